This design comes from an exercise in tuning for small area and a short achievable clock period on the open sky130 flow, not from production work.
Where RTL was checked, it was by simulation tests only, not by an equivalence proof against the original.
Order is by start time. A run may have started before the one above it ended, and the first run may already hold edits.
The series may have gaps, and a smaller design here may also do less where the tests do not look.
Function not checked in runs 1 to 10, 15 to 17, 21, 22, 24, 25, 33, 34, 39, 40, 42, 44, 47, 50 and 51: the RTL went through the layout flow alone.
No activity file was given, so power comes from the tool's default toggle rates.

### run.sh
#!/bin/bash
# synth_recipe.tcl (not shown) runs the flow's synth.tcl, then flattens the netlist and writes it again
# the make line also repeats each setting of config.mk as NAME=value (left out here)
make -C /OpenROAD-flow-scripts/flow DESIGN_CONFIG=/design/flow/config.mk WORK_HOME=/design/flow/orfs CLKGATE_MAP_FILE= SYNTH_SCRIPT=/design/flow/synth_recipe.tcl finish
### config.mk
export PLATFORM = sky130hd
export DESIGN_NAME = radix3_fft
export DESIGN_NICKNAME = radix3_fft
export VERILOG_FILES = /design/flow/design.v
export SDC_FILE = /design/flow/constraint.sdc
export NUM_CORES = 8
export LEC_CHECK = 0
export CAP_MARGIN = 20
export CORE_MARGIN = 2
export CORE_UTILIZATION = 40
export SLEW_MARGIN = 20
### constraint.sdc
create_clock -name core_clock -period 5.0 [get_ports {clk}]
set_input_delay 1.0000 -clock core_clock [delete_from_list [all_inputs] [get_ports {clk}]]
set_output_delay 1.0000 -clock core_clock [all_outputs]
set_load 0.01 [all_outputs]
### design.v
`timescale 1ns / 1ps
module Complex_adder(
    input [31:0] a_re,
    input [31:0] b_re,
    input [31:0] a_img,
    input [31:0] b_img,
    input clk,
    output [31:0] c_re,
    output [31:0] c_img
    );
floating_1 	M1 (.a(a_re),.b(b_re),.clk(clk),.c(c_re));
floating_1	M2 (.a(a_img),.b(b_img),.clk(clk),.c(c_img));
endmodule
`timescale 1ns / 1ps
module add_1(
    input [23:0] AA,
    input [23:0] BA,
    input [7:0] BEA,
    input [7:0] AEA,
    input ASA,
    input BSA,
    output reg [23:0] Z,
    output reg [7:0] ZE,
    output reg ZS,
    output reg E
    );
always @(ASA,BSA,AA,BA,AEA,BEA) begin
ZE<=(AEA|BEA);
if (ASA==1 && BSA==1) begin
ZS<=ASA;
{E,Z}<=AA+BA;
end
else if (ASA==0 && BSA==1) begin
if(AA>=BA) begin
ZS<=0;
end
else begin
ZS<=1;
end
{E,Z}<=AA+(~BA)+24'b1;
end
else if (ASA==1 && BSA==0) begin
if(AA>=BA) begin
ZS<=1;
end
else begin
ZS<=0;
end
{E,Z}<=BA+(~AA)+24'b1;
end
else begin
ZS<=ASA;
{E,Z}<=AA+BA;
end
end
endmodule
`timescale 1ns / 1ps
module align_1(
    input [7:0] BE,
    input [7:0] AE,
	 output reg [7:0] d
    );
always @(AE,BE) begin
if (AE>BE) begin
d=AE-BE;
end
else if (AE<BE) begin
d=BE-AE;
end
else begin
d=8'b0;
end
end
endmodule
`timescale 1ns / 1ps
module align_2(
    input [23:0] A,
    input [23:0] B,
    input [7:0] AE,
    input [7:0] BE,
    input [7:0] D,
    output reg [23:0] A1,
    output reg [23:0] B1,
    output reg [7:0] AE1,
    output reg [7:0] BE1
    );
always @(A,B,AE,BE,D) begin
if (AE>BE) begin
B1<=B>>D;
BE1<=BE+D;
A1<=A;
AE1<=AE;
end
else if (AE<BE) begin
A1<=A>>D;
AE1<=AE+D;
B1<=B;
BE1<=BE;
end
else begin
A1<=A;
B1<=B;
BE1<=BE;
AE1<=AE;
end
end
endmodule
`timescale 1ns / 1ps
module buf0(
    input [23:0] A,
    input [23:0] B,
    input [7:0] AE,
    input [7:0] BE,
    input AS,
    input BS,
	 input CLK,
    output reg [23:0] A1,
    output reg [23:0] B1,
    output reg [7:0] AE1,
    output reg [7:0] BE1,
    output reg AS1,
    output reg BS1
    );
always @(posedge CLK) begin
A1<=A;
B1<=B;
AE1<=AE;
BE1<=BE;
AS1<=AS;
BS1<=BS;
end
endmodule
`timescale 1ns / 1ps
module buf1(
    input [23:0] AA,
    input [23:0] BA,
    input [7:0] AEA,
    input [7:0] BEA,
    input ASA,
    input BSA,
	 input CLK,
    output reg [23:0] A1,
    output reg [23:0] B1,
    output reg [7:0] AE1,
    output reg [7:0] BE1,
    output reg AS1,
    output reg BS1
    );
always @(posedge CLK) begin
A1<=AA;
B1<=BA;
AE1<=AEA;
BE1<=BEA;
AS1<=ASA;
BS1<=BSA;
end
endmodule
`timescale 1ns / 1ps
module buf11(
    input [31:0] a_re,
    input [31:0] a_img,
    input [31:0] b_re_1,
    input [31:0] b_img_1,
    input [31:0] b_re_2,
    input [31:0] b_img_2,
    input clk,
    output reg [31:0] a0_re,
    output reg [31:0] a0_img,
    output reg [31:0] b0_re_1,
    output reg [31:0] b0_img_1,
    output reg [31:0] b0_re_2,
    output reg [31:0] b0_img_2
    );
always @(posedge clk) begin
a0_re<=a_re;
a0_img<=a_img;
b0_re_1<=b_re_1;
b0_img_1<=b_img_1;
b0_re_2<=b_re_2;
b0_img_2<=b_img_2;
end
endmodule
`timescale 1ns / 1ps
module buf12(
    input [31:0] a_re,
    input [31:0] b_re,
    input [31:0] a_img,
    input [31:0] b_img,
    input clk,
    output reg [31:0] a1_re,
    output reg [31:0] b1_re,
    output reg [31:0] a1_img,
    output reg [31:0] b1_img
    );
always @(posedge clk) begin
a1_re<=a_re;
b1_re<=b_re;
a1_img<=a_img;
b1_img<=b_img;
end
endmodule
`timescale 1ns / 1ps
module buf17(
    input [31:0] a1_re,
    input [31:0] b1_re,
	 input [31:0] b2_re,
    input [31:0] a1_img,
    input [31:0] b1_img,
	 input [31:0] b2_img,
    output reg [31:0] a3_re,
    output reg [31:0] b3_re,
	 output reg [31:0] b4_re,
    output reg [31:0] a3_img,
    output reg [31:0] b3_img,
	 output reg [31:0] b4_img,
    input clk
    );
always @(posedge clk) begin
a3_re<=a1_re;
a3_img<=a1_img;
b3_re<=b1_re;
b3_img<=b1_img;
b4_re<=b2_re;
b4_img<=b2_img;
end
endmodule
`timescale 1ns / 1ps
module buf19(
    input [31:0] c_re,
    input [31:0] c_img,
    input clk,
    output reg [31:0] c1_re,
    output reg [31:0] c1_img
    );
always @(posedge clk) begin
c1_re<=c_re;
c1_img<=c_img;
end
endmodule
`timescale 1ns / 1ps
module buf2(
    input [23:0] Z,
    input [7:0] ZE,
    input ZS,AS,BS,
    input E,
	 input CLK,
    output reg [23:0] Z1,
    output reg [7:0] ZE1,
    output reg ZS1,AS1,BS1,
    output reg E1
    );
always @(posedge CLK) begin
Z1<=Z;
ZE1<=ZE;
ZS1<=ZS;
E1<=E;
AS1<=AS;
BS1<=BS;
end
endmodule
`timescale 1ns / 1ps
module buf20(
    input [31:0] a1_re,
    input [31:0] b1_re,
	 input [31:0] b2_re,
    input [31:0] a1_img,
    input [31:0] b1_img,
	 input [31:0] b2_img,
    output reg [31:0] a2_re,
    output reg [31:0] b3_re,
	 output reg [31:0] b4_re,
    output reg [31:0] a2_img,
    output reg [31:0] b3_img,
	 output reg [31:0] b4_img,
    input clk
    );
always @(posedge clk) begin
a2_re<=a1_re;
a2_img<=a1_img;
b3_re<=b1_re;
b3_img<=b1_img;
b4_re<=b2_re;
b4_img<=b2_img;
end
endmodule
`timescale 1ns / 1ps
module buf21(
    input [31:0] a,
    input [31:0] b,
    input clk,
    output reg [31:0] a1,
    output reg [31:0] b1
    );
always @(posedge clk) begin
a1<=a;
b1<=b;
end
endmodule
`timescale 1ns / 1ps
module buf22(
    input [31:0] a_re,
    input [31:0] a_img,
    input clk,
    output reg [31:0] a1_re,
    output reg [31:0] a1_img
    );
reg [31:0] n [0:7];
reg [31:0] n1 [0:7];
always @(posedge clk) begin
n[0]<=a_re;
n[1]<=n[0];
n[2]<=n[1];
n[3]<=n[2];
n[4]<=n[3];
n[5]<=n[4];
n[6]<=n[5];
n[7]<=n[6];
a1_re<=n[7];
n1[0]<=a_img;
n1[1]<=n1[0];
n1[2]<=n1[1];
n1[3]<=n1[2];
n1[4]<=n1[3];
n1[5]<=n1[4];
n1[6]<=n1[5];
n1[7]<=n1[6];
a1_img<=n1[7];
end
endmodule
`timescale 1ns / 1ps
module buf23(
    input [31:0] a_re,
    input [31:0] a_img,
    input [31:0] b_re,
    input [31:0] b_img,
    input clk,
    output reg [31:0] a1_re,
    output reg [31:0] a1_img,
    output reg [31:0] b1_re,
    output reg [31:0] b1_img
    );
reg [31:0] n [0:6];
reg [31:0] n1 [0:6];	 
reg [31:0] n2 [0:6];
reg [31:0] n3 [0:6];
always @(posedge clk) begin
n[0]<=a_re;
n[1]<=n[0];
n[2]<=n[1];
n[3]<=n[2];
n[4]<=n[3];
n[5]<=n[4];
n[6]<=n[5];
a1_re<=n[6];
n1[0]<=a_img;
n1[1]<=n1[0];
n1[2]<=n1[1];
n1[3]<=n1[2];
n1[4]<=n1[3];
n1[5]<=n1[4];
n1[6]<=n1[5];
a1_img<=n1[6];
n2[0]<=b_img;
n2[1]<=n2[0];
n2[2]<=n2[1];
n2[3]<=n2[2];
n2[4]<=n2[3];
n2[5]<=n2[4];
n2[6]<=n2[5];
b1_img<=n2[6];
n3[0]<=b_re;
n3[1]<=n3[0];
n3[2]<=n3[1];
n3[3]<=n3[2];
n3[4]<=n3[3];
n3[5]<=n3[4];
n3[6]<=n3[5];
b1_re<=n3[6];
end
endmodule
`timescale 1ns / 1ps
module buf24(
    input [31:0] a_re,
    input [31:0] a_img,
    input clk,
    output reg [31:0] a1_re,
    output reg [31:0] a1_img
    );
reg [31:0] n [0:8];
reg [31:0] n1 [0:8];	
always @(posedge clk) begin
n[0]<=a_re;
n[1]<=n[0];
n[2]<=n[1];
n[3]<=n[2];
n[4]<=n[3];
n[5]<=n[4];
n[6]<=n[5];
n[7]<=n[6];
n[8]<=n[7];
a1_re<=n[8];
n1[0]<=a_img;
n1[1]<=n1[0];
n1[2]<=n1[1];
n1[3]<=n1[2];
n1[4]<=n1[3];
n1[5]<=n1[4];
n1[6]<=n1[5];
n1[7]<=n1[6];
n1[8]<=n1[7];
a1_img<=n1[8];
end
endmodule
`timescale 1ns / 1ps
module buf3(
    input [23:0] Z,
    input [4:0] C,
    input [7:0] ZE,
    input E,
    input AS,
    input BS,ZS,
	 input CLK,
    output reg [23:0] Z1,
    output reg [4:0] C1,
    output reg [7:0] ZE1,
    output reg E1,
    output reg AS1,
    output reg BS1,ZS1
    );
always @(posedge CLK) begin
Z1<=Z;
C1<=C;
ZE1<=ZE;
E1<=E;
ZS1<=ZS;
AS1<=AS;
BS1<=BS;
end
endmodule
`timescale 1ns / 1ps
module buf4(
    input [23:0] ZN,
    input [7:0] ZEN,
    input ZS,
	 input CLK,
    output reg [23:0] ZN1,
    output reg [7:0] ZEN1,
    output reg ZS1
    );
always @(posedge CLK) begin
ZN1<=ZN;
ZEN1<=ZEN;
ZS1<=ZS;
end
endmodule
`timescale 1ns / 1ps
module buf5(
    input [31:0] C,
    output reg [31:0] C1,
    input CLK
    );
always @(posedge CLK) begin
C1<=C;
end
endmodule
`timescale 1ns / 1ps
module buf6(
    input CLK,
    input AS,
    input BS,
    input E,
    input [23:0] Z,
    input [7:0] ZE,
    input ZS,
    output reg AS1,
    output reg BS1,
    output reg E1,
    output reg [23:0] Z1,
    output reg [7:0] ZE1,
    output reg ZS1
    );
always @(posedge CLK) begin
AS1<=AS;
BS1<=BS;
E1<=E;
Z1<=Z;
ZE1<=ZE;
ZS1<=ZS;
end
endmodule
`timescale 1ns / 1ps
module buf7(
    input [23:0] A,
    input [23:0] B,
    input [7:0] AE,
    input [7:0] BE,
    input AS,
    input BS,
    input [7:0] D,
    input CLK,
    output reg [23:0] A1,
    output reg [23:0] B1,
    output reg [7:0] AE1,
    output reg [7:0] BE1,
    output reg AS1,
    output reg BS1,
    output reg [7:0] D1
    );
always @(posedge CLK) begin
A1<=A;
B1<=B;
AE1<=AE;
BE1<=BE;
AS1<=AS;
BS1<=BS;
D1<=D;
end
endmodule
`timescale 1ns / 1ps
module bufin_out(
    input [31:0] a_re,
    input [31:0] b_re,
    input [31:0] c_re,
	 input [31:0] a_img,
	 input [31:0] b_img,
	 input [31:0] c_img,
    output reg [31:0] a1_re,
    output reg  [31:0] b1_re,
    output reg [31:0] c1_re,
	 output reg  [31:0] a1_img,
	 output reg  [31:0] b1_img,
	 output reg  [31:0] c1_img,
    input clk
    );
always @(posedge clk) begin
a1_re<=a_re;
a1_img<=a_img;
b1_re<=b_re;
b1_img<=b_img;
c1_re<=c_re;
c1_img<=c_img;
end
endmodule
`timescale 1ns / 1ps
module combine(
    input [23:0] ZN,
    input [7:0] ZEN,
    input ZS,
    output reg [31:0] C
    );
always @(ZN,ZEN,ZS) begin
C<={ZS,ZEN,ZN[22:0]};
end
endmodule
`timescale 1ns / 1ps
module decoder_1(
    input [23:0] Z,
    output reg [4:0] count
    );
always @(Z)
begin
casez(Z)
24'b01?????????????????????? : count=5'b00001;
24'b001????????????????????? : count=5'b00010;
24'b0001???????????????????? : count=5'b00011;
24'b00001??????????????????? : count=5'b00100;
24'b000001?????????????????? : count=5'b00101;
24'b0000001????????????????? : count=5'b00110;
24'b00000001???????????????? : count=5'b00111;
24'b000000001??????????????? : count=5'b01000;
24'b0000000001?????????????? : count=5'b01001;
24'b00000000001????????????? : count=5'b01010;
24'b000000000001???????????? : count=5'b01011;
24'b0000000000001??????????? : count=5'b01100;
24'b00000000000001?????????? : count=5'b01101;
24'b000000000000001????????? : count=5'b01110;
24'b0000000000000001???????? : count=5'b01111;
24'b00000000000000001??????? : count=5'b10000;
24'b000000000000000001?????? : count=5'b10001;
24'b0000000000000000001????? : count=5'b10010;
24'b00000000000000000001???? : count=5'b10011;
24'b000000000000000000001??? : count=5'b10100;
24'b0000000000000000000001?? : count=5'b10101;
24'b00000000000000000000001? : count=5'b10110;
24'b000000000000000000000001 : count=5'b10111;
default                      : count=5'b00000;
endcase
end
endmodule
`timescale 1ns / 1ps
module fft(
    input [31:0] a_re,
    input [31:0] a_img,
    input [31:0] b_re,
    input [31:0] b_img,
    input clk,
    output [31:0] x0_re,
    output [31:0] x0_img,
    output [31:0] x1_re,
    output [31:0] x1_img
    );
wire [31:0] a1_re,b1_re,a1_img,b1_img,a3_re,b3_re,a3_img,b3_img,b2_re,b2_img,b4_re,b4_img;
mulb M0 (.b(b_re),.b_out(b2_re));
mulb M1 (.b(b_img),.b_out(b2_img));
buf17			M3 (.a1_re(a_re),.b1_re(b_re),.b2_re(b2_re),.a1_img(a_img),.b1_img(b_img),.b2_img(b2_img),.clk(clk),.a3_re(a3_re),.b3_re(b3_re),.a3_img(a3_img),.b3_img(b3_img),.b4_re(b4_re),.b4_img(b4_img));
Complex_adder M4 (.a_re(a3_re),.b_re(b3_re),.a_img(a3_img),.b_img(b3_img),.clk(clk),.c_re(x0_re),.c_img(x0_img));
Complex_adder M5 (.a_re(a3_re),.b_re(b4_re),.a_img(a3_img),.b_img(b4_img),.clk(clk),.c_re(x1_re),.c_img(x1_img));
endmodule
`timescale 1ns / 1ps
module fft2(
    input [31:0] a_re,
    input [31:0] a_img,
    input [31:0] b_re,
    input [31:0] b_img,
    input clk,
    output [31:0] x0_re,
    output [31:0] x0_img,
    output [31:0] x1_re,
    output [31:0] x1_img
    );
wire [31:0] b_re_1,b_re_2,b_img_1,b_img_2;
wire [31:0] a0_re,a0_img,b0_re_1,b0_img_1,b0_re_2,b0_img_2;
assign b_re_1=b_re,b_img_1=b_img;
mul M0 (.a(b_re),.a_out(b_re_2));
mul M1 (.a(b_img),.a_out(b_img_2));
buf11 M2 (.a_re(a_re),.a_img(a_img),.b_re_1(b_re_1),.b_img_1(b_img_1),.b_re_2(b_re_2),.b_img_2(b_img_2),.clk(clk),.a0_re(a0_re),.a0_img(a0_img),.b0_re_1(b0_re_1),.b0_img_1(b0_img_1),.b0_re_2(b0_re_2),.b0_img_2(b0_img_2));
Complex_adder M3 (.a_re(a0_re),.b_re(b0_re_1),.a_img(a0_img),.b_img(b0_img_1),.clk(clk),.c_re(x0_re),.c_img(x0_img));
Complex_adder M4 (.a_re(a0_re),.b_re(b0_re_2),.a_img(a0_img),.b_img(b0_img_2),.clk(clk),.c_re(x1_re),.c_img(x1_img));
endmodule
`timescale 1ns / 1ps
module fft3(
    input [31:0] a_re,
    input [31:0] a_img,
    input [31:0] b_re,
    input [31:0] b_img,
    input clk,
    output [31:0] x0_re,
    output [31:0] x0_img,
    output [31:0] x1_re,
    output [31:0] x1_img
	 );
wire [31:0] b1_re,b1_img,b2_re,b2_img,a1_re,a1_img,b3_re,b3_img,b4_re,b4_img;
mulc M0 (.b(b_re),.b1(b_img),.b2(b1_re),.b3(b1_img),.b4(b2_re),.b5(b2_img));
buf20 M1 (.a1_re(a_re),.a1_img(a_img),.b1_re(b1_re),.b1_img(b1_img),.b2_re(b2_re),.b2_img(b2_img),.clk(clk),.a2_re(a1_re),.a2_img(a1_img),.b3_re(b3_re),.b3_img(b3_img),.b4_re(b4_re),.b4_img(b4_img));
Complex_adder M2 (.a_re(a1_re),.b_re(b4_img),.a_img(a1_img),.b_img(b3_re),.clk(clk),.c_re(x0_re),.c_img(x0_img));
Complex_adder M3 (.a_re(a1_re),.b_re(b3_img),.a_img(a1_img),.b_img(b4_re),.clk(clk),.c_re(x1_re),.c_img(x1_img));
endmodule
`timescale 1ns / 1ps
module floating_1(
    input [31:0] a,
    input [31:0] b,
    input clk,
    output [31:0] c
    );
parameter M=1'b1;
wire [31:0] c2;
wire [23:0] a_m,b_m,z,z_n,z_b,z_n_e,z_n_e_e,z_n_f;
wire [23:0] a_m_a_a,b_m_a_a,a_m_a,b_m_a,a_m_b,b_m_b,a_m_c,b_m_c,z_n_e_e_e;
wire [7:0] a_e,b_e,z_e,a_e_b,b_e_b,z_e_b,a_e_c,b_e_c,z_e_e;
wire [7:0] a_e_a,b_e_a,z_e_n,z_e_n_e,z_e_n_e_e,z_e_b_f,d_b,d_b_a,a_e_a_a,b_e_a_a;
wire [4:0] c1,c_e;
wire a_s_d_f,b_s_d_f,e_b_f,a_s,b_s,z_s,e,a_s_b,b_s_b,z_s_b,e_b,e_e,a_s_e,b_s_e,z_s_b_f;
wire a_s_a,b_s_a,a_s_c,b_s_c,a_s_d,b_s_d,z_s_s,z_s_s_s;
assign a_m={M,a[22:0]},b_m={M,b[22:0]},a_e=a[30:23],b_e=b[30:23],a_s=a[31],b_s=b[31];
buf0	M1		(.A(a_m),.B(b_m),.AE(a_e),.BE(b_e),.AS(a_s),.BS(b_s),.CLK(clk),.A1(a_m_c),.B1(b_m_c),.AE1(a_e_c),.BE1(b_e_c),.AS1(a_s_c),.BS1(b_s_c));
align_1	M2	(.AE(a_e_c),.BE(b_e_c),.d(d_b));
buf7	M3 (.A(a_m_c),.B(b_m_c),.AE(a_e_c),.BE(b_e_c),.AS(a_s_c),.BS(b_s_c),.D(d_b),.CLK(clk),.A1(a_m_a_a),.B1(b_m_a_a),.AE1(a_e_a_a),.BE1(b_e_a_a),.AS1(a_s_a_a),.BS1(b_s_a_a),.D1(d_b_a));
align_2 M4 (.A(a_m_a_a),.B(b_m_a_a),.AE(a_e_a_a),.BE(b_e_a_a),.D(d_b_a),.A1(a_m_a),.B1(b_m_a),.AE1(a_e_a),.BE1(b_e_a));
buf1 	M5	(.AA(a_m_a),.BA(b_m_a),.AEA(a_e_a),.BEA(b_e_a),.ASA(a_s_a_a),.BSA(b_s_a_a),.CLK(clk),.A1(a_m_b),.B1(b_m_b),.AE1(a_e_b),.BE1(b_e_b),.AS1(a_s_b),.BS1(b_s_b));
add_1	 M6  (.AA(a_m_b),.BA(b_m_b),.ASA(a_s_b),.BSA(b_s_b),.AEA(a_e_b),.BEA(b_e_b),.Z(z),.ZE(z_e),.ZS(z_s),.E(e));
buf2	M7		(.Z(z),.ZE(z_e),.ZS(z_s),.E(e),.AS(a_s_b),.BS(b_s_b),.CLK(clk),.Z1(z_b),.ZE1(z_e_b),.ZS1(z_s_b),.E1(e_b),.AS1(a_s_d),.BS1(b_s_d));
Sub_1	M8 (.Z(z_b),.AS(a_s_d),.BS(b_s_d),.E(e_b),.Z1(z_n));
buf6	M9 (.CLK(clk),.AS(a_s_d),.BS(b_s_d),.E(e_b),.Z(z_n),.ZE(z_e_b),.ZS(z_s_b),.AS1(a_s_d_f),.BS1(b_s_d_f),.E1(e_b_f),.Z1(z_n_f),.ZE1(z_e_b_f),.ZS1(z_s_b_f));
decoder_1	M10 (.Z(z_n_f),.count(c1));
buf3	M11 (.Z(z_n_f),.C(c1),.CLK(clk),.ZE(z_e_b_f),.E(e_b_f),.AS(a_s_d_f),.BS(b_s_d_f),.ZS(z_s_b_f),.Z1(z_n_e),.ZS1(z_s_s),.C1(c_e),.AS1(a_s_e),.BS1(b_s_e),.E1(e_e),.ZE1(z_e_e));
barrelshifter_1	M12  (.Z(z_n_e),.ZE(z_e_e),.c(c_e),.AS(a_s_e),.BS(b_s_e),.E(e_e),.ZN(z_n_e_e),.ZEN(z_e_n_e));
buf4	M13 (.ZN(z_n_e_e),.ZEN(z_e_n_e),.ZS(z_s_s),.CLK(clk),.ZS1(z_s_s_s),.ZEN1(z_e_n_e_e),.ZN1(z_n_e_e_e));
combine	M14 (.ZN(z_n_e_e_e),.ZEN(z_e_n_e_e),.ZS(z_s_s_s),.C(c2));
buf5	M15 (.C(c2),.CLK(clk),.C1(c));
endmodule
`timescale 1ns / 1ps
module mul(
    input [31:0] a,
    output [31:0] a_out
    );
assign a_out[31]=~a[31];
assign a_out[30:23]=a[30:23]-8'b00000001;
assign a_out[22:0]=a[22:0];
endmodule
`timescale 1ns / 1ps
module mul2(input [31:0] b,input clk,output [31:0] b_out
    );
wire [31:0] a_out,c_out,d_out,e_out,f_out,g_out,h_out;
assign a_out[31]=b[31];
assign a_out[30:23]=b[30:23];
assign a_out[22:0]=b[22:0];
assign c_out[31]=b[31];
assign c_out[30:23]=b[30:23]-8'b00000001;
assign c_out[22:0]=b[22:0];
assign d_out[31]=b[31];
assign d_out[30:23]=b[30:23]-8'b00000010;
assign d_out[22:0]=b[22:0];
assign f_out[31]=~b[31];
assign f_out[30:23]=b[30:23]-8'b00000110;
assign f_out[22:0]=b[22:0];
floating_1 M0 (.a(a_out),.b(c_out),.clk(clk),.c(e_out));
floating_1 M1 (.a(f_out),.b(d_out),.clk(clk),.c(g_out));
floating_1 M2 (.a(e_out),.b(g_out),.clk(clk),.c(h_out));
assign b_out[31]=~h_out[31];
assign b_out[30:23]=h_out[30:23]-8'b00000001;
assign b_out[22:0]=h_out[22:0];
endmodule
`timescale 1ns / 1ps
module mulb(
    input [31:0] b,
    output [31:0] b_out
    );
assign b_out[31]=~b[31];
assign b_out[30:0]=b[30:0];
endmodule
`timescale 1ns / 1ps
module mulc(
    input [31:0] b,
    input [31:0] b1,
    output [31:0] b2,
    output [31:0] b3,
    output [31:0] b4,
    output [31:0] b5
    );
assign b2=b,b3=b1;
assign b4[31]=~b[31],b4[30:0]=b[30:0],b5[31]=~b1[31],b5[30:0]=b1[30:0];
endmodule
`timescale 1ns / 1ps
module radix_3_1(
    input [31:0] a_re,
    input [31:0] b_re,
    input [31:0] c_re,
	 input [31:0] a_img,
	 input [31:0] b_img,
	 input [31:0] c_img,
    output [31:0] ao_re,
    output  [31:0] bo_re,
    output [31:0] co_re,
	 output  [31:0] ao_img,
	 output  [31:0] bo_img,
	 output  [31:0] co_img,
    input clk
    );
reg [31:0] n [0:7];
reg [31:0] n1 [0:7];
wire [31:0] a1_re,b1_re,c1_re,a1_img,b1_img,c1_img,a2_re,a2_img;
assign ao_re=a2_re;
assign ao_img=a2_img;
bufin_out M0 (.a_re(a_re),.b_re(b_re),.c_re(c_re),.a_img(a_img),.b_img(b_img),.c_img(c_img),.clk(clk),.a1_re(a1_re),.b1_re(b1_re),.c1_re(c1_re),.a1_img(a1_img),.b1_img(b1_img),.c1_img(c1_img));
buf22 M1 (.a_re(a1_re),.a_img(a1_img),.clk(clk),.a1_re(a2_re),.a1_img(a2_img));
fft M2 (.a_re(b1_re),.a_img(b1_img),.b_re(c1_re),.b_img(c1_img),.clk(clk),.x0_re(bo_re),.x0_img(bo_img),.x1_re(co_re),.x1_img(co_img));
endmodule
`timescale 1ns / 1ps
module radix_3_2(
    input [31:0] a_re,
    input [31:0] b_re,
    input [31:0] c_re,
	 input [31:0] a_img,
	 input [31:0] b_img,
	 input [31:0] c_img,
    output [31:0] ao_re,
    output  [31:0] bo_re,
    output [31:0] co_re,
	 output  [31:0] ao_img,
	 output  [31:0] bo_img,
	 output  [31:0] co_img,
    input clk
    );
reg [31:0] a,a1,a2,a3;
wire [31:0] a1_re,b1_re,a1_img,b1_img,aoo_re,aoo_img,boo_re,boo_img,c1_re,c1_img,coo_re,coo_img;
wire [31:0] a2_re,a2_img,b2_re,b2_img;
assign ao_re=a2_re,bo_re=b2_re,ao_img=a2_img,bo_img=b2_img;
buf12 M1 (.a_re(a_re),.b_re(b_re),.a_img(a_img),.b_img(b_img),.clk(clk),.a1_re(a1_re),.b1_re(b1_re),.a1_img(a1_img),.b1_img(b1_img));
buf19 M2 (.c_re(c_re),.c_img(c_img),.clk(clk),.c1_re(c1_re),.c1_img(c1_img));
fft2 M3 (.a_re(a1_re),.b_re(b1_re),.a_img(a1_img),.b_img(b1_img),.clk(clk),.x0_re(aoo_re),.x0_img(aoo_img),.x1_re(boo_re),.x1_img(boo_img));
mul2 M4 (.b(c1_re),.clk(clk),.b_out(coo_re));
mul2 M5 (.b(c1_img),.clk(clk),.b_out(coo_img));
buf21 M6 (.a(coo_re),.b(coo_img),.clk(clk),.a1(co_re),.b1(co_img));
buf23 M7(.a_re(aoo_re),.a_img(aoo_img),.b_re(boo_re),.b_img(boo_img),.clk(clk),.a1_re(a2_re),.a1_img(a2_img),.b1_re(b2_re),.b1_img(b2_img));
endmodule
`timescale 1ns / 1ps
module radix_3_3(
    input [31:0] a_re,
    input [31:0] b_re,
    input [31:0] c_re,
	 input [31:0] a_img,
	 input [31:0] b_img,
	 input [31:0] c_img,
    output [31:0] ao_re,
    output  [31:0] bo_re,
    output [31:0] co_re,
	 output  [31:0] ao_img,
	 output  [31:0] bo_img,
	 output  [31:0] co_img,
    input clk
    );
wire [31:0] a1_re,a1_img,b1_re,b1_img;
wire [31:0] a2_re,a2_img;
assign ao_re=a2_re,ao_img=a2_img;
buf12 M1 (.a_re(b_re),.b_re(c_re),.a_img(b_img),.b_img(c_img),.clk(clk),.a1_re(a1_re),.b1_re(b1_re),.a1_img(a1_img),.b1_img(b1_img));
fft3 M2 (.a_re(a1_re),.b_re(b1_re),.a_img(a1_img),.b_img(b1_img),.clk(clk),.x0_re(bo_re),.x0_img(bo_img),.x1_re(co_re),.x1_img(co_img));
buf24 M3 (.a_re(a_re),.a_img(a_img),.clk(clk),.a1_re(a2_re),.a1_img(a2_img));
endmodule
`timescale 1ns / 1ps
module radix_3_top(
    input [31:0] a_re,
    input [31:0] b_re,
    input [31:0] c_re,
	 input [31:0] a_img,
	 input [31:0] b_img,
	 input [31:0] c_img,
    output [31:0] ao_re,
    output  [31:0] bo_re,
    output [31:0] co_re,
	 output  [31:0] ao_img,
	 output  [31:0] bo_img,
	 output  [31:0] co_img,
    input clk
    );
wire [31:0] a1_re,a1_img,b1_re,b1_img,c1_re,c1_img,a2_re,a2_img,b2_re,b2_img,c2_re,c2_img;
wire [31:0] a3_re,a3_img,b3_re,b3_img,c3_re,c3_img,a4_re,a4_img,b4_re,b4_img,c4_re,c4_img;
wire [31:0] a6_re,a6_img,b6_re,b6_img,c6_re,c6_img,a5_re,a5_img,b5_re,b5_img,c5_re,c5_img;
bufin_out M0 (.a_re(a_re),.b_re(b_re),.c_re(c_re),.a_img(a_img),.b_img(b_img),.c_img(c_img),.clk(clk),.a1_re(a1_re),.b1_re(b1_re),.c1_re(c1_re),.a1_img(a1_img),.b1_img(b1_img),.c1_img(c1_img));
radix_3_1 M1 (.a_re(a1_re),.b_re(b1_re),.c_re(c1_re),.a_img(a1_img),.b_img(b1_img),.c_img(c1_img),.clk(clk),.ao_re(a2_re),.bo_re(b2_re),.co_re(c2_re),.ao_img(a2_img),.bo_img(b2_img),.co_img(c2_img));
bufin_out M2 (.a_re(a2_re),.b_re(b2_re),.c_re(c2_re),.a_img(a2_img),.b_img(b2_img),.c_img(c2_img),.clk(clk),.a1_re(a3_re),.b1_re(b3_re),.c1_re(c3_re),.a1_img(a3_img),.b1_img(b3_img),.c1_img(c3_img));
radix_3_2 M3 (.a_re(a3_re),.b_re(b3_re),.c_re(c3_re),.a_img(a3_img),.b_img(b3_img),.c_img(c3_img),.clk(clk),.ao_re(a4_re),.bo_re(b4_re),.co_re(c4_re),.ao_img(a4_img),.bo_img(b4_img),.co_img(c4_img));
bufin_out M4 (.a_re(a4_re),.b_re(b4_re),.c_re(c4_re),.a_img(a4_img),.b_img(b4_img),.c_img(c4_img),.clk(clk),.a1_re(a5_re),.b1_re(b5_re),.c1_re(c5_re),.a1_img(a5_img),.b1_img(b5_img),.c1_img(c5_img));
radix_3_3 M5 (.a_re(a5_re),.b_re(b5_re),.c_re(c5_re),.a_img(a5_img),.b_img(b5_img),.c_img(c5_img),.clk(clk),.ao_re(a6_re),.bo_re(b6_re),.co_re(c6_re),.ao_img(a6_img),.bo_img(b6_img),.co_img(c6_img));
bufin_out M6 (.a_re(a6_re),.b_re(b6_re),.c_re(c6_re),.a_img(a6_img),.b_img(b6_img),.c_img(c6_img),.clk(clk),.a1_re(ao_re),.b1_re(bo_re),.c1_re(co_re),.a1_img(ao_img),.b1_img(bo_img),.c1_img(co_img));
endmodule
`timescale 1ns / 1ps
module barrelshifter_1(
    input [23:0] Z,
	 input [7:0] ZE,
	 input [4:0] c,
	 input E,AS,BS,
    output reg [23:0] ZN,
	 output reg [7:0] ZEN
    );
	 parameter N=3'b0;
always @(Z,AS,BS,ZE,c,E) begin
if ((AS==0 && BS==1) || (AS==1 && BS==0)) begin
if (E==0) begin
ZN<=Z<<c;
ZEN<=ZE-{N,c};
end
else begin
ZN<=Z<<c;
ZEN<=ZE-{N,c};
end
end
else begin
if (E==1) begin
ZN<=Z>>1;
ZN[23]<=E;
ZEN<=ZE+8'b1;
end
else begin
ZN<=Z;
ZEN<=ZE;
end
end
end
endmodule
`timescale 1ns / 1ps
module Sub_1(
    input [23:0] Z,
	 input AS,BS,
    output reg [23:0] Z1,
    input E
    );
always@(Z,E,AS,BS) begin
if ((AS==0 && BS==0) || (AS==1 && BS==1)) begin
if (E==1) begin
Z1<=Z;
end
else
Z1<=Z;
end
else begin
if (E==1) begin
Z1<=(~Z)+24'b1;
end
else
Z1<=Z;
end
end
endmodule
`timescale 1ns / 1ps
module radix3_fft(
    input clk,
    input rst,
    input in_valid,
    input [31:0] a_re,
    input [31:0] a_img,
    input [31:0] b_re,
    input [31:0] b_img,
    input [31:0] c_re,
    input [31:0] c_img,
    output out_valid,
    output [31:0] ao_re,
    output [31:0] ao_img,
    output [31:0] bo_re,
    output [31:0] bo_img,
    output [31:0] co_re,
    output [31:0] co_img
    );
localparam LAT = 42;
reg [LAT-1:0] v;
always @(posedge clk) begin
if (rst)
	v <= {LAT{1'b0}};
else
	v <= {v[LAT-2:0], in_valid};
end
assign out_valid = v[LAT-1];
radix_3_top M0 (.a_re(a_re),.b_re(b_re),.c_re(c_re),.a_img(a_img),.b_img(b_img),.c_img(c_img),.clk(clk),
                .ao_re(ao_re),.bo_re(bo_re),.co_re(co_re),.ao_img(ao_img),.bo_img(bo_img),.co_img(co_img));
endmodule
==> results.sh, run 1 <==
export IMPL_cts_buffers=901
export IMPL_routed_via_count=226000
export IMPL_syn_to_final_growth_pct=14.2
export IMPL_worst_slew_pin_slew_ps=1110
export IMPL_fmaxAchievable_mhz=275
export IMPL_die_area_sq_um=838000
export IMPL_yosysMostFrequentCell="dfxtp_1"
export IMPL_synth_area_sq_um=332000
export IMPL_drcViolationCount=0
export IMPL_crit_path_end_kind="flip-flop"
export IMPL_period_needed_ps=3640
export IMPL_synth_largest_area_cell="dfxtp_1"
export IMPL_post_cts_resized=0
export IMPL_grt_pass1_wl_um=1310000
export IMPL_drive_above_1_share_pct=8.46
export IMPL_grt_ovfl_total=0
export IMPL_cp_arrival_ps=4590
export IMPL_grt_setup_unrepaired="false"
export IMPL_cts_tree="built"
export IMPL_ys_seq_elements=9374
export IMPL_ant_nets=0
export IMPL_cts_hold_buf=0
export IMPL_final_period_utilization_pct=72.7
export IMPL_nFillCells=76800
export IMPL_wl_per_cell_um=19.3
export IMPL_clock_sinks=9374
export IMPL_viasPerCell=5.11
export IMPL_yosysSeqAreaShare_pct=56.5
export IMPL_holdPathStages=0
export IMPL_rr_endpoint="M0.M1.M2.M5.M1.M7.E1$_DFF_P_"
export IMPL_fin_tns_setup_ps=0
export IMPL_cp_required_ps=5950
export IMPL_port_buffers=387
export IMPL_postCtsSetupBuffers=0
export IMPL_syn_area_per_cell_sq_um=10.3
export IMPL_finish_instance_area_sq_um=380000
export IMPL_clk_pin_slew_ps=60
export IMPL_rows=334
export IMPL_cp_start_kind="flip-flop"
export IMPL_pre_cts_slack_ps=1440
export IMPL_clock_root_buffer="clkbuf_16"
export IMPL_ys_top_cells_by_area="dfxtp_1, ha_1, mux2i_1"
export IMPL_synth_cells=32100
export IMPL_critPathKind="flip-flop to flip-flop"
export IMPL_r2r_start="M0.M1.M2.M4.M1.M5.A1[4]$_DFF_P_"
export IMPL_async_flop_share_pct=0
export IMPL_fp_coreArea_sq_um=828000
export IMPL_path_max_fanout=13
export IMPL_holdCritStartpoint="M0.M3.M4.M0.M1.A1[19]$_DFF_P_"
export IMPL_synth_distinct_cells=122
export IMPL_antenna_found_initial=49
export IMPL_hold_viol_final=0
export IMPL_clockBufferDepth=4
export IMPL_relSlewSlack_pct=25.9
export IMPL_first_pass_iters=9
export IMPL_layout_cells_non_filler=44200
export IMPL_place_gp_congestion=0.927
export IMPL_insertion_delay_ps=1170
export IMPL_die_h_um=916
export IMPL_dpl_hpwl_um=641000
export IMPL_worst_slack_ps=1360
export IMPL_fin_nets=34300
export IMPL_status="no timing/DRC/antenna violations"
export IMPL_die_w_um=916
export IMPL_grt_max_degree=68
export IMPL_synth_edff_count=0
export IMPL_setup_viol=0
export IMPL_r2r_slack_ps=1360
export IMPL_yosysTopAreaCellShare_pct=56.5
export IMPL_finClkSkew_ps=97.1
export IMPL_hp_class="flip-flop to flip-flop"
export IMPL_grt_pass1_vias=222000
export IMPL_slew_violations=0
export IMPL_yosys_warnings=36
export IMPL_synth_flop_cell="dfxtp_1"
export IMPL_max_cap_violations=0
export IMPL_dp_cells=42500
export IMPL_hold_end="M0.M3.M4.M0.M3.B1[19]$_DFF_P_"
export IMPL_netlist_top_cells_count="dfxtp_1, nand2_1, nor2_1"
export IMPL_p_leak_uw=0.160
export IMPL_drt_total_wl_um=852000
export IMPL_post_dp_cell_area_sq_um=347000
export IMPL_htreeDepth=6
export IMPL_power_density_nw_per_um2=832
export IMPL_worst_r2r_cell_count=12
export IMPL_grt_util_all_layers_pct=19.4
export IMPL_ir_worst_vdd_mv=0.613
export IMPL_ios=388
export IMPL_first_iter_violations=17200
export IMPL_initial_utilization_pct=40.1
critical path, cell delays in order (launching register included):
cell	delay, ps
dfxtp_1	370
inv_1	60
ha_1	550
nor2_1	180
a2111oi_4	430
o41ai_1	170
a31oi_1	410
nor3_1	140
or4b_1	540
a41oi_1	230
o21bai_1	140
mux2i_1	170
mux2i_1	90
routing by layer:
layer  vias up  routed length, um  GRT usage, %
met5         -                 27             0
met4         4              35200          7.54
met3      1696              40700          2.26
met2      6663             402000          33.2
met1    106000             374000          25.1
li1     111000                  -             -
flip-flops by register name, summed over array words and instances (netlist names), 42 cells and up:
name	flops
M0.M1.M1.n	256
M0.M1.M1.n1	256
M0.M3.M7.n	224
M0.M3.M7.n1	224
M0.M3.M7.n2	224
M0.M3.M7.n3	224
M0.M5.M3.n	288
M0.M5.M3.n1	288
v	42
how the worst max path moves through the flow:
stage / end / slack [ps] / start
after CTS: M0.M1.M2.M5.M2.M5.B1[22]$_DFF_P_ / 1420 / M0.M1.M2.M4.M2.M3.BE1[1]$_DFF_P_
after global placement: M0.M1.M2.M5.M2.M5.B1[22]$_DFF_P_ / 1470 / M0.M1.M2.M4.M2.M3.BE1[1]$_DFF_P_
after detailed placement: M0.M5.M2.M2.M2.M7.ZS1$_DFF_P_ / 1440 / M0.M5.M2.M3.M2.M5.A1[0]$_DFF_P_
after global routing: M0.M3.M3.M3.M1.M7.Z1[19]$_DFF_P_ / 1090 / M0.M3.M3.M3.M1.M5.A1[1]$_DFF_P_
final: M0.M1.M2.M5.M1.M7.E1$_DFF_P_ / 1360 / M0.M1.M2.M4.M1.M5.A1[4]$_DFF_P_
after floorplan: M0.M5.M2.M2.M1.M7.Z1[22]$_DFF_P_ / 2000 / M0.M5.M2.M3.M1.M5.A1[1]$_DFF_P_
cell families (layout without fill, tap and decap cells):
logic type / count (synthesis) / after routing / share of synthesized area, %
other: 0 / 25 / 0
flip-flops: 9374 / 9374 / 56.5
XOR/XNOR: 1194 / 1194 / 3.15
AO/OA/AOI/OAI: 7502 / 7502 / 14.3
buffers and inverters: 3126 / 4118 / 3.58
multiplexers: 1697 / 1697 / 5.64
adder cells (fa/ha/maj): 1722 / 1722 / 6.72
AND/OR/NAND/NOR: 7518 / 7518 / 10.2
stage by stage:
step,hold slack [ps],util (%),total power [uW]
finish,257,45.9,316000
detailed placement,312,42.0,246000
global route,170,45.9,337000
CTS,129,45.9,317000
floorplan,310,-,204000
global placement,310,42.0,245000
final cells by class:
type / instances / area [sq um] / share of cell area (%)
flip-flops and latches: 9374 / 188000 / 49.4
clock inverters: 486 / 6900 / 1.82
diodes: 25 / 62.6 / 0.0165
multi-input cells: 19600 / 133000 / 35.1
repair buffers: 680 / 6090 / 1.60
clock buffers: 1201 / 25400 / 6.69
inverters: 1751 / 6570 / 1.73
well taps: 11100 / 13900 / 3.65
report_power, final:
part           switching (uW)  leakage, uW  internal (uW)
Sequential              20900       0.0788         107000
Combinational           71500       0.0657          46100
Clock                   29200       0.0157          41600
placed cells by master (no fill, tap or decap), drive strengths merged, types with 295 or more instances in the layout:
| cell type | Yosys | final |
|---|---|---|
| a211oi | 313 | 313 |
| a21o | 430 | 430 |
| a21oi | 2204 | 2204 |
| clkbuf | 1051 | 1201 |
| clkdlybuf4s50 | 0 | 387 |
| clkinv | 43 | 295 |
| dfxtp | 9374 | 9374 |
| ha | 1616 | 1616 |
| inv | 1708 | 1782 |
| mux2 | 437 | 437 |
| mux2i | 1163 | 1163 |
| nand2 | 2517 | 2517 |
| nand3 | 316 | 316 |
| nor2 | 2492 | 2492 |
| nor2b | 372 | 372 |
| nor3 | 480 | 480 |
| o21ai | 1710 | 1710 |
| o21bai | 322 | 322 |
| o22ai | 468 | 468 |
| xnor2 | 730 | 730 |
| xor2 | 464 | 464 |
==> run 2: changes to the inputs <==
==> design.v (replaced) <==
`timescale 1ns / 1ps
module radix3_fft(
    input clk,
    input rst,
    input in_valid,
    input [31:0] a_re,
    input [31:0] a_img,
    input [31:0] b_re,
    input [31:0] b_img,
    input [31:0] c_re,
    input [31:0] c_img,
    output out_valid,
    output [31:0] ao_re,
    output [31:0] ao_img,
    output [31:0] bo_re,
    output [31:0] bo_img,
    output [31:0] co_re,
    output [31:0] co_img
    );
localparam [4:0] R1 = 5'b01111;     
localparam [4:0] R2 = 5'b01111;     
localparam [3:0] RM = 4'b0111;      
localparam [4:0] R3 = 5'b01111;     
localparam NOUT = 0;                
function integer cnt;
    input [31:0] v;
    integer i;
    begin
        cnt = 0;
        for (i = 0; i < 32; i = i + 1) cnt = cnt + v[i];
    end
endfunction
localparam L1 = cnt(R1);
localparam L2 = cnt(R2);
localparam LM = cnt(RM);
localparam L3 = cnt(R3);
localparam LMID = (L2 > LM) ? L2 : LM;
localparam LAT = L1 + LMID + L3 + NOUT;
reg [LAT-1:0] v;
always @(posedge clk) begin
    if (rst)
        v <= {LAT{1'b0}};
    else
        v <= {v[LAT-2:0], in_valid};
end
assign out_valid = v[LAT-1];
wire [31:0] s_re, s_img, d_re, d_img, a1_re, a1_img;
r3_pair #(.R(R1)) P1R (.clk(clk), .x(b_re),  .y(c_re),  .zp(s_re),  .zm(d_re));
r3_pair #(.R(R1)) P1I (.clk(clk), .x(b_img), .y(c_img), .zp(s_img), .zm(d_img));
r3_pipe #(.W(64), .N(L1)) DA (.clk(clk), .d({a_re, a_img}), .q({a1_re, a1_img}));
wire [31:0] ao2_re, ao2_img, p_re, p_img, m_re, m_img;
wire [31:0] ao3_re, ao3_img, p3_re, p3_img, m3_re, m3_img;
r3_st2 #(.R(R2)) S2R (.clk(clk), .a(a1_re),  .s(s_re),  .ao(ao2_re),  .p(p_re));
r3_st2 #(.R(R2)) S2I (.clk(clk), .a(a1_img), .s(s_img), .ao(ao2_img), .p(p_img));
r3_mul #(.R(RM)) MR (.clk(clk), .d(d_re),  .m(m_re));
r3_mul #(.R(RM)) MI (.clk(clk), .d(d_img), .m(m_img));
r3_pipe #(.W(128), .N(LMID - L2)) DP (.clk(clk), .d({ao2_re, ao2_img, p_re, p_img}),
                                      .q({ao3_re, ao3_img, p3_re, p3_img}));
r3_pipe #(.W(64), .N(LMID - LM)) DM (.clk(clk), .d({m_re, m_img}), .q({m3_re, m3_img}));
wire [31:0] bo4_re, co4_re, bo4_img, co4_img, ao4_re, ao4_img;
r3_pair #(.R(R3)) P3R (.clk(clk), .x(p3_re),  .y(m3_img), .zp(co4_re),  .zm(bo4_re));
r3_pair #(.R(R3)) P3I (.clk(clk), .x(p3_img), .y(m3_re),  .zp(bo4_img), .zm(co4_img));
r3_pipe #(.W(64), .N(L3)) DAO (.clk(clk), .d({ao3_re, ao3_img}), .q({ao4_re, ao4_img}));
r3_pipe #(.W(192), .N(NOUT)) DO (.clk(clk),
    .d({ao4_re, ao4_img, bo4_re, bo4_img, co4_re, co4_img}),
    .q({ao_re, ao_img, bo_re, bo_img, co_re, co_img}));
endmodule
module r3_pipe #(parameter W = 32, parameter N = 1) (
    input clk,
    input [W-1:0] d,
    output [W-1:0] q
    );
generate
    if (N == 0) begin : g_wire
        assign q = d;
    end else begin : g_reg
        reg [W-1:0] r [0:N-1];
        integer i;
        always @(posedge clk) begin
            r[0] <= d;
            for (i = 1; i < N; i = i + 1) r[i] <= r[i-1];
        end
        assign q = r[N-1];
    end
endgenerate
endmodule
module r3_cut #(parameter W = 32, parameter EN = 1) (
    input clk,
    input [W-1:0] d,
    output [W-1:0] q
    );
generate
    if (EN) begin : g_reg
        reg [W-1:0] r;
        always @(posedge clk) r <= d;
        assign q = r;
    end else begin : g_wire
        assign q = d;
    end
endgenerate
endmodule
module r3_norm (
    input [23:0] z,
    output [23:0] n,
    output [4:0] c
    );
wire z16 = ~|z[23:8];
wire [23:0] n1 = z16 ? {z[7:0], 16'd0} : z;
wire z8 = ~|n1[23:16];
wire [23:0] n2 = z8 ? {n1[15:0], 8'd0} : n1;
wire z4 = ~|n2[23:20];
wire [23:0] n3 = z4 ? {n2[19:0], 4'd0} : n2;
wire z2 = ~|n3[23:22];
wire [23:0] n4 = z2 ? {n3[21:0], 2'd0} : n3;
wire z1 = ~n4[23];
assign n = z1 ? {n4[22:0], 1'b0} : n4;
assign c = (z16 & z8) ? 5'd0 : {z16, z8, z4, z2, z1};
endmodule
module r3_pair #(parameter [4:0] R = 0) (
    input clk,
    input [31:0] x,
    input [31:0] y,
    output [31:0] zp,
    output [31:0] zm
    );
wire [31:0] xi, yi;
r3_cut #(.W(64), .EN(R[4])) C4 (.clk(clk), .d({x, y}), .q({xi, yi}));
wire xs = xi[31], ys = yi[31];
wire [7:0] xe = xi[30:23], ye = yi[30:23];
wire xbig = xi[30:0] >= yi[30:0];
wire [7:0] dxy = xe - ye;
wire [7:0] dyx = ye - xe;
wire [7:0] sh = xbig ? dxy : dyx;
wire [22:0] lf = xbig ? xi[22:0] : yi[22:0];
wire [22:0] sf = xbig ? yi[22:0] : xi[22:0];
wire [7:0] ea = xbig ? xe : ye;
wire shz = (|sh[7:5]) | (sh[4] & sh[3]);
wire same_a = ~(xs ^ ys);
wire sgn_a = xs;
wire sgnd_a = xs ^ ~xbig;
wire [22:0] lf_b, sf_b; wire [4:0] sh_b; wire shz_b, same_b, sgn_b, sgnd_b; wire [7:0] e_b;
r3_cut #(.W(23+23+5+1+1+1+1+8), .EN(R[0])) C0 (.clk(clk),
    .d({lf, sf, sh[4:0], shz, same_a, sgn_a, sgnd_a, ea}),
    .q({lf_b, sf_b, sh_b, shz_b, same_b, sgn_b, sgnd_b, e_b}));
wire [23:0] sm = shz_b ? 24'd0 : ({1'b1, sf_b} >> sh_b);
wire [22:0] lf_c; wire [23:0] sm_c; wire same_c, sgn_c, sgnd_c; wire [7:0] e_c;
r3_cut #(.W(23+24+3+8), .EN(R[1])) C1 (.clk(clk),
    .d({lf_b, sm, same_b, sgn_b, sgnd_b, e_b}),
    .q({lf_c, sm_c, same_c, sgn_c, sgnd_c, e_c}));
wire [24:0] sum = {1'b1, lf_c} + sm_c;
wire [23:0] dif = {1'b1, lf_c} - sm_c;
wire [24:0] sum_d; wire [23:0] dif_d; wire same_d, sgn_d, sgnd_d; wire [7:0] e_d;
r3_cut #(.W(25+24+3+8), .EN(R[2])) C2 (.clk(clk),
    .d({sum, dif, same_c, sgn_c, sgnd_c, e_c}),
    .q({sum_d, dif_d, same_d, sgn_d, sgnd_d, e_d}));
wire [23:0] dn; wire [4:0] dc;
r3_norm N (.z(dif_d), .n(dn), .c(dc));
wire [31:0] rs = {sgn_d, e_d + {7'd0, sum_d[24]}, sum_d[24] ? sum_d[23:1] : sum_d[22:0]};
wire [31:0] rd = {sgnd_d, e_d - {3'd0, dc}, dn[22:0]};
wire [31:0] zp_e = same_d ? rs : rd;
wire [31:0] zm_e = same_d ? rd : rs;
r3_cut #(.W(64), .EN(R[3])) C3 (.clk(clk), .d({zp_e, zm_e}), .q({zp, zm}));
endmodule
module r3_st2 #(parameter [4:0] R = 0) (
    input clk,
    input [31:0] a,
    input [31:0] s,
    output [31:0] ao,
    output [31:0] p
    );
wire [31:0] ai, si;
r3_cut #(.W(64), .EN(R[4])) C4 (.clk(clk), .d({a, s}), .q({ai, si}));
wire sa = ai[31];
wire same = ~(ai[31] ^ si[31]);
wire [7:0] ea = ai[30:23];
wire [7:0] es = si[30:23];
wire [7:0] es1 = es - 8'd1;
wire [7:0] eadd = same ? es : es1;
wire [7:0] esub = same ? es1 : es;
wire age = ea >= eadd;
wire [7:0] shA = age ? ea - eadd : eadd - ea;
wire [22:0] lfA = age ? ai[22:0] : si[22:0];
wire [22:0] sfA = age ? si[22:0] : ai[22:0];
wire [7:0] eA = age ? ea : eadd;
wire shzA = (|shA[7:5]) | (shA[4] & shA[3]);
wire abig = {ea, ai[22:0]} >= {esub, si[22:0]};
wire [7:0] shS = abig ? ea - esub : esub - ea;
wire [22:0] lfS = abig ? ai[22:0] : si[22:0];
wire [22:0] sfS = abig ? si[22:0] : ai[22:0];
wire [7:0] eS = abig ? ea : esub;
wire shzS = (|shS[7:5]) | (shS[4] & shS[3]);
wire sgnd = sa ^ ~abig;
wire [22:0] lfA_b, sfA_b, lfS_b, sfS_b; wire [4:0] shA_b, shS_b; wire [7:0] eA_b, eS_b;
wire shzA_b, shzS_b, same_b, sa_b, sgnd_b;
r3_cut #(.W(2*(23+23+5+8+1)+3), .EN(R[0])) C0 (.clk(clk),
    .d({lfA, sfA, shA[4:0], eA, shzA, lfS, sfS, shS[4:0], eS, shzS, same, sa, sgnd}),
    .q({lfA_b, sfA_b, shA_b, eA_b, shzA_b, lfS_b, sfS_b, shS_b, eS_b, shzS_b, same_b, sa_b, sgnd_b}));
wire [23:0] smA = shzA_b ? 24'd0 : ({1'b1, sfA_b} >> shA_b);
wire [23:0] smS = shzS_b ? 24'd0 : ({1'b1, sfS_b} >> shS_b);
wire [22:0] lfA_c, lfS_c; wire [23:0] smA_c, smS_c; wire [7:0] eA_c, eS_c; wire same_c, sa_c, sgnd_c;
r3_cut #(.W(2*(23+24+8)+3), .EN(R[1])) C1 (.clk(clk),
    .d({lfA_b, smA, eA_b, lfS_b, smS, eS_b, same_b, sa_b, sgnd_b}),
    .q({lfA_c, smA_c, eA_c, lfS_c, smS_c, eS_c, same_c, sa_c, sgnd_c}));
wire [24:0] sum = {1'b1, lfA_c} + smA_c;
wire [23:0] dif = {1'b1, lfS_c} - smS_c;
wire [24:0] sum_d; wire [23:0] dif_d; wire [7:0] eA_d, eS_d; wire same_d, sa_d, sgnd_d;
r3_cut #(.W(25+24+8+8+3), .EN(R[2])) C2 (.clk(clk),
    .d({sum, dif, eA_c, eS_c, same_c, sa_c, sgnd_c}),
    .q({sum_d, dif_d, eA_d, eS_d, same_d, sa_d, sgnd_d}));
wire [23:0] dn; wire [4:0] dc;
r3_norm N (.z(dif_d), .n(dn), .c(dc));
wire [31:0] rs = {sa_d, eA_d + {7'd0, sum_d[24]}, sum_d[24] ? sum_d[23:1] : sum_d[22:0]};
wire [31:0] rd = {sgnd_d, eS_d - {3'd0, dc}, dn[22:0]};
wire [31:0] ao_e = same_d ? rs : rd;
wire [31:0] p_e = same_d ? rd : rs;
r3_cut #(.W(64), .EN(R[3])) C3 (.clk(clk), .d({ao_e, p_e}), .q({ao, p}));
endmodule
module r3_mul #(parameter [3:0] R = 0) (
    input clk,
    input [31:0] d,
    output [31:0] m
    );
wire [31:0] di;
r3_cut #(.W(32), .EN(R[3])) C3 (.clk(clk), .d(d), .q(di));
wire sd = di[31];
wire [7:0] e = di[30:23];
wire [23:0] mm = {1'b1, di[22:0]};
wire [24:0] t = {1'b0, mm} + {2'b0, mm[23:1]};
wire [23:0] u = mm - {4'd0, mm[23:4]};
wire [22:0] f_b; wire [24:0] t_b; wire [23:0] u_b; wire [7:0] e_b; wire sd_b;
r3_cut #(.W(23+25+24+8+1), .EN(R[0])) C0 (.clk(clk),
    .d({di[22:0], t, u, e, sd}), .q({f_b, t_b, u_b, e_b, sd_b}));
wire c1 = t_b[24];
wire u23 = u_b[23];
wire ez = (e_b == 8'd0);
wire [23:0] s2 = u23 ? u_b : {u_b[22:0], 1'b0};
wire [23:0] s1 = ez ? {1'b1, f_b} : (c1 ? t_b[24:1] : t_b[23:0]);
wire [2:0] k = ez ? (u23 ? 3'd1 : 3'd2) : (3'd3 + {2'd0, c1} - {2'd0, u23});
wire [23:0] s2k = s2 >> k;
wire [7:0] e1 = ez ? 8'd255 : e_b + {7'd0, c1};
wire byp1 = (e_b == 8'd1) | ((e_b == 8'd255) & c1);
wire byp2 = (e_b[7:1] == 7'd1) | (e_b[7:1] == 7'd2);    
wire [31:0] mb = byp2 ? {sd_b, e_b + 8'd249, f_b}
                      : {~sd_b, (e_b[1] ? 8'd251 : 8'd253) + {7'd0, u23}, s2[22:0]};
wire byp = byp1 | byp2;
wire [23:0] s1_c, s2k_c; wire [7:0] e1_c; wire sd_c, byp_c; wire [31:0] mb_c;
r3_cut #(.W(24+24+8+1+1+32), .EN(R[1])) C1 (.clk(clk),
    .d({s1, s2k, e1, sd_b, byp, mb}), .q({s1_c, s2k_c, e1_c, sd_c, byp_c, mb_c}));
wire [24:0] h = {1'b0, s1_c} + {1'b0, s2k_c};
wire [31:0] mh = {~sd_c, e1_c + {7'd0, h[24]} - 8'd1, h[24] ? h[23:1] : h[22:0]};
wire [31:0] m_e = byp_c ? mb_c : mh;
r3_cut #(.W(32), .EN(R[2])) C2 (.clk(clk), .d(m_e), .q(m));
endmodule
==> run 2 against run 1 <==
  * Cell count is 63% lower
  * Clock skew fell by 43 ps
  * Critical path type unchanged
  * Via count down 62%
  * Critical path depth increased by 5
  * Setup slack worse by 1100 ps
  * Clock power fell by 69%
  * Fmax shrank 23%
  * Clock-buffer cell count shrank 834
  * Synthesized cell count decreased by 63%
  * Largest cell class is now multi-input combinational cells
  * Design area decreased by 64%
  * Wire length shrank 62%
==> results.sh, run 2 <==
export IMPL_hold_viol_final=0
export IMPL_wl_per_cell_um=19.6
export IMPL_yosys_warnings=15
export IMPL_rr_endpoint="S2I.C0.g_reg.r[3]$_DFF_P_"
export IMPL_initial_utilization_pct=40.3
export IMPL_antenna_found_initial=29
export IMPL_port_buffers=387
export IMPL_dpl_hpwl_um=258000
export IMPL_hp_class="flip-flop to flip-flop"
export IMPL_rows=197
export IMPL_ys_seq_elements=2706
export IMPL_critPathKind="flip-flop to flip-flop"
export IMPL_grt_util_all_layers_pct=21.1
export IMPL_final_common_cell="dfxtp_1"
export IMPL_syn_area_per_cell_sq_um=9.69
export IMPL_worst_r2r_cell_count=17
export IMPL_layout_cells_non_filler=16500
export IMPL_fin_tns_setup_ps=0
export IMPL_die_w_um=543
export IMPL_drcViolationCount=0
export IMPL_yosysSeqAreaShare_pct=46.6
export IMPL_critPathCapture="S2I.C0.g_reg.r[3]$_DFF_P_"
export IMPL_synth_edff_count=0
export IMPL_post_dp_cell_area_sq_um=125000
export IMPL_fp_coreArea_sq_um=289000
export IMPL_insertion_delay_ps=910
export IMPL_fin_nets=13300
export IMPL_cp_arrival_ps=5500
export IMPL_async_flop_share_pct=0
export IMPL_clock_root_buffer="clkbuf_16"
export IMPL_grt_ovfl_total=0
export IMPL_routed_via_count=85100
export IMPL_setup_viol=0
export IMPL_place_gp_congestion=0.932
export IMPL_status="no timing/DRC/antenna violations"
export IMPL_synth_cells=12000
export IMPL_cp_required_ps=5750
export IMPL_cp_num_cells=17
export IMPL_ys_top_cells_by_area="dfxtp_1, ha_1, mux2i_1"
export IMPL_fmaxAchievable_mhz=211
export IMPL_largestRegisters="DA.g_reg.r x256, DAO.g_reg.r x256"
export IMPL_viasPerCell=5.16
export IMPL_cts_buffers=288
export IMPL_path_cells="nor3_1 -> nor3b_1 -> nand2_1 -> xor2_1 -> inv_1 -> ha_1 -> nand2_2 -> nor4_4 -> o311ai_1 -> a211oi_2 -> or2_4 -> mux2i_1 -> o22ai_2 -> and3_1 -> a2111oi_0 -> or4b_1 -> a221o_1"
export IMPL_synth_flop_cell="dfxtp_1"
export IMPL_grt_pass1_wl_um=490000
export IMPL_max_stage_delay_ps=470
export IMPL_worst_slew_pin_slew_ps=1060
export IMPL_power_density_nw_per_um2=803
export IMPL_worst_slack_ps=255
export IMPL_crit_path_end_kind="flip-flop"
export IMPL_die_h_um=543
export IMPL_finClkSkew_ps=53.9
export IMPL_slew_violations=0
export IMPL_fin_hold_ws_ps=303
export IMPL_layout_common_cells="dfxtp_1, nand2_1, nor2_1, o21ai_0, ha_1"
export IMPL_drt_total_wl_um=324000
export IMPL_startpoint="P1I.C3.g_reg.r[57]$_DFF_P_"
export IMPL_relSlewSlack_pct=29.2
export IMPL_grt_max_degree=96
export IMPL_synth_area_sq_um=116000
export IMPL_synth_largest_area_cell="dfxtp_1"
export IMPL_critPathBufInv=1
export IMPL_htreeDepth=5
export IMPL_cts_hold_buf=0
export IMPL_clockBufferDepth=4
export IMPL_clk_pin_slew_ps=60
export IMPL_syn_to_final_growth_pct=16.1
export IMPL_dp_cells=16000
export IMPL_first_iter_violations=6405
export IMPL_cp_start_kind="flip-flop"
run 2: area by class of cell:
type / instances / area, sq um
Antenna cell: 8 / 20.0
Clock buffer: 367 / 7990
Clock inverter: 145 / 2070
Fill cell: 26800 / 154000
Inverter: 744 / 2790
Multi-Input combinational cell: 8032 / 57500
Sequential cell: 2706 / 54200
Tap cell: 3880 / 4850
Timing Repair Buffer: 606 / 5580
run 2: per-layer routing:
metal | vias up | wire (um) | GRT usage, %
met4 | 0 | 10100 | 6.67
met3 | 471 | 15400 | 2.73
met2 | 2206 | 146000 | 34.2
li1 | 42400 | - | -
met1 | 40000 | 153000 | 29.1
met5 | - | 0 | 0
run 2: logic make-up after synthesis:
| family | count (synthesis) | share of synthesized area (%) |
|---|---|---|
| multiplexers | 1151 | 11.3 |
| buffers and inverters | 1263 | 4.12 |
| adder cells (fa/ha/maj) | 776 | 8.61 |
| flip-flops | 2706 | 46.6 |
| other | 2 | 0.00646 |
| AND/OR/NAND/NOR | 2996 | 11.7 |
| AO/OA/AOI/OAI | 2601 | 13.9 |
| XOR/XNOR | 500 | 3.77 |
run 2: worst min-delay path by stage:
stage	from	to	slack [ps]
after floorplan	DA.g_reg.r[0][0]$_DFF_P_	DA.g_reg.r[1][0]$_DFF_P_	310
after global placement	P3R.C0.g_reg.r[9]$_DFF_P_	P3R.C1.g_reg.r[9]$_DFF_P_	310
after detailed placement	DA.g_reg.r[0][60]$_DFF_P_	DA.g_reg.r[1][60]$_DFF_P_	310
after CTS	MR.C2.g_reg.r[17]$_DFF_P_	DM.g_reg.r[0][49]$_DFF_P_	300
after global routing	S2R.C0.g_reg.r[47]$_DFF_P_	S2R.C1.g_reg.r[42]$_DFF_P_	310
final	MR.C2.g_reg.r[17]$_DFF_P_	DM.g_reg.r[0][49]$_DFF_P_	300
run 2: where the power goes:
| part | switching, uW | internal [uW] |
|---|---|---|
| clock | 9060 | 13200 |
| combinational | 28100 | 20400 |
| sequential | 6770 | 30800 |
run 2: what timing repair did:
action,CTS,global route
buffers inserted,0,0
endpoints found under the setup margin,0,3
resized for setup,0,7
hold endpoints to repair,0,0
==> run 3: changes to the inputs <==
--- a/config.mk
+++ b/config.mk
@@ -8,4 +8,5 @@
 export CAP_MARGIN = 20
 export CORE_MARGIN = 2
 export CORE_UTILIZATION = 40
+export SETUP_SLACK_MARGIN = 1.0
 export SLEW_MARGIN = 20
==> run 3 against run 2 <==
  * Now fails the layout checks on antenna violations
  * Setup slack better by 440 ps
  * Global-route usage hardly changed
  * Sequential share of layout area is 0.41 points lower
  * Power is 0.17% higher
  * Largest cell class unchanged
  * Largest power group unchanged
==> results.sh, run 3 <==
export IMPL_netlist_top_cells_count="dfxtp_1, nand2_1, nor2_1"
export IMPL_finish_instance_area_sq_um=136000
export IMPL_viasPerCell=5.19
export IMPL_initial_utilization_pct=40.3
export IMPL_syn_area_per_cell_sq_um=9.69
export IMPL_grt_util_all_layers_pct=21.2
export IMPL_hold_viol_final=0
export IMPL_clock_root_buffer="clkbuf_16"
export IMPL_max_stage_delay_ps=470
export IMPL_drcViolationCount=0
export IMPL_total_power_uw=108000
export IMPL_period_needed_ps=4310
export IMPL_place_gp_congestion=0.933
export IMPL_cp_start_kind="flip-flop"
export IMPL_clockBufferDepth=4
export IMPL_worst_slack_ps=694
export IMPL_violations="antenna violations"
export IMPL_syn_to_final_growth_pct=17.4
export IMPL_layout_cells_non_filler=16500
export IMPL_ios=388
export IMPL_cp_arrival_ps=5070
export IMPL_grt_pass1_wl_um=491000
export IMPL_die_h_um=543
export IMPL_ys_top_cells_by_area="dfxtp_1, ha_1, mux2i_1"
export IMPL_fin_nets=13400
export IMPL_crit_path_end_kind="flip-flop"
export IMPL_pre_cts_slack_ps=7.90
export IMPL_die_w_um=543
export IMPL_busiest_layer="met2"
export IMPL_slew_violations=0
export IMPL_max_cap_violations=0
export IMPL_yosysMostFrequentCell="dfxtp_1"
export IMPL_synth_largest_area_cell="dfxtp_1"
export IMPL_largestRegisters="DA.g_reg.r x256, DAO.g_reg.r x256"
export IMPL_yosysSeqAreaShare_pct=46.6
export IMPL_critPathKind="flip-flop to flip-flop"
export IMPL_clock_sinks=2706
export IMPL_async_flop_share_pct=0
export IMPL_nFillCells=26500
export IMPL_routed_via_count=85800
export IMPL_synth_cells=12000
export IMPL_grt_setup_unrepaired="true"
export IMPL_cts_tree="built"
export IMPL_rows=197
export IMPL_finClkSkew_ps=50.6
export IMPL_drt_total_wl_um=325000
export IMPL_grt_pass1_vias=82900
export IMPL_path_cells="inv_4 -> ha_4 -> nor3b_4 -> nor3b_4 -> nand2_2 -> xor2_2 -> inv_2 -> ha_4 -> nand2_4 -> nor4_4 -> o311ai_2 -> a211oi_2 -> or2_4 -> mux2_4 -> o22ai_4 -> or2_4 -> a21oi_1 -> or4b_1 -> a221o_1"
export IMPL_path_max_fanout=6
export IMPL_grt_use_met3_pct=3.25
export IMPL_insertion_delay_ps=910
export IMPL_ys_seq_elements=2706
export IMPL_fin_tns_setup_ps=0
export IMPL_htreeDepth=5
export IMPL_seqCellArea_sq_um=54200
export IMPL_yosysTopAreaCellShare_pct=46.6
export IMPL_yosys_warnings=15
export IMPL_gr_usage_met1_pct=28.4
export IMPL_p_leak_uw=0.0573
export IMPL_status="finished with violations"
export IMPL_critPathBufInv=2
export IMPL_relSlewSlack_pct=28.9
export IMPL_ir_worst_vdd_mv=0.391
export IMPL_first_iter_violations=6072
export IMPL_fin_hold_ws_ps=300
export IMPL_first_pass_iters=6
export IMPL_port_buffers=387
export IMPL_cp_top_family="simple AND/OR/NAND/NOR gates"
export IMPL_synth_area_sq_um=116000
export IMPL_met2_usage_pct=34.2
export IMPL_final_common_cell="dfxtp_1"
export IMPL_clk_pin_slew_ps=60
export IMPL_hp_class="flip-flop to flip-flop"
export IMPL_layout_common_cells="dfxtp_1, nand2_1, nor2_1, o21ai_0, inv_1"
export IMPL_grt_max_degree=88
export IMPL_synth_flop_cell="dfxtp_1"
export IMPL_power_density_nw_per_um2=795
export IMPL_drive_above_1_share_pct=11.7
export IMPL_antenna_found_initial=24
export IMPL_synth_distinct_cells=100
export IMPL_worst_slew_pin_slew_ps=1040
export IMPL_setup_viol=0
export IMPL_die_area_sq_um=295000
export IMPL_cp_required_ps=5760
export IMPL_fmaxAchievable_mhz=232
export IMPL_synth_edff_count=0
export IMPL_ant_nets=1
export IMPL_cts_buffers=285
export IMPL_fin_util_pct=47.3
export IMPL_dp_cells=15900
export IMPL_wl_per_cell_um=19.7
export IMPL_fp_coreArea_sq_um=289000
export IMPL_grt_ovfl_total=0
export IMPL_cts_hold_buf=0
export IMPL_post_dp_cell_area_sq_um=125000
export IMPL_final_period_utilization_pct=86.1
export IMPL_dpl_hpwl_um=256000
export IMPL_critPathSlowestCell="or4b_1"
export IMPL_multi_input_area_sq_um=58600
==> run 3: cell counts after synthesis <==
No cell type changed its count.
==> run 3: routing by layer <==
metal  wire (um)  vias to the layer above  share of wire (%)
met5         104                        -              0.032
met4       13000                       16                4.0
met3       17300                      604                5.3
met2      146000                     2367                 45
met1      149000                    40300                 46
li1            -                    42500                  -
==> run 3: worst paths after layout <==
kind | to | cells after the start | from | slack, ps
max | S2I.C0.g_reg.r[3]$_DFF_P_ | 19 | P1I.C3.g_reg.r[56]$_DFF_P_ | 690
max reg2reg | S2I.C0.g_reg.r[3]$_DFF_P_ | 19 | P1I.C3.g_reg.r[56]$_DFF_P_ | 690
min | P3R.C1.g_reg.r[43]$_DFF_P_ | 0 | P3R.C0.g_reg.r[48]$_DFF_P_ | 300
min reg2reg | P3R.C1.g_reg.r[43]$_DFF_P_ | 0 | P3R.C0.g_reg.r[48]$_DFF_P_ | 300
==> run 3: area by class of cell <==
class	count	area share [%]
Antenna cell	21	0.0385
Clock buffer	373	5.81
Clock inverter	140	1.54
Inverter	744	2.05
Multi-Input combinational cell	8032	43.0
Sequential cell	2706	39.7
Tap cell	3880	3.56
Timing Repair Buffer	639	4.30
==> run 3: what timing repair did <==
| item | CTS | global route |
|---|---|---|
| gates cloned | 0 | 0 |
| gates resized for setup | 87 | 172 |
| pin swaps | 23 | 60 |
| setup endpoints to repair | 190 | 177 |
| setup buffers | 30 | 33 |
==> run 3: cell families after synthesis <==
logic type / Yosys count / share of synthesized area [%]
adders and majority gates: 776 / 8.61
muxes: 1151 / 11.3
other: 2 / 0.00646
DFF: 2706 / 46.6
xor gates and xnor gates: 500 / 3.77
AOI/OAI and AO/OA: 2601 / 13.9
buffers and inverters: 1263 / 4.12
and+or+nand+nor: 2996 / 11.7
==> run 3: where the power goes <==
part           switching (uW)  internal, uW
logic                   27400         20800
clock network            9000         13300
registers                7180         30800
total                   43600         64900
==> run 4: changes to the inputs <==
--- a/config.mk
+++ b/config.mk
@@ -8,5 +8,5 @@
 export CAP_MARGIN = 20
 export CORE_MARGIN = 2
 export CORE_UTILIZATION = 40
-export SETUP_SLACK_MARGIN = 1.0
+export SETUP_SLACK_MARGIN = 2.0
 export SLEW_MARGIN = 20
==> run 4 against run 3 <==
  * Now clean on timing, DRC and antenna
  * Critical path depth down 2
  * First-iteration DRC count rose by 5.0%
  * Area after synthesis unchanged
  * Sequential power hardly changed
==> results.sh, run 4 <==
export IMPL_status="no timing/DRC/antenna violations"
export IMPL_slew_violations=0
export IMPL_synth_largest_area_cell="dfxtp_1"
export IMPL_period_needed_ps=4390
export IMPL_max_cap_violations=0
export IMPL_die_area_sq_um=295000
export IMPL_hp_class="flip-flop to flip-flop"
export IMPL_power_density_nw_per_um2=796
export IMPL_cp_start_kind="flip-flop"
export IMPL_postCtsSetupBuffers=432
export IMPL_combPwrFrac_pct=50.2
export IMPL_n_sequential_cell=2706
export IMPL_yosysMostFrequentCell="dfxtp_1"
export IMPL_relSlewSlack_pct=28.2
export IMPL_setup_viol=0
export IMPL_critPathSlowestCell="or4b_1"
export IMPL_first_iter_violations=6378
export IMPL_first_pass_iters=6
export IMPL_routed_via_count=90000
export IMPL_synth_cells=12000
export IMPL_holdCritStartpoint="P3R.C0.g_reg.r[8]$_DFF_P_"
export IMPL_synth_distinct_cells=100
export IMPL_taps=3880
export IMPL_inv_count=744
export IMPL_synth_area_sq_um=116000
export IMPL_wl_per_cell_um=20.1
export IMPL_multi_input_area_share_pct=43.9
export IMPL_cts_tree="built"
export IMPL_place_gp_congestion=0.920
export IMPL_ir_worst_vdd_mv=0.372
export IMPL_initial_utilization_pct=40.3
export IMPL_htreeDepth=5
export IMPL_fmaxAchievable_mhz=228
export IMPL_final_period_utilization_pct=87.7
export IMPL_net_switching_power_uw=48400
export IMPL_finClkSkew_ps=44.8
export IMPL_viasPerCell=5.23
export IMPL_clock_sinks=2706
export IMPL_pwr_share_clk_pct=18.7
export IMPL_n_antenna_cell=20
export IMPL_layout_common_cells="dfxtp_1, nand2_1, nor2_1, inv_1, ha_1"
export IMPL_fp_coreArea_sq_um=289000
export IMPL_largest_cell_class="multi-input combinational cells"
export IMPL_cts_hold_buf=0
export IMPL_p_leak_uw=0.0637
export IMPL_final_common_cell="dfxtp_1"
export IMPL_clk_pin_slew_ps=60
export IMPL_seq_share_pct=35.5
export IMPL_intPower_uw=73800
export IMPL_grt_setup_unrepaired="true"
export IMPL_grt_pass1_wl_um=514000
export IMPL_async_flop_share_pct=0
export IMPL_total_power_uw=122000
export IMPL_max_stage_delay_ps=470
export IMPL_netlist_top_cells_count="dfxtp_1, nand2_1, nor2_1"
export IMPL_critPathKind="flip-flop to flip-flop"
export IMPL_path_max_fanout=5
export IMPL_dpl_hpwl_um=250000
export IMPL_clkCellAreaFrac_pct=6.73
export IMPL_largestRegisters="DA.g_reg.r x256, DAO.g_reg.r x256"
export IMPL_path_cells="nor3_4 -> nor3b_4 -> nand2_4 -> nor3_4 -> xnor2_4 -> ha_4 -> nand2_4 -> nor4_4 -> o311ai_2 -> a211oi_2 -> or2_4 -> mux2_4 -> o22ai_4 -> or2_4 -> a21oi_1 -> or4b_1 -> a221o_1"
export IMPL_syn_to_final_growth_pct=32.1
export IMPL_buf_share_pct=8.79
export IMPL_ios=388
export IMPL_seqCellArea_sq_um=54500
export IMPL_die_h_um=543
export IMPL_fin_nets=14000
export IMPL_cp_top_family="simple AND/OR/NAND/NOR gates"
export IMPL_insertion_delay_ps=900
export IMPL_antenna_found_initial=52
export IMPL_yosysSeqAreaShare_pct=46.6
-- run 4: cell count changes in the layout (fill, tap and decap cells not counted), sizes merged, moves of 8 or more --
cell	delta
buf	+646
dlygate4sd2	+38
clkdlybuf4s15	+8
dlymetal6s2s	+11
clkdlybuf4s50	-100
clkbuf	+43
-- run 4: logic make-up (layout without fill, tap and decap cells) --
kind of cell | after synthesis | in the layout | share of synthesized area, %
fa+ha+maj | 776 | 776 | 8.61
buf+inv | 1263 | 2551 | 4.12
simple gates | 2996 | 2998 | 11.7
other cells | 2 | 28 | 0.00646
compound gates | 2601 | 2603 | 13.9
xor+xnor | 500 | 500 | 3.77
mux | 1151 | 1151 | 11.3
flops | 2706 | 2706 | 46.6
-- run 4: power by group through the flow --
stage                     sequential [uW]  combinational [uW]  clock [uW]
after floorplan                     34600               34400           0
after global placement              37900               45800           0
after detailed placement            38000               46300           0
after CTS                           37800               54700       23400
after global routing                38900               66400       24300
final                               38000               61400       22800
-- run 4: per-stage QoR --
| step | setup slack (ps) | hold WS (ps) | area, sq um | std cells | util (%) |
|---|---|---|---|---|---|
| after global routing | 449 | 287 | 154000 | 17200 | 53.2 |
| after floorplan | 739 | 309 | 119000 | 12000 | - |
| after global placement | -174 | 311 | 126000 | 15900 | 43.7 |
| final | 615 | 288 | 154000 | 17200 | 53.2 |
| after CTS | 581 | 287 | 147000 | 16900 | 50.8 |
| after detailed placement | 0.105 | 312 | 126000 | 15900 | 43.7 |
-- run 4: layer usage --
| metal | global-route usage, % | vias up | share of wire (%) | wire, um |
|---|---|---|---|---|
| li1 | - | 43900 | - | - |
| met5 | 0 | - | 0.067 | 230 |
| met3 | 3.51 | 635 | 5.5 | 19000 |
| met1 | 30.8 | 42900 | 46 | 160000 |
| met4 | 6.36 | 34 | 3.1 | 10800 |
| met2 | 34.9 | 2515 | 45 | 155000 |
-- run 4: worst paths after layout --
kind	to	slack, ps	cells after the start
max reg2reg	S2I.C0.g_reg.r[3]$_DFF_P_	610	17
min reg2reg	P3R.C1.g_reg.r[8]$_DFF_P_	290	0
max	S2I.C0.g_reg.r[3]$_DFF_P_	610	17
min	P3R.C1.g_reg.r[8]$_DFF_P_	290	0
==> run 5: too many edits to list; what changed since run 4 <==
design.v: 253 -> 285 lines; modules unchanged: 2
  radix3_fft: edited, 66 -> 61 lines, not shown
  r3_norm1: new, 11 lines
  r3_norm2: new, 13 lines
  r3_pair: edited, 45 -> 55 lines, not shown
  r3_st2: edited, 54 -> 70 lines, not shown
  r3_mul: edited, 36 -> 40 lines, not shown
  removed: r3_norm
==> module r3_norm1 as of run 5 <==
module r3_norm1 (
    input [23:0] z,
    output [23:0] n,
    output z16,
    output z8
    );
assign z16 = ~|z[23:8];
wire [23:0] n1 = z16 ? {z[7:0], 16'd0} : z;
assign z8 = ~|n1[23:16];
assign n = z8 ? {n1[15:0], 8'd0} : n1;
endmodule
==> module r3_norm2 as of run 5 <==
module r3_norm2 (
    input [23:0] z,
    output [23:0] n,
    output [2:0] c
    );
wire z4 = ~|z[23:20];
wire [23:0] n3 = z4 ? {z[19:0], 4'd0} : z;
wire z2 = ~|n3[23:22];
wire [23:0] n4 = z2 ? {n3[21:0], 2'd0} : n3;
wire z1 = ~n4[23];
assign n = z1 ? {n4[22:0], 1'b0} : n4;
assign c = {z4, z2, z1};
endmodule
--- a/config.mk
+++ b/config.mk
@@ -8,5 +8,5 @@
 export CAP_MARGIN = 20
 export CORE_MARGIN = 2
 export CORE_UTILIZATION = 40
-export SETUP_SLACK_MARGIN = 2.0
+export SETUP_SLACK_MARGIN = 2.5
 export SLEW_MARGIN = 20
==> run 5 against run 4 <==
  * Still clean
  * Design area grew 5.3%
  * Synthesized cell count shrank 1.5%
  * Wire length grew 0.87%
  * Via count shrank 1.7%
  * Sequential cell count grew 505
  * Global-route usage shrank 1.5 points
  * Register-to-register slack gained 1000 ps
  * Power grew 6.7%
  * Area after synthesis grew 9.1%
  * Sequential share of layout area grew 4.5 points
  * Critical path depth shrank 1
  * Largest power group unchanged
==> results.sh, run 5 <==
export IMPL_status="no timing/DRC/antenna violations"
export IMPL_critPathCapture="S2I.C4.g_reg.r[61]$_DFF_P_"
export IMPL_p_leak_uw=0.0686
export IMPL_dp_cells=16000
export IMPL_grt_pass1_wl_um=524000
export IMPL_worst_r2r_cell_count=16
export IMPL_route_met3_wl_um=15100
export IMPL_max_stage_delay_ps=360
export IMPL_first_pass_iters=8
export IMPL_rr_endpoint="S2I.C4.g_reg.r[61]$_DFF_P_"
export IMPL_grt_setup_unrepaired="true"
export IMPL_power_density_nw_per_um2=807
export IMPL_syn_to_final_growth_pct=27.5
export IMPL_r2r_slack_ps=1620
export IMPL_cts_tree="built"
export IMPL_die_area_sq_um=322000
export IMPL_final_common_cell="dfxtp_1"
export IMPL_ios=388
export IMPL_post_dp_cell_area_sq_um=136000
export IMPL_largestRegisters="DA.g_reg.r x320, DAO.g_reg.r x320, DM.g_reg.r x128"
export IMPL_critPathKind="flip-flop to flip-flop"
export IMPL_total_power_uw=131000
export IMPL_first_iter_violations=5766
export IMPL_synth_distinct_cells=93
export IMPL_layout_common_cells="dfxtp_1, nor2_1, inv_1, mux2_2, nand2_1"
export IMPL_viasPerCell=5.12
export IMPL_die_h_um=567
export IMPL_synth_area_sq_um=127000
export IMPL_wl_met2_um=168000
export IMPL_hp_class="primary input to flip-flop"
export IMPL_wl_per_cell_um=20.2
export IMPL_yosysSeqAreaShare_pct=50.7
export IMPL_htreeDepth=5
export IMPL_slew_violations=0
export IMPL_insertion_delay_ps=940
export IMPL_highest_layer="met5"
export IMPL_clockBufferDepth=4
export IMPL_ir_worst_vdd_mv=0.338
export IMPL_cts_hold_buf=0
export IMPL_critPathSlowestCell="nor3_4"
export IMPL_finClkSkew_ps=66.5
export IMPL_cp_num_cells=16
export IMPL_clock_sinks=3211
export IMPL_clk_pin_slew_ps=70
export IMPL_relSlewSlack_pct=24.0
export IMPL_final_period_utilization_pct=67.6
export IMPL_fin_hold_ws_ps=228
export IMPL_fp_coreArea_sq_um=315000
export IMPL_cp_start_kind="flip-flop"
export IMPL_pre_cts_slack_ps=918
export IMPL_synth_cells=11800
export IMPL_m1WireLength_um=154000
export IMPL_max_cap_violations=0
export IMPL_path_cells="or2_4 -> buf_6 -> nor3_4 -> buf_12 -> a21oi_4 -> a211oi_4 -> nand2b_4 -> nor2_4 -> ha_4 -> fa_2 -> nor2b_1 -> o21ai_1 -> nand2b_1 -> a211o_1 -> xnor2_1 -> mux2_2"
export IMPL_fmaxAchievable_mhz=296
export IMPL_fin_nets=13800
export IMPL_grt_max_degree=87
export IMPL_finish_instance_area_sq_um=162000
export IMPL_synth_largest_area_cell="dfxtp_1"
export IMPL_place_gp_congestion=0.902
export IMPL_layout_cells_non_filler=17300
export IMPL_cp_top_family="simple AND/OR/NAND/NOR gates"
export IMPL_netlist_top_cells_count="dfxtp_1, nor2_1, mux2_2"
export IMPL_ys_seq_elements=3211
export IMPL_grt_pass1_vias=88700
export IMPL_initial_utilization_pct=40.2
export IMPL_async_flop_share_pct=0
export IMPL_fin_util_pct=51.3
export IMPL_period_needed_ps=3380
export IMPL_setup_viol=0
export IMPL_path_max_fanout=5
run 5: cell types whose count changed after synthesis, moves of 120 or more:
cell,before,now
dfxtp_1,2706,3211
mux2_2,351,780
o21ai_0,809,349
nand2_1,1048,707
mux2i_1,703,547
a21oi_1,742,588
nor2_1,931,811
run 5: where the power goes:
group,switching (uW),internal [uW]
Combinational,29800,29500
Sequential,8570,36400
Clock,10500,15700
run 5: kinds of logic after synthesis:
| group | count (synthesis) | share of synthesized area (%) |
|---|---|---|
| AOI/OAI and AO/OA | 2000 | 10.2 |
| xor gates and xnor gates | 562 | 3.89 |
| adders and majority gates | 766 | 7.79 |
| buffers and inverters | 1246 | 3.72 |
| DFF | 3211 | 50.7 |
| muxes | 1511 | 14.4 |
| and+or+nand+nor | 2521 | 9.28 |
run 5: cell type report:
cell class	count	area, sq um
Timing Repair Buffer	1140	10500
Antenna cell	13	32.5
Clock buffer	446	9450
Clock inverter	155	2360
Inverter	775	2990
Fill cell	27100	154000
Sequential cell	3211	64700
Tap cell	4160	5200
Multi-Input combinational cell	7367	66500
run 5: metal layers:
| layer | global-route usage (%) | up-vias |
|---|---|---|
| met5 | 0 | - |
| met4 | 6.20 | 4 |
| met3 | 2.57 | 622 |
| met2 | 35.5 | 2299 |
| met1 | 26.7 | 42500 |
| li1 | - | 43000 |
run 5: timing repair:
item,4_1_cts,5_1_grt
gates cloned,23,10
setup endpoints to repair,957,649
pin swaps,482,499
buffers inserted,412,235
resized for setup,1962,864
run 5: how the worst min path moves through the flow:
stage,startpoint,to,cells past startpoint
final,c_re[1],P1R.C0.g_reg.r[27]$_DFF_P_,1
after global routing,c_img[19],P1I.C0.g_reg.r[45]$_DFF_P_,1
after CTS,c_img[15],P1I.C0.g_reg.r[41]$_DFF_P_,1
after detailed placement,S2I.C2.g_reg.r[2]$_DFF_P_,S2I.C3.g_reg.r[1]$_DFF_P_,0
after global placement,DM.g_reg.r[0][7]$_DFF_P_,DM.g_reg.r[1][7]$_DFF_P_,0
after floorplan,DA.g_reg.r[0][0]$_DFF_P_,DA.g_reg.r[1][0]$_DFF_P_,0
==> run 6: changes to the inputs <==
--- a/config.mk
+++ b/config.mk
@@ -8,5 +8,5 @@
 export CAP_MARGIN = 20
 export CORE_MARGIN = 2
 export CORE_UTILIZATION = 40
-export SETUP_SLACK_MARGIN = 2.5
+export SETUP_SLACK_MARGIN = 1.5
 export SLEW_MARGIN = 20
==> run 6 against run 5 <==
  * Die area unchanged
  * Largest power group unchanged
  * Sequential cell count unchanged
  * Worst hold slack improved by 73 ps
  * Via count is 5.7% lower
  * Cell count down 3.7%
  * First-iteration DRC count is 8.8% lower
  * Sequential share of layout area increased by 3.6 points
  * Still clean
  * Combinational power fell by about 20%
  * Power fell by 10%
==> results.sh, run 6 <==
export IMPL_die_h_um=567
export IMPL_critPathKind="flip-flop to flip-flop"
export IMPL_grt_pass1_wl_um=478000
export IMPL_first_iter_violations=5258
export IMPL_clock_sinks=3211
export IMPL_fmaxAchievable_mhz=288
export IMPL_synth_largest_area_cell="dfxtp_1"
export IMPL_clockBufferDepth=4
export IMPL_synth_distinct_cells=93
export IMPL_dpl_hpwl_um=237000
export IMPL_pre_cts_slack_ps=790
export IMPL_dp_cells=16000
export IMPL_period_needed_ps=3470
export IMPL_netlist_top_cells_count="dfxtp_1, nor2_1, mux2_2"
export IMPL_max_stage_delay_ps=510
export IMPL_layout_common_cells="dfxtp_1, nor2_1, mux2_2, inv_1, ha_1"
export IMPL_fin_hold_ws_ps=301
export IMPL_layout_cells_non_filler=16600
export IMPL_setup_viol=0
export IMPL_initial_utilization_pct=40.2
export IMPL_ir_worst_vdd_mv=0.374
export IMPL_final_period_utilization_pct=69.3
export IMPL_grt_pass1_vias=83400
export IMPL_finClkSkew_ps=46.2
export IMPL_cp_start_kind="flip-flop"
export IMPL_grt_setup_unrepaired="true"
export IMPL_cts_hold_buf=0
export IMPL_power_density_nw_per_um2=793
export IMPL_final_common_cell="dfxtp_1"
export IMPL_total_power_uw=117000
export IMPL_place_gp_congestion=0.929
export IMPL_drt_total_wl_um=307000
export IMPL_yosysSeqAreaShare_pct=50.7
export IMPL_yosysTopAreaCellShare_pct=50.7
export IMPL_grt_max_degree=87
export IMPL_ys_seq_elements=3211
export IMPL_die_area_sq_um=322000
export IMPL_hp_class="flip-flop to flip-flop"
export IMPL_fp_coreArea_sq_um=315000
export IMPL_status="no timing/DRC/antenna violations"
export IMPL_clk_pin_slew_ps=60
export IMPL_highest_layer="met5"
export IMPL_syn_to_final_growth_pct=16.5
export IMPL_critPathSlowestCell="or4_4"
export IMPL_route_met3_wl_um=13200
export IMPL_path_max_fanout=3
export IMPL_grt_use_met3_pct=2.49
export IMPL_first_pass_iters=6
export IMPL_max_cap_violations=0
export IMPL_htreeDepth=5
export IMPL_gr_usage_met1_pct=25.3
export IMPL_insertion_delay_ps=910
export IMPL_cp_top_family="compound AO/OA/AOI/OAI gates"
export IMPL_slew_violations=0
export IMPL_largestRegisters="DA.g_reg.r x320, DAO.g_reg.r x320, DM.g_reg.r x128"
export IMPL_synth_area_sq_um=127000
export IMPL_busiest_layer="met2"
export IMPL_viasPerCell=5.01
export IMPL_fin_util_pct=46.9
export IMPL_cts_tree="built"
export IMPL_path_cells="ha_4 -> fa_2 -> a21o_1 -> a21oi_2 -> a21oi_2 -> o21ai_2 -> o2111a_2 -> o31ai_4 -> and2_4 -> o21a_1 -> buf_12 -> clkinv_8 -> ha_4 -> nand2_2 -> or4_4 -> nor3_4 -> xor2_1"
export IMPL_routed_via_count=83400
export IMPL_relSlewSlack_pct=27.1
export IMPL_ios=388
export IMPL_post_dp_cell_area_sq_um=135000
export IMPL_met2_usage_pct=29.8
export IMPL_synth_cells=11800
export IMPL_p_leak_uw=0.0630
export IMPL_wl_per_cell_um=18.5
export IMPL_wl_met2_um=138000
export IMPL_fin_nets=13200
[run 6: cell types whose count changed in the layout (fill, tap and decap cells not counted), moves of 109 or more]
| cell | delta |
|---|---|
| ha_1 | +181 |
| buf_6 | -172 |
| dfxtp_2 | -111 |
| clkdlybuf4s50_1 | +251 |
| buf_4 | -383 |
| mux2_4 | -116 |
| dfxtp_1 | +169 |
| mux2i_1 | +109 |
| o21ai_0 | +149 |
| a21oi_2 | -110 |
| a21oi_1 | +141 |
| buf_2 | -145 |
| ha_4 | -140 |
[run 6: timing repair]
| item | CTS | global route |
|---|---|---|
| pin swaps | 17 | 47 |
| gates cloned | 1 | 4 |
| resized for setup | 47 | 111 |
| endpoints found under the hold margin | 0 | 0 |
| buffers inserted | 15 | 31 |
| setup endpoints to repair | 46 | 69 |
[run 6: worst paths after layout]
check,start,endpoint,slack [ps],cells past startpoint
worst max-delay path,MI.C1.g_reg.r[33]$_DFF_P_,MI.C2.g_reg.r[30]$_DFF_P_,1530,17
worst min-delay path,S2R.C4.g_reg.r[42]$_DFF_P_,DAO.g_reg.r[0][42]$_DFF_P_,300,0
worst max register to register,MI.C1.g_reg.r[33]$_DFF_P_,MI.C2.g_reg.r[30]$_DFF_P_,1530,17
worst min register to register,S2R.C4.g_reg.r[42]$_DFF_P_,DAO.g_reg.r[0][42]$_DFF_P_,300,0
[run 6: kinds of logic (layout without fill, tap and decap cells)]
kind of cell	Yosys count	count (layout)	synth area share (%)
and+or+nand+nor	2521	2523	9.28
xor gates and xnor gates	562	562	3.89
muxes	1511	1511	14.4
adders and majority gates	766	766	7.79
DFF	3211	3211	50.7
buffers and inverters	1246	1897	3.72
AOI/OAI and AO/OA	2000	2000	10.2
other	0	4	0
[run 6: power by group]
| part | switching, uW | internal [uW] |
|---|---|---|
| clock network | 10300 | 15700 |
| logic | 25300 | 22000 |
| registers | 7680 | 36200 |
| total | 43300 | 73900 |
[run 6: layout make-up]
type,instances,area [sq um]
fillers,28500,168000
flip-flops and latches,3211,64300
multi-input cells,7362,58500
clock buffers,449,9450
well taps,4160,5200
repair buffers,521,4940
inverters,775,2930
clock inverters,152,2320
diodes,4,10.0
==> run 7: changes to the inputs <==
--- a/design.v
+++ b/design.v
@@ -138,14 +138,14 @@
 wire same_a = ~(xi[31] ^ yi[31]);
 wire sgn_a = xi[31];
 wire sgnd_a = xi[31] ^ ~xbig;
-wire [22:0] xf_b, yf_b; wire [7:0] xe_b, ye_b; wire [4:0] sh_b;
+wire [7:0] emax = xbig ? xe : ye;
+wire [22:0] xf_b, yf_b; wire [7:0] ea; wire [4:0] sh_b;
 wire xbig_b, shz_b, same_b, sgn_b, sgnd_b;
-r3_cut #(.W(23+23+8+8+5+5), .EN(R[0])) C0 (.clk(clk),
-    .d({xi[22:0], yi[22:0], xe, ye, sh[4:0], xbig, shz, same_a, sgn_a, sgnd_a}),
-    .q({xf_b, yf_b, xe_b, ye_b, sh_b, xbig_b, shz_b, same_b, sgn_b, sgnd_b}));
+r3_cut #(.W(23+23+8+5+5), .EN(R[0])) C0 (.clk(clk),
+    .d({xi[22:0], yi[22:0], emax, sh[4:0], xbig, shz, same_a, sgn_a, sgnd_a}),
+    .q({xf_b, yf_b, ea, sh_b, xbig_b, shz_b, same_b, sgn_b, sgnd_b}));
 wire [22:0] lf = xbig_b ? xf_b : yf_b;
 wire [22:0] sf = xbig_b ? yf_b : xf_b;
-wire [7:0] ea = xbig_b ? xe_b : ye_b;
 wire [23:0] sm = shz_b ? 24'd0 : ({1'b1, sf} >> sh_b);
 wire [22:0] lf_c; wire [23:0] sm_c; wire same_c, sgn_c, sgnd_c; wire [7:0] e_c;
 r3_cut #(.W(23+24+3+8), .EN(R[1])) C1 (.clk(clk),
@@ -161,14 +161,14 @@
 r3_norm1 N1 (.z(dif_d), .n(dn1), .z16(z16), .z8(z8));
 wire [31:0] rs = {sgn_d, e_d + {7'd0, sum_d[24]}, sum_d[24] ? sum_d[23:1] : sum_d[22:0]};
 wire zero = z16 & z8;
-wire [23:0] dn1_e; wire [31:0] rs_e; wire [7:0] e_e; wire z16_e, z8_e, zero_e, same_e, sgnd_e;
-r3_cut #(.W(24+32+8+5), .EN(R[3])) C3 (.clk(clk),
-    .d({dn1, rs, e_d, z16, z8, zero, same_d, sgnd_d}),
-    .q({dn1_e, rs_e, e_e, z16_e, z8_e, zero_e, same_e, sgnd_e}));
+wire [7:0] e16 = e_d - {3'd0, (zero ? 2'd0 : {z16, z8}), 3'd0};
+wire [23:0] dn1_e; wire [31:0] rs_e; wire [7:0] e_e; wire zero_e, same_e, sgnd_e;
+r3_cut #(.W(24+32+8+3), .EN(R[3])) C3 (.clk(clk),
+    .d({dn1, rs, e16, zero, same_d, sgnd_d}),
+    .q({dn1_e, rs_e, e_e, zero_e, same_e, sgnd_e}));
 wire [23:0] dn; wire [2:0] dc;
 r3_norm2 N2 (.z(dn1_e), .n(dn), .c(dc));
-wire [4:0] cnt = zero_e ? 5'd0 : {z16_e, z8_e, dc};
-wire [31:0] rd = {sgnd_e, e_e - {3'd0, cnt}, dn[22:0]};
+wire [31:0] rd = {sgnd_e, e_e - {5'd0, (zero_e ? 3'd0 : dc)}, dn[22:0]};
 wire [31:0] zp_e = same_e ? rs_e : rd;
 wire [31:0] zm_e = same_e ? rd : rs_e;
 r3_cut #(.W(64), .EN(R[4])) C4 (.clk(clk), .d({zp_e, zm_e}), .q({zp, zm}));
@@ -201,20 +201,24 @@
 wire abig = same ? big1 : big0;
 wire [7:0] shS = same ? (big1 ? d1 : n1) : (big0 ? d0 : n0);
 wire [7:0] eSo = same ? es1 : es;
-wire shzA = (|shA[7:5]) | (shA[4] & shA[3]);
-wire shzS = (|shS[7:5]) | (shS[4] & shS[3]);
+wire zd0 = (|d0[7:5]) | (d0[4] & d0[3]);
+wire zn0 = (|n0[7:5]) | (n0[4] & n0[3]);
+wire zd1 = (|d1[7:5]) | (d1[4] & d1[3]);
+wire zn1 = (|n1[7:5]) | (n1[4] & n1[3]);
+wire shzA = same ? (ge0 ? zd0 : zn0) : (ge1 ? zd1 : zn1);
+wire shzS = same ? (big1 ? zd1 : zn1) : (big0 ? zd0 : zn0);
 wire sgnd = sa ^ ~abig;
-wire [22:0] af_b, sf_b; wire [7:0] ea_b, eAo_b, eSo_b; wire [4:0] shA_b, shS_b;
+wire [7:0] eAm = ageA ? ea : eAo;
+wire [7:0] eSm = abig ? ea : eSo;
+wire [22:0] af_b, sf_b; wire [7:0] eA, eS; wire [4:0] shA_b, shS_b;
 wire ageA_b, abig_b, shzA_b, shzS_b, same_b, sa_b, sgnd_b;
-r3_cut #(.W(23+23+8+8+8+5+5+7), .EN(R[0])) C0 (.clk(clk),
-    .d({ai[22:0], si[22:0], ea, eAo, eSo, shA[4:0], shS[4:0], ageA, abig, shzA, shzS, same, sa, sgnd}),
-    .q({af_b, sf_b, ea_b, eAo_b, eSo_b, shA_b, shS_b, ageA_b, abig_b, shzA_b, shzS_b, same_b, sa_b, sgnd_b}));
+r3_cut #(.W(23+23+8+8+5+5+7), .EN(R[0])) C0 (.clk(clk),
+    .d({ai[22:0], si[22:0], eAm, eSm, shA[4:0], shS[4:0], ageA, abig, shzA, shzS, same, sa, sgnd}),
+    .q({af_b, sf_b, eA, eS, shA_b, shS_b, ageA_b, abig_b, shzA_b, shzS_b, same_b, sa_b, sgnd_b}));
 wire [22:0] lfA = ageA_b ? af_b : sf_b;
 wire [22:0] sfA = ageA_b ? sf_b : af_b;
-wire [7:0] eA = ageA_b ? ea_b : eAo_b;
 wire [22:0] lfS = abig_b ? af_b : sf_b;
 wire [22:0] sfS = abig_b ? sf_b : af_b;
-wire [7:0] eS = abig_b ? ea_b : eSo_b;
 wire [23:0] smA = shzA_b ? 24'd0 : ({1'b1, sfA} >> shA_b);
 wire [23:0] smS = shzS_b ? 24'd0 : ({1'b1, sfS} >> shS_b);
 wire [22:0] lfA_c, lfS_c; wire [23:0] smA_c, smS_c; wire [7:0] eA_c, eS_c; wire same_c, sa_c, sgnd_c;
@@ -231,14 +235,14 @@
 r3_norm1 N1 (.z(dif_d), .n(dn1), .z16(z16), .z8(z8));
 wire [31:0] rs = {sa_d, eA_d + {7'd0, sum_d[24]}, sum_d[24] ? sum_d[23:1] : sum_d[22:0]};
 wire zero = z16 & z8;
-wire [23:0] dn1_e; wire [31:0] rs_e; wire [7:0] eS_e; wire z16_e, z8_e, zero_e, same_e, sgnd_e;
-r3_cut #(.W(24+32+8+5), .EN(R[3])) C3 (.clk(clk),
-    .d({dn1, rs, eS_d, z16, z8, zero, same_d, sgnd_d}),
-    .q({dn1_e, rs_e, eS_e, z16_e, z8_e, zero_e, same_e, sgnd_e}));
+wire [7:0] e16 = eS_d - {3'd0, (zero ? 2'd0 : {z16, z8}), 3'd0};
+wire [23:0] dn1_e; wire [31:0] rs_e; wire [7:0] eS_e; wire zero_e, same_e, sgnd_e;
+r3_cut #(.W(24+32+8+3), .EN(R[3])) C3 (.clk(clk),
+    .d({dn1, rs, e16, zero, same_d, sgnd_d}),
+    .q({dn1_e, rs_e, eS_e, zero_e, same_e, sgnd_e}));
 wire [23:0] dn; wire [2:0] dc;
 r3_norm2 N2 (.z(dn1_e), .n(dn), .c(dc));
-wire [4:0] cnt = zero_e ? 5'd0 : {z16_e, z8_e, dc};
-wire [31:0] rd = {sgnd_e, eS_e - {3'd0, cnt}, dn[22:0]};
+wire [31:0] rd = {sgnd_e, eS_e - {5'd0, (zero_e ? 3'd0 : dc)}, dn[22:0]};
 wire [31:0] ao_e = same_e ? rs_e : rd;
 wire [31:0] p_e = same_e ? rd : rs_e;
 r3_cut #(.W(64), .EN(R[4])) C4 (.clk(clk), .d({ao_e, p_e}), .q({ao, p}));
@@ -276,10 +280,11 @@
                 byp1 ? (e_b[1] ? 8'd252 : 8'd254) + {7'd0, u23} :
                 ez   ? 8'd255 : e_b + {7'd0, c1};
 wire sg = byp2 ? sd_b : ~sd_b;
-wire [23:0] s1_c, s2k_c; wire [7:0] e1_c; wire sg_c;
-r3_cut #(.W(24+24+8+1), .EN(R[1])) C1 (.clk(clk),
-    .d({s1, s2k, e1, sg}), .q({s1_c, s2k_c, e1_c, sg_c}));
+wire [7:0] e0 = e1 - 8'd1;
+wire [23:0] s1_c, s2k_c; wire [7:0] e1_c, e0_c; wire sg_c;
+r3_cut #(.W(24+24+8+8+1), .EN(R[1])) C1 (.clk(clk),
+    .d({s1, s2k, e1, e0, sg}), .q({s1_c, s2k_c, e1_c, e0_c, sg_c}));
 wire [24:0] h = {1'b0, s1_c} + {1'b0, s2k_c};
-wire [31:0] m_e = {sg_c, e1_c + {7'd0, h[24]} - 8'd1, h[24] ? h[23:1] : h[22:0]};
+wire [31:0] m_e = {sg_c, h[24] ? e1_c : e0_c, h[24] ? h[23:1] : h[22:0]};
 r3_cut #(.W(32), .EN(R[2])) C2 (.clk(clk), .d(m_e), .q(m));
 endmodule
==> run 7 against run 6 <==
  * Global-route usage is 0.42 points lower
  * Worst hold slack better by 7.7 ps
  * Die area is 0.65% higher
  * Largest power group unchanged
  * Largest cell class unchanged
  * Still clean
==> results.sh, run 7 <==
export IMPL_status="no timing/DRC/antenna violations"
export IMPL_pwr_share_clk_pct=21.9
export IMPL_p_leak_uw=0.0632
export IMPL_comb_power_uw=46100
export IMPL_nFillCells=29400
export IMPL_fp_coreArea_sq_um=318000
export IMPL_fin_tns_setup_ps=0
export IMPL_final_period_utilization_pct=67.4
export IMPL_period_needed_ps=3370
export IMPL_first_pass_iters=6
export IMPL_final_common_cell="dfxtp_1"
export IMPL_clock_power_uw=25200
export IMPL_sw_frac_of_total_pct=36.6
export IMPL_grt_use_met3_pct=2.75
export IMPL_highest_layer="met5"
export IMPL_maxPowerGroup="combinational logic"
export IMPL_cp_start_kind="flip-flop"
export IMPL_dpl_hpwl_um=230000
export IMPL_htreeDepth=5
export IMPL_insertion_delay_ps=900
export IMPL_synth_area_sq_um=128000
export IMPL_setup_viol=0
export IMPL_grt_pass1_wl_um=466000
export IMPL_drt_total_wl_um=300000
export IMPL_max_cap_violations=0
export IMPL_ys_top_cells_by_area="dfxtp_1, mux2_2, ha_1"
export IMPL_fmaxAchievable_mhz=297
export IMPL_wl_per_cell_um=17.9
export IMPL_clockBufferDepth=4
export IMPL_p_seq_uw=43900
export IMPL_post_dp_cell_area_sq_um=136000
export IMPL_viasPerCell=4.94
export IMPL_clk_pin_slew_ps=60
export IMPL_ios=388
export IMPL_max_stage_delay_ps=590
export IMPL_busiest_layer="met2"
export IMPL_net_switching_power_uw=42200
export IMPL_first_iter_violations=4811
export IMPL_power_density_nw_per_um2=780
export IMPL_synth_largest_area_cell="dfxtp_1"
export IMPL_wl_met2_um=129000
export IMPL_initial_utilization_pct=40.2
export IMPL_layout_common_cells="dfxtp_1, nor2_1, inv_1, mux2_2, ha_1"
export IMPL_cts_hold_buf=0
export IMPL_ys_seq_elements=3167
export IMPL_synth_cells=12000
export IMPL_ir_worst_vdd_mv=0.337
export IMPL_die_h_um=569
export IMPL_pre_cts_slack_ps=400
export IMPL_netlist_top_cells_count="dfxtp_1, nor2_1, inv_1"
export IMPL_finClkSkew_ps=54.9
export IMPL_hp_class="flip-flop to flip-flop"
export IMPL_grt_max_degree=89
export IMPL_met2_usage_pct=27.9
export IMPL_yosysSeqAreaShare_pct=49.7
export IMPL_place_gp_congestion=0.884
export IMPL_yosysTopAreaCellShare_pct=49.7
export IMPL_fin_nets=13300
export IMPL_route_met3_wl_um=13300
export IMPL_combPwrFrac_pct=40.0
export IMPL_relSlewSlack_pct=24.9
export IMPL_seqPwrFrac_pct=38.1
export IMPL_slew_violations=0
export IMPL_cp_top_family="compound AO/OA/AOI/OAI gates"
export IMPL_critPathKind="flip-flop to flip-flop"
export IMPL_path_cells="inv_1 -> ha_1 -> a21o_1 -> a21o_1 -> a211o_1 -> a211oi_1 -> o31ai_1 -> a211oi_4 -> buf_6 -> mux2_2 -> nand2_1 -> o21ai_0"
export IMPL_grt_pass1_vias=80300
export IMPL_largestRegisters="DA.g_reg.r x320, DAO.g_reg.r x320, DM.g_reg.r x128"
export IMPL_routed_via_count=82800
export IMPL_cts_tree="built"
export IMPL_grt_setup_unrepaired="true"
[run 7: changes by cell type in the layout (fill, tap and decap cells not counted), moves of 35 or more]
cell,change
o21ai_0,+73
dfxtp_1,-36
a21oi_1,+91
inv_1,+60
mux2i_1,+52
nand2_1,-126
a22oi_1,-44
o21ai_1,-36
a211oi_1,+35
a31oi_1,-48
[run 7: through the flow]
stage | utilization [%] | total power, uW | instances
finish | 46.5 | 115000 | 16800
global route | 46.5 | 123000 | 16800
CTS | 46.3 | 116000 | 16700
detailed placement | 42.7 | 89700 | 16100
global placement | 42.7 | 89600 | 16100
floorplan | - | 75100 | 12000
[run 7: path summary, 6_finish.rpt]
check	startpoint	endpoint	slack [ps]	cells after the start
hold / removal	DAO.g_reg.r[3][36]$_DFF_P_	DAO.g_reg.r[4][36]$_DFF_P_	310	0
setup reg to reg	P1R.C4.g_reg.r[44]$_DFF_P_	S2R.C0.g_reg.r[10]$_DFF_P_	1630	12
setup / recovery	P1R.C4.g_reg.r[44]$_DFF_P_	S2R.C0.g_reg.r[10]$_DFF_P_	1630	12
hold reg to reg	DAO.g_reg.r[3][36]$_DFF_P_	DAO.g_reg.r[4][36]$_DFF_P_	310	0
[run 7: final cells by class]
cell class	instances	area (sq um)	area share, %
multi-input cells	7492	59700	40.4
clock buffers	455	9390	6.36
flip-flops and latches	3167	63400	43.0
repair buffers	498	4830	3.27
diodes	8	20.0	0.0136
well taps	4180	5230	3.54
inverters	819	3070	2.08
clock inverters	140	1980	1.34
[run 7: logic make-up (layout without fill, tap and decap cells)]
| logic type | after synthesis | after routing | synth area share, % |
|---|---|---|---|
| other | 0 | 8 | 0 |
| DFF | 3167 | 3167 | 49.7 |
| and+or+nand+nor | 2447 | 2447 | 9.14 |
| xor gates and xnor gates | 562 | 562 | 3.86 |
| muxes | 1579 | 1579 | 14.9 |
| buffers and inverters | 1294 | 1912 | 3.89 |
| adders and majority gates | 766 | 766 | 7.78 |
| AOI/OAI and AO/OA | 2138 | 2138 | 10.8 |
[run 7: what timing repair did]
action,CTS,global route
pin swaps,3,11
cloned,0,1
hold endpoints to repair,0,0
buffers inserted,11,13
setup endpoints to repair,77,147
gates resized for setup,24,68
==> run 8: changes to the inputs <==
--- a/config.mk
+++ b/config.mk
@@ -5,6 +5,7 @@
 export SDC_FILE = /design/flow/constraint.sdc
 export NUM_CORES = 8
 export LEC_CHECK = 0
+export ABC_AREA = 1
 export CAP_MARGIN = 20
 export CORE_MARGIN = 2
 export CORE_UTILIZATION = 40
==> run 8 against run 7 <==
  * Highest routed layer unchanged
  * Cell count increased by 23%
  * Via count increased by 18%
  * Synthesized cell count increased by 32%
  * Global-route usage increased by 1.3 points
  * Still clean
  * Clock skew increased by 25 ps
  * Sequential power decreased by 2%
  * First-iteration DRC count increased by 41%
  * Power increased by 3.1%
  * Wire length increased by 8.7%
  * Non-clock buffer count decreased by 43
  * Sequential cell count unchanged
==> results.sh, run 8 <==
export IMPL_power_density_nw_per_um2=801
export IMPL_htreeDepth=5
export IMPL_seqPwrFrac_pct=36.2
export IMPL_grt_pass1_wl_um=508000
export IMPL_period_needed_ps=3370
export IMPL_cts_hold_buf=0
export IMPL_met2_usage_pct=29.7
export IMPL_combPwrFrac_pct=42.4
export IMPL_max_cap_violations=0
export IMPL_layout_cells_non_filler=20600
export IMPL_ios=388
export IMPL_drcViolationCount=0
export IMPL_ir_worst_vdd_mv=0.434
export IMPL_net_switching_power_uw=49300
export IMPL_slew_violations=0
export IMPL_place_gp_congestion=0.946
export IMPL_first_pass_iters=6
export IMPL_wl_per_cell_um=15.8
export IMPL_fmaxAchievable_mhz=297
export IMPL_yosysTopAreaCellShare_pct=49.1
export IMPL_highest_layer="met5"
export IMPL_wl_met2_um=138000
export IMPL_netlist_top_cells_count="nand2_1, dfxtp_1, o21ai_0"
export IMPL_clockBufferDepth=4
export IMPL_grt_setup_unrepaired="true"
export IMPL_relSlewSlack_pct=16.2
export IMPL_fin_nets=17000
export IMPL_cts_tree="built"
export IMPL_largestRegisters="DA.g_reg.r x320, DAO.g_reg.r x320, DM.g_reg.r x128"
export IMPL_layout_common_cells="nand2_1, dfxtp_1, o21ai_0, inv_1, a21oi_1"
export IMPL_routed_via_count=98000
export IMPL_first_iter_violations=6769
export IMPL_grt_max_degree=93
export IMPL_insertion_delay_ps=940
export IMPL_grt_pass1_vias=91400
export IMPL_fin_util_pct=46.1
export IMPL_die_h_um=572
export IMPL_synth_largest_area_cell="dfxtp_1"
export IMPL_fp_coreArea_sq_um=321000
export IMPL_ys_seq_elements=3167
export IMPL_total_power_uw=119000
export IMPL_finClkSkew_ps=79.7
export IMPL_dp_cells=20000
export IMPL_cp_start_kind="flip-flop"
export IMPL_busiest_layer="met2"
export IMPL_setup_viol=0
export IMPL_sw_frac_of_total_pct=41.5
export IMPL_dpl_hpwl_um=256000
export IMPL_synth_distinct_cells=70
export IMPL_maxPowerGroup="combinational logic"
export IMPL_clk_pin_slew_ps=60
export IMPL_status="no timing/DRC/antenna violations"
export IMPL_pwr_share_clk_pct=21.4
export IMPL_comb_power_uw=50400
export IMPL_post_dp_cell_area_sq_um=136000
export IMPL_final_common_cell="nand2_1"
export IMPL_final_period_utilization_pct=67.4
export IMPL_grt_use_met3_pct=2.60
export IMPL_pre_cts_slack_ps=1060
export IMPL_p_leak_uw=0.0684
export IMPL_fin_tns_setup_ps=0
export IMPL_hp_class="flip-flop to flip-flop"
export IMPL_route_met3_wl_um=16500
export IMPL_clock_power_uw=25400
export IMPL_yosysSeqAreaShare_pct=49.1
export IMPL_ys_top_cells_by_area="dfxtp_1, nand2_1, o21ai_0"
export IMPL_p_seq_uw=43000
export IMPL_synth_area_sq_um=129000
export IMPL_critPathKind="flip-flop to flip-flop"
export IMPL_synth_edff_count=0
export IMPL_synth_cells=15800
-- run 8: changes by cell type after synthesis, moves of 236 or more --
| cell | change |
|---|---|
| inv_1 | +894 |
| xnor2_1 | -265 |
| nand2_1 | +3020 |
| o21ai_0 | +1479 |
| nand3_1 | +285 |
| mux2_2 | -804 |
| xor2_1 | +263 |
| mux2i_1 | -465 |
| a21oi_1 | +236 |
-- run 8: worst paths after layout --
| path | start | to | slack [ps] | cells after the start |
|---|---|---|---|---|
| setup / recovery | P1R.C3.g_reg.r[65]$_DFF_P_ | P1R.C4.g_reg.r[60]$_DFF_P_ | 1630 | 14 |
| setup reg to reg | P1R.C3.g_reg.r[65]$_DFF_P_ | P1R.C4.g_reg.r[60]$_DFF_P_ | 1630 | 14 |
| hold / removal | S2R.C0.g_reg.r[29]$_DFF_P_ | S2R.C1.g_reg.r[62]$_DFF_P_ | 280 | 0 |
| hold reg to reg | S2R.C0.g_reg.r[29]$_DFF_P_ | S2R.C1.g_reg.r[62]$_DFF_P_ | 280 | 0 |
-- run 8: worst max-delay path, stage by stage (launching register included) --
cell and delay (ps):
dfxtp_1 310, inv_2 70, nand4_2 170, o21ai_2 410, nor2_4 170, a21oi_4 340
inv_2 210, nor2_1 130, ha_1 200, nor2_1 60, a211oi_1 290, nand3b_1 180
xnor2_1 240, nand2_1 70, o21ai_0 320
-- run 8: cell type report --
type                            instances  area (sq um)
Fill cell                           31400        173000
Sequential cell                      3167         63400
Inverter                             1760          6630
Multi-Input combinational cell      10300         56900
Antenna cell                           18          45.0
Clock inverter                        153          2230
Tap cell                             4305          5390
Timing Repair inverter                  1          5.00
Timing Repair Buffer                  455          4400
Clock buffer                          444          9250
-- run 8: kinds of logic after synthesis --
family / count (synthesis) / share of synthesized area (%)
buffers and inverters: 2348 / 7.10
flip-flops: 3167 / 49.1
multiplexers: 134 / 1.04
AND/OR/NAND/NOR: 5454 / 17.3
AO/OA/AOI/OAI: 3366 / 14.0
adder cells (fa/ha/maj): 766 / 7.68
XOR/XNOR: 560 / 3.80
-- run 8: timing repair --
item | CTS | global route
setup endpoints to repair | 35 | 84
setup buffers | 0 | 6
cloned | 0 | 10
gates resized for setup | 10 | 43
pin swaps | 1 | 9
==> run 9: changes to the inputs <==
==> config.mk (replaced) <==
export PLATFORM = sky130hd
export DESIGN_NAME = radix3_fft
export DESIGN_NICKNAME = radix3_fft
export VERILOG_FILES = /design/flow/design.v
export SDC_FILE = /design/flow/constraint.sdc
export NUM_CORES = 8
export LEC_CHECK = 0
export CAP_MARGIN = 20
export CORE_MARGIN = 2
export CORE_UTILIZATION = 60
export PLACE_DENSITY = 0.75
export SETUP_SLACK_MARGIN = 1.7
export SLEW_MARGIN = 20
==> run 9 against run 8 <==
  * Still clean
  * Core utilization is 23 points higher
  * Design area shrank 1.5%
  * Setup slack lost 10 ps
  * Sequential power grew 3%
  * Clock-buffer cell count fell by 26
  * Register-to-register slack barely moved
  * Global-route usage is 8.2 points higher
  * Critical path depth fell by 1
  * Worst hold slack gained 8.6 ps
  * Cell count down 25%
  * Sequential share of layout area up 0.67 points
  * Area after synthesis decreased by 1.2%
  * Critical path type unchanged
  * Largest power group unchanged
  * Highest routed layer unchanged
==> results.sh, run 9 <==
export IMPL_relSlewSlack_pct=23.4
export IMPL_critPathSlowestCell="or3_4"
export IMPL_synth_top_family_by_area="multiplexers"
export IMPL_synth_cells=12000
export IMPL_fin_nets=13300
export IMPL_ys_top_cells_by_area="dfxtp_1, mux2_2, ha_1"
export IMPL_synthAdderAreaFrac_pct=7.78
export IMPL_htreeDepth=5
export IMPL_grt_use_met3_pct=3.99
export IMPL_cts_tree="built"
export IMPL_ios=388
export IMPL_largestRegisters="DA.g_reg.r x320, DAO.g_reg.r x320, DM.g_reg.r x128"
export IMPL_status="no timing/DRC/antenna violations"
export IMPL_clockBufferDepth=4
export IMPL_post_dp_cell_area_sq_um=134000
export IMPL_total_power_uw=116000
export IMPL_max_stage_delay_ps=410
export IMPL_grt_max_degree=89
export IMPL_slew_violations=0
export IMPL_path_cells="or3_4 -> or2_4 -> or3_4 -> xnor2_4 -> ha_4 -> nand4_1 -> a21oi_2 -> a211oi_4 -> buf_12 -> buf_12 -> mux2i_4 -> clkbuf_16 -> o21ai_0"
export IMPL_wl_met2_um=142000
export IMPL_synth_compound_area_share_pct=10.8
export IMPL_insertion_delay_ps=940
export IMPL_grt_pass1_vias=85000
export IMPL_fmaxAchievable_mhz=296
export IMPL_synth_edff_count=0
export IMPL_synth_largest_area_cell="dfxtp_1"
export IMPL_finClkSkew_ps=36.3
export IMPL_clk_pin_slew_ps=60
export IMPL_multi_input_area_sq_um=60300
export IMPL_fp_coreArea_sq_um=212000
export IMPL_synth_area_sq_um=128000
export IMPL_layout_common_cells="dfxtp_1, nor2_1, inv_1, mux2_2, ha_1"
export IMPL_die_h_um=465
export IMPL_cts_hold_buf=0
export IMPL_die_area_sq_um=216000
export IMPL_drive_above_1_share_pct=15.0
export IMPL_final_common_cell="dfxtp_1"
export IMPL_seqCellArea_sq_um=63500
export IMPL_yosysTopAreaCellShare_pct=49.7
export IMPL_setup_viol=0
export IMPL_dpl_hpwl_um=236000
export IMPL_period_needed_ps=3380
export IMPL_yosysSeqAreaShare_pct=49.7
export IMPL_ir_worst_vdd_mv=0.500
export IMPL_highest_layer="met5"
export IMPL_drcViolationCount=0
export IMPL_route_met3_wl_um=16900
export IMPL_max_cap_violations=0
export IMPL_synth_mux_area_share_pct=14.9
export IMPL_routed_via_count=86500
export IMPL_wl_per_cell_um=20.0
export IMPL_yosys_warnings=15
export IMPL_critPathKind="flip-flop to flip-flop"
export IMPL_hp_class="flip-flop to flip-flop"
export IMPL_first_pass_iters=8
export IMPL_synthSimpleGateAreaFrac_pct=9.14
export IMPL_met2_usage_pct=45.3
export IMPL_nFillCells=15700
export IMPL_ys_seq_elements=3167
export IMPL_pre_cts_slack_ps=567
export IMPL_synth_distinct_cells=102
export IMPL_grt_pass1_wl_um=476000
export IMPL_p_leak_uw=0.0632
export IMPL_place_gp_congestion=0.950
export IMPL_final_period_utilization_pct=67.6
export IMPL_fin_tns_setup_ps=0
export IMPL_first_iter_violations=6072
export IMPL_power_density_nw_per_um2=793
export IMPL_yosys_area_share_xor_xnor_pct=3.86
export IMPL_syn_to_final_growth_pct=14.5
run 9: changes by cell type after synthesis, moves of 263 or more:
cell     previous run  this run
inv_1            1710       816
mux2_2              2       806
mux2i_1           132       597
nand2_1          3602       582
nand3_1           461       176
o21ai_0          1898       419
xnor2_1           132       397
xor2_1            428       165
run 9: final timing paths:
| check | startpoint | end | slack, ps | cells after the start |
|---|---|---|---|---|
| worst max register to register | P1R.C4.g_reg.r[59]$_DFF_P_ | S2R.C0.g_reg.r[18]$_DFF_P_ | 1620 | 13 |
| worst min register to register | DAO.g_reg.r[3][54]$_DFF_P_ | DAO.g_reg.r[4][54]$_DFF_P_ | 290 | 0 |
| worst max-delay path | P1R.C4.g_reg.r[59]$_DFF_P_ | S2R.C0.g_reg.r[18]$_DFF_P_ | 1620 | 13 |
| worst min-delay path | DAO.g_reg.r[3][54]$_DFF_P_ | DAO.g_reg.r[4][54]$_DFF_P_ | 290 | 0 |
run 9: repair_timing:
item                       CTS  global route
setup buffers               15            32
setup endpoints to repair  167           183
resized for setup          102           142
pin swaps                   11            30
gates cloned                 4             5
run 9: worst max-delay path, delay by kind of cell (launching register included):
family | cells | cell delay, ps
AO/OA/AOI/OAI | 3 | 370
XOR/XNOR | 1 | 150
adder cells (fa/ha/maj) | 1 | 290
buffers and inverters | 3 | 500
flip-flops | 1 | 360
multiplexers | 1 | 280
AND/OR/NAND/NOR | 4 | 1280
run 9: final cells by class:
class / count / area share [%]
multi-input combinational: 7495 / 41.2
antenna: 11 / 0.0188
tap: 2821 / 2.42
clock buffer: 418 / 6.09
clock inverter: 137 / 1.19
sequential: 3167 / 43.4
inverter: 819 / 2.10
timing repair buffer: 522 / 3.51
run 9: per-stage QoR:
stage | hold slack [ps] | utilization (%) | std cells
after global routing | 304 | 69.0 | 15400
final | 291 | 69.0 | 15400
after detailed placement | 312 | 63.2 | 14800
after CTS | 293 | 68.5 | 15300
after floorplan | 310 | - | 12000
after global placement | 310 | 63.2 | 14800
run 9: report_power, final:
part           switching [uW]  internal [uW]
Sequential               8500          35900
Clock                    9660          14200
Combinational           25100          22500
Total                   43200          72600
==> run 10: changes to the inputs <==
--- a/config.mk
+++ b/config.mk
@@ -8,6 +8,5 @@
 export CAP_MARGIN = 20
 export CORE_MARGIN = 2
 export CORE_UTILIZATION = 60
-export PLACE_DENSITY = 0.75
-export SETUP_SLACK_MARGIN = 1.7
+export SETUP_SLACK_MARGIN = 1.5
 export SLEW_MARGIN = 20
==> run 10 against run 9 <==
  * Global-route usage shrank 0.18 points
  * Still clean on timing, DRC and antenna
  * Critical endpoint is now S2R.C4.g_reg.r[62]$_DFF_P_
  * Sequential cell count stayed put
  * Critical path type unchanged
  * Largest cell class unchanged
  * Via count fell by 0.58%
==> results.sh, run 10 <==
export IMPL_slew_violations=0
export IMPL_crit_path_end_kind="flip-flop"
export IMPL_port_buffers=387
export IMPL_cp_required_ps=5850
export IMPL_synth_largest_area_cell="dfxtp_1"
export IMPL_p_leak_uw=0.0631
export IMPL_routed_via_count=86000
export IMPL_critPathKind="flip-flop to flip-flop"
export IMPL_worst_slack_ps=1610
export IMPL_insertion_delay_ps=960
export IMPL_synth_cells=12000
export IMPL_r2r_start="S2R.C3.g_reg.r[66]$_DFF_P_"
export IMPL_clock_root_buffer="clkbuf_16"
export IMPL_rows=169
export IMPL_die_area_sq_um=216000
export IMPL_holdPathStages=0
export IMPL_worst_r2r_cell_count=11
export IMPL_ant_nets=0
export IMPL_synth_flop_cell="dfxtp_1"
export IMPL_async_flop_share_pct=0
export IMPL_netlist_top_cells_count="dfxtp_1, nor2_1, inv_1"
export IMPL_htreeDepth=5
export IMPL_wl_per_cell_um=19.8
export IMPL_layout_common_cells="dfxtp_1, nor2_1, inv_1, mux2_2, ha_1"
export IMPL_hp_class="flip-flop to flip-flop"
export IMPL_r2r_slack_ps=1610
export IMPL_status="no timing/DRC/antenna violations"
export IMPL_final_period_utilization_pct=67.9
export IMPL_yosysSeqAreaShare_pct=49.7
export IMPL_syn_to_final_growth_pct=14.1
export IMPL_hold_end="DAO.g_reg.r[2][50]$_DFF_P_"
export IMPL_yosysMostFrequentCell="dfxtp_1"
export IMPL_final_common_cell="dfxtp_1"
export IMPL_path_cells="nor2_2 -> nand2_2 -> o21ai_2 -> or2_2 -> ha_1 -> a21oi_1 -> o21bai_1 -> or3_1 -> or3_1 -> xnor2_1 -> mux2_2"
export IMPL_setup_viol=0
export IMPL_post_dp_cell_area_sq_um=134000
export IMPL_period_needed_ps=3390
export IMPL_holdCritStartpoint="DAO.g_reg.r[1][50]$_DFF_P_"
export IMPL_ys_seq_elements=3167
export IMPL_syn_area_per_cell_sq_um=10.7
export IMPL_antenna_found_initial=34
export IMPL_cts_tree="built"
export IMPL_drt_total_wl_um=304000
export IMPL_grt_pass1_vias=84900
export IMPL_ios=388
export IMPL_grt_setup_unrepaired="true"
export IMPL_cp_start_kind="flip-flop"
export IMPL_drive_above_1_share_pct=14.4
export IMPL_finClkSkew_ps=45.9
export IMPL_critPathCapture="S2R.C4.g_reg.r[62]$_DFF_P_"
export IMPL_fin_tns_setup_ps=0
export IMPL_nFillCells=16000
export IMPL_die_w_um=465
export IMPL_clockBufferDepth=4
export IMPL_fin_nets=13200
export IMPL_synth_distinct_cells=102
export IMPL_yosys_warnings=15
export IMPL_fp_coreArea_sq_um=212000
export IMPL_drcViolationCount=0
export IMPL_synth_edff_count=0
export IMPL_relSlewSlack_pct=25.2
export IMPL_fmaxAchievable_mhz=295
export IMPL_pre_cts_slack_ps=528
export IMPL_dpl_hpwl_um=231000
export IMPL_grt_pass1_wl_um=474000
export IMPL_finish_instance_area_sq_um=146000
export IMPL_grt_max_degree=89
export IMPL_clock_sinks=3167
export IMPL_cp_num_cells=11
export IMPL_synth_area_sq_um=128000
export IMPL_rr_endpoint="S2R.C4.g_reg.r[62]$_DFF_P_"
export IMPL_clk_pin_slew_ps=60
export IMPL_first_pass_iters=8
export IMPL_power_density_nw_per_um2=795
export IMPL_cp_top_family="simple AND/OR/NAND/NOR gates"
export IMPL_crit_top_cell="or3_1"
export IMPL_hold_viol_final=0
export IMPL_cp_arrival_ps=4240
export IMPL_worst_slew_pin_slew_ps=1120
export IMPL_place_gp_congestion=0.941
export IMPL_initial_utilization_pct=60.2
export IMPL_critPathBufInv=0
export IMPL_die_h_um=465
export IMPL_grt_ovfl_total=0
export IMPL_yosysTopAreaCellShare_pct=49.7
export IMPL_startpoint="S2R.C3.g_reg.r[66]$_DFF_P_"
export IMPL_max_stage_delay_ps=510
export IMPL_critPathSlowestCell="nor2_2"
export IMPL_path_max_fanout=14
export IMPL_ys_top_cells_by_area="dfxtp_1, mux2_2, ha_1"
export IMPL_max_cap_violations=0
export IMPL_first_iter_violations=5781
export IMPL_largestRegisters="DA.g_reg.r x320, DAO.g_reg.r x320, DM.g_reg.r x128"
export IMPL_cts_buffers=325
export IMPL_ir_worst_vdd_mv=0.542
export IMPL_viasPerCell=5.60
export IMPL_fin_hold_ws_ps=299
export IMPL_grt_util_all_layers_pct=27.3
-- run 10: cell counts after synthesis --
No cell type changed its count.
-- run 10: layout make-up --
cell class,count,area [sq um],share of cell area (%)
diodes,10,25.0,0.0172
clock buffers,434,9240,6.34
clock inverters,142,1860,1.28
inverters,819,3070,2.11
multi-input cells,7493,59800,41.0
flip-flops and latches,3167,63500,43.6
well taps,2821,3530,2.42
repair buffers,481,4670,3.21
-- run 10: timing repair --
action	in CTS	in global routing
pin swaps	2	10
endpoints found under the setup margin	82	137
gates cloned	0	2
setup buffers	7	10
resized for setup	32	77
hold buffers	0	0
-- run 10: routing by layer --
layer | track usage, % | vias to the layer above | wire, um
met5 | 0 | - | 63
met3 | 3.90 | 514 | 16300
li1 | - | 42200 | -
met2 | 44.3 | 2471 | 138000
met4 | 8.91 | 10 | 9210
met1 | 37.7 | 40800 | 140000
-- run 10: cells by family after synthesis --
| group | synth area share (%) |
|---|---|
| DFF | 49.7 |
| and+or+nand+nor | 9.14 |
| AOI/OAI and AO/OA | 10.8 |
| muxes | 14.9 |
| buffers and inverters | 3.89 |
| adders and majority gates | 7.78 |
| xor gates and xnor gates | 3.86 |
-- run 10: metrics by stage --
step,instances,util [%],total power [uW]
after floorplan,12000,-,75100
after global placement,14800,63.2,89000
after detailed placement,14800,63.2,90000
after CTS,15300,68.5,115000
after global routing,15400,68.7,123000
final,15400,68.7,116000
-- run 10: worst reg2reg max path: stages, from the launching register on --
cell	delay, ps
dfxtp_1	350
nor2_2	510
nand2_2	330
o21ai_2	260
or2_2	190
ha_1	240
a21oi_1	130
o21bai_1	110
or3_1	370
or3_1	370
xnor2_1	170
mux2_2	290
-- run 10: power by group --
| part | leakage [uW] | internal, uW | switching, uW | total, uW |
|---|---|---|---|---|
| clock network | 0.00544 | 15000 | 9790 | 24800 |
| logic | 0.0310 | 22100 | 24800 | 46900 |
| registers | 0.0266 | 35900 | 8160 | 44000 |
| total | 0.0631 | 73000 | 42700 | 116000 |
==> run 11: too many edits to list; what changed since run 10 <==
design.v: 290 -> 326 lines; modules unchanged: 2
  radix3_fft: edited, 61 -> 61 lines
  r3_nstep: new, 11 lines
  r3_norm1: edited, 11 -> 22 lines, not shown
  r3_norm2: edited, 13 -> 19 lines, not shown
  r3_fin: new, 34 lines, not shown
  r3_pair: edited, 55 -> 36 lines, not shown
  r3_st2: edited, 74 -> 64 lines, shown in part
  r3_mul: edited, 41 -> 44 lines, not shown
==> module radix3_fft, changes in run 11 <==
@@ -18,7 +18,7 @@
     );
 parameter [5:0] R1 = 6'b011111;     
 parameter [5:0] R2 = 6'b011111;     
-parameter [3:0] RM = 4'b0111;       
+parameter [4:0] RM = 5'b10111;      
 parameter [5:0] R3 = 6'b011111;     
 function integer cnt;
     input [31:0] x;
==> module r3_nstep as of run 11 <==
module r3_nstep #(parameter K = 16) (
    input [23:0] z,
    input [7:0] e,
    input zero,
    output [23:0] n,
    output [7:0] en
    );
wire zk = ~|z[23:24-K];
assign n = zk ? (z << K) : z;
assign en = (zk & ~zero) ? e - K : e;
endmodule
==> module r3_st2, changes in run 11, first 25 of 111 lines <==
@@ -11,64 +11,54 @@
 wire same = ~(ai[31] ^ si[31]);
 wire [7:0] ea = ai[30:23];
 wire [7:0] es = si[30:23];
+wire [22:0] fa = ai[22:0];
+wire [22:0] fs = si[22:0];
+wire [8:0] t9 = {1'b0, ea} - {1'b0, es};
+wire tneg = t9[8];                  
+wire [7:0] d0 = t9[7:0];            
+wire [7:0] n1 = es + ~ea;           
 wire [7:0] es1 = es - 8'd1;
-wire ge0 = ea >= es;
-wire big0 = ai[30:0] >= si[30:0];
-wire [7:0] d0 = ea - es;
-wire [7:0] n0 = es - ea;
-wire ge1 = ea >= es1;
-wire big1 = {ea, ai[22:0]} >= {es1, si[22:0]};
-wire [7:0] d1 = ea - es1;
-wire [7:0] n1 = es1 - ea;
-wire ageA = same ? ge0 : ge1;
-wire [7:0] shA = same ? (ge0 ? d0 : n0) : (ge1 ? d1 : n1);
-wire [7:0] eAo = same ? es : es1;
-wire abig = same ? big1 : big0;
-wire [7:0] shS = same ? (big1 ? d1 : n1) : (big0 ? d0 : n0);
-wire [7:0] eSo = same ? es1 : es;
--- a/config.mk
+++ b/config.mk
@@ -7,6 +7,6 @@
 export LEC_CHECK = 0
 export CAP_MARGIN = 20
 export CORE_MARGIN = 2
-export CORE_UTILIZATION = 60
-export SETUP_SLACK_MARGIN = 1.5
+export CORE_UTILIZATION = 40
+export SETUP_SLACK_MARGIN = 1.7
 export SLEW_MARGIN = 20
==> run 11 against run 10 <==
  * Largest cell class unchanged
  * Fmax rose by 4.5%
  * Core utilization fell by 22 points
  * First-iteration DRC count rose by 4.1%
  * Cell count rose by 11%
  * Still clean
  * Via count fell by 1.6%
  * Largest power group is now registers
  * Sequential cell count rose by 74
  * Combinational power fell by 13%
  * Die area rose by 49%
==> results.sh, run 11 <==
export IMPL_path_max_fanout=7
export IMPL_synth_edff_count=0
export IMPL_fp_coreArea_sq_um=318000
export IMPL_place_gp_congestion=0.882
export IMPL_grt_util_all_layers_pct=18.0
export IMPL_largestRegisters="DA.g_reg.r x320, DAO.g_reg.r x320"
export IMPL_async_flop_share_pct=0
export IMPL_relSlewSlack_pct=7.66
export IMPL_layout_cells_non_filler=17000
export IMPL_critPathBufInv=1
export IMPL_grt_setup_unrepaired="true"
export IMPL_sw_frac_of_total_pct=35.9
export IMPL_fmaxAchievable_mhz=308
export IMPL_dp_cells=16300
export IMPL_die_w_um=568
export IMPL_ios=388
export IMPL_cp_start_kind="flip-flop"
export IMPL_finClkSkew_ps=39.3
export IMPL_die_area_sq_um=323000
export IMPL_grt_max_degree=95
export IMPL_fin_tns_setup_ps=0
export IMPL_holdCritStartpoint="MI.C2.g_reg.r[23]$_DFF_P_"
export IMPL_max_cap_violations=0
export IMPL_clockBufferDepth=4
export IMPL_dpl_hpwl_um=227000
export IMPL_layout_common_cells="dfxtp_1, nor2_1, inv_1, nand2_1, ha_1"
export IMPL_power_density_nw_per_um2=750
export IMPL_hold_viol_final=0
export IMPL_die_h_um=568
export IMPL_wl_per_cell_um=17.6
export IMPL_period_needed_ps=3250
export IMPL_worst_slew_pin_slew_ps=1350
export IMPL_port_buffers=387
export IMPL_syn_to_final_growth_pct=16.3
export IMPL_viasPerCell=4.97
export IMPL_final_period_utilization_pct=65.0
export IMPL_slew_violations=0
export IMPL_syn_area_per_cell_sq_um=10.5
export IMPL_path_cells="or4_4 -> nor2_4 -> xnor2_1 -> ha_2 -> o311ai_4 -> mux2_4 -> o22ai_4 -> nand4_1 -> buf_4 -> xor2_1 -> mux2i_1"
export IMPL_seqCellArea_sq_um=65000
export IMPL_antenna_found_initial=39
export IMPL_clock_sinks=3241
export IMPL_combPwrFrac_pct=36.8
export IMPL_final_common_cell="dfxtp_1"
export IMPL_startpoint="P1R.F.C1.g_reg.r[63]$_DFF_P_"
export IMPL_crit_path_end_kind="flip-flop"
export IMPL_htreeDepth=5
export IMPL_status="no timing/DRC/antenna violations"
export IMPL_intPower_uw=71200
export IMPL_yosysSeqAreaShare_pct=50.9
export IMPL_cp_arrival_ps=3980
export IMPL_first_iter_violations=6019
export IMPL_cts_tree="built"
export IMPL_grt_pass1_wl_um=466000
export IMPL_yosysMostFrequentCell="dfxtp_1"
export IMPL_routed_via_count=84600
export IMPL_synth_area_sq_um=127000
export IMPL_critPathSlowestCell="or4_4"
export IMPL_first_pass_iters=8
export IMPL_clk_pin_slew_ps=70
export IMPL_pwr_share_clk_pct=23.9
export IMPL_cts_buffers=340
export IMPL_drt_total_wl_um=300000
export IMPL_drive_above_1_share_pct=12.4
export IMPL_synth_flop_cell="dfxtp_1"
export IMPL_ys_seq_elements=3241
export IMPL_synth_cells=12200
export IMPL_seqPwrFrac_pct=39.3
export IMPL_ir_worst_vdd_mv=0.358
export IMPL_yosys_warnings=16
export IMPL_netlist_top_cells_count="dfxtp_1, nor2_1, inv_1"
export IMPL_setup_viol=0
export IMPL_net_switching_power_uw=39900
export IMPL_synth_distinct_cells=101
export IMPL_p_leak_uw=0.0638
export IMPL_yosysTopAreaCellShare_pct=50.9
export IMPL_r2r_start="P1R.F.C1.g_reg.r[63]$_DFF_P_"
export IMPL_cp_top_family="simple AND/OR/NAND/NOR gates"
export IMPL_initial_utilization_pct=40.1
export IMPL_synth_largest_area_cell="dfxtp_1"
export IMPL_rows=207
export IMPL_nFillCells=29400
export IMPL_grt_ovfl_total=0
export IMPL_hp_class="flip-flop to flip-flop"
export IMPL_drcViolationCount=0
export IMPL_critPathKind="flip-flop to flip-flop"
export IMPL_clock_root_buffer="clkbuf_16"
export IMPL_grt_pass1_vias=80300
export IMPL_fin_nets=13400
export IMPL_ant_nets=0
export IMPL_multi_input_area_sq_um=58000
export IMPL_max_stage_delay_ps=560
export IMPL_cp_required_ps=5730
export IMPL_insertion_delay_ps=930
export IMPL_ys_top_cells_by_area="dfxtp_1, ha_1, mux2_2"
run 11: stage by stage:
stage	cell area, sq um	worst slack, ps	total power [uW]	util (%)	hold WS [ps]
finish	148000	1750	111000	46.7	306
global route	148000	1590	119000	46.7	308
CTS	148000	1700	112000	46.5	301
detailed placement	135000	1090	84400	42.6	312
global placement	135000	1050	84300	42.6	310
floorplan	127000	1830	71000	-	310
run 11: kinds of logic after synthesis:
logic type | share of synthesized area [%]
muxes | 12.4
buffers and inverters | 3.98
AOI/OAI and AO/OA | 11.4
adders and majority gates | 7.26
xor gates and xnor gates | 4.26
DFF | 50.9
and+or+nand+nor | 9.79
run 11: final cells by class:
| cell class | instances | area share, % |
|---|---|---|
| antenna | 69 | 0.117 |
| clock buffer | 450 | 6.44 |
| clock inverter | 161 | 1.64 |
| inverter | 853 | 2.16 |
| multi-input combinational | 7585 | 39.1 |
| sequential | 3241 | 43.8 |
| tap | 4180 | 3.53 |
| timing repair buffer | 490 | 3.14 |
run 11: worst paths after layout:
kind,depth (start not counted),slack (ps),endpoint
worst max-delay path,11,1750,P1R.F.C2.g_reg.r[59]$_DFF_P_
worst min-delay path,0,310,DM.g_reg.r[0][23]$_DFF_P_
worst max register to register,11,1750,P1R.F.C2.g_reg.r[59]$_DFF_P_
worst min register to register,0,310,DM.g_reg.r[0][23]$_DFF_P_
run 11: power groups by stage:
stage	clock [uW]	combinational [uW]	sequential (uW)
final	26600	40900	43600
after CTS	27200	40600	43700
after global placement	0	40200	44000
after floorplan	0	30500	40600
after global routing	28400	45400	44800
after detailed placement	0	40200	44200
run 11: metal layers:
metal | GRT usage, % | wire (um)
met1 | 26.1 | 148000
met4 | 5.99 | 8190
met5 | 0 | 145
met3 | 3.14 | 16100
met2 | 26.8 | 127000
run 11: timing repair:
item / 4_1_cts / 5_1_grt
endpoints found under the setup margin: 49 / 105
pin swaps: 5 / 16
gates resized for setup: 25 / 88
setup buffers: 4 / 17
hold buffers: 0 / 0
==> run 12: changes to the inputs <==
--- a/config.mk
+++ b/config.mk
@@ -8,5 +8,5 @@
 export CAP_MARGIN = 20
 export CORE_MARGIN = 2
 export CORE_UTILIZATION = 40
-export SETUP_SLACK_MARGIN = 1.7
+export SETUP_SLACK_MARGIN = 2.1
 export SLEW_MARGIN = 20
==> run 12 against run 11 <==
  * Still clean on timing, DRC and antenna
  * Design area grew 1.7%
  * Clock-buffer cell count increased by 8
  * Non-clock buffer count up 98
  * Register-to-register slack better by 140 ps
  * Wire length is 1.1% higher
  * Area after synthesis unchanged
  * Worst hold slack got worse by 38 ps
  * Critical path depth grew 1
  * Sequential share of layout area is 0.66 points lower
  * First-iteration DRC count decreased by 1.9%
  * Fmax rose by 4.4%
  * Largest power group unchanged
==> results.sh, run 12 <==
export IMPL_clock_root_buffer="clkbuf_16"
export IMPL_sw_frac_of_total_pct=36.1
export IMPL_clock_sinks=3241
export IMPL_synth_largest_area_cell="dfxtp_1"
export IMPL_grt_pass1_vias=81300
export IMPL_max_stage_delay_ps=570
export IMPL_cp_start_kind="flip-flop"
export IMPL_initial_utilization_pct=40.1
export IMPL_fmaxAchievable_mhz=322
export IMPL_status="no timing/DRC/antenna violations"
export IMPL_p_seq_uw=43400
export IMPL_drive_above_1_share_pct=15.4
export IMPL_crit_path_end_kind="flip-flop"
export IMPL_ir_worst_vdd_mv=0.333
export IMPL_viasPerCell=4.98
export IMPL_yosys_area_share_xor_xnor_pct=4.26
export IMPL_netlist_top_cells_count="dfxtp_1, nor2_1, inv_1"
export IMPL_fin_nets=13500
export IMPL_seqCellArea_sq_um=65100
export IMPL_ios=388
export IMPL_postCtsSetupBuffers=48
export IMPL_critPathKind="flip-flop to flip-flop"
export IMPL_synth_top_family_by_area="multiplexers"
export IMPL_setup_viol=0
export IMPL_syn_to_final_growth_pct=18.3
export IMPL_seqPwrFrac_pct=38.6
export IMPL_grt_setup_unrepaired="true"
export IMPL_cts_tree="built"
export IMPL_path_max_fanout=2
export IMPL_yosysSeqAreaShare_pct=50.9
export IMPL_die_h_um=568
export IMPL_yosysTopAreaCellShare_pct=50.9
export IMPL_syn_area_per_cell_sq_um=10.5
export IMPL_fp_coreArea_sq_um=318000
export IMPL_max_cap_violations=0
export IMPL_grt_ovfl_total=0
export IMPL_insertion_delay_ps=930
export IMPL_synth_edff_count=0
export IMPL_multi_input_area_sq_um=59700
export IMPL_cts_buffers=339
export IMPL_hold_viol_final=0
export IMPL_antenna_found_initial=42
export IMPL_worst_r2r_cell_count=12
export IMPL_combPwrFrac_pct=38.1
export IMPL_slew_violations=0
export IMPL_place_gp_congestion=0.885
export IMPL_p_leak_uw=0.0646
export IMPL_cp_top_family="simple AND/OR/NAND/NOR gates"
export IMPL_rr_endpoint="P1R.F.C2.g_reg.r[61]$_DFF_P_"
export IMPL_relSlewSlack_pct=18.1
export IMPL_first_iter_violations=5905
export IMPL_post_cts_resized=243
export IMPL_holdPathStages=0
export IMPL_power_density_nw_per_um2=746
export IMPL_rows=207
export IMPL_r2r_start="P1R.F.C1.g_reg.r[66]$_DFF_P_"
export IMPL_period_needed_ps=3110
export IMPL_grt_util_all_layers_pct=18.0
export IMPL_grt_pass1_wl_um=466000
export IMPL_critPathBufInv=0
export IMPL_finClkSkew_ps=60.9
export IMPL_die_w_um=568
export IMPL_fin_tns_setup_ps=0
export IMPL_yosysMostFrequentCell="dfxtp_1"
export IMPL_hold_end="DAO.g_reg.r[2][63]$_DFF_P_"
export IMPL_synth_mux_area_share_pct=12.4
export IMPL_synth_flop_cell="dfxtp_1"
export IMPL_yosys_warnings=16
export IMPL_synth_distinct_cells=101
export IMPL_synthAdderAreaFrac_pct=7.26
export IMPL_net_switching_power_uw=40500
## run 12: stage by stage
step                instance area (sq um)  worst slack, ps  utilization (%)  hold slack, ps  total power [uW]
floorplan                          128000             1970                -             310             71100
global placement                   136000             1290             42.7             310             84400
detailed placement                 136000             1250             42.7             312             84500
CTS                                149000             1880             46.8             259            112000
global route                       151000             1700             47.4             275            120000
finish                             151000             1890             47.5             268            112000
## run 12: how the worst max path moves through the flow
stage | start | endpoint | slack, ps | depth (start not counted)
floorplan | P3I.F.C1.g_reg.r[64]$_DFF_P_ | P3I.F.C2.g_reg.r[30]$_DFF_P_ | 1970 | 13
global placement | P1I.F.C1.g_reg.r[63]$_DFF_P_ | P1I.F.C2.g_reg.r[60]$_DFF_P_ | 1290 | 11
detailed placement | P1I.F.C1.g_reg.r[63]$_DFF_P_ | P1I.F.C2.g_reg.r[60]$_DFF_P_ | 1250 | 11
CTS | P1R.F.C1.g_reg.r[66]$_DFF_P_ | P1R.F.C2.g_reg.r[61]$_DFF_P_ | 1880 | 12
global route | P3I.F.C1.g_reg.r[66]$_DFF_P_ | P3I.F.C2.g_reg.r[30]$_DFF_P_ | 1700 | 12
finish | P1R.F.C1.g_reg.r[66]$_DFF_P_ | P1R.F.C2.g_reg.r[61]$_DFF_P_ | 1890 | 12
## run 12: worst reg2reg max path, delay by kind of cell, from the launching register on
family / cells / cell delay (ps)
AO/OA/AOI/OAI: 2 / 250
XOR/XNOR: 2 / 210
adder cells (fa/ha/maj): 2 / 560
flip-flops: 1 / 350
multiplexers: 2 / 630
AND/OR/NAND/NOR: 4 / 980
## run 12: area by class of cell
cell class,count,share of cell area (%)
flip-flops and latches,3241,43.2
multi-input cells,7586,39.6
clock buffers,458,6.52
repair buffers,588,3.63
well taps,4180,3.47
inverters,853,2.14
clock inverters,147,1.38
diodes,35,0.0581
repair inverters,1,0.00498
## run 12: routing by layer
layer | track usage [%] | vias up | part of all wire [%]
li1 | - | 43200 | -
met1 | 25.7 | 39200 | 49
met2 | 27.4 | 2196 | 43
met3 | 3.23 | 428 | 5.5
met4 | 5.53 | 22 | 2.8
met5 | 0 | - | 0.050
==> run 13: changes to the inputs <==
--- a/config.mk
+++ b/config.mk
@@ -8,5 +8,5 @@
 export CAP_MARGIN = 20
 export CORE_MARGIN = 2
 export CORE_UTILIZATION = 40
-export SETUP_SLACK_MARGIN = 2.1
+export SETUP_SLACK_MARGIN = 2.6
 export SLEW_MARGIN = 20
==> run 13 against run 12 <==
  * Combinational power is about 20% higher
  * Synthesized cell count stayed put
  * Highest routed layer unchanged
  * Via count is 4.7% higher
  * Clock power hardly changed
  * Core utilization is 3.7 points higher
  * Fmax is 1.4% higher
  * Area after synthesis stayed put
  * Sequential share of layout area is 2.9 points lower
  * First-iteration DRC count is 12% higher
  * Critical path depth stayed put
==> results.sh, run 13 <==
export IMPL_status="no timing/DRC/antenna violations"
export IMPL_synth_edff_count=0
export IMPL_netlist_top_cells_count="dfxtp_1, nor2_1, inv_1"
export IMPL_fmaxAchievable_mhz=326
export IMPL_pre_cts_slack_ps=1310
export IMPL_wl_per_cell_um=18.2
export IMPL_yosysTopAreaCellShare_pct=50.9
export IMPL_fin_hold_ws_ps=253
export IMPL_cp_arrival_ps=3840
export IMPL_die_h_um=568
export IMPL_crit_path_end_kind="flip-flop"
export IMPL_grt_pass1_wl_um=486000
export IMPL_ios=388
export IMPL_synth_top_family_by_area="multiplexers"
export IMPL_fin_nets=14100
export IMPL_max_cap_violations=0
export IMPL_synth_cells=12200
export IMPL_dp_cells=16300
export IMPL_post_cts_resized=1978
export IMPL_critPathKind="flip-flop to flip-flop"
export IMPL_layout_cells_non_filler=17700
export IMPL_path_max_fanout=2
export IMPL_first_iter_violations=6595
export IMPL_yosys_area_share_xor_xnor_pct=4.26
export IMPL_clock_root_buffer="clkbuf_16"
export IMPL_die_w_um=568
export IMPL_syn_area_per_cell_sq_um=10.5
export IMPL_post_dp_cell_area_sq_um=137000
export IMPL_viasPerCell=5.03
export IMPL_grt_pass1_vias=84600
export IMPL_total_power_uw=122000
export IMPL_cts_buffers=340
export IMPL_yosysSeqAreaShare_pct=50.9
export IMPL_grt_setup_unrepaired="true"
export IMPL_synth_largest_area_cell="dfxtp_1"
export IMPL_clockBufferDepth=4
export IMPL_initial_utilization_pct=40.1
export IMPL_hp_class="primary input to flip-flop"
export IMPL_ys_seq_elements=3241
export IMPL_cts_hold_buf=0
export IMPL_cp_start_kind="flip-flop"
export IMPL_synth_distinct_cells=101
export IMPL_hold_viol_final=0
export IMPL_final_period_utilization_pct=61.3
export IMPL_fin_util_pct=51.1
export IMPL_cp_required_ps=5780
export IMPL_ir_worst_vdd_mv=0.343
export IMPL_die_area_sq_um=323000
export IMPL_postCtsSetupBuffers=377
export IMPL_yosys_warnings=16
export IMPL_critPathSlowestCell="or4_4"
export IMPL_finClkSkew_ps=65.5
export IMPL_setup_viol=0
export IMPL_synth_compound_area_share_pct=11.4
export IMPL_max_stage_delay_ps=550
export IMPL_rows=207
export IMPL_finish_instance_area_sq_um=162000
export IMPL_fin_tns_setup_ps=0
export IMPL_drcViolationCount=0
export IMPL_synthSimpleGateAreaFrac_pct=9.79
export IMPL_place_gp_congestion=0.885
export IMPL_insertion_delay_ps=940
export IMPL_routed_via_count=89000
export IMPL_fp_coreArea_sq_um=318000
export IMPL_nFillCells=27900
export IMPL_clock_sinks=3241
export IMPL_drt_total_wl_um=322000
export IMPL_grt_ovfl_total=0
export IMPL_antenna_found_initial=31
export IMPL_ant_nets=0
export IMPL_synth_flop_cell="dfxtp_1"
export IMPL_synthAdderAreaFrac_pct=7.26
export IMPL_layout_common_cells="dfxtp_1, nor2_1, inv_1, nand2_1, buf_4"
export IMPL_syn_to_final_growth_pct=27.4
export IMPL_async_flop_share_pct=0
export IMPL_synth_area_sq_um=127000
export IMPL_synth_mux_area_share_pct=12.4
export IMPL_drive_above_1_share_pct=28.3
export IMPL_worst_slew_pin_slew_ps=1140
export IMPL_p_leak_uw=0.0690
export IMPL_final_common_cell="dfxtp_1"
export IMPL_htreeDepth=5
export IMPL_ys_top_cells_by_area="dfxtp_1, ha_1, mux2_2"
export IMPL_first_pass_iters=7
export IMPL_cts_tree="built"
export IMPL_relSlewSlack_pct=24.0
export IMPL_largestRegisters="DA.g_reg.r x320, DAO.g_reg.r x320"
export IMPL_path_cells="or4_4 -> nor2_4 -> xnor2_2 -> ha_1 -> inv_1 -> a221oi_2 -> nand4_1 -> or3_4 -> a2111oi_4 -> a31oi_1 -> xor2_1 -> mux2i_1"
export IMPL_dpl_hpwl_um=228000
export IMPL_worst_slack_ps=1930
export IMPL_slew_violations=0
export IMPL_power_density_nw_per_um2=749
export IMPL_clk_pin_slew_ps=60
export IMPL_period_needed_ps=3070
export IMPL_grt_util_all_layers_pct=18.7
export IMPL_grt_max_degree=85
export IMPL_port_buffers=387
export IMPL_yosysMostFrequentCell="dfxtp_1"
## run 13: cell types whose count changed in the layout (fill, tap and decap cells not counted), sizes merged, moves of 5 or more
| cell | delta |
|---|---|
| buf | +743 |
| clkdlybuf4s50 | -183 |
| dlygate4sd2 | -18 |
| clkinv | +15 |
| clkbuf | +13 |
| clkinvlp | +12 |
| diode | +10 |
| bufbuf | +7 |
| dlymetal6s2s | +6 |
| inv | -5 |
## run 13: worst max-delay path, delay by kind of cell (launching register included)
kind	cells	cell delay, ps
simple gates	4	1240
compound gates	3	640
flops	1	340
xor+xnor	2	290
fa+ha+maj	1	270
mux	1	100
buf+inv	1	40
## run 13: cell type report
class                           instances  area, sq um  area share (%)
Clock buffer                          462         9810            6.04
Timing Repair Buffer                 1153        10500            6.48
Sequential cell                      3241        65500            40.3
Inverter                              853         3310            2.04
Multi-Input combinational cell       7589        65800            40.5
Clock inverter                        166         2080            1.28
Antenna cell                           45          113          0.0694
Timing Repair inverter                  4         27.5          0.0170
Tap cell                             4180         5230            3.22
## run 13: routing by layer
layer	up-vias	global-route usage [%]	routed length (um)
met5	-	0	104
met4	16	6.54	10800
met3	561	3.15	17000
met2	2285	28.6	140000
met1	41700	26.5	154000
li1	44400	-	-
## run 13: path summary, 6_finish.rpt
path	startpoint	end	slack (ps)	cells after the start
min reg2reg	MI.C2.g_reg.r[9]$_DFF_P_	DM.g_reg.r[0][9]$_DFF_P_	300	0
max	P3I.F.C1.g_reg.r[63]$_DFF_P_	P3I.F.C2.g_reg.r[30]$_DFF_P_	1930	12
min	c_img[1]	P1I.C0.g_reg.r[32]$_DFF_P_	250	1
max reg2reg	P3I.F.C1.g_reg.r[63]$_DFF_P_	P3I.F.C2.g_reg.r[30]$_DFF_P_	1930	12
## run 13: where the power goes
group / leakage, uW / switching (uW) / internal [uW]
combinational: 0.0360 / 26200 / 25000
sequential: 0.0273 / 7520 / 36600
clock: 0.00579 / 10600 / 15700
total: 0.0690 / 44300 / 77300
==> run 14: changes to the inputs <==
--- a/config.mk
+++ b/config.mk
@@ -8,5 +8,6 @@
 export CAP_MARGIN = 20
 export CORE_MARGIN = 2
 export CORE_UTILIZATION = 40
-export SETUP_SLACK_MARGIN = 2.6
+export CTS_BUF_LIST = sky130_fd_sc_hd__clkbuf_8
+export SETUP_SLACK_MARGIN = 2.1
 export SLEW_MARGIN = 20
==> run 14 against run 13 <==
  * Still clean on timing, DRC and antenna
  * Sequential share of layout area rose by 3.0 points
  * Cell count fell by 1.5%
  * Design area fell by 7.6%
  * Register-to-register slack got worse by 60 ps
  * Wire length fell by 5.0%
  * Clock power fell by 7.6%
  * Die area did not move
  * Non-clock buffer count fell by 554
  * Power fell by 9.6%
  * Global-route usage fell by 0.57 points
  * Core utilization fell by 3.9 points
  * Largest cell class is now flip-flops and latches
  * Largest power group is now registers
  * Highest routed layer unchanged
==> results.sh, run 14 <==
export IMPL_cts_tree="built"
export IMPL_syn_to_final_growth_pct=17.8
export IMPL_grt_util_all_layers_pct=18.1
export IMPL_yosysTopAreaCellShare_pct=50.9
export IMPL_multi_input_area_sq_um=59700
export IMPL_die_w_um=568
export IMPL_cp_arrival_ps=4130
export IMPL_drive_above_1_share_pct=17.2
export IMPL_met2_usage_pct=27.5
export IMPL_ant_nets=0
export IMPL_clock_sinks=3241
export IMPL_holdCritStartpoint="DA.g_reg.r[2][56]$_DFF_P_"
export IMPL_period_needed_ps=3130
export IMPL_worst_r2r_cell_count=12
export IMPL_nFillCells=29500
export IMPL_worst_slew_pin_slew_ps=1200
export IMPL_grt_pass1_wl_um=471000
export IMPL_sw_frac_of_total_pct=37.1
export IMPL_die_area_sq_um=323000
export IMPL_synth_cells=12200
export IMPL_dpl_hpwl_um=228000
export IMPL_syn_area_per_cell_sq_um=10.5
export IMPL_cp_required_ps=6000
export IMPL_p_leak_uw=0.0654
export IMPL_ir_worst_vdd_mv=0.354
export IMPL_gr_usage_met1_pct=25.5
export IMPL_pre_cts_slack_ps=1250
export IMPL_clock_root_buffer="clkbuf_8"
export IMPL_ios=388
export IMPL_fin_tns_setup_ps=0
export IMPL_status="no timing/DRC/antenna violations"
export IMPL_viasPerCell=4.94
export IMPL_clk_pin_slew_ps=60
export IMPL_fmaxAchievable_mhz=319
export IMPL_synth_area_sq_um=127000
export IMPL_slew_violations=0
export IMPL_final_period_utilization_pct=62.6
export IMPL_critPathKind="flip-flop to flip-flop"
export IMPL_rr_endpoint="P1R.F.C2.g_reg.r[29]$_DFF_P_"
export IMPL_fp_coreArea_sq_um=318000
export IMPL_routed_via_count=86200
export IMPL_yosysMostFrequentCell="dfxtp_1"
export IMPL_die_h_um=568
export IMPL_critPathBufInv=0
export IMPL_cp_start_kind="flip-flop"
export IMPL_hold_end="DA.g_reg.r[3][56]$_DFF_P_"
export IMPL_async_flop_share_pct=0
export IMPL_cp_top_family="simple AND/OR/NAND/NOR gates"
export IMPL_netlist_top_cells_count="dfxtp_1, nor2_1, inv_1"
export IMPL_seqPwrFrac_pct=39.5
export IMPL_setup_viol=0
export IMPL_first_pass_iters=10
export IMPL_holdPathStages=0
export IMPL_drcViolationCount=0
export IMPL_largestRegisters="DA.g_reg.r x320, DAO.g_reg.r x320"
export IMPL_relSlewSlack_pct=19.7
export IMPL_crit_path_end_kind="flip-flop"
export IMPL_place_gp_congestion=0.885
export IMPL_cts_buffers=538
export IMPL_path_max_fanout=2
export IMPL_worst_slack_ps=1870
export IMPL_startpoint="P1R.F.C1.g_reg.r[65]$_DFF_P_"
export IMPL_grt_max_degree=86
export IMPL_htreeDepth=6
export IMPL_synth_largest_area_cell="dfxtp_1"
export IMPL_rows=207
export IMPL_port_buffers=387
export IMPL_first_iter_violations=5835
export IMPL_r2r_start="P1R.F.C1.g_reg.r[65]$_DFF_P_"
export IMPL_synth_distinct_cells=101
export IMPL_critPathCapture="P1R.F.C2.g_reg.r[29]$_DFF_P_"
-- run 14: cell count changes in the layout (fill, tap and decap cells not counted), moves of 181 or more --
cell,change
clkbuf_8,+611
buf_4,-389
clkbuf_16,-360
dfxtp_1,+212
buf_6,-202
inv_1,+181
-- run 14: logic make-up after synthesis --
group,after synthesis,synth area share (%)
AO/OA/AOI/OAI,2187,11.4
buffers and inverters,1333,3.98
XOR/XNOR,620,4.26
flip-flops,3241,50.9
multiplexers,1366,12.4
AND/OR/NAND/NOR,2689,9.79
adder cells (fa/ha/maj),723,7.26
-- run 14: area by class of cell --
class | count | share of cell area (%)
Antenna cell | 29 | 0.0484
Clock buffer | 672 | 6.16
Inverter | 853 | 2.15
Timing Repair inverter | 1 | 0.00500
Clock inverter | 269 | 1.44
Timing Repair Buffer | 599 | 3.58
Multi-Input combinational cell | 7586 | 39.8
Tap cell | 4180 | 3.48
Sequential cell | 3241 | 43.4
-- run 14: stage by stage --
step / hold slack (ps) / instances / util [%] / area [sq um]
final: 301 / 17400 / 47.3 / 150000
after global routing: 205 / 17400 / 47.3 / 150000
after CTS: 151 / 17300 / 46.6 / 148000
after detailed placement: 312 / 16300 / 42.7 / 136000
after global placement: 310 / 16300 / 42.7 / 136000
after floorplan: 310 / 12200 / - / 128000
-- run 14: power groups by stage --
| stage | Sequential [uW] | Clock [uW] | Combinational [uW] |
|---|---|---|---|
| after floorplan | 40600 | 0 | 30500 |
| after global placement | 43800 | 0 | 40500 |
| after detailed placement | 44000 | 0 | 40600 |
| after CTS | 43400 | 24900 | 40900 |
| after global routing | 44600 | 26100 | 46900 |
| final | 43400 | 24200 | 42300 |
-- run 14: layer usage --
layer	up-vias	share of wire [%]
li1	43700	-
met5	-	0.083
met2	2294	43
met3	550	5.9
met1	39600	48
met4	34	3.0
-- run 14: what timing repair did --
action | in CTS | in global routing
endpoints found under the hold margin | 0 | 0
gates resized for setup | 453 | 320
endpoints found under the setup margin | 444 | 249
gates cloned | 0 | 5
pin swaps | 70 | 126
buffers inserted | 50 | 82
==> run 15: changes to the inputs <==
--- a/design.v
+++ b/design.v
@@ -287,40 +287,40 @@
     );
 wire [31:0] di;
 r3_cut #(.W(32), .EN(R[3])) C3 (.clk(clk), .d(d), .q(di));
-wire sd = di[31];
-wire [7:0] e = di[30:23];
 wire [23:0] mm = {1'b1, di[22:0]};
 wire [24:0] t = {1'b0, mm} + {2'b0, mm[23:1]};
 wire [23:0] u = mm - {4'd0, mm[23:4]};
-wire [22:0] f_b; wire [24:0] t_b; wire [23:0] u_b; wire [7:0] e_b; wire sd_b;
-r3_cut #(.W(23+25+24+8+1), .EN(R[0])) C0 (.clk(clk),
-    .d({di[22:0], t, u, e, sd}), .q({f_b, t_b, u_b, e_b, sd_b}));
-wire c1 = t_b[24];
+wire [22:0] f_b; wire c1; wire [23:0] u_b; wire [7:0] e_b; wire sd_b;
+r3_cut #(.W(23+1+24+8+1), .EN(R[0])) C0 (.clk(clk),
+    .d({di[22:0], t[24], u, di[30:23], di[31]}), .q({f_b, c1, u_b, e_b, sd_b}));
 wire u23 = u_b[23];
 wire ez = (e_b == 8'd0);
 wire byp1 = (e_b == 8'd1) | ((e_b == 8'd255) & c1);
 wire byp2 = (e_b[7:1] == 7'd1) | (e_b[7:1] == 7'd2);    
 wire byp = byp1 | byp2;
+wire nrm = ~byp & ~ez;
+wire [23:0] m_b = {1'b1, f_b};
 wire [23:0] s2 = u23 ? u_b : {u_b[22:0], 1'b0};
-wire [23:0] s1 = byp2 ? {1'b1, f_b} :
-                 byp1 ? s2 :
-                 ez   ? {1'b1, f_b} :
-                 c1   ? t_b[24:1] : t_b[23:0];
-wire [23:0] s2k = byp ? 24'd0 :
-                  ez  ? {1'd0, u_b[23:1]} :
-                  c1  ? {3'd0, u_b[23:3]} : {2'd0, u_b[23:2]};
+wire [24:0] o1 = {1'b0, byp1 ? s2 : m_b};
+wire [24:0] o2 = nrm ? {2'd0, m_b[23:1]} : 25'd0;
+wire [24:0] o3 = nrm ? {3'd0, u_b[23:3], 1'b0} : ez ? {2'd0, u_b[23:1]} : 25'd0;
+wire cin = nrm & ~c1 & u_b[2];
+wire sh = nrm & c1;
 wire [7:0] e1 = byp2 ? e_b + 8'd250 :
                 byp1 ? (e_b[1] ? 8'd252 : 8'd254) + {7'd0, u23} :
                 ez   ? 8'd255 : e_b + {7'd0, c1};
-wire sg = byp2 ? sd_b : ~sd_b;
 wire [7:0] e0 = e1 - 8'd1;
-wire [23:0] s1_c, s2k_c; wire [7:0] e1_c, e0_c; wire sg_c;
-r3_cut #(.W(24+24+8+8+1), .EN(R[1])) C1 (.clk(clk),
-    .d({s1, s2k, e1, e0, sg}), .q({s1_c, s2k_c, e1_c, e0_c, sg_c}));
-wire [24:0] h = {1'b0, s1_c} + {1'b0, s2k_c};
-wire [24:0] h_d; wire [7:0] e1_d, e0_d; wire sg_d;
-r3_cut #(.W(25+8+8+1), .EN(R[4])) C4 (.clk(clk),
-    .d({h, e1_c, e0_c, sg_c}), .q({h_d, e1_d, e0_d, sg_d}));
-wire [31:0] m_e = {sg_d, h_d[24] ? e1_d : e0_d, h_d[24] ? h_d[23:1] : h_d[22:0]};
+wire sg = byp2 ? sd_b : ~sd_b;
+wire [24:0] cs_s = o1 ^ o2 ^ o3;
+wire [24:0] cs_c = (o1 & o2) | (o1 & o3) | (o2 & o3);
+wire [24:0] cs_s_c, cs_c_c; wire cin_c, sh_c, sg_c; wire [7:0] e1_c, e0_c;
+r3_cut #(.W(25+25+3+8+8), .EN(R[1])) C1 (.clk(clk),
+    .d({cs_s, cs_c, cin, sh, sg, e1, e0}), .q({cs_s_c, cs_c_c, cin_c, sh_c, sg_c, e1_c, e0_c}));
+wire [25:0] w = {1'b0, cs_s_c} + {cs_c_c, cin_c};
+wire [25:0] w_d; wire sh_d, sg_d; wire [7:0] e1_d, e0_d;
+r3_cut #(.W(26+2+8+8), .EN(R[4])) C4 (.clk(clk),
+    .d({w, sh_c, sg_c, e1_c, e0_c}), .q({w_d, sh_d, sg_d, e1_d, e0_d}));
+wire [24:0] h = sh_d ? w_d[25:1] : w_d[24:0];
+wire [31:0] m_e = {sg_d, h[24] ? e1_d : e0_d, h[24] ? h[23:1] : h[22:0]};
 r3_cut #(.W(32), .EN(R[2])) C2 (.clk(clk), .d(m_e), .q(m));
 endmodule
--- a/config.mk
+++ b/config.mk
@@ -8,6 +8,5 @@
 export CAP_MARGIN = 20
 export CORE_MARGIN = 2
 export CORE_UTILIZATION = 40
-export CTS_BUF_LIST = sky130_fd_sc_hd__clkbuf_8
 export SETUP_SLACK_MARGIN = 2.1
 export SLEW_MARGIN = 20
==> run 15 against run 14 <==
  * Area after synthesis decreased by 2.4%
  * Clock power increased by 5%
  * Design area decreased by 1.7%
  * Largest cell class unchanged
  * Worst hold slack got worse by 9.1 ps
  * Largest power group unchanged
  * Cell count decreased by 4.3%
  * Still clean
  * Global-route usage increased by 0.74 points
  * Sequential power increased by 2%
==> results.sh, run 15 <==
export IMPL_place_gp_congestion=0.908
export IMPL_die_w_um=562
export IMPL_ios=388
export IMPL_synth_distinct_cells=91
export IMPL_routed_via_count=83600
export IMPL_cts_tree="built"
export IMPL_rows=204
export IMPL_route_met3_wl_um=14900
export IMPL_m1WireLength_um=147000
export IMPL_die_h_um=562
export IMPL_nFillCells=27800
export IMPL_htreeDepth=5
export IMPL_largest_cell_class="flip-flops and latches"
export IMPL_final_period_utilization_pct=61.2
export IMPL_grt_util_all_layers_pct=18.9
export IMPL_num_multi_input_gates=7307
export IMPL_buffers_excl_clock=624
export IMPL_ant_nets=0
export IMPL_fp_coreArea_sq_um=309000
export IMPL_buf_share_pct=3.94
export IMPL_crit_path_end_kind="flip-flop"
export IMPL_clock_root_buffer="clkbuf_16"
export IMPL_wl_met2_um=140000
export IMPL_grt_pass1_wl_um=475000
export IMPL_async_flop_share_pct=0
export IMPL_synth_largest_area_cell="dfxtp_1"
export IMPL_n_sequential_cell=3199
export IMPL_n_clock_buffer=457
export IMPL_path_max_fanout=8
export IMPL_critPathBufInv=1
export IMPL_cp_start_kind="flip-flop"
export IMPL_yosysMostFrequentCell="dfxtp_1"
export IMPL_status="no timing/DRC/antenna violations"
export IMPL_drcViolationCount=0
export IMPL_syn_area_per_cell_sq_um=10.6
export IMPL_ir_worst_vdd_mv=0.317
export IMPL_cp_top_family="simple AND/OR/NAND/NOR gates"
export IMPL_final_common_cell="dfxtp_1"
export IMPL_taps=4120
export IMPL_period_needed_ps=3060
export IMPL_seqPwrFrac_pct=39.8
export IMPL_fin_tns_setup_ps=0
export IMPL_port_buffers=387
export IMPL_viasPerCell=5.01
export IMPL_multi_input_area_sq_um=57700
export IMPL_clkCellAreaFrac_pct=7.80
export IMPL_p_leak_uw=0.0634
export IMPL_inv_count=830
export IMPL_yosysTopAreaCellShare_pct=51.5
export IMPL_setup_viol=0
export IMPL_clock_sinks=3199
export IMPL_crit_top_cell="xor2_2"
export IMPL_dpl_hpwl_um=239000
export IMPL_netlist_top_cells_count="dfxtp_1, nand2_1, inv_1"
export IMPL_syn_to_final_growth_pct=18.6
export IMPL_die_area_sq_um=315000
export IMPL_n_antenna_cell=4
export IMPL_slew_violations=0
export IMPL_worst_slew_pin_slew_ps=1120
export IMPL_largestRegisters="DA.g_reg.r x320, DAO.g_reg.r x320"
export IMPL_relSlewSlack_pct=25.1
export IMPL_synth_cells=11800
export IMPL_highest_layer="met5"
export IMPL_cts_buffers=330
export IMPL_cp_required_ps=5780
export IMPL_grt_max_degree=95
export IMPL_clk_pin_slew_ps=60
export IMPL_first_iter_violations=5331
export IMPL_fmaxAchievable_mhz=327
export IMPL_multi_input_area_share_pct=39.1
export IMPL_first_pass_iters=12
==> run 15: final timing paths <==
kind	from	end	slack (ps)	cells after the start
worst max-delay path	P1R.F.C1.g_reg.r[63]$_DFF_P_	P1R.F.C2.g_reg.r[62]$_DFF_P_	1940	11
worst min-delay path	S2I.C1.g_reg.r[8]$_DFF_P_	S2I.F.C0.g_reg.r[8]$_DFF_P_	290	0
worst max register to register	P1R.F.C1.g_reg.r[63]$_DFF_P_	P1R.F.C2.g_reg.r[62]$_DFF_P_	1940	11
worst min register to register	S2I.C1.g_reg.r[8]$_DFF_P_	S2I.F.C0.g_reg.r[8]$_DFF_P_	290	0
==> run 15: metrics by stage <==
stage                     std cells  worst slack [ps]  instance area [sq um]  util [%]
after floorplan               11800              2040                 125000         -
after global placement        15900              1170                 133000      42.9
after detailed placement      15900              1320                 133000      42.9
after CTS                     16600              1900                 145000      47.0
after global routing          16700              1870                 148000      47.7
final                         16700              1940                 148000      47.7
==> run 15: kinds of logic (layout without fill, tap and decap cells) <==
| family | Yosys count | in the layout | share of synthesized area [%] |
|---|---|---|---|
| other | 0 | 4 | 0 |
| AOI/OAI and AO/OA | 2074 | 2074 | 10.8 |
| buffers and inverters | 1280 | 2054 | 3.89 |
| adders and majority gates | 764 | 764 | 8.11 |
| and+or+nand+nor | 2635 | 2637 | 9.71 |
| xor gates and xnor gates | 591 | 591 | 4.17 |
| muxes | 1241 | 1241 | 11.8 |
| DFF | 3199 | 3199 | 51.5 |
==> run 15: power groups by stage <==
stage | Sequential (uW) | Clock [uW] | Combinational, uW
final | 44100 | 25500 | 41400
after global placement | 44400 | 0 | 38400
after CTS | 44200 | 26100 | 39900
after floorplan | 40000 | 0 | 28800
after global routing | 45200 | 27200 | 45500
after detailed placement | 44600 | 0 | 38700
==> run 15: repair_timing <==
item | CTS | global route
pin swaps | 76 | 148
gates cloned | 1 | 5
setup buffers | 79 | 76
endpoints found under the setup margin | 341 | 283
gates resized for setup | 258 | 369
==> run 15: per-layer routing <==
metal | GRT usage (%) | up-vias
li1 | - | 41600
met5 | 0 | -
met1 | 25.8 | 39200
met2 | 30.4 | 2208
met3 | 2.79 | 512
met4 | 6.43 | 2
==> run 16: changes to the inputs <==
--- a/design.v
+++ b/design.v
@@ -94,59 +94,67 @@
     end
 endgenerate
 endmodule
-module r3_nstep #(parameter K = 16) (
+module r3_lzc (
     input [23:0] z,
-    input [7:0] e,
-    input zero,
-    output [23:0] n,
-    output [7:0] en
+    output [4:0] c
     );
-wire zk = ~|z[23:24-K];
-assign n = zk ? (z << K) : z;
-assign en = (zk & ~zero) ? e - K : e;
+wire [31:0] v = {z, 8'hff};
+wire [15:0] a1; wire [15:0] c1;
+wire [7:0] a2; wire [15:0] c2;
+wire [3:0] a3; wire [11:0] c3;
+wire [1:0] a4; wire [7:0] c4;
+genvar i;
+generate
+    for (i = 0; i < 16; i = i + 1) begin : g1
+        assign a1[i] = ~v[2*i+1] & ~v[2*i];
+        assign c1[i] = ~v[2*i+1];
+    end
+    for (i = 0; i < 8; i = i + 1) begin : g2
+        assign a2[i] = a1[2*i+1] & a1[2*i];
+        assign c2[2*i+1:2*i] = a1[2*i+1] ? {1'b1, c1[2*i]} : {1'b0, c1[2*i+1]};
+    end
+    for (i = 0; i < 4; i = i + 1) begin : g3
+        assign a3[i] = a2[2*i+1] & a2[2*i];
+        assign c3[3*i+2:3*i] = a2[2*i+1] ? {1'b1, c2[4*i+1:4*i]} : {1'b0, c2[4*i+3:4*i+2]};
+    end
+    for (i = 0; i < 2; i = i + 1) begin : g4
+        assign a4[i] = a3[2*i+1] & a3[2*i];
+        assign c4[4*i+3:4*i] = a3[2*i+1] ? {1'b1, c3[6*i+2:6*i]} : {1'b0, c3[6*i+5:6*i+3]};
+    end
+endgenerate
+assign c = a4[1] ? {1'b1, c4[3:0]} : {1'b0, c4[7:4]};
 endmodule
-module r3_norm1 #(parameter NS = 2) (
+module r3_norm1 (
     input [23:0] z,
-    input [7:0] e,
     output [23:0] n,
-    output [7:0] en,
+    output [4:0] c,
     output zero
     );
 assign zero = ~|z;
-wire [23:0] n1, n2, n3; wire [7:0] e1, e2, e3;
-r3_nstep #(.K(16)) S16 (.z(z), .e(e), .zero(zero), .n(n1), .en(e1));
-r3_nstep #(.K(8)) S8 (.z(n1), .e(e1), .zero(zero), .n(n2), .en(e2));
-generate
-    if (NS > 2) begin : g3
-        r3_nstep #(.K(4)) S4 (.z(n2), .e(e2), .zero(zero), .n(n3), .en(e3));
-    end else begin : g2
-        assign n3 = n2;
-        assign e3 = e2;
-    end
-endgenerate
-assign n = n3;
-assign en = e3;
+wire z16 = ~|z[23:8];
+wire [23:0] n1 = z16 ? {z[7:0], 16'd0} : z;
+wire z8 = ~|n1[23:16];
+assign n = z8 ? {n1[15:0], 8'd0} : n1;
+wire [4:0] lz;
+r3_lzc L (.z(z), .c(lz));
+assign c = zero ? 5'd0 : lz;
 endmodule
-module r3_norm2 #(parameter NS = 2) (
+module r3_norm2 (
     input [23:0] z,
     input [7:0] e,
-    input zero,
+    input [4:0] c,
     output [23:0] n,
     output [7:0] en
     );
-wire [23:0] n3, n4; wire [7:0] e3, e4;
-generate
-    if (NS > 2) begin : g3
-        assign n3 = z;
-        assign e3 = e;
-    end else begin : g2
-        r3_nstep #(.K(4)) S4 (.z(z), .e(e), .zero(zero), .n(n3), .en(e3));
-    end
-endgenerate
-r3_nstep #(.K(2)) S2 (.z(n3), .e(e3), .zero(zero), .n(n4), .en(e4));
-r3_nstep #(.K(1)) S1 (.z(n4), .e(e4), .zero(zero), .n(n), .en(en));
+wire z4 = ~|z[23:20];
+wire [23:0] n3 = z4 ? {z[19:0], 4'd0} : z;
+wire z2 = ~|n3[23:22];
+wire [23:0] n4 = z2 ? {n3[21:0], 2'd0} : n3;
+wire z1 = ~n4[23];
+assign n = z1 ? {n4[22:0], 1'b0} : n4;
+assign en = e - {3'd0, c};
 endmodule
-module r3_fin #(parameter [2:0] R = 0, parameter NS = 2) (
+module r3_fin #(parameter [2:0] R = 0) (
     input clk,
     input [23:0] la,
     input [23:0] sa,
@@ -166,15 +174,15 @@
 r3_cut #(.W(25+24+8+8+3), .EN(R[0])) C0 (.clk(clk),
     .d({sum, dif, ea, es, same, sgn, sgnd}),
     .q({sum_d, dif_d, ea_d, es_d, same_d, sgn_d, sgnd_d}));
-wire [23:0] dn1; wire [7:0] en1; wire zero;
-r3_norm1 #(.NS(NS)) N1 (.z(dif_d), .e(es_d), .n(dn1), .en(en1), .zero(zero));
+wire [23:0] dn1; wire [4:0] lz; wire zero;
+r3_norm1 N1 (.z(dif_d), .n(dn1), .c(lz), .zero(zero));
 wire [31:0] rs = {sgn_d, sum_d[24] ? ea_d + 8'd1 : ea_d, sum_d[24] ? sum_d[23:1] : sum_d[22:0]};
-wire [23:0] dn1_e; wire [31:0] rs_e; wire [7:0] en1_e; wire zero_e, same_e, sgnd_e;
-r3_cut #(.W(24+32+8+3), .EN(R[1])) C1 (.clk(clk),
-    .d({dn1, rs, en1, zero, same_d, sgnd_d}),
-    .q({dn1_e, rs_e, en1_e, zero_e, same_e, sgnd_e}));
+wire [23:0] dn1_e; wire [31:0] rs_e; wire [7:0] es_e; wire [4:0] lz_e; wire same_e, sgnd_e;
+r3_cut #(.W(24+32+8+5+2), .EN(R[1])) C1 (.clk(clk),
+    .d({dn1, rs, es_d, lz, same_d, sgnd_d}),
+    .q({dn1_e, rs_e, es_e, lz_e, same_e, sgnd_e}));
 wire [23:0] dn; wire [7:0] en;
-r3_norm2 #(.NS(NS)) N2 (.z(dn1_e), .e(en1_e), .zero(zero_e), .n(dn), .en(en));
+r3_norm2 N2 (.z(dn1_e), .e(es_e), .c(lz_e), .n(dn), .en(en));
 wire [31:0] rd = {sgnd_e, en, dn[22:0]};
 wire [31:0] zp_e = same_e ? rs_e : rd;
 wire [31:0] zm_e = same_e ? rd : rs_e;
==> run 16 against run 15 <==
  * Still clean
  * Fmax grew 4.1%
  * Setup slack gained 120 ps
  * Sequential cell count grew 24
  * Core utilization shrank 0.38 points
  * Clock skew grew 23 ps
  * Sequential power is essentially flat
  * Wire length shrank 2.2%
  * Critical path type unchanged
  * Largest cell class unchanged
==> results.sh, run 16 <==
export IMPL_crit_top_cell="a21oi_2"
export IMPL_cp_arrival_ps=3710
export IMPL_seqPwrFrac_pct=39.4
export IMPL_routed_via_count=83600
export IMPL_relSlewSlack_pct=17.2
export IMPL_ios=388
export IMPL_highest_layer="met5"
export IMPL_layout_cells_non_filler=16700
export IMPL_syn_area_per_cell_sq_um=10.7
export IMPL_async_flop_share_pct=0
export IMPL_critPathBufInv=3
export IMPL_cp_start_kind="flip-flop"
export IMPL_path_max_fanout=12
export IMPL_synth_mux_area_share_pct=12.2
export IMPL_cp_required_ps=5760
export IMPL_status="no timing/DRC/antenna violations"
export IMPL_drcViolationCount=0
export IMPL_setup_viol=0
export IMPL_synth_compound_area_share_pct=11.5
export IMPL_cp_top_family="compound AO/OA/AOI/OAI gates"
export IMPL_yosys_area_share_xor_xnor_pct=3.33
export IMPL_cts_buffers=335
export IMPL_yosysMostFrequentCell="dfxtp_1"
export IMPL_busiest_layer="met2"
export IMPL_met2_usage_pct=30.4
export IMPL_grt_use_met3_pct=2.11
export IMPL_die_h_um=563
export IMPL_rows=205
export IMPL_pre_cts_slack_ps=1400
export IMPL_synth_top_family_by_area="multiplexers"
export IMPL_viasPerCell=5.02
export IMPL_ys_seq_elements=3223
export IMPL_p_leak_uw=0.0631
export IMPL_syn_to_final_growth_pct=18.0
export IMPL_dp_cells=15900
export IMPL_gr_usage_met1_pct=25.5
export IMPL_grt_util_all_layers_pct=18.5
export IMPL_cts_tree="built"
export IMPL_fp_coreArea_sq_um=311000
export IMPL_place_gp_congestion=0.893
export IMPL_first_pass_iters=9
export IMPL_final_common_cell="dfxtp_1"
export IMPL_slew_violations=0
export IMPL_synth_distinct_cells=103
export IMPL_clock_sinks=3223
export IMPL_synthAdderAreaFrac_pct=8.11
export IMPL_final_period_utilization_pct=58.8
export IMPL_fmaxAchievable_mhz=340
export IMPL_first_iter_violations=5219
export IMPL_htreeDepth=5
export IMPL_sw_frac_of_total_pct=36.2
export IMPL_power_density_nw_per_um2=754
export IMPL_fin_tns_setup_ps=0
export IMPL_worst_slew_pin_slew_ps=1210
export IMPL_ant_nets=0
export IMPL_crit_path_end_kind="flip-flop"
export IMPL_route_met3_wl_um=12100
export IMPL_clock_root_buffer="clkbuf_16"
export IMPL_clk_pin_slew_ps=60
export IMPL_netlist_top_cells_count="dfxtp_1, inv_1, nor2_1"
export IMPL_die_w_um=563
export IMPL_grt_max_degree=88
export IMPL_yosysTopAreaCellShare_pct=51.6
export IMPL_grt_pass1_wl_um=472000
export IMPL_largestRegisters="DA.g_reg.r x320, DAO.g_reg.r x320"
export IMPL_dpl_hpwl_um=234000
export IMPL_synthSimpleGateAreaFrac_pct=9.02
export IMPL_wl_met2_um=139000
export IMPL_synth_cells=11700
export IMPL_ir_worst_vdd_mv=0.347
export IMPL_synth_largest_area_cell="dfxtp_1"
## run 16: cell count changes after synthesis, sizes merged, moves of 33 or more
cell and delta:
clkbuf -107, o21bai +51, o21ai -87, a21oi +86
nand2 -182, nor3 +34, a211oi +33, inv +89
nand3 -72, xnor2 -104, buf +79, nor2 +41
a32o +39
## run 16: through the flow
stage                     area (sq um)  hold slack (ps)  power (uW)  util, %
after global routing            147000              288      119000     47.4
after global placement          133000              310       83300     42.7
after detailed placement        133000              312       83800     42.7
after CTS                       146000              271      111000     46.8
final                           147000              281      111000     47.4
after floorplan                 125000              310       69900        -
## run 16: timing repair
action	4_1_cts	5_1_grt
resized for setup	190	254
gates cloned	2	2
endpoints found under the setup margin	416	264
endpoints found under the hold margin	0	0
setup buffers	60	59
pin swaps	55	119
## run 16: worst register-to-register path: stages (launching register included)
cell and delay (ps):
dfxtp_2 440, inv_1 170, ha_4 320, o21ai_0 190
o21bai_1 110, or4b_1 480, a22o_1 220, a21oi_2 160
nand4_1 190, a21oi_2 250, buf_4 140, buf_6 90
a221oi_2 60
## run 16: layout make-up
type,instances,area [sq um]
timing repair buffer,571,5390
clock inverter,159,2180
clock buffer,458,9550
multi-input combinational,7167,57000
sequential,3223,64600
inverter,916,3450
fill,28500,164000
tap,4140,5180
antenna,28,70.1
timing repair inverter,1,7.51
## run 16: final timing paths
path | cells past startpoint | end | slack [ps] | from
worst max register to register | 12 | S2I.C0.g_reg.r[0]$_DFF_P_ | 2060 | P1I.F.C2.g_reg.r[58]$_DFF_P_
worst max-delay path | 12 | S2I.C0.g_reg.r[0]$_DFF_P_ | 2060 | P1I.F.C2.g_reg.r[58]$_DFF_P_
worst min-delay path | 0 | DA.g_reg.r[4][43]$_DFF_P_ | 280 | DA.g_reg.r[3][43]$_DFF_P_
worst min register to register | 0 | DA.g_reg.r[4][43]$_DFF_P_ | 280 | DA.g_reg.r[3][43]$_DFF_P_
## run 16: power by group through the flow
stage	sequential (uW)	combinational, uW	clock (uW)
final	43800	41700	25700
after global routing	45000	46100	27400
after CTS	43900	40600	26400
after detailed placement	44400	39400	0
after global placement	44200	39100	0
after floorplan	40500	29400	0
==> run 17: changes to the inputs <==
--- a/config.mk
+++ b/config.mk
@@ -8,5 +8,5 @@
 export CAP_MARGIN = 20
 export CORE_MARGIN = 2
 export CORE_UTILIZATION = 40
-export SETUP_SLACK_MARGIN = 2.1
+export SETUP_SLACK_MARGIN = 2.4
 export SLEW_MARGIN = 20
==> run 17 against run 16 <==
  * First-iteration DRC count rose by 8.1%
  * Fmax shrank 3.5%
  * Still clean on timing, DRC and antenna
  * Non-clock buffer count up 169
  * Clock power hardly changed
  * Sequential share of layout area fell by 0.98 points
==> results.sh, run 17 <==
export IMPL_status="no timing/DRC/antenna violations"
export IMPL_synth_edff_count=0
export IMPL_cts_tree="built"
export IMPL_dpl_hpwl_um=226000
export IMPL_syn_to_final_growth_pct=20.9
export IMPL_slew_violations=0
export IMPL_post_dp_cell_area_sq_um=133000
export IMPL_clock_root_buffer="clkbuf_16"
export IMPL_final_common_cell="dfxtp_1"
export IMPL_setup_viol=0
export IMPL_cp_arrival_ps=3880
export IMPL_die_h_um=563
export IMPL_clock_sinks=3223
export IMPL_m1WireLength_um=146000
export IMPL_gr_usage_met1_pct=25.4
export IMPL_synth_cells=11700
export IMPL_insertion_delay_ps=930
export IMPL_drcViolationCount=0
export IMPL_synth_distinct_cells=103
export IMPL_yosys_area_share_xor_xnor_pct=3.33
export IMPL_holdCritStartpoint="DA.g_reg.r[3][25]$_DFF_P_"
export IMPL_netlist_top_cells_count="dfxtp_1, inv_1, nor2_1"
export IMPL_layout_cells_non_filler=16800
export IMPL_ir_worst_vdd_mv=0.440
export IMPL_busiest_layer="met2"
export IMPL_fp_coreArea_sq_um=311000
export IMPL_async_flop_share_pct=0
export IMPL_startpoint="P1I.F.C2.g_reg.r[55]$_DFF_P_"
export IMPL_viasPerCell=5.02
export IMPL_finish_instance_area_sq_um=151000
export IMPL_cts_buffers=333
export IMPL_place_gp_congestion=0.895
export IMPL_post_cts_resized=694
export IMPL_total_power_uw=114000
export IMPL_syn_area_per_cell_sq_um=10.7
export IMPL_sw_frac_of_total_pct=36.6
export IMPL_ant_nets=0
export IMPL_routed_via_count=84300
export IMPL_synthAdderAreaFrac_pct=8.11
export IMPL_htreeDepth=5
export IMPL_yosysTopAreaCellShare_pct=51.6
export IMPL_synth_compound_area_share_pct=11.5
export IMPL_postCtsSetupBuffers=166
export IMPL_final_period_utilization_pct=61.0
export IMPL_synth_top_family_by_area="multiplexers"
export IMPL_seqPwrFrac_pct=38.6
export IMPL_first_pass_iters=9
export IMPL_fmaxAchievable_mhz=328
export IMPL_largestRegisters="DA.g_reg.r x320, DAO.g_reg.r x320"
export IMPL_r2r_start="P1I.F.C2.g_reg.r[55]$_DFF_P_"
export IMPL_worst_slew_pin_slew_ps=1030
export IMPL_route_met3_wl_um=14000
export IMPL_met2_usage_pct=29.6
export IMPL_synth_largest_area_cell="dfxtp_1"
export IMPL_dp_cells=15900
export IMPL_grt_pass1_wl_um=470000
export IMPL_ys_seq_elements=3223
export IMPL_cp_required_ps=5830
export IMPL_synth_flop_cell="dfxtp_1"
export IMPL_ios=388
export IMPL_first_iter_violations=5641
export IMPL_power_density_nw_per_um2=752
export IMPL_grt_use_met3_pct=2.67
export IMPL_path_max_fanout=5
export IMPL_grt_util_all_layers_pct=18.4
export IMPL_wl_met2_um=137000
export IMPL_rows=205
export IMPL_die_w_um=563
export IMPL_yosysMostFrequentCell="dfxtp_1"
export IMPL_grt_max_degree=88
export IMPL_clk_pin_slew_ps=70
run 17: cell types whose count changed in the layout (fill, tap and decap cells not counted), moves of 25 or more:
cell	before	now
clkdlybuf4s50_1	382	193
dlygate4sd2_1	5	167
buf_4	161	282
a21oi_1	705	652
dfxtp_1	3171	3119
ha_1	648	601
o21ai_0	310	268
a21oi_2	27	67
ha_4	17	56
dfxtp_2	34	67
nor2_1	796	763
inv_1	901	873
diode_2	28	3
run 17: critical path, stage by stage, from the launching register on:
cell	delay, ps
dfxtp_4	400
ha_4	150
inv_2	40
fa_2	390
a211oi_2	190
o21bai_1	100
or4b_1	500
a22o_1	220
a21oi_2	200
nand4_1	250
a21oi_4	260
nor3b_2	70
a221oi_2	250
run 17: per-stage QoR:
step                      setup slack [ps]  util [%]
final                                 1950      48.5
after global routing                  1820      48.5
after CTS                             2000      47.5
after detailed placement              1520      42.7
after global placement                1500      42.7
after floorplan                       2270         -
run 17: final cells by class:
cell class | count | area [sq um]
fill | 28000 | 160000
sequential | 3223 | 64700
multi-input combinational | 7178 | 59200
clock buffer | 463 | 9600
timing repair buffer | 740 | 6850
tap | 4140 | 5180
inverter | 916 | 3480
clock inverter | 141 | 2050
timing repair inverter | 2 | 12.5
antenna | 3 | 7.51
run 17: power by group through the flow:
stage | sequential [uW] | combinational, uW | clock, uW
detailed placement | 44400 | 39500 | 0
floorplan | 40500 | 29600 | 0
CTS | 43900 | 41300 | 26500
global placement | 44200 | 39100 | 0
global route | 45100 | 48400 | 27600
finish | 43900 | 44000 | 25800
run 17: worst paths after layout:
path	slack, ps	end	depth (start not counted)
setup / recovery	1950	S2I.C0.g_reg.r[0]$_DFF_P_	12
hold / removal	300	DA.g_reg.r[4][25]$_DFF_P_	0
setup reg to reg	1950	S2I.C0.g_reg.r[0]$_DFF_P_	12
hold reg to reg	300	DA.g_reg.r[4][25]$_DFF_P_	0
run 17: cells by family (layout without fill, tap and decap cells):
group                      count (synthesis)  after routing
DFF                                     3223           3223
and+or+nand+nor                         2449           2461
AOI/OAI and AO/OA                       2186           2187
buffers and inverters                   1340           2262
muxes                                   1290           1290
adders and majority gates                764            764
xor gates and xnor gates                 476            476
other                                      0              3
==> run 18: changes to the inputs <==
--- a/design.v
+++ b/design.v
@@ -258,32 +258,32 @@
 wire abig1 = mp1 ? (feq1 & fge) : ~esz;
 wire [3:0] sel0 = mp1 ? (w ? 4'b0000 : 4'b0100) : (abig0 ? 4'b1000 : 4'b0010);
 wire [3:0] sel1 = mp1 ? (abig1 ? 4'b0001 : 4'b1000) : (esz ? 4'b0000 : 4'b0100);
-wire [3:0] selA = same ? sel0 : sel1;
-wire [3:0] selS = same ? sel1 : sel0;
-wire abigA = same ? abig0 : abig1;
-wire abigS = same ? abig1 : abig0;
-wire [7:0] eA = same ? e0 : e1;
-wire [7:0] eS = same ? e1 : e0;
-wire sgnd = sa ^ ~abigS;
-wire [22:0] fa_b, fs_b; wire [4:0] sg_b; wire [3:0] selA_b, selS_b; wire [7:0] eA_b, eS_b;
-wire sgz_b, mp1_b, abigA_b, abigS_b, same_b, sa_b, sgnd_b;
-r3_cut #(.W(23+23+5+4+4+8+8+7), .EN(R[0])) C0 (.clk(clk),
-    .d({fa, fs, sg[4:0], selA, selS, eA, eS, sgz, mp1, abigA, abigS, same, sa, sgnd}),
-    .q({fa_b, fs_b, sg_b, selA_b, selS_b, eA_b, eS_b, sgz_b, mp1_b, abigA_b, abigS_b, same_b, sa_b, sgnd_b}));
+wire [22:0] fa_b, fs_b; wire [4:0] sg_b; wire [3:0] sel0_b, sel1_b; wire [7:0] e0_b, e1_b;
+wire sgz_b, mp1_b, abig0_b, abig1_b, same_b, sa_b;
+r3_cut #(.W(23+23+5+4+4+8+8+6), .EN(R[0])) C0 (.clk(clk),
+    .d({fa, fs, sg[4:0], sel0, sel1, e0, e1, sgz, mp1, abig0, abig1, same, sa}),
+    .q({fa_b, fs_b, sg_b, sel0_b, sel1_b, e0_b, e1_b, sgz_b, mp1_b, abig0_b, abig1_b, same_b, sa_b}));
+wire [3:0] selA = same_b ? sel0_b : sel1_b;
+wire [3:0] selS = same_b ? sel1_b : sel0_b;
+wire abigA = same_b ? abig0_b : abig1_b;
+wire abigS = same_b ? abig1_b : abig0_b;
+wire [7:0] eA = same_b ? e0_b : e1_b;
+wire [7:0] eS = same_b ? e1_b : e0_b;
+wire sgnd = sa_b ^ ~abigS;
 wire [23:0] ma = {1'b1, fa_b};
 wire [23:0] ms = {1'b1, fs_b};
 wire [23:0] xs = mp1_b ? ma : ms;
 wire [23:0] base = sgz_b ? 24'd0 : (xs >> sg_b);
 wire [23:0] base1 = {1'b0, base[23:1]};
-wire [23:0] smA = ({24{selA_b[3]}} & base) | ({24{selA_b[2]}} & base1) |
-                  ({24{selA_b[1]}} & ma) | ({24{selA_b[0]}} & ms);
-wire [23:0] smS = ({24{selS_b[3]}} & base) | ({24{selS_b[2]}} & base1) |
-                  ({24{selS_b[1]}} & ma) | ({24{selS_b[0]}} & ms);
-wire [22:0] lfA = abigA_b ? fa_b : fs_b;
-wire [22:0] lfS = abigS_b ? fa_b : fs_b;
+wire [23:0] smA = ({24{selA[3]}} & base) | ({24{selA[2]}} & base1) |
+                  ({24{selA[1]}} & ma) | ({24{selA[0]}} & ms);
+wire [23:0] smS = ({24{selS[3]}} & base) | ({24{selS[2]}} & base1) |
+                  ({24{selS[1]}} & ma) | ({24{selS[0]}} & ms);
+wire [22:0] lfA = abigA ? fa_b : fs_b;
+wire [22:0] lfS = abigS ? fa_b : fs_b;
 wire [22:0] lfA_c, lfS_c; wire [23:0] smA_c, smS_c; wire [7:0] eA_c, eS_c; wire same_c, sa_c, sgnd_c;
 r3_cut #(.W(2*(23+24+8)+3), .EN(R[1])) C1 (.clk(clk),
-    .d({lfA, smA, eA_b, lfS, smS, eS_b, same_b, sa_b, sgnd_b}),
+    .d({lfA, smA, eA, lfS, smS, eS, same_b, sa_b, sgnd}),
     .q({lfA_c, smA_c, eA_c, lfS_c, smS_c, eS_c, same_c, sa_c, sgnd_c}));
 r3_fin #(.R(R[4:2])) F (.clk(clk), .la({1'b1, lfA_c}), .sa(smA_c), .ls({1'b1, lfS_c}), .ss(smS_c),
     .ea(eA_c), .es(eS_c), .same(same_c), .sgn(sa_c), .sgnd(sgnd_c), .zp(ao), .zm(p));
@@ -298,13 +298,15 @@
 wire [23:0] mm = {1'b1, di[22:0]};
 wire [24:0] t = {1'b0, mm} + {2'b0, mm[23:1]};
 wire [23:0] u = mm - {4'd0, mm[23:4]};
-wire [22:0] f_b; wire c1; wire [23:0] u_b; wire [7:0] e_b; wire sd_b;
-r3_cut #(.W(23+1+24+8+1), .EN(R[0])) C0 (.clk(clk),
-    .d({di[22:0], t[24], u, di[30:23], di[31]}), .q({f_b, c1, u_b, e_b, sd_b}));
+wire [7:0] e = di[30:23];
+wire ez_a = (e == 8'd0);
+wire byp1_a = (e == 8'd1) | ((e == 8'd255) & t[24]);
+wire byp2_a = (e[7:1] == 7'd1) | (e[7:1] == 7'd2);    
+wire [22:0] f_b; wire c1; wire [23:0] u_b; wire [7:0] e_b; wire sd_b, ez, byp1, byp2;
+r3_cut #(.W(23+1+24+8+1+3), .EN(R[0])) C0 (.clk(clk),
+    .d({di[22:0], t[24], u, e, di[31], ez_a, byp1_a, byp2_a}),
+    .q({f_b, c1, u_b, e_b, sd_b, ez, byp1, byp2}));
 wire u23 = u_b[23];
-wire ez = (e_b == 8'd0);
-wire byp1 = (e_b == 8'd1) | ((e_b == 8'd255) & c1);
-wire byp2 = (e_b[7:1] == 7'd1) | (e_b[7:1] == 7'd2);    
 wire byp = byp1 | byp2;
 wire nrm = ~byp & ~ez;
 wire [23:0] m_b = {1'b1, f_b};
--- a/config.mk
+++ b/config.mk
@@ -8,5 +8,5 @@
 export CAP_MARGIN = 20
 export CORE_MARGIN = 2
 export CORE_UTILIZATION = 40
-export SETUP_SLACK_MARGIN = 2.4
+export SETUP_SLACK_MARGIN = 2.1
 export SLEW_MARGIN = 20
==> run 18 against run 17 <==
  * Sequential share of layout area up 1.3 points
  * Area after synthesis down 0.23%
  * Setup slack better by 110 ps
  * Clock-buffer cell count unchanged
  * Still clean
  * Sequential cell count did not move
  * Clock power about the same
  * Critical path depth unchanged
  * Power decreased by 3.8%
  * Largest power group is now registers
==> results.sh, run 18 <==
export IMPL_status="no timing/DRC/antenna violations"
export IMPL_cts_buffers=336
export IMPL_max_stage_delay_ps=390
export IMPL_finish_instance_area_sq_um=147000
export IMPL_htreeDepth=5
export IMPL_ir_worst_vdd_mv=0.351
export IMPL_die_w_um=562
export IMPL_yosysTopAreaCellShare_pct=51.7
export IMPL_hold_end="DA.g_reg.r[3][10]$_DFF_P_"
export IMPL_async_flop_share_pct=0
export IMPL_dp_cells=15800
export IMPL_first_iter_violations=5070
export IMPL_rows=205
export IMPL_r2r_start="P1R.C1.g_reg.r[11]$_SDFF_PP0_"
export IMPL_synth_distinct_cells=88
export IMPL_dpl_hpwl_um=228000
export IMPL_path_cells="ha_4 -> fa_2 -> nand2b_4 -> a221oi_2 -> o22a_1 -> o41a_1 -> a2111oi_4 -> o21bai_1 -> a31oi_2 -> o31ai_2 -> buf_4 -> xnor2_2"
export IMPL_holdPathStages=0
export IMPL_cp_start_kind="flip-flop"
export IMPL_worst_slew_pin_slew_ps=1200
export IMPL_grt_util_all_layers_pct=18.2
export IMPL_seqPwrFrac_pct=39.9
export IMPL_drcViolationCount=0
export IMPL_grt_pass1_wl_um=465000
export IMPL_worst_slack_ps=2060
export IMPL_synth_largest_area_cell="dfxtp_1"
export IMPL_pre_cts_slack_ps=1250
export IMPL_die_h_um=562
export IMPL_netlist_top_cells_count="dfxtp_1, inv_1, nor2_1"
export IMPL_max_cap_violations=0
export IMPL_fin_nets=13100
export IMPL_clock_root_buffer="clkbuf_16"
export IMPL_antenna_found_initial=16
export IMPL_yosys_warnings=16
export IMPL_critPathSlowestCell="fa_2"
export IMPL_clock_sinks=3223
export IMPL_r2r_slack_ps=2060
export IMPL_ant_nets=0
export IMPL_routed_via_count=82200
export IMPL_p_leak_uw=0.0626
export IMPL_rr_endpoint="P1R.F.C0.g_reg.r[65]$_DFF_P_"
export IMPL_yosysMostFrequentCell="dfxtp_1"
export IMPL_final_period_utilization_pct=58.8
export IMPL_viasPerCell=4.97
export IMPL_slew_violations=0
export IMPL_cts_tree="built"
export IMPL_power_density_nw_per_um2=745
export IMPL_grt_max_degree=67
export IMPL_ios=388
export IMPL_critPathBufInv=1
export IMPL_setup_viol=0
export IMPL_ys_top_cells_by_area="dfxtp_1, ha_1, mux2_2"
export IMPL_finClkSkew_ps=60.6
export IMPL_place_gp_congestion=0.879
export IMPL_syn_area_per_cell_sq_um=10.7
export IMPL_pwr_share_clk_pct=23.7
export IMPL_layout_cells_non_filler=16500
export IMPL_synth_edff_count=0
export IMPL_insertion_delay_ps=930
export IMPL_post_dp_cell_area_sq_um=133000
export IMPL_syn_to_final_growth_pct=17.5
export IMPL_critPathCapture="P1R.F.C0.g_reg.r[65]$_DFF_P_"
export IMPL_fmaxAchievable_mhz=340
export IMPL_ys_seq_elements=3223
export IMPL_worst_r2r_cell_count=12
export IMPL_startpoint="P1R.C1.g_reg.r[11]$_SDFF_PP0_"
export IMPL_synth_cells=11700
export IMPL_cp_top_family="compound AO/OA/AOI/OAI gates"
export IMPL_sw_frac_of_total_pct=35.9
export IMPL_clk_pin_slew_ps=60
export IMPL_final_common_cell="dfxtp_1"
==> run 18: changes by cell type after synthesis, sizes merged, moves of 34 or more <==
cell | before | now
a22oi | 83 | 49
and2 | 84 | 127
nand2 | 744 | 668
o21ai | 360 | 442
inv | 915 | 829
==> run 18: what timing repair did <==
item / in CTS / in global routing
pin swaps: 23 / 81
cloned: 2 / 0
buffers inserted: 45 / 59
endpoints found under the hold margin: 0 / 0
setup endpoints to repair: 427 / 289
resized for setup: 148 / 188
hold buffers: 0 / 0
==> run 18: through the flow <==
stage / total power (uW) / utilization, %
floorplan: 68800 / -
CTS: 109000 / 46.7
global route: 117000 / 47.1
global placement: 82000 / 42.6
detailed placement: 82500 / 42.7
finish: 109000 / 47.1
==> run 18: layout make-up <==
class | instances | area (sq um)
sequential | 3223 | 64600
timing repair buffer | 560 | 5260
fill | 28300 | 165000
timing repair inverter | 1 | 7.51
clock inverter | 148 | 2050
inverter | 830 | 3120
antenna | 8 | 20.0
tap | 4140 | 5180
clock buffer | 463 | 9690
multi-input combinational | 7167 | 56600
==> run 18: power by group through the flow <==
stage	clock network, uW	registers, uW	logic [uW]
CTS	26500	43800	39000
global route	27600	44800	44100
finish	25800	43600	39800
global placement	0	44100	37900
floorplan	0	40400	28400
detailed placement	0	44300	38200
==> run 18: cells by family after synthesis <==
family / Yosys count / synth area share [%]
flip-flops: 3223 / 51.7
AND/OR/NAND/NOR: 2415 / 8.99
AO/OA/AOI/OAI: 2178 / 11.3
multiplexers: 1318 / 12.5
buffers and inverters: 1281 / 3.95
adder cells (fa/ha/maj): 762 / 8.11
XOR/XNOR: 493 / 3.46
==> run 18: layer usage <==
metal  track usage, %  part of all wire, %  vias up
li1                 -                    -    41300
met1             25.1                   48    38500
met5                0                0.018        -
met4             5.09                  2.6        8
met3             2.68                  4.3      475
met2             29.4                   45     1886
==> run 19: changes to the inputs <==
--- a/config.mk
+++ b/config.mk
@@ -8,5 +8,5 @@
 export CAP_MARGIN = 20
 export CORE_MARGIN = 2
 export CORE_UTILIZATION = 40
-export SETUP_SLACK_MARGIN = 2.1
+export SETUP_SLACK_MARGIN = 2.5
 export SLEW_MARGIN = 20
==> run 19 against run 18 <==
  * Still clean on timing, DRC and antenna
  * Synthesized cell count did not move
  * Wire length rose by 2.8%
  * Register-to-register slack improved by 50 ps
  * Clock-buffer cell count rose by 5
  * Design area rose by 3.4%
  * Power rose by 3.8%
  * Sequential cell count did not move
  * Worst hold slack got worse by 16 ps
  * Critical path type unchanged
  * Critical endpoint is now P1R.F.C0.g_reg.r[67]$_DFF_P_
==> results.sh, run 19 <==
export IMPL_dpl_hpwl_um=227000
export IMPL_cts_buffers=334
export IMPL_clk_pin_slew_ps=60
export IMPL_pre_cts_slack_ps=1260
export IMPL_synth_largest_area_cell="dfxtp_1"
export IMPL_clock_sinks=3223
export IMPL_htreeDepth=5
export IMPL_fmaxAchievable_mhz=346
export IMPL_viasPerCell=5.00
export IMPL_synthAdderAreaFrac_pct=8.11
export IMPL_clock_root_buffer="clkbuf_16"
export IMPL_setup_viol=0
export IMPL_clockBufferDepth=4
export IMPL_yosysMostFrequentCell="dfxtp_1"
export IMPL_yosysTopAreaCellShare_pct=51.7
export IMPL_yosys_warnings=16
export IMPL_synth_mux_area_share_pct=12.5
export IMPL_antenna_found_initial=19
export IMPL_dp_cells=15800
export IMPL_layout_cells_non_filler=16800
export IMPL_path_cells="ha_4 -> fa_2 -> nand2b_1 -> a221oi_2 -> o22a_1 -> o41a_1 -> a2111oi_4 -> o21bai_1 -> a31oi_1 -> o31ai_2 -> a211o_1"
export IMPL_cts_tree="built"
export IMPL_synth_edff_count=0
export IMPL_place_gp_congestion=0.887
export IMPL_die_w_um=562
export IMPL_finClkSkew_ps=58.2
export IMPL_insertion_delay_ps=930
export IMPL_cts_hold_buf=0
export IMPL_ys_seq_elements=3223
export IMPL_ys_top_cells_by_area="dfxtp_1, ha_1, mux2_2"
export IMPL_synth_distinct_cells=88
export IMPL_syn_to_final_growth_pct=21.5
export IMPL_netlist_top_cells_count="dfxtp_1, inv_1, nor2_1"
export IMPL_ir_worst_vdd_mv=0.351
export IMPL_synth_compound_area_share_pct=11.3
export IMPL_p_leak_uw=0.0646
export IMPL_final_common_cell="dfxtp_1"
export IMPL_pwr_share_clk_pct=22.9
export IMPL_drcViolationCount=0
export IMPL_max_cap_violations=0
export IMPL_die_h_um=562
export IMPL_critPathBufInv=0
export IMPL_sw_frac_of_total_pct=36.2
export IMPL_rows=205
export IMPL_worst_slack_ps=2110
export IMPL_synthSimpleGateAreaFrac_pct=8.99
export IMPL_fin_nets=13300
export IMPL_maxPowerGroup="registers"
export IMPL_ant_nets=0
export IMPL_routed_via_count=83900
export IMPL_cp_start_kind="flip-flop"
export IMPL_grt_max_degree=88
export IMPL_cp_top_family="compound AO/OA/AOI/OAI gates"
export IMPL_slew_violations=0
export IMPL_p_seq_uw=43800
export IMPL_worst_slew_pin_slew_ps=1170
export IMPL_max_stage_delay_ps=380
export IMPL_seqPwrFrac_pct=38.6
export IMPL_yosys_area_share_xor_xnor_pct=3.46
export IMPL_final_period_utilization_pct=57.9
export IMPL_comb_power_uw=43700
export IMPL_synth_cells=11700
export IMPL_wl_per_cell_um=18.2
export IMPL_first_iter_violations=5170
export IMPL_grt_util_all_layers_pct=18.4
export IMPL_ios=388
export IMPL_power_density_nw_per_um2=749
export IMPL_syn_area_per_cell_sq_um=10.7
export IMPL_status="no timing/DRC/antenna violations"
export IMPL_critPathSlowestCell="o41a_1"
export IMPL_synth_top_family_by_area="multiplexers"
[run 19: routing by layer]
metal  GRT usage (%)  vias to the layer above  wire length (um)
met5               0                        -                24
met4            4.88                        4              7650
met3            2.64                      484             13100
met2            30.3                     1945            140000
met1            25.2                    39600            144000
li1                -                    41900                 -
[run 19: per-stage QoR]
step	hold WS (ps)	utilization [%]	power [uW]	area (sq um)
floorplan	310	-	69000	125000
global placement	309	42.7	82000	133000
detailed placement	312	42.8	82500	133000
CTS	261	47.6	111000	148000
global route	262	48.7	121000	152000
finish	274	48.7	113000	152000
[run 19: worst paths after layout]
kind,depth (start not counted),slack [ps],start,end
setup / recovery,11,2110,P1R.C1.g_reg.r[35]$_DFF_P_,P1R.F.C0.g_reg.r[67]$_DFF_P_
hold / removal,0,270,DA.g_reg.r[3][10]$_DFF_P_,DA.g_reg.r[4][10]$_DFF_P_
setup reg to reg,11,2110,P1R.C1.g_reg.r[35]$_DFF_P_,P1R.F.C0.g_reg.r[67]$_DFF_P_
hold reg to reg,0,270,DA.g_reg.r[3][10]$_DFF_P_,DA.g_reg.r[4][10]$_DFF_P_
[run 19: cell type report]
type,count,area [sq um]
Clock inverter,145,2100
Timing Repair inverter,1,7.51
Fill cell,27900,160000
Multi-Input combinational cell,7175,60000
Tap cell,4140,5180
Timing Repair Buffer,809,6630
Clock buffer,468,9720
Sequential cell,3223,64800
Inverter,830,3170
Antenna cell,4,10.0
[run 19: cells by family (layout without fill, tap and decap cells)]
group	Yosys count	in the layout
flip-flops	3223	3223
multiplexers	1318	1319
AO/OA/AOI/OAI	2178	2180
buffers and inverters	1281	2253
AND/OR/NAND/NOR	2415	2421
XOR/XNOR	493	493
other	0	4
adder cells (fa/ha/maj)	762	762
[run 19: worst reg2reg max path, stage by stage (launching register included)]
cell,delay [ps]
dfxtp_2,330
ha_4,160
fa_2,360
nand2b_1,120
a221oi_2,80
o22a_1,200
o41a_1,380
a2111oi_4,370
o21bai_1,140
a31oi_1,220
o31ai_2,140
a211o_1,260
[run 19: timing repair]
action / CTS / global route
buffers inserted: 205 / 145
pin swaps: 261 / 322
setup endpoints to repair: 961 / 535
cloned: 7 / 11
gates resized for setup: 1389 / 545
==> run 20: changes to the inputs <==
--- a/config.mk
+++ b/config.mk
@@ -8,5 +8,7 @@
 export CAP_MARGIN = 20
 export CORE_MARGIN = 2
 export CORE_UTILIZATION = 40
-export SETUP_SLACK_MARGIN = 2.5
+export CTS_CLUSTER_DIAMETER = 100
+export CTS_CLUSTER_SIZE = 30
+export SETUP_SLACK_MARGIN = 2.3
 export SLEW_MARGIN = 20
==> run 20 against run 19 <==
  * Combinational power is 5.7% lower
  * Setup slack worse by 21 ps
  * Core utilization shrank 3.2 points
  * Cell count decreased by 3.4%
  * Sequential share of layout area up 3.0 points
  * Sequential power about the same
  * Register-to-register slack lost 20 ps
  * Die area unchanged
  * Via count shrank 3.5%
==> results.sh, run 20 <==
export IMPL_status="no timing/DRC/antenna violations"
export IMPL_finish_instance_area_sq_um=142000
export IMPL_cp_start_kind="flip-flop"
export IMPL_pre_cts_slack_ps=1220
export IMPL_rows=205
export IMPL_highest_layer="met5"
export IMPL_dp_cells=15800
export IMPL_drcViolationCount=0
export IMPL_total_power_uw=99200
export IMPL_ios=388
export IMPL_fin_tns_setup_ps=0
export IMPL_route_met3_wl_um=10000
export IMPL_slew_violations=0
export IMPL_fmaxAchievable_mhz=343
export IMPL_drive_above_1_share_pct=15.1
export IMPL_fin_hold_ws_ps=307
export IMPL_yosys_warnings=16
export IMPL_first_iter_violations=4901
export IMPL_die_area_sq_um=316000
export IMPL_insertion_delay_ps=880
export IMPL_synth_compound_area_share_pct=11.3
export IMPL_yosys_area_share_xor_xnor_pct=3.46
export IMPL_ir_worst_vdd_mv=0.335
export IMPL_yosysSeqAreaShare_pct=51.7
export IMPL_die_h_um=562
export IMPL_fp_coreArea_sq_um=311000
export IMPL_nFillCells=28800
export IMPL_synth_flop_cell="dfxtp_1"
export IMPL_grt_pass1_vias=80700
export IMPL_largestRegisters="DA.g_reg.r x320, DAO.g_reg.r x320"
export IMPL_multi_input_area_sq_um=58100
export IMPL_gr_usage_met1_pct=24.9
export IMPL_wl_met2_um=134000
export IMPL_grt_util_all_layers_pct=17.9
export IMPL_period_needed_ps=2910
export IMPL_max_cap_violations=0
export IMPL_ant_nets=0
export IMPL_wl_per_cell_um=18.1
export IMPL_drt_total_wl_um=295000
export IMPL_routed_via_count=81000
export IMPL_grt_ovfl_total=0
export IMPL_final_common_cell="dfxtp_1"
export IMPL_busiest_layer="met2"
export IMPL_syn_to_final_growth_pct=13.5
export IMPL_layout_common_cells="dfxtp_1, inv_1, nor2_1, a21oi_1, nand2_1"
export IMPL_crit_path_end_kind="flip-flop"
export IMPL_setup_viol=0
export IMPL_layout_cells_non_filler=16200
export IMPL_path_max_fanout=2
export IMPL_yosysTopAreaCellShare_pct=51.7
export IMPL_yosysMostFrequentCell="dfxtp_1"
export IMPL_ys_seq_elements=3223
export IMPL_grt_max_degree=88
export IMPL_clock_root_buffer="clkbuf_16"
export IMPL_seqCellArea_sq_um=64700
export IMPL_ys_top_cells_by_area="dfxtp_1, ha_1, mux2_2"
export IMPL_cp_arrival_ps=3670
export IMPL_viasPerCell=4.99
export IMPL_post_dp_cell_area_sq_um=133000
export IMPL_die_w_um=562
export IMPL_worst_slack_ps=2090
export IMPL_synth_top_family_by_area="multiplexers"
export IMPL_clock_sinks=3223
export IMPL_dpl_hpwl_um=228000
export IMPL_synth_mux_area_share_pct=12.5
export IMPL_hp_class="flip-flop to flip-flop"
export IMPL_first_pass_iters=11
export IMPL_met2_usage_pct=29.5
export IMPL_antenna_found_initial=15
export IMPL_cts_buffers=146
export IMPL_initial_utilization_pct=40.1
export IMPL_hold_viol_final=0
export IMPL_synth_area_sq_um=125000
export IMPL_async_flop_share_pct=0
export IMPL_finClkSkew_ps=36.3
export IMPL_clk_pin_slew_ps=110
export IMPL_grt_pass1_wl_um=457000
export IMPL_synth_largest_area_cell="dfxtp_1"
export IMPL_cp_required_ps=5760
export IMPL_synth_distinct_cells=88
export IMPL_clockBufferDepth=4
export IMPL_htreeDepth=4
export IMPL_worst_slew_pin_slew_ps=1160
export IMPL_grt_use_met3_pct=1.88
export IMPL_port_buffers=387
export IMPL_p_leak_uw=0.0600
export IMPL_fin_nets=13000
export IMPL_cts_tree="built"
export IMPL_synthAdderAreaFrac_pct=8.11
export IMPL_m1WireLength_um=143000
export IMPL_grt_setup_unrepaired="true"
export IMPL_critPathKind="flip-flop to flip-flop"
export IMPL_netlist_top_cells_count="dfxtp_1, inv_1, nor2_1"
export IMPL_synth_cells=11700
export IMPL_final_period_utilization_pct=58.3
export IMPL_power_density_nw_per_um2=700
export IMPL_synth_edff_count=0
export IMPL_relSlewSlack_pct=22.3
export IMPL_synthSimpleGateAreaFrac_pct=8.99
export IMPL_place_gp_congestion=0.895
export IMPL_fin_util_pct=45.5
export IMPL_syn_area_per_cell_sq_um=10.7
run 20: cell counts after synthesis:
Identical to the previous run, type by type.
run 20: worst max-delay path, cell delays in order (launching register included):
cell and delay [ps]:
dfxtp_2 350, ha_4 160, fa_2 390, nand2b_4 90
a221oi_2 70, o22a_1 200, o41a_1 390, a2111oi_4 440
o21bai_1 140, a31oi_2 200, o31ai_2 120, a211o_1 270
run 20: logic make-up (layout without fill, tap and decap cells):
family,Yosys count,in the layout
compound gates,2178,2180
xor+xnor,493,493
fa+ha+maj,762,762
buf+inv,1281,1689
flops,3223,3223
mux,1318,1318
other cells,0,9
simple gates,2415,2417
run 20: final timing paths:
check | startpoint | to | slack (ps) | cells after the start
hold reg to reg | DA.g_reg.r[0][34]$_DFF_P_ | DA.g_reg.r[1][34]$_DFF_P_ | 310 | 0
hold / removal | DA.g_reg.r[0][34]$_DFF_P_ | DA.g_reg.r[1][34]$_DFF_P_ | 310 | 0
setup / recovery | P1R.C1.g_reg.r[11]$_SDFF_PP0_ | P1R.F.C0.g_reg.r[67]$_DFF_P_ | 2090 | 11
setup reg to reg | P1R.C1.g_reg.r[11]$_SDFF_PP0_ | P1R.F.C0.g_reg.r[67]$_DFF_P_ | 2090 | 11
run 20: report_power, final:
part	internal (uW)	switching [uW]	leakage, uW
Sequential	36000	7480	0.0271
Combinational	19200	22000	0.0306
Clock	6020	8420	0.00226
run 20: cell type report:
cell class              count  area share [%]
flip-flops and latches   3223            45.7
multi-input cells        7170            41.0
repair buffers            638            4.08
well taps                4140            3.66
clock buffers             163            2.70
inverters                 830            2.23
clock inverters            57           0.596
diodes                      9          0.0159
repair inverters            1         0.00530
run 20: repair_timing:
| action | 4_1_cts | 5_1_grt |
|---|---|---|
| setup endpoints to repair | 770 | 369 |
| pin swaps | 95 | 213 |
| hold endpoints to repair | 0 | 0 |
| gates resized for setup | 513 | 352 |
| buffers inserted | 85 | 98 |
| hold buffers | 0 | 0 |
| gates cloned | 5 | 3 |
==> run 21: changes to the inputs <==
--- a/design.v
+++ b/design.v
@@ -154,6 +154,33 @@
 assign n = z1 ? {n4[22:0], 1'b0} : n4;
 assign en = e - {3'd0, c};
 endmodule
+module r3_add #(parameter W = 24) (
+    input [W-1:0] a,
+    input [W-1:0] b,
+    input ci,
+    output [W:0] s
+    );
+localparam L = $clog2(W + 1);
+wire [W:0] g [0:L];
+wire [W:0] p [0:L];
+assign g[0] = {a & b, ci};
+assign p[0] = {a ^ b, 1'b0};
+genvar k, i;
+generate
+    for (k = 0; k < L; k = k + 1) begin : lv
+        for (i = 0; i <= W; i = i + 1) begin : nd
+            if (i >= (1 << k)) begin : cmb
+                assign g[k+1][i] = g[k][i] | (p[k][i] & g[k][i-(1<<k)]);
+                assign p[k+1][i] = p[k][i] & p[k][i-(1<<k)];
+            end else begin : pas
+                assign g[k+1][i] = g[k][i];
+                assign p[k+1][i] = p[k][i];
+            end
+        end
+    end
+endgenerate
+assign s = {g[L][W], p[0][W:1] ^ g[L][W-1:0]};
+endmodule
 module r3_fin #(parameter [2:0] R = 0) (
     input clk,
     input [23:0] la,
@@ -168,8 +195,11 @@
     output [31:0] zp,
     output [31:0] zm
     );
-wire [24:0] sum = {1'b0, la} + {1'b0, sa};
-wire [23:0] dif = ls - ss;
+wire [24:0] sum;
+wire [24:0] dif_c;
+r3_add #(.W(24)) AS (.a(la), .b(sa), .ci(1'b0), .s(sum));
+r3_add #(.W(24)) AD (.a(ls), .b(~ss), .ci(1'b1), .s(dif_c));
+wire [23:0] dif = dif_c[23:0];
 wire [24:0] sum_d; wire [23:0] dif_d; wire [7:0] ea_d, es_d; wire same_d, sgn_d, sgnd_d;
 r3_cut #(.W(25+24+8+8+3), .EN(R[0])) C0 (.clk(clk),
     .d({sum, dif, ea, es, same, sgn, sgnd}),
@@ -198,9 +228,13 @@
 wire [31:0] xi, yi;
 r3_cut #(.W(64), .EN(R[5])) C5 (.clk(clk), .d({x, y}), .q({xi, yi}));
 wire [7:0] xe = xi[30:23], ye = yi[30:23];
-wire xbig = xi[30:0] >= yi[30:0];
-wire [7:0] dxy = xe - ye;
-wire [7:0] dyx = ye - xe;
+wire [31:0] cxy; wire [8:0] sxy, syx;
+r3_add #(.W(31)) CM (.a(xi[30:0]), .b(~yi[30:0]), .ci(1'b1), .s(cxy));
+r3_add #(.W(8)) SX (.a(xe), .b(~ye), .ci(1'b1), .s(sxy));
+r3_add #(.W(8)) SY (.a(ye), .b(~xe), .ci(1'b1), .s(syx));
+wire xbig = cxy[31];
+wire [7:0] dxy = sxy[7:0];
+wire [7:0] dyx = syx[7:0];
 wire zxy = (|dxy[7:5]) | (dxy[4] & dxy[3]);
 wire zyx = (|dyx[7:5]) | (dyx[4] & dyx[3]);
 wire same_a = ~(xi[31] ^ yi[31]);
@@ -239,11 +273,15 @@
 wire [7:0] es = si[30:23];
 wire [22:0] fa = ai[22:0];
 wire [22:0] fs = si[22:0];
-wire [8:0] t9 = {1'b0, ea} - {1'b0, es};
-wire tneg = t9[8];                  
+wire [8:0] t9, n9, e9; wire [23:0] f24;
+r3_add #(.W(8)) SD (.a(ea), .b(~es), .ci(1'b1), .s(t9));
+r3_add #(.W(8)) SN (.a(es), .b(~ea), .ci(1'b0), .s(n9));
+r3_add #(.W(8)) SE (.a(es), .b(8'hff), .ci(1'b0), .s(e9));
+r3_add #(.W(23)) CF (.a(fa), .b(~fs), .ci(1'b1), .s(f24));
+wire tneg = ~t9[8];                 
 wire [7:0] d0 = t9[7:0];            
-wire [7:0] n1 = es + ~ea;           
-wire [7:0] es1 = es - 8'd1;
+wire [7:0] n1 = n9[7:0];            
+wire [7:0] es1 = e9[7:0];           
 wire esz = ~|es;
 wire w = esz & ea[7];
 wire mp1 = tneg | w;                
@@ -251,7 +289,7 @@
 wire sgz = (|sg[7:5]) | (sg[4] & sg[3]);
 wire feq0 = ~|d0;                   
 wire feq1 = ~|n1;                   
-wire fge = fa >= fs;
+wire fge = f24[23];
 wire [7:0] e0 = tneg ? es : ea;
 wire [7:0] e1 = (tneg | esz) ? es1 : ea;
 wire abig0 = mp1 ? w : ~(feq0 & ~fge);
@@ -296,8 +334,10 @@
 wire [31:0] di;
 r3_cut #(.W(32), .EN(R[3])) C3 (.clk(clk), .d(d), .q(di));
 wire [23:0] mm = {1'b1, di[22:0]};
-wire [24:0] t = {1'b0, mm} + {2'b0, mm[23:1]};
-wire [23:0] u = mm - {4'd0, mm[23:4]};
+wire [24:0] t, u25;
+r3_add #(.W(24)) AT (.a(mm), .b({1'b0, mm[23:1]}), .ci(1'b0), .s(t));
+r3_add #(.W(24)) AU (.a(mm), .b(~{4'd0, mm[23:4]}), .ci(1'b1), .s(u25));
+wire [23:0] u = u25[23:0];
 wire [7:0] e = di[30:23];
 wire ez_a = (e == 8'd0);
 wire byp1_a = (e == 8'd1) | ((e == 8'd255) & t[24]);
@@ -326,7 +366,8 @@
 wire [24:0] cs_s_c, cs_c_c; wire cin_c, sh_c, sg_c; wire [7:0] e1_c, e0_c;
 r3_cut #(.W(25+25+3+8+8), .EN(R[1])) C1 (.clk(clk),
     .d({cs_s, cs_c, cin, sh, sg, e1, e0}), .q({cs_s_c, cs_c_c, cin_c, sh_c, sg_c, e1_c, e0_c}));
-wire [25:0] w = {1'b0, cs_s_c} + {cs_c_c, cin_c};
+wire [25:0] w;
+r3_add #(.W(25)) AW (.a(cs_s_c), .b({cs_c_c[23:0], cin_c}), .ci(1'b0), .s(w));
 wire [25:0] w_d; wire sh_d, sg_d; wire [7:0] e1_d, e0_d;
 r3_cut #(.W(26+2+8+8), .EN(R[4])) C4 (.clk(clk),
     .d({w, sh_c, sg_c, e1_c, e0_c}), .q({w_d, sh_d, sg_d, e1_d, e0_d}));
==> run 21 against run 20 <==
  * Still clean on timing, DRC and antenna
  * Via count up 1.0%
  * Non-clock buffer count shrank 8
  * Register-to-register slack got worse by 99 ps
  * Clock skew increased by 26 ps
  * Sequential power is essentially flat
  * Worst hold slack got worse by 15 ps
  * Combinational power grew 4.9%
  * Critical endpoint unchanged
  * Largest power group unchanged
==> results.sh, run 21 <==
export IMPL_p_leak_uw=0.0598
export IMPL_ys_top_cells_by_area="dfxtp_1, ha_1, mux2_2"
export IMPL_insertion_delay_ps=890
export IMPL_hp_class="flip-flop to flip-flop"
export IMPL_fp_coreArea_sq_um=311000
export IMPL_cts_buffers=145
export IMPL_cts_tree="built"
export IMPL_worst_r2r_cell_count=12
export IMPL_route_met3_wl_um=11900
export IMPL_holdPathStages=0
export IMPL_grt_pass1_vias=81200
export IMPL_ys_seq_elements=3223
export IMPL_synth_edff_count=0
export IMPL_ant_nets=0
export IMPL_routed_via_count=81900
export IMPL_layout_cells_non_filler=16200
export IMPL_finClkSkew_ps=62.1
export IMPL_crit_top_cell="o31ai_4"
export IMPL_grt_ovfl_total=0
export IMPL_power_density_nw_per_um2=716
export IMPL_worst_slew_pin_slew_ps=1150
export IMPL_ios=388
export IMPL_wl_per_cell_um=18.6
export IMPL_critPathSlowestCell="o41a_1"
export IMPL_total_power_uw=101000
export IMPL_yosysTopAreaCellShare_pct=51.7
export IMPL_yosysMostFrequentCell="dfxtp_1"
export IMPL_slew_violations=0
export IMPL_dpl_hpwl_um=233000
export IMPL_status="no timing/DRC/antenna violations"
export IMPL_die_w_um=563
export IMPL_wl_met2_um=137000
export IMPL_fmaxAchievable_mhz=332
export IMPL_setup_viol=0
export IMPL_clk_pin_slew_ps=110
export IMPL_critPathBufInv=1
export IMPL_relSlewSlack_pct=23.1
export IMPL_drt_total_wl_um=302000
export IMPL_pre_cts_slack_ps=1190
export IMPL_largestRegisters="DA.g_reg.r x320, DAO.g_reg.r x320"
export IMPL_path_cells="ha_4 -> inv_2 -> fa_2 -> o21ba_4 -> o211a_4 -> o31ai_4 -> a311oi_2 -> o41a_1 -> o31a_1 -> o31ai_4 -> a211oi_2 -> o31ai_2"
export IMPL_yosys_warnings=21
export IMPL_path_max_fanout=4
export IMPL_period_needed_ps=3010
export IMPL_synth_flop_cell="dfxtp_1"
export IMPL_cts_hold_buf=0
export IMPL_synth_cells=11700
export IMPL_crit_path_end_kind="flip-flop"
export IMPL_worst_slack_ps=1990
export IMPL_fin_nets=13000
export IMPL_syn_area_per_cell_sq_um=10.7
export IMPL_yosysSeqAreaShare_pct=51.7
export IMPL_highest_layer="met5"
export IMPL_port_buffers=387
export IMPL_grt_util_all_layers_pct=18.3
export IMPL_place_gp_congestion=0.927
export IMPL_grt_setup_unrepaired="true"
export IMPL_grt_max_degree=88
export IMPL_finish_instance_area_sq_um=141000
export IMPL_fin_util_pct=45.4
export IMPL_clock_root_buffer="clkbuf_16"
export IMPL_viasPerCell=5.04
export IMPL_antenna_found_initial=22
export IMPL_rows=205
export IMPL_ir_worst_vdd_mv=0.325
export IMPL_postCtsSetupBuffers=75
export IMPL_layout_common_cells="dfxtp_1, inv_1, nor2_1, a21oi_1"
export IMPL_post_dp_cell_area_sq_um=133000
export IMPL_cp_num_cells=12
export IMPL_cp_required_ps=5780
export IMPL_cp_start_kind="flip-flop"
run 21: cell count changes in the layout (fill, tap and decap cells not counted), moves of 19 or more:
cell     change
nand3_1     -31
inv_1       +19
xnor2_1     +40
o21ai_0     +26
nand4_1     -21
or2_2       +24
xor2_1      -32
a22oi_1     +29
run 21: worst paths after layout:
| kind | start | to | slack, ps |
|---|---|---|---|
| hold / removal | DA.g_reg.r[1][5]$_DFF_P_ | DA.g_reg.r[2][5]$_DFF_P_ | 290 |
| setup reg to reg | P1R.C1.g_reg.r[11]$_SDFF_PP0_ | P1R.F.C0.g_reg.r[67]$_DFF_P_ | 1990 |
| setup / recovery | P1R.C1.g_reg.r[11]$_SDFF_PP0_ | P1R.F.C0.g_reg.r[67]$_DFF_P_ | 1990 |
| hold reg to reg | DA.g_reg.r[1][5]$_DFF_P_ | DA.g_reg.r[2][5]$_DFF_P_ | 290 |
run 21: where the power goes:
part / switching [uW] / leakage (uW) / internal [uW]
Combinational: 23600 / 0.0305 / 19600
Sequential: 7550 / 0.0271 / 36200
Clock: 8340 / 0.00221 / 5880
run 21: cells by family (layout without fill, tap and decap cells):
kind of cell / Yosys count / in the layout / share of synthesized area (%)
compound gates: 2256 / 2257 / 11.6
other cells: 0 / 8 / 0
fa+ha+maj: 762 / 762 / 8.06
flops: 3223 / 3223 / 51.7
mux: 1315 / 1315 / 12.5
buf+inv: 1277 / 1683 / 3.95
simple gates: 2343 / 2346 / 8.67
xor+xnor: 505 / 505 / 3.54
run 21: area by class of cell:
type / count / area (sq um) / area share, %
Timing Repair inverter: 1 / 7.51 / 0.00531
Sequential cell: 3223 / 64700 / 45.8
Clock buffer: 155 / 3750 / 2.65
Inverter: 843 / 3190 / 2.26
Tap cell: 4140 / 5180 / 3.67
Multi-Input combinational cell: 7185 / 58000 / 41.0
Antenna cell: 8 / 20.0 / 0.0142
Timing Repair Buffer: 630 / 5690 / 4.03
Clock inverter: 54 / 790 / 0.559
run 21: routing by layer:
layer  GRT usage [%]  up-vias
met4            5.45        2
met1            25.4    38800
met2            30.1     1802
li1                -    40900
met5               0        -
met3            1.89      373
==> run 22: changes to the inputs <==
--- a/config.mk
+++ b/config.mk
@@ -8,7 +8,5 @@
 export CAP_MARGIN = 20
 export CORE_MARGIN = 2
 export CORE_UTILIZATION = 40
-export CTS_CLUSTER_DIAMETER = 100
-export CTS_CLUSTER_SIZE = 30
 export SETUP_SLACK_MARGIN = 2.3
 export SLEW_MARGIN = 20
==> run 22 against run 21 <==
  * Still clean on timing, DRC and antenna
  * Non-clock buffer count is 5 higher
  * Synthesized cell count stayed put
  * Clock power rose by 88%
  * Power up 12%
  * Cell count rose by 2.5%
  * Die area stayed put
  * Sequential power is essentially flat
==> results.sh, run 22 <==
export IMPL_status="no timing/DRC/antenna violations"
export IMPL_ir_worst_vdd_mv=0.307
export IMPL_rr_endpoint="P1R.F.C0.g_reg.r[67]$_DFF_P_"
export IMPL_grt_setup_unrepaired="true"
export IMPL_rows=205
export IMPL_max_cap_violations=0
export IMPL_worst_r2r_cell_count=12
export IMPL_drt_total_wl_um=307000
export IMPL_clock_root_buffer="clkbuf_16"
export IMPL_wl_per_cell_um=18.5
export IMPL_hp_class="flip-flop to flip-flop"
export IMPL_insertion_delay_ps=930
export IMPL_die_w_um=563
export IMPL_finClkSkew_ps=56.5
export IMPL_grt_max_degree=88
export IMPL_viasPerCell=5.02
export IMPL_yosys_warnings=21
export IMPL_power_density_nw_per_um2=764
export IMPL_layout_cells_non_filler=16600
export IMPL_ios=388
export IMPL_fin_nets=13200
export IMPL_cts_buffers=337
export IMPL_p_leak_uw=0.0634
export IMPL_cp_start_kind="flip-flop"
export IMPL_routed_via_count=83500
export IMPL_holdPathStages=0
export IMPL_layout_common_cells="dfxtp_1, inv_1, nor2_1, a21oi_1, mux2_2"
export IMPL_crit_top_cell="o31ai_4"
export IMPL_cts_hold_buf=0
export IMPL_fmaxAchievable_mhz=332
export IMPL_crit_path_end_kind="flip-flop"
export IMPL_grt_pass1_vias=83400
export IMPL_fin_util_pct=47.8
export IMPL_grt_ovfl_total=0
export IMPL_cts_tree="built"
export IMPL_path_max_fanout=4
export IMPL_synth_distinct_cells=93
export IMPL_ant_nets=0
export IMPL_postCtsSetupBuffers=74
export IMPL_critPathSlowestCell="o41a_1"
export IMPL_ys_top_cells_by_area="dfxtp_1, ha_1, mux2_2"
export IMPL_ys_seq_elements=3223
export IMPL_worst_slew_pin_slew_ps=1160
export IMPL_slew_violations=0
export IMPL_largestRegisters="DA.g_reg.r x320, DAO.g_reg.r x320"
export IMPL_r2r_slack_ps=1990
export IMPL_clk_pin_slew_ps=60
export IMPL_final_common_cell="dfxtp_1"
export IMPL_place_gp_congestion=0.927
export IMPL_cp_top_family="compound AO/OA/AOI/OAI gates"
export IMPL_holdCritStartpoint="P1R.F.C2.g_reg.r[36]$_DFF_P_"
export IMPL_yosysSeqAreaShare_pct=51.7
export IMPL_cp_required_ps=5810
export IMPL_worst_slack_ps=1990
export IMPL_grt_util_all_layers_pct=18.7
export IMPL_critPathBufInv=1
export IMPL_synth_edff_count=0
export IMPL_path_cells="ha_4 -> inv_2 -> fa_2 -> o21ba_4 -> o211a_4 -> o31ai_4 -> a311oi_2 -> o41a_1 -> o31a_1 -> o31ai_4 -> a211oi_2 -> o31ai_2"
export IMPL_fp_coreArea_sq_um=311000
export IMPL_r2r_start="P1R.C1.g_reg.r[11]$_SDFF_PP0_"
export IMPL_yosysMostFrequentCell="dfxtp_1"
export IMPL_hold_end="S2R.C0.g_reg.r[39]$_DFF_P_"
export IMPL_post_dp_cell_area_sq_um=133000
export IMPL_antenna_found_initial=23
export IMPL_finish_instance_area_sq_um=149000
export IMPL_yosysTopAreaCellShare_pct=51.7
export IMPL_period_needed_ps=3010
export IMPL_synth_cells=11700
export IMPL_syn_area_per_cell_sq_um=10.7
export IMPL_port_buffers=387
export IMPL_synth_flop_cell="dfxtp_1"
## run 22: worst max path at each step
stage	start	endpoint	slack, ps	cells after the start
final	P1R.C1.g_reg.r[11]$_SDFF_PP0_	P1R.F.C0.g_reg.r[67]$_DFF_P_	1990	12
after global routing	P1R.C1.g_reg.r[11]$_SDFF_PP0_	P1R.F.C0.g_reg.r[67]$_DFF_P_	1880	12
after CTS	P1R.C1.g_reg.r[11]$_SDFF_PP0_	P1R.F.C0.g_reg.r[67]$_DFF_P_	1940	12
after detailed placement	c_re[1]	P1R.C0.g_reg.r[4]$_DFF_P_	1190	11
after global placement	c_re[1]	P1R.C0.g_reg.r[4]$_DFF_P_	1110	11
after floorplan	P1R.C1.g_reg.r[11]$_SDFF_PP0_	P1R.F.C0.g_reg.r[67]$_DFF_P_	2150	12
## run 22: cell families after synthesis
logic type,after synthesis,synth area share [%]
DFF,3223,51.7
and+or+nand+nor,2343,8.67
AOI/OAI and AO/OA,2256,11.6
muxes,1315,12.5
buffers and inverters,1277,3.95
adders and majority gates,762,8.06
xor gates and xnor gates,505,3.54
## run 22: final cells by class
type	count	area [sq um]
timing repair buffer	635	5740
antenna	5	12.5
clock buffer	435	9360
inverter	843	3190
timing repair inverter	1	7.51
fill	28300	162000
sequential	3223	64700
tap	4140	5180
clock inverter	182	2760
multi-input combinational	7184	57900
## run 22: through the flow
| stage | hold WS (ps) | power, uW |
|---|---|---|
| final | 308 | 114000 |
| after global routing | 314 | 121000 |
| after CTS | 297 | 113000 |
| after detailed placement | 312 | 84900 |
| after global placement | 310 | 84400 |
| after floorplan | 310 | 70200 |
## run 22: routing by layer
| metal | part of all wire (%) | track usage (%) | up-vias | wire [um] |
|---|---|---|---|---|
| li1 | - | - | 41500 | - |
| met1 | 47 | 25.5 | 39400 | 145000 |
| met2 | 45 | 30.4 | 2096 | 140000 |
| met3 | 4.4 | 2.43 | 520 | 13600 |
| met4 | 3.1 | 6.39 | 4 | 9660 |
| met5 | 0.0085 | 0 | - | 26 |
## run 22: report_power, final
part           total (uW)  internal, uW  switching, uW
logic               43100         19600          23600
clock network       26700         16100          10500
registers           43900         36300           7580
==> run 23: changes to the inputs <==
==> design.v: back to that of run 18 <==
==> run 23 against run 22 <==
  * Sequential share of layout area rose by 0.20 points
  * Highest routed layer unchanged
  * Die area is essentially flat
  * Clock skew down 9.7 ps
  * Still clean
  * Cell count fell by 0.31%
  * Critical path type unchanged
  * Area after synthesis about the same
  * Combinational power fell by 4.9%
  * Sequential cell count unchanged
  * Non-clock buffer count shrank 6
  * Global-route usage down 0.53 points
  * Clock-buffer cell count increased by 4
  * Worst hold slack got worse by 22 ps
  * Largest power group unchanged
==> results.sh, run 23 <==
export IMPL_place_gp_congestion=0.895
export IMPL_synth_distinct_cells=88
export IMPL_yosysTopAreaCellShare_pct=51.7
export IMPL_cts_hold_buf=0
export IMPL_largestRegisters="DA.g_reg.r x320, DAO.g_reg.r x320"
export IMPL_cts_tree="built"
export IMPL_grt_max_degree=88
export IMPL_die_w_um=562
export IMPL_routed_via_count=82600
export IMPL_synth_cells=11700
export IMPL_total_power_uw=110000
export IMPL_startpoint="P1R.C1.g_reg.r[11]$_SDFF_PP0_"
export IMPL_critPathCapture="P1R.F.C0.g_reg.r[67]$_DFF_P_"
export IMPL_rows=205
export IMPL_synth_flop_cell="dfxtp_1"
export IMPL_hold_end="DAO.g_reg.r[2][37]$_DFF_P_"
export IMPL_dpl_hpwl_um=228000
export IMPL_layout_common_cells="dfxtp_1, inv_1, nor2_1, a21oi_1, nand2_1"
export IMPL_grt_pass1_vias=82700
export IMPL_period_needed_ps=2790
export IMPL_post_dp_cell_area_sq_um=133000
export IMPL_cp_required_ps=5790
export IMPL_slew_violations=0
export IMPL_rr_endpoint="P1R.F.C0.g_reg.r[67]$_DFF_P_"
export IMPL_fp_coreArea_sq_um=311000
export IMPL_worst_slew_pin_slew_ps=1160
export IMPL_insertion_delay_ps=930
export IMPL_max_cap_violations=0
export IMPL_r2r_start="P1R.C1.g_reg.r[11]$_SDFF_PP0_"
export IMPL_cts_buffers=331
export IMPL_syn_area_per_cell_sq_um=10.7
export IMPL_yosys_warnings=16
export IMPL_fin_nets=13100
export IMPL_wl_per_cell_um=18.0
export IMPL_drt_total_wl_um=299000
export IMPL_ys_top_cells_by_area="dfxtp_1, ha_1, mux2_2"
export IMPL_cp_start_kind="flip-flop"
export IMPL_grt_ovfl_total=0
export IMPL_holdPathStages=0
export IMPL_yosysSeqAreaShare_pct=51.7
export IMPL_p_leak_uw=0.0633
export IMPL_final_common_cell="dfxtp_1"
export IMPL_grt_setup_unrepaired="true"
export IMPL_r2r_slack_ps=2210
export IMPL_first_iter_violations=5056
export IMPL_yosysMostFrequentCell="dfxtp_1"
export IMPL_fmaxAchievable_mhz=358
export IMPL_ir_worst_vdd_mv=0.329
export IMPL_antenna_found_initial=18
export IMPL_hp_class="flip-flop to flip-flop"
export IMPL_port_buffers=387
export IMPL_path_max_fanout=2
export IMPL_grt_util_all_layers_pct=18.1
export IMPL_layout_cells_non_filler=16600
export IMPL_status="no timing/DRC/antenna violations"
export IMPL_clk_pin_slew_ps=60
export IMPL_clock_root_buffer="clkbuf_16"
export IMPL_power_density_nw_per_um2=743
export IMPL_ant_nets=0
export IMPL_nFillCells=28300
export IMPL_crit_path_end_kind="flip-flop"
export IMPL_worst_slack_ps=2210
export IMPL_ios=388
export IMPL_worst_r2r_cell_count=11
export IMPL_fin_util_pct=47.6
export IMPL_fin_hold_ws_ps=286
export IMPL_synth_edff_count=0
export IMPL_finish_instance_area_sq_um=148000
export IMPL_finClkSkew_ps=46.8
export IMPL_holdCritStartpoint="DAO.g_reg.r[1][37]$_DFF_P_"
export IMPL_ys_seq_elements=3223
==> run 23: changes by cell type after synthesis, sizes merged, moves of 22 or more <==
cell    delta
clkbuf    +24
a22oi     -26
nor3      +22
xor2      +33
or2       -27
nand3     +31
o21ai     -47
xnor2     -45
==> run 23: cell type report <==
cell class | instances | area (sq um) | area share (%)
Sequential cell | 3223 | 64700 | 43.7
Multi-Input combinational cell | 7168 | 57900 | 39.1
Clock buffer | 439 | 9360 | 6.32
Timing Repair Buffer | 629 | 5690 | 3.84
Tap cell | 4140 | 5180 | 3.50
Inverter | 830 | 3160 | 2.13
Clock inverter | 161 | 2070 | 1.40
Antenna cell | 5 | 12.5 | 0.00845
Timing Repair inverter | 1 | 7.51 | 0.00507
==> run 23: cells by family after synthesis <==
kind of cell             Yosys count  synth area share (%)
flip-flops                      3223                  51.7
AND/OR/NAND/NOR                 2415                  8.99
AO/OA/AOI/OAI                   2178                  11.3
multiplexers                    1318                  12.5
buffers and inverters           1281                  3.95
adder cells (fa/ha/maj)          762                  8.11
XOR/XNOR                         493                  3.46
==> run 23: repair_timing <==
item	4_1_cts	5_1_grt
buffers inserted	85	90
setup endpoints to repair	760	358
cloned	4	1
gates resized for setup	495	314
hold endpoints to repair	0	0
pin swaps	98	191
==> run 23: where the power goes <==
group	leakage [uW]	switching, uW	internal [uW]	total, uW
clock	0.00557	10300	15100	25400
sequential	0.0271	7480	36100	43600
combinational	0.0306	21900	19000	41000
total	0.0633	39800	70200	110000
==> run 23: critical path, cell delays in order, from the launching register on <==
cell and delay [ps]:
dfxtp_2 330, ha_4 160, fa_2 360, nand2b_4 100
a221oi_2 70, o22a_1 210, o41a_1 380, a2111oi_4 370
o21bai_1 140, a31oi_2 190, o31ai_2 100, a211o_1 270
==> run 23: metal layers <==
| layer | wire length [um] | part of all wire [%] | global-route usage [%] |
|---|---|---|---|
| met5 | 25 | 0.0084 | 0 |
| met4 | 7970 | 2.7 | 5.04 |
| met3 | 13000 | 4.4 | 2.64 |
| met2 | 135000 | 45 | 29.6 |
| met1 | 143000 | 48 | 24.9 |
==> run 24: changes to the inputs <==
--- a/design.v
+++ b/design.v
@@ -21,6 +21,8 @@
 parameter [5:0] R2 = 6'b011111;     
 parameter [4:0] RM = 5'b10111;      
 parameter [5:0] R3 = 6'b011111;     
+parameter H1 = 0;                   
+parameter H3 = 1;                   
 function integer cnt;
     input [31:0] x;
     integer i;
@@ -44,8 +46,8 @@
 end
 assign out_valid = v[LAT-1];
 wire [31:0] s_re, s_img, d_re, d_img, a1_re, a1_img;
-r3_pair #(.R(R1)) P1R (.clk(clk), .x(b_re),  .y(c_re),  .zp(s_re),  .zm(d_re));
-r3_pair #(.R(R1)) P1I (.clk(clk), .x(b_img), .y(c_img), .zp(s_img), .zm(d_img));
+r3_pair #(.R(R1), .HEAVY(H1)) P1R (.clk(clk), .x(b_re),  .y(c_re),  .zp(s_re),  .zm(d_re));
+r3_pair #(.R(R1), .HEAVY(H1)) P1I (.clk(clk), .x(b_img), .y(c_img), .zp(s_img), .zm(d_img));
 r3_pipe #(.W(64), .N(L1)) DA (.clk(clk), .d({a_re, a_img}), .q({a1_re, a1_img}));
 wire [31:0] ao2_re, ao2_img, p_re, p_img, m_re, m_img;
 wire [31:0] ao3_re, ao3_img, p3_re, p3_img, m3_re, m3_img;
@@ -56,8 +58,8 @@
 r3_pipe #(.W(128), .N(LMID - L2)) DP (.clk(clk), .d({ao2_re, ao2_img, p_re, p_img}),
                                       .q({ao3_re, ao3_img, p3_re, p3_img}));
 r3_pipe #(.W(64), .N(LMID - LM)) DM (.clk(clk), .d({m_re, m_img}), .q({m3_re, m3_img}));
-r3_pair #(.R(R3)) P3R (.clk(clk), .x(p3_re),  .y(m3_img), .zp(co_re),  .zm(bo_re));
-r3_pair #(.R(R3)) P3I (.clk(clk), .x(p3_img), .y(m3_re),  .zp(bo_img), .zm(co_img));
+r3_pair #(.R(R3), .HEAVY(H3)) P3R (.clk(clk), .x(p3_re),  .y(m3_img), .zp(co_re),  .zm(bo_re));
+r3_pair #(.R(R3), .HEAVY(H3)) P3I (.clk(clk), .x(p3_img), .y(m3_re),  .zp(bo_img), .zm(co_img));
 r3_pipe #(.W(64), .N(L3)) DAO (.clk(clk), .d({ao3_re, ao3_img}), .q({ao_re, ao_img}));
 endmodule
 module r3_pipe #(parameter W = 32, parameter N = 1) (
@@ -154,6 +156,33 @@
 assign n = z1 ? {n4[22:0], 1'b0} : n4;
 assign en = e - {3'd0, c};
 endmodule
+module r3_add #(parameter W = 24) (
+    input [W-1:0] a,
+    input [W-1:0] b,
+    input ci,
+    output [W:0] s
+    );
+localparam L = $clog2(W + 1);
+wire [W:0] g [0:L];
+wire [W:0] p [0:L];
+assign g[0] = {a & b, ci};
+assign p[0] = {a ^ b, 1'b0};
+genvar k, i;
+generate
+    for (k = 0; k < L; k = k + 1) begin : lv
+        for (i = 0; i <= W; i = i + 1) begin : nd
+            if (i >= (1 << k)) begin : cmb
+                assign g[k+1][i] = g[k][i] | (p[k][i] & g[k][i-(1<<k)]);
+                assign p[k+1][i] = p[k][i] & p[k][i-(1<<k)];
+            end else begin : pas
+                assign g[k+1][i] = g[k][i];
+                assign p[k+1][i] = p[k][i];
+            end
+        end
+    end
+endgenerate
+assign s = {g[L][W], p[0][W:1] ^ g[L][W-1:0]};
+endmodule
 module r3_fin #(parameter [2:0] R = 0) (
     input clk,
     input [23:0] la,
@@ -168,8 +197,11 @@
     output [31:0] zp,
     output [31:0] zm
     );
-wire [24:0] sum = {1'b0, la} + {1'b0, sa};
-wire [23:0] dif = ls - ss;
+wire [24:0] sum;
+wire [24:0] dif_c;
+r3_add #(.W(24)) AS (.a(la), .b(sa), .ci(1'b0), .s(sum));
+r3_add #(.W(24)) AD (.a(ls), .b(~ss), .ci(1'b1), .s(dif_c));
+wire [23:0] dif = dif_c[23:0];
 wire [24:0] sum_d; wire [23:0] dif_d; wire [7:0] ea_d, es_d; wire same_d, sgn_d, sgnd_d;
 r3_cut #(.W(25+24+8+8+3), .EN(R[0])) C0 (.clk(clk),
     .d({sum, dif, ea, es, same, sgn, sgnd}),
@@ -188,7 +220,7 @@
 wire [31:0] zm_e = same_e ? rd : rs_e;
 r3_cut #(.W(64), .EN(R[2])) C2 (.clk(clk), .d({zp_e, zm_e}), .q({zp, zm}));
 endmodule
-module r3_pair #(parameter [5:0] R = 0) (
+module r3_pair #(parameter [5:0] R = 0, parameter HEAVY = 0) (
     input clk,
     input [31:0] x,
     input [31:0] y,
@@ -198,21 +230,35 @@
 wire [31:0] xi, yi;
 r3_cut #(.W(64), .EN(R[5])) C5 (.clk(clk), .d({x, y}), .q({xi, yi}));
 wire [7:0] xe = xi[30:23], ye = yi[30:23];
-wire xbig = xi[30:0] >= yi[30:0];
-wire [7:0] dxy = xe - ye;
-wire [7:0] dyx = ye - xe;
+wire [31:0] cxy; wire [8:0] sxy, syx;
+r3_add #(.W(31)) CM (.a(xi[30:0]), .b(~yi[30:0]), .ci(1'b1), .s(cxy));
+r3_add #(.W(8)) SX (.a(xe), .b(~ye), .ci(1'b1), .s(sxy));
+r3_add #(.W(8)) SY (.a(ye), .b(~xe), .ci(1'b1), .s(syx));
+wire xbig = cxy[31];
+wire [7:0] dxy = sxy[7:0];
+wire [7:0] dyx = syx[7:0];
 wire zxy = (|dxy[7:5]) | (dxy[4] & dxy[3]);
 wire zyx = (|dyx[7:5]) | (dyx[4] & dyx[3]);
 wire same_a = ~(xi[31] ^ yi[31]);
 wire sgn_a = xi[31];
-wire [22:0] xf_b, yf_b; wire [7:0] xe_b, ye_b; wire [4:0] dxy_b, dyx_b;
-wire xbig_b, zxy_b, zyx_b, same_b, sgn_b;
-r3_cut #(.W(23+23+8+8+5+5+5), .EN(R[0])) C0 (.clk(clk),
-    .d({xi[22:0], yi[22:0], xe, ye, dxy[4:0], dyx[4:0], xbig, zxy, zyx, same_a, sgn_a}),
-    .q({xf_b, yf_b, xe_b, ye_b, dxy_b, dyx_b, xbig_b, zxy_b, zyx_b, same_b, sgn_b}));
-wire [4:0] sh = xbig_b ? dxy_b : dyx_b;
-wire shz = xbig_b ? zxy_b : zyx_b;
-wire [7:0] ea = xbig_b ? xe_b : ye_b;
+wire [22:0] xf_b, yf_b; wire [4:0] sh; wire [7:0] ea;
+wire xbig_b, shz, same_b, sgn_b;
+generate
+    if (HEAVY) begin : g_heavy
+        r3_cut #(.W(23+23+5+8+4), .EN(R[0])) C0 (.clk(clk),
+            .d({xi[22:0], yi[22:0], xbig ? dxy[4:0] : dyx[4:0], xbig ? xe : ye,
+                xbig, xbig ? zxy : zyx, same_a, sgn_a}),
+            .q({xf_b, yf_b, sh, ea, xbig_b, shz, same_b, sgn_b}));
+    end else begin : g_light
+        wire [7:0] xe_b, ye_b; wire [4:0] dxy_b, dyx_b; wire zxy_b, zyx_b;
+        r3_cut #(.W(23+23+8+8+5+5+5), .EN(R[0])) C0 (.clk(clk),
+            .d({xi[22:0], yi[22:0], xe, ye, dxy[4:0], dyx[4:0], xbig, zxy, zyx, same_a, sgn_a}),
+            .q({xf_b, yf_b, xe_b, ye_b, dxy_b, dyx_b, xbig_b, zxy_b, zyx_b, same_b, sgn_b}));
+        assign sh = xbig_b ? dxy_b : dyx_b;
+        assign shz = xbig_b ? zxy_b : zyx_b;
+        assign ea = xbig_b ? xe_b : ye_b;
+    end
+endgenerate
 wire sgnd_b = sgn_b ^ ~xbig_b;
 wire [22:0] lf = xbig_b ? xf_b : yf_b;
 wire [22:0] sf = xbig_b ? yf_b : xf_b;
@@ -239,11 +285,15 @@
 wire [7:0] es = si[30:23];
 wire [22:0] fa = ai[22:0];
 wire [22:0] fs = si[22:0];
-wire [8:0] t9 = {1'b0, ea} - {1'b0, es};
-wire tneg = t9[8];                  
+wire [8:0] t9, n9, e9; wire [23:0] f24;
+r3_add #(.W(8)) SD (.a(ea), .b(~es), .ci(1'b1), .s(t9));
+r3_add #(.W(8)) SN (.a(es), .b(~ea), .ci(1'b0), .s(n9));
+r3_add #(.W(8)) SE (.a(es), .b(8'hff), .ci(1'b0), .s(e9));
+r3_add #(.W(23)) CF (.a(fa), .b(~fs), .ci(1'b1), .s(f24));
+wire tneg = ~t9[8];                 
 wire [7:0] d0 = t9[7:0];            
-wire [7:0] n1 = es + ~ea;           
-wire [7:0] es1 = es - 8'd1;
+wire [7:0] n1 = n9[7:0];            
+wire [7:0] es1 = e9[7:0];           
 wire esz = ~|es;
 wire w = esz & ea[7];
 wire mp1 = tneg | w;                
@@ -251,7 +301,7 @@
 wire sgz = (|sg[7:5]) | (sg[4] & sg[3]);
 wire feq0 = ~|d0;                   
 wire feq1 = ~|n1;                   
-wire fge = fa >= fs;
+wire fge = f24[23];
 wire [7:0] e0 = tneg ? es : ea;
 wire [7:0] e1 = (tneg | esz) ? es1 : ea;
 wire abig0 = mp1 ? w : ~(feq0 & ~fge);
@@ -296,8 +346,10 @@
 wire [31:0] di;
 r3_cut #(.W(32), .EN(R[3])) C3 (.clk(clk), .d(d), .q(di));
 wire [23:0] mm = {1'b1, di[22:0]};
-wire [24:0] t = {1'b0, mm} + {2'b0, mm[23:1]};
-wire [23:0] u = mm - {4'd0, mm[23:4]};
+wire [24:0] t, u25;
+r3_add #(.W(24)) AT (.a(mm), .b({1'b0, mm[23:1]}), .ci(1'b0), .s(t));
+r3_add #(.W(24)) AU (.a(mm), .b(~{4'd0, mm[23:4]}), .ci(1'b1), .s(u25));
+wire [23:0] u = u25[23:0];
 wire [7:0] e = di[30:23];
 wire ez_a = (e == 8'd0);
 wire byp1_a = (e == 8'd1) | ((e == 8'd255) & t[24]);
@@ -319,17 +371,18 @@
 wire [7:0] e1 = byp2 ? e_b + 8'd250 :
                 byp1 ? (e_b[1] ? 8'd252 : 8'd254) + {7'd0, u23} :
                 ez   ? 8'd255 : e_b + {7'd0, c1};
-wire [7:0] e0 = e1 - 8'd1;
 wire sg = byp2 ? sd_b : ~sd_b;
 wire [24:0] cs_s = o1 ^ o2 ^ o3;
 wire [24:0] cs_c = (o1 & o2) | (o1 & o3) | (o2 & o3);
-wire [24:0] cs_s_c, cs_c_c; wire cin_c, sh_c, sg_c; wire [7:0] e1_c, e0_c;
-r3_cut #(.W(25+25+3+8+8), .EN(R[1])) C1 (.clk(clk),
-    .d({cs_s, cs_c, cin, sh, sg, e1, e0}), .q({cs_s_c, cs_c_c, cin_c, sh_c, sg_c, e1_c, e0_c}));
-wire [25:0] w = {1'b0, cs_s_c} + {cs_c_c, cin_c};
-wire [25:0] w_d; wire sh_d, sg_d; wire [7:0] e1_d, e0_d;
-r3_cut #(.W(26+2+8+8), .EN(R[4])) C4 (.clk(clk),
-    .d({w, sh_c, sg_c, e1_c, e0_c}), .q({w_d, sh_d, sg_d, e1_d, e0_d}));
+wire [24:0] cs_s_c, cs_c_c; wire cin_c, sh_c, sg_c; wire [7:0] e1_c;
+r3_cut #(.W(25+25+3+8), .EN(R[1])) C1 (.clk(clk),
+    .d({cs_s, cs_c, cin, sh, sg, e1}), .q({cs_s_c, cs_c_c, cin_c, sh_c, sg_c, e1_c}));
+wire [25:0] w;
+r3_add #(.W(25)) AW (.a(cs_s_c), .b({cs_c_c[23:0], cin_c}), .ci(1'b0), .s(w));
+wire [25:0] w_d; wire sh_d, sg_d; wire [7:0] e1_d;
+r3_cut #(.W(26+2+8), .EN(R[4])) C4 (.clk(clk),
+    .d({w, sh_c, sg_c, e1_c}), .q({w_d, sh_d, sg_d, e1_d}));
+wire [7:0] e0_d = e1_d - 8'd1;
 wire [24:0] h = sh_d ? w_d[25:1] : w_d[24:0];
 wire [31:0] m_e = {sg_d, h[24] ? e1_d : e0_d, h[24] ? h[23:1] : h[22:0]};
 r3_cut #(.W(32), .EN(R[2])) C2 (.clk(clk), .d(m_e), .q(m));
--- a/config.mk
+++ b/config.mk
@@ -8,5 +8,7 @@
 export CAP_MARGIN = 20
 export CORE_MARGIN = 2
 export CORE_UTILIZATION = 40
+export CTS_CLUSTER_DIAMETER = 100
+export CTS_CLUSTER_SIZE = 30
 export SETUP_SLACK_MARGIN = 2.3
 export SLEW_MARGIN = 20
==> run 24 against run 23 <==
  * Clock skew up 4.0 ps
  * Via count down 1.7%
  * First-iteration DRC count up 7.5%
  * Critical path depth unchanged
  * Sequential cell count down 58
  * Synthesized cell count down 1.2%
  * Core utilization down 2.1 points
  * Power down 8.5%
  * Critical path type unchanged
  * Largest cell class unchanged
  * Largest power group unchanged
  * Highest routed layer unchanged
==> results.sh, run 24 <==
export IMPL_worst_slew_pin_slew_ps=1060
export IMPL_highest_layer="met5"
export IMPL_grt_max_degree=88
export IMPL_worst_slack_ps=1990
export IMPL_grt_setup_unrepaired="true"
export IMPL_period_needed_ps=3010
export IMPL_layout_cells_non_filler=16100
export IMPL_cts_buffers=142
export IMPL_nFillCells=28600
export IMPL_port_buffers=387
export IMPL_finClkSkew_ps=50.7
export IMPL_ys_seq_elements=3165
export IMPL_m1WireLength_um=144000
export IMPL_die_w_um=560
export IMPL_holdCritStartpoint="DA.g_reg.r[0][37]$_DFF_P_"
export IMPL_net_switching_power_uw=39000
export IMPL_hp_class="flip-flop to flip-flop"
export IMPL_synth_cells=11500
export IMPL_ant_nets=0
export IMPL_p_seq_uw=43500
export IMPL_antenna_found_initial=32
export IMPL_wl_per_cell_um=18.7
export IMPL_path_max_fanout=2
export IMPL_grt_pass1_vias=80500
export IMPL_p_leak_uw=0.0593
export IMPL_clock_power_uw=14000
export IMPL_ios=388
export IMPL_layout_common_cells="dfxtp_1, inv_1, nor2_1, mux2_2, a21oi_1"
export IMPL_yosysMostFrequentCell="dfxtp_1"
export IMPL_wl_met2_um=135000
export IMPL_max_cap_violations=0
export IMPL_gr_usage_met1_pct=25.6
export IMPL_finish_instance_area_sq_um=140000
export IMPL_insertion_delay_ps=890
export IMPL_fmaxAchievable_mhz=332
export IMPL_clock_root_buffer="clkbuf_16"
export IMPL_drt_total_wl_um=300000
export IMPL_cp_start_kind="flip-flop"
export IMPL_cts_tree="built"
export IMPL_route_met3_wl_um=13400
export IMPL_status="no timing/DRC/antenna violations"
export IMPL_clk_pin_slew_ps=100
export IMPL_synth_distinct_cells=100
export IMPL_fin_util_pct=45.4
export IMPL_first_iter_violations=5437
export IMPL_grt_use_met3_pct=2.11
export IMPL_yosysTopAreaCellShare_pct=51.2
export IMPL_largestRegisters="DA.g_reg.r x320, DAO.g_reg.r x320"
export IMPL_total_power_uw=101000
export IMPL_syn_area_per_cell_sq_um=10.7
export IMPL_fp_coreArea_sq_um=308000
export IMPL_grt_util_all_layers_pct=18.3
export IMPL_seqPwrFrac_pct=43.2
export IMPL_synth_edff_count=0
export IMPL_fin_hold_ws_ps=300
export IMPL_holdPathStages=0
export IMPL_yosysSeqAreaShare_pct=51.2
export IMPL_ir_worst_vdd_mv=0.310
export IMPL_post_dp_cell_area_sq_um=132000
export IMPL_sw_frac_of_total_pct=38.8
export IMPL_cp_required_ps=5830
export IMPL_intPower_uw=61600
export IMPL_met2_usage_pct=29.9
export IMPL_grt_ovfl_total=0
export IMPL_dpl_hpwl_um=230000
export IMPL_crit_path_end_kind="flip-flop"
export IMPL_power_density_nw_per_um2=718
export IMPL_routed_via_count=81200
export IMPL_maxPowerGroup="registers"
export IMPL_rows=204
export IMPL_comb_power_uw=43100
==> run 24: cell count changes after synthesis, moves of 16 or more <==
cell,previous run,this run
nand4_1,78,60
a21o_1,161,198
a21oi_1,734,681
buf_2,67,45
inv_1,828,803
nand3_1,148,104
xnor2_1,324,350
nand2_1,668,621
a22oi_1,49,33
xor2_1,169,152
o22a_1,9,30
dfxtp_1,3223,3165
==> run 24: final cells by class <==
| class | count | area, sq um | area share (%) |
|---|---|---|---|
| diodes | 6 | 15.0 | 0.0107 |
| clock buffers | 162 | 3780 | 2.69 |
| clock inverters | 49 | 676 | 0.482 |
| inverters | 810 | 3070 | 2.19 |
| multi-input cells | 7120 | 58100 | 41.5 |
| flip-flops and latches | 3165 | 63600 | 45.4 |
| well taps | 4120 | 5150 | 3.68 |
| repair buffers | 629 | 5700 | 4.07 |
| repair inverters | 2 | 15.0 | 0.0107 |
==> run 24: cell families (layout without fill, tap and decap cells) <==
| logic type | count (synthesis) | in the layout | share of synthesized area, % |
|---|---|---|---|
| buf+inv | 1251 | 1652 | 3.92 |
| fa+ha+maj | 762 | 762 | 8.14 |
| compound gates | 2211 | 2215 | 11.7 |
| xor+xnor | 502 | 502 | 3.56 |
| other cells | 0 | 6 | 0 |
| simple gates | 2322 | 2323 | 8.83 |
| mux | 1318 | 1318 | 12.6 |
| flops | 3165 | 3165 | 51.2 |
==> run 24: worst max-delay path: stages, from the launching register on <==
cell	delay, ps
dfxtp_2	340
ha_4	160
fa_2	350
a21o_1	180
a21oi_2	180
o21ai_1	80
a221o_1	430
a211oi_4	320
o41ai_4	130
a211o_1	330
a2111oi_4	300
nand3b_1	150
==> run 24: final timing paths <==
| path | endpoint | slack, ps |
|---|---|---|
| worst max-delay path | S2R.F.C0.g_reg.r[65]$_DFF_P_ | 1990 |
| worst min register to register | DA.g_reg.r[1][37]$_DFF_P_ | 300 |
| worst min-delay path | DA.g_reg.r[1][37]$_DFF_P_ | 300 |
| worst max register to register | S2R.F.C0.g_reg.r[65]$_DFF_P_ | 1990 |
==> run 24: what timing repair did <==
item	CTS	global route
gates resized for setup	544	347
pin swaps	122	189
setup buffers	90	90
setup endpoints to repair	806	352
cloned	6	2
==> run 25: changes to the inputs <==
--- a/config.mk
+++ b/config.mk
@@ -8,7 +8,5 @@
 export CAP_MARGIN = 20
 export CORE_MARGIN = 2
 export CORE_UTILIZATION = 40
-export CTS_CLUSTER_DIAMETER = 100
-export CTS_CLUSTER_SIZE = 30
 export SETUP_SLACK_MARGIN = 2.3
 export SLEW_MARGIN = 20
==> run 25 against run 24 <==
  * Power grew 12%
  * Highest routed layer unchanged
  * Largest power group unchanged
  * Sequential cell count is the same
  * Area after synthesis did not move
  * Still clean on timing, DRC and antenna
==> results.sh, run 25 <==
export IMPL_status="no timing/DRC/antenna violations"
export IMPL_final_common_cell="dfxtp_1"
export IMPL_yosysMostFrequentCell="dfxtp_1"
export IMPL_ant_nets=0
export IMPL_final_period_utilization_pct=59.0
export IMPL_critPathSlowestCell="a221o_1"
export IMPL_fin_nets=13000
export IMPL_die_area_sq_um=314000
export IMPL_ios=388
export IMPL_synth_compound_area_share_pct=11.7
export IMPL_slew_violations=0
export IMPL_crit_path_end_kind="flip-flop"
export IMPL_multi_input_area_sq_um=58100
export IMPL_ir_worst_vdd_mv=0.343
export IMPL_grt_pass1_vias=82900
export IMPL_cp_arrival_ps=3830
export IMPL_synthSimpleGateAreaFrac_pct=8.83
export IMPL_clockBufferDepth=4
export IMPL_ys_top_cells_by_area="dfxtp_1, ha_1, mux2_2"
export IMPL_die_w_um=560
export IMPL_yosysTopAreaCellShare_pct=51.2
export IMPL_fin_hold_ws_ps=289
export IMPL_drt_total_wl_um=304000
export IMPL_yosysSeqAreaShare_pct=51.2
export IMPL_relSlewSlack_pct=28.1
export IMPL_viasPerCell=5.03
export IMPL_setup_viol=0
export IMPL_cp_required_ps=5880
export IMPL_clk_pin_slew_ps=60
export IMPL_seqCellArea_sq_um=63600
export IMPL_netlist_top_cells_count="dfxtp_1, inv_1, nor2_1"
export IMPL_cts_hold_buf=0
export IMPL_ys_seq_elements=3165
export IMPL_grt_ovfl_total=0
export IMPL_nFillCells=28000
export IMPL_total_power_uw=112000
export IMPL_max_cap_violations=0
export IMPL_grt_util_all_layers_pct=18.5
export IMPL_synth_largest_area_cell="dfxtp_1"
export IMPL_cts_tree="built"
export IMPL_die_h_um=560
export IMPL_hold_viol_final=0
export IMPL_fin_tns_setup_ps=0
export IMPL_place_gp_congestion=0.897
export IMPL_synth_cells=11500
export IMPL_yosys_warnings=22
export IMPL_synthAdderAreaFrac_pct=8.14
export IMPL_synth_edff_count=0
export IMPL_fmaxAchievable_mhz=339
export IMPL_critPathBufInv=0
export IMPL_htreeDepth=5
export IMPL_max_stage_delay_ps=420
export IMPL_grt_max_degree=88
export IMPL_fp_coreArea_sq_um=308000
export IMPL_largestRegisters="DA.g_reg.r x320, DAO.g_reg.r x320"
export IMPL_period_needed_ps=2950
export IMPL_synth_flop_cell="dfxtp_1"
export IMPL_synth_mux_area_share_pct=12.6
export IMPL_path_cells="ha_4 -> fa_2 -> a21o_1 -> a21oi_2 -> o21ai_1 -> a221o_1 -> a211oi_4 -> o41ai_4 -> a211o_1 -> a2111oi_4 -> nand3b_1"
export IMPL_critPathKind="flip-flop to flip-flop"
export IMPL_cp_start_kind="flip-flop"
export IMPL_routed_via_count=82800
export IMPL_synth_distinct_cells=100
export IMPL_drive_above_1_share_pct=17.5
export IMPL_pre_cts_slack_ps=1130
export IMPL_cp_top_family="compound AO/OA/AOI/OAI gates"
export IMPL_worst_slack_ps=2050
export IMPL_cts_buffers=332
export IMPL_clock_root_buffer="clkbuf_16"
export IMPL_grt_setup_unrepaired="true"
export IMPL_power_density_nw_per_um2=763
export IMPL_yosys_area_share_xor_xnor_pct=3.56
export IMPL_hp_class="primary input to flip-flop"
export IMPL_dpl_hpwl_um=230000
export IMPL_fin_util_pct=47.8
export IMPL_port_buffers=387
export IMPL_p_leak_uw=0.0629
export IMPL_rows=204
export IMPL_first_pass_iters=12
export IMPL_clock_sinks=3165
export IMPL_insertion_delay_ps=950
export IMPL_wl_per_cell_um=18.5
export IMPL_synth_top_family_by_area="multiplexers"
export IMPL_drcViolationCount=0
export IMPL_async_flop_share_pct=0
export IMPL_worst_slew_pin_slew_ps=1070
export IMPL_first_iter_violations=5405
export IMPL_grt_pass1_wl_um=471000
export IMPL_synth_area_sq_um=124000
export IMPL_finClkSkew_ps=62.8
export IMPL_layout_common_cells="dfxtp_1, inv_1, nor2_1, mux2_2"
export IMPL_syn_area_per_cell_sq_um=10.7
export IMPL_syn_to_final_growth_pct=19.1
export IMPL_path_max_fanout=2
export IMPL_initial_utilization_pct=40.1
export IMPL_antenna_found_initial=32
[run 25: path summary, 6_finish.rpt]
path                                            startpoint                            endpoint  slack, ps  depth (start not counted)
worst min-delay path                              c_re[23]  P1R.g_light.C0.g_reg.r[15]$_DFF_P_        290                          1
worst min register to register  DAO.g_reg.r[1][60]$_DFF_P_          DAO.g_reg.r[2][60]$_DFF_P_        300                          0
worst max register to register  S2R.C1.g_reg.r[90]$_DFF_P_        S2R.F.C0.g_reg.r[65]$_DFF_P_       2050                         11
worst max-delay path            S2R.C1.g_reg.r[90]$_DFF_P_        S2R.F.C0.g_reg.r[65]$_DFF_P_       2050                         11
[run 25: cells by family (layout without fill, tap and decap cells)]
| logic type | Yosys count | count (layout) |
|---|---|---|
| adders and majority gates | 762 | 762 |
| AOI/OAI and AO/OA | 2211 | 2214 |
| xor gates and xnor gates | 502 | 502 |
| buffers and inverters | 1251 | 2054 |
| DFF | 3165 | 3165 |
| muxes | 1318 | 1318 |
| other | 0 | 6 |
| and+or+nand+nor | 2322 | 2324 |
[run 25: layout make-up]
type	instances	area share (%)
timing repair buffer	643	3.93
clock inverter	182	1.69
inverter	810	2.08
clock buffer	417	6.19
multi-input combinational	7120	39.4
tap	4120	3.50
sequential	3165	43.2
antenna	6	0.0102
timing repair inverter	2	0.0102
[run 25: through the flow]
stage                     instances  area [sq um]
after detailed placement      15700        132000
final                         16500        147000
after global placement        15700        132000
after CTS                     16300        145000
after floorplan               11500        124000
after global routing          16500        147000
[run 25: repair_timing]
item | 4_1_cts | 5_1_grt
setup endpoints to repair | 803 | 358
resized for setup | 535 | 330
buffers inserted | 74 | 120
gates cloned | 6 | 2
pin swaps | 111 | 203
[run 25: per-layer routing]
| layer | up-vias | global-route usage, % | share of wire [%] |
|---|---|---|---|
| li1 | 41100 | - | - |
| met1 | 39100 | 25.5 | 48 |
| met2 | 2017 | 30.1 | 45 |
| met3 | 479 | 3.01 | 4.9 |
| met4 | 6 | 5.06 | 2.6 |
| met5 | - | 0 | 0.013 |
[run 25: power breakdown]
group,switching [uW],internal [uW]
registers,8010,35500
logic,22800,20300
clock network,10400,15300
==> run 26: changes to the inputs <==
==> design.v: back to that of run 18 <==
--- a/config.mk
+++ b/config.mk
@@ -8,5 +8,7 @@
 export CAP_MARGIN = 20
 export CORE_MARGIN = 2
 export CORE_UTILIZATION = 40
+export CTS_CLUSTER_DIAMETER = 80
+export CTS_CLUSTER_SIZE = 24
 export SETUP_SLACK_MARGIN = 2.3
 export SLEW_MARGIN = 20
==> run 26 against run 25 <==
  * Cell count is 1.1% lower
  * Via count decreased by 1.8%
  * Highest routed layer unchanged
  * First-iteration DRC count fell by 5.3%
==> results.sh, run 26 <==
export IMPL_fin_nets=13000
export IMPL_relSlewSlack_pct=22.5
export IMPL_layout_cells_non_filler=16300
export IMPL_yosysTopAreaCellShare_pct=51.7
export IMPL_synth_cells=11700
export IMPL_fp_coreArea_sq_um=311000
export IMPL_path_max_fanout=2
export IMPL_synth_largest_area_cell="dfxtp_1"
export IMPL_ios=388
export IMPL_largestRegisters="DA.g_reg.r x320, DAO.g_reg.r x320"
export IMPL_clock_sinks=3223
export IMPL_place_gp_congestion=0.895
export IMPL_rows=205
export IMPL_synth_flop_cell="dfxtp_1"
export IMPL_clockBufferDepth=4
export IMPL_routed_via_count=81300
export IMPL_finClkSkew_ps=55.0
export IMPL_hp_class="flip-flop to flip-flop"
export IMPL_syn_to_final_growth_pct=14.1
export IMPL_cts_buffers=178
export IMPL_finish_instance_area_sq_um=142000
export IMPL_grt_max_degree=88
export IMPL_layout_common_cells="dfxtp_1, inv_1, nor2_1, a21oi_1, nand2_1"
export IMPL_critPathSlowestCell="o41a_1"
export IMPL_clk_pin_slew_ps=90
export IMPL_die_h_um=562
export IMPL_first_pass_iters=10
export IMPL_worst_r2r_cell_count=11
export IMPL_drt_total_wl_um=295000
export IMPL_yosysMostFrequentCell="dfxtp_1"
export IMPL_first_iter_violations=5120
export IMPL_path_cells="ha_4 -> fa_2 -> nand2b_4 -> a221oi_2 -> o22a_1 -> o41a_1 -> a2111oi_4 -> o21bai_1 -> a31oi_2 -> o31ai_2 -> a211o_1"
export IMPL_grt_pass1_vias=80800
export IMPL_postCtsSetupBuffers=97
export IMPL_port_buffers=387
export IMPL_yosysSeqAreaShare_pct=51.7
export IMPL_fin_tns_setup_ps=0
export IMPL_seqCellArea_sq_um=64700
export IMPL_synth_distinct_cells=88
export IMPL_hold_viol_final=0
export IMPL_period_needed_ps=2820
export IMPL_cp_start_kind="flip-flop"
export IMPL_grt_pass1_wl_um=458000
export IMPL_ir_worst_vdd_mv=0.308
export IMPL_ys_seq_elements=3223
export IMPL_ant_nets=0
export IMPL_insertion_delay_ps=900
export IMPL_wl_per_cell_um=18.1
export IMPL_startpoint="P1R.C1.g_reg.r[11]$_SDFF_PP0_"
export IMPL_clock_root_buffer="clkbuf_16"
export IMPL_cp_arrival_ps=3600
export IMPL_p_leak_uw=0.0605
export IMPL_viasPerCell=5.00
export IMPL_dpl_hpwl_um=228000
export IMPL_status="no timing/DRC/antenna violations"
export IMPL_ys_top_cells_by_area="dfxtp_1, ha_1, mux2_2"
export IMPL_grt_ovfl_total=0
export IMPL_antenna_found_initial=15
export IMPL_nFillCells=28700
export IMPL_fin_util_pct=45.8
export IMPL_critPathCapture="P1R.F.C0.g_reg.r[67]$_DFF_P_"
export IMPL_netlist_top_cells_count="dfxtp_1, inv_1, nor2_1"
export IMPL_setup_viol=0
export IMPL_power_density_nw_per_um2=706
export IMPL_critPathKind="flip-flop to flip-flop"
export IMPL_die_w_um=562
export IMPL_async_flop_share_pct=0
export IMPL_worst_slack_ps=2180
export IMPL_drive_above_1_share_pct=15.2
export IMPL_rr_endpoint="P1R.F.C0.g_reg.r[67]$_DFF_P_"
export IMPL_yosys_warnings=16
## run 26: cell types whose count changed in the layout (fill, tap and decap cells not counted), moves of 39 or more
cell,previous run,this run
clkbuf_16,336,179
dfxtp_1,3077,3150
clkinv_2,65,6
nand3_1,99,146
a21oi_1,623,667
nand2_1,612,652
a21o_1,198,159
## run 26: final cells by class
cell class	count	share of cell area [%]
timing repair inverter	1	0.00527
multi-input combinational	7170	40.8
sequential	3223	45.4
clock buffer	200	3.24
tap	4140	3.64
clock inverter	67	0.649
timing repair buffer	635	4.05
inverter	830	2.22
antenna	10	0.0176
## run 26: cell families (layout without fill, tap and decap cells)
family | count (synthesis) | count (layout) | synth area share, %
other cells | 0 | 10 | 0
fa+ha+maj | 762 | 762 | 8.11
flops | 3223 | 3223 | 51.7
buf+inv | 1281 | 1733 | 3.95
compound gates | 2178 | 2180 | 11.3
mux | 1318 | 1318 | 12.5
xor+xnor | 493 | 493 | 3.46
simple gates | 2415 | 2417 | 8.99
## run 26: how the worst min path moves through the flow
| stage | start | to |
|---|---|---|
| after floorplan | DA.g_reg.r[0][0]$_DFF_P_ | DA.g_reg.r[1][0]$_DFF_P_ |
| after global placement | DA.g_reg.r[2][61]$_DFF_P_ | DA.g_reg.r[3][61]$_DFF_P_ |
| after detailed placement | P1I.F.C0.g_reg.r[2]$_DFF_P_ | P1I.F.C1.g_reg.r[1]$_DFF_P_ |
| after CTS | DA.g_reg.r[2][31]$_DFF_P_ | DA.g_reg.r[3][31]$_DFF_P_ |
| after global routing | DA.g_reg.r[2][31]$_DFF_P_ | DA.g_reg.r[3][31]$_DFF_P_ |
| final | DA.g_reg.r[2][31]$_DFF_P_ | DA.g_reg.r[3][31]$_DFF_P_ |
## run 26: where the power goes
part / leakage, uW / total, uW / switching [uW] / internal [uW]
sequential: 0.0271 / 43500 / 7480 / 36100
clock: 0.00269 / 15900 / 8670 / 7220
combinational: 0.0307 / 41100 / 22000 / 19100
total: 0.0605 / 101000 / 38200 / 62400
## run 26: per-layer routing
metal  wire [um]  vias to the layer above  GRT usage [%]
li1            -                    41000              -
met1      143000                    38400           25.0
met2      135000                     1571           29.6
met5          25                        -              0
met3       11100                      360           2.11
met4        6890                        4           4.33
==> run 27: changes to the inputs <==
--- a/config.mk
+++ b/config.mk
@@ -10,5 +10,5 @@
 export CORE_UTILIZATION = 40
 export CTS_CLUSTER_DIAMETER = 80
 export CTS_CLUSTER_SIZE = 24
-export SETUP_SLACK_MARGIN = 2.3
+export SETUP_SLACK_MARGIN = 2.4
 export SLEW_MARGIN = 20
==> run 27 against run 26 <==
  * Synthesized cell count unchanged
  * Clock-buffer cell count unchanged
  * Critical path depth unchanged
  * Clock skew decreased by 10 ps
  * Combinational power increased by 4%
  * Area after synthesis unchanged
  * Cell count increased by 0.40%
  * Sequential cell count unchanged
  * Largest power group unchanged
==> results.sh, run 27 <==
export IMPL_fp_coreArea_sq_um=311000
export IMPL_hp_class="flip-flop to flip-flop"
export IMPL_layout_cells_non_filler=16300
export IMPL_intPower_uw=63300
export IMPL_path_max_fanout=2
export IMPL_synth_distinct_cells=88
export IMPL_period_needed_ps=2860
export IMPL_cp_start_kind="flip-flop"
export IMPL_sw_frac_of_total_pct=38.0
export IMPL_layout_common_cells="dfxtp_1, inv_1, nor2_1, nand2_1, mux2_2"
export IMPL_ys_seq_elements=3223
export IMPL_yosys_warnings=16
export IMPL_comb_power_uw=42700
export IMPL_antenna_found_initial=17
export IMPL_largestRegisters="DA.g_reg.r x320, DAO.g_reg.r x320"
export IMPL_fin_tns_setup_ps=0
export IMPL_netlist_top_cells_count="dfxtp_1, inv_1, nor2_1"
export IMPL_critPathSlowestCell="o41a_1"
export IMPL_pwr_share_clk_pct=15.6
export IMPL_clock_root_buffer="clkbuf_16"
export IMPL_status="no timing/DRC/antenna violations"
export IMPL_clock_sinks=3223
export IMPL_clk_pin_slew_ps=90
export IMPL_yosysMostFrequentCell="dfxtp_1"
export IMPL_grt_max_degree=88
export IMPL_insertion_delay_ps=890
export IMPL_yosysSeqAreaShare_pct=51.7
export IMPL_ir_worst_vdd_mv=0.370
export IMPL_place_gp_congestion=0.898
export IMPL_fin_nets=13100
export IMPL_synth_flop_cell="dfxtp_1"
export IMPL_nFillCells=28500
export IMPL_first_iter_violations=5354
export IMPL_post_cts_resized=670
export IMPL_port_buffers=387
export IMPL_drt_total_wl_um=300000
export IMPL_finClkSkew_ps=45.0
export IMPL_die_w_um=562
export IMPL_ant_nets=0
export IMPL_dpl_hpwl_um=229000
export IMPL_fin_util_pct=46.3
export IMPL_p_leak_uw=0.0610
export IMPL_worst_slack_ps=2140
export IMPL_relSlewSlack_pct=23.5
export IMPL_grt_pass1_wl_um=464000
export IMPL_clockBufferDepth=4
export IMPL_ys_top_cells_by_area="dfxtp_1, ha_1, mux2_2"
export IMPL_synth_largest_area_cell="dfxtp_1"
export IMPL_routed_via_count=82100
export IMPL_rows=205
export IMPL_seqCellArea_sq_um=64800
export IMPL_first_pass_iters=10
export IMPL_ios=388
export IMPL_setup_viol=0
export IMPL_drive_above_1_share_pct=17.3
export IMPL_wl_per_cell_um=18.4
export IMPL_maxPowerGroup="registers"
export IMPL_cp_arrival_ps=3630
export IMPL_die_h_um=562
export IMPL_grt_ovfl_total=0
export IMPL_critPathKind="flip-flop to flip-flop"
export IMPL_yosysTopAreaCellShare_pct=51.7
export IMPL_cts_buffers=179
export IMPL_net_switching_power_uw=38800
export IMPL_clock_power_uw=15900
export IMPL_syn_to_final_growth_pct=15.5
export IMPL_worst_slew_pin_slew_ps=1140
export IMPL_combPwrFrac_pct=41.8
export IMPL_async_flop_share_pct=0
export IMPL_grt_pass1_vias=81600
export IMPL_power_density_nw_per_um2=709
==> run 27: cell counts after synthesis <==
Identical to the previous run, type by type.
==> run 27: layer usage <==
layer / up-vias / GRT usage [%] / share of wire [%]
met5: - / 0 / 0.0043
met4: 2 / 4.38 / 2.4
met3: 382 / 2.31 / 4.0
met2: 1762 / 30.1 / 46
met1: 38800 / 25.0 / 48
li1: 41100 / - / -
==> run 27: area by class of cell <==
| type | count | area share (%) |
|---|---|---|
| Timing Repair inverter | 1 | 0.00521 |
| Clock inverter | 67 | 0.595 |
| Sequential cell | 3223 | 44.9 |
| Clock buffer | 200 | 3.27 |
| Multi-Input combinational cell | 7170 | 40.9 |
| Timing Repair Buffer | 709 | 4.46 |
| Inverter | 830 | 2.19 |
| Tap cell | 4140 | 3.59 |
| Antenna cell | 1 | 0.00174 |
==> run 27: stage by stage <==
| step | total power [uW] | area, sq um |
|---|---|---|
| floorplan | 68900 | 125000 |
| global placement | 82100 | 133000 |
| detailed placement | 82600 | 133000 |
| CTS | 100000 | 141000 |
| global route | 109000 | 144000 |
| finish | 102000 | 144000 |
==> run 27: worst paths after layout <==
check | depth (start not counted) | start | endpoint
setup / recovery | 11 | P1R.C1.g_reg.r[35]$_DFF_P_ | P1R.F.C0.g_reg.r[67]$_DFF_P_
setup reg to reg | 11 | P1R.C1.g_reg.r[35]$_DFF_P_ | P1R.F.C0.g_reg.r[67]$_DFF_P_
hold / removal | 0 | DA.g_reg.r[2][31]$_DFF_P_ | DA.g_reg.r[3][31]$_DFF_P_
hold reg to reg | 0 | DA.g_reg.r[2][31]$_DFF_P_ | DA.g_reg.r[3][31]$_DFF_P_
==> run 27: kinds of logic (layout without fill, tap and decap cells) <==
| family | after synthesis | count (layout) | share of synthesized area [%] |
|---|---|---|---|
| AOI/OAI and AO/OA | 2178 | 2180 | 11.3 |
| xor gates and xnor gates | 493 | 493 | 3.46 |
| and+or+nand+nor | 2415 | 2417 | 8.99 |
| other | 0 | 1 | 0 |
| DFF | 3223 | 3223 | 51.7 |
| buffers and inverters | 1281 | 1807 | 3.95 |
| muxes | 1318 | 1318 | 12.5 |
| adders and majority gates | 762 | 762 | 8.11 |
==> run 28: changes to the inputs <==
--- a/config.mk
+++ b/config.mk
@@ -10,5 +10,5 @@
 export CORE_UTILIZATION = 40
 export CTS_CLUSTER_DIAMETER = 80
 export CTS_CLUSTER_SIZE = 24
-export SETUP_SLACK_MARGIN = 2.4
+export SETUP_SLACK_MARGIN = 2.2
 export SLEW_MARGIN = 20
==> run 28 against run 27 <==
  * Still clean
  * Setup slack gained 21 ps
  * Clock-buffer cell count rose by 2
  * Wire length down 1.8%
  * Largest cell class unchanged
==> results.sh, run 28 <==
export IMPL_synth_edff_count=0
export IMPL_yosysSeqAreaShare_pct=51.7
export IMPL_initial_utilization_pct=40.1
export IMPL_worst_r2r_cell_count=10
export IMPL_clk_pin_slew_ps=90
export IMPL_clock_sinks=3223
export IMPL_grt_setup_unrepaired="true"
export IMPL_layout_common_cells="dfxtp_1, inv_1, nor2_1, a21oi_1, nand2_1"
export IMPL_cp_start_kind="flip-flop"
export IMPL_worst_slew_pin_slew_ps=1170
export IMPL_grt_util_all_layers_pct=17.9
export IMPL_grt_pass1_vias=80100
export IMPL_relSlewSlack_pct=21.7
export IMPL_die_area_sq_um=316000
export IMPL_hold_viol_final=0
export IMPL_port_buffers=387
export IMPL_drcViolationCount=0
export IMPL_antenna_found_initial=21
export IMPL_clockBufferDepth=4
export IMPL_wl_per_cell_um=18.2
export IMPL_fin_tns_setup_ps=0
export IMPL_power_density_nw_per_um2=705
export IMPL_r2r_start="S2R.C0.g_reg.r[4]$_DFF_P_"
export IMPL_cts_hold_buf=0
export IMPL_crit_path_end_kind="flip-flop"
export IMPL_yosys_warnings=16
export IMPL_holdCritStartpoint="DAO.g_reg.r[0][61]$_DFF_P_"
export IMPL_setup_viol=0
export IMPL_synth_flop_cell="dfxtp_1"
export IMPL_async_flop_share_pct=0
export IMPL_clock_root_buffer="clkbuf_16"
export IMPL_cts_buffers=177
export IMPL_die_h_um=562
export IMPL_syn_to_final_growth_pct=13.1
export IMPL_yosysTopAreaCellShare_pct=51.7
export IMPL_die_w_um=562
export IMPL_ant_nets=0
export IMPL_viasPerCell=5.00
export IMPL_path_max_fanout=12
export IMPL_grt_pass1_wl_um=458000
export IMPL_layout_cells_non_filler=16200
export IMPL_slew_violations=0
export IMPL_fmaxAchievable_mhz=352
export IMPL_startpoint="S2R.C0.g_reg.r[4]$_DFF_P_"
export IMPL_ys_top_cells_by_area="dfxtp_1, ha_1, mux2_2"
export IMPL_status="no timing/DRC/antenna violations"
export IMPL_period_needed_ps=2840
export IMPL_first_iter_violations=5033
export IMPL_r2r_slack_ps=2160
export IMPL_ios=388
export IMPL_fp_coreArea_sq_um=311000
export IMPL_netlist_top_cells_count="dfxtp_1, inv_1, nor2_1"
export IMPL_drt_total_wl_um=295000
export IMPL_fin_nets=12900
export IMPL_fin_util_pct=45.3
export IMPL_rr_endpoint="S2R.C1.g_reg.r[17]$_DFF_P_"
export IMPL_place_gp_congestion=0.888
export IMPL_grt_max_degree=88
export IMPL_htreeDepth=4
export IMPL_cts_tree="built"
export IMPL_dpl_hpwl_um=228000
export IMPL_ir_worst_vdd_mv=0.375
export IMPL_synth_area_sq_um=125000
export IMPL_grt_ovfl_total=0
export IMPL_critPathKind="flip-flop to flip-flop"
export IMPL_largestRegisters="DA.g_reg.r x320, DAO.g_reg.r x320"
export IMPL_final_common_cell="dfxtp_1"
export IMPL_final_period_utilization_pct=56.8
export IMPL_synth_distinct_cells=88
export IMPL_first_pass_iters=8
export IMPL_cp_required_ps=5740
export IMPL_rows=205
export IMPL_hold_end="DAO.g_reg.r[1][61]$_DFF_P_"
export IMPL_p_leak_uw=0.0600
export IMPL_yosysMostFrequentCell="dfxtp_1"
export IMPL_dp_cells=15800
export IMPL_syn_area_per_cell_sq_um=10.7
export IMPL_max_cap_violations=0
export IMPL_finClkSkew_ps=70.1
export IMPL_ys_seq_elements=3223
export IMPL_drive_above_1_share_pct=13.7
export IMPL_synth_largest_area_cell="dfxtp_1"
export IMPL_hp_class="flip-flop to flip-flop"
export IMPL_holdPathStages=0
export IMPL_synth_cells=11700
export IMPL_critPathCapture="S2R.C1.g_reg.r[17]$_DFF_P_"
export IMPL_routed_via_count=81200
export IMPL_cp_arrival_ps=3580
export IMPL_insertion_delay_ps=900
[run 28: cell counts after synthesis]
No cell type changed its count.
[run 28: report_power, final]
group	internal [uW]	switching (uW)	leakage (uW)
logic	18300	21700	0.0302
clock network	7380	8610	0.00273
registers	36000	7350	0.0271
total	61700	37600	0.0600
[run 28: logic make-up after synthesis]
| group | count (synthesis) | share of synthesized area (%) |
|---|---|---|
| AOI/OAI and AO/OA | 2178 | 11.3 |
| xor gates and xnor gates | 493 | 3.46 |
| adders and majority gates | 762 | 8.11 |
| buffers and inverters | 1281 | 3.95 |
| DFF | 3223 | 51.7 |
| muxes | 1318 | 12.5 |
| and+or+nand+nor | 2415 | 8.99 |
[run 28: final cells by class]
class | count | area (sq um)
antenna | 5 | 12.5
inverter | 830 | 3130
sequential | 3223 | 64700
timing repair inverter | 1 | 7.51
timing repair buffer | 580 | 5260
multi-input combinational | 7169 | 57200
tap | 4140 | 5180
clock inverter | 66 | 923
fill | 28800 | 170000
clock buffer | 202 | 4710
[run 28: timing repair]
| item | in CTS | in global routing |
|---|---|---|
| setup buffers | 62 | 62 |
| pin swaps | 65 | 120 |
| gates cloned | 3 | 3 |
| gates resized for setup | 405 | 232 |
| endpoints found under the setup margin | 677 | 355 |
[run 28: per-layer routing]
| layer | part of all wire (%) | GRT usage (%) | vias to the layer above |
|---|---|---|---|
| met1 | 48 | 25.0 | 38300 |
| met2 | 46 | 29.5 | 1719 |
| met4 | 2.0 | 3.85 | 8 |
| met3 | 4.1 | 2.28 | 320 |
| met5 | 0.020 | 0 | - |
| li1 | - | - | 40800 |
[run 28: metrics by stage]
step	power [uW]	cell area, sq um	setup WS, ps	hold slack, ps
3_3_place_gp	82000	133000	1270	310
6_report	99400	141000	2160	302
3_5_place_dp	82500	133000	1220	312
2_1_floorplan	68800	125000	2170	310
4_1_cts	99100	140000	1950	300
5_1_grt	106000	141000	2040	305
[run 28: worst max-delay path: stages (launching register included)]
cell and delay (ps):
dfxtp_4 400, bufbuf_16 310, mux4_2 510, nand2_1 80, nand2_1 80, mux2i_1 330, a211oi_1 150, a21oi_1 220
nor2_1 100, a222oi_1 380, o21ai_1 140
==> run 29: changes to the inputs <==
--- a/design.v
+++ b/design.v
@@ -21,6 +21,8 @@
 parameter [5:0] R2 = 6'b011111;     
 parameter [4:0] RM = 5'b10111;      
 parameter [5:0] R3 = 6'b011111;     
+parameter H1 = 0;                   
+parameter H3 = 1;                   
 function integer cnt;
     input [31:0] x;
     integer i;
@@ -44,8 +46,8 @@
 end
 assign out_valid = v[LAT-1];
 wire [31:0] s_re, s_img, d_re, d_img, a1_re, a1_img;
-r3_pair #(.R(R1)) P1R (.clk(clk), .x(b_re),  .y(c_re),  .zp(s_re),  .zm(d_re));
-r3_pair #(.R(R1)) P1I (.clk(clk), .x(b_img), .y(c_img), .zp(s_img), .zm(d_img));
+r3_pair #(.R(R1), .HEAVY(H1)) P1R (.clk(clk), .x(b_re),  .y(c_re),  .zp(s_re),  .zm(d_re));
+r3_pair #(.R(R1), .HEAVY(H1)) P1I (.clk(clk), .x(b_img), .y(c_img), .zp(s_img), .zm(d_img));
 r3_pipe #(.W(64), .N(L1)) DA (.clk(clk), .d({a_re, a_img}), .q({a1_re, a1_img}));
 wire [31:0] ao2_re, ao2_img, p_re, p_img, m_re, m_img;
 wire [31:0] ao3_re, ao3_img, p3_re, p3_img, m3_re, m3_img;
@@ -56,8 +58,8 @@
 r3_pipe #(.W(128), .N(LMID - L2)) DP (.clk(clk), .d({ao2_re, ao2_img, p_re, p_img}),
                                       .q({ao3_re, ao3_img, p3_re, p3_img}));
 r3_pipe #(.W(64), .N(LMID - LM)) DM (.clk(clk), .d({m_re, m_img}), .q({m3_re, m3_img}));
-r3_pair #(.R(R3)) P3R (.clk(clk), .x(p3_re),  .y(m3_img), .zp(co_re),  .zm(bo_re));
-r3_pair #(.R(R3)) P3I (.clk(clk), .x(p3_img), .y(m3_re),  .zp(bo_img), .zm(co_img));
+r3_pair #(.R(R3), .HEAVY(H3)) P3R (.clk(clk), .x(p3_re),  .y(m3_img), .zp(co_re),  .zm(bo_re));
+r3_pair #(.R(R3), .HEAVY(H3)) P3I (.clk(clk), .x(p3_img), .y(m3_re),  .zp(bo_img), .zm(co_img));
 r3_pipe #(.W(64), .N(L3)) DAO (.clk(clk), .d({ao3_re, ao3_img}), .q({ao_re, ao_img}));
 endmodule
 module r3_pipe #(parameter W = 32, parameter N = 1) (
@@ -188,7 +190,7 @@
 wire [31:0] zm_e = same_e ? rd : rs_e;
 r3_cut #(.W(64), .EN(R[2])) C2 (.clk(clk), .d({zp_e, zm_e}), .q({zp, zm}));
 endmodule
-module r3_pair #(parameter [5:0] R = 0) (
+module r3_pair #(parameter [5:0] R = 0, parameter HEAVY = 0) (
     input clk,
     input [31:0] x,
     input [31:0] y,
@@ -205,14 +207,24 @@
 wire zyx = (|dyx[7:5]) | (dyx[4] & dyx[3]);
 wire same_a = ~(xi[31] ^ yi[31]);
 wire sgn_a = xi[31];
-wire [22:0] xf_b, yf_b; wire [7:0] xe_b, ye_b; wire [4:0] dxy_b, dyx_b;
-wire xbig_b, zxy_b, zyx_b, same_b, sgn_b;
-r3_cut #(.W(23+23+8+8+5+5+5), .EN(R[0])) C0 (.clk(clk),
-    .d({xi[22:0], yi[22:0], xe, ye, dxy[4:0], dyx[4:0], xbig, zxy, zyx, same_a, sgn_a}),
-    .q({xf_b, yf_b, xe_b, ye_b, dxy_b, dyx_b, xbig_b, zxy_b, zyx_b, same_b, sgn_b}));
-wire [4:0] sh = xbig_b ? dxy_b : dyx_b;
-wire shz = xbig_b ? zxy_b : zyx_b;
-wire [7:0] ea = xbig_b ? xe_b : ye_b;
+wire [22:0] xf_b, yf_b; wire [4:0] sh; wire [7:0] ea;
+wire xbig_b, shz, same_b, sgn_b;
+generate
+    if (HEAVY) begin : g_heavy
+        r3_cut #(.W(23+23+5+8+4), .EN(R[0])) C0 (.clk(clk),
+            .d({xi[22:0], yi[22:0], xbig ? dxy[4:0] : dyx[4:0], xbig ? xe : ye,
+                xbig, xbig ? zxy : zyx, same_a, sgn_a}),
+            .q({xf_b, yf_b, sh, ea, xbig_b, shz, same_b, sgn_b}));
+    end else begin : g_light
+        wire [7:0] xe_b, ye_b; wire [4:0] dxy_b, dyx_b; wire zxy_b, zyx_b;
+        r3_cut #(.W(23+23+8+8+5+5+5), .EN(R[0])) C0 (.clk(clk),
+            .d({xi[22:0], yi[22:0], xe, ye, dxy[4:0], dyx[4:0], xbig, zxy, zyx, same_a, sgn_a}),
+            .q({xf_b, yf_b, xe_b, ye_b, dxy_b, dyx_b, xbig_b, zxy_b, zyx_b, same_b, sgn_b}));
+        assign sh = xbig_b ? dxy_b : dyx_b;
+        assign shz = xbig_b ? zxy_b : zyx_b;
+        assign ea = xbig_b ? xe_b : ye_b;
+    end
+endgenerate
 wire sgnd_b = sgn_b ^ ~xbig_b;
 wire [22:0] lf = xbig_b ? xf_b : yf_b;
 wire [22:0] sf = xbig_b ? yf_b : xf_b;
@@ -319,17 +331,17 @@
 wire [7:0] e1 = byp2 ? e_b + 8'd250 :
                 byp1 ? (e_b[1] ? 8'd252 : 8'd254) + {7'd0, u23} :
                 ez   ? 8'd255 : e_b + {7'd0, c1};
-wire [7:0] e0 = e1 - 8'd1;
 wire sg = byp2 ? sd_b : ~sd_b;
 wire [24:0] cs_s = o1 ^ o2 ^ o3;
 wire [24:0] cs_c = (o1 & o2) | (o1 & o3) | (o2 & o3);
-wire [24:0] cs_s_c, cs_c_c; wire cin_c, sh_c, sg_c; wire [7:0] e1_c, e0_c;
-r3_cut #(.W(25+25+3+8+8), .EN(R[1])) C1 (.clk(clk),
-    .d({cs_s, cs_c, cin, sh, sg, e1, e0}), .q({cs_s_c, cs_c_c, cin_c, sh_c, sg_c, e1_c, e0_c}));
+wire [24:0] cs_s_c, cs_c_c; wire cin_c, sh_c, sg_c; wire [7:0] e1_c;
+r3_cut #(.W(25+25+3+8), .EN(R[1])) C1 (.clk(clk),
+    .d({cs_s, cs_c, cin, sh, sg, e1}), .q({cs_s_c, cs_c_c, cin_c, sh_c, sg_c, e1_c}));
 wire [25:0] w = {1'b0, cs_s_c} + {cs_c_c, cin_c};
-wire [25:0] w_d; wire sh_d, sg_d; wire [7:0] e1_d, e0_d;
-r3_cut #(.W(26+2+8+8), .EN(R[4])) C4 (.clk(clk),
-    .d({w, sh_c, sg_c, e1_c, e0_c}), .q({w_d, sh_d, sg_d, e1_d, e0_d}));
+wire [25:0] w_d; wire sh_d, sg_d; wire [7:0] e1_d;
+r3_cut #(.W(26+2+8), .EN(R[4])) C4 (.clk(clk),
+    .d({w, sh_c, sg_c, e1_c}), .q({w_d, sh_d, sg_d, e1_d}));
+wire [7:0] e0_d = e1_d - 8'd1;
 wire [24:0] h = sh_d ? w_d[25:1] : w_d[24:0];
 wire [31:0] m_e = {sg_d, h[24] ? e1_d : e0_d, h[24] ? h[23:1] : h[22:0]};
 r3_cut #(.W(32), .EN(R[2])) C2 (.clk(clk), .d(m_e), .q(m));
--- a/config.mk
+++ b/config.mk
@@ -10,5 +10,5 @@
 export CORE_UTILIZATION = 40
 export CTS_CLUSTER_DIAMETER = 80
 export CTS_CLUSTER_SIZE = 24
-export SETUP_SLACK_MARGIN = 2.2
+export SETUP_SLACK_MARGIN = 2.3
 export SLEW_MARGIN = 20
==> run 29 against run 28 <==
  * Still clean
  * Setup slack better by 61 ps
  * Global-route usage is 0.53 points higher
  * Sequential share of layout area is 0.84 points lower
  * Sequential cell count is 58 lower
  * Clock-buffer cell count is 4 lower
  * Area after synthesis is 1.0% lower
  * Combinational power is 9.8% higher
  * Clock power hardly changed
  * First-iteration DRC count is 4.6% higher
  * Die area is 1.0% lower
  * Critical path type unchanged
  * Critical endpoint is now S2I.C1.g_reg.r[17]$_DFF_P_
==> results.sh, run 29 <==
export IMPL_status="no timing/DRC/antenna violations"
export IMPL_power_density_nw_per_um2=728
export IMPL_relSlewSlack_pct=17.4
export IMPL_cts_buffers=178
export IMPL_synth_distinct_cells=94
export IMPL_cts_tree="built"
export IMPL_cp_start_kind="flip-flop"
export IMPL_cp_top_family="multiplexers"
export IMPL_finClkSkew_ps=57.7
export IMPL_wl_met2_um=135000
export IMPL_rr_endpoint="S2I.C1.g_reg.r[17]$_DFF_P_"
export IMPL_fin_hold_ws_ps=287
export IMPL_synth_mux_area_share_pct=12.8
export IMPL_grt_max_degree=88
export IMPL_routed_via_count=81100
export IMPL_layout_cells_non_filler=16100
export IMPL_syn_to_final_growth_pct=14.4
export IMPL_holdPathStages=0
export IMPL_layout_common_cells="dfxtp_1, inv_1, nor2_1, mux2_2, a21oi_1"
export IMPL_max_cap_violations=0
export IMPL_met2_usage_pct=29.6
export IMPL_ios=388
export IMPL_yosysTopAreaCellShare_pct=51.3
export IMPL_cp_arrival_ps=3500
export IMPL_synth_compound_area_share_pct=11.6
export IMPL_htreeDepth=4
export IMPL_async_flop_share_pct=0
export IMPL_hold_viol_final=0
export IMPL_die_area_sq_um=313000
export IMPL_busiest_layer="met2"
export IMPL_grt_pass1_wl_um=465000
export IMPL_grt_util_all_layers_pct=18.4
export IMPL_netlist_top_cells_count="dfxtp_1, inv_1, nor2_1"
export IMPL_synth_largest_area_cell="dfxtp_1"
export IMPL_path_cells="buf_12 -> mux4_2 -> mux2_2 -> mux4_2 -> nor2b_4 -> o21ba_4 -> a222oi_1 -> o21ai_1"
export IMPL_initial_utilization_pct=40.3
export IMPL_cts_hold_buf=0
export IMPL_largestRegisters="DA.g_reg.r x320, DAO.g_reg.r x320"
export IMPL_cp_required_ps=5720
export IMPL_insertion_delay_ps=900
export IMPL_yosys_area_share_xor_xnor_pct=3.58
export IMPL_worst_slack_ps=2220
export IMPL_fmaxAchievable_mhz=360
export IMPL_first_pass_iters=10
export IMPL_wl_per_cell_um=18.9
export IMPL_critPathBufInv=1
export IMPL_drive_above_1_share_pct=15.9
export IMPL_nFillCells=28200
export IMPL_hp_class="flip-flop to flip-flop"
export IMPL_m1WireLength_um=147000
export IMPL_die_h_um=560
export IMPL_p_leak_uw=0.0597
export IMPL_dpl_hpwl_um=234000
export IMPL_yosys_warnings=17
export IMPL_crit_top_cell="mux4_2"
export IMPL_highest_layer="met5"
export IMPL_grt_pass1_vias=79800
export IMPL_worst_slew_pin_slew_ps=1200
export IMPL_synth_edff_count=0
export IMPL_final_common_cell="dfxtp_1"
export IMPL_critPathKind="flip-flop to flip-flop"
export IMPL_holdCritStartpoint="DAO.g_reg.r[3][30]$_DFF_P_"
export IMPL_worst_r2r_cell_count=8
export IMPL_r2r_start="S2I.C0.g_reg.r[4]$_DFF_P_"
export IMPL_clock_root_buffer="clkbuf_16"
export IMPL_synthSimpleGateAreaFrac_pct=8.53
export IMPL_final_period_utilization_pct=55.6
export IMPL_post_dp_cell_area_sq_um=132000
export IMPL_syn_area_per_cell_sq_um=10.8
export IMPL_die_w_um=560
export IMPL_fin_nets=12800
[run 29: cell count changes after synthesis, sizes merged, moves of 16 or more]
cell,delta
nand2,-164
dfxtp,-58
clkbuf,+39
buf,-38
nand3,-37
a21oi,-32
a21o,+28
a32o,+20
a31oi,+19
o21bai,+19
mux2,+18
nand4,-18
o21ai,+16
o22a,+16
[run 29: cell families after synthesis]
logic type | Yosys count
fa+ha+maj | 762
flops | 3165
xor+xnor | 504
compound gates | 2219
buf+inv | 1272
simple gates | 2222
mux | 1336
[run 29: worst max-delay path by stage]
stage | start | endpoint | depth (start not counted)
6_report | S2I.C0.g_reg.r[4]$_DFF_P_ | S2I.C1.g_reg.r[17]$_DFF_P_ | 8
5_1_grt | S2I.C0.g_reg.r[4]$_DFF_P_ | S2I.C1.g_reg.r[17]$_DFF_P_ | 8
4_1_cts | P3R.C1.g_reg.r[19]$_SDFF_PP0_ | P3R.F.C0.g_reg.r[67]$_DFF_P_ | 11
3_5_place_dp | P1I.F.C1.g_reg.r[70]$_DFF_P_ | P1I.F.C2.g_reg.r[40]$_DFF_P_ | 10
3_3_place_gp | P1I.F.C1.g_reg.r[70]$_DFF_P_ | P1I.F.C2.g_reg.r[51]$_DFF_P_ | 8
2_1_floorplan | P1I.F.C2.g_reg.r[55]$_DFF_P_ | S2I.C0.g_reg.r[5]$_DFF_P_ | 13
[run 29: power by group]
part           internal [uW]  switching [uW]
sequential             35500            7430
combinational          20600           23400
clock                   7220            8630
total                  63300           39400
[run 29: cell type report]
| type | count | area (sq um) | area share, % |
|---|---|---|---|
| Timing Repair Buffer | 635 | 5790 | 4.10 |
| Antenna cell | 27 | 67.6 | 0.0478 |
| Inverter | 820 | 3100 | 2.19 |
| Clock buffer | 198 | 4690 | 3.32 |
| Multi-Input combinational cell | 7044 | 58000 | 41.1 |
| Sequential cell | 3165 | 63500 | 45.0 |
| Tap cell | 4100 | 5130 | 3.63 |
| Clock inverter | 68 | 922 | 0.653 |
[run 29: what timing repair did]
item                       4_1_cts  5_1_grt
resized for setup              488      411
pin swaps                       61      200
gates cloned                     2        8
setup endpoints to repair      744      332
buffers inserted                74       89
==> run 30: changes to the inputs <==
--- a/config.mk
+++ b/config.mk
@@ -10,5 +10,5 @@
 export CORE_UTILIZATION = 40
 export CTS_CLUSTER_DIAMETER = 80
 export CTS_CLUSTER_SIZE = 24
-export SETUP_SLACK_MARGIN = 2.3
+export SETUP_SLACK_MARGIN = 2.4
 export SLEW_MARGIN = 20
==> run 30 against run 29 <==
  * Still clean on timing, DRC and antenna
  * Sequential power about the same
  * Worst hold slack improved by 14 ps
  * Clock power about the same
  * Via count increased by 0.96%
  * Highest routed layer unchanged
==> results.sh, run 30 <==
export IMPL_path_cells="ha_4 -> inv_2 -> fa_2 -> nor2_4 -> o21ai_2 -> nand4_1 -> nand2_2 -> o41ai_4 -> o41ai_2 -> o41ai_2 -> o221ai_2 -> xnor2_1"
export IMPL_drt_total_wl_um=311000
export IMPL_ios=388
export IMPL_fin_tns_setup_ps=0
export IMPL_max_stage_delay_ps=410
export IMPL_insertion_delay_ps=900
export IMPL_seqPwrFrac_pct=40.7
export IMPL_grt_max_degree=88
export IMPL_clockBufferDepth=4
export IMPL_die_h_um=560
export IMPL_port_buffers=387
export IMPL_ir_worst_vdd_mv=0.286
export IMPL_htreeDepth=4
export IMPL_intPower_uw=65100
export IMPL_critPathKind="flip-flop to flip-flop"
export IMPL_net_switching_power_uw=40800
export IMPL_grt_setup_unrepaired="true"
export IMPL_synth_area_sq_um=123000
export IMPL_fp_coreArea_sq_um=307000
export IMPL_relSlewSlack_pct=22.9
export IMPL_ant_nets=0
export IMPL_cp_start_kind="flip-flop"
export IMPL_grt_util_all_layers_pct=18.9
export IMPL_wl_per_cell_um=19.2
export IMPL_layout_common_cells="dfxtp_1, inv_1, nor2_1, mux2_2, a21oi_1"
export IMPL_syn_to_final_growth_pct=16.7
export IMPL_dpl_hpwl_um=235000
export IMPL_fmaxAchievable_mhz=357
export IMPL_clk_pin_slew_ps=80
export IMPL_post_dp_cell_area_sq_um=132000
export IMPL_initial_utilization_pct=40.3
export IMPL_worst_slew_pin_slew_ps=1150
export IMPL_first_pass_iters=9
export IMPL_yosysMostFrequentCell="dfxtp_1"
export IMPL_routed_via_count=81900
export IMPL_yosys_warnings=17
export IMPL_netlist_top_cells_count="dfxtp_1, inv_1, nor2_1"
export IMPL_hold_viol_final=0
export IMPL_grt_ovfl_total=0
export IMPL_syn_area_per_cell_sq_um=10.8
export IMPL_final_period_utilization_pct=56.1
export IMPL_first_iter_violations=5048
export IMPL_finish_instance_area_sq_um=144000
export IMPL_die_area_sq_um=313000
export IMPL_synth_edff_count=0
export IMPL_finClkSkew_ps=50.5
export IMPL_setup_viol=0
export IMPL_fin_util_pct=47.0
export IMPL_p_leak_uw=0.0607
export IMPL_synth_flop_cell="dfxtp_1"
export IMPL_cp_required_ps=5810
export IMPL_critPathSlowestCell="fa_2"
export IMPL_synth_cells=11500
export IMPL_pwr_share_clk_pct=15.0
export IMPL_synth_largest_area_cell="dfxtp_1"
export IMPL_max_cap_violations=0
export IMPL_crit_path_end_kind="flip-flop"
export IMPL_place_gp_congestion=0.896
export IMPL_grt_pass1_vias=80900
export IMPL_viasPerCell=5.05
export IMPL_r2r_slack_ps=2200
export IMPL_critPathBufInv=1
export IMPL_yosysSeqAreaShare_pct=51.3
export IMPL_fin_hold_ws_ps=301
export IMPL_drive_above_1_share_pct=18.8
export IMPL_async_flop_share_pct=0
export IMPL_period_needed_ps=2800
export IMPL_status="no timing/DRC/antenna violations"
export IMPL_path_max_fanout=2
export IMPL_rows=203
export IMPL_yosysTopAreaCellShare_pct=51.3
export IMPL_cts_hold_buf=0
export IMPL_cp_top_family="compound AO/OA/AOI/OAI gates"
export IMPL_crit_top_cell="o41ai_2"
export IMPL_cts_tree="built"
export IMPL_final_common_cell="dfxtp_1"
export IMPL_antenna_found_initial=31
export IMPL_sw_frac_of_total_pct=38.5
export IMPL_cts_buffers=179
export IMPL_largestRegisters="DA.g_reg.r x320, DAO.g_reg.r x320"
export IMPL_die_w_um=560
export IMPL_ys_top_cells_by_area="dfxtp_1, ha_1, mux2_2"
export IMPL_slew_violations=0
export IMPL_synth_distinct_cells=94
export IMPL_cp_arrival_ps=3620
export IMPL_clock_sinks=3165
export IMPL_hp_class="flip-flop to flip-flop"
export IMPL_fin_nets=13000
export IMPL_drcViolationCount=0
export IMPL_grt_pass1_wl_um=474000
export IMPL_clock_root_buffer="clkbuf_16"
export IMPL_power_density_nw_per_um2=735
export IMPL_ys_seq_elements=3165
export IMPL_combPwrFrac_pct=44.3
run 30: power by group through the flow:
stage | Combinational [uW] | Sequential, uW | Clock [uW]
floorplan | 30100 | 39900 | 0
detailed placement | 40600 | 43800 | 0
global placement | 40200 | 43600 | 0
finish | 46900 | 43200 | 15900
global route | 51400 | 44300 | 17300
CTS | 43500 | 43200 | 16400
run 30: final cells by class:
cell class | instances | area (sq um)
repair inverters | 1 | 7.51
clock buffers | 197 | 4640
repair buffers | 782 | 7140
diodes | 27 | 67.6
well taps | 4100 | 5130
clock inverters | 72 | 962
multi-input cells | 7049 | 59500
inverters | 820 | 3100
fillers | 28100 | 162000
flip-flops and latches | 3165 | 63600
run 30: final timing paths:
check	end	start	depth (start not counted)
max	P3R.F.C0.g_reg.r[65]$_DFF_P_	P3R.C1.g_reg.r[35]$_DFF_P_	12
min	DAO.g_reg.r[0][31]$_DFF_P_	S2I.F.C2.g_reg.r[63]$_DFF_P_	0
max reg2reg	P3R.F.C0.g_reg.r[65]$_DFF_P_	P3R.C1.g_reg.r[35]$_DFF_P_	12
min reg2reg	DAO.g_reg.r[0][31]$_DFF_P_	S2I.F.C2.g_reg.r[63]$_DFF_P_	0
run 30: cell families (layout without fill, tap and decap cells):
family	after synthesis	in the layout	synth area share (%)
compound gates	2219	2220	11.6
xor+xnor	504	504	3.58
fa+ha+maj	762	762	8.20
buf+inv	1272	1872	3.94
flops	3165	3165	51.3
mux	1336	1336	12.8
other cells	0	27	0
simple gates	2222	2227	8.53
run 30: stage by stage:
step           instances  total power [uW]  worst slack, ps
2_1_floorplan      11500             70000             2330
3_3_place_gp       15600             83900              721
3_5_place_dp       15600             84400             1080
4_1_cts            16000            103000             2140
5_1_grt            16200            113000             2090
6_report           16200            106000             2200
run 30: what timing repair did:
item                       in CTS  in global routing
gates cloned                   11                  5
gates resized for setup       737                584
setup endpoints to repair     852                443
pin swaps                     201                347
setup buffers                 169                145
run 30: routing by layer:
metal  track usage, %  up-vias  routed length, um
li1                 -    40700                  -
met1             26.6    38800             149000
met2             30.4     1912             141000
met3             2.38      407              13400
met4             4.96        8               7660
met5                0        -                 47
==> run 31: changes to the inputs <==
--- a/config.mk
+++ b/config.mk
@@ -10,5 +10,6 @@
 export CORE_UTILIZATION = 40
 export CTS_CLUSTER_DIAMETER = 80
 export CTS_CLUSTER_SIZE = 24
-export SETUP_SLACK_MARGIN = 2.4
+export PLACE_DENSITY = 0.7
+export SETUP_SLACK_MARGIN = 2.3
 export SLEW_MARGIN = 20
==> run 31 against run 30 <==
  * Highest routed layer unchanged
  * Wire length fell by 11%
  * Clock skew is 5.5 ps higher
  * Critical endpoint is now P3R.F.C0.g_reg.r[41]$_DFF_P_
  * Global-route usage is 2.0 points lower
  * Sequential power about the same
  * Fmax is 2.0% higher
  * Via count shrank 2.3%
  * Synthesized cell count unchanged
  * Critical path depth is the same
  * Still clean
  * Worst hold slack worse by 9.1 ps
==> results.sh, run 31 <==
export IMPL_status="no timing/DRC/antenna violations"
export IMPL_met2_usage_pct=25.8
export IMPL_largestRegisters="DA.g_reg.r x320, DAO.g_reg.r x320"
export IMPL_net_switching_power_uw=38100
export IMPL_grt_pass1_vias=75600
export IMPL_fp_coreArea_sq_um=307000
export IMPL_yosysTopAreaCellShare_pct=51.3
export IMPL_drcViolationCount=0
export IMPL_dp_cells=15600
export IMPL_fin_hold_ws_ps=292
export IMPL_first_iter_violations=5837
export IMPL_drive_above_1_share_pct=15.2
export IMPL_grt_ovfl_total=0
export IMPL_drt_total_wl_um=278000
export IMPL_r2r_start="P3R.C1.g_reg.r[35]$_DFF_P_"
export IMPL_seqPwrFrac_pct=42.6
export IMPL_yosysMostFrequentCell="dfxtp_1"
export IMPL_power_density_nw_per_um2=718
export IMPL_grt_pass1_wl_um=429000
export IMPL_comb_power_uw=42400
export IMPL_post_dp_cell_area_sq_um=131000
export IMPL_die_h_um=560
export IMPL_finClkSkew_ps=56.0
export IMPL_maxPowerGroup="registers"
export IMPL_port_buffers=387
export IMPL_layout_common_cells="dfxtp_1, inv_1, nor2_1, mux2_2, a21oi_1"
export IMPL_dpl_hpwl_um=210000
export IMPL_hold_viol_final=0
export IMPL_async_flop_share_pct=0
export IMPL_yosys_warnings=17
export IMPL_worst_slew_pin_slew_ps=1140
export IMPL_place_gp_congestion=0.917
export IMPL_fmaxAchievable_mhz=364
export IMPL_multi_input_area_sq_um=57500
export IMPL_cp_start_kind="flip-flop"
export IMPL_synth_area_sq_um=123000
export IMPL_clk_pin_slew_ps=90
export IMPL_final_common_cell="dfxtp_1"
export IMPL_fin_tns_setup_ps=0
export IMPL_worst_slack_ps=2250
export IMPL_ys_top_cells_by_area="dfxtp_1, ha_1, mux2_2"
export IMPL_clockBufferDepth=4
export IMPL_yosysSeqAreaShare_pct=51.3
export IMPL_synth_largest_area_cell="dfxtp_1"
export IMPL_ys_seq_elements=3165
export IMPL_synth_flop_cell="dfxtp_1"
export IMPL_cp_arrival_ps=3560
export IMPL_viasPerCell=4.99
export IMPL_first_pass_iters=9
export IMPL_grt_max_degree=88
export IMPL_relSlewSlack_pct=23.7
export IMPL_critPathKind="flip-flop to flip-flop"
export IMPL_htreeDepth=4
export IMPL_max_cap_violations=0
export IMPL_path_max_fanout=3
export IMPL_finish_instance_area_sq_um=141000
export IMPL_grt_util_all_layers_pct=16.9
export IMPL_combPwrFrac_pct=42.0
export IMPL_pwr_share_clk_pct=15.4
export IMPL_ant_nets=0
export IMPL_sw_frac_of_total_pct=37.8
export IMPL_pre_cts_slack_ps=1550
export IMPL_crit_path_end_kind="flip-flop"
export IMPL_cts_buffers=176
export IMPL_seqCellArea_sq_um=63500
export IMPL_cp_required_ps=5810
export IMPL_fin_util_pct=45.8
export IMPL_grt_setup_unrepaired="true"
export IMPL_hp_class="flip-flop to flip-flop"
export IMPL_insertion_delay_ps=890
export IMPL_routed_via_count=80000
==> run 31: changes by cell type in the layout (fill, tap and decap cells not counted), moves of 19 or more <==
cell,delta
buf_4,-86
a21oi_1,+43
o21ai_0,+35
a21oi_2,-34
buf_6,-34
dfxtp_1,+34
ha_1,+32
mux2i_1,+28
ha_4,-24
dfxtp_2,-21
mux2_2,+20
mux2_4,-20
inv_1,+19
==> run 31: kinds of logic after synthesis <==
family / Yosys count / share of synthesized area [%]
fa+ha+maj: 762 / 8.20
mux: 1336 / 12.8
buf+inv: 1272 / 3.94
compound gates: 2219 / 11.6
xor+xnor: 504 / 3.58
flops: 3165 / 51.3
simple gates: 2222 / 8.53
==> run 31: layout make-up <==
| cell class | instances | share of cell area (%) |
|---|---|---|
| timing repair buffer | 641 | 4.06 |
| timing repair inverter | 3 | 0.0142 |
| clock buffer | 196 | 3.28 |
| sequential | 3165 | 45.2 |
| clock inverter | 59 | 0.596 |
| multi-input combinational | 7044 | 41.0 |
| inverter | 820 | 2.20 |
| antenna | 14 | 0.0249 |
| tap | 4100 | 3.65 |
==> run 31: repair_timing <==
item                       4_1_cts  5_1_grt
setup buffers                   73      107
pin swaps                       74      199
setup endpoints to repair      732      280
gates cloned                     3        2
resized for setup              432      362
hold buffers                     0        0
==> run 31: worst paths after layout <==
path,endpoint,slack [ps],cells after the start
worst max-delay path,P3R.F.C0.g_reg.r[41]$_DFF_P_,2250,12
worst min-delay path,DA.g_reg.r[1][0]$_DFF_P_,290,0
worst max register to register,P3R.F.C0.g_reg.r[41]$_DFF_P_,2250,12
worst min register to register,DA.g_reg.r[1][0]$_DFF_P_,290,0
==> run 31: critical path: stages, from the launching register on <==
cell and delay [ps]:
dfxtp_2 350, inv_2 60, ha_4 130, fa_2 200, nor2b_2 50, o31a_1 290, o41ai_4 300, a211oi_2 130
o31ai_2 330, a211oi_2 140, o41ai_2 370, nand4b_1 190, o311ai_2 120
==> run 31: layer usage <==
metal,vias up,share of wire [%]
li1,40400,-
met1,37100,48
met2,2048,43
met3,400,4.9
met4,18,3.9
met5,-,0.040
==> run 32: changes to the inputs <==
--- a/config.mk
+++ b/config.mk
@@ -7,9 +7,8 @@
 export LEC_CHECK = 0
 export CAP_MARGIN = 20
 export CORE_MARGIN = 2
-export CORE_UTILIZATION = 40
+export CORE_UTILIZATION = 50
 export CTS_CLUSTER_DIAMETER = 80
 export CTS_CLUSTER_SIZE = 24
-export PLACE_DENSITY = 0.7
 export SETUP_SLACK_MARGIN = 2.3
 export SLEW_MARGIN = 20
==> run 32 against run 31 <==
  * Register-to-register slack lost 50 ps
  * Setup slack got worse by 54 ps
  * Via count increased by 0.58%
  * Clock-buffer cell count fell by 7
  * Core utilization increased by 11 points
  * Critical path type unchanged
  * Highest routed layer unchanged
  * Sequential cell count stayed put
==> results.sh, run 32 <==
export IMPL_status="no timing/DRC/antenna violations"
export IMPL_sw_frac_of_total_pct=38.3
export IMPL_max_stage_delay_ps=380
export IMPL_ys_seq_elements=3165
export IMPL_worst_slew_pin_slew_ps=1330
export IMPL_fp_coreArea_sq_um=246000
export IMPL_grt_pass1_wl_um=449000
export IMPL_drive_above_1_share_pct=15.6
export IMPL_largestRegisters="DA.g_reg.r x320, DAO.g_reg.r x320"
export IMPL_critPathSlowestCell="dfxtp_4"
export IMPL_path_max_fanout=3
export IMPL_critPathKind="flip-flop to flip-flop"
export IMPL_drcViolationCount=0
export IMPL_pre_cts_slack_ps=1470
export IMPL_synth_largest_area_cell="dfxtp_1"
export IMPL_met2_usage_pct=35.8
export IMPL_max_cap_violations=0
export IMPL_htreeDepth=4
export IMPL_dpl_hpwl_um=227000
export IMPL_relSlewSlack_pct=10.1
export IMPL_rr_endpoint="S2R.F.C0.g_reg.r[42]$_DFF_P_"
export IMPL_r2r_slack_ps=2200
export IMPL_dp_cells=14700
export IMPL_finClkSkew_ps=39.1
export IMPL_yosysSeqAreaShare_pct=51.3
export IMPL_yosysMostFrequentCell="dfxtp_1"
export IMPL_clockBufferDepth=3
export IMPL_wl_met2_um=131000
export IMPL_yosys_warnings=17
export IMPL_synth_area_sq_um=123000
export IMPL_place_gp_congestion=0.885
export IMPL_hp_class="flip-flop to flip-flop"
export IMPL_multi_input_area_sq_um=58000
export IMPL_m1WireLength_um=144000
export IMPL_r2r_start="S2R.C1.g_reg.r[12]$_DFF_P_"
export IMPL_grt_setup_unrepaired="true"
export IMPL_cp_required_ps=5760
export IMPL_route_met3_wl_um=12800
export IMPL_cp_arrival_ps=3560
export IMPL_drt_total_wl_um=294000
export IMPL_viasPerCell=5.31
export IMPL_ys_top_cells_by_area="dfxtp_1, ha_1, mux2_2"
export IMPL_cts_hold_buf=0
export IMPL_worst_r2r_cell_count=11
export IMPL_first_pass_iters=9
export IMPL_first_iter_violations=5429
export IMPL_ant_nets=0
export IMPL_cts_buffers=169
export IMPL_synth_flop_cell="dfxtp_1"
export IMPL_grt_pass1_vias=77700
export IMPL_seqCellArea_sq_um=63500
export IMPL_holdPathStages=0
export IMPL_grt_max_degree=88
export IMPL_comb_power_uw=43700
export IMPL_die_h_um=501
export IMPL_final_common_cell="dfxtp_1"
export IMPL_layout_common_cells="dfxtp_1, inv_1, nor2_1, mux2_2, a21oi_1"
export IMPL_power_density_nw_per_um2=727
export IMPL_seqPwrFrac_pct=42.2
export IMPL_combPwrFrac_pct=43.0
export IMPL_clk_pin_slew_ps=90
export IMPL_routed_via_count=80500
export IMPL_fmaxAchievable_mhz=357
export IMPL_hold_viol_final=0
export IMPL_highest_layer="met5"
export IMPL_critPathBufInv=1
export IMPL_port_buffers=387
export IMPL_worst_slack_ps=2200
export IMPL_insertion_delay_ps=880
export IMPL_maxPowerGroup="combinational logic"
export IMPL_fin_tns_setup_ps=0
## run 32: how the worst max path moves through the flow
stage	from	end	slack, ps	cells past startpoint
after floorplan	P1I.F.C2.g_reg.r[55]$_DFF_P_	S2I.C0.g_reg.r[5]$_DFF_P_	2230	13
final	S2R.C1.g_reg.r[12]$_DFF_P_	S2R.F.C0.g_reg.r[42]$_DFF_P_	2200	11
after CTS	P3R.C1.g_reg.r[13]$_SDFF_PP0_	P3R.F.C0.g_reg.r[41]$_DFF_P_	2230	11
after global routing	P3R.C1.g_reg.r[11]$_SDFF_PP0_	P3R.F.C0.g_reg.r[41]$_DFF_P_	2110	12
after global placement	P1I.F.C1.g_reg.r[69]$_DFF_P_	P1I.F.C2.g_reg.r[48]$_DFF_P_	960	8
after detailed placement	P1R.F.C1.g_reg.r[70]$_DFF_P_	P1R.F.C2.g_reg.r[18]$_DFF_P_	1470	9
## run 32: final cells by class
class | count | share of cell area, %
well taps | 3220 | 2.88
repair buffers | 637 | 4.11
flip-flops and latches | 3165 | 45.5
clock buffers | 189 | 3.15
diodes | 24 | 0.0430
multi-input cells | 7048 | 41.5
clock inverters | 63 | 0.605
repair inverters | 1 | 0.00537
inverters | 820 | 2.21
## run 32: kinds of logic after synthesis
| kind of cell | after synthesis | share of synthesized area [%] |
|---|---|---|
| multiplexers | 1336 | 12.8 |
| AND/OR/NAND/NOR | 2222 | 8.53 |
| XOR/XNOR | 504 | 3.58 |
| AO/OA/AOI/OAI | 2219 | 11.6 |
| buffers and inverters | 1272 | 3.94 |
| adder cells (fa/ha/maj) | 762 | 8.20 |
| flip-flops | 3165 | 51.3 |
## run 32: metrics by stage
step | hold WS [ps] | total power (uW) | utilization [%] | cell area, sq um
global route | 327 | 109000 | 56.8 | 140000
CTS | 324 | 100000 | 55.9 | 137000
detailed placement | 312 | 83800 | 53.1 | 130000
global placement | 310 | 83200 | 53.1 | 130000
finish | 319 | 102000 | 56.9 | 140000
floorplan | 310 | 69900 | - | 124000
## run 32: what timing repair did
action / CTS / global route
endpoints found under the setup margin: 752 / 323
pin swaps: 88 / 199
resized for setup: 506 / 372
gates cloned: 2 / 5
buffers inserted: 82 / 87
==> run 33: changes to the inputs <==
--- a/design.v
+++ b/design.v
@@ -322,9 +322,8 @@
 wire byp = byp1 | byp2;
 wire nrm = ~byp & ~ez;
 wire [23:0] m_b = {1'b1, f_b};
-wire [23:0] s2 = u23 ? u_b : {u_b[22:0], 1'b0};
-wire [24:0] o1 = {1'b0, byp1 ? s2 : m_b};
-wire [24:0] o2 = nrm ? {2'd0, m_b[23:1]} : 25'd0;
+wire [24:0] o1 = {1'b0, byp1 ? u_b : m_b};
+wire [24:0] o2 = nrm ? {2'd0, m_b[23:1]} : (byp1 & ~u23) ? {1'b0, u_b} : 25'd0;
 wire [24:0] o3 = nrm ? {3'd0, u_b[23:3], 1'b0} : ez ? {2'd0, u_b[23:1]} : 25'd0;
 wire cin = nrm & ~c1 & u_b[2];
 wire sh = nrm & c1;
--- a/config.mk
+++ b/config.mk
@@ -7,8 +7,9 @@
 export LEC_CHECK = 0
 export CAP_MARGIN = 20
 export CORE_MARGIN = 2
-export CORE_UTILIZATION = 50
+export CORE_UTILIZATION = 40
 export CTS_CLUSTER_DIAMETER = 80
 export CTS_CLUSTER_SIZE = 24
+export PLACE_DENSITY = 0.7
 export SETUP_SLACK_MARGIN = 2.3
 export SLEW_MARGIN = 20
==> run 33 against run 32 <==
  * Largest cell class unchanged
  * Synthesized cell count is 1.2% higher
  * Die area is 25% higher
  * Worst hold slack worse by 29 ps
  * Non-clock buffer count is 20 lower
  * Sequential cell count is 4 higher
  * Setup slack worse by 66 ps
  * Critical path depth stayed put
  * Clock power is 3% higher
  * Area after synthesis is 0.53% higher
  * Power is 0.16% higher
  * Sequential power is 1% higher
  * Clock-buffer cell count is 3 higher
==> results.sh, run 33 <==
export IMPL_status="no timing/DRC/antenna violations"
export IMPL_max_cap_violations=0
export IMPL_sw_frac_of_total_pct=38.6
export IMPL_routed_via_count=81200
export IMPL_seqCellArea_sq_um=63600
export IMPL_fp_coreArea_sq_um=309000
export IMPL_insertion_delay_ps=920
export IMPL_fin_tns_setup_ps=0
export IMPL_drive_above_1_share_pct=14.4
export IMPL_cp_required_ps=5800
export IMPL_yosys_area_share_xor_xnor_pct=3.63
export IMPL_pre_cts_slack_ps=1340
export IMPL_critPathKind="flip-flop to flip-flop"
export IMPL_max_stage_delay_ps=350
export IMPL_post_dp_cell_area_sq_um=132000
export IMPL_synthAdderAreaFrac_pct=8.15
export IMPL_power_density_nw_per_um2=721
export IMPL_synthSimpleGateAreaFrac_pct=8.53
export IMPL_synth_largest_area_cell="dfxtp_1"
export IMPL_postCtsSetupBuffers=67
export IMPL_critPathSlowestCell="o311a_1"
export IMPL_highest_layer="met5"
export IMPL_hp_class="flip-flop to flip-flop"
export IMPL_relSlewSlack_pct=30.6
export IMPL_fin_nets=12900
export IMPL_yosysMostFrequentCell="dfxtp_1"
export IMPL_synth_flop_cell="dfxtp_1"
export IMPL_drcViolationCount=0
export IMPL_fin_hold_ws_ps=290
export IMPL_post_cts_resized=428
export IMPL_netlist_top_cells_count="dfxtp_1, inv_1, nor2_1"
export IMPL_path_max_fanout=3
export IMPL_m1WireLength_um=138000
export IMPL_net_switching_power_uw=39300
export IMPL_route_met3_wl_um=12200
export IMPL_synth_compound_area_share_pct=11.5
export IMPL_yosys_warnings=17
export IMPL_multi_input_area_sq_um=57800
export IMPL_yosysSeqAreaShare_pct=51.1
export IMPL_hold_viol_final=0
export IMPL_finClkSkew_ps=67.3
export IMPL_wl_met2_um=126000
export IMPL_ant_nets=0
export IMPL_place_gp_congestion=0.933
export IMPL_layout_common_cells="dfxtp_1, inv_1, nor2_1, a21oi_1, ha_1"
export IMPL_viasPerCell=5.02
export IMPL_cts_hold_buf=0
export IMPL_grt_max_degree=88
export IMPL_ys_top_cells_by_area="dfxtp_1, ha_1, mux2_2"
export IMPL_ys_seq_elements=3169
export IMPL_htreeDepth=4
export IMPL_worst_slack_ps=2130
export IMPL_syn_to_final_growth_pct=13.7
export IMPL_cp_arrival_ps=3670
export IMPL_first_iter_violations=5969
export IMPL_drt_total_wl_um=286000
export IMPL_finish_instance_area_sq_um=141000
export IMPL_worst_slew_pin_slew_ps=1010
export IMPL_grt_pass1_wl_um=440000
export IMPL_grt_pass1_vias=77300
export IMPL_clk_pin_slew_ps=90
export IMPL_dpl_hpwl_um=218000
export IMPL_first_pass_iters=9
export IMPL_synth_area_sq_um=124000
export IMPL_synth_top_family_by_area="multiplexers"
export IMPL_port_buffers=387
export IMPL_grt_setup_unrepaired="true"
export IMPL_combPwrFrac_pct=42.1
export IMPL_met2_usage_pct=27.5
export IMPL_cts_buffers=175
export IMPL_rows=204
[run 33: cell count changes after synthesis, moves of 15 or more]
| cell | change |
|---|---|
| mux2i_1 | +79 |
| nor3_1 | +26 |
| o21ai_1 | -43 |
| a22o_1 | -28 |
| a22oi_1 | +77 |
| nor2_1 | -24 |
| mux2_2 | -57 |
| inv_1 | +67 |
| nand2_1 | +107 |
| nor2b_1 | -15 |
| and2_1 | -46 |
| o21bai_1 | -15 |
[run 33: metrics by stage]
step / total power, uW / util [%]
global route: 109000 / 45.7
global placement: 83400 / 42.8
floorplan: 70200 / -
detailed placement: 83900 / 42.8
finish: 102000 / 45.7
CTS: 100000 / 45.0
[run 33: final timing paths]
kind | from | to | slack, ps | cells past startpoint
setup reg to reg | P3I.C1.g_reg.r[11]$_SDFF_PP0_ | P3I.F.C0.g_reg.r[65]$_DFF_P_ | 2130 | 11
hold reg to reg | DAO.g_reg.r[3][39]$_DFF_P_ | DAO.g_reg.r[4][39]$_DFF_P_ | 290 | 0
hold / removal | DAO.g_reg.r[3][39]$_DFF_P_ | DAO.g_reg.r[4][39]$_DFF_P_ | 290 | 0
setup / recovery | P3I.C1.g_reg.r[11]$_SDFF_PP0_ | P3I.F.C0.g_reg.r[65]$_DFF_P_ | 2130 | 11
[run 33: critical path: cells and delay by family (launching register included)]
kind | cells | cell delay (ps)
AOI/OAI and AO/OA | 6 | 1530
adders and majority gates | 2 | 500
DFF | 1 | 340
muxes | 1 | 210
and+or+nand+nor | 2 | 210
[run 33: power groups by stage]
stage | combinational, uW | sequential (uW) | clock (uW)
after floorplan | 30200 | 40000 | 0
after global placement | 39600 | 43800 | 0
after detailed placement | 39800 | 44000 | 0
after CTS | 40600 | 43400 | 16100
after global routing | 47200 | 44500 | 16900
final | 42800 | 43300 | 15500
[run 33: layout make-up]
| type | count | area share, % |
|---|---|---|
| clock buffers | 192 | 3.18 |
| flip-flops and latches | 3169 | 45.1 |
| well taps | 4120 | 3.65 |
| diodes | 6 | 0.0106 |
| clock inverters | 68 | 0.697 |
| repair inverters | 2 | 0.0106 |
| repair buffers | 617 | 4.01 |
| inverters | 891 | 2.40 |
| multi-input cells | 7112 | 41.0 |
==> run 34: changes to the inputs <==
--- a/design.v
+++ b/design.v
@@ -136,7 +136,9 @@
 wire z16 = ~|z[23:8];
 wire [23:0] n1 = z16 ? {z[7:0], 16'd0} : z;
 wire z8 = ~|n1[23:16];
-assign n = z8 ? {n1[15:0], 8'd0} : n1;
+wire [23:0] n2 = z8 ? {n1[15:0], 8'd0} : n1;
+wire z4 = ~|n2[23:20];
+assign n = z4 ? {n2[19:0], 4'd0} : n2;
 wire [4:0] lz;
 r3_lzc L (.z(z), .c(lz));
 assign c = zero ? 5'd0 : lz;
@@ -148,8 +150,7 @@
     output [23:0] n,
     output [7:0] en
     );
-wire z4 = ~|z[23:20];
-wire [23:0] n3 = z4 ? {z[19:0], 4'd0} : z;
+wire [23:0] n3 = z;
 wire z2 = ~|n3[23:22];
 wire [23:0] n4 = z2 ? {n3[21:0], 2'd0} : n3;
 wire z1 = ~n4[23];
==> run 34 against run 33 <==
  * Fmax shrank 2.1%
  * Wire length fell by 2.6%
  * Clock-buffer cell count is 2 higher
==> results.sh, run 34 <==
export IMPL_path_max_fanout=2
export IMPL_r2r_start="S2R.C1.g_reg.r[66]$_DFF_P_"
export IMPL_htreeDepth=4
export IMPL_slew_violations=0
export IMPL_drcViolationCount=0
export IMPL_power_density_nw_per_um2=712
export IMPL_rows=204
export IMPL_place_gp_congestion=0.923
export IMPL_status="no timing/DRC/antenna violations"
export IMPL_cts_hold_buf=0
export IMPL_finClkSkew_ps=58.2
export IMPL_fin_hold_ws_ps=309
export IMPL_synth_flop_cell="dfxtp_1"
export IMPL_post_dp_cell_area_sq_um=132000
export IMPL_first_iter_violations=5956
export IMPL_fin_util_pct=45.8
export IMPL_hold_viol_final=0
export IMPL_critPathCapture="S2R.F.C0.g_reg.r[67]$_DFF_P_"
export IMPL_hp_class="flip-flop to flip-flop"
export IMPL_worst_slack_ps=2070
export IMPL_yosysMostFrequentCell="dfxtp_1"
export IMPL_grt_pass1_wl_um=431000
export IMPL_cp_required_ps=5790
export IMPL_netlist_top_cells_count="dfxtp_1, inv_1, mux2_2"
export IMPL_clk_pin_slew_ps=90
export IMPL_grt_pass1_vias=76000
export IMPL_total_power_uw=101000
export IMPL_holdPathStages=0
export IMPL_layout_common_cells="dfxtp_1, inv_1, mux2_2, nor2_1, ha_1"
export IMPL_r2r_slack_ps=2070
export IMPL_critPathKind="flip-flop to flip-flop"
export IMPL_cp_arrival_ps=3720
export IMPL_yosysTopAreaCellShare_pct=51.3
export IMPL_pre_cts_slack_ps=1130
export IMPL_ys_top_cells_by_area="dfxtp_1, ha_1, mux2_2"
export IMPL_synth_area_sq_um=124000
export IMPL_startpoint="S2R.C1.g_reg.r[66]$_DFF_P_"
export IMPL_synth_top_family_by_area="multiplexers"
export IMPL_final_period_utilization_pct=58.6
export IMPL_viasPerCell=5.01
export IMPL_dpl_hpwl_um=209000
export IMPL_drive_above_1_share_pct=16.6
export IMPL_relSlewSlack_pct=24.2
export IMPL_fin_tns_setup_ps=0
export IMPL_synth_compound_area_share_pct=11.3
export IMPL_cts_buffers=178
export IMPL_routed_via_count=80100
export IMPL_first_pass_iters=11
export IMPL_ant_nets=0
export IMPL_synthAdderAreaFrac_pct=8.18
export IMPL_max_stage_delay_ps=440
export IMPL_grt_max_degree=77
export IMPL_port_buffers=387
export IMPL_critPathSlowestCell="or4_4"
export IMPL_fp_coreArea_sq_um=308000
export IMPL_yosys_area_share_xor_xnor_pct=3.56
export IMPL_fin_nets=12700
export IMPL_die_h_um=560
export IMPL_syn_to_final_growth_pct=14.3
export IMPL_yosys_warnings=17
export IMPL_drt_total_wl_um=279000
export IMPL_max_cap_violations=0
export IMPL_synth_largest_area_cell="dfxtp_1"
export IMPL_insertion_delay_ps=910
export IMPL_synthSimpleGateAreaFrac_pct=8.17
export IMPL_worst_r2r_cell_count=11
export IMPL_critPathBufInv=0
export IMPL_worst_slew_pin_slew_ps=1130
export IMPL_cp_top_family="compound AO/OA/AOI/OAI gates"
export IMPL_cp_num_cells=11
export IMPL_finish_instance_area_sq_um=141000
[run 34: changes by cell type in the layout (fill, tap and decap cells not counted), sizes merged, moves of 19 or more]
| cell | previous run | this run |
|---|---|---|
| and3 | 51 | 82 |
| nor3 | 147 | 121 |
| mux2 | 623 | 752 |
| a21oi | 695 | 661 |
| nor2 | 779 | 719 |
| buf | 226 | 259 |
| nand2 | 613 | 486 |
| mux2i | 612 | 544 |
| a221oi | 15 | 54 |
| a31oi | 51 | 70 |
| a21o | 203 | 154 |
| nor2b | 129 | 148 |
[run 34: per-layer routing]
metal  vias to the layer above  global-route usage [%]  wire length, um
li1                      40200                       -                -
met1                     37500                    23.7           133000
met2                      1933                    27.3           125000
met3                       416                    2.18            12700
met4                         4                    4.58             7990
met5                         -                       0               26
[run 34: layout make-up]
type	count	area, sq um	area share, %
Antenna cell	6	15.0	0.0106
Clock buffer	194	4590	3.24
Clock inverter	66	1070	0.754
Inverter	866	3270	2.32
Multi-Input combinational cell	6915	58000	41.0
Sequential cell	3169	63600	45.0
Tap cell	4120	5150	3.65
Timing Repair Buffer	646	5730	4.05
[run 34: where the power goes]
part / internal, uW / total [uW] / switching [uW]
Combinational: 19800 / 41800 / 22000
Clock: 7220 / 15900 / 8680
Sequential: 35400 / 42900 / 7450
Total: 62500 / 101000 / 38200
[run 34: worst min-delay path by stage]
stage,to,from,slack [ps]
after floorplan,DA.g_reg.r[1][0]$_DFF_P_,DA.g_reg.r[0][0]$_DFF_P_,310
after global placement,DA.g_reg.r[4][26]$_DFF_P_,DA.g_reg.r[3][26]$_DFF_P_,310
after detailed placement,DA.g_reg.r[1][18]$_DFF_P_,DA.g_reg.r[0][18]$_DFF_P_,310
after CTS,DAO.g_reg.r[4][41]$_DFF_P_,DAO.g_reg.r[3][41]$_DFF_P_,300
after global routing,DAO.g_reg.r[4][41]$_DFF_P_,DAO.g_reg.r[3][41]$_DFF_P_,320
final,P1I.F.C1.g_reg.r[1]$_DFF_P_,P1I.F.C0.g_reg.r[2]$_DFF_P_,310
[run 34: timing repair]
action,CTS,global route
pin swaps,108,197
gates resized for setup,516,354
buffers inserted,101,92
gates cloned,4,4
endpoints found under the setup margin,578,312
--- run 35: outline of the changes from run 34 ---
design.v: 348 -> 439 lines; modules unchanged: 3
  radix3_fft: edited, 63 -> 86 lines, not shown
  r3_norm1: edited, 17 -> 15 lines
  r3_norm2: edited, 14 -> 15 lines
  r3_fin: edited, 34 -> 48 lines, not shown
  r3_pair: edited, 46 -> 61 lines, not shown
  r3_st2: edited, 64 -> 78 lines, not shown
  r3_mul: edited, 45 -> 71 lines, not shown
==> module r3_norm1 as of run 35 <==
module r3_norm1 (
    input [23:0] z,
    output [23:0] n,
    output [4:0] c,
    output zero
    );
assign zero = ~|z;
wire z16 = ~|z[23:8];
wire [23:0] n1 = z16 ? {z[7:0], 16'd0} : z;
wire z8 = ~|n1[23:16];
assign n = z8 ? {n1[15:0], 8'd0} : n1;
wire [4:0] lz;
r3_lzc L (.z(z), .c(lz));
assign c = zero ? 5'd0 : lz;
endmodule
==> module r3_norm2, changes in run 35 <==
@@ -5,7 +5,8 @@
     output [23:0] n,
     output [7:0] en
     );
-wire [23:0] n3 = z;
+wire z4 = ~|z[23:20];
+wire [23:0] n3 = z4 ? {z[19:0], 4'd0} : z;
 wire z2 = ~|n3[23:22];
 wire [23:0] n4 = z2 ? {n3[21:0], 2'd0} : n3;
 wire z1 = ~n4[23];
--- a/config.mk
+++ b/config.mk
@@ -13,3 +13,4 @@
 export PLACE_DENSITY = 0.7
 export SETUP_SLACK_MARGIN = 2.3
 export SLEW_MARGIN = 20
+export SYNTH_HIERARCHICAL = 1
==> run 35 against run 34 <==
  * Still clean on timing, DRC and antenna
  * First-iteration DRC count increased by 7.7%
  * Critical path depth fell by 3
  * Global-route usage grew 0.55 points
  * Combinational power rose by 12%
  * Clock skew decreased by 2.4 ps
  * Non-clock buffer count down 160
  * Design area is 3.0% higher
  * Via count increased by 8.1%
  * Critical endpoint is now S2I.gC1.C1.g_reg.r[71]$_DFF_P_
  * Largest power group is now combinational logic
  * Highest routed layer unchanged
==> results.sh, run 35 <==
export IMPL_layout_common_cells="dfxtp_1, mux2_2, inv_1, ha_1, a21oi_1"
export IMPL_insertion_delay_ps=910
export IMPL_fmaxAchievable_mhz=377
export IMPL_post_cts_resized=236
export IMPL_place_gp_congestion=0.932
export IMPL_final_common_cell="dfxtp_1"
export IMPL_die_h_um=578
export IMPL_worst_slew_pin_slew_ps=1100
export IMPL_rr_endpoint="S2I.gC1.C1.g_reg.r[71]$_DFF_P_"
export IMPL_grt_util_all_layers_pct=17.5
export IMPL_rows=210
export IMPL_ant_nets=0
export IMPL_cp_start_kind="flip-flop"
export IMPL_nFillCells=30400
export IMPL_multi_input_area_sq_um=62700
export IMPL_fin_tns_setup_ps=0
export IMPL_cp_required_ps=5750
export IMPL_final_period_utilization_pct=53.0
export IMPL_finClkSkew_ps=55.8
export IMPL_path_max_fanout=35
export IMPL_setup_viol=0
export IMPL_finish_instance_area_sq_um=146000
export IMPL_grt_ovfl_total=0
export IMPL_drive_above_1_share_pct=14.7
export IMPL_initial_utilization_pct=40.2
export IMPL_viasPerCell=5.21
export IMPL_r2r_start="S2I.gC0.C0.g_reg.r[30]$_DFF_P_"
export IMPL_p_seq_uw=43900
export IMPL_busiest_layer="met2"
export IMPL_met2_usage_pct=27.0
export IMPL_largestRegisters="gDA.DA.g_reg.r x320, gDAO.DAO.g_reg.r x320"
export IMPL_cts_buffers=181
export IMPL_combPwrFrac_pct=43.7
export IMPL_hold_viol_final=0
export IMPL_gr_usage_met1_pct=24.9
export IMPL_net_switching_power_uw=41800
export IMPL_yosys_warnings=23
export IMPL_routed_via_count=86600
export IMPL_power_density_nw_per_um2=734
export IMPL_r2r_slack_ps=2350
export IMPL_grt_setup_unrepaired="true"
export IMPL_grt_pass1_wl_um=468000
export IMPL_maxPowerGroup="combinational logic"
export IMPL_clock_root_buffer="clkbuf_16"
export IMPL_pwr_share_clk_pct=15.1
export IMPL_syn_area_per_cell_sq_um=11.0
export IMPL_intPower_uw=65000
export IMPL_clock_power_uw=16200
export IMPL_htreeDepth=4
export IMPL_clk_pin_slew_ps=90
export IMPL_grt_pass1_vias=82100
export IMPL_synth_area_sq_um=132000
export IMPL_clockBufferDepth=4
export IMPL_synth_cells=12000
export IMPL_grt_max_degree=65
export IMPL_max_cap_violations=0
export IMPL_hp_class="flip-flop to flip-flop"
export IMPL_crit_path_end_kind="flip-flop"
export IMPL_port_buffers=387
export IMPL_comb_power_uw=46700
export IMPL_fin_hold_ws_ps=298
export IMPL_drcViolationCount=0
export IMPL_cts_tree="built"
export IMPL_die_w_um=578
export IMPL_seqCellArea_sq_um=64400
export IMPL_drt_total_wl_um=304000
export IMPL_ir_worst_vdd_mv=0.343
export IMPL_worst_r2r_cell_count=8
export IMPL_post_dp_cell_area_sq_um=139000
export IMPL_period_needed_ps=2650
export IMPL_status="no timing/DRC/antenna violations"
export IMPL_first_pass_iters=8
export IMPL_wl_per_cell_um=18.3
export IMPL_p_leak_uw=0.0607
export IMPL_startpoint="S2I.gC0.C0.g_reg.r[30]$_DFF_P_"
export IMPL_antenna_found_initial=38
export IMPL_first_iter_violations=6413
export IMPL_grt_use_met3_pct=2.24
export IMPL_seqPwrFrac_pct=41.1
export IMPL_fin_nets=13100
export IMPL_die_area_sq_um=334000
export IMPL_sw_frac_of_total_pct=39.1
export IMPL_fp_coreArea_sq_um=328000
export IMPL_ios=388
export IMPL_slew_violations=0
export IMPL_clock_sinks=3215
export IMPL_cts_hold_buf=0
export IMPL_postCtsSetupBuffers=18
export IMPL_syn_to_final_growth_pct=10.5
export IMPL_dpl_hpwl_um=234000
export IMPL_cp_arrival_ps=3400
export IMPL_critPathKind="flip-flop to flip-flop"
export IMPL_relSlewSlack_pct=26.2
export IMPL_critPathCapture="S2I.gC1.C1.g_reg.r[71]$_DFF_P_"
-- run 35: stage by stage --
stage	total power, uW	cells	setup WS (ps)	util [%]
after detailed placement	90300	16300	1700	42.5
after global placement	89800	16300	1750	42.5
after global routing	114000	16600	2270	44.4
after floorplan	76300	12000	2410	-
final	107000	16600	2350	44.4
after CTS	107000	16600	2270	44.3
-- run 35: worst min path at each step --
stage / from / end / slack, ps / depth (start not counted)
2_1_floorplan: P1I.F.gC2.C2.g_reg.r[31]$_DFF_P_ / MI.gC0.C0.g_reg.r[3]$_DFF_P_ / 310 / 0
3_3_place_gp: MI.gC4.C4.g_reg.r[8]$_DFF_P_ / MI.gC2.C2.g_reg.r[31]$_DFF_P_ / 310 / 0
3_5_place_dp: P3I.F.gC0.C0.g_reg.r[2]$_DFF_P_ / P3I.F.gC1.C1.g_reg.r[1]$_DFF_P_ / 310 / 0
4_1_cts: gDA.DA.g_reg.r[3][29]$_DFF_P_ / gDA.DA.g_reg.r[4][29]$_DFF_P_ / 310 / 0
5_1_grt: gDAO.DAO.g_reg.r[1][30]$_DFF_P_ / gDAO.DAO.g_reg.r[2][30]$_DFF_P_ / 320 / 0
6_report: gDA.DA.g_reg.r[3][18]$_DFF_P_ / gDA.DA.g_reg.r[4][18]$_DFF_P_ / 300 / 0
-- run 35: cell type report --
cell class                      count  share of cell area, %
Multi-Input combinational cell   7573                   43.1
Tap cell                         4346                   3.73
Timing Repair Buffer              486                   3.09
Clock buffer                      194                   3.22
Clock inverter                     70                  0.730
Antenna cell                       19                 0.0327
Sequential cell                  3215                   44.2
Inverter                          718                   1.86
-- run 35: routing by layer --
metal / vias up / part of all wire, %
li1: 43000 / -
met1: 40700 / 48
met2: 2494 / 43
met3: 452 / 5.1
met4: 10 / 3.6
met5: - / 0.020
-- run 35: critical path, stage by stage (launching register included) --
cell and delay [ps]:
dfxtp_1 320, buf_4 340, clkinvlp_4 280, nor2_1 350, a221oi_1 170, a211oi_1 490
o22ai_1 150, a21oi_2 230, o221ai_1 160
==> run 36: changes to the inputs <==
--- a/config.mk
+++ b/config.mk
@@ -11,6 +11,6 @@
 export CTS_CLUSTER_DIAMETER = 80
 export CTS_CLUSTER_SIZE = 24
 export PLACE_DENSITY = 0.7
-export SETUP_SLACK_MARGIN = 2.3
+export SETUP_SLACK_MARGIN = 2.7
 export SLEW_MARGIN = 20
 export SYNTH_HIERARCHICAL = 1
==> run 36 against run 35 <==
  * Clock-buffer cell count up 4
  * Critical endpoint is now S2R.gC0.C0.g_reg.r[22]$_DFF_P_
  * Die area unchanged
  * Still clean on timing, DRC and antenna
  * Wire length grew 5.0%
==> results.sh, run 36 <==
export IMPL_ios=388
export IMPL_initial_utilization_pct=40.2
export IMPL_rows=210
export IMPL_die_area_sq_um=334000
export IMPL_nFillCells=29800
export IMPL_cts_hold_buf=0
export IMPL_post_dp_cell_area_sq_um=139000
export IMPL_seqPwrFrac_pct=39.2
export IMPL_fin_nets=13400
export IMPL_drt_total_wl_um=320000
export IMPL_hp_class="flip-flop to flip-flop"
export IMPL_combPwrFrac_pct=46.6
export IMPL_cp_required_ps=5850
export IMPL_grt_ovfl_total=0
export IMPL_drive_above_1_share_pct=24.0
export IMPL_path_cells="inv_1 -> ha_2 -> o21ai_0 -> nor2_1 -> o31a_1 -> a21oi_1 -> or4_4 -> nor3_4 -> buf_4"
export IMPL_relSlewSlack_pct=31.3
export IMPL_insertion_delay_ps=920
export IMPL_cts_tree="built"
export IMPL_largestRegisters="gDA.DA.g_reg.r x320, gDAO.DAO.g_reg.r x320"
export IMPL_syn_to_final_growth_pct=15.3
export IMPL_clk_pin_slew_ps=90
export IMPL_max_cap_violations=0
export IMPL_layout_common_cells="dfxtp_1, mux2_2, inv_1, nor2_1, ha_1"
export IMPL_fin_hold_ws_ps=295
export IMPL_clockBufferDepth=4
export IMPL_setup_viol=0
export IMPL_sw_frac_of_total_pct=39.4
export IMPL_rr_endpoint="S2R.gC0.C0.g_reg.r[22]$_DFF_P_"
export IMPL_clock_root_buffer="clkbuf_16"
export IMPL_worst_slack_ps=2360
export IMPL_total_power_uw=113000
export IMPL_cp_start_kind="flip-flop"
export IMPL_worst_slew_pin_slew_ps=1010
export IMPL_drcViolationCount=0
export IMPL_port_buffers=387
export IMPL_power_density_nw_per_um2=747
export IMPL_place_gp_congestion=0.927
export IMPL_first_iter_violations=6278
export IMPL_first_pass_iters=6
export IMPL_die_w_um=578
export IMPL_dpl_hpwl_um=237000
export IMPL_grt_setup_unrepaired="true"
export IMPL_cts_buffers=179
export IMPL_net_switching_power_uw=44700
export IMPL_antenna_found_initial=28
export IMPL_ir_worst_vdd_mv=0.364
export IMPL_critPathSlowestCell="or4_4"
export IMPL_worst_r2r_cell_count=9
export IMPL_grt_pass1_vias=83700
export IMPL_r2r_slack_ps=2360
export IMPL_r2r_start="gDA.DA.g_reg.r[4][58]$_DFF_P_"
export IMPL_yosys_warnings=23
export IMPL_max_stage_delay_ps=550
export IMPL_grt_util_all_layers_pct=18.0
export IMPL_fin_util_pct=46.4
export IMPL_final_common_cell="dfxtp_1"
export IMPL_intPower_uw=68700
export IMPL_hold_end="gDA.DA.g_reg.r[2][20]$_DFF_P_"
export IMPL_critPathBufInv=2
export IMPL_routed_via_count=88600
export IMPL_grt_pass1_wl_um=482000
export IMPL_status="no timing/DRC/antenna violations"
export IMPL_htreeDepth=4
export IMPL_synth_cells=12000
export IMPL_grt_max_degree=65
export IMPL_wl_per_cell_um=18.9
export IMPL_fmaxAchievable_mhz=379
export IMPL_cp_arrival_ps=3490
export IMPL_finish_instance_area_sq_um=152000
export IMPL_fin_tns_setup_ps=0
export IMPL_critPathKind="flip-flop to flip-flop"
export IMPL_layout_cells_non_filler=16900
export IMPL_period_needed_ps=2640
export IMPL_syn_area_per_cell_sq_um=11.0
export IMPL_path_max_fanout=10
export IMPL_crit_path_end_kind="flip-flop"
export IMPL_pwr_share_clk_pct=14.2
export IMPL_p_leak_uw=0.0625
export IMPL_fp_coreArea_sq_um=328000
export IMPL_clock_sinks=3215
export IMPL_slew_violations=0
export IMPL_cp_top_family="simple AND/OR/NAND/NOR gates"
export IMPL_ant_nets=0
export IMPL_holdCritStartpoint="gDA.DA.g_reg.r[1][20]$_DFF_P_"
export IMPL_final_period_utilization_pct=52.8
export IMPL_viasPerCell=5.24
export IMPL_die_h_um=578
export IMPL_finClkSkew_ps=72.3
export IMPL_pre_cts_slack_ps=1920
export IMPL_hold_viol_final=0
export IMPL_dp_cells=16300
export IMPL_synth_area_sq_um=132000
export IMPL_holdPathStages=0
run 36: worst max-delay path by stage:
| stage | startpoint | endpoint | slack [ps] | cells past startpoint |
|---|---|---|---|---|
| CTS | gDA.DA.g_reg.r[4][55]$_DFF_P_ | S2R.gC0.C0.g_reg.r[2]$_DFF_P_ | 2410 | 10 |
| detailed placement | gDA.DA.g_reg.r[4][59]$_DFF_P_ | S2R.gC0.C0.g_reg.r[2]$_DFF_P_ | 1920 | 9 |
| global route | gDA.DA.g_reg.r[4][55]$_DFF_P_ | S2R.gC0.C0.g_reg.r[5]$_DFF_P_ | 2290 | 11 |
| global placement | gDM.DM.g_reg.r[0][27]$_DFF_P_ | P3R.g_heavy.gC0.C0.g_reg.r[11]$_DFF_P_ | 1990 | 7 |
| floorplan | gDA.DA.g_reg.r[4][23]$_DFF_P_ | S2I.gC0.C0.g_reg.r[2]$_DFF_P_ | 2520 | 10 |
| finish | gDA.DA.g_reg.r[4][58]$_DFF_P_ | S2R.gC0.C0.g_reg.r[22]$_DFF_P_ | 2360 | 9 |
run 36: layout make-up:
| cell class | count | area, sq um | area share (%) |
|---|---|---|---|
| inverters | 718 | 2740 | 1.80 |
| repair buffers | 762 | 6860 | 4.51 |
| clock inverters | 64 | 926 | 0.609 |
| multi-input cells | 7585 | 66300 | 43.6 |
| well taps | 4346 | 5440 | 3.58 |
| flip-flops and latches | 3215 | 64900 | 42.7 |
| diodes | 17 | 42.5 | 0.0280 |
| clock buffers | 198 | 4740 | 3.12 |
run 36: power groups by stage:
stage / Clock, uW / Combinational (uW) / Sequential, uW
after floorplan: 0 / 35400 / 40900
after global placement: 0 / 45900 / 44400
after detailed placement: 0 / 46100 / 44600
after CTS: 16500 / 48200 / 44200
after global routing: 17400 / 57700 / 45600
final: 16100 / 52900 / 44500
run 36: layer usage:
metal	track usage [%]	vias up	share of wire [%]
li1	-	43600	-
met3	2.03	516	4.9
met5	0	-	0.028
met1	25.6	41800	47
met4	6.09	14	3.6
met2	28.4	2560	44
run 36: repair_timing:
action	in CTS	in global routing
pin swaps	147	283
buffers inserted	122	183
gates cloned	16	13
resized for setup	1276	689
setup endpoints to repair	800	712
endpoints found under the hold margin	0	0
==> run 37: changes to the inputs <==
--- a/config.mk
+++ b/config.mk
@@ -11,6 +11,6 @@
 export CTS_CLUSTER_DIAMETER = 80
 export CTS_CLUSTER_SIZE = 24
 export PLACE_DENSITY = 0.7
-export SETUP_SLACK_MARGIN = 2.7
+export SETUP_SLACK_MARGIN = 2.5
 export SLEW_MARGIN = 20
 export SYNTH_HIERARCHICAL = 1
==> run 37 against run 36 <==
  * Design area shrank 3.3%
  * Largest cell class is now flip-flops and latches
  * Critical path depth rose by 1
  * Critical path type unchanged
  * Wire length down 4.3%
  * Worst hold slack better by 6.8 ps
==> results.sh, run 37 <==
export IMPL_ir_worst_vdd_mv=0.339
export IMPL_fp_coreArea_sq_um=328000
export IMPL_final_common_cell="dfxtp_1"
export IMPL_fin_tns_setup_ps=0
export IMPL_dpl_hpwl_um=234000
export IMPL_grt_max_degree=65
export IMPL_crit_top_cell="a221o_1"
export IMPL_ios=388
export IMPL_fin_hold_ws_ps=301
export IMPL_r2r_start="gDA.DA.g_reg.r[4][55]$_DFF_P_"
export IMPL_drive_above_1_share_pct=17.4
export IMPL_fin_util_pct=44.8
export IMPL_post_cts_resized=627
export IMPL_p_leak_uw=0.0611
export IMPL_syn_to_final_growth_pct=11.5
export IMPL_first_iter_violations=6322
export IMPL_drcViolationCount=0
export IMPL_worst_slew_pin_slew_ps=1050
export IMPL_cp_required_ps=5790
export IMPL_cp_arrival_ps=3390
export IMPL_postCtsSetupBuffers=52
export IMPL_path_cells="inv_2 -> ha_4 -> fa_2 -> a21o_1 -> a221o_1 -> and2_0 -> a221o_1 -> a22oi_2 -> nor3_4 -> or2_1"
export IMPL_largestRegisters="gDA.DA.g_reg.r x320, gDAO.DAO.g_reg.r x320"
export IMPL_power_density_nw_per_um2=735
export IMPL_hp_class="flip-flop to flip-flop"
export IMPL_yosys_warnings=23
export IMPL_setup_viol=0
export IMPL_clock_sinks=3215
export IMPL_port_buffers=387
export IMPL_die_w_um=578
export IMPL_crit_path_end_kind="flip-flop"
export IMPL_initial_utilization_pct=40.2
export IMPL_dp_cells=16300
export IMPL_grt_pass1_vias=82700
export IMPL_startpoint="gDA.DA.g_reg.r[4][55]$_DFF_P_"
export IMPL_wl_per_cell_um=18.3
export IMPL_max_cap_violations=0
export IMPL_slew_violations=0
export IMPL_cts_hold_buf=0
export IMPL_worst_slack_ps=2400
export IMPL_routed_via_count=87000
export IMPL_die_h_um=578
export IMPL_hold_viol_final=0
export IMPL_cts_buffers=178
export IMPL_viasPerCell=5.21
export IMPL_grt_util_all_layers_pct=17.6
export IMPL_relSlewSlack_pct=28.5
export IMPL_die_area_sq_um=334000
export IMPL_critPathSlowestCell="fa_2"
export IMPL_grt_ovfl_total=0
export IMPL_grt_use_met3_pct=1.95
export IMPL_clock_root_buffer="clkbuf_16"
export IMPL_gr_usage_met1_pct=25.1
export IMPL_rows=210
export IMPL_grt_pass1_wl_um=473000
export IMPL_max_stage_delay_ps=380
export IMPL_finClkSkew_ps=66.6
export IMPL_htreeDepth=4
export IMPL_clk_pin_slew_ps=90
export IMPL_syn_area_per_cell_sq_um=11.0
export IMPL_busiest_layer="met2"
export IMPL_antenna_found_initial=39
export IMPL_synth_area_sq_um=132000
export IMPL_status="no timing/DRC/antenna violations"
export IMPL_fmaxAchievable_mhz=385
export IMPL_ant_nets=0
export IMPL_critPathKind="flip-flop to flip-flop"
export IMPL_cp_start_kind="flip-flop"
export IMPL_first_pass_iters=9
export IMPL_place_gp_congestion=0.936
export IMPL_pre_cts_slack_ps=1770
export IMPL_layout_cells_non_filler=16700
export IMPL_insertion_delay_ps=900
export IMPL_path_max_fanout=4
export IMPL_cts_tree="built"
export IMPL_synth_cells=12000
export IMPL_drt_total_wl_um=306000
export IMPL_clockBufferDepth=4
export IMPL_final_period_utilization_pct=52.0
export IMPL_holdCritStartpoint="gDAO.DAO.g_reg.r[2][1]$_DFF_P_"
export IMPL_period_needed_ps=2600
export IMPL_fin_nets=13200
export IMPL_met2_usage_pct=27.4
export IMPL_grt_setup_unrepaired="true"
export IMPL_layout_common_cells="dfxtp_1, mux2_2, inv_1, ha_1, a21oi_1"
[run 37: cell types whose count changed in the layout (fill, tap and decap cells not counted), moves of 39 or more]
| cell | previous run | this run |
|---|---|---|
| a21oi_1 | 544 | 584 |
| dfxtp_4 | 60 | 12 |
| buf_4 | 308 | 152 |
| dfxtp_2 | 223 | 85 |
| buf_6 | 115 | 15 |
| ha_1 | 566 | 660 |
| buf_2 | 107 | 68 |
| ha_4 | 91 | 15 |
| clkdlybuf4s15_2 | 0 | 41 |
| dfxtp_1 | 2932 | 3118 |
| dlygate4sd2_1 | 0 | 54 |
| mux2i_1 | 534 | 573 |
[run 37: metal layers]
layer  up-vias  routed length [um]
li1      43100                   -
met5         -                  74
met4        10               10700
met1     41000              147000
met2      2357              133000
met3       446               14500
[run 37: per-stage QoR]
step                      cell area (sq um)  total power (uW)
after floorplan                      132000             76300
after global placement               139000             90000
after detailed placement             139000             90500
after CTS                            145000            107000
after global routing                 147000            115000
final                                147000            108000
[run 37: cell type report]
| class | instances | area, sq um |
|---|---|---|
| sequential | 3215 | 64500 |
| tap | 4346 | 5440 |
| multi-input combinational | 7573 | 63400 |
| clock inverter | 64 | 940 |
| timing repair buffer | 570 | 5170 |
| fill | 30300 | 181000 |
| inverter | 718 | 2720 |
| clock buffer | 191 | 4650 |
| antenna | 25 | 62.6 |
[run 37: power breakdown]
part,switching (uW),total [uW],leakage [uW],internal (uW)
combinational,25800,48100,0.0313,22300
clock,8580,15900,0.00273,7310
sequential,7810,44000,0.0271,36200
total,42200,108000,0.0611,65800
[run 37: worst paths after layout]
path                                    endpoint  slack, ps  depth (start not counted)
setup / recovery   S2R.gC0.C0.g_reg.r[2]$_DFF_P_       2400                         10
setup reg to reg   S2R.gC0.C0.g_reg.r[2]$_DFF_P_       2400                         10
hold / removal    gDAO.DAO.g_reg.r[3][1]$_DFF_P_        300                          0
hold reg to reg   gDAO.DAO.g_reg.r[3][1]$_DFF_P_        300                          0
[run 37: critical path, delay by kind of cell, from the launching register on]
family	cells	cell delay, ps
and+or+nand+nor	3	450
adders and majority gates	2	540
buffers and inverters	1	50
DFF	1	340
AOI/OAI and AO/OA	4	1100
==> run 38: changes to the inputs <==
--- a/design.v
+++ b/design.v
@@ -318,25 +318,27 @@
 wire w = esz & ea[7];
 wire mp1 = tneg | w;                
 wire [7:0] sg = mp1 ? n1 : d0;
-wire sgz = (|sg[7:5]) | (sg[4] & sg[3]);
+wire zd0 = (|d0[7:5]) | (d0[4] & d0[3]);
+wire zn1 = (|n1[7:5]) | (n1[4] & n1[3]);
+wire sgz = mp1 ? zn1 : zd0;
 wire feq0 = ~|d0;                   
 wire feq1 = ~|n1;                   
 wire fge = fa >= fs;
 wire [7:0] e0 = tneg ? es : ea;
 wire [7:0] e1 = (tneg | esz) ? es1 : ea;
-wire abig0 = mp1 ? w : ~(feq0 & ~fge);
-wire abig1 = mp1 ? (feq1 & fge) : ~esz;
-wire [3:0] sel0 = mp1 ? (w ? 4'b0000 : 4'b0100) : (abig0 ? 4'b1000 : 4'b0010);
-wire [3:0] sel1 = mp1 ? (abig1 ? 4'b0001 : 4'b1000) : (esz ? 4'b0000 : 4'b0100);
-wire [22:0] fa_b, fs_b; wire [4:0] sg_b; wire [3:0] sel0_b, sel1_b; wire [7:0] e0_b, e1_b;
-wire sgz_b, mp1_b, abig0_b, abig1_b, same_b, sa_b;
+wire [22:0] fa_b, fs_b; wire [4:0] sg_b; wire [7:0] e0_b, e1_b;
+wire sgz_b, mp1_b, w_b, esz_b, feq0_b, feq1_b, fge_b, same_b, sa_b;
 generate
     if (R[0]) begin : gC0
-        r3_cut #(.W(23+23+5+4+4+8+8+6)) C0 (.clk(clk), .d({fa, fs, sg[4:0], sel0, sel1, e0, e1, sgz, mp1, abig0, abig1, same, sa}), .q({fa_b, fs_b, sg_b, sel0_b, sel1_b, e0_b, e1_b, sgz_b, mp1_b, abig0_b, abig1_b, same_b, sa_b}));
+        r3_cut #(.W(23+23+5+8+8+9)) C0 (.clk(clk), .d({fa, fs, sg[4:0], e0, e1, sgz, mp1, w, esz, feq0, feq1, fge, same, sa}), .q({fa_b, fs_b, sg_b, e0_b, e1_b, sgz_b, mp1_b, w_b, esz_b, feq0_b, feq1_b, fge_b, same_b, sa_b}));
     end else begin : nC0
-        assign {fa_b, fs_b, sg_b, sel0_b, sel1_b, e0_b, e1_b, sgz_b, mp1_b, abig0_b, abig1_b, same_b, sa_b} = {fa, fs, sg[4:0], sel0, sel1, e0, e1, sgz, mp1, abig0, abig1, same, sa};
+        assign {fa_b, fs_b, sg_b, e0_b, e1_b, sgz_b, mp1_b, w_b, esz_b, feq0_b, feq1_b, fge_b, same_b, sa_b} = {fa, fs, sg[4:0], e0, e1, sgz, mp1, w, esz, feq0, feq1, fge, same, sa};
     end
 endgenerate
+wire abig0_b = mp1_b ? w_b : ~(feq0_b & ~fge_b);
+wire abig1_b = mp1_b ? (feq1_b & fge_b) : ~esz_b;
+wire [3:0] sel0_b = mp1_b ? (w_b ? 4'b0000 : 4'b0100) : (abig0_b ? 4'b1000 : 4'b0010);
+wire [3:0] sel1_b = mp1_b ? (abig1_b ? 4'b0001 : 4'b1000) : (esz_b ? 4'b0000 : 4'b0100);
 wire [3:0] selA = same_b ? sel0_b : sel1_b;
 wire [3:0] selS = same_b ? sel1_b : sel0_b;
 wire abigA = same_b ? abig0_b : abig1_b;
==> run 38 against run 37 <==
  * Still clean
  * Sequential power decreased by 1%
  * Cell count decreased by 0.58%
  * Clock power is essentially flat
  * Sequential cell count decreased by 10
  * Fmax rose by 1.8%
  * Global-route usage is 0.13 points lower
  * Sequential share of layout area increased by 0.11 points
  * Critical path depth did not move
  * Core utilization down 0.21 points
  * Register-to-register slack better by 50 ps
  * Combinational power decreased by 4.6%
  * Via count is 0.47% lower
  * Critical endpoint is now P3R.g_heavy.gC0.C0.g_reg.r[2]$_DFF_P_
  * Largest cell class unchanged
==> results.sh, run 38 <==
export IMPL_status="no timing/DRC/antenna violations"
export IMPL_grt_max_degree=65
export IMPL_power_density_nw_per_um2=720
export IMPL_grt_pass1_wl_um=471000
export IMPL_viasPerCell=5.21
export IMPL_path_max_fanout=4
export IMPL_final_common_cell="dfxtp_1"
export IMPL_dp_cells=16200
export IMPL_drcViolationCount=0
export IMPL_clock_sinks=3205
export IMPL_htreeDepth=4
export IMPL_setup_viol=0
export IMPL_layout_common_cells="dfxtp_1, mux2_2, inv_1, ha_1, mux2i_1"
export IMPL_hold_viol_final=0
export IMPL_hold_end="gDA.DA.g_reg.r[1][62]$_DFF_P_"
export IMPL_syn_to_final_growth_pct=11.0
export IMPL_slew_violations=0
export IMPL_insertion_delay_ps=890
export IMPL_holdPathStages=0
export IMPL_drive_above_1_share_pct=17.7
export IMPL_routed_via_count=86600
export IMPL_die_h_um=577
export IMPL_worst_slew_pin_slew_ps=1130
export IMPL_clk_pin_slew_ps=90
export IMPL_cts_tree="built"
export IMPL_layout_cells_non_filler=16600
export IMPL_dpl_hpwl_um=230000
export IMPL_clockBufferDepth=4
export IMPL_cts_buffers=178
export IMPL_grt_setup_unrepaired="true"
export IMPL_first_iter_violations=6444
export IMPL_max_cap_violations=0
export IMPL_finClkSkew_ps=51.6
export IMPL_ios=388
export IMPL_final_period_utilization_pct=51.0
export IMPL_ant_nets=0
export IMPL_cp_start_kind="flip-flop"
export IMPL_holdCritStartpoint="gDA.DA.g_reg.r[0][62]$_DFF_P_"
export IMPL_cp_required_ps=5750
export IMPL_rows=210
export IMPL_fmaxAchievable_mhz=392
export IMPL_antenna_found_initial=11
export IMPL_cts_hold_buf=0
export IMPL_grt_util_all_layers_pct=17.5
export IMPL_period_needed_ps=2550
export IMPL_drt_total_wl_um=303000
export IMPL_die_area_sq_um=334000
export IMPL_fin_nets=13100
export IMPL_startpoint="gDM.DM.g_reg.r[0][23]$_DFF_P_"
export IMPL_crit_path_end_kind="flip-flop"
export IMPL_initial_utilization_pct=40.2
export IMPL_relSlewSlack_pct=24.5
export IMPL_hp_class="flip-flop to flip-flop"
export IMPL_clock_root_buffer="clkbuf_16"
export IMPL_die_w_um=577
export IMPL_first_pass_iters=9
export IMPL_fin_tns_setup_ps=0
export IMPL_worst_r2r_cell_count=10
export IMPL_yosys_warnings=23
export IMPL_wl_per_cell_um=18.3
export IMPL_grt_ovfl_total=0
export IMPL_rr_endpoint="P3R.g_heavy.gC0.C0.g_reg.r[2]$_DFF_P_"
export IMPL_grt_pass1_vias=83300
export IMPL_critPathKind="flip-flop to flip-flop"
export IMPL_synth_cells=11900
export IMPL_largestRegisters="gDA.DA.g_reg.r x320, gDAO.DAO.g_reg.r x320"
export IMPL_r2r_start="gDM.DM.g_reg.r[0][23]$_DFF_P_"
export IMPL_synth_area_sq_um=132000
export IMPL_port_buffers=387
export IMPL_r2r_slack_ps=2450
export IMPL_total_power_uw=105000
export IMPL_ir_worst_vdd_mv=0.350
export IMPL_fp_coreArea_sq_um=327000
export IMPL_syn_area_per_cell_sq_um=11.1
export IMPL_p_leak_uw=0.0606
export IMPL_cp_arrival_ps=3300
export IMPL_fin_util_pct=44.6
export IMPL_place_gp_congestion=0.912
run 38: critical path, cell delays in order (launching register included):
cell	delay, ps
dfxtp_1	400
inv_1	90
ha_1	240
fa_1	420
inv_1	70
a21oi_1	80
o21ai_2	200
mux2_2	350
o221ai_1	190
nor4b_2	260
a22oi_1	100
run 38: per-layer routing:
| metal | part of all wire (%) | wire, um | track usage [%] |
|---|---|---|---|
| met1 | 47 | 144000 | 24.3 |
| met2 | 45 | 136000 | 28.4 |
| met3 | 4.9 | 14900 | 2.41 |
| met4 | 2.7 | 8290 | 4.63 |
| met5 | 0.015 | 44 | 0 |
run 38: worst max-delay path by stage:
| stage | end | slack (ps) | cells past startpoint |
|---|---|---|---|
| global placement | P1I.g_light.gC0.C0.g_reg.r[3]$_DFF_P_ | 1780 | 9 |
| floorplan | S2I.gC0.C0.g_reg.r[28]$_DFF_P_ | 2480 | 9 |
| global route | P3R.g_heavy.gC0.C0.g_reg.r[2]$_DFF_P_ | 2360 | 10 |
| detailed placement | P1I.g_light.gC0.C0.g_reg.r[3]$_DFF_P_ | 1750 | 9 |
| CTS | P3R.g_heavy.gC0.C0.g_reg.r[10]$_DFF_P_ | 2460 | 9 |
| finish | P3R.g_heavy.gC0.C0.g_reg.r[2]$_DFF_P_ | 2450 | 10 |
run 38: per-stage QoR:
step | setup WS, ps | hold slack (ps) | area (sq um)
after floorplan | 2480 | 310 | 132000
after global placement | 1780 | 310 | 139000
after detailed placement | 1750 | 312 | 139000
after CTS | 2460 | 295 | 145000
after global routing | 2360 | 320 | 146000
final | 2450 | 304 | 146000
run 38: area by class of cell:
class	count	area (sq um)
fill	30600	181000
sequential	3205	64300
multi-input combinational	7531	63300
tap	4346	5440
timing repair buffer	538	4750
clock buffer	194	4610
inverter	720	2710
clock inverter	62	935
antenna	8	20.0
timing repair inverter	1	5.00
run 38: what timing repair did:
item | CTS | global route
setup buffers | 38 | 52
resized for setup | 791 | 202
gates cloned | 9 | 3
setup endpoints to repair | 569 | 326
pin swaps | 28 | 65
run 38: power by group:
part	leakage [uW]	switching, uW	internal [uW]
logic	0.0309	24800	21100
clock network	0.00270	8640	7200
registers	0.0270	7670	35800
total	0.0606	41100	64100
==> run 39: changes to the inputs <==
--- a/design.v
+++ b/design.v
@@ -179,20 +179,23 @@
 assign n = z1 ? {n4[22:0], 1'b0} : n4;
 assign en = e - {3'd0, c};
 endmodule
-module r3_fin #(parameter [2:0] R = 0) (
+module r3_fin #(parameter [2:0] R = 0, parameter ONE = 0) (
     input clk,
     input [23:0] la,
     input [23:0] sa,
-    input [23:0] ls,
-    input [23:0] ss,
+    input [23:0] ls_in,
+    input [23:0] ss_in,
     input [7:0] ea,
-    input [7:0] es,
+    input [7:0] es_in,
     input same,
     input sgn,
     input sgnd,
     output [31:0] zp,
     output [31:0] zm
     );
+wire [23:0] ls = ONE ? la : ls_in;
+wire [23:0] ss = ONE ? sa : ss_in;
+wire [7:0] es = ONE ? ea : es_in;
 wire [24:0] sum = {1'b0, la} + {1'b0, sa};
 wire [23:0] dif = ls - ss;
 wire [24:0] sum_d; wire [23:0] dif_d; wire [7:0] ea_d, es_d; wire same_d, sgn_d, sgnd_d;
@@ -285,8 +288,8 @@
         assign {lf_c, sm_c, same_c, sgn_c, sgnd_c, e_c} = {lf, sm, same_b, sgn_b, sgnd_b, ea};
     end
 endgenerate
-r3_fin #(.R(R[4:2])) F (.clk(clk), .la({1'b1, lf_c}), .sa(sm_c), .ls({1'b1, lf_c}), .ss(sm_c),
-    .ea(e_c), .es(e_c), .same(same_c), .sgn(sgn_c), .sgnd(sgnd_c), .zp(zp), .zm(zm));
+r3_fin #(.R(R[4:2]), .ONE(1)) F (.clk(clk), .la({1'b1, lf_c}), .sa(sm_c), .ls_in(24'd0), .ss_in(24'd0),
+    .ea(e_c), .es_in(8'd0), .same(same_c), .sgn(sgn_c), .sgnd(sgnd_c), .zp(zp), .zm(zm));
 endmodule
 module r3_st2 #(parameter [5:0] R = 0) (
     input clk,
@@ -365,8 +368,8 @@
         assign {lfA_c, smA_c, eA_c, lfS_c, smS_c, eS_c, same_c, sa_c, sgnd_c} = {lfA, smA, eA, lfS, smS, eS, same_b, sa_b, sgnd};
     end
 endgenerate
-r3_fin #(.R(R[4:2])) F (.clk(clk), .la({1'b1, lfA_c}), .sa(smA_c), .ls({1'b1, lfS_c}), .ss(smS_c),
-    .ea(eA_c), .es(eS_c), .same(same_c), .sgn(sa_c), .sgnd(sgnd_c), .zp(ao), .zm(p));
+r3_fin #(.R(R[4:2])) F (.clk(clk), .la({1'b1, lfA_c}), .sa(smA_c), .ls_in({1'b1, lfS_c}), .ss_in(smS_c),
+    .ea(eA_c), .es_in(eS_c), .same(same_c), .sgn(sa_c), .sgnd(sgnd_c), .zp(ao), .zm(p));
 endmodule
 module r3_mul #(parameter [4:0] R = 0) (
     input clk,
==> run 39 against run 38 <==
  * Still clean on timing, DRC and antenna
  * Clock-buffer cell count is 1 higher
  * Sequential cell count is the same
  * Design area increased by 1.1%
  * Wire length is 2.0% higher
  * Area after synthesis rose by 1.3%
  * Synthesized cell count is 3.0% higher
  * Worst hold slack improved by 5.3 ps
  * Via count increased by 2.2%
  * Combinational power up 0.9%
  * First-iteration DRC count fell by 9.3%
  * Die area up 1.3%
  * Sequential power hardly changed
  * Highest routed layer unchanged
==> results.sh, run 39 <==
export IMPL_htreeDepth=4
export IMPL_post_dp_cell_area_sq_um=140000
export IMPL_insertion_delay_ps=910
export IMPL_fin_util_pct=44.6
export IMPL_first_iter_violations=5845
export IMPL_worst_slew_pin_slew_ps=1100
export IMPL_syn_area_per_cell_sq_um=10.9
export IMPL_cp_start_kind="flip-flop"
export IMPL_hp_class="flip-flop to flip-flop"
export IMPL_clock_sinks=3205
export IMPL_syn_to_final_growth_pct=10.8
export IMPL_finish_instance_area_sq_um=148000
export IMPL_crit_path_end_kind="flip-flop"
export IMPL_wl_per_cell_um=18.3
export IMPL_cp_required_ps=5810
export IMPL_p_leak_uw=0.0604
export IMPL_die_area_sq_um=338000
export IMPL_synth_cells=12300
export IMPL_max_cap_violations=0
export IMPL_power_density_nw_per_um2=719
export IMPL_routed_via_count=88400
export IMPL_ant_nets=0
export IMPL_drcViolationCount=0
export IMPL_cts_hold_buf=0
export IMPL_drive_above_1_share_pct=18.2
export IMPL_antenna_found_initial=14
export IMPL_finClkSkew_ps=41.7
export IMPL_largestRegisters="gDA.DA.g_reg.r x320, gDAO.DAO.g_reg.r x320"
export IMPL_final_common_cell="dfxtp_1"
export IMPL_die_h_um=581
export IMPL_setup_viol=0
export IMPL_viasPerCell=5.22
export IMPL_clk_pin_slew_ps=100
export IMPL_port_buffers=387
export IMPL_relSlewSlack_pct=26.2
export IMPL_ios=388
export IMPL_rows=211
export IMPL_layout_cells_non_filler=16900
export IMPL_fin_hold_ws_ps=309
export IMPL_hold_viol_final=0
export IMPL_dp_cells=16600
export IMPL_grt_pass1_wl_um=482000
export IMPL_period_needed_ps=2510
export IMPL_grt_ovfl_total=0
export IMPL_path_max_fanout=6
export IMPL_critPathKind="flip-flop to flip-flop"
export IMPL_layout_common_cells="dfxtp_1, mux2_2, inv_1, nor2_1, ha_1"
export IMPL_final_period_utilization_pct=50.1
export IMPL_grt_setup_unrepaired="true"
export IMPL_dpl_hpwl_um=235000
export IMPL_fp_coreArea_sq_um=331000
export IMPL_fin_tns_setup_ps=0
export IMPL_grt_max_degree=65
export IMPL_status="no timing/DRC/antenna violations"
export IMPL_die_w_um=581
export IMPL_yosys_warnings=23
export IMPL_synth_area_sq_um=133000
export IMPL_cts_tree="built"
export IMPL_place_gp_congestion=0.909
export IMPL_first_pass_iters=8
export IMPL_grt_pass1_vias=85300
export IMPL_grt_util_all_layers_pct=17.5
export IMPL_fmaxAchievable_mhz=399
export IMPL_ir_worst_vdd_mv=0.367
export IMPL_initial_utilization_pct=40.3
export IMPL_fin_nets=13400
export IMPL_slew_violations=0
export IMPL_clockBufferDepth=4
export IMPL_cts_buffers=181
export IMPL_drt_total_wl_um=309000
export IMPL_clock_root_buffer="clkbuf_16"
export IMPL_cp_arrival_ps=3310
-- run 39: metrics by stage --
| stage | setup slack (ps) | total power, uW |
|---|---|---|
| 2_1_floorplan | 2480 | 74700 |
| 3_3_place_gp | 1760 | 88200 |
| 3_5_place_dp | 1750 | 88700 |
| 4_1_cts | 2460 | 105000 |
| 5_1_grt | 2350 | 113000 |
| 6_report | 2490 | 106000 |
-- run 39: cell type report --
type                       count  area [sq um]
timing repair buffer         535          4260
fill                       30900        183000
multi-input combinational   7737         64700
tap                         4366          5460
clock buffer                 195          4680
clock inverter                76          1170
sequential                  3205         64300
antenna                        4          10.0
timing repair inverter         1          5.00
inverter                     806          3040
-- run 39: what timing repair did --
action,4_1_cts,5_1_grt
setup endpoints to repair,581,288
cloned,9,3
setup buffers,30,48
pin swaps,19,73
gates resized for setup,928,234
-- run 39: per-layer routing --
metal | wire length (um) | GRT usage, %
met5 | 69 | 0
met4 | 9490 | 5.22
met3 | 14200 | 2.00
met2 | 141000 | 28.7
met1 | 145000 | 24.2
-- run 39: critical path: stages (launching register included) --
cell and delay (ps):
dfxtp_2 370, inv_1 70, ha_1 310, nand4_1 200
nor3_1 100, a221oi_1 270, o211ai_1 210, buf_4 190
a31oi_4 300, mux2_1 360
-- run 39: where the power goes --
part	switching [uW]	total (uW)	internal, uW
clock network	8880	16300	7430
registers	7760	43600	35800
logic	25100	46300	21200
-- run 39: path summary, 6_finish.rpt --
check | startpoint | cells after the start | end | slack (ps)
setup / recovery | gDM.DM.g_reg.r[0][23]$_DFF_P_ | 9 | P3R.g_heavy.gC0.C0.g_reg.r[11]$_DFF_P_ | 2490
hold / removal | gDA.DA.g_reg.r[3][44]$_DFF_P_ | 0 | gDA.DA.g_reg.r[4][44]$_DFF_P_ | 310
setup reg to reg | gDM.DM.g_reg.r[0][23]$_DFF_P_ | 9 | P3R.g_heavy.gC0.C0.g_reg.r[11]$_DFF_P_ | 2490
hold reg to reg | gDA.DA.g_reg.r[3][44]$_DFF_P_ | 0 | gDA.DA.g_reg.r[4][44]$_DFF_P_ | 310
==> run 40: changes to the inputs <==
--- a/design.v
+++ b/design.v
@@ -119,11 +119,37 @@
     end
 endgenerate
 endmodule
-module r3_lzc (
-    input [23:0] z,
-    output [4:0] c
+module r3_fin #(parameter [2:0] R = 0) (
+    input clk,
+    input [23:0] la,
+    input [23:0] sa,
+    input [23:0] ls,
+    input [23:0] ss,
+    input [7:0] ea,
+    input [7:0] es,
+    input same,
+    input sgn,
+    input sgnd,
+    output [31:0] zp,
+    output [31:0] zm
     );
-wire [31:0] v = {z, 8'hff};
+wire [24:0] sum = {1'b0, la} + {1'b0, sa};
+wire [23:0] dif = ls - ss;
+wire [24:0] sum_d; wire [23:0] dif_d; wire [7:0] ea_d, es_d; wire same_d, sgn_d, sgnd_d;
+generate
+    if (R[0]) begin : gC0
+        r3_cut #(.W(25+24+8+8+3)) C0 (.clk(clk), .d({sum, dif, ea, es, same, sgn, sgnd}), .q({sum_d, dif_d, ea_d, es_d, same_d, sgn_d, sgnd_d}));
+    end else begin : nC0
+        assign {sum_d, dif_d, ea_d, es_d, same_d, sgn_d, sgnd_d} = {sum, dif, ea, es, same, sgn, sgnd};
+    end
+endgenerate
+wire [23:0] dn1; wire [4:0] lz; wire zero;
+assign zero = ~|dif_d;
+wire z16 = ~|dif_d[23:8];
+wire [23:0] n1 = z16 ? {dif_d[7:0], 16'd0} : dif_d;
+wire z8 = ~|n1[23:16];
+assign dn1 = z8 ? {n1[15:0], 8'd0} : n1;
+wire [31:0] lv = {dif_d, 8'hff};
 wire [15:0] a1; wire [15:0] c1;
 wire [7:0] a2; wire [15:0] c2;
 wire [3:0] a3; wire [11:0] c3;
@@ -131,8 +157,8 @@
 genvar i;
 generate
     for (i = 0; i < 16; i = i + 1) begin : g1
-        assign a1[i] = ~v[2*i+1] & ~v[2*i];
-        assign c1[i] = ~v[2*i+1];
+        assign a1[i] = ~lv[2*i+1] & ~lv[2*i];
+        assign c1[i] = ~lv[2*i+1];
     end
     for (i = 0; i < 8; i = i + 1) begin : g2
         assign a2[i] = a1[2*i+1] & a1[2*i];
@@ -147,67 +173,8 @@
         assign c4[4*i+3:4*i] = a3[2*i+1] ? {1'b1, c3[6*i+2:6*i]} : {1'b0, c3[6*i+5:6*i+3]};
     end
 endgenerate
-assign c = a4[1] ? {1'b1, c4[3:0]} : {1'b0, c4[7:4]};
-endmodule
-module r3_norm1 (
-    input [23:0] z,
-    output [23:0] n,
-    output [4:0] c,
-    output zero
-    );
-assign zero = ~|z;
-wire z16 = ~|z[23:8];
-wire [23:0] n1 = z16 ? {z[7:0], 16'd0} : z;
-wire z8 = ~|n1[23:16];
-assign n = z8 ? {n1[15:0], 8'd0} : n1;
-wire [4:0] lz;
-r3_lzc L (.z(z), .c(lz));
-assign c = zero ? 5'd0 : lz;
-endmodule
-module r3_norm2 (
-    input [23:0] z,
-    input [7:0] e,
-    input [4:0] c,
-    output [23:0] n,
-    output [7:0] en
-    );
-wire z4 = ~|z[23:20];
-wire [23:0] n3 = z4 ? {z[19:0], 4'd0} : z;
-wire z2 = ~|n3[23:22];
-wire [23:0] n4 = z2 ? {n3[21:0], 2'd0} : n3;
-wire z1 = ~n4[23];
-assign n = z1 ? {n4[22:0], 1'b0} : n4;
-assign en = e - {3'd0, c};
-endmodule
-module r3_fin #(parameter [2:0] R = 0, parameter ONE = 0) (
-    input clk,
-    input [23:0] la,
-    input [23:0] sa,
-    input [23:0] ls_in,
-    input [23:0] ss_in,
-    input [7:0] ea,
-    input [7:0] es_in,
-    input same,
-    input sgn,
-    input sgnd,
-    output [31:0] zp,
-    output [31:0] zm
-    );
-wire [23:0] ls = ONE ? la : ls_in;
-wire [23:0] ss = ONE ? sa : ss_in;
-wire [7:0] es = ONE ? ea : es_in;
-wire [24:0] sum = {1'b0, la} + {1'b0, sa};
-wire [23:0] dif = ls - ss;
-wire [24:0] sum_d; wire [23:0] dif_d; wire [7:0] ea_d, es_d; wire same_d, sgn_d, sgnd_d;
-generate
-    if (R[0]) begin : gC0
-        r3_cut #(.W(25+24+8+8+3)) C0 (.clk(clk), .d({sum, dif, ea, es, same, sgn, sgnd}), .q({sum_d, dif_d, ea_d, es_d, same_d, sgn_d, sgnd_d}));
-    end else begin : nC0
-        assign {sum_d, dif_d, ea_d, es_d, same_d, sgn_d, sgnd_d} = {sum, dif, ea, es, same, sgn, sgnd};
-    end
-endgenerate
-wire [23:0] dn1; wire [4:0] lz; wire zero;
-r3_norm1 N1 (.z(dif_d), .n(dn1), .c(lz), .zero(zero));
+wire [4:0] lzt = a4[1] ? {1'b1, c4[3:0]} : {1'b0, c4[7:4]};
+assign lz = zero ? 5'd0 : lzt;
 wire [31:0] rs = {sgn_d, sum_d[24] ? ea_d + 8'd1 : ea_d, sum_d[24] ? sum_d[23:1] : sum_d[22:0]};
 wire [23:0] dn1_e; wire [31:0] rs_e; wire [7:0] es_e; wire [4:0] lz_e; wire same_e, sgnd_e;
 generate
@@ -218,7 +185,13 @@
     end
 endgenerate
 wire [23:0] dn; wire [7:0] en;
-r3_norm2 N2 (.z(dn1_e), .e(es_e), .c(lz_e), .n(dn), .en(en));
+wire z4 = ~|dn1_e[23:20];
+wire [23:0] n3 = z4 ? {dn1_e[19:0], 4'd0} : dn1_e;
+wire z2 = ~|n3[23:22];
+wire [23:0] n4 = z2 ? {n3[21:0], 2'd0} : n3;
+wire z1 = ~n4[23];
+assign dn = z1 ? {n4[22:0], 1'b0} : n4;
+assign en = es_e - {3'd0, lz_e};
 wire [31:0] rd = {sgnd_e, en, dn[22:0]};
 wire [31:0] zp_e = same_e ? rs_e : rd;
 wire [31:0] zm_e = same_e ? rd : rs_e;
@@ -288,8 +261,8 @@
         assign {lf_c, sm_c, same_c, sgn_c, sgnd_c, e_c} = {lf, sm, same_b, sgn_b, sgnd_b, ea};
     end
 endgenerate
-r3_fin #(.R(R[4:2]), .ONE(1)) F (.clk(clk), .la({1'b1, lf_c}), .sa(sm_c), .ls_in(24'd0), .ss_in(24'd0),
-    .ea(e_c), .es_in(8'd0), .same(same_c), .sgn(sgn_c), .sgnd(sgnd_c), .zp(zp), .zm(zm));
+r3_fin #(.R(R[4:2])) F (.clk(clk), .la({1'b1, lf_c}), .sa(sm_c), .ls({1'b1, lf_c}), .ss(sm_c),
+    .ea(e_c), .es(e_c), .same(same_c), .sgn(sgn_c), .sgnd(sgnd_c), .zp(zp), .zm(zm));
 endmodule
 module r3_st2 #(parameter [5:0] R = 0) (
     input clk,
@@ -368,8 +341,8 @@
         assign {lfA_c, smA_c, eA_c, lfS_c, smS_c, eS_c, same_c, sa_c, sgnd_c} = {lfA, smA, eA, lfS, smS, eS, same_b, sa_b, sgnd};
     end
 endgenerate
-r3_fin #(.R(R[4:2])) F (.clk(clk), .la({1'b1, lfA_c}), .sa(smA_c), .ls_in({1'b1, lfS_c}), .ss_in(smS_c),
-    .ea(eA_c), .es_in(eS_c), .same(same_c), .sgn(sa_c), .sgnd(sgnd_c), .zp(ao), .zm(p));
+r3_fin #(.R(R[4:2])) F (.clk(clk), .la({1'b1, lfA_c}), .sa(smA_c), .ls({1'b1, lfS_c}), .ss(smS_c),
+    .ea(eA_c), .es(eS_c), .same(same_c), .sgn(sa_c), .sgnd(sgnd_c), .zp(ao), .zm(p));
 endmodule
 module r3_mul #(parameter [4:0] R = 0) (
     input clk,
==> run 40 against run 39 <==
  * Still clean on timing, DRC and antenna
  * Die area down 2.8%
  * Sequential cell count unchanged
  * Core utilization up 0.61 points
  * Fmax down 2.4%
  * Cell count down 0.73%
  * Synthesized cell count down 1.5%
  * Setup slack worse by 63 ps
  * Register-to-register slack worse by 60 ps
  * Highest routed layer unchanged
  * Design area down 1.5%
  * Power down 1.9%
  * Worst hold slack worse by 23 ps
  * Combinational power down 3%
==> results.sh, run 40 <==
export IMPL_final_period_utilization_pct=51.4
export IMPL_net_switching_power_uw=40600
export IMPL_die_h_um=573
export IMPL_cp_arrival_ps=3380
export IMPL_drt_total_wl_um=299000
export IMPL_dpl_hpwl_um=228000
export IMPL_hold_viol_final=0
export IMPL_largestRegisters="gDA.DA.g_reg.r x320, gDAO.DAO.g_reg.r x320"
export IMPL_syn_to_final_growth_pct=12.2
export IMPL_p_leak_uw=0.0604
export IMPL_cts_buffers=178
export IMPL_place_gp_congestion=0.924
export IMPL_clockBufferDepth=4
export IMPL_grt_max_degree=82
export IMPL_synth_cells=12100
export IMPL_holdPathStages=0
export IMPL_clk_pin_slew_ps=90
export IMPL_first_pass_iters=6
export IMPL_post_dp_cell_area_sq_um=137000
export IMPL_postCtsSetupBuffers=49
export IMPL_cts_tree="built"
export IMPL_synth_area_sq_um=130000
export IMPL_combPwrFrac_pct=43.3
export IMPL_fin_util_pct=45.2
export IMPL_clock_root_buffer="clkbuf_16"
export IMPL_first_iter_violations=5971
export IMPL_ir_worst_vdd_mv=0.346
export IMPL_r2r_start="gDM.DM.g_reg.r[0][33]$_DFF_P_"
export IMPL_drive_above_1_share_pct=17.1
export IMPL_worst_r2r_cell_count=11
export IMPL_status="no timing/DRC/antenna violations"
export IMPL_drcViolationCount=0
export IMPL_multi_input_area_sq_um=61900
export IMPL_setup_viol=0
export IMPL_syn_area_per_cell_sq_um=10.7
export IMPL_die_w_um=573
export IMPL_initial_utilization_pct=40.3
export IMPL_seqPwrFrac_pct=41.6
export IMPL_power_density_nw_per_um2=717
export IMPL_grt_util_all_layers_pct=17.3
export IMPL_hold_end="S2I.F.gC0.C0.g_reg.r[0]$_DFF_P_"
export IMPL_fin_nets=13400
export IMPL_grt_pass1_vias=81500
export IMPL_ant_nets=0
export IMPL_fin_tns_setup_ps=0
export IMPL_r2r_slack_ps=2430
export IMPL_critPathCapture="P3I.g_heavy.gC0.C0.g_reg.r[16]$_DFF_P_"
export IMPL_post_cts_resized=894
export IMPL_htreeDepth=4
export IMPL_grt_setup_unrepaired="true"
export IMPL_grt_pass1_wl_um=462000
export IMPL_nFillCells=29900
export IMPL_finClkSkew_ps=60.3
export IMPL_final_common_cell="dfxtp_1"
export IMPL_viasPerCell=5.12
export IMPL_period_needed_ps=2570
export IMPL_fp_coreArea_sq_um=322000
export IMPL_relSlewSlack_pct=26.8
export IMPL_port_buffers=387
export IMPL_cp_start_kind="flip-flop"
export IMPL_pwr_share_clk_pct=15.2
export IMPL_startpoint="gDM.DM.g_reg.r[0][33]$_DFF_P_"
export IMPL_slew_violations=0
export IMPL_critPathKind="flip-flop to flip-flop"
export IMPL_rr_endpoint="P3I.g_heavy.gC0.C0.g_reg.r[16]$_DFF_P_"
export IMPL_holdCritStartpoint="S2I.gC1.C1.g_reg.r[0]$_DFF_P_"
export IMPL_cts_hold_buf=0
export IMPL_routed_via_count=86000
export IMPL_wl_per_cell_um=17.8
export IMPL_clock_sinks=3205
export IMPL_worst_slew_pin_slew_ps=1080
-- run 40: cell types whose count changed in the layout (fill, tap and decap cells not counted), sizes merged, moves of 55 or more --
cell | previous run | this run
nand3 | 114 | 236
mux2 | 962 | 762
a21oi | 606 | 716
nand2 | 574 | 696
mux2i | 585 | 640
nor2b | 212 | 136
clkdlybuf4s15 | 1 | 71
o21ai | 446 | 543
-- run 40: cell families (layout without fill, tap and decap cells) --
family | Yosys count | after routing | synth area share [%]
compound gates | 2352 | 2361 | 12.2
xor+xnor | 492 | 492 | 3.33
fa+ha+maj | 776 | 776 | 7.95
buf+inv | 1261 | 1654 | 4.14
flops | 3205 | 3205 | 49.5
mux | 1502 | 1508 | 13.5
other cells | 8 | 24 | 0.0232
simple gates | 2475 | 2476 | 9.39
-- run 40: per-layer routing --
layer	vias up	wire (um)	track usage [%]	part of all wire (%)
met5	-	7	0	0.0023
met4	2	10600	5.68	3.5
met3	465	14600	2.19	4.9
met2	2286	132000	27.5	44
met1	40300	142000	24.4	47
li1	43000	-	-	-
-- run 40: power groups by stage --
stage	sequential [uW]	clock [uW]	combinational, uW
2_1_floorplan	40200	0	32600
3_3_place_gp	43800	0	42000
3_5_place_dp	44000	0	42300
4_1_cts	43400	16300	43300
5_1_grt	44500	17200	49600
6_report	43300	15800	45100
-- run 40: layout make-up --
cell class | instances | area share, %
antenna | 6 | 0.0103
clock buffer | 193 | 3.17
clock inverter | 63 | 0.647
inverter | 812 | 2.10
multi-input combinational | 7631 | 42.6
sequential | 3205 | 44.3
tap | 4305 | 3.70
timing repair buffer | 586 | 3.50
-- run 40: worst max-delay path, stage by stage, from the launching register on --
cell,delay (ps)
dfxtp_2,330
inv_1,40
ha_1,310
nand3b_1,100
a21oi_2,60
o31a_1,280
o41a_1,360
a2111oi_4,350
buf_6,160
buf_12,120
mux2i_1,210
xnor2_1,130
-- run 40: through the flow --
step / instances / worst slack [ps] / hold slack [ps]
5_1_grt: 16800 / 2330 / 298
6_report: 16800 / 2430 / 286
2_1_floorplan: 12100 / 2480 / 310
3_3_place_gp: 16400 / 1780 / 310
3_5_place_dp: 16400 / 1770 / 312
4_1_cts: 16700 / 2430 / 282
==> run 41: changes to the inputs <==
==> design.v: back to that of run 38 <==
--- a/config.mk
+++ b/config.mk
@@ -8,8 +8,9 @@
 export CAP_MARGIN = 20
 export CORE_MARGIN = 2
 export CORE_UTILIZATION = 40
-export CTS_CLUSTER_DIAMETER = 80
-export CTS_CLUSTER_SIZE = 24
+export CTS_BUF_LIST = sky130_fd_sc_hd__clkbuf_8
+export CTS_CLUSTER_DIAMETER = 60
+export CTS_CLUSTER_SIZE = 16
 export PLACE_DENSITY = 0.7
 export SETUP_SLACK_MARGIN = 2.5
 export SLEW_MARGIN = 20
==> run 41 against run 40 <==
  * Design area up 0.78%
  * Sequential power about the same
  * Power up 1.4%
  * Combinational power up 2%
  * Core utilization down 0.44 points
  * Clock power about the same
  * Setup slack better by 36 ps
  * Sequential share of layout area down 0.34 points
  * Register-to-register slack better by 98 ps
  * Fmax up 1.4%
  * Clock skew up 12 ps
  * Area after synthesis up 1.6%
  * Critical path type is now flip-flop to output port
  * Largest cell class unchanged
  * Largest power group unchanged
==> results.sh, run 41 <==
export IMPL_hold_viol_final=0
export IMPL_period_needed_ps=2530
export IMPL_synth_area_sq_um=132000
export IMPL_layout_cells_non_filler=16800
export IMPL_place_gp_congestion=0.912
export IMPL_ios=388
export IMPL_hp_class="flip-flop to flip-flop"
export IMPL_combPwrFrac_pct=43.7
export IMPL_r2r_slack_ps=2530
export IMPL_grt_util_all_layers_pct=17.5
export IMPL_viasPerCell=5.19
export IMPL_synth_cells=11900
export IMPL_antenna_found_initial=10
export IMPL_drcViolationCount=0
export IMPL_grt_pass1_vias=84200
export IMPL_grt_max_degree=65
export IMPL_net_switching_power_uw=41500
export IMPL_path_max_fanout=1
export IMPL_seqPwrFrac_pct=41.3
export IMPL_grt_ovfl_total=0
export IMPL_holdPathStages=0
export IMPL_htreeDepth=5
export IMPL_largestRegisters="gDA.DA.g_reg.r x320, gDAO.DAO.g_reg.r x320"
export IMPL_pwr_share_clk_pct=15.0
export IMPL_crit_path_end_kind="output port"
export IMPL_intPower_uw=64100
export IMPL_rows=210
export IMPL_finClkSkew_ps=72.8
export IMPL_ir_worst_vdd_mv=0.310
export IMPL_die_area_sq_um=334000
export IMPL_clockBufferDepth=4
export IMPL_first_iter_violations=6623
export IMPL_yosys_warnings=23
export IMPL_syn_to_final_growth_pct=11.4
export IMPL_wl_per_cell_um=18.2
export IMPL_final_common_cell="dfxtp_1"
export IMPL_die_h_um=577
export IMPL_insertion_delay_ps=1090
export IMPL_ant_nets=0
export IMPL_cp_required_ps=4000
export IMPL_sw_frac_of_total_pct=39.3
export IMPL_fin_tns_setup_ps=0
export IMPL_worst_slew_pin_slew_ps=1140
export IMPL_holdCritStartpoint="S2R.gC1.C1.g_reg.r[0]$_DFF_P_"
export IMPL_clk_pin_slew_ps=100
export IMPL_cts_tree="built"
export IMPL_finish_instance_area_sq_um=147000
export IMPL_max_stage_delay_ps=360
export IMPL_critPathBufInv=1
export IMPL_post_dp_cell_area_sq_um=139000
export IMPL_die_w_um=577
export IMPL_fp_coreArea_sq_um=327000
export IMPL_rr_endpoint="S2R.gC1.C1.g_reg.r[76]$_DFF_P_"
export IMPL_initial_utilization_pct=40.2
export IMPL_critPathKind="flip-flop to output port"
export IMPL_clock_sinks=3205
export IMPL_slew_violations=0
export IMPL_max_cap_violations=0
export IMPL_r2r_start="S2R.gC0.C0.g_reg.r[25]$_DFF_P_"
export IMPL_cp_arrival_ps=1530
export IMPL_fmaxAchievable_mhz=395
export IMPL_total_power_uw=106000
export IMPL_first_pass_iters=6
export IMPL_cts_buffers=284
export IMPL_critPathSlowestCell="dfxtp_2"
export IMPL_power_density_nw_per_um2=721
export IMPL_cp_start_kind="flip-flop"
export IMPL_path_cells="buf_6"
export IMPL_startpoint="P3I.F.gC2.C2.g_reg.r[31]$_DFF_P_"
export IMPL_status="no timing/DRC/antenna violations"
export IMPL_setup_viol=0
export IMPL_drt_total_wl_um=305000
export IMPL_worst_r2r_cell_count=8
export IMPL_dp_cells=16200
export IMPL_fin_nets=13200
export IMPL_cp_top_family="flip-flops"
export IMPL_clock_root_buffer="clkbuf_8"
export IMPL_drive_above_1_share_pct=19.4
export IMPL_relSlewSlack_pct=23.5
export IMPL_grt_pass1_wl_um=473000
export IMPL_layout_common_cells="dfxtp_1, mux2_2, inv_1, ha_1, mux2i_1"
export IMPL_grt_setup_unrepaired="true"
export IMPL_p_leak_uw=0.0609
export IMPL_syn_area_per_cell_sq_um=11.1
export IMPL_port_buffers=387
export IMPL_routed_via_count=87100
export IMPL_hold_end="S2R.F.gC0.C0.g_reg.r[0]$_DFF_P_"
export IMPL_final_period_utilization_pct=50.6
export IMPL_dpl_hpwl_um=230000
==> run 41: worst max-delay path by stage <==
stage	end	cells after the start
after floorplan	S2I.gC0.C0.g_reg.r[28]$_DFF_P_	9
after global placement	P1I.g_light.gC0.C0.g_reg.r[3]$_DFF_P_	9
after detailed placement	P1I.g_light.gC0.C0.g_reg.r[3]$_DFF_P_	9
after CTS	co_img[30]	1
after global routing	bo_re[8]	1
final	co_img[31]	1
==> run 41: power by group through the flow <==
stage	registers, uW	logic [uW]	clock network [uW]
after CTS	43500	44800	16400
after global routing	44700	50600	17400
after floorplan	40500	33600	0
final	43600	46200	15900
after global placement	44000	43700	0
after detailed placement	44200	44000	0
==> run 41: what timing repair did <==
item / 4_1_cts / 5_1_grt
setup buffers: 33 / 53
pin swaps: 24 / 64
endpoints found under the setup margin: 569 / 480
hold buffers: 0 / 0
resized for setup: 991 / 247
cloned: 10 / 2
==> run 41: cell type report <==
| type | count | area [sq um] |
|---|---|---|
| multi-input combinational | 7533 | 63400 |
| tap | 4346 | 5440 |
| fill | 30600 | 181000 |
| timing repair buffer | 533 | 4800 |
| inverter | 720 | 2700 |
| sequential | 3205 | 64400 |
| antenna | 12 | 30.0 |
| clock buffer | 299 | 4120 |
| clock inverter | 134 | 1650 |
==> run 41: metal layers <==
layer / global-route usage (%) / wire length [um] / vias up
met2: 28.3 / 137000 / 2483
li1: - / - / 43100
met1: 24.2 / 144000 / 41000
met4: 5.12 / 8850 / 4
met5: 0 / 30 / -
met3: 2.64 / 15600 / 509
==> run 41: per-stage QoR <==
step                utilization, %  setup WS [ps]  hold slack [ps]
CTS                           44.3           2330              249
finish                        44.8           2470              311
global route                  44.8           2350              270
detailed placement            42.4           1750              312
global placement              42.4           1780              310
floorplan                        -           2480              310
==> run 42: changes to the inputs <==
==> design.v: back to that of run 40 <==
==> run 42 against run 41 <==
  * Critical endpoint is now P3I.g_heavy.gC0.C0.g_reg.r[14]$_DFF_P_
  * Setup slack got worse by 74 ps
  * Fmax is 2.8% lower
  * Wire length decreased by 1.5%
  * Die area is 1.5% lower
  * Largest power group unchanged
  * Combinational power fell by 2%
  * Non-clock buffer count up 58
  * Clock-buffer cell count fell by 7
  * Still clean
  * Highest routed layer unchanged
  * Cell count rose by 1.1%
==> results.sh, run 42 <==
export IMPL_status="no timing/DRC/antenna violations"
export IMPL_slew_violations=0
export IMPL_drt_total_wl_um=301000
export IMPL_p_leak_uw=0.0607
export IMPL_critPathBufInv=3
export IMPL_layout_common_cells="dfxtp_1, inv_1, mux2_2, nand2_1"
export IMPL_dpl_hpwl_um=228000
export IMPL_cts_tree="built"
export IMPL_pre_cts_slack_ps=1770
export IMPL_fin_tns_setup_ps=0
export IMPL_first_pass_iters=9
export IMPL_grt_setup_unrepaired="true"
export IMPL_drive_above_1_share_pct=18.7
export IMPL_grt_util_all_layers_pct=17.4
export IMPL_seqPwrFrac_pct=41.7
export IMPL_synth_area_sq_um=130000
export IMPL_critPathKind="flip-flop to flip-flop"
export IMPL_place_gp_congestion=0.924
export IMPL_viasPerCell=5.10
export IMPL_hp_class="flip-flop to flip-flop"
export IMPL_path_max_fanout=5
export IMPL_final_common_cell="dfxtp_1"
export IMPL_clock_sinks=3205
export IMPL_power_density_nw_per_um2=716
export IMPL_max_stage_delay_ps=380
export IMPL_cp_required_ps=5980
export IMPL_finish_instance_area_sq_um=146000
export IMPL_die_h_um=573
export IMPL_p_seq_uw=43500
export IMPL_cp_start_kind="flip-flop"
export IMPL_total_power_uw=104000
export IMPL_cp_arrival_ps=3590
export IMPL_post_dp_cell_area_sq_um=137000
export IMPL_worst_slew_pin_slew_ps=1040
export IMPL_routed_via_count=86600
export IMPL_clock_root_buffer="clkbuf_8"
export IMPL_path_cells="inv_1 -> ha_4 -> a21oi_2 -> a21oi_2 -> o31a_1 -> o41a_1 -> a2111oi_4 -> buf_6 -> buf_12 -> mux2i_4 -> xor2_1"
export IMPL_hold_viol_final=0
export IMPL_sw_frac_of_total_pct=39.1
export IMPL_ir_worst_vdd_mv=0.432
export IMPL_nFillCells=29900
export IMPL_grt_pass1_vias=82400
export IMPL_setup_viol=0
export IMPL_fin_hold_ws_ps=286
export IMPL_relSlewSlack_pct=29.3
export IMPL_cts_buffers=276
export IMPL_net_switching_power_uw=40900
export IMPL_grt_max_degree=82
export IMPL_synth_cells=12100
export IMPL_antenna_found_initial=26
export IMPL_initial_utilization_pct=40.3
export IMPL_ios=388
export IMPL_maxPowerGroup="combinational logic"
export IMPL_fin_nets=13500
export IMPL_insertion_delay_ps=1070
export IMPL_clock_power_uw=15400
export IMPL_pwr_share_clk_pct=14.8
export IMPL_fp_coreArea_sq_um=322000
export IMPL_combPwrFrac_pct=43.6
export IMPL_fmaxAchievable_mhz=384
export IMPL_critPathSlowestCell="a2111oi_4"
export IMPL_final_period_utilization_pct=52.1
export IMPL_first_iter_violations=6294
export IMPL_wl_per_cell_um=17.7
export IMPL_syn_to_final_growth_pct=12.5
export IMPL_cp_top_family="compound AO/OA/AOI/OAI gates"
export IMPL_finClkSkew_ps=56.0
export IMPL_period_needed_ps=2610
export IMPL_worst_slack_ps=2390
export IMPL_clk_pin_slew_ps=100
export IMPL_drcViolationCount=0
==> run 42: layout make-up <==
| type | instances | area, sq um | area share [%] |
|---|---|---|---|
| clock inverters | 124 | 1520 | 1.04 |
| repair buffers | 591 | 5390 | 3.69 |
| clock buffers | 292 | 4020 | 2.76 |
| inverters | 812 | 3050 | 2.09 |
| multi-input cells | 7631 | 61900 | 42.5 |
| flip-flops and latches | 3205 | 64500 | 44.2 |
| well taps | 4305 | 5390 | 3.70 |
| diodes | 12 | 30.0 | 0.0206 |
==> run 42: final timing paths <==
check | from | to | slack [ps] | cells after the start
worst min register to register | gDAO.DAO.g_reg.r[2][47]$_DFF_P_ | gDAO.DAO.g_reg.r[3][47]$_DFF_P_ | 290 | 0
worst max register to register | gDM.DM.g_reg.r[0][34]$_DFF_P_ | P3I.g_heavy.gC0.C0.g_reg.r[14]$_DFF_P_ | 2390 | 11
worst min-delay path | gDAO.DAO.g_reg.r[2][47]$_DFF_P_ | gDAO.DAO.g_reg.r[3][47]$_DFF_P_ | 290 | 0
worst max-delay path | gDM.DM.g_reg.r[0][34]$_DFF_P_ | P3I.g_heavy.gC0.C0.g_reg.r[14]$_DFF_P_ | 2390 | 11
==> run 42: layer usage <==
metal	global-route usage [%]	vias up	share of wire, %
met3	2.60	529	5.0
met4	6.01	4	3.6
li1	-	43200	-
met2	27.4	2323	44
met1	24.2	40600	47
met5	0	-	0.0070
==> run 42: cells by family (layout without fill, tap and decap cells) <==
family,Yosys count,count (layout)
adder cells (fa/ha/maj),776,776
AND/OR/NAND/NOR,2475,2476
multiplexers,1502,1508
other,8,30
buffers and inverters,1261,1819
AO/OA/AOI/OAI,2352,2361
XOR/XNOR,492,492
flip-flops,3205,3205
==> run 42: repair_timing <==
item / CTS / global route
setup endpoints to repair: 853 / 595
pin swaps: 66 / 112
hold buffers: 0 / 0
cloned: 13 / 9
setup buffers: 52 / 81
gates resized for setup: 1088 / 364
==> run 42: through the flow <==
stage               cells  utilization (%)
detailed placement  16400             42.6
floorplan           12100                -
global route        17000             45.3
CTS                 16900             44.6
global placement    16400             42.6
finish              17000             45.3
==> run 43: changes to the inputs <==
==> design.v: back to that of run 38 <==
--- a/config.mk
+++ b/config.mk
@@ -12,6 +12,6 @@
 export CTS_CLUSTER_DIAMETER = 60
 export CTS_CLUSTER_SIZE = 16
 export PLACE_DENSITY = 0.7
-export SETUP_SLACK_MARGIN = 2.5
+export SETUP_SLACK_MARGIN = 2.45
 export SLEW_MARGIN = 20
 export SYNTH_HIERARCHICAL = 1
==> run 43 against run 42 <==
  * Via count rose by 0.58%
  * Design area rose by 0.20%
  * Register-to-register slack improved by 95 ps
  * Clock skew rose by 2.0 ps
  * Critical path depth fell by 10
  * First-iteration DRC count fell by 0.64%
  * Sequential power barely moved
  * Clock-buffer cell count rose by 12
  * Combinational power rose by 0.9%
  * Critical path type is now flip-flop to output port
  * Critical endpoint is now ao_re[5]
  * Largest power group unchanged
==> results.sh, run 43 <==
export IMPL_insertion_delay_ps=1090
export IMPL_p_leak_uw=0.0608
export IMPL_path_max_fanout=1
export IMPL_seqPwrFrac_pct=41.5
export IMPL_die_w_um=577
export IMPL_intPower_uw=63400
export IMPL_yosys_warnings=23
export IMPL_synth_area_sq_um=132000
export IMPL_layout_common_cells="dfxtp_1, mux2_2, inv_1, ha_1, mux2i_1"
export IMPL_fmaxAchievable_mhz=393
export IMPL_final_common_cell="dfxtp_1"
export IMPL_rows=210
export IMPL_dp_cells=16200
export IMPL_fp_coreArea_sq_um=327000
export IMPL_die_area_sq_um=334000
export IMPL_clock_sinks=3205
export IMPL_fin_hold_ws_ps=283
export IMPL_ir_worst_vdd_mv=0.317
export IMPL_r2r_start="S2I.gC0.C0.g_reg.r[26]$_DFF_P_"
export IMPL_first_iter_violations=6254
export IMPL_grt_ovfl_total=0
export IMPL_power_density_nw_per_um2=719
export IMPL_clockBufferDepth=4
export IMPL_die_h_um=577
export IMPL_total_power_uw=105000
export IMPL_place_gp_congestion=0.931
export IMPL_largestRegisters="gDA.DA.g_reg.r x320, gDAO.DAO.g_reg.r x320"
export IMPL_critPathKind="flip-flop to output port"
export IMPL_first_pass_iters=6
export IMPL_ant_nets=0
export IMPL_hp_class="flip-flop to flip-flop"
export IMPL_r2r_slack_ps=2490
export IMPL_critPathBufInv=1
export IMPL_fin_util_pct=44.6
export IMPL_layout_cells_non_filler=16800
export IMPL_fin_tns_setup_ps=0
export IMPL_worst_slew_pin_slew_ps=1150
export IMPL_initial_utilization_pct=40.2
export IMPL_period_needed_ps=2540
export IMPL_ios=388
export IMPL_drcViolationCount=0
export IMPL_critPathSlowestCell="dfxtp_1"
export IMPL_cts_tree="built"
export IMPL_grt_max_degree=65
export IMPL_sw_frac_of_total_pct=39.6
export IMPL_grt_util_all_layers_pct=17.6
export IMPL_nFillCells=30700
export IMPL_pwr_share_clk_pct=14.8
export IMPL_holdPathStages=0
export IMPL_drive_above_1_share_pct=18.9
export IMPL_htreeDepth=5
export IMPL_final_period_utilization_pct=50.9
export IMPL_holdCritStartpoint="gDAO.DAO.g_reg.r[2][55]$_DFF_P_"
export IMPL_finClkSkew_ps=57.9
export IMPL_net_switching_power_uw=41500
export IMPL_cp_arrival_ps=1540
export IMPL_status="no timing/DRC/antenna violations"
export IMPL_cts_hold_buf=0
export IMPL_routed_via_count=87100
export IMPL_cp_start_kind="flip-flop"
export IMPL_max_stage_delay_ps=320
export IMPL_path_cells="buf_2"
export IMPL_rr_endpoint="S2I.gC1.C1.g_reg.r[14]$_DFF_P_"
export IMPL_wl_per_cell_um=18.2
export IMPL_crit_path_end_kind="output port"
export IMPL_setup_viol=0
export IMPL_cts_buffers=285
export IMPL_synth_cells=11900
export IMPL_cp_required_ps=4000
export IMPL_fin_nets=13200
export IMPL_dpl_hpwl_um=230000
export IMPL_clk_pin_slew_ps=90
export IMPL_antenna_found_initial=17
export IMPL_worst_r2r_cell_count=8
export IMPL_cp_num_cells=1
export IMPL_hold_end="gDAO.DAO.g_reg.r[3][55]$_DFF_P_"
export IMPL_viasPerCell=5.19
export IMPL_cp_top_family="flip-flops"
export IMPL_hold_viol_final=0
export IMPL_grt_pass1_vias=84000
export IMPL_syn_to_final_growth_pct=11.0
export IMPL_max_cap_violations=0
export IMPL_slew_violations=0
export IMPL_relSlewSlack_pct=23.3
export IMPL_clock_root_buffer="clkbuf_8"
export IMPL_grt_pass1_wl_um=474000
export IMPL_drt_total_wl_um=305000
export IMPL_grt_setup_unrepaired="true"
export IMPL_combPwrFrac_pct=43.7
export IMPL_port_buffers=387
export IMPL_syn_area_per_cell_sq_um=11.1
run 43: metrics by stage:
step / instance area [sq um] / worst slack, ps
3_3_place_gp: 139000 / 1830
5_1_grt: 146000 / 2340
3_5_place_dp: 139000 / 1790
2_1_floorplan: 132000 / 2450
6_report: 146000 / 2460
4_1_cts: 145000 / 2310
run 43: power by group through the flow:
stage	Sequential [uW]	Clock, uW	Combinational, uW
final	43600	15500	45900
after CTS	43600	16100	44700
after floorplan	40500	0	33600
after detailed placement	44200	0	44000
after global routing	44700	17000	50300
after global placement	44000	0	43800
run 43: how the worst max path moves through the flow:
stage / from / end / slack, ps
after global placement: c_img[25] / P1I.g_light.gC0.C0.g_reg.r[3]$_DFF_P_ / 1830
after global routing: gDAO.DAO.g_reg.r[4][49]$_DFF_P_ / ao_re[17] / 2340
after detailed placement: c_re[25] / P1R.g_light.gC0.C0.g_reg.r[3]$_DFF_P_ / 1790
final: gDAO.DAO.g_reg.r[4][37]$_DFF_P_ / ao_re[5] / 2460
after floorplan: c_img[25] / P1I.g_light.gC0.C0.g_reg.r[3]$_DFF_P_ / 2450
after CTS: gDAO.DAO.g_reg.r[4][43]$_DFF_P_ / ao_re[11] / 2310
run 43: timing repair:
item | CTS | global route
resized for setup | 979 | 184
pin swaps | 12 | 52
gates cloned | 14 | 1
endpoints found under the setup margin | 658 | 482
buffers inserted | 32 | 43
run 43: layout make-up:
cell class / instances / area, sq um / area share, %
timing repair inverter: 1 / 5.00 / 0.00343
inverter: 720 / 2710 / 1.85
clock inverter: 132 / 1440 / 0.987
sequential: 3205 / 64400 / 44.1
tap: 4346 / 5440 / 3.72
clock buffer: 304 / 4180 / 2.86
antenna: 7 / 17.5 / 0.0120
multi-input combinational: 7535 / 63100 / 43.2
timing repair buffer: 522 / 4800 / 3.29
run 43: metal layers:
layer  track usage, %  vias up  routed length [um]
li1                 -    43100                   -
met1             24.3    41100              144000
met2             28.3     2377              136000
met3             2.49      536               14900
met4             5.59       10                9740
met5                0        -                  71
==> run 44: too many edits to list; what changed since run 43 <==
design.v: 441 -> 450 lines; modules unchanged: 3
  r3_fin: edited, 48 -> 93 lines, shown in part
  r3_pair: edited, 61 -> 69 lines, not shown
  r3_st2: edited, 80 -> 86 lines, not shown
  r3_mul: edited, 71 -> 81 lines, not shown
  removed: r3_lzc, r3_norm1, r3_norm2
==> module r3_fin, changes in run 44, first 41 of 101 lines <==
@@ -1,46 +1,91 @@
-module r3_fin #(parameter [2:0] R = 0) (
+module r3_fin #(parameter [2:0] R = 0, parameter ONE = 0) (
     input clk,
     input [23:0] la,
     input [23:0] sa,
-    input [23:0] ls,
-    input [23:0] ss,
+    input [23:0] ls_in,
+    input [23:0] ss_in,
     input [7:0] ea,
-    input [7:0] es,
+    input [7:0] es_in,
     input same,
     input sgn,
     input sgnd,
     output [31:0] zp,
     output [31:0] zm
     );
+wire [23:0] ls = ONE ? la : ls_in;
+wire [23:0] ss = ONE ? sa : ss_in;
+wire [7:0] es = ONE ? ea : es_in;
 wire [24:0] sum = {1'b0, la} + {1'b0, sa};
 wire [23:0] dif = ls - ss;
 wire [24:0] sum_d; wire [23:0] dif_d; wire [7:0] ea_d, es_d; wire same_d, sgn_d, sgnd_d;
 generate
     if (R[0]) begin : gC0
-        r3_cut #(.W(25+24+8+8+3)) C0 (.clk(clk), .d({sum, dif, ea, es, same, sgn, sgnd}), .q({sum_d, dif_d, ea_d, es_d, same_d, sgn_d, sgnd_d}));
+        reg [25+24+8+8+3-1:0] r;
+        always @(posedge clk) r <= {sum, dif, ea, es, same, sgn, sgnd};
+        assign {sum_d, dif_d, ea_d, es_d, same_d, sgn_d, sgnd_d} = r;
     end else begin : nC0
         assign {sum_d, dif_d, ea_d, es_d, same_d, sgn_d, sgnd_d} = {sum, dif, ea, es, same, sgn, sgnd};
     end
 endgenerate
 wire [23:0] dn1; wire [4:0] lz; wire zero;
-r3_norm1 N1 (.z(dif_d), .n(dn1), .c(lz), .zero(zero));
+assign zero = ~|dif_d;
+wire z16 = ~|dif_d[23:8];
+wire [23:0] n1 = z16 ? {dif_d[7:0], 16'd0} : dif_d;
+wire z8 = ~|n1[23:16];
--- a/config.mk
+++ b/config.mk
@@ -12,6 +12,6 @@
 export CTS_CLUSTER_DIAMETER = 60
 export CTS_CLUSTER_SIZE = 16
 export PLACE_DENSITY = 0.7
-export SETUP_SLACK_MARGIN = 2.45
+export SETUP_SLACK_MARGIN = 2.5
 export SLEW_MARGIN = 20
 export SYNTH_HIERARCHICAL = 1
==> run 44 against run 43 <==
  * Clock-buffer cell count down 9
  * Combinational power about the same
  * Register-to-register slack worse by 30 ps
  * Cell count up 2.8%
  * Still clean
  * Worst hold slack better by 19 ps
  * Synthesized cell count up 4.2%
  * Sequential cell count down 42
  * Setup slack better by 0.76 ps
  * Via count up 2.7%
  * Clock power about the same
  * Die area down 1.9%
  * Design area about the same
==> results.sh, run 44 <==
export IMPL_worst_slack_ps=2460
export IMPL_largestRegisters="gDA.DA.g_reg.r x320, gDAO.DAO.g_reg.r x320"
export IMPL_hp_class="flip-flop to flip-flop"
export IMPL_yosys_warnings=17
export IMPL_drt_total_wl_um=314000
export IMPL_clockBufferDepth=4
export IMPL_routed_via_count=89500
export IMPL_max_stage_delay_ps=430
export IMPL_hold_viol_final=0
export IMPL_grt_util_all_layers_pct=18.5
export IMPL_net_switching_power_uw=41700
export IMPL_grt_max_degree=65
export IMPL_clock_root_buffer="clkbuf_8"
export IMPL_grt_setup_unrepaired="true"
export IMPL_path_max_fanout=6
export IMPL_critPathBufInv=2
export IMPL_max_cap_violations=0
export IMPL_clk_pin_slew_ps=90
export IMPL_place_gp_congestion=0.946
export IMPL_finClkSkew_ps=66.3
export IMPL_synth_area_sq_um=129000
export IMPL_sw_frac_of_total_pct=40.2
export IMPL_slew_violations=0
export IMPL_grt_ovfl_total=0
export IMPL_drive_above_1_share_pct=18.0
export IMPL_syn_area_per_cell_sq_um=10.4
export IMPL_relSlewSlack_pct=20.9
export IMPL_period_needed_ps=2540
export IMPL_rows=208
export IMPL_critPathSlowestCell="a2111oi_4"
export IMPL_pre_cts_slack_ps=1690
export IMPL_cp_required_ps=5970
export IMPL_antenna_found_initial=16
export IMPL_cts_tree="built"
export IMPL_setup_viol=0
export IMPL_worst_slew_pin_slew_ps=1190
export IMPL_seqPwrFrac_pct=41.4
export IMPL_wl_per_cell_um=18.2
export IMPL_startpoint="S2R.F.gC2.r[2]$_DFF_P_"
export IMPL_ir_worst_vdd_mv=0.385
export IMPL_power_density_nw_per_um2=711
export IMPL_ant_nets=0
export IMPL_die_area_sq_um=327000
export IMPL_holdCritStartpoint="P1I.gC1.r[1]$_DFF_P_"
export IMPL_die_w_um=572
export IMPL_initial_utilization_pct=40.2
export IMPL_combPwrFrac_pct=43.9
export IMPL_first_iter_violations=7160
export IMPL_intPower_uw=62200
export IMPL_port_buffers=387
export IMPL_cp_top_family="compound AO/OA/AOI/OAI gates"
export IMPL_fmaxAchievable_mhz=393
export IMPL_fin_tns_setup_ps=0
export IMPL_cp_start_kind="flip-flop"
export IMPL_critPathKind="flip-flop to flip-flop"
export IMPL_cts_buffers=278
export IMPL_status="no timing/DRC/antenna violations"
export IMPL_pwr_share_clk_pct=14.6
export IMPL_final_period_utilization_pct=50.9
export IMPL_drcViolationCount=0
export IMPL_insertion_delay_ps=1060
export IMPL_layout_common_cells="dfxtp_1, nor2_1, inv_1, nand2_1, a21oi_1"
export IMPL_first_pass_iters=6
export IMPL_dpl_hpwl_um=236000
export IMPL_fp_coreArea_sq_um=321000
export IMPL_cp_arrival_ps=3510
export IMPL_fin_nets=13800
export IMPL_dp_cells=16700
export IMPL_viasPerCell=5.19
export IMPL_syn_to_final_growth_pct=13.3
export IMPL_crit_path_end_kind="flip-flop"
export IMPL_htreeDepth=5
export IMPL_synth_cells=12400
export IMPL_final_common_cell="dfxtp_1"
export IMPL_clock_sinks=3163
export IMPL_grt_pass1_vias=85800
export IMPL_ios=388
export IMPL_r2r_start="S2R.F.gC2.r[2]$_DFF_P_"
export IMPL_die_h_um=572
export IMPL_p_leak_uw=0.0607
export IMPL_layout_cells_non_filler=17200
export IMPL_path_cells="ha_4 -> a21oi_4 -> a21oi_2 -> o31ai_2 -> o211ai_1 -> a2111oi_4 -> buf_6 -> buf_12 -> mux2i_4 -> xnor2_1"
export IMPL_grt_pass1_wl_um=486000
==> run 44: per-stage QoR <==
step | hold WS (ps) | util [%] | power [uW] | instance area [sq um]
finish | 302 | 45.5 | 104000 | 146000
global route | 312 | 45.5 | 111000 | 146000
CTS | 247 | 44.7 | 102000 | 143000
detailed placement | 312 | 42.5 | 85400 | 136000
global placement | 310 | 42.5 | 84900 | 136000
floorplan | 310 | - | 71300 | 129000
==> run 44: per-layer routing <==
layer	track usage, %	part of all wire (%)	up-vias	wire length, um
met5	0	0	-	0
met1	25.3	46	41900	146000
met2	29.6	45	2645	141000
li1	-	-	44300	-
met3	2.61	5.5	608	17200
met4	6.56	3.5	0	10900
==> run 44: area by class of cell <==
class	count	area, sq um
sequential	3163	63700
timing repair buffer	620	5870
fill	30000	175000
multi-input combinational	7920	62700
tap	4305	5390
antenna	7	17.5
inverter	810	3070
clock inverter	122	1370
clock buffer	295	4060
==> run 44: what timing repair did <==
action	in CTS	in global routing
setup buffers	83	67
hold buffers	0	0
setup endpoints to repair	739	628
gates cloned	9	5
pin swaps	53	147
gates resized for setup	1219	507
==> run 44: final timing paths <==
| check | to | depth (start not counted) | slack (ps) |
|---|---|---|---|
| max | P3R.g_heavy.gC0.r[15]$_DFF_P_ | 10 | 2460 |
| min | P1I.F.gC0.r[12]$_DFF_P_ | 0 | 300 |
| max reg2reg | P3R.g_heavy.gC0.r[15]$_DFF_P_ | 10 | 2460 |
| min reg2reg | P1I.F.gC0.r[12]$_DFF_P_ | 0 | 300 |
==> run 44: power groups by stage <==
stage | registers [uW] | logic (uW) | clock network, uW
6_report | 43100 | 45600 | 15200
2_1_floorplan | 39700 | 31600 | 0
5_1_grt | 44200 | 50100 | 16700
3_5_place_dp | 43400 | 42000 | 0
3_3_place_gp | 43200 | 41700 | 0
4_1_cts | 42800 | 43300 | 15800
==> run 45: changes to the inputs <==
==> design.v: back to that of run 38 <==
--- a/config.mk
+++ b/config.mk
@@ -7,7 +7,7 @@
 export LEC_CHECK = 0
 export CAP_MARGIN = 20
 export CORE_MARGIN = 2
-export CORE_UTILIZATION = 40
+export CORE_UTILIZATION = 55
 export CTS_BUF_LIST = sky130_fd_sc_hd__clkbuf_8
 export CTS_CLUSTER_DIAMETER = 60
 export CTS_CLUSTER_SIZE = 16
==> run 45 against run 44 <==
  * Critical path depth decreased by 9
  * Still clean
  * Global-route usage increased by 7.1 points
  * Combinational power increased by 4%
  * Clock power decreased by 12%
  * Power increased by 0.72%
  * Worst hold slack improved by 7.0 ps
  * Design area decreased by 1.1%
  * Die area decreased by 26%
  * Sequential power increased by 2%
  * Cell count decreased by 9.9%
  * Critical endpoint is now co_img[23]
  * Register-to-register slack improved by 70 ps
  * Largest power group unchanged
  * Wire length increased by 2.3%
==> results.sh, run 45 <==
export IMPL_finClkSkew_ps=42.8
export IMPL_htreeDepth=4
export IMPL_first_pass_iters=27
export IMPL_fin_nets=13300
export IMPL_final_period_utilization_pct=50.5
export IMPL_routed_via_count=88800
export IMPL_critPathBufInv=1
export IMPL_initial_utilization_pct=55.3
export IMPL_grt_pass1_vias=88100
export IMPL_cp_required_ps=4000
export IMPL_fmaxAchievable_mhz=396
export IMPL_pre_cts_slack_ps=1660
export IMPL_place_gp_congestion=0.960
export IMPL_syn_to_final_growth_pct=9.84
export IMPL_drive_above_1_share_pct=19.5
export IMPL_drt_total_wl_um=322000
export IMPL_syn_area_per_cell_sq_um=11.1
export IMPL_holdPathStages=0
export IMPL_rows=179
export IMPL_fin_tns_setup_ps=0
export IMPL_post_dp_cell_area_sq_um=138000
export IMPL_grt_pass1_wl_um=498000
export IMPL_cts_buffers=239
export IMPL_hp_class="flip-flop to flip-flop"
export IMPL_layout_common_cells="dfxtp_1, mux2_2, inv_1, ha_1, mux2i_1"
export IMPL_setup_viol=0
export IMPL_grt_max_degree=65
export IMPL_clock_sinks=3205
export IMPL_cp_num_cells=1
export IMPL_clk_pin_slew_ps=100
export IMPL_path_max_fanout=1
export IMPL_period_needed_ps=2530
export IMPL_total_power_uw=105000
export IMPL_die_w_um=493
export IMPL_ant_nets=0
export IMPL_grt_ovfl_total=0
export IMPL_synth_cells=11900
export IMPL_die_area_sq_um=243000
export IMPL_first_iter_violations=6828
export IMPL_status="no timing/DRC/antenna violations"
export IMPL_port_buffers=387
export IMPL_finish_instance_area_sq_um=145000
export IMPL_drcViolationCount=0
export IMPL_cts_tree="built"
export IMPL_max_cap_violations=0
export IMPL_fin_hold_ws_ps=309
export IMPL_ir_worst_vdd_mv=0.331
export IMPL_viasPerCell=5.71
export IMPL_wl_per_cell_um=20.7
export IMPL_synth_area_sq_um=132000
export IMPL_hold_viol_final=0
export IMPL_antenna_found_initial=21
export IMPL_worst_slew_pin_slew_ps=1190
export IMPL_crit_path_end_kind="output port"
export IMPL_final_common_cell="dfxtp_1"
export IMPL_grt_util_all_layers_pct=25.6
export IMPL_worst_r2r_cell_count=9
export IMPL_die_h_um=493
export IMPL_largestRegisters="gDA.DA.g_reg.r x320, gDAO.DAO.g_reg.r x320"
export IMPL_slew_violations=0
export IMPL_clock_root_buffer="clkbuf_8"
export IMPL_yosys_warnings=23
export IMPL_cp_start_kind="flip-flop"
export IMPL_path_cells="buf_6"
export IMPL_relSlewSlack_pct=20.6
export IMPL_power_density_nw_per_um2=724
export IMPL_grt_setup_unrepaired="true"
export IMPL_max_stage_delay_ps=340
export IMPL_ios=388
export IMPL_critPathSlowestCell="dfxtp_2"
export IMPL_clockBufferDepth=3
export IMPL_worst_slack_ps=2470
export IMPL_cp_top_family="flip-flops"
export IMPL_critPathKind="flip-flop to output port"
export IMPL_insertion_delay_ps=1070
export IMPL_cp_arrival_ps=1530
export IMPL_dpl_hpwl_um=246000
export IMPL_p_leak_uw=0.0606
export IMPL_fp_coreArea_sq_um=238000
-- run 45: path summary, 6_finish.rpt --
kind,start,to,slack (ps)
worst max-delay path,P3I.F.gC2.C2.g_reg.r[23]$_DFF_P_,co_img[23],2470
worst max register to register,P1R.gC1.C1.g_reg.r[15]$_DFF_P_,P1R.F.gC0.C0.g_reg.r[36]$_DFF_P_,2530
worst min-delay path,gDAO.DAO.g_reg.r[0][26]$_DFF_P_,gDAO.DAO.g_reg.r[1][26]$_DFF_P_,310
worst min register to register,gDAO.DAO.g_reg.r[0][26]$_DFF_P_,gDAO.DAO.g_reg.r[1][26]$_DFF_P_,310
-- run 45: per-layer routing --
layer  global-route usage, %  vias to the layer above  wire length, um
met5                       0                        -               92
met4                    8.13                       14            10200
met3                    3.38                      613            16000
met2                    43.1                     2722           151000
met1                    33.9                    42400           144000
li1                        -                    43000                -
-- run 45: what timing repair did --
action                                   CTS  global route
gates resized for setup                 1066           304
hold buffers                               0             0
hold endpoints to repair                   0             0
pin swaps                                 37            86
cloned                                    13             3
endpoints found under the setup margin   611           511
setup buffers                             45            75
-- run 45: layout make-up --
| type | count | area [sq um] |
|---|---|---|
| timing repair inverter | 2 | 10.0 |
| clock inverter | 72 | 845 |
| fill | 19500 | 93300 |
| antenna | 4 | 10.0 |
| tap | 3167 | 3960 |
| inverter | 720 | 2710 |
| clock buffer | 256 | 3520 |
| sequential | 3205 | 64400 |
| multi-input combinational | 7534 | 63700 |
| timing repair buffer | 580 | 5300 |
-- run 45: per-stage QoR --
stage	instances	utilization, %
detailed placement	15100	57.8
global placement	15100	57.8
floorplan	11900	-
CTS	15500	60.0
finish	15500	60.8
global route	15500	60.8
-- run 45: report_power, final --
group          switching [uW]  internal (uW)  total [uW]
logic                   25300          21900       47200
clock network            8120           5280       13400
registers                8150          35900       44000
total                   41600          63100      105000
==> run 46: changes to the inputs <==
--- a/config.mk
+++ b/config.mk
@@ -7,11 +7,11 @@
 export LEC_CHECK = 0
 export CAP_MARGIN = 20
 export CORE_MARGIN = 2
-export CORE_UTILIZATION = 55
+export CORE_UTILIZATION = 65
 export CTS_BUF_LIST = sky130_fd_sc_hd__clkbuf_8
 export CTS_CLUSTER_DIAMETER = 60
 export CTS_CLUSTER_SIZE = 16
-export PLACE_DENSITY = 0.7
+export PLACE_DENSITY = 0.75
 export SETUP_SLACK_MARGIN = 2.5
 export SLEW_MARGIN = 20
 export SYNTH_HIERARCHICAL = 1
==> run 46 against run 45 <==
  * Wire length down 0.91%
  * Critical endpoint is now ao_img[28]
  * Largest power group unchanged
  * Sequential cell count unchanged
  * Sequential share of layout area up 0.27 points
  * Highest routed layer unchanged
  * Worst hold slack about the same
  * Power about the same
==> results.sh, run 46 <==
export IMPL_status="no timing/DRC/antenna violations"
export IMPL_cts_tree="built"
export IMPL_antenna_found_initial=11
export IMPL_clockBufferDepth=3
export IMPL_grt_pass1_wl_um=490000
export IMPL_grt_use_met3_pct=3.77
export IMPL_dp_cells=14600
export IMPL_fp_coreArea_sq_um=202000
export IMPL_path_max_fanout=1
export IMPL_die_area_sq_um=206000
export IMPL_clk_pin_slew_ps=90
export IMPL_grt_max_degree=65
export IMPL_grt_pass1_vias=88300
export IMPL_post_dp_cell_area_sq_um=137000
export IMPL_die_h_um=454
export IMPL_critPathKind="flip-flop to output port"
export IMPL_port_buffers=387
export IMPL_cp_arrival_ps=1530
export IMPL_drcViolationCount=0
export IMPL_busiest_layer="met2"
export IMPL_first_iter_violations=7693
export IMPL_route_met3_wl_um=17500
export IMPL_worst_slew_pin_slew_ps=1160
export IMPL_insertion_delay_ps=1060
export IMPL_drive_above_1_share_pct=19.4
export IMPL_finish_instance_area_sq_um=144000
export IMPL_final_period_utilization_pct=50.6
export IMPL_clock_root_buffer="clkbuf_8"
export IMPL_first_pass_iters=6
export IMPL_synth_area_sq_um=132000
export IMPL_hold_end="gDA.DA.g_reg.r[4][61]$_DFF_P_"
export IMPL_path_cells="buf_6"
export IMPL_hp_class="flip-flop to flip-flop"
export IMPL_power_density_nw_per_um2=729
export IMPL_wl_met2_um=153000
export IMPL_yosys_warnings=23
export IMPL_ir_worst_vdd_mv=0.409
export IMPL_fmaxAchievable_mhz=395
export IMPL_grt_ovfl_total=0
export IMPL_gr_usage_met1_pct=38.7
export IMPL_finClkSkew_ps=54.7
export IMPL_synth_cells=11900
export IMPL_highest_layer="met5"
export IMPL_cp_start_kind="flip-flop"
export IMPL_fin_nets=13300
export IMPL_holdCritStartpoint="gDA.DA.g_reg.r[3][61]$_DFF_P_"
export IMPL_layout_common_cells="dfxtp_1, mux2_2, inv_1, ha_1, mux2i_1"
export IMPL_cts_buffers=236
export IMPL_largestRegisters="gDA.DA.g_reg.r x320, gDAO.DAO.g_reg.r x320"
export IMPL_cts_hold_buf=0
export IMPL_worst_slack_ps=2470
export IMPL_die_w_um=454
export IMPL_cp_top_family="flip-flops"
export IMPL_p_leak_uw=0.0605
export IMPL_cp_required_ps=4000
export IMPL_syn_to_final_growth_pct=9.23
export IMPL_clock_sinks=3205
export IMPL_slew_violations=0
export IMPL_place_gp_congestion=0.971
export IMPL_fin_hold_ws_ps=309
export IMPL_r2r_start="P1I.gC1.C1.g_reg.r[15]$_DFF_P_"
export IMPL_ant_nets=0
export IMPL_dpl_hpwl_um=242000
export IMPL_r2r_slack_ps=2500
export IMPL_m1WireLength_um=137000
export IMPL_crit_path_end_kind="output port"
export IMPL_ios=388
export IMPL_fin_tns_setup_ps=0
export IMPL_setup_viol=0
export IMPL_rows=165
export IMPL_initial_utilization_pct=65.2
export IMPL_max_cap_violations=0
export IMPL_drt_total_wl_um=319000
export IMPL_fin_util_pct=71.2
export IMPL_critPathSlowestCell="dfxtp_4"
export IMPL_rr_endpoint="P1I.F.gC0.C0.g_reg.r[42]$_DFF_P_"
export IMPL_wl_per_cell_um=21.2
export IMPL_total_power_uw=105000
export IMPL_pre_cts_slack_ps=1710
export IMPL_routed_via_count=90000
export IMPL_relSlewSlack_pct=22.4
export IMPL_viasPerCell=5.99
export IMPL_period_needed_ps=2530
export IMPL_holdPathStages=0
export IMPL_critPathBufInv=1
export IMPL_hold_viol_final=0
export IMPL_syn_area_per_cell_sq_um=11.1
export IMPL_htreeDepth=4
export IMPL_grt_setup_unrepaired="true"
export IMPL_max_stage_delay_ps=370
export IMPL_layout_cells_non_filler=15000
export IMPL_met2_usage_pct=50.7
export IMPL_grt_util_all_layers_pct=29.7
export IMPL_worst_r2r_cell_count=9
export IMPL_final_common_cell="dfxtp_1"
-- run 46: cell types whose count changed in the layout (fill, tap and decap cells not counted), sizes merged --
cell,change
clkbuf,-12
clkinv,-10
buf,+2
clkinvlp,+2
bufinv,-1
diode,-1
inv,+1
nor3,+1
o31ai,+1
-- run 46: where the power goes --
| part | internal (uW) | leakage [uW] | total (uW) | switching [uW] |
|---|---|---|---|---|
| sequential | 35900 | 0.0270 | 44100 | 8190 |
| combinational | 22000 | 0.0313 | 47600 | 25500 |
| clock | 5050 | 0.00216 | 13100 | 8030 |
| total | 63000 | 0.0605 | 105000 | 41800 |
-- run 46: layout make-up --
class / instances / area, sq um
clock buffer: 245 / 3370
timing repair inverter: 2 / 10.0
antenna: 3 / 7.51
inverter: 720 / 2710
sequential: 3205 / 64500
timing repair buffer: 581 / 5360
tap: 2672 / 3340
fill: 14400 / 58000
multi-input combinational: 7536 / 63600
clock inverter: 64 / 803
-- run 46: repair_timing --
| item | 4_1_cts | 5_1_grt |
|---|---|---|
| setup buffers | 45 | 85 |
| gates cloned | 15 | 2 |
| gates resized for setup | 1051 | 291 |
| setup endpoints to repair | 652 | 559 |
| pin swaps | 33 | 72 |
-- run 46: worst max-delay path by stage --
| stage | startpoint | endpoint | slack (ps) | depth (start not counted) |
|---|---|---|---|---|
| finish | gDAO.DAO.g_reg.r[4][28]$_DFF_P_ | ao_img[28] | 2470 | 1 |
| global route | gDAO.DAO.g_reg.r[4][28]$_DFF_P_ | ao_img[28] | 2380 | 1 |
| CTS | gDAO.DAO.g_reg.r[4][28]$_DFF_P_ | ao_img[28] | 2350 | 1 |
| detailed placement | S2I.gC0.C0.g_reg.r[1]$_DFF_P_ | S2I.gC1.C1.g_reg.r[104]$_DFF_P_ | 1710 | 6 |
| global placement | gDA.DA.g_reg.r[4][55]$_DFF_P_ | S2R.gC0.C0.g_reg.r[16]$_DFF_P_ | 1760 | 10 |
| floorplan | gDA.DA.g_reg.r[4][23]$_DFF_P_ | S2I.gC0.C0.g_reg.r[28]$_DFF_P_ | 2480 | 9 |
==> run 47: changes to the inputs <==
==> design.v: back to that of run 44 <==
--- a/config.mk
+++ b/config.mk
@@ -7,11 +7,11 @@
 export LEC_CHECK = 0
 export CAP_MARGIN = 20
 export CORE_MARGIN = 2
-export CORE_UTILIZATION = 65
+export CORE_UTILIZATION = 55
 export CTS_BUF_LIST = sky130_fd_sc_hd__clkbuf_8
 export CTS_CLUSTER_DIAMETER = 60
 export CTS_CLUSTER_SIZE = 16
-export PLACE_DENSITY = 0.75
+export PLACE_DENSITY = 0.7
 export SETUP_SLACK_MARGIN = 2.5
 export SLEW_MARGIN = 20
 export SYNTH_HIERARCHICAL = 1
==> run 47 against run 46 <==
  * Sequential power is 2% lower
  * Combinational power hardly changed
  * Clock-buffer cell count is 5 higher
  * Wire length is 6.4% higher
  * Via count is 1.5% higher
  * Critical path depth is 9 higher
  * Sequential share of layout area is 0.67 points lower
  * Global-route usage is 2.5 points lower
  * Largest power group unchanged
  * Synthesized cell count is 4.2% higher
  * Still clean on timing, DRC and antenna
  * Area after synthesis is 1.9% lower
  * Sequential cell count is 42 lower
  * Cell count is 6.4% higher
==> results.sh, run 47 <==
export IMPL_layout_common_cells="dfxtp_1, nor2_1, inv_1, nand2_1, a21oi_1"
export IMPL_rows=177
export IMPL_maxPowerGroup="combinational logic"
export IMPL_first_iter_violations=6507
export IMPL_synth_cells=12400
export IMPL_final_common_cell="dfxtp_1"
export IMPL_nFillCells=19200
export IMPL_largestRegisters="gDA.DA.g_reg.r x320, gDAO.DAO.g_reg.r x320"
export IMPL_clock_sinks=3163
export IMPL_wl_per_cell_um=21.2
export IMPL_intPower_uw=61300
export IMPL_slew_violations=0
export IMPL_port_buffers=387
export IMPL_period_needed_ps=2660
export IMPL_drcViolationCount=0
export IMPL_htreeDepth=4
export IMPL_fin_nets=13700
export IMPL_net_switching_power_uw=42500
export IMPL_drt_total_wl_um=339000
export IMPL_p_leak_uw=0.0603
export IMPL_drive_above_1_share_pct=18.1
export IMPL_path_max_fanout=7
export IMPL_yosys_warnings=17
export IMPL_grt_max_degree=65
export IMPL_syn_to_final_growth_pct=11.7
export IMPL_pwr_share_clk_pct=12.7
export IMPL_cts_tree="built"
export IMPL_max_cap_violations=0
export IMPL_grt_pass1_wl_um=513000
export IMPL_setup_viol=0
export IMPL_ant_nets=0
export IMPL_grt_setup_unrepaired="true"
export IMPL_status="no timing/DRC/antenna violations"
export IMPL_initial_utilization_pct=55.4
export IMPL_fmaxAchievable_mhz=375
export IMPL_fin_tns_setup_ps=0
export IMPL_cp_arrival_ps=3660
export IMPL_critPathKind="flip-flop to flip-flop"
export IMPL_ios=388
export IMPL_dpl_hpwl_um=257000
export IMPL_fp_coreArea_sq_um=233000
export IMPL_place_gp_congestion=0.951
export IMPL_syn_area_per_cell_sq_um=10.4
export IMPL_first_pass_iters=6
export IMPL_grt_ovfl_total=0
export IMPL_path_cells="inv_1 -> ha_4 -> a21oi_2 -> a21oi_1 -> o31ai_2 -> o211ai_1 -> a2111oi_4 -> buf_6 -> mux2i_2 -> xor2_1"
export IMPL_final_period_utilization_pct=53.3
export IMPL_cts_hold_buf=0
export IMPL_routed_via_count=91400
export IMPL_die_area_sq_um=238000
export IMPL_p_seq_uw=43300
export IMPL_clock_power_uw=13200
export IMPL_crit_path_end_kind="flip-flop"
export IMPL_viasPerCell=5.71
export IMPL_seqPwrFrac_pct=41.7
export IMPL_hp_class="flip-flop to flip-flop"
export IMPL_cts_buffers=238
export IMPL_grt_util_all_layers_pct=27.2
export IMPL_pre_cts_slack_ps=1640
export IMPL_antenna_found_initial=14
export IMPL_ir_worst_vdd_mv=0.406
export IMPL_clock_root_buffer="clkbuf_8"
export IMPL_critPathSlowestCell="a2111oi_4"
export IMPL_comb_power_uw=47400
export IMPL_die_w_um=488
export IMPL_hold_viol_final=0
export IMPL_worst_slack_ps=2340
export IMPL_die_h_um=488
export IMPL_finClkSkew_ps=62.0
export IMPL_insertion_delay_ps=1090
export IMPL_combPwrFrac_pct=45.6
export IMPL_clk_pin_slew_ps=100
export IMPL_grt_pass1_vias=88800
export IMPL_relSlewSlack_pct=24.6
export IMPL_cp_required_ps=5990
export IMPL_worst_slew_pin_slew_ps=1130
export IMPL_synth_area_sq_um=129000
export IMPL_power_density_nw_per_um2=720
export IMPL_max_stage_delay_ps=510
export IMPL_clockBufferDepth=3
export IMPL_cp_start_kind="flip-flop"
export IMPL_sw_frac_of_total_pct=40.9
==> run 47: area by class of cell <==
class | instances | area, sq um | area share (%)
flip-flops and latches | 3163 | 63700 | 44.2
well taps | 3132 | 3920 | 2.72
clock buffers | 250 | 3440 | 2.39
repair buffers | 641 | 5960 | 4.14
inverters | 810 | 3070 | 2.13
repair inverters | 1 | 7.51 | 0.00521
multi-input cells | 7921 | 63200 | 43.9
clock inverters | 76 | 833 | 0.578
diodes | 3 | 7.51 | 0.00521
==> run 47: worst max-delay path, delay by kind of cell (launching register included) <==
| family | cells | cell delay, ps |
|---|---|---|
| AOI/OAI and AO/OA | 5 | 1300 |
| xor gates and xnor gates | 1 | 160 |
| adders and majority gates | 1 | 250 |
| buffers and inverters | 2 | 280 |
| DFF | 1 | 340 |
| muxes | 1 | 240 |
==> run 47: final timing paths <==
kind,start,end,slack (ps),depth (start not counted)
max,gDM.DM.g_reg.r[0][2]$_DFF_P_,P3R.g_heavy.gC0.r[14]$_DFF_P_,2340,10
min,MI.gC1.r[8]$_DFF_P_,MI.gC4.r[8]$_DFF_P_,300,0
max reg2reg,gDM.DM.g_reg.r[0][2]$_DFF_P_,P3R.g_heavy.gC0.r[14]$_DFF_P_,2340,10
min reg2reg,MI.gC1.r[8]$_DFF_P_,MI.gC4.r[8]$_DFF_P_,300,0
==> run 47: routing by layer <==
metal | routed length [um] | track usage (%) | vias to the layer above
met5 | 40 | 0 | -
met4 | 11700 | 9.04 | 6
met3 | 17700 | 3.45 | 568
met2 | 157000 | 45.2 | 2800
met1 | 152000 | 36.7 | 43800
li1 | - | - | 44200
==> run 47: stage by stage <==
step	instances	total power, uW	hold WS, ps	area, sq um	utilization, %
after CTS	15900	101000	241	141000	60.6
after floorplan	12400	71300	310	129000	-
after global placement	15500	85700	309	135000	57.9
after global routing	16000	110000	266	144000	61.8
final	16000	104000	301	144000	61.8
after detailed placement	15500	86400	312	135000	57.9
==> run 47: what timing repair did <==
action,CTS,global route
pin swaps,72,132
setup buffers,90,85
gates cloned,12,4
endpoints found under the setup margin,853,653
resized for setup,1292,526
==> run 48: changes to the inputs <==
==> design.v: back to that of run 38 <==
--- a/config.mk
+++ b/config.mk
@@ -12,6 +12,6 @@
 export CTS_CLUSTER_DIAMETER = 60
 export CTS_CLUSTER_SIZE = 16
 export PLACE_DENSITY = 0.7
-export SETUP_SLACK_MARGIN = 2.5
+export SETUP_SLACK_MARGIN = 2.55
 export SLEW_MARGIN = 20
 export SYNTH_HIERARCHICAL = 1
==> run 48 against run 47 <==
  * Setup slack better by 120 ps
  * Area after synthesis increased by 2.0%
  * Largest cell class unchanged
  * Still clean on timing, DRC and antenna
  * Largest power group unchanged
  * Critical endpoint is now bo_img[11]
  * Register-to-register slack gained 230 ps
  * Design area up 1.0%
==> results.sh, run 48 <==
export IMPL_die_w_um=493
export IMPL_finish_instance_area_sq_um=146000
export IMPL_total_power_uw=106000
export IMPL_viasPerCell=5.70
export IMPL_wl_per_cell_um=21.1
export IMPL_slew_violations=0
export IMPL_antenna_found_initial=20
export IMPL_nFillCells=19500
export IMPL_busiest_layer="met2"
export IMPL_ant_nets=0
export IMPL_clk_pin_slew_ps=100
export IMPL_grt_use_met3_pct=4.13
export IMPL_fin_tns_setup_ps=0
export IMPL_grt_setup_unrepaired="true"
export IMPL_met2_usage_pct=43.8
export IMPL_dpl_hpwl_um=251000
export IMPL_final_period_utilization_pct=50.9
export IMPL_die_area_sq_um=243000
export IMPL_grt_pass1_wl_um=506000
export IMPL_initial_utilization_pct=55.3
export IMPL_synth_cells=11900
export IMPL_hold_viol_final=0
export IMPL_cp_arrival_ps=1550
export IMPL_post_dp_cell_area_sq_um=138000
export IMPL_max_stage_delay_ps=320
export IMPL_ir_worst_vdd_mv=0.312
export IMPL_rows=179
export IMPL_worst_slew_pin_slew_ps=1180
export IMPL_worst_slack_ps=2450
export IMPL_grt_pass1_vias=88400
export IMPL_first_iter_violations=6325
export IMPL_grt_ovfl_total=0
export IMPL_largestRegisters="gDA.DA.g_reg.r x320, gDAO.DAO.g_reg.r x320"
export IMPL_layout_cells_non_filler=15600
export IMPL_net_switching_power_uw=42300
export IMPL_die_h_um=493
export IMPL_routed_via_count=88900
export IMPL_syn_to_final_growth_pct=10.6
export IMPL_cp_required_ps=4000
export IMPL_cp_top_family="flip-flops"
export IMPL_critPathBufInv=1
export IMPL_clock_sinks=3205
export IMPL_max_cap_violations=0
export IMPL_fin_nets=13300
export IMPL_grt_util_all_layers_pct=26.1
export IMPL_multi_input_area_sq_um=64000
export IMPL_cts_buffers=276
export IMPL_pwr_share_clk_pct=13.3
export IMPL_clockBufferDepth=4
export IMPL_setup_viol=0
export IMPL_power_density_nw_per_um2=730
export IMPL_yosys_warnings=23
export IMPL_port_buffers=387
export IMPL_critPathSlowestCell="dfxtp_1"
export IMPL_fp_coreArea_sq_um=238000
export IMPL_place_gp_congestion=0.946
export IMPL_first_pass_iters=28
export IMPL_crit_path_end_kind="output port"
export IMPL_status="no timing/DRC/antenna violations"
export IMPL_ios=388
export IMPL_grt_max_degree=65
export IMPL_syn_area_per_cell_sq_um=11.1
export IMPL_gr_usage_met1_pct=34.5
export IMPL_drt_total_wl_um=330000
export IMPL_cts_tree="built"
export IMPL_period_needed_ps=2550
export IMPL_dp_cells=15100
export IMPL_layout_common_cells="dfxtp_1, mux2_2, inv_1, ha_1, mux2i_1"
export IMPL_fmaxAchievable_mhz=393
export IMPL_seqPwrFrac_pct=41.4
export IMPL_synth_area_sq_um=132000
export IMPL_final_common_cell="dfxtp_1"
export IMPL_cp_start_kind="flip-flop"
export IMPL_drive_above_1_share_pct=20.5
export IMPL_intPower_uw=63900
export IMPL_clock_root_buffer="clkbuf_8"
export IMPL_htreeDepth=5
export IMPL_critPathKind="flip-flop to output port"
export IMPL_insertion_delay_ps=1080
export IMPL_seqCellArea_sq_um=64500
export IMPL_pre_cts_slack_ps=1560
export IMPL_combPwrFrac_pct=45.3
export IMPL_sw_frac_of_total_pct=39.8
export IMPL_path_max_fanout=1
export IMPL_hp_class="flip-flop to flip-flop"
export IMPL_path_cells="buf_2"
export IMPL_p_leak_uw=0.0610
export IMPL_finClkSkew_ps=66.1
export IMPL_drcViolationCount=0
export IMPL_relSlewSlack_pct=21.2
## run 48: final cells by class
class | count | area share, %
timing repair inverter | 2 | 0.00688
inverter | 720 | 1.86
antenna | 4 | 0.00688
clock inverter | 79 | 0.526
multi-input combinational | 7535 | 44.0
timing repair buffer | 601 | 3.86
clock buffer | 289 | 2.73
sequential | 3205 | 44.3
tap | 3167 | 2.72
## run 48: metrics by stage
stage	hold slack, ps	utilization, %
after floorplan	310	-
after global placement	310	57.8
after detailed placement	312	57.8
after CTS	236	60.3
after global routing	282	61.2
final	300	61.2
## run 48: repair_timing
action / in CTS / in global routing
pin swaps: 55 / 117
setup buffers: 69 / 73
setup endpoints to repair: 687 / 563
hold buffers: 0 / 0
gates resized for setup: 1138 / 334
gates cloned: 14 / 4
## run 48: final timing paths
check                                    from                          endpoint  slack, ps  depth (start not counted)
min reg2reg   gDAO.DAO.g_reg.r[1][32]$_DFF_P_   gDAO.DAO.g_reg.r[2][32]$_DFF_P_        300                          0
min           gDAO.DAO.g_reg.r[1][32]$_DFF_P_   gDAO.DAO.g_reg.r[2][32]$_DFF_P_        300                          0
max reg2reg    P3R.gC1.C1.g_reg.r[39]$_DFF_P_  P3R.F.gC0.C0.g_reg.r[66]$_DFF_P_       2570                          8
max          P3I.F.gC2.C2.g_reg.r[43]$_DFF_P_                        bo_img[11]       2450                          1
## run 48: layer usage
layer / part of all wire, % / wire length [um]
met1: 45 / 147000
met2: 47 / 155000
met3: 5.1 / 16900
met4: 3.3 / 10700
met5: 0.021 / 69
## run 48: worst reg2reg max path: stages, from the launching register on
cell and delay (ps):
dfxtp_1 360, ha_1 370, a21o_1 240, o21bai_2 240, o211ai_1 210, o211ai_1 260, o21ai_0 340, a21oi_1 130
xor2_1 150
## run 48: power groups by stage
stage	Combinational, uW	Clock [uW]	Sequential, uW
detailed placement	44600	0	44400
floorplan	33600	0	40500
finish	48100	14100	44000
global route	52500	15500	45000
CTS	45900	14600	43900
global placement	44000	0	44200
==> run 49: changes to the inputs <==
--- a/config.mk
+++ b/config.mk
@@ -9,9 +9,9 @@
 export CORE_MARGIN = 2
 export CORE_UTILIZATION = 55
 export CTS_BUF_LIST = sky130_fd_sc_hd__clkbuf_8
-export CTS_CLUSTER_DIAMETER = 60
-export CTS_CLUSTER_SIZE = 16
+export CTS_CLUSTER_DIAMETER = 50
+export CTS_CLUSTER_SIZE = 12
 export PLACE_DENSITY = 0.7
-export SETUP_SLACK_MARGIN = 2.55
+export SETUP_SLACK_MARGIN = 2.5
 export SLEW_MARGIN = 20
 export SYNTH_HIERARCHICAL = 1
==> run 49 against run 48 <==
  * Highest routed layer unchanged
  * Register-to-register slack worse by 120 ps
  * Still clean on timing, DRC and antenna
  * Wire length is 1.4% lower
  * Die area is the same
  * Largest power group unchanged
  * Critical path depth increased by 6
  * First-iteration DRC count grew 4.0%
  * Sequential cell count did not move
  * Design area is 0.81% higher
==> results.sh, run 49 <==
export IMPL_status="no timing/DRC/antenna violations"
export IMPL_fin_util_pct=61.7
export IMPL_hold_viol_final=0
export IMPL_clock_sinks=3205
export IMPL_total_power_uw=108000
export IMPL_cp_required_ps=5950
export IMPL_final_period_utilization_pct=51.1
export IMPL_finClkSkew_ps=70.5
export IMPL_max_stage_delay_ps=580
export IMPL_worst_slew_pin_slew_ps=1170
export IMPL_drcViolationCount=0
export IMPL_combPwrFrac_pct=43.7
export IMPL_first_iter_violations=6581
export IMPL_clock_power_uw=17000
export IMPL_ios=388
export IMPL_startpoint="S2R.gC0.C0.g_reg.r[25]$_DFF_P_"
export IMPL_cts_buffers=364
export IMPL_critPathSlowestCell="a31oi_1"
export IMPL_wl_per_cell_um=20.7
export IMPL_clock_root_buffer="clkbuf_8"
export IMPL_first_pass_iters=27
export IMPL_ir_worst_vdd_mv=0.325
export IMPL_slew_violations=0
export IMPL_max_cap_violations=0
export IMPL_nFillCells=19300
export IMPL_htreeDepth=5
export IMPL_rows=179
export IMPL_routed_via_count=89900
export IMPL_relSlewSlack_pct=22.2
export IMPL_fp_coreArea_sq_um=238000
export IMPL_drive_above_1_share_pct=20.6
export IMPL_rr_endpoint="S2R.gC1.C1.g_reg.r[25]$_DFF_P_"
export IMPL_grt_ovfl_total=0
export IMPL_final_common_cell="dfxtp_1"
export IMPL_grt_max_degree=65
export IMPL_p_leak_uw=0.0617
export IMPL_clk_pin_slew_ps=80
export IMPL_p_seq_uw=44100
export IMPL_viasPerCell=5.72
export IMPL_cts_hold_buf=0
export IMPL_path_cells="buf_8 -> mux2_1 -> mux4_2 -> nor2_1 -> a211oi_1 -> a31oi_1 -> o221ai_1"
export IMPL_antenna_found_initial=22
export IMPL_synth_cells=11900
export IMPL_die_w_um=493
export IMPL_fin_nets=13400
export IMPL_setup_viol=0
export IMPL_yosys_warnings=23
export IMPL_fmaxAchievable_mhz=392
export IMPL_cp_start_kind="flip-flop"
export IMPL_grt_util_all_layers_pct=25.8
export IMPL_r2r_slack_ps=2450
export IMPL_fin_tns_setup_ps=0
export IMPL_path_max_fanout=8
export IMPL_power_density_nw_per_um2=739
export IMPL_net_switching_power_uw=42500
export IMPL_die_area_sq_um=243000
export IMPL_dpl_hpwl_um=246000
export IMPL_syn_area_per_cell_sq_um=11.1
export IMPL_cp_arrival_ps=3500
export IMPL_period_needed_ps=2550
export IMPL_r2r_start="S2R.gC0.C0.g_reg.r[25]$_DFF_P_"
export IMPL_drt_total_wl_um=325000
export IMPL_grt_pass1_wl_um=502000
export IMPL_clockBufferDepth=4
export IMPL_ant_nets=0
export IMPL_maxPowerGroup="combinational logic"
export IMPL_crit_path_end_kind="flip-flop"
export IMPL_post_dp_cell_area_sq_um=138000
export IMPL_layout_cells_non_filler=15700
export IMPL_seqPwrFrac_pct=40.7
export IMPL_insertion_delay_ps=1100
export IMPL_synth_area_sq_um=132000
export IMPL_dp_cells=15100
export IMPL_finish_instance_area_sq_um=147000
export IMPL_syn_to_final_growth_pct=11.5
export IMPL_port_buffers=387
export IMPL_layout_common_cells="dfxtp_1, mux2_2, inv_1, ha_1, mux2i_1"
export IMPL_comb_power_uw=47400
export IMPL_pwr_share_clk_pct=15.7
export IMPL_hp_class="flip-flop to flip-flop"
export IMPL_intPower_uw=66000
export IMPL_sw_frac_of_total_pct=39.2
export IMPL_pre_cts_slack_ps=1660
export IMPL_critPathKind="flip-flop to flip-flop"
export IMPL_cts_tree="built"
export IMPL_largestRegisters="gDA.DA.g_reg.r x320, gDAO.DAO.g_reg.r x320"
export IMPL_place_gp_congestion=0.960
export IMPL_initial_utilization_pct=55.3
export IMPL_die_h_um=493
export IMPL_fin_hold_ws_ps=274
export IMPL_grt_setup_unrepaired="true"
export IMPL_worst_r2r_cell_count=7
export IMPL_critPathCapture="S2R.gC1.C1.g_reg.r[25]$_DFF_P_"
export IMPL_worst_slack_ps=2450
export IMPL_grt_pass1_vias=89300
==> run 49: cell type report <==
cell class | count | area (sq um) | share of cell area (%)
clock inverter | 116 | 1270 | 0.866
tap | 3167 | 3960 | 2.70
inverter | 720 | 2710 | 1.85
timing repair buffer | 587 | 5350 | 3.65
multi-input combinational | 7533 | 63700 | 43.4
clock buffer | 385 | 5300 | 3.61
antenna | 5 | 12.5 | 0.00853
sequential | 3205 | 64400 | 43.9
timing repair inverter | 2 | 10.0 | 0.00682
==> run 49: what timing repair did <==
action	4_1_cts	5_1_grt
pin swaps	36	78
buffers inserted	43	83
setup endpoints to repair	592	482
gates cloned	13	3
resized for setup	1041	312
==> run 49: metal layers <==
layer | part of all wire (%) | wire length (um) | track usage (%) | vias to the layer above
met5 | 0.025 | 81 | 0 | -
met4 | 3.1 | 10200 | 8.19 | 12
met3 | 5.5 | 17700 | 3.98 | 655
met2 | 47 | 153000 | 43.4 | 2902
met1 | 44 | 144000 | 33.9 | 42900
li1 | - | - | - | 43300
==> run 49: worst min-delay path by stage <==
stage | startpoint | end | cells past startpoint
finish | S2R.gC1.C1.g_reg.r[8]$_DFF_P_ | S2R.F.gC0.C0.g_reg.r[8]$_DFF_P_ | 0
global route | S2R.gC1.C1.g_reg.r[8]$_DFF_P_ | S2R.F.gC0.C0.g_reg.r[8]$_DFF_P_ | 0
CTS | a_img[21] | gDA.DA.g_reg.r[0][21]$_DFF_P_ | 1
detailed placement | P1I.F.gC0.C0.g_reg.r[1]$_DFF_P_ | P1I.F.gC1.C1.g_reg.r[46]$_DFF_P_ | 0
global placement | S2I.F.gC0.C0.g_reg.r[0]$_DFF_P_ | S2I.F.gC1.C1.g_reg.r[0]$_DFF_P_ | 0
floorplan | P1I.F.gC2.C2.g_reg.r[31]$_DFF_P_ | MI.gC0.C0.g_reg.r[3]$_DFF_P_ | 0
==> run 49: critical path: cells and delay by family (launching register included) <==
kind,cells,cell delay (ps)
flip-flops,1,440
buffers and inverters,1,150
AND/OR/NAND/NOR,1,110
multiplexers,2,860
AO/OA/AOI/OAI,3,890
==> run 50: changes to the inputs <==
--- a/design.v
+++ b/design.v
@@ -22,7 +22,7 @@
 parameter [4:0] RM = 5'b10111;      
 parameter [5:0] R3 = 6'b011111;     
 parameter H1 = 0;                   
-parameter H3 = 1;                   
+parameter H3 = 0;                   
 function integer cnt;
     input [31:0] x;
     integer i;
--- a/config.mk
+++ b/config.mk
@@ -9,8 +9,8 @@
 export CORE_MARGIN = 2
 export CORE_UTILIZATION = 55
 export CTS_BUF_LIST = sky130_fd_sc_hd__clkbuf_8
-export CTS_CLUSTER_DIAMETER = 50
-export CTS_CLUSTER_SIZE = 12
+export CTS_CLUSTER_DIAMETER = 60
+export CTS_CLUSTER_SIZE = 16
 export PLACE_DENSITY = 0.7
 export SETUP_SLACK_MARGIN = 2.5
 export SLEW_MARGIN = 20
==> run 50 against run 49 <==
  * Synthesized cell count grew 2.1%
  * Die area rose by 1.1%
  * Combinational power barely moved
  * Via count rose by 0.92%
  * Core utilization down 1.1 points
  * Non-clock buffer count is 47 lower
  * Register-to-register slack better by 80 ps
  * Sequential share of layout area rose by 0.65 points
  * Wire length rose by 0.88%
  * Power shrank 2.2%
==> results.sh, run 50 <==
export IMPL_clock_sinks=3233
export IMPL_grt_setup_unrepaired="true"
export IMPL_wl_per_cell_um=20.7
export IMPL_ir_worst_vdd_mv=0.283
export IMPL_intPower_uw=63900
export IMPL_dp_cells=15300
export IMPL_first_iter_violations=6684
export IMPL_sw_frac_of_total_pct=39.7
export IMPL_crit_path_end_kind="output port"
export IMPL_drt_total_wl_um=328000
export IMPL_grt_ovfl_total=0
export IMPL_port_buffers=387
export IMPL_path_cells="buf_6"
export IMPL_synth_cells=12200
export IMPL_final_common_cell="dfxtp_1"
export IMPL_routed_via_count=90700
export IMPL_dpl_hpwl_um=254000
export IMPL_cp_start_kind="flip-flop"
export IMPL_clk_pin_slew_ps=90
export IMPL_fin_hold_ws_ps=300
export IMPL_met2_usage_pct=43.0
export IMPL_drcViolationCount=0
export IMPL_finClkSkew_ps=70.3
export IMPL_layout_common_cells="dfxtp_1, mux2_2, inv_1, ha_1, mux2i_1"
export IMPL_pre_cts_slack_ps=1610
export IMPL_htreeDepth=5
export IMPL_r2r_slack_ps=2530
export IMPL_viasPerCell=5.74
export IMPL_clockBufferDepth=4
export IMPL_hp_class="flip-flop to flip-flop"
export IMPL_cp_required_ps=4000
export IMPL_yosys_warnings=22
export IMPL_syn_to_final_growth_pct=9.68
export IMPL_route_met3_wl_um=16300
export IMPL_grt_max_degree=65
export IMPL_synth_area_sq_um=133000
export IMPL_insertion_delay_ps=1080
export IMPL_setup_viol=0
export IMPL_fin_tns_setup_ps=0
export IMPL_initial_utilization_pct=55.3
export IMPL_combPwrFrac_pct=44.6
export IMPL_hold_end="gDAO.DAO.g_reg.r[4][60]$_DFF_P_"
export IMPL_grt_util_all_layers_pct=25.7
export IMPL_fmaxAchievable_mhz=398
export IMPL_cts_tree="built"
export IMPL_fp_coreArea_sq_um=241000
export IMPL_ios=388
export IMPL_grt_pass1_vias=89700
export IMPL_fin_util_pct=60.6
export IMPL_antenna_found_initial=15
export IMPL_cts_hold_buf=0
export IMPL_clock_root_buffer="clkbuf_8"
export IMPL_status="no timing/DRC/antenna violations"
export IMPL_first_pass_iters=8
export IMPL_slew_violations=0
export IMPL_grt_use_met3_pct=3.55
export IMPL_holdCritStartpoint="gDAO.DAO.g_reg.r[3][60]$_DFF_P_"
export IMPL_critPathKind="flip-flop to output port"
export IMPL_final_period_utilization_pct=50.2
export IMPL_layout_cells_non_filler=15800
export IMPL_die_area_sq_um=246000
export IMPL_busiest_layer="met2"
export IMPL_max_stage_delay_ps=330
export IMPL_die_w_um=496
export IMPL_nFillCells=19700
export IMPL_rows=180
export IMPL_p_leak_uw=0.0615
export IMPL_r2r_start="P3I.gC1.C1.g_reg.r[35]$_DFF_P_"
export IMPL_critPathBufInv=1
export IMPL_grt_pass1_wl_um=506000
export IMPL_die_h_um=496
export IMPL_holdPathStages=0
export IMPL_m1WireLength_um=146000
export IMPL_period_needed_ps=2510
export IMPL_net_switching_power_uw=42100
export IMPL_cts_buffers=274
export IMPL_worst_r2r_cell_count=9
export IMPL_highest_layer="met5"
export IMPL_cp_arrival_ps=1510
export IMPL_ant_nets=0
export IMPL_syn_area_per_cell_sq_um=10.9
export IMPL_critPathSlowestCell="dfxtp_2"
export IMPL_place_gp_congestion=0.951
export IMPL_relSlewSlack_pct=24.5
export IMPL_worst_slack_ps=2490
export IMPL_power_density_nw_per_um2=727
export IMPL_path_max_fanout=1
export IMPL_worst_slew_pin_slew_ps=1130
export IMPL_fin_nets=13500
export IMPL_largestRegisters="gDA.DA.g_reg.r x320, gDAO.DAO.g_reg.r x320"
export IMPL_pwr_share_clk_pct=13.5
export IMPL_rr_endpoint="P3I.F.gC0.C0.g_reg.r[39]$_DFF_P_"
export IMPL_gr_usage_met1_pct=33.7
export IMPL_cp_top_family="flip-flops"
export IMPL_wl_met2_um=153000
export IMPL_max_cap_violations=0
export IMPL_seqPwrFrac_pct=41.9
export IMPL_hold_viol_final=0
export IMPL_drive_above_1_share_pct=18.2
==> run 50: worst max-delay path by stage <==
stage,from,to,cells past startpoint
3_5_place_dp,c_re[4],P1R.g_light.gC0.C0.g_reg.r[4]$_DFF_P_,9
4_1_cts,gDAO.DAO.g_reg.r[4][21]$_DFF_P_,ao_img[21],1
2_1_floorplan,c_img[27],P1I.g_light.gC0.C0.g_reg.r[2]$_DFF_P_,8
3_3_place_gp,c_re[4],P1R.g_light.gC0.C0.g_reg.r[4]$_DFF_P_,9
5_1_grt,gDAO.DAO.g_reg.r[4][16]$_DFF_P_,ao_img[16],1
6_report,gDAO.DAO.g_reg.r[4][0]$_DFF_P_,ao_img[0],1
==> run 50: area by class of cell <==
| cell class | instances | area, sq um | share of cell area [%] |
|---|---|---|---|
| Timing Repair Buffer | 540 | 4970 | 3.41 |
| Inverter | 740 | 2780 | 1.90 |
| Antenna cell | 5 | 12.5 | 0.00858 |
| Clock inverter | 69 | 813 | 0.558 |
| Clock buffer | 292 | 4020 | 2.76 |
| Tap cell | 3185 | 3990 | 2.73 |
| Multi-Input combinational cell | 7745 | 64300 | 44.1 |
| Sequential cell | 3233 | 65000 | 44.5 |
==> run 50: worst register-to-register path, delay by kind of cell, from the launching register on <==
kind,cells,cell delay [ps]
fa+ha+maj,2,410
buf+inv,1,50
compound gates,4,1240
flops,1,330
simple gates,2,330
==> run 50: power groups by stage <==
stage	Sequential, uW	Clock, uW	Combinational [uW]
floorplan	41100	0	33900
global placement	44700	0	44400
detailed placement	45000	0	44900
CTS	44400	14800	45500
global route	45600	15700	51600
finish	44500	14300	47300
==> run 50: per-stage QoR <==
step,total power [uW],cell area (sq um)
2_1_floorplan,74900,133000
3_3_place_gp,89100,139000
3_5_place_dp,89900,139000
4_1_cts,105000,144000
5_1_grt,113000,146000
6_report,106000,146000
==> run 50: timing repair <==
item / 4_1_cts / 5_1_grt
resized for setup: 994 / 276
setup buffers: 33 / 57
endpoints found under the setup margin: 670 / 557
cloned: 7 / 4
pin swaps: 22 / 60
==> run 51: changes to the inputs <==
==> design.v: back to that of run 40 <==
==> run 51 against run 50 <==
  * Still clean
  * Fmax fell by 3.0%
  * Sequential share of layout area increased by 0.31 points
  * Sequential cell count shrank 28
  * Combinational power barely moved
  * Synthesized cell count fell by 0.72%
  * Die area shrank 2.6%
  * Global-route usage is 0.95 points higher
  * Power is 1.4% lower
  * Largest cell class unchanged
==> results.sh, run 51 <==
export IMPL_drt_total_wl_um=331000
export IMPL_insertion_delay_ps=1110
export IMPL_syn_to_final_growth_pct=11.0
export IMPL_port_buffers=387
export IMPL_holdPathStages=0
export IMPL_route_met3_wl_um=15900
export IMPL_yosysSeqAreaShare_pct=49.5
export IMPL_grt_ovfl_total=0
export IMPL_post_dp_cell_area_sq_um=136000
export IMPL_wl_per_cell_um=21.0
export IMPL_fin_util_pct=61.3
export IMPL_finish_instance_area_sq_um=144000
export IMPL_period_needed_ps=2590
export IMPL_pre_cts_slack_ps=1660
export IMPL_r2r_slack_ps=2410
export IMPL_die_w_um=489
export IMPL_ant_nets=0
export IMPL_path_max_fanout=14
export IMPL_rr_endpoint="S2I.gC1.C1.g_reg.r[30]$_DFF_P_"
export IMPL_syn_area_per_cell_sq_um=10.7
export IMPL_grt_pass1_wl_um=503000
export IMPL_routed_via_count=88700
export IMPL_highest_layer="met5"
export IMPL_rows=178
export IMPL_hold_viol_final=0
export IMPL_p_leak_uw=0.0603
export IMPL_grt_pass1_vias=87200
export IMPL_htreeDepth=4
export IMPL_clock_root_buffer="clkbuf_8"
export IMPL_seqCellArea_sq_um=64500
export IMPL_cp_required_ps=5950
export IMPL_final_common_cell="dfxtp_1"
export IMPL_viasPerCell=5.63
export IMPL_multi_input_area_sq_um=62400
export IMPL_fp_coreArea_sq_um=235000
export IMPL_grt_setup_unrepaired="true"
export IMPL_cts_hold_buf=0
export IMPL_grt_util_all_layers_pct=26.7
export IMPL_first_iter_violations=6024
export IMPL_relSlewSlack_pct=25.9
export IMPL_critPathKind="flip-flop to flip-flop"
export IMPL_layout_cells_non_filler=15700
export IMPL_drcViolationCount=0
export IMPL_finClkSkew_ps=75.1
export IMPL_dpl_hpwl_um=256000
export IMPL_hold_end="S2I.F.gC0.C0.g_reg.r[3]$_DFF_P_"
export IMPL_grt_max_degree=82
export IMPL_max_cap_violations=0
export IMPL_clk_pin_slew_ps=100
export IMPL_total_power_uw=105000
export IMPL_m1WireLength_um=149000
export IMPL_ir_worst_vdd_mv=0.363
export IMPL_synth_cells=12100
export IMPL_yosys_warnings=23
export IMPL_cts_buffers=237
export IMPL_slew_violations=0
export IMPL_status="no timing/DRC/antenna violations"
export IMPL_clockBufferDepth=3
export IMPL_power_density_nw_per_um2=727
export IMPL_worst_slew_pin_slew_ps=1090
export IMPL_wl_met2_um=155000
export IMPL_holdCritStartpoint="S2I.gC1.C1.g_reg.r[3]$_DFF_P_"
export IMPL_startpoint="S2I.gC0.C0.g_reg.r[29]$_DFF_P_"
export IMPL_initial_utilization_pct=55.2
export IMPL_final_period_utilization_pct=51.8
export IMPL_ios=388
export IMPL_crit_path_end_kind="flip-flop"
export IMPL_fin_nets=13500
export IMPL_dp_cells=15200
export IMPL_setup_viol=0
export IMPL_worst_slack_ps=2410
-- run 51: how the worst max path moves through the flow --
stage | end | slack [ps] | cells past startpoint
floorplan | S2I.gC0.C0.g_reg.r[28]$_DFF_P_ | 2480 | 9
global placement | S2I.gC0.C0.g_reg.r[16]$_DFF_P_ | 1740 | 10
detailed placement | S2I.gC0.C0.g_reg.r[16]$_DFF_P_ | 1660 | 10
CTS | ao_re[25] | 2320 | 1
global route | P3I.g_heavy.gC0.C0.g_reg.r[14]$_DFF_P_ | 2320 | 11
finish | S2I.gC1.C1.g_reg.r[30]$_DFF_P_ | 2410 | 3
-- run 51: layer usage --
metal	vias up	global-route usage, %
met5	-	0
met4	18	8.91
met3	614	3.75
met2	2536	44.6
met1	42400	35.4
li1	43100	-
-- run 51: logic make-up (layout without fill, tap and decap cells) --
| family | count (synthesis) | count (layout) | share of synthesized area (%) |
|---|---|---|---|
| XOR/XNOR | 492 | 492 | 3.33 |
| flip-flops | 3205 | 3205 | 49.5 |
| AO/OA/AOI/OAI | 2352 | 2359 | 12.2 |
| AND/OR/NAND/NOR | 2475 | 2477 | 9.39 |
| adder cells (fa/ha/maj) | 776 | 776 | 7.95 |
| buffers and inverters | 1261 | 1744 | 4.14 |
| other | 8 | 31 | 0.0232 |
| multiplexers | 1502 | 1507 | 13.5 |
-- run 51: cell type report --
type | instances | area share [%]
Antenna cell | 13 | 0.0226
Clock buffer | 252 | 2.41
Clock inverter | 71 | 0.566
Inverter | 812 | 2.12
Multi-Input combinational cell | 7629 | 43.4
Sequential cell | 3205 | 44.9
Tap cell | 3150 | 2.74
Timing Repair Buffer | 609 | 3.90
-- run 51: worst max-delay path: stages, from the launching register on --
cell and delay, ps:
dfxtp_1 560, nor3_1 900, o211ai_1 520, o221ai_1 480
-- run 51: power breakdown --
part | internal [uW] | switching (uW) | leakage [uW] | total (uW)
Combinational | 21500 | 26000 | 0.0311 | 47600
Clock | 5010 | 8240 | 0.00225 | 13300
Sequential | 35900 | 7880 | 0.0270 | 43800
-- run 51: repair_timing --
action	CTS	global route
buffers inserted	59	92
pin swaps	84	130
hold endpoints to repair	0	0
gates cloned	13	5
gates resized for setup	1231	389
endpoints found under the setup margin	808	604
==> run 52: changes to the inputs <==
==> design.v: back to that of run 38 <==
--- a/config.mk
+++ b/config.mk
@@ -9,8 +9,8 @@
 export CORE_MARGIN = 2
 export CORE_UTILIZATION = 55
 export CTS_BUF_LIST = sky130_fd_sc_hd__clkbuf_8
-export CTS_CLUSTER_DIAMETER = 60
-export CTS_CLUSTER_SIZE = 16
+export CTS_CLUSTER_DIAMETER = 70
+export CTS_CLUSTER_SIZE = 20
 export PLACE_DENSITY = 0.7
 export SETUP_SLACK_MARGIN = 2.5
 export SLEW_MARGIN = 20
==> run 52 against run 51 <==
  * Still clean on timing, DRC and antenna
  * Non-clock buffer count fell by 31
  * Sequential cell count is the same
  * Critical path depth up 6
  * Via count shrank 0.36%
  * Setup slack better by 80 ps
  * Area after synthesis up 1.6%
  * Power down 0.82%
  * Die area grew 1.5%
  * Core utilization shrank 0.74 points
  * Critical path type unchanged
==> results.sh, run 52 <==
export IMPL_cts_tree="built"
export IMPL_fp_coreArea_sq_um=238000
export IMPL_path_cells="inv_1 -> ha_1 -> and2b_2 -> o2111ai_2 -> a32oi_2 -> a31oi_2 -> o21a_1 -> o31ai_2 -> xor2_1"
export IMPL_viasPerCell=5.70
export IMPL_grt_pass1_vias=87600
export IMPL_drcViolationCount=0
export IMPL_path_max_fanout=3
export IMPL_critPathKind="flip-flop to flip-flop"
export IMPL_drt_total_wl_um=321000
export IMPL_antenna_found_initial=22
export IMPL_max_cap_violations=0
export IMPL_grt_util_all_layers_pct=25.5
export IMPL_cp_start_kind="flip-flop"
export IMPL_fin_nets=13200
export IMPL_max_stage_delay_ps=410
export IMPL_net_switching_power_uw=41400
export IMPL_ios=388
export IMPL_p_leak_uw=0.0602
export IMPL_synth_area_sq_um=132000
export IMPL_die_area_sq_um=243000
export IMPL_ir_worst_vdd_mv=0.346
export IMPL_post_dp_cell_area_sq_um=138000
export IMPL_grt_setup_unrepaired="true"
export IMPL_synth_cells=11900
export IMPL_die_w_um=493
export IMPL_clock_root_buffer="clkbuf_8"
export IMPL_layout_common_cells="dfxtp_1, mux2_2, inv_1, ha_1, mux2i_1"
export IMPL_worst_slew_pin_slew_ps=1150
export IMPL_insertion_delay_ps=1030
export IMPL_relSlewSlack_pct=23.6
export IMPL_largestRegisters="gDA.DA.g_reg.r x320, gDAO.DAO.g_reg.r x320"
export IMPL_dpl_hpwl_um=246000
export IMPL_holdCritStartpoint="gDA.DA.g_reg.r[1][10]$_DFF_P_"
export IMPL_hold_viol_final=0
export IMPL_syn_to_final_growth_pct=9.43
export IMPL_period_needed_ps=2510
export IMPL_drive_above_1_share_pct=19.4
export IMPL_combPwrFrac_pct=45.5
export IMPL_total_power_uw=104000
export IMPL_ant_nets=0
export IMPL_grt_max_degree=65
export IMPL_power_density_nw_per_um2=721
export IMPL_first_pass_iters=27
export IMPL_hp_class="flip-flop to flip-flop"
export IMPL_intPower_uw=62300
export IMPL_yosys_warnings=23
export IMPL_clockBufferDepth=3
export IMPL_syn_area_per_cell_sq_um=11.1
export IMPL_seqPwrFrac_pct=42.4
export IMPL_cp_arrival_ps=3430
export IMPL_critPathSlowestCell="a32oi_2"
export IMPL_startpoint="P3R.gC1.C1.g_reg.r[35]$_DFF_P_"
export IMPL_die_h_um=493
export IMPL_setup_viol=0
export IMPL_finish_instance_area_sq_um=144000
export IMPL_clock_sinks=3205
export IMPL_clk_pin_slew_ps=110
export IMPL_first_iter_violations=6498
export IMPL_final_common_cell="dfxtp_1"
export IMPL_r2r_slack_ps=2490
export IMPL_crit_path_end_kind="flip-flop"
export IMPL_place_gp_congestion=0.960
export IMPL_r2r_start="P3R.gC1.C1.g_reg.r[35]$_DFF_P_"
export IMPL_cts_buffers=199
export IMPL_status="no timing/DRC/antenna violations"
export IMPL_fin_tns_setup_ps=0
export IMPL_fmaxAchievable_mhz=399
export IMPL_cts_hold_buf=0
export IMPL_slew_violations=0
export IMPL_routed_via_count=88300
export IMPL_wl_per_cell_um=20.7
export IMPL_htreeDepth=4
export IMPL_cp_required_ps=5920
export IMPL_finClkSkew_ps=35.5
export IMPL_initial_utilization_pct=55.3
export IMPL_rows=179
export IMPL_pwr_share_clk_pct=12.1
export IMPL_grt_pass1_wl_um=496000
export IMPL_grt_ovfl_total=0
export IMPL_sw_frac_of_total_pct=39.9
export IMPL_final_period_utilization_pct=50.2
export IMPL_port_buffers=387
-- run 52: area by class of cell --
cell class	instances	area, sq um
Antenna cell	5	12.5
Inverter	720	2710
Multi-Input combinational cell	7534	63700
Fill cell	19500	93900
Timing Repair inverter	1	5.00
Clock inverter	73	913
Sequential cell	3205	64500
Tap cell	3167	3960
Clock buffer	211	2900
Timing Repair Buffer	578	5290
-- run 52: metrics by stage --
stage | setup slack [ps] | hold slack (ps) | utilization (%) | std cells
after detailed placement | 1660 | 312 | 57.8 | 15100
after CTS | 2360 | 269 | 59.7 | 15400
after global routing | 2380 | 299 | 60.5 | 15500
final | 2490 | 316 | 60.5 | 15500
after global placement | 1710 | 310 | 57.8 | 15100
after floorplan | 2480 | 310 | - | 11900
-- run 52: critical path, delay by kind of cell, from the launching register on --
family,cells,cell delay [ps]
buffers and inverters,1,60
DFF,1,390
adders and majority gates,1,220
AOI/OAI and AO/OA,5,1280
and+or+nand+nor,1,240
xor gates and xnor gates,1,230
-- run 52: routing by layer --
metal / up-vias / global-route usage (%) / part of all wire, % / wire length [um]
met5: - / 0 / 0.028 / 89
met1: 42200 / 33.9 / 45 / 145000
li1: 42900 / - / - / -
met4: 14 / 7.47 / 3.0 / 9630
met2: 2576 / 43.2 / 47 / 151000
met3: 584 / 3.40 / 4.7 / 15100
-- run 52: path summary, 6_finish.rpt --
check / end / cells past startpoint
setup / recovery: P3R.F.gC0.C0.g_reg.r[36]$_DFF_P_ / 9
hold / removal: gDA.DA.g_reg.r[2][10]$_DFF_P_ / 0
setup reg to reg: P3R.F.gC0.C0.g_reg.r[36]$_DFF_P_ / 9
hold reg to reg: gDA.DA.g_reg.r[2][10]$_DFF_P_ / 0
-- run 52: repair_timing --
action,4_1_cts,5_1_grt
cloned,12,3
resized for setup,1074,309
pin swaps,38,83
buffers inserted,45,73
setup endpoints to repair,614,506
-- run 52: power groups by stage --
stage | combinational, uW | clock, uW | sequential (uW)
3_5_place_dp | 44200 | 0 | 44400
5_1_grt | 51600 | 13800 | 45000
2_1_floorplan | 33600 | 0 | 40500
6_report | 47200 | 12500 | 44000
4_1_cts | 45200 | 12900 | 43900
3_3_place_gp | 43500 | 0 | 44200
==> run 53: changes to the inputs <==
--- a/config.mk
+++ b/config.mk
@@ -8,10 +8,9 @@
 export CAP_MARGIN = 20
 export CORE_MARGIN = 2
 export CORE_UTILIZATION = 55
-export CTS_BUF_LIST = sky130_fd_sc_hd__clkbuf_8
-export CTS_CLUSTER_DIAMETER = 70
-export CTS_CLUSTER_SIZE = 20
+export CTS_CLUSTER_DIAMETER = 60
+export CTS_CLUSTER_SIZE = 16
 export PLACE_DENSITY = 0.7
-export SETUP_SLACK_MARGIN = 2.5
+export SETUP_SLACK_MARGIN = 2.55
 export SLEW_MARGIN = 20
 export SYNTH_HIERARCHICAL = 1
==> run 53 against run 52 <==
  * Still clean
  * Cell count rose by 0.69%
  * Area after synthesis did not move
  * Clock skew rose by 21 ps
  * Highest routed layer unchanged
==> results.sh, run 53 <==
export IMPL_synth_area_sq_um=132000
export IMPL_insertion_delay_ps=930
export IMPL_rr_endpoint="P3R.F.gC0.C0.g_reg.r[66]$_DFF_P_"
export IMPL_critPathKind="flip-flop to flip-flop"
export IMPL_max_stage_delay_ps=370
export IMPL_die_h_um=493
export IMPL_grt_max_degree=65
export IMPL_routed_via_count=89200
export IMPL_clock_root_buffer="clkbuf_16"
export IMPL_ir_worst_vdd_mv=0.319
export IMPL_fin_util_pct=62.4
export IMPL_syn_to_final_growth_pct=12.9
export IMPL_drt_total_wl_um=332000
export IMPL_grt_pass1_vias=88700
export IMPL_startpoint="P3R.gC1.C1.g_reg.r[39]$_DFF_P_"
export IMPL_first_iter_violations=6484
export IMPL_holdCritStartpoint="gDAO.DAO.g_reg.r[1][32]$_DFF_P_"
export IMPL_yosys_warnings=23
export IMPL_sw_frac_of_total_pct=38.6
export IMPL_post_dp_cell_area_sq_um=138000
export IMPL_grt_setup_unrepaired="true"
export IMPL_finish_instance_area_sq_um=148000
export IMPL_die_area_sq_um=243000
export IMPL_ios=388
export IMPL_setup_viol=0
export IMPL_viasPerCell=5.72
export IMPL_worst_r2r_cell_count=8
export IMPL_combPwrFrac_pct=43.0
export IMPL_crit_top_cell="o211ai_1"
export IMPL_grt_ovfl_total=0
export IMPL_relSlewSlack_pct=19.5
export IMPL_clockBufferDepth=4
export IMPL_wl_per_cell_um=21.3
export IMPL_route_met3_wl_um=17000
export IMPL_fin_tns_setup_ps=0
export IMPL_r2r_slack_ps=2550
export IMPL_final_period_utilization_pct=49.0
export IMPL_first_pass_iters=30
export IMPL_hp_class="flip-flop to flip-flop"
export IMPL_hold_viol_final=0
export IMPL_nFillCells=19100
export IMPL_cp_required_ps=5810
export IMPL_finClkSkew_ps=56.9
export IMPL_intPower_uw=68600
export IMPL_path_max_fanout=4
export IMPL_htreeDepth=5
export IMPL_highest_layer="met5"
export IMPL_fp_coreArea_sq_um=238000
export IMPL_cts_tree="built"
export IMPL_die_w_um=493
export IMPL_holdPathStages=0
export IMPL_clk_pin_slew_ps=70
export IMPL_worst_slew_pin_slew_ps=1210
export IMPL_hold_end="gDAO.DAO.g_reg.r[2][32]$_DFF_P_"
export IMPL_p_leak_uw=0.0623
export IMPL_total_power_uw=112000
export IMPL_largestRegisters="gDA.DA.g_reg.r x320, gDAO.DAO.g_reg.r x320"
export IMPL_place_gp_congestion=0.946
export IMPL_cp_arrival_ps=3260
export IMPL_syn_area_per_cell_sq_um=11.1
export IMPL_ant_nets=0
export IMPL_period_needed_ps=2450
export IMPL_fin_nets=13300
export IMPL_r2r_start="P3R.gC1.C1.g_reg.r[39]$_DFF_P_"
export IMPL_wl_met2_um=158000
export IMPL_cp_start_kind="flip-flop"
export IMPL_drcViolationCount=0
export IMPL_seqPwrFrac_pct=39.3
export IMPL_drive_above_1_share_pct=20.2
export IMPL_synth_cells=11900
export IMPL_worst_slack_ps=2550
export IMPL_antenna_found_initial=20
export IMPL_pre_cts_slack_ps=1560
export IMPL_cts_buffers=276
export IMPL_port_buffers=387
export IMPL_fmaxAchievable_mhz=408
export IMPL_layout_common_cells="dfxtp_1, mux2_2, inv_1, ha_1, mux2i_1"
export IMPL_grt_util_all_layers_pct=26.2
export IMPL_rows=179
export IMPL_cts_hold_buf=0
export IMPL_critPathSlowestCell="ha_1"
export IMPL_initial_utilization_pct=55.3
export IMPL_clock_sinks=3205
export IMPL_max_cap_violations=0
export IMPL_power_density_nw_per_um2=753
export IMPL_path_cells="ha_1 -> a21o_1 -> o21bai_1 -> o211ai_1 -> o211ai_1 -> o21ai_0 -> a21oi_1 -> xor2_1"
export IMPL_status="no timing/DRC/antenna violations"
export IMPL_grt_pass1_wl_um=509000
export IMPL_dpl_hpwl_um=251000
export IMPL_net_switching_power_uw=43200
export IMPL_pwr_share_clk_pct=17.7
export IMPL_final_common_cell="dfxtp_1"
export IMPL_m1WireLength_um=147000
export IMPL_slew_violations=0
export IMPL_crit_path_end_kind="flip-flop"
[run 53: what timing repair did]
action	in CTS	in global routing
pin swaps	59	126
setup endpoints to repair	673	403
gates cloned	14	4
endpoints found under the hold margin	0	0
gates resized for setup	1069	318
buffers inserted	60	81
[run 53: worst max path at each step]
stage | to | slack, ps
floorplan | P1I.g_light.gC0.C0.g_reg.r[3]$_DFF_P_ | 2490
global placement | P3R.g_heavy.gC0.C0.g_reg.r[11]$_DFF_P_ | 1700
detailed placement | P3R.g_heavy.gC0.C0.g_reg.r[11]$_DFF_P_ | 1560
CTS | bo_re[0] | 2530
global route | P3R.g_heavy.gC0.C0.g_reg.r[14]$_DFF_P_ | 2440
finish | P3R.F.gC0.C0.g_reg.r[66]$_DFF_P_ | 2550
[run 53: layer usage]
metal	vias up	global-route usage (%)
met4	18	7.72
met3	583	4.06
met2	2638	44.5
li1	43200	-
met5	-	0
met1	42800	34.4
[run 53: through the flow]
step | std cells | hold WS (ps)
global route | 15600 | 296
global placement | 15100 | 310
CTS | 15500 | 297
detailed placement | 15100 | 312
floorplan | 11900 | 310
finish | 15600 | 307
[run 53: cell type report]
cell class,count,area [sq um],share of cell area (%)
Inverter,720,2710,1.83
Multi-Input combinational cell,7534,64200,43.3
Timing Repair Buffer,602,5220,3.52
Tap cell,3167,3960,2.67
Clock buffer,300,7170,4.83
Antenna cell,3,7.51,0.00506
Timing Repair inverter,2,10.0,0.00674
Sequential cell,3205,64400,43.4
Clock inverter,68,756,0.509
[run 53: critical path, delay by kind of cell, from the launching register on]
family,cells,cell delay [ps]
xor gates and xnor gates,1,150
AOI/OAI and AO/OA,6,1450
adders and majority gates,1,370
DFF,1,350
[run 53: power groups by stage]
| stage | combinational, uW | sequential [uW] | clock (uW) |
|---|---|---|---|
| floorplan | 33600 | 40500 | 0 |
| global placement | 44000 | 44200 | 0 |
| detailed placement | 44600 | 44400 | 0 |
| CTS | 45800 | 43900 | 20200 |
| global route | 52300 | 45000 | 21200 |
| finish | 48100 | 44000 | 19800 |
==> run 54: changes to the inputs <==
--- a/config.mk
+++ b/config.mk
@@ -7,10 +7,11 @@
 export LEC_CHECK = 0
 export CAP_MARGIN = 20
 export CORE_MARGIN = 2
-export CORE_UTILIZATION = 55
+export CORE_UTILIZATION = 48
+export CTS_BUF_LIST = sky130_fd_sc_hd__clkbuf_8
 export CTS_CLUSTER_DIAMETER = 60
 export CTS_CLUSTER_SIZE = 16
 export PLACE_DENSITY = 0.7
-export SETUP_SLACK_MARGIN = 2.55
+export SETUP_SLACK_MARGIN = 2.5
 export SLEW_MARGIN = 20
 export SYNTH_HIERARCHICAL = 1
==> run 54 against run 53 <==
  * Die area is 14% higher
  * Core utilization is 9.0 points lower
  * Sequential share of layout area is 0.75 points higher
  * Critical path depth is 7 lower
  * Design area is 1.6% lower
  * Register-to-register slack worse by 30 ps
  * Fmax is 2.1% lower
  * Non-clock buffer count is 27 lower
==> results.sh, run 54 <==
export IMPL_ant_nets=0
export IMPL_path_cells="buf_6"
export IMPL_finClkSkew_ps=72.7
export IMPL_largestRegisters="gDA.DA.g_reg.r x320, gDAO.DAO.g_reg.r x320"
export IMPL_drive_above_1_share_pct=19.9
export IMPL_insertion_delay_ps=1050
export IMPL_holdCritStartpoint="S2R.gC1.C1.g_reg.r[3]$_DFF_P_"
export IMPL_power_density_nw_per_um2=729
export IMPL_cp_start_kind="flip-flop"
export IMPL_drt_total_wl_um=329000
export IMPL_status="no timing/DRC/antenna violations"
export IMPL_worst_slew_pin_slew_ps=1160
export IMPL_die_h_um=528
export IMPL_setup_viol=0
export IMPL_cts_hold_buf=0
export IMPL_synth_area_sq_um=132000
export IMPL_drcViolationCount=0
export IMPL_ios=388
export IMPL_place_gp_congestion=0.950
export IMPL_die_w_um=528
export IMPL_fin_nets=13300
export IMPL_fp_coreArea_sq_um=273000
export IMPL_ir_worst_vdd_mv=0.305
export IMPL_dpl_hpwl_um=250000
export IMPL_fin_tns_setup_ps=0
export IMPL_cp_arrival_ps=1510
export IMPL_routed_via_count=88800
export IMPL_grt_max_degree=65
export IMPL_path_max_fanout=1
export IMPL_port_buffers=387
export IMPL_final_common_cell="dfxtp_1"
export IMPL_grt_ovfl_total=0
export IMPL_critPathSlowestCell="dfxtp_2"
export IMPL_clockBufferDepth=4
export IMPL_hp_class="flip-flop to flip-flop"
export IMPL_critPathBufInv=1
export IMPL_fin_util_pct=53.5
export IMPL_max_stage_delay_ps=360
export IMPL_hold_viol_final=0
export IMPL_grt_setup_unrepaired="true"
export IMPL_wl_per_cell_um=20.5
export IMPL_syn_area_per_cell_sq_um=11.1
export IMPL_crit_path_end_kind="output port"
export IMPL_nFillCells=23700
export IMPL_first_iter_violations=5865
export IMPL_relSlewSlack_pct=22.4
export IMPL_period_needed_ps=2510
export IMPL_cp_required_ps=4000
export IMPL_rows=192
export IMPL_r2r_start="S2I.gC0.C0.g_reg.r[25]$_DFF_P_"
export IMPL_fmaxAchievable_mhz=399
export IMPL_cp_top_family="flip-flops"
export IMPL_clock_root_buffer="clkbuf_8"
export IMPL_yosys_warnings=23
export IMPL_grt_pass1_wl_um=506000
export IMPL_antenna_found_initial=28
export IMPL_grt_pass1_vias=88300
export IMPL_final_period_utilization_pct=50.1
export IMPL_max_cap_violations=0
export IMPL_p_leak_uw=0.0611
export IMPL_grt_util_all_layers_pct=22.6
export IMPL_layout_common_cells="dfxtp_1, mux2_2, inv_1, ha_1, mux2i_1"
export IMPL_clk_pin_slew_ps=90
export IMPL_cts_buffers=273
export IMPL_critPathKind="flip-flop to output port"
export IMPL_viasPerCell=5.54
export IMPL_htreeDepth=5
export IMPL_syn_to_final_growth_pct=11.0
export IMPL_die_area_sq_um=278000
export IMPL_initial_utilization_pct=48.2
export IMPL_slew_violations=0
export IMPL_first_pass_iters=6
export IMPL_cts_tree="built"
export IMPL_synth_cells=11900
export IMPL_clock_sinks=3205
export IMPL_startpoint="gDAO.DAO.g_reg.r[4][37]$_DFF_P_"
run 54: cell count changes in the layout (fill, tap and decap cells not counted), moves of 12 or more:
cell / change
a21oi_1: +12
buf_4: -24
dfxtp_1: -35
buf_2: -57
buf_6: +44
ha_4: -23
clkbuf_8: +277
clkbuf_16: -281
ha_1: +21
dfxtp_2: +35
inv_1: +22
run 54: timing repair:
action / 4_1_cts / 5_1_grt
setup endpoints to repair: 766 / 582
pin swaps: 34 / 86
gates resized for setup: 1051 / 308
buffers inserted: 46 / 85
cloned: 15 / 4
run 54: cell type report:
cell class                 instances  area, sq um  area share [%]
inverter                         720         2710            1.85
clock inverter                   117         1360           0.934
tap                             3589         4490            3.07
clock buffer                     286         3940            2.69
sequential                      3205        64400            44.1
timing repair buffer             575         5460            3.74
multi-input combinational       7537        63600            43.6
antenna                            3         7.51         0.00514
timing repair inverter             1         5.00         0.00343
run 54: metal layers:
| layer | GRT usage (%) | part of all wire [%] | wire length, um | up-vias |
|---|---|---|---|---|
| met1 | 30.4 | 46 | 150000 | 42500 |
| met4 | 7.58 | 3.3 | 10800 | 20 |
| met5 | 0 | 0.038 | 126 | - |
| met2 | 37.4 | 46 | 151000 | 2516 |
| met3 | 3.14 | 4.9 | 16300 | 598 |
| li1 | - | - | - | 43200 |
run 54: final timing paths:
kind / endpoint / cells after the start / slack, ps
worst max-delay path: ao_re[5] / 1 / 2490
worst min-delay path: S2R.F.gC0.C0.g_reg.r[3]$_DFF_P_ / 0 / 290
worst max register to register: S2I.gC1.C1.g_reg.r[79]$_DFF_P_ / 7 / 2520
worst min register to register: S2R.F.gC0.C0.g_reg.r[3]$_DFF_P_ / 0 / 290
run 54: power breakdown:
group	switching, uW	internal, uW
sequential	8180	35900
clock	8840	6270
combinational	25300	22000
total	42300	64200
run 54: stage by stage:
step	total power (uW)	hold WS, ps	setup WS (ps)	cells	cell area (sq um)
floorplan	74200	310	2480	11900	132000
global placement	87900	309	1680	15500	138000
detailed placement	88700	312	1620	15500	138000
CTS	105000	268	2360	15900	144000
global route	113000	292	2400	16000	146000
finish	106000	287	2490	16000	146000
==> run 55: changes to the inputs <==
--- a/config.mk
+++ b/config.mk
@@ -7,8 +7,8 @@
 export LEC_CHECK = 0
 export CAP_MARGIN = 20
 export CORE_MARGIN = 2
-export CORE_UTILIZATION = 48
-export CTS_BUF_LIST = sky130_fd_sc_hd__clkbuf_8
+export CORE_UTILIZATION = 55
+export CTS_BUF_LIST = sky130_fd_sc_hd__clkbuf_8 sky130_fd_sc_hd__clkbuf_16
 export CTS_CLUSTER_DIAMETER = 60
 export CTS_CLUSTER_SIZE = 16
 export PLACE_DENSITY = 0.7
==> run 55 against run 54 <==
  * Still clean on timing, DRC and antenna
  * Critical endpoint is now P3R.F.gC0.C0.g_reg.r[36]$_DFF_P_
  * Highest routed layer unchanged
  * Largest power group unchanged
  * Sequential power barely moved
  * Clock power up 22%
  * Core utilization up 8.3 points
==> results.sh, run 55 <==
export IMPL_grt_pass1_wl_um=500000
export IMPL_clk_pin_slew_ps=70
export IMPL_crit_path_end_kind="flip-flop"
export IMPL_die_w_um=493
export IMPL_htreeDepth=4
export IMPL_viasPerCell=5.73
export IMPL_yosys_warnings=23
export IMPL_synth_cells=11900
export IMPL_clock_root_buffer="clkbuf_16"
export IMPL_fmaxAchievable_mhz=404
export IMPL_die_h_um=493
export IMPL_max_cap_violations=0
export IMPL_power_density_nw_per_um2=744
export IMPL_sw_frac_of_total_pct=38.7
export IMPL_final_common_cell="dfxtp_1"
export IMPL_slew_violations=0
export IMPL_critPathSlowestCell="ha_2"
export IMPL_net_switching_power_uw=42300
export IMPL_grt_pass1_vias=88200
export IMPL_cts_tree="built"
export IMPL_drcViolationCount=0
export IMPL_total_power_uw=109000
export IMPL_antenna_found_initial=23
export IMPL_ant_nets=0
export IMPL_relSlewSlack_pct=22.9
export IMPL_syn_to_final_growth_pct=11.6
export IMPL_initial_utilization_pct=55.3
export IMPL_ios=388
export IMPL_ir_worst_vdd_mv=0.379
export IMPL_hp_class="flip-flop to flip-flop"
export IMPL_path_cells="inv_1 -> ha_2 -> a21o_1 -> a31oi_2 -> a32oi_2 -> a31oi_1 -> o21a_1 -> o31ai_2 -> xor2_1"
export IMPL_path_max_fanout=5
export IMPL_final_period_utilization_pct=49.6
export IMPL_first_iter_violations=6627
export IMPL_routed_via_count=89000
export IMPL_port_buffers=387
export IMPL_drt_total_wl_um=323000
export IMPL_fp_coreArea_sq_um=238000
export IMPL_first_pass_iters=28
export IMPL_hold_viol_final=0
export IMPL_grt_ovfl_total=0
export IMPL_pre_cts_slack_ps=1660
export IMPL_seqPwrFrac_pct=40.2
export IMPL_dpl_hpwl_um=246000
export IMPL_setup_viol=0
export IMPL_worst_slew_pin_slew_ps=1160
export IMPL_worst_slack_ps=2520
export IMPL_layout_common_cells="dfxtp_1, mux2_2, inv_1, ha_1, mux2i_1"
export IMPL_intPower_uw=66900
export IMPL_largestRegisters="gDA.DA.g_reg.r x320, gDAO.DAO.g_reg.r x320"
export IMPL_synth_area_sq_um=132000
export IMPL_wl_per_cell_um=20.8
export IMPL_critPathBufInv=1
export IMPL_cp_top_family="compound AO/OA/AOI/OAI gates"
export IMPL_grt_setup_unrepaired="true"
export IMPL_critPathKind="flip-flop to flip-flop"
export IMPL_cp_required_ps=5800
export IMPL_pwr_share_clk_pct=16.8
export IMPL_fin_tns_setup_ps=0
export IMPL_status="no timing/DRC/antenna violations"
export IMPL_fin_nets=13300
export IMPL_finClkSkew_ps=33.7
export IMPL_fin_util_pct=61.7
export IMPL_clock_sinks=3205
export IMPL_cp_arrival_ps=3280
export IMPL_cts_buffers=239
export IMPL_combPwrFrac_pct=43.0
export IMPL_grt_util_all_layers_pct=25.7
export IMPL_period_needed_ps=2480
export IMPL_place_gp_congestion=0.960
export IMPL_die_area_sq_um=243000
export IMPL_clockBufferDepth=3
export IMPL_p_leak_uw=0.0617
export IMPL_insertion_delay_ps=910
export IMPL_grt_max_degree=65
export IMPL_cp_start_kind="flip-flop"
export IMPL_syn_area_per_cell_sq_um=11.1
export IMPL_max_stage_delay_ps=390
export IMPL_drive_above_1_share_pct=18.7
export IMPL_rows=179
run 55: repair_timing:
| item | 4_1_cts | 5_1_grt |
|---|---|---|
| setup buffers | 42 | 76 |
| pin swaps | 37 | 82 |
| endpoints found under the setup margin | 602 | 321 |
| gates cloned | 13 | 3 |
| resized for setup | 839 | 270 |
| hold buffers | 0 | 0 |
run 55: power by group through the flow:
| stage | registers [uW] | clock network [uW] | logic (uW) |
|---|---|---|---|
| after floorplan | 40500 | 0 | 33600 |
| after global placement | 44200 | 0 | 43500 |
| after detailed placement | 44400 | 0 | 44200 |
| after CTS | 43800 | 18800 | 45000 |
| after global routing | 44900 | 19700 | 51300 |
| final | 43900 | 18400 | 46900 |
run 55: layer usage:
metal,vias up,wire (um),GRT usage (%)
met5,-,68,0
met4,10,9770,7.74
met3,583,15700,3.59
met2,2649,153000,43.5
met1,42700,145000,34.0
li1,43100,-,-
run 55: worst paths after layout:
kind	startpoint	end	slack (ps)	cells after the start
max reg2reg	P3R.gC1.C1.g_reg.r[15]$_DFF_P_	P3R.F.gC0.C0.g_reg.r[36]$_DFF_P_	2520	9
min	gDAO.DAO.g_reg.r[1][27]$_DFF_P_	gDAO.DAO.g_reg.r[2][27]$_DFF_P_	310	0
max	P3R.gC1.C1.g_reg.r[15]$_DFF_P_	P3R.F.gC0.C0.g_reg.r[36]$_DFF_P_	2520	9
min reg2reg	gDAO.DAO.g_reg.r[1][27]$_DFF_P_	gDAO.DAO.g_reg.r[2][27]$_DFF_P_	310	0
run 55: area by class of cell:
type	instances	area, sq um
Clock inverter	72	956
Inverter	720	2710
Antenna cell	4	10.0
Multi-Input combinational cell	7533	63700
Fill cell	19200	91000
Sequential cell	3205	64300
Clock buffer	256	6270
Timing Repair Buffer	579	4880
Timing Repair inverter	2	10.0
Tap cell	3167	3960
run 55: metrics by stage:
stage / instances / area [sq um] / hold WS, ps
floorplan: 11900 / 132000 / 310
global placement: 15100 / 137000 / 310
detailed placement: 15100 / 138000 / 312
CTS: 15500 / 145000 / 305
global route: 15500 / 147000 / 317
finish: 15500 / 147000 / 311

[re-timing with driven ports]
Ports are ideal in the flow. The routed layouts listed here were re-timed in OpenROAD. Step 1 (the two cells are an assumption about what drives the block):
set clk [get_ports {clk}]
set_driving_cell -lib_cell sky130_fd_sc_hd__clkbuf_16 $clk
set_driving_cell -lib_cell sky130_fd_sc_hd__buf_2 [delete_from_list [all_inputs] $clk]
Step 2 also shifts input and output timing later by t, the mid clock arrival at the registers, as if the neighbouring blocks saw the same clock. Slacks: no drivers / after step 1 / after step 2; pairs: no drivers / after step 1.
run	t, ns	slack for setup (ns)	hold WS [ns]	worst setup path after step 2	latest minus earliest clock arrival (ns)
run 1	1.268	1.364 / 1.364 / 1.364	0.257 / 0.142 / 0.257	register to register	0.147 / 0.147
run 2	0.972	0.255 / 0.255 / -0.183	0.303 / 0.303 / 0.303	input to register	0.056 / 0.056
run 3	0.974	0.694 / 0.694 / 0.283	0.300 / 0.300 / 0.300	input to register	0.077 / 0.077
run 4	0.971	0.615 / 0.615 / 0.615	0.288 / 0.288 / 0.288	register to register	0.049 / 0.048
run 5	1.004	1.618 / 1.618 / 1.530	0.228 / 0.150 / 0.284	input to register	0.070 / 0.070
run 6	0.987	1.533 / 1.533 / 0.792	0.301 / 0.301 / 0.301	input to register	0.055 / 0.055
run 7	0.973	1.629 / 1.629 / 0.766	0.308 / 0.308 / 0.308	input to register	0.067 / 0.066
run 8	1.008	1.628 / 1.628 / 1.487	0.282 / 0.282 / 0.282	input to register	0.083 / 0.083
run 9	1.020	1.618 / 1.618 / 0.843	0.291 / 0.291 / 0.291	input to register	0.039 / 0.039
run 10	1.026	1.606 / 1.606 / 0.698	0.299 / 0.299 / 0.299	input to register	0.055 / 0.055
run 11	0.994	1.752 / 1.752 / 1.111	0.306 / 0.306 / 0.306	input to register	0.065 / 0.065
run 12	0.990	1.890 / 1.890 / 1.355	0.268 / 0.268 / 0.268	input to register	0.069 / 0.069
run 13	0.996	1.933 / 1.933 / 1.685	0.253 / 0.178 / 0.296	input to register	0.067 / 0.067
run 14	1.200	1.870 / 1.870 / 1.357	0.301 / 0.240 / 0.301	input to register	0.057 / 0.057
run 15	0.989	1.938 / 1.938 / 1.350	0.292 / 0.292 / 0.292	input to register	0.056 / 0.056
run 16	0.987	2.058 / 2.058 / 1.438	0.281 / 0.281 / 0.281	input to register	0.078 / 0.078
run 17	1.003	1.952 / 1.952 / 1.632	0.300 / 0.254 / 0.300	input to register	0.073 / 0.072
run 18	1.004	2.061 / 2.061 / 1.281	0.290 / 0.264 / 0.290	input to register	0.066 / 0.066
run 19	0.998	2.107 / 2.107 / 1.619	0.274 / 0.257 / 0.274	input to register	0.062 / 0.062
run 20	0.949	2.086 / 2.086 / 1.471	0.307 / 0.301 / 0.307	input to register	0.073 / 0.073
run 21	0.960	1.987 / 1.987 / 1.529	0.292 / 0.239 / 0.292	input to register	0.072 / 0.072
run 22	1.003	1.991 / 1.991 / 1.510	0.308 / 0.308 / 0.308	input to register	0.061 / 0.062
run 23	1.005	2.210 / 2.210 / 1.437	0.286 / 0.264 / 0.286	input to register	0.064 / 0.064
run 24	0.958	1.992 / 1.992 / 1.476	0.300 / 0.240 / 0.300	input to register	0.084 / 0.084
run 25	1.018	2.050 / 2.050 / 1.424	0.289 / 0.203 / 0.297	input to register	0.076 / 0.076
run 26	0.981	2.183 / 2.183 / 1.472	0.295 / 0.280 / 0.295	input to register	0.070 / 0.070
run 27	0.978	2.140 / 2.140 / 1.575	0.306 / 0.272 / 0.306	input to register	0.051 / 0.051
run 28	0.960	2.160 / 2.160 / 1.348	0.302 / 0.302 / 0.302	input to register	0.072 / 0.071
run 29	0.964	2.222 / 2.222 / 1.507	0.287 / 0.287 / 0.287	input to register	0.067 / 0.067
run 30	0.978	2.195 / 2.195 / 1.584	0.301 / 0.301 / 0.301	input to register	0.056 / 0.056
run 31	0.962	2.250 / 2.250 / 1.560	0.292 / 0.292 / 0.292	input to register	0.074 / 0.074
run 32	0.954	2.196 / 2.196 / 1.511	0.319 / 0.319 / 0.319	input to register	0.040 / 0.040
run 33	0.988	2.130 / 2.130 / 1.548	0.290 / 0.290 / 0.290	input to register	0.077 / 0.077
run 34	0.976	2.068 / 2.068 / 1.498	0.309 / 0.309 / 0.309	input to register	0.059 / 0.059
run 35	0.967	2.350 / 2.350 / 1.601	0.298 / 0.298 / 0.298	input to register	0.080 / 0.080
run 36	0.978	2.362 / 2.362 / 1.949	0.295 / 0.295 / 0.295	input to register	0.088 / 0.088
run 37	0.945	2.401 / 2.401 / 1.806	0.301 / 0.301 / 0.301	input to register	0.101 / 0.101
run 38	0.978	2.448 / 2.448 / 1.735	0.304 / 0.304 / 0.304	input to register	0.072 / 0.072
run 39	0.997	2.495 / 2.490 / 1.742	0.309 / 0.309 / 0.309	input to register	0.054 / 0.054
run 40	0.973	2.432 / 2.432 / 1.738	0.286 / 0.286 / 0.286	input to register	0.084 / 0.084
run 41	1.142	2.469 / 2.372 / 1.733	0.311 / 0.290 / 0.311	input to register	0.090 / 0.090
run 42	1.142	2.395 / 2.360 / 1.733	0.286 / 0.286 / 0.286	input to register	0.070 / 0.070
run 43	1.150	2.455 / 2.359 / 1.731	0.283 / 0.282 / 0.283	input to register	0.090 / 0.091
run 44	1.115	2.456 / 2.375 / 1.732	0.302 / 0.302 / 0.302	input to register	0.079 / 0.079
run 45	1.139	2.473 / 2.378 / 1.674	0.309 / 0.291 / 0.309	input to register	0.056 / 0.057
run 46	1.124	2.470 / 2.380 / 1.703	0.309 / 0.309 / 0.309	input to register	0.066 / 0.066
run 47	1.151	2.336 / 2.336 / 1.654	0.301 / 0.274 / 0.301	input to register	0.067 / 0.067
run 48	1.149	2.453 / 2.361 / 1.662	0.300 / 0.279 / 0.300	input to register	0.086 / 0.085
run 49	1.159	2.447 / 2.363 / 1.713	0.274 / 0.269 / 0.274	input to register	0.077 / 0.077
run 50	1.134	2.488 / 2.393 / 1.664	0.300 / 0.300 / 0.300	input to register	0.074 / 0.074
run 51	1.159	2.411 / 2.342 / 1.699	0.306 / 0.264 / 0.306	input to register	0.079 / 0.078
run 52	1.111	2.491 / 2.405 / 1.702	0.316 / 0.316 / 0.316	input to register	0.044 / 0.045
run 53	1.008	2.548 / 2.518 / 1.704	0.307 / 0.307 / 0.307	input to register	0.069 / 0.068
run 54	1.103	2.494 / 2.402 / 1.694	0.287 / 0.287 / 0.287	input to register	0.086 / 0.087
run 55	0.986	2.522 / 2.488 / 1.731	0.311 / 0.311 / 0.311	input to register	0.038 / 0.039
Met with ideal ports but missed after step 2: setup timing in run 2. For run 10, which loses most, drivers alone change the setup slack by 0.000 ns; drivers and shift together by -0.908 ns.
